Context: an optimization exercise on an open-source flow, tuned for small area and a short achievable clock period. The choices shown serve that exercise and are no tape-out recipe. At most, simulation tests tie the RTL to the original design; equivalence was not proved. Order is by start time. A run may have started before the one above it ended, and the first run may already hold edits. Some runs may be left out. An edit can pass the tests and still lose a function that they never use. Only the layout flow was run in runs 1 to 6, 10, 11, 14, 15, 18, 19, 22 and 23; the RTL was not checked for function there. The clock port is modelled as an ideal driver; clocking choices that lean on that would not hold on a real chip.

[flow/config.mk]
export PLATFORM = sky130hd
export DESIGN_NAME = mul_A
export DESIGN_NICKNAME = mul_A
export VERILOG_FILES = /design/flow/design.v
export SDC_FILE = /design/flow/constraint.sdc
export NUM_CORES = 4
export LEC_CHECK = 0
export CAP_MARGIN = 20
export CORE_MARGIN = 2
export CORE_UTILIZATION = 40
export SLEW_MARGIN = 20
[flow/constraint.sdc]
create_clock -name core_clock -period 5.0 [get_ports {CLK}]
set_input_delay 1.0000 -clock core_clock [delete_from_list [all_inputs] [get_ports {CLK}]]
set_output_delay 1.0000 -clock core_clock [all_outputs]
set_load 0.01 [all_outputs]
[flow/run.sh]
#!/bin/bash
# synth_recipe.tcl (not shown) runs the flow's synth.tcl, then flattens the netlist and writes it again
# the make line also repeats each setting of config.mk as NAME=value (left out here)
make -C /OpenROAD-flow-scripts/flow DESIGN_CONFIG=/design/flow/config.mk WORK_HOME=/design/flow/orfs CLKGATE_MAP_FILE= SYNTH_SCRIPT=/design/flow/synth_recipe.tcl finish
[flow/design.v]
module mul_A (CLK, RESETn, a, b, y);
	parameter bw = 32;
	input [bw-1:0] a, b;
	input CLK;
	input RESETn;
	output [2*bw-1:0] y;
	reg [bw-1:0] a_pipe [bw-1:0];
	reg [bw-1:0] b_pipe [bw-1:0];
	reg [2*bw-1:0] partials [bw-1:0];
	genvar i, j;
	for(i=0; i<bw; i=i+1) begin : gen1
		always@(posedge CLK) begin
			if(!RESETn) begin
				a_pipe[i] <= 0;
				b_pipe[i] <= 0;
				partials[i] <= 0;
			end
			else begin
				if(i==0) begin
					a_pipe[i] <= a;
					b_pipe[i] <= b;
					partials[i] <=(a_pipe[i][i] ? b_pipe[i] << i : 0);
				end
				else begin
					a_pipe[i] <= a_pipe[i-1];
					b_pipe[i] <= b_pipe[i-1];
					partials[i] <=(a_pipe[i][i] ? b_pipe[i] << i : 0) + partials[i-1];
				end				
			end
		end
	end
	assign y = partials[bw-1];
endmodule
==> results of run 1 <==
==> logic make-up (layout without fill, tap and decap cells) <==
| logic type | Yosys count | in the layout | synth area share (%) |
|---|---|---|---|
| other | 0 | 51 | 0 |
| AOI/OAI and AO/OA | 2719 | 2719 | 13.1 |
| and+or+nand+nor | 5889 | 5889 | 24.1 |
| DFF | 3103 | 3103 | 46.0 |
| buffers and inverters | 775 | 1001 | 2.16 |
| adders and majority gates | 1022 | 1022 | 9.64 |
| muxes | 46 | 46 | 0.342 |
| xor gates and xnor gates | 718 | 718 | 4.66 |
==> flip-flops by register name, indices dropped and copies added (netlist names) <==
signal,flops
partials,1551
a_pipe,528
b_pipe,1024
==> synthesized netlist by cell type, types with 26 or more instances <==
cell type	count	share of area, %
and2_1	3231	15
dfxtp_1	3103	46
nor2_1	1093	3.0
ha_1	991	9.2
a21oi_1	814	3.0
a21o_1	546	3.0
clkbuf_1	540	1.5
nand2_1	506	1.4
o21ai_0	419	1.6
xnor2_1	381	2.5
xor2_1	337	2.2
inv_1	224	0.62
nand3_1	220	0.82
nor3_1	188	0.70
and3_1	146	0.68
o21bai_1	144	0.80
nand2b_1	123	0.57
a211oi_1	115	0.64
o21a_1	112	0.62
a31oi_1	101	0.47
nand4_1	101	0.47
nor2b_1	95	0.44
o211ai_1	68	0.38
mux2i_1	45	0.33
nor3b_1	37	0.21
a41oi_1	36	0.23
o31ai_1	36	0.20
or3_1	35	0.16
fa_1	31	0.46
nor4_1	27	0.13
or2_2	27	0.13
a211o_1	26	0.17
==> per-stage QoR <==
stage	util, %	hold WS (ns)	cell area (um2)	setup slack (ns)
6_report	45.1	0.391	152000	0.886
5_1_grt	45.1	0.407	152000	0.626
4_1_cts	45.1	0.393	152000	0.994
3_5_place_dp	41.8	0.417	141000	1.01
3_3_place_gp	41.8	0.412	141000	1.06
2_1_floorplan	-	0.412	135000	1.82
==> final cells by class <==
class                   count  area share, %
diodes                     51         0.0841
well taps                4515           3.72
multi-input cells       10400           46.1
inverters                 225          0.561
repair buffers            196           1.30
clock inverters           125           1.05
flip-flops and latches   3103           40.9
clock buffers             455           6.24
==> path summary, 6_finish.rpt <==
check,cells past startpoint,to,slack [ns],start
hold reg to reg,1,partials[12][6],0.39,partials[11][6]
setup reg to reg,12,partials[26][56],0.89,a_pipe[26][26]
setup / recovery,12,partials[26][56],0.89,a_pipe[26][26]
hold / removal,1,partials[12][6],0.39,partials[11][6]
==> metal layers <==
metal	global-route usage (%)	up-vias	share of wire [%]
li1	-	48400	-
met5	0	-	0
met4	5.86	0	3.5
met1	22.5	42200	48
met3	1.96	468	2.9
met2	28.1	1244	45
==> worst max-delay path, stage by stage (launching register included) <==
cell      delay (ns)
dfxtp_1         0.58
and2_1          0.28
ha_1            0.21
fa_1            0.44
a21o_1          0.22
a22oi_1         0.29
a211oi_1        0.21
o311ai_2        0.48
o21ai_0         0.41
a31o_2          0.38
a31oi_1         0.22
xor2_1          0.17
nor2_1          0.05
==> results by group, run 1 <==
Run status
  – Status: timing/DRC/antenna clean

Routing
  – Initial drt markers: approximately 5000
  – Routed WL per cell: 15.4 um
  – DR vias: slightly above 90000
  – Vias per cell: around 4.8
  – # DRC: 0
  – Final ANT Viol Nets: 0
  – Drt total wl: a little under 300000 um
  – First-pass iteration count of the detailed router: 6

Cells and area
  – FF+latch area: ~62000 um2
  – Area growth syn-to-layout: 12.4%
  – Post-route insts no fill: 19100
  – Nets: roughly 15000
  – Fraction of layout cells with a size suffix above 1: ~4.8%
  – Filler cell count: between 30000 and 40000
  – Commonest cells after routing, fill and taps aside: 3231 x and2_1, 3103 x dfxtp_1, 1093 x nor2_1
  – Most common cell after layout, fill and taps aside: and2_1
  – Multi-input gate area: 70000 um2

Synthesis
  – Ys async rst share: 0%
  – Synthesized Nets: between 15000 and 20000
  – Count of cell types in the netlist: slightly below 100
  – Top FF cell, synth: dfxtp_1
  – Synth Cell Area: around 140000 um2
  – Seq cells post-synth: 3103
  – Warnings from Yosys: 4
  – Register area share after synthesis: 46.0%
  – EDFF count, synth: 0
  – Avg Inst Size Synth: between 9 and 10 um2
  – Post-Synthesis Cells: between 10000 and 15000

Die
  – Die height: between 500 and 600 um
  – Die ar.: 342000 um2
  – Core area: around 340000 um2
  – Die Wd: between 500 and 600 um
  – Rows: roughly 210
  – Starting Density: 40.2%
  – Ports: 130

STA
  – Final Skew: approximately 0.058 ns
  – Min Tclk post-route: just over 4 ns
  – Achievable clock frequency: about 0.24 GHz
  – Measured slew at the worst slew-check pin: 1.03 ns
  – Finish-stage setup viols: 0
  – Final hold viol count: 0
  – Worst slew margin: 31.4%
  – RSZ-0062 raised after global routing: false
  – Fin. max-slew vios: 0
  – Fin crit share: between 80% and 90%
  – Setup_tns: 0 ns

Placement
  – Cells after DPL: between 15000 and 20000
  – Final GP Congestion: 0.866
  – DP HPWL: about 210000 um
  – Port Buf Inserts: about 130

Global routing
  – GRT overflow: 0
  – First-pass GRT wire length: ~480000 um
  – Initial antenna violation count: 10
  – Total track usage: between 15 and 20%
  – Vias in the first global route: 90600
  – Largest net degree at the start of global routing: 272

Critical path
  – Worst setup path class: reg -> reg
  – Critical path endpoint category: flop
  – Arr. time, crit path: slightly below 5 ns
  – CP startpoint kind: flop
  – Worst Path Max Fanout: 32
  – Worst Path Required: between 5 and 6 ns

Flow run
  – Maxcap violations: 0

Clock network
  – CTS tree: yes
  – Post-CTS Setup Repair Bufs: 0
  – CTS Buffer Depth: 4
  – # hold bufs at CTS: 0
  – H-tree levels: 5
  – Worst-path clk slew: around 0.060 ns
  – Sink Count: 3103
  – Worst-Skew Late Latency: 0.87 ns
  – CTS buffer count: 324
  – CTS Root Cell: clkbuf_16
  – Post-CTS Resized: 0

Worst hold path
  – Worst hold path class: reg -> reg
Power of run 1 is not shown: the default activity estimate is doubtful for this run.
--- run 2: outline of the changes from run 1 ---
flow/design.v: 33 -> 4283 lines; modules unchanged: 0
  mul_A: edited, 33 -> 4283 lines, shown in part
==> module mul_A, changes in run 2, first 106 of 4312 lines <==
@@ -1,33 +1,4283 @@
 module mul_A (CLK, RESETn, a, b, y);
-	parameter bw = 32;
-	input [bw-1:0] a, b;
 	input CLK;
 	input RESETn;
-	output [2*bw-1:0] y;
-	reg [bw-1:0] a_pipe [bw-1:0];
-	reg [bw-1:0] b_pipe [bw-1:0];
-	reg [2*bw-1:0] partials [bw-1:0];
-	genvar i, j;
-	for(i=0; i<bw; i=i+1) begin : gen1
-		always@(posedge CLK) begin
-			if(!RESETn) begin
-				a_pipe[i] <= 0;
-				b_pipe[i] <= 0;
-				partials[i] <= 0;
-			end
-			else begin
-				if(i==0) begin
-					a_pipe[i] <= a;
-					b_pipe[i] <= b;
-					partials[i] <=(a_pipe[i][i] ? b_pipe[i] << i : 0);
-				end
-				else begin
-					a_pipe[i] <= a_pipe[i-1];
-					b_pipe[i] <= b_pipe[i-1];
-					partials[i] <=(a_pipe[i][i] ? b_pipe[i] << i : 0) + partials[i-1];
-				end				
-			end
-		end
+	input [31:0] a, b;
+	output [63:0] y;
+	reg [31:0] b0;
+	reg d0_n0;
+	reg d0_o0;
+	reg d0_t0;
+	reg d0_n1;
+	reg d0_o1;
+	reg d0_t1;
+	reg d0_n2;
+	reg d0_o2;
+	reg d0_t2;
+	reg d0_n3;
+	reg d0_o3;
+	reg d0_t3;
+	reg d0_n4;
+	reg d0_o4;
+	reg d0_t4;
+	reg a0_9;
+	reg a0_10;
+	reg a0_11;
+	reg a0_12;
+	reg a0_13;
+	reg a0_14;
+	reg a0_15;
+	reg a0_16;
+	reg a0_17;
+	reg a0_18;
+	reg a0_19;
+	reg a0_20;
+	reg a0_21;
+	reg a0_22;
+	reg a0_23;
+	reg a0_24;
+	reg a0_25;
+	reg a0_26;
+	reg a0_27;
+	reg a0_28;
+	reg a0_29;
+	reg a0_30;
+	reg a0_31;
+	reg m1_0_0;
+	reg m1_0_1;
+	reg m1_1_0;
+	reg m1_2_0;
+	reg m1_2_1;
+	reg m1_3_0;
+	reg m1_3_1;
+	reg m1_4_0;
+	reg m1_4_1;
+	reg m1_5_0;
+	reg m1_5_1;
+	reg m1_6_0;
+	reg m1_6_1;
+	reg m1_7_0;
+	reg m1_7_1;
+	reg m1_8_0;
+	reg m1_8_1;
+	reg m1_9_0;
+	reg m1_9_1;
+	reg m1_10_0;
+	reg m1_10_1;
+	reg m1_11_0;
+	reg m1_11_1;
+	reg m1_12_0;
+	reg m1_12_1;
+	reg m1_13_0;
+	reg m1_13_1;
+	reg m1_14_0;
+	reg m1_14_1;
+	reg m1_15_0;
+	reg m1_15_1;
+	reg m1_16_0;
+	reg m1_16_1;
+	reg m1_17_0;
==> results by group, run 2 <==
Run status
  – Status: timing/DRC/antenna clean

Synthesis
  – Seq cells post-synth: 2392 (-23%)
  – Top FF cell, synth: dfxtp_1
  – Synthesized Nets: 6053 (-61%)
  – Top post-synthesis cells by area: dfxtp_1 65%, fa_1 13%, xnor2_1 5.5%
  – Avg Inst Size Synth: 13.6 um2 (+44%)
  – Warnings from Yosys: 1 (-3)
  – Most frequent cells after synthesis: 2392 x dfxtp_1, 570 x inv_1, 493 x a22oi_1
  – Post-Synthesis Cells: 5414 (-62%)
  – EDFF count, synth: 0 (unchanged)
  – Count of cell types in the netlist: 63 (-36%)
  – Ys async rst share: 0% (unchanged)
  – Synth Cell Area: 73700 um2 (-45%)
  – Area leader, netlist: dfxtp_1
  – Yosys top cell area share: 65.0% (+19 points)
  – Count leader, synth: dfxtp_1
  – Register area share after synthesis: 65.0% (+19 points)

Cells and area
  – FF+latch area: 48000 um2 (-23%)
  – Design Area, Final: 85400 um2 (-44%)
  – Post-route insts no fill: 8167 (-57%)
  – Area growth syn-to-layout: 15.8%
  – Fraction of layout cells with a size suffix above 1: 8.03% (+3.3 points)
  – Multi-input gate area: 22500 um2 (-68%)
  – Filler cell count: 16200 (-50%)
  – Commonest cells after routing, fill and taps aside: 2351 x dfxtp_1, 570 x inv_1, 493 x a22oi_1
  – Most common cell after layout, fill and taps aside: dfxtp_1
  – Nets: 6145 (-60%)

Critical path
  – Critical path endpoint category: flop
  – Largest stage delay, worst path: 1.01 ns (+0.43 ns)
  – CP startpoint kind: flop
  – Worst Path Required: 5.68 ns (-0.05 ns)
  – Cell mode on critical path: fa_1
  – Slowest-stage cell, CP: dfxtp_1
  – Worst Path Max Fanout: 19 (-41%)
  – Buf/Inv on CP: 3 (+3)
  – Crit path max-delay family: adder cells
  – Worst setup path class: reg -> reg
  – Arr. time, crit path: 3.97 ns (-0.88 ns)
  – CP cell instances: buf_4, a22oi_1, xnor2_1, fa_1, inv_1, fa_1, inv_1, fa_1

Clock network
  – Post-CTS Setup Repair Bufs: 0 (unchanged)
  – H-tree levels: 4 (-1)
  – Sink Count: 2392 (-23%)
  – Post-CTS Resized: 0 (unchanged)
  – CTS buffer count: 225 (-31%)
  – Worst-Skew Late Latency: 0.85 ns (-0.02 ns)
  – CTS Root Cell: clkbuf_16
  – CTS Buffer Depth: 3 (-1)
  – CTS tree: yes
  – Worst-path clk slew: 0.06 ns (about the same)
  – # hold bufs at CTS: 0 (unchanged)

STA
  – Fin. max-slew vios: 0 (unchanged)
  – Setup_tns: 0 ns (unchanged)
  – Hold_ws: 0.263 ns (-0.128 ns)
  – RSZ-0062 raised after global routing: false
  – Final Skew: 0.0789 ns (+0.0213 ns)
  – Finish-stage setup viols: 0 (unchanged)
  – Fin crit share: 65.8% (-16 points)
  – Final hold viol count: 0 (unchanged)
  – Min Tclk post-route: 3.29 ns (-0.825 ns)
  – Measured slew at the worst slew-check pin: 1.13 ns (+0.101 ns)
  – Worst slew margin: 24.5% (-6.9 points)
  – Achievable clock frequency: 0.304 GHz (+25%)

Routing
  – # DRC: 0 (unchanged)
  – Final ANT Viol Nets: 0 (unchanged)
  – Routed WL per cell: 14.4 um (-6.8%)
  – DR vias: 35500 (-62%)
  – First-pass iteration count of the detailed router: 7 (+1)
  – Drt total wl: 117000 um (-60%)
  – Initial drt markers: 2052 (-59%)
  – Vias per cell: 4.35 (-10%)

Global routing
  – Total track usage: 12.6% (-4.3 points)
  – Vias in the first global route: 36400 (-60%)
  – Largest net degree at the start of global routing: 71 (-74%)
  – Initial antenna violation count: 0 (-10)
  – First-pass GRT wire length: 191000 um (-60%)
  – GRT overflow: 0 (unchanged)

Placement
  – Cells after DPL: 7743 (-58%)
  – Placed Area: 77200 um2 (-45%)
  – Port Buf Inserts: 129 (unchanged)
  – Final GP Congestion: 0.814 (-6.1%)
  – DP HPWL: 75600 um (-64%)

Die
  – Die height: 433 um (-26%)
  – Ports: 130 (unchanged)
  – Die ar.: 188000 um2 (-45%)
  – Core area: 183000 um2 (-46%)
  – Die Wd: 433 um (-26%)
  – Rows: 157 (-26%)
  – Starting Density: 40.3% (+0.094 points)

Worst hold path
  – Worst hold path class: reg -> reg

Flow run
  – Maxcap violations: 0 (unchanged)
-- run 2: per-layer routing --
metal  global-route usage, %  vias up  part of all wire, %  routed length, um
met5                       0        -                    0                  0
met4                    5.79        0                  3.6               4190
met3                    2.88      287                  5.4               6330
met2                    20.1      906                   45              53200
met1                    16.2    17000                   46              53700
li1                        -    17300                    -                  -
-- run 2: worst paths after layout --
kind         startpoint       to  slack, ns  depth (start not counted)
max              d2_t12  m3_46_1       1.71                          8
min             p19[29]  p20[29]       0.26                          0
max reg2reg      d2_t12  m3_46_1       1.71                          8
min reg2reg     p19[29]  p20[29]       0.26                          0
-- run 2: area by class of cell --
cell class / instances / share of cell area [%]
Antenna cell: 1 / 0.00293
Clock buffer: 306 / 7.40
Multi-Input combinational cell: 2161 / 26.4
Tap cell: 2464 / 3.61
Timing Repair Buffer: 153 / 1.80
Inverter: 573 / 2.52
Clock inverter: 117 / 2.09
Sequential cell: 2392 / 56.2
-- run 2: per-stage QoR --
stage | utilization [%] | worst slack [ns]
CTS | 46.6 | 1.68
floorplan | - | 2.10
global placement | 42.1 | 1.54
detailed placement | 42.2 | 1.64
global route | 46.6 | 1.64
finish | 46.6 | 1.71
-- run 2: cells by family after synthesis --
kind of cell    after synthesis  share of synthesized area [%]
compound gates              672                           6.57
xor+xnor                    601                           7.14
fa+ha+maj                   573                           14.6
buf+inv                     861                           4.46
flops                      2392                           65.0
mux                           4                         0.0543
simple gates                311                           2.15
Power of run 2 is not shown: the default activity estimate is doubtful for this run.
==> run 3: changes to the inputs <==
--- a/flow/config.mk
+++ b/flow/config.mk
@@ -7,5 +7,6 @@
 export LEC_CHECK = 0
 export CAP_MARGIN = 20
 export CORE_MARGIN = 2
-export CORE_UTILIZATION = 40
+export CORE_UTILIZATION = 55
+export SETUP_SLACK_MARGIN = 2.6
 export SLEW_MARGIN = 20
==> results by group, run 3 <==
Run status
  – Status: timing/DRC/antenna clean

Routing
  – DR vias: 37300 (+4.9%)
  – Initial drt markers: 2150 (+4.8%)
  – Final ANT Viol Nets: 0 (unchanged)
  – # DRC: 0 (unchanged)
  – Routed WL per cell: 16.9 um (+17%)
  – Vias per cell: 4.87 (+12%)
  – First-pass iteration count of the detailed router: 5 (-2)
  – Drt total wl: 129000 um (+10%)

Cells and area
  – N_diodes: 0 (-1)
  – Most common cell after layout, fill and taps aside: dfxtp_1
  – FF+latch area: 48200 um2 (+0.50%)
  – Fraction of layout cells with a size suffix above 1: 23.7% (+16 points)
  – Multi-input gate area: 24900 um2 (+10%)
  – Area growth syn-to-layout: 21.3%
  – Commonest cells after routing, fill and taps aside: 2255 x dfxtp_1, 452 x inv_1, 365 x xnor2_1
  – Filler cell count: 9612 (-41%)
  – Nets: 6343 (+3.2%)

Die
  – Rows: 134 (-15%)
  – Die Wd: 370 um (-15%)
  – Starting Density: 55.3% (+15 points)
  – Die ar.: 137000 um2 (-27%)
  – Core area: 133000 um2 (-27%)
  – Ports: 130 (unchanged)
  – Die height: 370 um (-15%)

Global routing
  – GRT overflow: 0 (unchanged)
  – Vias in the first global route: 38300 (+5.1%)
  – First-pass GRT wire length: 204000 um (+6.9%)
  – Initial antenna violation count: 1 (+1)
  – Total track usage: 19.0% (+6.4 points)
  – Largest net degree at the start of global routing: 71 (unchanged)

Synthesis
  – Post-Synthesis Cells: 5414 (unchanged)
  – Yosys top cell area share: 65.0% (unchanged)
  – Register area share after synthesis: 65.0% (unchanged)
  – Seq cells post-synth: 2392 (unchanged)
  – Top FF cell, synth: dfxtp_1
  – Synthesized Nets: 6053 (unchanged)
  – Count leader, synth: dfxtp_1
  – EDFF count, synth: 0 (unchanged)
  – Avg Inst Size Synth: 13.6 um2 (unchanged)
  – Top post-synthesis cells by area: dfxtp_1 65%, fa_1 13%, xnor2_1 5.5%
  – Count of cell types in the netlist: 63 (unchanged)
  – Ys async rst share: 0% (unchanged)
  – Synth Cell Area: 73700 um2 (unchanged)
  – Most frequent cells after synthesis: 2392 x dfxtp_1, 570 x inv_1, 493 x a22oi_1
  – Warnings from Yosys: 1 (unchanged)
  – Area leader, netlist: dfxtp_1

Clock network
  – CTS Root Cell: clkbuf_16
  – CTS buffer count: 214 (-4.9%)
  – Worst-Skew Late Latency: 0.82 ns (-0.03 ns)
  – CTS tree: yes
  – H-tree levels: 4 (unchanged)
  – CTS Buffer Depth: 3 (unchanged)
  – Worst-path clk slew: 0.06 ns (about the same)
  – Sink Count: 2392 (unchanged)
  – # hold bufs at CTS: 0 (unchanged)

STA
  – Final hold viol count: 0 (unchanged)
  – Fin crit share: 53.7% (-12 points)
  – Finish-stage setup viols: 0 (unchanged)
  – Measured slew at the worst slew-check pin: 0.888 ns (-0.243 ns)
  – Min Tclk post-route: 2.68 ns (-0.606 ns)
  – Final Skew: 0.0676 ns (-0.0113 ns)
  – Achievable clock frequency: 0.373 GHz (+23%)
  – Setup_tns: 0 ns (unchanged)
  – RSZ-0062 raised after global routing: true
  – Worst slew margin: 40.8% (+16 points)
  – Fin. max-slew vios: 0 (unchanged)

Placement
  – Port Buf Inserts: 129 (unchanged)
  – DP HPWL: 77700 um (+2.7%)
  – Final GP Congestion: 0.815 (+0.12%)

Critical path
  – Worst setup path class: reg -> reg
  – Worst Path Max Fanout: 7 (-12)
  – CP startpoint kind: flop
  – Cell mode on critical path: fa_1
  – CP cell instances: buf_12, a22oi_2, xor2_1, fa_1, fa_1, inv_2, fa_2
  – Slowest-stage cell, CP: fa_1
  – Worst Path Required: 5.71 ns (+0.03 ns)
  – Critical path endpoint category: flop
  – Largest stage delay, worst path: 0.57 ns (-0.44 ns)
  – Arr. time, crit path: 3.40 ns (-0.57 ns)

Worst hold path
  – Worst hold path class: reg -> reg

Flow run
  – Maxcap violations: 0 (unchanged)
run 3: cell counts after synthesis:
Identical to the previous run, type by type.
run 3: timing repair:
action | in CTS | in global routing
endpoints found under the setup margin | 350 | 235
buffers inserted | 125 | 52
pin swaps | 208 | 334
gates resized for setup | 660 | 463
cloned | 10 | 6
run 3: cells by family (layout without fill, tap and decap cells):
family                     Yosys count  after routing  share of synthesized area (%)
muxes                                4              4                         0.0543
adders and majority gates          573            573                           14.6
AOI/OAI and AO/OA                  672            672                           6.57
buffers and inverters              861           1332                           4.46
DFF                               2392           2392                           65.0
and+or+nand+nor                    311            311                           2.15
xor gates and xnor gates           601            601                           7.14
run 3: final cells by class:
class	count	area share [%]
well taps	1768	2.47
clock buffers	296	6.89
flip-flops and latches	2392	53.9
multi-input cells	2161	27.8
clock inverters	101	1.65
inverters	573	2.41
repair buffers	362	4.85
run 3: per-stage QoR:
| stage | utilization [%] | worst slack (ns) | instance area (um2) | hold slack, ns | std cells |
|---|---|---|---|---|---|
| global placement | 57.4 | 1.76 | 76500 | 0.309 | 7063 |
| detailed placement | 57.4 | 1.72 | 76500 | 0.312 | 7063 |
| finish | 67.1 | 2.32 | 89400 | 0.259 | 7653 |
| global route | 67.1 | 2.23 | 89400 | 0.255 | 7653 |
| CTS | 65.3 | 2.32 | 87100 | 0.254 | 7595 |
| floorplan | - | 2.52 | 74200 | 0.310 | 5414 |
run 3: path summary, 6_finish.rpt:
path,slack (ns),endpoint,depth (start not counted),startpoint
worst max-delay path,2.32,m2_29_1,7,d1_t5
worst min-delay path,0.26,p9[36],0,p8[36]
worst max register to register,2.32,m2_29_1,7,d1_t5
worst min register to register,0.26,p9[36],0,p8[36]
run 3: routing by layer:
metal | GRT usage, % | share of wire [%] | vias up
li1 | - | - | 17700
met1 | 23.7 | 42 | 18200
met2 | 31.2 | 47 | 1065
met3 | 4.43 | 6.0 | 320
met4 | 8.86 | 4.2 | 2
met5 | 0 | 0.011 | -
run 3: critical path, delay by kind of cell, from the launching register on:
family,cells,cell delay [ns]
compound gates,1,0.16
buf+inv,2,0.20
flops,1,0.39
xor+xnor,1,0.19
fa+ha+maj,3,1.63
Power of run 3 is not shown: the default activity estimate is doubtful for this run.
==> run 4: changes to the inputs <==
--- a/flow/config.mk
+++ b/flow/config.mk
@@ -8,5 +8,6 @@
 export CAP_MARGIN = 20
 export CORE_MARGIN = 2
 export CORE_UTILIZATION = 55
+export CTS_BUF_LIST = sky130_fd_sc_hd__clkbuf_8 sky130_fd_sc_hd__clkbuf_4
 export SETUP_SLACK_MARGIN = 2.6
 export SLEW_MARGIN = 20
==> results by group, run 4 <==
Run status
  – Status: timing/DRC/antenna clean

Synthesis
  – Mux cell area share after synthesis: 0.0543% (unchanged)
  – EDFF count, synth: 0 (unchanged)
  – Seq cells post-synth: 2392 (unchanged)
  – Ys async rst share: 0% (unchanged)
  – Compound-Gate Fraction of Synth Area: 6.57% (unchanged)
  – Yosys top cell area share: 65.0% (unchanged)
  – Count leader, synth: dfxtp_1
  – Adder-cell share of the synthesized area: 14.6% (unchanged)
  – Top FF cell, synth: dfxtp_1
  – Warnings from Yosys: 1 (unchanged)
  – Register area share after synthesis: 65.0% (unchanged)
  – Post-Synthesis Cells: 5414 (unchanged)
  – Synthesized Nets: 6053 (unchanged)
  – Count of cell types in the netlist: 63 (unchanged)
  – Area leader, netlist: dfxtp_1
  – Top post-synthesis cells by area: dfxtp_1 65%, fa_1 13%, xnor2_1 5.5%
  – XOR/XNOR Fraction of Synth Area: 7.14% (unchanged)
  – Main combinational cell family by area after synthesis: adder cells
  – Avg Inst Size Synth: 13.6 um2 (unchanged)
  – Most frequent cells after synthesis: 2392 x dfxtp_1, 570 x inv_1, 493 x a22oi_1
  – Synth Cell Area: 73700 um2 (unchanged)
  – Simple-gate portion of the synthesized area: 2.15% (unchanged)

Critical path
  – Reg2Reg Depth: 7 (unchanged)
  – Flop2flop setup slack: 2.29 ns (-0.03 ns)
  – Critical path endpoint category: flop
  – Worst setup path class: reg -> reg
  – Critical path launch point: d1_t5
  – Slowest-stage cell, CP: fa_1
  – Largest stage delay, worst path: 0.59 ns (+0.02 ns)
  – CP cell instances: clkbuf_16, a22oi_2, xor2_1, fa_2, fa_1, inv_2, fa_2
  – Worst Path Required: 5.88 ns (+0.17 ns)
  – CP Capture Point: m2_30_1
  – Worst Path Max Fanout: 8 (+1)
  – Cell mode on critical path: fa_2
  – Worst r2r src: d1_t5
  – Reg2reg end: m2_30_1
  – CP startpoint kind: flop
  – Arr. time, crit path: 3.59 ns (+0.19 ns)

Die
  – Starting Density: 55.3% (unchanged)
  – Die height: 370 um (unchanged)
  – Core area: 133000 um2 (unchanged)
  – Die ar.: 137000 um2 (unchanged)
  – Rows: 134 (unchanged)
  – Ports: 130 (unchanged)
  – Die Wd: 370 um (unchanged)

Routing
  – Vias per cell: 4.83 (-0.77%)
  – Drt total wl: 131000 um (+1.6%)
  – First-pass iteration count of the detailed router: 5 (unchanged)
  – Routed WL per cell: 16.6 um (-1.4%)
  – DR vias: 38100 (+2.3%)
  – Final ANT Viol Nets: 0 (unchanged)
  – # DRC: 0 (unchanged)
  – Initial drt markers: 2103 (-2.2%)

Global routing
  – Total track usage: 19.0% (+0.073 points)
  – GRT overflow: 0 (unchanged)
  – First-pass GRT wire length: 207000 um (+1.3%)
  – Vias in the first global route: 39900 (+4.3%)
  – Initial antenna violation count: 2 (+1)
  – Largest net degree at the start of global routing: 71 (unchanged)

Cells and area
  – Area growth syn-to-layout: 21.6%
  – Fraction of layout cells with a size suffix above 1: 27.4% (+3.7 points)
  – Nets: 6508 (+2.6%)
  – Commonest cells after routing, fill and taps aside: 2243 x dfxtp_1, 458 x clkbuf_8, 442 x inv_1
  – Most common cell after layout, fill and taps aside: dfxtp_1

STA
  – RSZ-0062 raised after global routing: true
  – Finish-stage setup viols: 0 (unchanged)
  – Final Skew: 0.0754 ns (+0.00781 ns)
  – Fin. max-slew vios: 0 (unchanged)
  – Fin crit share: 54.3% (+0.60 points)
  – Final hold viol count: 0 (unchanged)
  – Measured slew at the worst slew-check pin: 0.891 ns (+0.00320 ns)
  – Min Tclk post-route: 2.71 ns (+0.0298 ns)
  – Setup_tns: 0 ns (unchanged)
  – Achievable clock frequency: 0.369 GHz (-1.1%)
  – Worst slew margin: 40.6% (-0.21 points)

Clock network
  – H-tree levels: 5 (+1)
  – CTS Root Cell: clkbuf_8
  – Worst-Skew Late Latency: 0.97 ns (+0.15 ns)
  – CTS tree: yes
  – CTS buffer count: 364 (+70%)
  – # hold bufs at CTS: 0 (unchanged)
  – Sink Count: 2392 (unchanged)
  – CTS Buffer Depth: 4 (+1)
  – Worst-path clk slew: 0.06 ns (about the same)

Worst hold path
  – Worst hold path class: reg -> reg

Placement
  – Final GP Congestion: 0.815 (unchanged)
  – DP HPWL: 77700 um (unchanged)
  – Port Buf Inserts: 129 (unchanged)

Flow run
  – Maxcap violations: 0 (unchanged)
==> run 4: cell types whose count changed in the layout (fill, tap and decap cells not counted), moves of 19 or more <==
cell       delta
clkbuf_8    +407
clkbuf_16   -206
clkbuf_4    +111
fa_2         +19
clkbuf_1     -32
fa_1         -19
clkinv_2     -24
==> run 4: how the worst min path moves through the flow <==
| stage | from | end | slack [ns] | cells after the start |
|---|---|---|---|---|
| floorplan | a0_18 | a1_18 | 0.31 | 0 |
| global placement | l2_3 | l3_3 | 0.31 | 0 |
| finish | p6[18] | p7[18] | 0.27 | 0 |
| CTS | p6[18] | p7[18] | 0.26 | 0 |
| global route | p6[18] | p7[18] | 0.28 | 0 |
| detailed placement | l3_2 | l4_2 | 0.31 | 0 |
==> run 4: what timing repair did <==
item | 4_1_cts | 5_1_grt
gates resized for setup | 603 | 541
gates cloned | 9 | 15
setup endpoints to repair | 348 | 279
buffers inserted | 127 | 57
pin swaps | 156 | 429
==> run 4: per-layer routing <==
layer	vias to the layer above	wire, um	track usage (%)
met4	0	4950	8.86
li1	18100	-	-
met2	1179	62300	31.4
met3	333	8430	4.87
met5	-	0	0
met1	18500	55500	23.4
==> run 4: area by class of cell <==
type	count	area [um2]
clock inverters	46	579
fillers	9722	43700
clock buffers	569	7140
multi-input cells	2161	24800
inverters	573	2150
flip-flops and latches	2392	48200
diodes	3	7.51
well taps	1768	2210
repair buffers	377	4510
==> run 4: cells by family (layout without fill, tap and decap cells) <==
group | Yosys count | in the layout
mux | 4 | 4
xor+xnor | 601 | 601
flops | 2392 | 2392
simple gates | 311 | 311
buf+inv | 861 | 1565
other cells | 0 | 3
fa+ha+maj | 573 | 573
compound gates | 672 | 672
==> run 4: metrics by stage <==
stage                     std cells  setup slack (ns)  cell area [um2]  hold WS (ns)  utilization [%]
after detailed placement       7063              1.72            76500         0.312             57.4
after global placement         7063              1.76            76500         0.309             57.4
after CTS                      7814              2.36            86800         0.260             65.1
final                          7889              2.29            89600         0.268             67.2
after global routing           7889              2.25            89600         0.277             67.2
after floorplan                5414              2.52            74200         0.310                -
==> run 4: critical path, delay by kind of cell, from the launching register on <==
| kind | cells | cell delay [ns] |
|---|---|---|
| AOI/OAI and AO/OA | 1 | 0.16 |
| xor gates and xnor gates | 1 | 0.20 |
| adders and majority gates | 3 | 1.63 |
| buffers and inverters | 2 | 0.24 |
| DFF | 1 | 0.40 |
Power of run 4 is not shown: the default activity estimate is doubtful for this run.
--- run 5: outline of the changes from run 4 ---
flow/design.v: 4283 -> 5203 lines; modules unchanged: 0
  mul_A: edited, 4283 -> 5203 lines, shown in part
==> module mul_A, changes in run 5, first 130 of 7257 lines <==
@@ -16,9 +16,8 @@
 	reg d0_n3;
 	reg d0_o3;
 	reg d0_t3;
-	reg d0_n4;
-	reg d0_o4;
-	reg d0_t4;
+	reg a0_7;
+	reg a0_8;
 	reg a0_9;
 	reg a0_10;
 	reg a0_11;
@@ -121,24 +120,20 @@
 	reg m1_38_1;
 	reg m1_39_0;
 	reg m1_39_1;
-	reg m1_40_0;
-	reg m1_40_1;
-	reg m1_41_0;
-	reg m1_41_1;
 	reg nd1;
 	reg [31:0] b1;
+	reg d1_n4;
+	reg d1_o4;
+	reg d1_t4;
 	reg d1_n5;
 	reg d1_o5;
 	reg d1_t5;
-	reg d1_n6;
-	reg d1_o6;
-	reg d1_t6;
-	reg d1_n7;
-	reg d1_o7;
-	reg d1_t7;
-	reg d1_n8;
-	reg d1_o8;
-	reg d1_t8;
+	reg a1_11;
+	reg a1_12;
+	reg a1_13;
+	reg a1_14;
+	reg a1_15;
+	reg a1_16;
 	reg a1_17;
 	reg a1_18;
 	reg a1_19;
@@ -162,8 +157,10 @@
 	reg l2_5;
 	reg l2_6;
 	reg l2_7;
-	reg l2_8;
-	reg l2_9;
+	reg m2_8_0;
+	reg m2_8_1;
+	reg m2_9_0;
+	reg m2_9_1;
 	reg m2_10_0;
 	reg m2_10_1;
 	reg m2_11_0;
@@ -232,32 +229,24 @@
 	reg m2_42_1;
 	reg m2_43_0;
 	reg m2_43_1;
-	reg m2_44_0;
-	reg m2_44_1;
-	reg m2_45_0;
-	reg m2_45_1;
-	reg m2_46_0;
-	reg m2_46_1;
-	reg m2_47_0;
-	reg m2_47_1;
-	reg m2_48_0;
-	reg m2_48_1;
-	reg m2_49_0;
-	reg m2_49_1;
 	reg nd2;
 	reg [31:0] b2;
-	reg d2_n9;
-	reg d2_o9;
-	reg d2_t9;
-	reg d2_n10;
-	reg d2_o10;
-	reg d2_t10;
-	reg d2_n11;
-	reg d2_o11;
-	reg d2_t11;
-	reg d2_n12;
-	reg d2_o12;
-	reg d2_t12;
+	reg d2_n6;
+	reg d2_o6;
+	reg d2_t6;
+	reg d2_n7;
+	reg d2_o7;
+	reg d2_t7;
+	reg a2_15;
+	reg a2_16;
+	reg a2_17;
+	reg a2_18;
+	reg a2_19;
+	reg a2_20;
+	reg a2_21;
+	reg a2_22;
+	reg a2_23;
+	reg a2_24;
 	reg a2_25;
 	reg a2_26;
 	reg a2_27;
@@ -265,14 +254,10 @@
 	reg a2_29;
 	reg a2_30;
 	reg a2_31;
+	reg l3_8;
+	reg l3_9;
 	reg l3_10;
 	reg l3_11;
-	reg l3_12;
-	reg l3_13;
-	reg l3_14;
-	reg l3_15;
-	reg l3_16;
-	reg l3_17;
 	reg l3_0;
 	reg l3_1;
 	reg l3_2;
@@ -281,8 +266,18 @@
 	reg l3_5;
 	reg l3_6;
 	reg l3_7;
-	reg l3_8;
--- a/flow/config.mk
+++ b/flow/config.mk
@@ -8,6 +8,5 @@
 export CAP_MARGIN = 20
 export CORE_MARGIN = 2
 export CORE_UTILIZATION = 55
-export CTS_BUF_LIST = sky130_fd_sc_hd__clkbuf_8 sky130_fd_sc_hd__clkbuf_4
-export SETUP_SLACK_MARGIN = 2.6
+export SETUP_SLACK_MARGIN = 2.75
 export SLEW_MARGIN = 20
==> results by group, run 5 <==
Run status
  – Status: timing/DRC/antenna clean

Clock network
  – CTS Buffer Depth: 3 (-1)
  – Worst-path clk slew: 0.06 ns (about the same)
  – H-tree levels: 4 (-1)
  – CTS tree: yes
  – Sink Count: 2652 (+11%)
  – CTS Root Cell: clkbuf_16
  – Worst-Skew Late Latency: 0.85 ns (-0.12 ns)
  – CTS buffer count: 237 (-35%)

Global routing
  – Largest net degree at the start of global routing: 71 (unchanged)
  – GR met3 Demand/Resource: 3.62% (-1.3 points)
  – GR Util met1: 20.7% (-2.7 points)
  – Total track usage: 16.2% (-2.8 points)
  – First-pass GRT wire length: 199000 um (-3.8%)
  – Met2 GRT Util: 27.0% (-4.5 points)
  – Vias in the first global route: 40300 (+0.92%)
  – Gr busiest metal: met2
  – GRT overflow: 0 (unchanged)
  – Initial antenna violation count: 5 (+3)

Synthesis
  – Count of cell types in the netlist: 59 (-6.3%)
  – Count leader, synth: dfxtp_1
  – Synthesized Nets: 6587 (+8.8%)
  – Most frequent cells after synthesis: 2652 x dfxtp_1, 840 x inv_1, 490 x a22oi_1
  – Synth Cell Area: 80200 um2 (+8.8%)
  – Top post-synthesis cells by area: dfxtp_1 66%, fa_1 12%, a22oi_1 4.6%
  – Seq cells post-synth: 2652 (+11%)
  – Area leader, netlist: dfxtp_1
  – Ys async rst share: 0% (unchanged)
  – EDFF count, synth: 0 (unchanged)
  – Yosys top cell area share: 66.2% (+1.2 points)
  – Register area share after synthesis: 66.2% (+1.2 points)
  – Top FF cell, synth: dfxtp_1
  – Warnings from Yosys: 1 (unchanged)
  – Post-Synthesis Cells: 5917 (+9.3%)
  – Avg Inst Size Synth: 13.6 um2 (-0.42%)

Routing
  – # DRC: 0 (unchanged)
  – Final ANT Viol Nets: 0 (unchanged)
  – First-pass iteration count of the detailed router: 5 (unchanged)
  – Vias per cell: 4.65 (-3.7%)
  – Routed WL per cell: 14.4 um (-14%)
  – DR vias: 38300 (+0.49%)
  – Drt total wl: 118000 um (-10%)
  – Initial drt markers: 1310 (-38%)

Cells and area
  – N_diodes: 0 (-3)
  – Fraction of layout cells with a size suffix above 1: 10.0% (-17 points)
  – Post-route insts no fill: 8228 (+4.3%)
  – FF+latch area: 53200 um2 (+10%)
  – Multi-input gate area: 23200 um2 (-6.3%)
  – Most common cell after layout, fill and taps aside: dfxtp_1
  – Filler cell count: 11100 (+14%)
  – Area growth syn-to-layout: 15.0%
  – Commonest cells after routing, fill and taps aside: 2589 x dfxtp_1, 840 x inv_1, 489 x a22oi_1
  – Nets: 6781 (+4.2%)

Worst hold path
  – WHS Endpoint: p12[38]
  – Hold Crit Depth: 0 (unchanged)
  – Worst hold path class: reg -> reg
  – Hold wc startpoint: p11[38]

Die
  – Core area: 145000 um2 (+8.9%)
  – Rows: 140 (+4.5%)
  – Die height: 386 um (+4.3%)
  – Starting Density: 55.2% (-0.060 points)
  – Die Wd: 386 um (+4.3%)
  – Die ar.: 149000 um2 (+8.7%)
  – Ports: 130 (unchanged)

Critical path
  – Worst Path Required: 4.00 ns (-1.88 ns)
  – Worst r2r src: m8_32_1
  – Buf/Inv on CP: 1 (-1)
  – CP startpoint kind: flop
  – Reg2reg end: p9[60]
  – Arr. time, crit path: 1.28 ns (-2.31 ns)
  – Slowest-stage cell, CP: dfxtp_1
  – Worst setup path class: reg -> out
  – CP cell instances: buf_2
  – Critical path endpoint category: output port
  – Worst Path Max Fanout: 1 (-7)
  – Crit path max-delay family: flip-flops
  – Largest stage delay, worst path: 0.31 ns (-0.28 ns)
  – Flop2flop setup slack: 2.76 ns (+0.47 ns)
  – Reg2Reg Depth: 9 (+2)

STA
  – Setup_tns: 0 ns (unchanged)
  – Min Tclk post-route: 2.28 ns (-0.430 ns)
  – Finish-stage setup viols: 0 (unchanged)
  – Final hold viol count: 0 (unchanged)
  – Fin. max-slew vios: 0 (unchanged)
  – Measured slew at the worst slew-check pin: 0.955 ns (+0.0638 ns)
  – Worst slew margin: 36.3% (-4.3 points)
  – Achievable clock frequency: 0.438 GHz (+19%)
  – Fin crit share: 45.7% (-8.6 points)
  – RSZ-0062 raised after global routing: true
  – Final Skew: 0.0928 ns (+0.0174 ns)

Placement
  – Port Buf Inserts: 129 (unchanged)
  – Cells after DPL: 7763 (+9.9%)
  – DP HPWL: 78400 um (+1.0%)
  – Final GP Congestion: 0.791 (-2.9%)

Flow run
  – Maxcap violations: 0 (unchanged)
[run 5: changes by cell type after synthesis, moves of 17 or more]
cell	change
dfxtp_1	+260
nor2_1	-17
xnor2_1	-152
clkbuf_1	-42
inv_1	+270
ha_1	+28
and2_1	+23
clkbuf_2	-21
xor2_1	+154
[run 5: final cells by class]
cell class | instances | area share [%]
Timing Repair Buffer | 196 | 2.06
Tap cell | 1917 | 2.60
Clock inverter | 99 | 1.53
Clock buffer | 340 | 7.53
Inverter | 840 | 3.42
Sequential cell | 2652 | 57.7
Multi-Input combinational cell | 2184 | 25.2
[run 5: how the worst max path moves through the flow]
stage / startpoint / slack (ns) / cells after the start / end
floorplan: d0_n0 / 2.71 / 6 / m1_6_1
global placement: d6_t14 / 2.26 / 6 / m7_33_1
detailed placement: d6_t14 / 2.23 / 6 / m7_38_1
CTS: y[12] / 2.61 / 1 / y[12]
global route: y[13] / 2.62 / 1 / y[13]
finish: y[4] / 2.72 / 1 / y[4]
[run 5: kinds of logic (layout without fill, tap and decap cells)]
family | Yosys count | count (layout) | synth area share (%)
DFF | 2652 | 2652 | 66.2
buffers and inverters | 1081 | 1475 | 5.14
AOI/OAI and AO/OA | 670 | 670 | 6.04
adders and majority gates | 604 | 604 | 14.0
xor gates and xnor gates | 603 | 603 | 6.59
and+or+nand+nor | 305 | 305 | 2.05
muxes | 2 | 2 | 0.0265
[run 5: stage by stage]
| step | setup slack, ns | hold WS (ns) | cell area (um2) | utilization [%] |
|---|---|---|---|---|
| finish | 2.72 | 0.282 | 92200 | 63.5 |
| global route | 2.62 | 0.282 | 92200 | 63.5 |
| CTS | 2.61 | 0.280 | 91600 | 63.1 |
| detailed placement | 2.23 | 0.312 | 83300 | 57.3 |
| global placement | 2.26 | 0.310 | 83200 | 57.3 |
| floorplan | 2.71 | 0.310 | 80200 | - |
[run 5: per-layer routing]
| metal | vias up | routed length (um) |
|---|---|---|
| met2 | 545 | 55600 |
| met4 | 0 | 2980 |
| li1 | 18800 | - |
| met3 | 200 | 5000 |
| met5 | - | 0 |
| met1 | 18700 | 54600 |
[run 5: what timing repair did]
| item | in CTS | in global routing |
|---|---|---|
| pin swaps | 11 | 14 |
| gates cloned | 0 | 1 |
| hold buffers | 0 | 0 |
| endpoints found under the setup margin | 466 | 300 |
| resized for setup | 313 | 102 |
| setup buffers | 14 | 11 |
| endpoints found under the hold margin | 0 | 0 |
Power of run 5 is not shown: the default activity estimate is doubtful for this run.
==> run 6: changes to the inputs <==
--- a/flow/design.v
+++ b/flow/design.v
@@ -673,7 +673,7 @@
 	reg d6_n15;
 	reg d6_o15;
 	reg d6_t15;
-	reg a6_31;
+	reg d6_p16;
 	reg l7_24;
 	reg l7_25;
 	reg l7_26;
@@ -774,105 +774,7 @@
 	reg m7_62_1;
 	reg m7_63_0;
 	reg m7_63_1;
-	reg nd7;
-	reg [31:0] b7;
-	reg d7_p16;
-	reg l8_28;
-	reg l8_29;
-	reg l8_30;
-	reg l8_31;
-	reg l8_0;
-	reg l8_1;
-	reg l8_2;
-	reg l8_3;
-	reg l8_4;
-	reg l8_5;
-	reg l8_6;
-	reg l8_7;
-	reg l8_8;
-	reg l8_9;
-	reg l8_10;
-	reg l8_11;
-	reg l8_12;
-	reg l8_13;
-	reg l8_14;
-	reg l8_15;
-	reg l8_16;
-	reg l8_17;
-	reg l8_18;
-	reg l8_19;
-	reg l8_20;
-	reg l8_21;
-	reg l8_22;
-	reg l8_23;
-	reg l8_24;
-	reg l8_25;
-	reg l8_26;
-	reg l8_27;
-	reg m8_32_0;
-	reg m8_32_1;
-	reg m8_33_0;
-	reg m8_33_1;
-	reg m8_34_0;
-	reg m8_34_1;
-	reg m8_35_0;
-	reg m8_35_1;
-	reg m8_36_0;
-	reg m8_36_1;
-	reg m8_37_0;
-	reg m8_37_1;
-	reg m8_38_0;
-	reg m8_38_1;
-	reg m8_39_0;
-	reg m8_39_1;
-	reg m8_40_0;
-	reg m8_40_1;
-	reg m8_41_0;
-	reg m8_41_1;
-	reg m8_42_0;
-	reg m8_42_1;
-	reg m8_43_0;
-	reg m8_43_1;
-	reg m8_44_0;
-	reg m8_44_1;
-	reg m8_45_0;
-	reg m8_45_1;
-	reg m8_46_0;
-	reg m8_46_1;
-	reg m8_47_0;
-	reg m8_47_1;
-	reg m8_48_0;
-	reg m8_48_1;
-	reg m8_49_0;
-	reg m8_49_1;
-	reg m8_50_0;
-	reg m8_50_1;
-	reg m8_51_0;
-	reg m8_51_1;
-	reg m8_52_0;
-	reg m8_52_1;
-	reg m8_53_0;
-	reg m8_53_1;
-	reg m8_54_0;
-	reg m8_54_1;
-	reg m8_55_0;
-	reg m8_55_1;
-	reg m8_56_0;
-	reg m8_56_1;
-	reg m8_57_0;
-	reg m8_57_1;
-	reg m8_58_0;
-	reg m8_58_1;
-	reg m8_59_0;
-	reg m8_59_1;
-	reg m8_60_0;
-	reg m8_60_1;
-	reg m8_61_0;
-	reg m8_61_1;
-	reg m8_62_0;
-	reg m8_62_1;
-	reg m8_63_0;
-	reg m8_63_1;
+	reg [63:0] p8;
 	reg [63:0] p9;
 	reg [63:0] p10;
 	reg [63:0] p11;
@@ -2291,43 +2193,43 @@
 	wire pp1391;
 	wire pp1392;
 	wire nn1393;
-	wire s1394;
-	wire c1395;
-	wire s1396;
-	wire c1397;
-	wire [4:0] sum1398;
-	wire s1399;
-	wire c1400;
-	wire s1401;
-	wire c1402;
-	wire s1403;
-	wire c1404;
-	wire s1405;
-	wire c1406;
-	wire s1407;
-	wire c1408;
-	wire s1409;
-	wire c1410;
-	wire s1411;
-	wire c1412;
-	wire s1413;
-	wire c1414;
-	wire s1415;
-	wire c1416;
-	wire s1417;
-	wire c1418;
-	wire s1419;
-	wire c1420;
-	wire s1421;
-	wire c1422;
-	wire s1423;
-	wire c1424;
-	wire s1425;
-	wire c1426;
-	wire s1427;
-	wire c1428;
-	wire s1429;
-	wire c1430;
+	wire pp1394;
+	wire pp1395;
+	wire pp1396;
+	wire pp1397;
+	wire pp1398;
+	wire pp1399;
+	wire pp1400;
+	wire pp1401;
+	wire pp1402;
+	wire pp1403;
+	wire pp1404;
+	wire pp1405;
+	wire pp1406;
+	wire pp1407;
+	wire pp1408;
+	wire pp1409;
+	wire pp1410;
+	wire pp1411;
+	wire pp1412;
+	wire pp1413;
+	wire pp1414;
+	wire pp1415;
+	wire pp1416;
+	wire pp1417;
+	wire pp1418;
+	wire pp1419;
+	wire pp1420;
+	wire pp1421;
+	wire pp1422;
+	wire pp1423;
+	wire pp1424;
+	wire pp1425;
+	wire s1426;
+	wire c1427;
+	wire s1428;
+	wire c1429;
+	wire [4:0] sum1430;
 	wire s1431;
 	wire c1432;
 	wire s1433;
@@ -2432,172 +2334,107 @@
 	wire c1532;
 	wire s1533;
 	wire c1534;
-	wire pp1535;
-	wire pp1536;
-	wire pp1537;
-	wire pp1538;
-	wire pp1539;
-	wire pp1540;
-	wire pp1541;
-	wire pp1542;
-	wire pp1543;
-	wire pp1544;
-	wire pp1545;
-	wire pp1546;
-	wire pp1547;
-	wire pp1548;
-	wire pp1549;
-	wire pp1550;
-	wire pp1551;
-	wire pp1552;
-	wire pp1553;
-	wire pp1554;
-	wire pp1555;
-	wire pp1556;
-	wire pp1557;
-	wire pp1558;
-	wire pp1559;
-	wire pp1560;
-	wire pp1561;
-	wire pp1562;
-	wire pp1563;
-	wire pp1564;
-	wire pp1565;
-	wire pp1566;
+	wire s1535;
+	wire c1536;
+	wire s1537;
+	wire c1538;
+	wire s1539;
+	wire c1540;
+	wire s1541;
+	wire c1542;
+	wire s1543;
+	wire c1544;
+	wire s1545;
+	wire c1546;
+	wire s1547;
+	wire c1548;
+	wire s1549;
+	wire c1550;
+	wire s1551;
+	wire c1552;
+	wire s1553;
+	wire c1554;
+	wire s1555;
+	wire c1556;
+	wire s1557;
+	wire c1558;
+	wire s1559;
+	wire c1560;
+	wire s1561;
+	wire c1562;
+	wire s1563;
+	wire c1564;
+	wire s1565;
+	wire c1566;
 	wire s1567;
 	wire c1568;
 	wire s1569;
 	wire c1570;
-	wire [4:0] sum1571;
-	wire s1572;
-	wire c1573;
-	wire s1574;
-	wire c1575;
-	wire s1576;
-	wire c1577;
-	wire s1578;
-	wire c1579;
-	wire s1580;
-	wire c1581;
-	wire s1582;
-	wire c1583;
-	wire s1584;
-	wire c1585;
-	wire s1586;
-	wire c1587;
-	wire s1588;
-	wire c1589;
-	wire s1590;
-	wire c1591;
-	wire s1592;
-	wire c1593;
-	wire s1594;
-	wire c1595;
-	wire s1596;
-	wire c1597;
-	wire s1598;
-	wire c1599;
-	wire s1600;
-	wire c1601;
-	wire s1602;
-	wire c1603;
-	wire s1604;
-	wire c1605;
-	wire s1606;
-	wire c1607;
-	wire s1608;
-	wire c1609;
-	wire s1610;
-	wire c1611;
-	wire s1612;
-	wire c1613;
-	wire s1614;
-	wire c1615;
-	wire s1616;
-	wire c1617;
-	wire s1618;
-	wire c1619;
-	wire s1620;
-	wire c1621;
-	wire s1622;
-	wire c1623;
-	wire s1624;
-	wire c1625;
-	wire s1626;
-	wire c1627;
-	wire s1628;
-	wire c1629;
-	wire s1630;
-	wire c1631;
-	wire s1632;
-	wire c1633;
-	wire s1634;
-	wire c1635;
-	wire s1636;
-	wire c1637;
-	wire s1638;
-	wire c1639;
-	wire s1640;
-	wire c1641;
-	wire s1642;
-	wire c1643;
-	wire s1644;
-	wire c1645;
-	wire s1646;
-	wire c1647;
-	wire s1648;
-	wire c1649;
-	wire s1650;
-	wire c1651;
-	wire s1652;
-	wire c1653;
-	wire s1654;
-	wire c1655;
-	wire s1656;
-	wire c1657;
-	wire s1658;
-	wire c1659;
-	wire s1660;
-	wire c1661;
-	wire s1662;
-	wire c1663;
-	wire s1664;
-	wire c1665;
-	wire s1666;
-	wire c1667;
-	wire s1668;
-	wire c1669;
-	wire s1670;
-	wire c1671;
-	wire s1672;
-	wire c1673;
-	wire s1674;
-	wire c1675;
-	wire s1676;
-	wire c1677;
-	wire s1678;
-	wire c1679;
-	wire s1680;
-	wire c1681;
-	wire s1682;
-	wire c1683;
-	wire s1684;
-	wire c1685;
-	wire s1686;
-	wire c1687;
-	wire s1688;
-	wire c1689;
-	wire s1690;
-	wire c1691;
-	wire s1692;
-	wire c1693;
-	wire s1694;
-	wire c1695;
-	wire s1696;
-	wire c1697;
-	wire s1698;
-	wire c1699;
-	wire [32:0] sum1700;
+	wire s1571;
+	wire c1572;
+	wire s1573;
+	wire c1574;
+	wire s1575;
+	wire c1576;
+	wire s1577;
+	wire c1578;
+	wire s1579;
+	wire c1580;
+	wire s1581;
+	wire c1582;
+	wire s1583;
+	wire c1584;
+	wire s1585;
+	wire c1586;
+	wire s1587;
+	wire c1588;
+	wire s1589;
+	wire c1590;
+	wire s1591;
+	wire c1592;
+	wire s1593;
+	wire c1594;
+	wire s1595;
+	wire c1596;
+	wire s1597;
+	wire c1598;
+	wire s1599;
+	wire c1600;
+	wire s1601;
+	wire c1602;
+	wire s1603;
+	wire c1604;
+	wire s1605;
+	wire c1606;
+	wire s1607;
+	wire c1608;
+	wire s1609;
+	wire c1610;
+	wire s1611;
+	wire c1612;
+	wire s1613;
+	wire c1614;
+	wire s1615;
+	wire c1616;
+	wire s1617;
+	wire c1618;
+	wire s1619;
+	wire c1620;
+	wire s1621;
+	wire c1622;
+	wire s1623;
+	wire c1624;
+	wire s1625;
+	wire c1626;
+	wire s1627;
+	wire c1628;
+	wire s1629;
+	wire c1630;
+	wire s1631;
+	wire c1632;
+	wire s1633;
+	wire c1634;
+	wire [36:0] sum1635;
 	wire [63:0] prod;
 	assign pp1 = (d0_o0 & b0[0]) ^ d0_n0;
 	assign pp2 = ((d0_o0 & b0[1]) | (d0_t0 & b0[0])) ^ d0_n0;
@@ -3992,314 +3829,249 @@
 	assign pp1391 = ((d6_o15 & b6[31]) | (d6_t15 & b6[30])) ^ d6_n15;
 	assign pp1392 = (d6_t15 & b6[31]) ^ d6_n15;
 	assign nn1393 = ~d6_n15;
-	assign s1394 = m6_26_0 ^ m6_26_1;
-	assign c1395 = m6_26_0 & m6_26_1;
-	assign s1396 = m6_27_0 ^ m6_27_1;
-	assign c1397 = m6_27_0 & m6_27_1;
-	assign sum1398 = {1'b0, {c1395, nd6, m6_25_0, m6_24_0}} + {1'b0, {s1396, s1394, m6_25_1, m6_24_1}};
-	assign s1399 = m6_28_0 ^ m6_28_1 ^ d6_n14;
-	assign c1400 = (m6_28_0 & m6_28_1) | (m6_28_0 & d6_n14) | (m6_28_1 & d6_n14);
-	assign s1401 = c1397 ^ s1399 ^ pp1326;
-	assign c1402 = (c1397 & s1399) | (c1397 & pp1326) | (s1399 & pp1326);
-	assign s1403 = m6_29_0 ^ m6_29_1;
-	assign c1404 = m6_29_0 & m6_29_1;
-	assign s1405 = s1403 ^ c1400 ^ pp1327;
-	assign c1406 = (s1403 & c1400) | (s1403 & pp1327) | (c1400 & pp1327);
-	assign s1407 = m6_30_0 ^ m6_30_1 ^ c1404;
-	assign c1408 = (m6_30_0 & m6_30_1) | (m6_30_0 & c1404) | (m6_30_1 & c1404);
-	assign s1409 = pp1328 ^ pp1360 ^ s1407;
-	assign c1410 = (pp1328 & pp1360) | (pp1328 & s1407) | (pp1360 & s1407);
-	assign s1411 = m6_31_0 ^ m6_31_1 ^ pp1329;
-	assign c1412 = (m6_31_0 & m6_31_1) | (m6_31_0 & pp1329) | (m6_31_1 & pp1329);
-	assign s1413 = pp1361 ^ c1408 ^ s1411;
-	assign c1414 = (pp1361 & c1408) | (pp1361 & s1411) | (c1408 & s1411);
-	assign s1415 = m6_32_0 ^ m6_32_1 ^ pp1330;
-	assign c1416 = (m6_32_0 & m6_32_1) | (m6_32_0 & pp1330) | (m6_32_1 & pp1330);
-	assign s1417 = pp1362 ^ c1412 ^ s1415;
-	assign c1418 = (pp1362 & c1412) | (pp1362 & s1415) | (c1412 & s1415);
-	assign s1419 = m6_33_0 ^ m6_33_1 ^ pp1331;
-	assign c1420 = (m6_33_0 & m6_33_1) | (m6_33_0 & pp1331) | (m6_33_1 & pp1331);
-	assign s1421 = pp1363 ^ c1416 ^ s1419;
-	assign c1422 = (pp1363 & c1416) | (pp1363 & s1419) | (c1416 & s1419);
-	assign s1423 = m6_34_0 ^ m6_34_1 ^ pp1332;
-	assign c1424 = (m6_34_0 & m6_34_1) | (m6_34_0 & pp1332) | (m6_34_1 & pp1332);
-	assign s1425 = pp1364 ^ c1420 ^ s1423;
-	assign c1426 = (pp1364 & c1420) | (pp1364 & s1423) | (c1420 & s1423);
-	assign s1427 = m6_35_0 ^ m6_35_1 ^ pp1333;
-	assign c1428 = (m6_35_0 & m6_35_1) | (m6_35_0 & pp1333) | (m6_35_1 & pp1333);
-	assign s1429 = pp1365 ^ c1424 ^ s1427;
-	assign c1430 = (pp1365 & c1424) | (pp1365 & s1427) | (c1424 & s1427);
-	assign s1431 = m6_36_0 ^ m6_36_1 ^ pp1334;
-	assign c1432 = (m6_36_0 & m6_36_1) | (m6_36_0 & pp1334) | (m6_36_1 & pp1334);
-	assign s1433 = pp1366 ^ c1428 ^ s1431;
-	assign c1434 = (pp1366 & c1428) | (pp1366 & s1431) | (c1428 & s1431);
-	assign s1435 = m6_37_0 ^ m6_37_1 ^ pp1335;
-	assign c1436 = (m6_37_0 & m6_37_1) | (m6_37_0 & pp1335) | (m6_37_1 & pp1335);
-	assign s1437 = pp1367 ^ c1432 ^ s1435;
-	assign c1438 = (pp1367 & c1432) | (pp1367 & s1435) | (c1432 & s1435);
-	assign s1439 = m6_38_0 ^ m6_38_1 ^ pp1336;
-	assign c1440 = (m6_38_0 & m6_38_1) | (m6_38_0 & pp1336) | (m6_38_1 & pp1336);
-	assign s1441 = pp1368 ^ c1436 ^ s1439;
-	assign c1442 = (pp1368 & c1436) | (pp1368 & s1439) | (c1436 & s1439);
-	assign s1443 = m6_39_0 ^ m6_39_1 ^ pp1337;
-	assign c1444 = (m6_39_0 & m6_39_1) | (m6_39_0 & pp1337) | (m6_39_1 & pp1337);
-	assign s1445 = pp1369 ^ c1440 ^ s1443;
-	assign c1446 = (pp1369 & c1440) | (pp1369 & s1443) | (c1440 & s1443);
-	assign s1447 = m6_40_0 ^ m6_40_1 ^ pp1338;
-	assign c1448 = (m6_40_0 & m6_40_1) | (m6_40_0 & pp1338) | (m6_40_1 & pp1338);
-	assign s1449 = pp1370 ^ c1444 ^ s1447;
-	assign c1450 = (pp1370 & c1444) | (pp1370 & s1447) | (c1444 & s1447);
-	assign s1451 = m6_41_0 ^ m6_41_1 ^ pp1339;
-	assign c1452 = (m6_41_0 & m6_41_1) | (m6_41_0 & pp1339) | (m6_41_1 & pp1339);
-	assign s1453 = pp1371 ^ c1448 ^ s1451;
-	assign c1454 = (pp1371 & c1448) | (pp1371 & s1451) | (c1448 & s1451);
-	assign s1455 = m6_42_0 ^ m6_42_1 ^ pp1340;
-	assign c1456 = (m6_42_0 & m6_42_1) | (m6_42_0 & pp1340) | (m6_42_1 & pp1340);
-	assign s1457 = pp1372 ^ c1452 ^ s1455;
-	assign c1458 = (pp1372 & c1452) | (pp1372 & s1455) | (c1452 & s1455);
-	assign s1459 = m6_43_0 ^ m6_43_1 ^ pp1341;
-	assign c1460 = (m6_43_0 & m6_43_1) | (m6_43_0 & pp1341) | (m6_43_1 & pp1341);
-	assign s1461 = pp1373 ^ c1456 ^ s1459;
-	assign c1462 = (pp1373 & c1456) | (pp1373 & s1459) | (c1456 & s1459);
-	assign s1463 = m6_44_0 ^ m6_44_1 ^ pp1342;
-	assign c1464 = (m6_44_0 & m6_44_1) | (m6_44_0 & pp1342) | (m6_44_1 & pp1342);
-	assign s1465 = pp1374 ^ c1460 ^ s1463;
-	assign c1466 = (pp1374 & c1460) | (pp1374 & s1463) | (c1460 & s1463);
-	assign s1467 = m6_45_0 ^ m6_45_1 ^ pp1343;
-	assign c1468 = (m6_45_0 & m6_45_1) | (m6_45_0 & pp1343) | (m6_45_1 & pp1343);
-	assign s1469 = pp1375 ^ c1464 ^ s1467;
-	assign c1470 = (pp1375 & c1464) | (pp1375 & s1467) | (c1464 & s1467);
-	assign s1471 = m6_46_0 ^ m6_46_1 ^ pp1344;
-	assign c1472 = (m6_46_0 & m6_46_1) | (m6_46_0 & pp1344) | (m6_46_1 & pp1344);
-	assign s1473 = pp1376 ^ c1468 ^ s1471;
-	assign c1474 = (pp1376 & c1468) | (pp1376 & s1471) | (c1468 & s1471);
-	assign s1475 = m6_47_0 ^ m6_47_1 ^ pp1345;
-	assign c1476 = (m6_47_0 & m6_47_1) | (m6_47_0 & pp1345) | (m6_47_1 & pp1345);
-	assign s1477 = pp1377 ^ c1472 ^ s1475;
-	assign c1478 = (pp1377 & c1472) | (pp1377 & s1475) | (c1472 & s1475);
-	assign s1479 = m6_48_0 ^ m6_48_1 ^ pp1346;
-	assign c1480 = (m6_48_0 & m6_48_1) | (m6_48_0 & pp1346) | (m6_48_1 & pp1346);
-	assign s1481 = pp1378 ^ c1476 ^ s1479;
-	assign c1482 = (pp1378 & c1476) | (pp1378 & s1479) | (c1476 & s1479);
-	assign s1483 = m6_49_0 ^ m6_49_1 ^ pp1347;
-	assign c1484 = (m6_49_0 & m6_49_1) | (m6_49_0 & pp1347) | (m6_49_1 & pp1347);
-	assign s1485 = pp1379 ^ c1480 ^ s1483;
-	assign c1486 = (pp1379 & c1480) | (pp1379 & s1483) | (c1480 & s1483);
-	assign s1487 = m6_50_0 ^ m6_50_1 ^ pp1348;
-	assign c1488 = (m6_50_0 & m6_50_1) | (m6_50_0 & pp1348) | (m6_50_1 & pp1348);
-	assign s1489 = pp1380 ^ c1484 ^ s1487;
-	assign c1490 = (pp1380 & c1484) | (pp1380 & s1487) | (c1484 & s1487);
-	assign s1491 = m6_51_0 ^ m6_51_1 ^ pp1349;
-	assign c1492 = (m6_51_0 & m6_51_1) | (m6_51_0 & pp1349) | (m6_51_1 & pp1349);
-	assign s1493 = pp1381 ^ c1488 ^ s1491;
-	assign c1494 = (pp1381 & c1488) | (pp1381 & s1491) | (c1488 & s1491);
-	assign s1495 = m6_52_0 ^ m6_52_1 ^ pp1350;
-	assign c1496 = (m6_52_0 & m6_52_1) | (m6_52_0 & pp1350) | (m6_52_1 & pp1350);
-	assign s1497 = pp1382 ^ c1492 ^ s1495;
-	assign c1498 = (pp1382 & c1492) | (pp1382 & s1495) | (c1492 & s1495);
-	assign s1499 = m6_53_0 ^ m6_53_1 ^ pp1351;
-	assign c1500 = (m6_53_0 & m6_53_1) | (m6_53_0 & pp1351) | (m6_53_1 & pp1351);
-	assign s1501 = pp1383 ^ c1496 ^ s1499;
-	assign c1502 = (pp1383 & c1496) | (pp1383 & s1499) | (c1496 & s1499);
-	assign s1503 = m6_54_0 ^ m6_54_1 ^ pp1352;
-	assign c1504 = (m6_54_0 & m6_54_1) | (m6_54_0 & pp1352) | (m6_54_1 & pp1352);
-	assign s1505 = pp1384 ^ c1500 ^ s1503;
-	assign c1506 = (pp1384 & c1500) | (pp1384 & s1503) | (c1500 & s1503);
-	assign s1507 = m6_55_0 ^ m6_55_1 ^ pp1353;
-	assign c1508 = (m6_55_0 & m6_55_1) | (m6_55_0 & pp1353) | (m6_55_1 & pp1353);
-	assign s1509 = pp1385 ^ c1504 ^ s1507;
-	assign c1510 = (pp1385 & c1504) | (pp1385 & s1507) | (c1504 & s1507);
-	assign s1511 = m6_56_0 ^ m6_56_1 ^ pp1354;
-	assign c1512 = (m6_56_0 & m6_56_1) | (m6_56_0 & pp1354) | (m6_56_1 & pp1354);
-	assign s1513 = pp1386 ^ c1508 ^ s1511;
-	assign c1514 = (pp1386 & c1508) | (pp1386 & s1511) | (c1508 & s1511);
-	assign s1515 = m6_57_0 ^ m6_57_1 ^ pp1355;
-	assign c1516 = (m6_57_0 & m6_57_1) | (m6_57_0 & pp1355) | (m6_57_1 & pp1355);
-	assign s1517 = pp1387 ^ c1512 ^ s1515;
-	assign c1518 = (pp1387 & c1512) | (pp1387 & s1515) | (c1512 & s1515);
-	assign s1519 = m6_58_0 ^ m6_58_1 ^ pp1356;
-	assign c1520 = (m6_58_0 & m6_58_1) | (m6_58_0 & pp1356) | (m6_58_1 & pp1356);
-	assign s1521 = pp1388 ^ c1516 ^ s1519;
-	assign c1522 = (pp1388 & c1516) | (pp1388 & s1519) | (c1516 & s1519);
-	assign s1523 = m6_59_0 ^ m6_59_1 ^ pp1357;
-	assign c1524 = (m6_59_0 & m6_59_1) | (m6_59_0 & pp1357) | (m6_59_1 & pp1357);
-	assign s1525 = pp1389 ^ c1520 ^ s1523;
-	assign c1526 = (pp1389 & c1520) | (pp1389 & s1523) | (c1520 & s1523);
-	assign s1527 = 1'b1 ^ pp1358;
-	assign c1528 = 1'b1 & pp1358;
-	assign s1529 = pp1390 ^ s1527 ^ c1524;
-	assign c1530 = (pp1390 & s1527) | (pp1390 & c1524) | (s1527 & c1524);
-	assign s1531 = nn1359 ^ pp1391 ^ c1528;
-	assign c1532 = (nn1359 & pp1391) | (nn1359 & c1528) | (pp1391 & c1528);
-	assign s1533 = 1'b1 ^ pp1392;
-	assign c1534 = 1'b1 & pp1392;
-	assign pp1535 = d7_p16 & b7[0];
-	assign pp1536 = d7_p16 & b7[1];
-	assign pp1537 = d7_p16 & b7[2];
-	assign pp1538 = d7_p16 & b7[3];
-	assign pp1539 = d7_p16 & b7[4];
-	assign pp1540 = d7_p16 & b7[5];
-	assign pp1541 = d7_p16 & b7[6];
-	assign pp1542 = d7_p16 & b7[7];
-	assign pp1543 = d7_p16 & b7[8];
-	assign pp1544 = d7_p16 & b7[9];
-	assign pp1545 = d7_p16 & b7[10];
-	assign pp1546 = d7_p16 & b7[11];
-	assign pp1547 = d7_p16 & b7[12];
-	assign pp1548 = d7_p16 & b7[13];
-	assign pp1549 = d7_p16 & b7[14];
-	assign pp1550 = d7_p16 & b7[15];
-	assign pp1551 = d7_p16 & b7[16];
-	assign pp1552 = d7_p16 & b7[17];
-	assign pp1553 = d7_p16 & b7[18];
-	assign pp1554 = d7_p16 & b7[19];
-	assign pp1555 = d7_p16 & b7[20];
-	assign pp1556 = d7_p16 & b7[21];
-	assign pp1557 = d7_p16 & b7[22];
-	assign pp1558 = d7_p16 & b7[23];
-	assign pp1559 = d7_p16 & b7[24];
-	assign pp1560 = d7_p16 & b7[25];
-	assign pp1561 = d7_p16 & b7[26];
-	assign pp1562 = d7_p16 & b7[27];
-	assign pp1563 = d7_p16 & b7[28];
-	assign pp1564 = d7_p16 & b7[29];
-	assign pp1565 = d7_p16 & b7[30];
-	assign pp1566 = d7_p16 & b7[31];
-	assign s1567 = m7_30_0 ^ m7_30_1;
-	assign c1568 = m7_30_0 & m7_30_1;
-	assign s1569 = m7_31_0 ^ m7_31_1;
-	assign c1570 = m7_31_0 & m7_31_1;
-	assign sum1571 = {1'b0, {c1568, nd7, m7_29_0, m7_28_0}} + {1'b0, {s1569, s1567, m7_29_1, m7_28_1}};
-	assign s1572 = m7_32_0 ^ m7_32_1;
-	assign c1573 = m7_32_0 & m7_32_1;
-	assign s1574 = c1570 ^ s1572 ^ pp1535;
-	assign c1575 = (c1570 & s1572) | (c1570 & pp1535) | (s1572 & pp1535);
-	assign s1576 = m7_33_0 ^ m7_33_1;
-	assign c1577 = m7_33_0 & m7_33_1;
-	assign s1578 = c1573 ^ s1576 ^ pp1536;
-	assign c1579 = (c1573 & s1576) | (c1573 & pp1536) | (s1576 & pp1536);
-	assign s1580 = m7_34_0 ^ m7_34_1;
-	assign c1581 = m7_34_0 & m7_34_1;
-	assign s1582 = c1577 ^ s1580 ^ pp1537;
-	assign c1583 = (c1577 & s1580) | (c1577 & pp1537) | (s1580 & pp1537);
-	assign s1584 = m7_35_0 ^ m7_35_1;
-	assign c1585 = m7_35_0 & m7_35_1;
-	assign s1586 = c1581 ^ s1584 ^ pp1538;
-	assign c1587 = (c1581 & s1584) | (c1581 & pp1538) | (s1584 & pp1538);
-	assign s1588 = m7_36_0 ^ m7_36_1;
-	assign c1589 = m7_36_0 & m7_36_1;
-	assign s1590 = c1585 ^ s1588 ^ pp1539;
-	assign c1591 = (c1585 & s1588) | (c1585 & pp1539) | (s1588 & pp1539);
-	assign s1592 = m7_37_0 ^ m7_37_1;
-	assign c1593 = m7_37_0 & m7_37_1;
-	assign s1594 = c1589 ^ s1592 ^ pp1540;
-	assign c1595 = (c1589 & s1592) | (c1589 & pp1540) | (s1592 & pp1540);
-	assign s1596 = m7_38_0 ^ m7_38_1;
-	assign c1597 = m7_38_0 & m7_38_1;
-	assign s1598 = c1593 ^ s1596 ^ pp1541;
-	assign c1599 = (c1593 & s1596) | (c1593 & pp1541) | (s1596 & pp1541);
-	assign s1600 = m7_39_0 ^ m7_39_1;
-	assign c1601 = m7_39_0 & m7_39_1;
-	assign s1602 = c1597 ^ s1600 ^ pp1542;
-	assign c1603 = (c1597 & s1600) | (c1597 & pp1542) | (s1600 & pp1542);
-	assign s1604 = m7_40_0 ^ m7_40_1;
-	assign c1605 = m7_40_0 & m7_40_1;
-	assign s1606 = c1601 ^ s1604 ^ pp1543;
-	assign c1607 = (c1601 & s1604) | (c1601 & pp1543) | (s1604 & pp1543);
-	assign s1608 = m7_41_0 ^ m7_41_1;
-	assign c1609 = m7_41_0 & m7_41_1;
-	assign s1610 = c1605 ^ s1608 ^ pp1544;
-	assign c1611 = (c1605 & s1608) | (c1605 & pp1544) | (s1608 & pp1544);
-	assign s1612 = m7_42_0 ^ m7_42_1;
-	assign c1613 = m7_42_0 & m7_42_1;
-	assign s1614 = c1609 ^ s1612 ^ pp1545;
-	assign c1615 = (c1609 & s1612) | (c1609 & pp1545) | (s1612 & pp1545);
-	assign s1616 = m7_43_0 ^ m7_43_1;
-	assign c1617 = m7_43_0 & m7_43_1;
-	assign s1618 = c1613 ^ s1616 ^ pp1546;
-	assign c1619 = (c1613 & s1616) | (c1613 & pp1546) | (s1616 & pp1546);
-	assign s1620 = m7_44_0 ^ m7_44_1;
-	assign c1621 = m7_44_0 & m7_44_1;
-	assign s1622 = c1617 ^ s1620 ^ pp1547;
-	assign c1623 = (c1617 & s1620) | (c1617 & pp1547) | (s1620 & pp1547);
-	assign s1624 = m7_45_0 ^ m7_45_1;
-	assign c1625 = m7_45_0 & m7_45_1;
-	assign s1626 = c1621 ^ s1624 ^ pp1548;
-	assign c1627 = (c1621 & s1624) | (c1621 & pp1548) | (s1624 & pp1548);
-	assign s1628 = m7_46_0 ^ m7_46_1;
-	assign c1629 = m7_46_0 & m7_46_1;
-	assign s1630 = c1625 ^ s1628 ^ pp1549;
-	assign c1631 = (c1625 & s1628) | (c1625 & pp1549) | (s1628 & pp1549);
-	assign s1632 = m7_47_0 ^ m7_47_1;
-	assign c1633 = m7_47_0 & m7_47_1;
-	assign s1634 = c1629 ^ s1632 ^ pp1550;
-	assign c1635 = (c1629 & s1632) | (c1629 & pp1550) | (s1632 & pp1550);
-	assign s1636 = m7_48_0 ^ m7_48_1;
-	assign c1637 = m7_48_0 & m7_48_1;
-	assign s1638 = c1633 ^ s1636 ^ pp1551;
-	assign c1639 = (c1633 & s1636) | (c1633 & pp1551) | (s1636 & pp1551);
-	assign s1640 = m7_49_0 ^ m7_49_1;
-	assign c1641 = m7_49_0 & m7_49_1;
-	assign s1642 = c1637 ^ s1640 ^ pp1552;
-	assign c1643 = (c1637 & s1640) | (c1637 & pp1552) | (s1640 & pp1552);
-	assign s1644 = m7_50_0 ^ m7_50_1;
-	assign c1645 = m7_50_0 & m7_50_1;
-	assign s1646 = c1641 ^ s1644 ^ pp1553;
-	assign c1647 = (c1641 & s1644) | (c1641 & pp1553) | (s1644 & pp1553);
-	assign s1648 = m7_51_0 ^ m7_51_1;
-	assign c1649 = m7_51_0 & m7_51_1;
-	assign s1650 = c1645 ^ s1648 ^ pp1554;
-	assign c1651 = (c1645 & s1648) | (c1645 & pp1554) | (s1648 & pp1554);
-	assign s1652 = m7_52_0 ^ m7_52_1;
-	assign c1653 = m7_52_0 & m7_52_1;
-	assign s1654 = c1649 ^ s1652 ^ pp1555;
-	assign c1655 = (c1649 & s1652) | (c1649 & pp1555) | (s1652 & pp1555);
-	assign s1656 = m7_53_0 ^ m7_53_1;
-	assign c1657 = m7_53_0 & m7_53_1;
-	assign s1658 = c1653 ^ s1656 ^ pp1556;
-	assign c1659 = (c1653 & s1656) | (c1653 & pp1556) | (s1656 & pp1556);
-	assign s1660 = m7_54_0 ^ m7_54_1;
-	assign c1661 = m7_54_0 & m7_54_1;
-	assign s1662 = c1657 ^ s1660 ^ pp1557;
-	assign c1663 = (c1657 & s1660) | (c1657 & pp1557) | (s1660 & pp1557);
-	assign s1664 = m7_55_0 ^ m7_55_1;
-	assign c1665 = m7_55_0 & m7_55_1;
-	assign s1666 = c1661 ^ s1664 ^ pp1558;
-	assign c1667 = (c1661 & s1664) | (c1661 & pp1558) | (s1664 & pp1558);
-	assign s1668 = m7_56_0 ^ m7_56_1;
-	assign c1669 = m7_56_0 & m7_56_1;
-	assign s1670 = c1665 ^ s1668 ^ pp1559;
-	assign c1671 = (c1665 & s1668) | (c1665 & pp1559) | (s1668 & pp1559);
-	assign s1672 = m7_57_0 ^ m7_57_1;
-	assign c1673 = m7_57_0 & m7_57_1;
-	assign s1674 = c1669 ^ s1672 ^ pp1560;
-	assign c1675 = (c1669 & s1672) | (c1669 & pp1560) | (s1672 & pp1560);
-	assign s1676 = m7_58_0 ^ m7_58_1;
-	assign c1677 = m7_58_0 & m7_58_1;
-	assign s1678 = c1673 ^ s1676 ^ pp1561;
-	assign c1679 = (c1673 & s1676) | (c1673 & pp1561) | (s1676 & pp1561);
-	assign s1680 = m7_59_0 ^ m7_59_1;
-	assign c1681 = m7_59_0 & m7_59_1;
-	assign s1682 = c1677 ^ s1680 ^ pp1562;
-	assign c1683 = (c1677 & s1680) | (c1677 & pp1562) | (s1680 & pp1562);
-	assign s1684 = m7_60_0 ^ m7_60_1;
-	assign c1685 = m7_60_0 & m7_60_1;
-	assign s1686 = c1681 ^ s1684 ^ pp1563;
-	assign c1687 = (c1681 & s1684) | (c1681 & pp1563) | (s1684 & pp1563);
-	assign s1688 = m7_61_0 ^ m7_61_1;
-	assign c1689 = m7_61_0 & m7_61_1;
-	assign s1690 = c1685 ^ s1688 ^ pp1564;
-	assign c1691 = (c1685 & s1688) | (c1685 & pp1564) | (s1688 & pp1564);
-	assign s1692 = m7_62_0 ^ m7_62_1;
-	assign c1693 = m7_62_0 & m7_62_1;
-	assign s1694 = c1689 ^ s1692 ^ pp1565;
-	assign c1695 = (c1689 & s1692) | (c1689 & pp1565) | (s1692 & pp1565);
-	assign s1696 = m7_63_0 ^ m7_63_1;
-	assign c1697 = m7_63_0 & m7_63_1;
-	assign s1698 = c1693 ^ s1696 ^ pp1566;
-	assign c1699 = (c1693 & s1696) | (c1693 & pp1566) | (s1696 & pp1566);
-	assign sum1700 = {1'b0, {m8_63_0, m8_62_0, m8_61_0, m8_60_0, m8_59_0, m8_58_0, m8_57_0, m8_56_0, m8_55_0, m8_54_0, m8_53_0, m8_52_0, m8_51_0, m8_50_0, m8_49_0, m8_48_0, m8_47_0, m8_46_0, m8_45_0, m8_44_0, m8_43_0, m8_42_0, m8_41_0, m8_40_0, m8_39_0, m8_38_0, m8_37_0, m8_36_0, m8_35_0, m8_34_0, m8_33_0, m8_32_0}} + {1'b0, {m8_63_1, m8_62_1, m8_61_1, m8_60_1, m8_59_1, m8_58_1, m8_57_1, m8_56_1, m8_55_1, m8_54_1, m8_53_1, m8_52_1, m8_51_1, m8_50_1, m8_49_1, m8_48_1, m8_47_1, m8_46_1, m8_45_1, m8_44_1, m8_43_1, m8_42_1, m8_41_1, m8_40_1, m8_39_1, m8_38_1, m8_37_1, m8_36_1, m8_35_1, m8_34_1, m8_33_1, m8_32_1}};
-	assign prod = {sum1700[31], sum1700[30], sum1700[29], sum1700[28], sum1700[27], sum1700[26], sum1700[25], sum1700[24], sum1700[23], sum1700[22], sum1700[21], sum1700[20], sum1700[19], sum1700[18], sum1700[17], sum1700[16], sum1700[15], sum1700[14], sum1700[13], sum1700[12], sum1700[11], sum1700[10], sum1700[9], sum1700[8], sum1700[7], sum1700[6], sum1700[5], sum1700[4], sum1700[3], sum1700[2], sum1700[1], sum1700[0], l8_31, l8_30, l8_29, l8_28, l8_27, l8_26, l8_25, l8_24, l8_23, l8_22, l8_21, l8_20, l8_19, l8_18, l8_17, l8_16, l8_15, l8_14, l8_13, l8_12, l8_11, l8_10, l8_9, l8_8, l8_7, l8_6, l8_5, l8_4, l8_3, l8_2, l8_1, l8_0};
+	assign pp1394 = d6_p16 & b6[0];
+	assign pp1395 = d6_p16 & b6[1];
+	assign pp1396 = d6_p16 & b6[2];
+	assign pp1397 = d6_p16 & b6[3];
+	assign pp1398 = d6_p16 & b6[4];
+	assign pp1399 = d6_p16 & b6[5];
+	assign pp1400 = d6_p16 & b6[6];
+	assign pp1401 = d6_p16 & b6[7];
+	assign pp1402 = d6_p16 & b6[8];
+	assign pp1403 = d6_p16 & b6[9];
+	assign pp1404 = d6_p16 & b6[10];
+	assign pp1405 = d6_p16 & b6[11];
+	assign pp1406 = d6_p16 & b6[12];
+	assign pp1407 = d6_p16 & b6[13];
+	assign pp1408 = d6_p16 & b6[14];
+	assign pp1409 = d6_p16 & b6[15];
+	assign pp1410 = d6_p16 & b6[16];
+	assign pp1411 = d6_p16 & b6[17];
+	assign pp1412 = d6_p16 & b6[18];
+	assign pp1413 = d6_p16 & b6[19];
+	assign pp1414 = d6_p16 & b6[20];
+	assign pp1415 = d6_p16 & b6[21];
+	assign pp1416 = d6_p16 & b6[22];
+	assign pp1417 = d6_p16 & b6[23];
+	assign pp1418 = d6_p16 & b6[24];
+	assign pp1419 = d6_p16 & b6[25];
+	assign pp1420 = d6_p16 & b6[26];
+	assign pp1421 = d6_p16 & b6[27];
+	assign pp1422 = d6_p16 & b6[28];
+	assign pp1423 = d6_p16 & b6[29];
+	assign pp1424 = d6_p16 & b6[30];
+	assign pp1425 = d6_p16 & b6[31];
+	assign s1426 = m6_26_0 ^ m6_26_1;
+	assign c1427 = m6_26_0 & m6_26_1;
+	assign s1428 = m6_27_0 ^ m6_27_1;
+	assign c1429 = m6_27_0 & m6_27_1;
+	assign sum1430 = {1'b0, {c1427, nd6, m6_25_0, m6_24_0}} + {1'b0, {s1428, s1426, m6_25_1, m6_24_1}};
+	assign s1431 = m6_28_0 ^ m6_28_1 ^ d6_n14;
+	assign c1432 = (m6_28_0 & m6_28_1) | (m6_28_0 & d6_n14) | (m6_28_1 & d6_n14);
+	assign s1433 = c1429 ^ s1431 ^ pp1326;
+	assign c1434 = (c1429 & s1431) | (c1429 & pp1326) | (s1431 & pp1326);
+	assign s1435 = m6_29_0 ^ m6_29_1;
+	assign c1436 = m6_29_0 & m6_29_1;
+	assign s1437 = s1435 ^ c1432 ^ pp1327;
+	assign c1438 = (s1435 & c1432) | (s1435 & pp1327) | (c1432 & pp1327);
+	assign s1439 = m6_30_0 ^ m6_30_1;
+	assign c1440 = m6_30_0 & m6_30_1;
+	assign s1441 = d6_n15 ^ c1436 ^ s1439;
+	assign c1442 = (d6_n15 & c1436) | (d6_n15 & s1439) | (c1436 & s1439);
+	assign s1443 = pp1328 ^ pp1360 ^ s1441;
+	assign c1444 = (pp1328 & pp1360) | (pp1328 & s1441) | (pp1360 & s1441);
+	assign s1445 = m6_31_0 ^ m6_31_1;
+	assign c1446 = m6_31_0 & m6_31_1;
+	assign s1447 = c1440 ^ s1445 ^ pp1329;
+	assign c1448 = (c1440 & s1445) | (c1440 & pp1329) | (s1445 & pp1329);
+	assign s1449 = pp1361 ^ c1442 ^ s1447;
+	assign c1450 = (pp1361 & c1442) | (pp1361 & s1447) | (c1442 & s1447);
+	assign s1451 = m6_32_0 ^ m6_32_1 ^ c1446;
+	assign c1452 = (m6_32_0 & m6_32_1) | (m6_32_0 & c1446) | (m6_32_1 & c1446);
+	assign s1453 = pp1394 ^ pp1330 ^ pp1362;
+	assign c1454 = (pp1394 & pp1330) | (pp1394 & pp1362) | (pp1330 & pp1362);
+	assign s1455 = s1451 ^ c1448 ^ s1453;
+	assign c1456 = (s1451 & c1448) | (s1451 & s1453) | (c1448 & s1453);
+	assign s1457 = m6_33_0 ^ m6_33_1 ^ pp1395;
+	assign c1458 = (m6_33_0 & m6_33_1) | (m6_33_0 & pp1395) | (m6_33_1 & pp1395);
+	assign s1459 = pp1331 ^ pp1363 ^ c1452;
+	assign c1460 = (pp1331 & pp1363) | (pp1331 & c1452) | (pp1363 & c1452);
+	assign s1461 = s1457 ^ c1454 ^ s1459;
+	assign c1462 = (s1457 & c1454) | (s1457 & s1459) | (c1454 & s1459);
+	assign s1463 = m6_34_0 ^ m6_34_1 ^ pp1396;
+	assign c1464 = (m6_34_0 & m6_34_1) | (m6_34_0 & pp1396) | (m6_34_1 & pp1396);
+	assign s1465 = pp1332 ^ pp1364 ^ c1458;
+	assign c1466 = (pp1332 & pp1364) | (pp1332 & c1458) | (pp1364 & c1458);
+	assign s1467 = s1463 ^ c1460 ^ s1465;
+	assign c1468 = (s1463 & c1460) | (s1463 & s1465) | (c1460 & s1465);
+	assign s1469 = m6_35_0 ^ m6_35_1 ^ pp1397;
+	assign c1470 = (m6_35_0 & m6_35_1) | (m6_35_0 & pp1397) | (m6_35_1 & pp1397);
+	assign s1471 = pp1333 ^ pp1365 ^ c1464;
+	assign c1472 = (pp1333 & pp1365) | (pp1333 & c1464) | (pp1365 & c1464);
+	assign s1473 = s1469 ^ c1466 ^ s1471;
+	assign c1474 = (s1469 & c1466) | (s1469 & s1471) | (c1466 & s1471);
+	assign s1475 = m6_36_0 ^ m6_36_1 ^ pp1398;
+	assign c1476 = (m6_36_0 & m6_36_1) | (m6_36_0 & pp1398) | (m6_36_1 & pp1398);
+	assign s1477 = pp1334 ^ pp1366 ^ c1470;
+	assign c1478 = (pp1334 & pp1366) | (pp1334 & c1470) | (pp1366 & c1470);
+	assign s1479 = s1475 ^ c1472 ^ s1477;
+	assign c1480 = (s1475 & c1472) | (s1475 & s1477) | (c1472 & s1477);
+	assign s1481 = m6_37_0 ^ m6_37_1 ^ pp1399;
+	assign c1482 = (m6_37_0 & m6_37_1) | (m6_37_0 & pp1399) | (m6_37_1 & pp1399);
+	assign s1483 = pp1335 ^ pp1367 ^ c1476;
+	assign c1484 = (pp1335 & pp1367) | (pp1335 & c1476) | (pp1367 & c1476);
+	assign s1485 = s1481 ^ c1478 ^ s1483;
+	assign c1486 = (s1481 & c1478) | (s1481 & s1483) | (c1478 & s1483);
+	assign s1487 = m6_38_0 ^ m6_38_1 ^ pp1400;
+	assign c1488 = (m6_38_0 & m6_38_1) | (m6_38_0 & pp1400) | (m6_38_1 & pp1400);
+	assign s1489 = pp1336 ^ pp1368 ^ c1482;
+	assign c1490 = (pp1336 & pp1368) | (pp1336 & c1482) | (pp1368 & c1482);
+	assign s1491 = s1487 ^ c1484 ^ s1489;
+	assign c1492 = (s1487 & c1484) | (s1487 & s1489) | (c1484 & s1489);
+	assign s1493 = m6_39_0 ^ m6_39_1 ^ pp1401;
+	assign c1494 = (m6_39_0 & m6_39_1) | (m6_39_0 & pp1401) | (m6_39_1 & pp1401);
+	assign s1495 = pp1337 ^ pp1369 ^ c1488;
+	assign c1496 = (pp1337 & pp1369) | (pp1337 & c1488) | (pp1369 & c1488);
+	assign s1497 = s1493 ^ c1490 ^ s1495;
+	assign c1498 = (s1493 & c1490) | (s1493 & s1495) | (c1490 & s1495);
+	assign s1499 = m6_40_0 ^ m6_40_1 ^ pp1402;
+	assign c1500 = (m6_40_0 & m6_40_1) | (m6_40_0 & pp1402) | (m6_40_1 & pp1402);
+	assign s1501 = pp1338 ^ pp1370 ^ c1494;
+	assign c1502 = (pp1338 & pp1370) | (pp1338 & c1494) | (pp1370 & c1494);
+	assign s1503 = s1499 ^ c1496 ^ s1501;
+	assign c1504 = (s1499 & c1496) | (s1499 & s1501) | (c1496 & s1501);
+	assign s1505 = m6_41_0 ^ m6_41_1 ^ pp1403;
+	assign c1506 = (m6_41_0 & m6_41_1) | (m6_41_0 & pp1403) | (m6_41_1 & pp1403);
+	assign s1507 = pp1339 ^ pp1371 ^ c1500;
+	assign c1508 = (pp1339 & pp1371) | (pp1339 & c1500) | (pp1371 & c1500);
+	assign s1509 = s1505 ^ c1502 ^ s1507;
+	assign c1510 = (s1505 & c1502) | (s1505 & s1507) | (c1502 & s1507);
+	assign s1511 = m6_42_0 ^ m6_42_1 ^ pp1404;
+	assign c1512 = (m6_42_0 & m6_42_1) | (m6_42_0 & pp1404) | (m6_42_1 & pp1404);
+	assign s1513 = pp1340 ^ pp1372 ^ c1506;
+	assign c1514 = (pp1340 & pp1372) | (pp1340 & c1506) | (pp1372 & c1506);
+	assign s1515 = s1511 ^ c1508 ^ s1513;
+	assign c1516 = (s1511 & c1508) | (s1511 & s1513) | (c1508 & s1513);
+	assign s1517 = m6_43_0 ^ m6_43_1 ^ pp1405;
+	assign c1518 = (m6_43_0 & m6_43_1) | (m6_43_0 & pp1405) | (m6_43_1 & pp1405);
+	assign s1519 = pp1341 ^ pp1373 ^ c1512;
+	assign c1520 = (pp1341 & pp1373) | (pp1341 & c1512) | (pp1373 & c1512);
+	assign s1521 = s1517 ^ c1514 ^ s1519;
+	assign c1522 = (s1517 & c1514) | (s1517 & s1519) | (c1514 & s1519);
+	assign s1523 = m6_44_0 ^ m6_44_1 ^ pp1406;
+	assign c1524 = (m6_44_0 & m6_44_1) | (m6_44_0 & pp1406) | (m6_44_1 & pp1406);
+	assign s1525 = pp1342 ^ pp1374 ^ c1518;
+	assign c1526 = (pp1342 & pp1374) | (pp1342 & c1518) | (pp1374 & c1518);
+	assign s1527 = s1523 ^ c1520 ^ s1525;
+	assign c1528 = (s1523 & c1520) | (s1523 & s1525) | (c1520 & s1525);
+	assign s1529 = m6_45_0 ^ m6_45_1 ^ pp1407;
+	assign c1530 = (m6_45_0 & m6_45_1) | (m6_45_0 & pp1407) | (m6_45_1 & pp1407);
+	assign s1531 = pp1343 ^ pp1375 ^ c1524;
+	assign c1532 = (pp1343 & pp1375) | (pp1343 & c1524) | (pp1375 & c1524);
+	assign s1533 = s1529 ^ c1526 ^ s1531;
+	assign c1534 = (s1529 & c1526) | (s1529 & s1531) | (c1526 & s1531);
+	assign s1535 = m6_46_0 ^ m6_46_1 ^ pp1408;
+	assign c1536 = (m6_46_0 & m6_46_1) | (m6_46_0 & pp1408) | (m6_46_1 & pp1408);
+	assign s1537 = pp1344 ^ pp1376 ^ c1530;
+	assign c1538 = (pp1344 & pp1376) | (pp1344 & c1530) | (pp1376 & c1530);
+	assign s1539 = s1535 ^ c1532 ^ s1537;
+	assign c1540 = (s1535 & c1532) | (s1535 & s1537) | (c1532 & s1537);
+	assign s1541 = m6_47_0 ^ m6_47_1 ^ pp1409;
+	assign c1542 = (m6_47_0 & m6_47_1) | (m6_47_0 & pp1409) | (m6_47_1 & pp1409);
+	assign s1543 = pp1345 ^ pp1377 ^ c1536;
+	assign c1544 = (pp1345 & pp1377) | (pp1345 & c1536) | (pp1377 & c1536);
+	assign s1545 = s1541 ^ c1538 ^ s1543;
+	assign c1546 = (s1541 & c1538) | (s1541 & s1543) | (c1538 & s1543);
+	assign s1547 = m6_48_0 ^ m6_48_1 ^ pp1410;
+	assign c1548 = (m6_48_0 & m6_48_1) | (m6_48_0 & pp1410) | (m6_48_1 & pp1410);
+	assign s1549 = pp1346 ^ pp1378 ^ c1542;
+	assign c1550 = (pp1346 & pp1378) | (pp1346 & c1542) | (pp1378 & c1542);
+	assign s1551 = s1547 ^ c1544 ^ s1549;
+	assign c1552 = (s1547 & c1544) | (s1547 & s1549) | (c1544 & s1549);
+	assign s1553 = m6_49_0 ^ m6_49_1 ^ pp1411;
+	assign c1554 = (m6_49_0 & m6_49_1) | (m6_49_0 & pp1411) | (m6_49_1 & pp1411);
+	assign s1555 = pp1347 ^ pp1379 ^ c1548;
+	assign c1556 = (pp1347 & pp1379) | (pp1347 & c1548) | (pp1379 & c1548);
+	assign s1557 = s1553 ^ c1550 ^ s1555;
+	assign c1558 = (s1553 & c1550) | (s1553 & s1555) | (c1550 & s1555);
+	assign s1559 = m6_50_0 ^ m6_50_1 ^ pp1412;
+	assign c1560 = (m6_50_0 & m6_50_1) | (m6_50_0 & pp1412) | (m6_50_1 & pp1412);
+	assign s1561 = pp1348 ^ pp1380 ^ c1554;
+	assign c1562 = (pp1348 & pp1380) | (pp1348 & c1554) | (pp1380 & c1554);
+	assign s1563 = s1559 ^ c1556 ^ s1561;
+	assign c1564 = (s1559 & c1556) | (s1559 & s1561) | (c1556 & s1561);
+	assign s1565 = m6_51_0 ^ m6_51_1 ^ pp1413;
+	assign c1566 = (m6_51_0 & m6_51_1) | (m6_51_0 & pp1413) | (m6_51_1 & pp1413);
+	assign s1567 = pp1349 ^ pp1381 ^ c1560;
+	assign c1568 = (pp1349 & pp1381) | (pp1349 & c1560) | (pp1381 & c1560);
+	assign s1569 = s1565 ^ c1562 ^ s1567;
+	assign c1570 = (s1565 & c1562) | (s1565 & s1567) | (c1562 & s1567);
+	assign s1571 = m6_52_0 ^ m6_52_1 ^ pp1414;
+	assign c1572 = (m6_52_0 & m6_52_1) | (m6_52_0 & pp1414) | (m6_52_1 & pp1414);
+	assign s1573 = pp1350 ^ pp1382 ^ c1566;
+	assign c1574 = (pp1350 & pp1382) | (pp1350 & c1566) | (pp1382 & c1566);
+	assign s1575 = s1571 ^ c1568 ^ s1573;
+	assign c1576 = (s1571 & c1568) | (s1571 & s1573) | (c1568 & s1573);
+	assign s1577 = m6_53_0 ^ m6_53_1 ^ pp1415;
+	assign c1578 = (m6_53_0 & m6_53_1) | (m6_53_0 & pp1415) | (m6_53_1 & pp1415);
+	assign s1579 = pp1351 ^ pp1383 ^ c1572;
+	assign c1580 = (pp1351 & pp1383) | (pp1351 & c1572) | (pp1383 & c1572);
+	assign s1581 = s1577 ^ c1574 ^ s1579;
+	assign c1582 = (s1577 & c1574) | (s1577 & s1579) | (c1574 & s1579);
+	assign s1583 = m6_54_0 ^ m6_54_1 ^ pp1416;
+	assign c1584 = (m6_54_0 & m6_54_1) | (m6_54_0 & pp1416) | (m6_54_1 & pp1416);
+	assign s1585 = pp1352 ^ pp1384 ^ c1578;
+	assign c1586 = (pp1352 & pp1384) | (pp1352 & c1578) | (pp1384 & c1578);
+	assign s1587 = s1583 ^ c1580 ^ s1585;
+	assign c1588 = (s1583 & c1580) | (s1583 & s1585) | (c1580 & s1585);
+	assign s1589 = m6_55_0 ^ m6_55_1 ^ pp1417;
+	assign c1590 = (m6_55_0 & m6_55_1) | (m6_55_0 & pp1417) | (m6_55_1 & pp1417);
+	assign s1591 = pp1353 ^ pp1385 ^ c1584;
+	assign c1592 = (pp1353 & pp1385) | (pp1353 & c1584) | (pp1385 & c1584);
+	assign s1593 = s1589 ^ c1586 ^ s1591;
+	assign c1594 = (s1589 & c1586) | (s1589 & s1591) | (c1586 & s1591);
+	assign s1595 = m6_56_0 ^ m6_56_1 ^ pp1418;
+	assign c1596 = (m6_56_0 & m6_56_1) | (m6_56_0 & pp1418) | (m6_56_1 & pp1418);
+	assign s1597 = pp1354 ^ pp1386 ^ c1590;
+	assign c1598 = (pp1354 & pp1386) | (pp1354 & c1590) | (pp1386 & c1590);
+	assign s1599 = s1595 ^ c1592 ^ s1597;
+	assign c1600 = (s1595 & c1592) | (s1595 & s1597) | (c1592 & s1597);
+	assign s1601 = m6_57_0 ^ m6_57_1 ^ pp1419;
+	assign c1602 = (m6_57_0 & m6_57_1) | (m6_57_0 & pp1419) | (m6_57_1 & pp1419);
+	assign s1603 = pp1355 ^ pp1387 ^ c1596;
+	assign c1604 = (pp1355 & pp1387) | (pp1355 & c1596) | (pp1387 & c1596);
+	assign s1605 = s1601 ^ c1598 ^ s1603;
+	assign c1606 = (s1601 & c1598) | (s1601 & s1603) | (c1598 & s1603);
+	assign s1607 = m6_58_0 ^ m6_58_1 ^ pp1420;
+	assign c1608 = (m6_58_0 & m6_58_1) | (m6_58_0 & pp1420) | (m6_58_1 & pp1420);
+	assign s1609 = pp1356 ^ pp1388 ^ c1602;
+	assign c1610 = (pp1356 & pp1388) | (pp1356 & c1602) | (pp1388 & c1602);
+	assign s1611 = s1607 ^ c1604 ^ s1609;
+	assign c1612 = (s1607 & c1604) | (s1607 & s1609) | (c1604 & s1609);
+	assign s1613 = m6_59_0 ^ m6_59_1 ^ pp1421;
+	assign c1614 = (m6_59_0 & m6_59_1) | (m6_59_0 & pp1421) | (m6_59_1 & pp1421);
+	assign s1615 = pp1357 ^ pp1389 ^ c1608;
+	assign c1616 = (pp1357 & pp1389) | (pp1357 & c1608) | (pp1389 & c1608);
+	assign s1617 = s1613 ^ c1610 ^ s1615;
+	assign c1618 = (s1613 & c1610) | (s1613 & s1615) | (c1610 & s1615);
+	assign s1619 = 1'b1 ^ pp1422;
+	assign c1620 = 1'b1 & pp1422;
+	assign s1621 = pp1358 ^ pp1390 ^ s1619;
+	assign c1622 = (pp1358 & pp1390) | (pp1358 & s1619) | (pp1390 & s1619);
+	assign s1623 = c1614 ^ s1621 ^ c1616;
+	assign c1624 = (c1614 & s1621) | (c1614 & c1616) | (s1621 & c1616);
+	assign s1625 = nn1359 ^ pp1423 ^ pp1391;
+	assign c1626 = (nn1359 & pp1423) | (nn1359 & pp1391) | (pp1423 & pp1391);
+	assign s1627 = c1620 ^ s1625 ^ c1622;
+	assign c1628 = (c1620 & s1625) | (c1620 & c1622) | (s1625 & c1622);
+	assign s1629 = 1'b1 ^ pp1424;
+	assign c1630 = 1'b1 & pp1424;
+	assign s1631 = pp1392 ^ s1629 ^ c1626;
+	assign c1632 = (pp1392 & s1629) | (pp1392 & c1626) | (s1629 & c1626);
+	assign s1633 = nn1393 ^ pp1425 ^ c1630;
+	assign c1634 = (nn1393 & pp1425) | (nn1393 & c1630) | (pp1425 & c1630);
+	assign sum1635 = {1'b0, {m7_63_0, m7_62_0, m7_61_0, m7_60_0, m7_59_0, m7_58_0, m7_57_0, m7_56_0, m7_55_0, m7_54_0, m7_53_0, m7_52_0, m7_51_0, m7_50_0, m7_49_0, m7_48_0, m7_47_0, m7_46_0, m7_45_0, m7_44_0, m7_43_0, m7_42_0, m7_41_0, m7_40_0, m7_39_0, m7_38_0, m7_37_0, m7_36_0, m7_35_0, m7_34_0, m7_33_0, m7_32_0, m7_31_0, m7_30_0, m7_29_0, m7_28_0}} + {1'b0, {m7_63_1, m7_62_1, m7_61_1, m7_60_1, m7_59_1, m7_58_1, m7_57_1, m7_56_1, m7_55_1, m7_54_1, m7_53_1, m7_52_1, m7_51_1, m7_50_1, m7_49_1, m7_48_1, m7_47_1, m7_46_1, m7_45_1, m7_44_1, m7_43_1, m7_42_1, m7_41_1, m7_40_1, m7_39_1, m7_38_1, m7_37_1, m7_36_1, m7_35_1, m7_34_1, m7_33_1, m7_32_1, m7_31_1, m7_30_1, m7_29_1, m7_28_1}};
+	assign prod = {sum1635[35], sum1635[34], sum1635[33], sum1635[32], sum1635[31], sum1635[30], sum1635[29], sum1635[28], sum1635[27], sum1635[26], sum1635[25], sum1635[24], sum1635[23], sum1635[22], sum1635[21], sum1635[20], sum1635[19], sum1635[18], sum1635[17], sum1635[16], sum1635[15], sum1635[14], sum1635[13], sum1635[12], sum1635[11], sum1635[10], sum1635[9], sum1635[8], sum1635[7], sum1635[6], sum1635[5], sum1635[4], sum1635[3], sum1635[2], sum1635[1], sum1635[0], l7_27, l7_26, l7_25, l7_24, l7_23, l7_22, l7_21, l7_20, l7_19, l7_18, l7_17, l7_16, l7_15, l7_14, l7_13, l7_12, l7_11, l7_10, l7_9, l7_8, l7_7, l7_6, l7_5, l7_4, l7_3, l7_2, l7_1, l7_0};
 	always @(posedge CLK) begin
 		b0 <= b;
 		d0_n0 <= a[1];
@@ -4971,11 +4743,11 @@
 		d6_n15 <= a5_31;
 		d6_o15 <= a5_30 ^ a5_29;
 		d6_t15 <= (a5_31 & ~a5_30 & ~a5_29) | (~a5_31 & a5_30 & a5_29);
-		a6_31 <= a5_31;
-		l7_24 <= sum1398[0];
-		l7_25 <= sum1398[1];
-		l7_26 <= sum1398[2];
-		l7_27 <= sum1398[3];
+		d6_p16 <= a5_31;
+		l7_24 <= sum1430[0];
+		l7_25 <= sum1430[1];
+		l7_26 <= sum1430[2];
+		l7_27 <= sum1430[3];
 		l7_0 <= l6_0;
 		l7_1 <= l6_1;
 		l7_2 <= l6_2;
@@ -5000,178 +4772,80 @@
 		l7_21 <= l6_21;
 		l7_22 <= l6_22;
 		l7_23 <= l6_23;
-		m7_28_0 <= sum1398[4];
-		m7_28_1 <= s1401;
-		m7_29_0 <= c1402;
-		m7_29_1 <= s1405;
-		m7_30_0 <= c1406;
-		m7_30_1 <= s1409;
-		m7_31_0 <= c1410;
-		m7_31_1 <= s1413;
-		m7_32_0 <= c1414;
-		m7_32_1 <= s1417;
-		m7_33_0 <= c1418;
-		m7_33_1 <= s1421;
-		m7_34_0 <= c1422;
-		m7_34_1 <= s1425;
-		m7_35_0 <= c1426;
-		m7_35_1 <= s1429;
-		m7_36_0 <= c1430;
-		m7_36_1 <= s1433;
-		m7_37_0 <= c1434;
-		m7_37_1 <= s1437;
-		m7_38_0 <= c1438;
-		m7_38_1 <= s1441;
-		m7_39_0 <= c1442;
-		m7_39_1 <= s1445;
-		m7_40_0 <= c1446;
-		m7_40_1 <= s1449;
-		m7_41_0 <= c1450;
-		m7_41_1 <= s1453;
-		m7_42_0 <= c1454;
-		m7_42_1 <= s1457;
-		m7_43_0 <= c1458;
-		m7_43_1 <= s1461;
-		m7_44_0 <= c1462;
-		m7_44_1 <= s1465;
-		m7_45_0 <= c1466;
-		m7_45_1 <= s1469;
-		m7_46_0 <= c1470;
-		m7_46_1 <= s1473;
-		m7_47_0 <= c1474;
-		m7_47_1 <= s1477;
-		m7_48_0 <= c1478;
-		m7_48_1 <= s1481;
-		m7_49_0 <= c1482;
-		m7_49_1 <= s1485;
-		m7_50_0 <= c1486;
-		m7_50_1 <= s1489;
-		m7_51_0 <= c1490;
-		m7_51_1 <= s1493;
-		m7_52_0 <= c1494;
-		m7_52_1 <= s1497;
-		m7_53_0 <= c1498;
-		m7_53_1 <= s1501;
-		m7_54_0 <= c1502;
-		m7_54_1 <= s1505;
-		m7_55_0 <= c1506;
-		m7_55_1 <= s1509;
-		m7_56_0 <= c1510;
-		m7_56_1 <= s1513;
-		m7_57_0 <= c1514;
-		m7_57_1 <= s1517;
-		m7_58_0 <= c1518;
-		m7_58_1 <= s1521;
-		m7_59_0 <= c1522;
-		m7_59_1 <= s1525;
-		m7_60_0 <= c1526;
-		m7_60_1 <= s1529;
-		m7_61_0 <= c1530;
-		m7_61_1 <= s1531;
-		m7_62_0 <= c1532;
-		m7_62_1 <= s1533;
-		m7_63_0 <= nn1393;
-		m7_63_1 <= c1534;
-		nd7 <= d6_n15;
-		b7 <= b6;
-		d7_p16 <= a6_31;
-		l8_28 <= sum1571[0];
-		l8_29 <= sum1571[1];
-		l8_30 <= sum1571[2];
-		l8_31 <= sum1571[3];
-		l8_0 <= l7_0;
-		l8_1 <= l7_1;
-		l8_2 <= l7_2;
-		l8_3 <= l7_3;
-		l8_4 <= l7_4;
-		l8_5 <= l7_5;
-		l8_6 <= l7_6;
-		l8_7 <= l7_7;
-		l8_8 <= l7_8;
-		l8_9 <= l7_9;
-		l8_10 <= l7_10;
-		l8_11 <= l7_11;
-		l8_12 <= l7_12;
-		l8_13 <= l7_13;
-		l8_14 <= l7_14;
-		l8_15 <= l7_15;
-		l8_16 <= l7_16;
-		l8_17 <= l7_17;
-		l8_18 <= l7_18;
-		l8_19 <= l7_19;
-		l8_20 <= l7_20;
-		l8_21 <= l7_21;
-		l8_22 <= l7_22;
-		l8_23 <= l7_23;
-		l8_24 <= l7_24;
-		l8_25 <= l7_25;
-		l8_26 <= l7_26;
-		l8_27 <= l7_27;
-		m8_32_0 <= sum1571[4];
-		m8_32_1 <= s1574;
-		m8_33_0 <= c1575;
-		m8_33_1 <= s1578;
-		m8_34_0 <= c1579;
-		m8_34_1 <= s1582;
-		m8_35_0 <= c1583;
-		m8_35_1 <= s1586;
-		m8_36_0 <= c1587;
-		m8_36_1 <= s1590;
-		m8_37_0 <= c1591;
-		m8_37_1 <= s1594;
-		m8_38_0 <= c1595;
-		m8_38_1 <= s1598;
-		m8_39_0 <= c1599;
-		m8_39_1 <= s1602;
-		m8_40_0 <= c1603;
-		m8_40_1 <= s1606;
-		m8_41_0 <= c1607;
-		m8_41_1 <= s1610;
-		m8_42_0 <= c1611;
-		m8_42_1 <= s1614;
-		m8_43_0 <= c1615;
-		m8_43_1 <= s1618;
-		m8_44_0 <= c1619;
-		m8_44_1 <= s1622;
-		m8_45_0 <= c1623;
-		m8_45_1 <= s1626;
-		m8_46_0 <= c1627;
-		m8_46_1 <= s1630;
-		m8_47_0 <= c1631;
-		m8_47_1 <= s1634;
-		m8_48_0 <= c1635;
-		m8_48_1 <= s1638;
-		m8_49_0 <= c1639;
-		m8_49_1 <= s1642;
-		m8_50_0 <= c1643;
-		m8_50_1 <= s1646;
-		m8_51_0 <= c1647;
-		m8_51_1 <= s1650;
-		m8_52_0 <= c1651;
-		m8_52_1 <= s1654;
-		m8_53_0 <= c1655;
-		m8_53_1 <= s1658;
-		m8_54_0 <= c1659;
-		m8_54_1 <= s1662;
-		m8_55_0 <= c1663;
-		m8_55_1 <= s1666;
-		m8_56_0 <= c1667;
-		m8_56_1 <= s1670;
-		m8_57_0 <= c1671;
-		m8_57_1 <= s1674;
-		m8_58_0 <= c1675;
-		m8_58_1 <= s1678;
-		m8_59_0 <= c1679;
-		m8_59_1 <= s1682;
-		m8_60_0 <= c1683;
-		m8_60_1 <= s1686;
-		m8_61_0 <= c1687;
-		m8_61_1 <= s1690;
-		m8_62_0 <= c1691;
-		m8_62_1 <= s1694;
-		m8_63_0 <= c1695;
-		m8_63_1 <= s1698;
-		p9 <= prod;
+		m7_28_0 <= sum1430[4];
+		m7_28_1 <= s1433;
+		m7_29_0 <= c1434;
+		m7_29_1 <= s1437;
+		m7_30_0 <= c1438;
+		m7_30_1 <= s1443;
+		m7_31_0 <= c1444;
+		m7_31_1 <= s1449;
+		m7_32_0 <= c1450;
+		m7_32_1 <= s1455;
+		m7_33_0 <= c1456;
+		m7_33_1 <= s1461;
+		m7_34_0 <= c1462;
+		m7_34_1 <= s1467;
+		m7_35_0 <= c1468;
+		m7_35_1 <= s1473;
+		m7_36_0 <= c1474;
+		m7_36_1 <= s1479;
+		m7_37_0 <= c1480;
+		m7_37_1 <= s1485;
+		m7_38_0 <= c1486;
+		m7_38_1 <= s1491;
+		m7_39_0 <= c1492;
+		m7_39_1 <= s1497;
+		m7_40_0 <= c1498;
+		m7_40_1 <= s1503;
+		m7_41_0 <= c1504;
+		m7_41_1 <= s1509;
+		m7_42_0 <= c1510;
+		m7_42_1 <= s1515;
+		m7_43_0 <= c1516;
+		m7_43_1 <= s1521;
+		m7_44_0 <= c1522;
+		m7_44_1 <= s1527;
+		m7_45_0 <= c1528;
+		m7_45_1 <= s1533;
+		m7_46_0 <= c1534;
+		m7_46_1 <= s1539;
+		m7_47_0 <= c1540;
+		m7_47_1 <= s1545;
+		m7_48_0 <= c1546;
+		m7_48_1 <= s1551;
+		m7_49_0 <= c1552;
+		m7_49_1 <= s1557;
+		m7_50_0 <= c1558;
+		m7_50_1 <= s1563;
+		m7_51_0 <= c1564;
+		m7_51_1 <= s1569;
+		m7_52_0 <= c1570;
+		m7_52_1 <= s1575;
+		m7_53_0 <= c1576;
+		m7_53_1 <= s1581;
+		m7_54_0 <= c1582;
+		m7_54_1 <= s1587;
+		m7_55_0 <= c1588;
+		m7_55_1 <= s1593;
+		m7_56_0 <= c1594;
+		m7_56_1 <= s1599;
+		m7_57_0 <= c1600;
+		m7_57_1 <= s1605;
+		m7_58_0 <= c1606;
+		m7_58_1 <= s1611;
+		m7_59_0 <= c1612;
+		m7_59_1 <= s1617;
+		m7_60_0 <= c1618;
+		m7_60_1 <= s1623;
+		m7_61_0 <= c1624;
+		m7_61_1 <= s1627;
+		m7_62_0 <= c1628;
+		m7_62_1 <= s1631;
+		m7_63_0 <= c1632;
+		m7_63_1 <= s1633;
+		p8 <= prod;
+		p9 <= p8;
 		p10 <= p9;
 		p11 <= p10;
 		p12 <= p11;
==> results by group, run 6 <==
STA
  – Achievable clock frequency: 0.402 GHz (-8.1%)
  – RSZ-0062 raised after global routing: true
  – Fin crit share: 49.7% (+4.1 points)
  – Final Skew: 0.0729 ns (-0.0200 ns)
  – Measured slew at the worst slew-check pin: 0.932 ns (-0.0234 ns)
  – Setup_tns: 0 ns (unchanged)
  – Min Tclk post-route: 2.49 ns (+0.203 ns)
  – Final hold viol count: 0 (unchanged)
  – Finish-stage setup viols: 0 (unchanged)
  – Fin. max-slew vios: 0 (unchanged)
  – Worst slew margin: 37.9% (+1.6 points)

Clock network
  – Worst-Skew Late Latency: 0.85 ns (about the same)
  – H-tree levels: 4 (unchanged)
  – Sink Count: 2587 (-2.5%)
  – Worst-path clk slew: 0.06 ns (about the same)
  – CTS buffer count: 232 (-2.1%)
  – CTS Buffer Depth: 3 (unchanged)
  – CTS Root Cell: clkbuf_16
  – CTS tree: yes
  – # hold bufs at CTS: 0 (unchanged)

Routing
  – DR vias: 37800 (-1.2%)
  – Final ANT Viol Nets: 0 (unchanged)
  – Routed WL per cell: 15.0 um (+4.5%)
  – # DRC: 0 (unchanged)
  – Drt total wl: 121000 um (+2.3%)
  – First-pass iteration count of the detailed router: 5 (unchanged)
  – Vias per cell: 4.69 (+0.84%)
  – Initial drt markers: 1697 (+30%)

Synthesis
  – EDFF count, synth: 0 (unchanged)
  – Synth Cell Area: 78200 um2 (-2.5%)
  – Ys async rst share: 0% (unchanged)
  – Top FF cell, synth: dfxtp_1
  – Yosys top cell area share: 66.3% (about the same)
  – Count leader, synth: dfxtp_1
  – Post-Synthesis Cells: 5742 (-3.0%)
  – Most frequent cells after synthesis: 2587 x dfxtp_1, 769 x inv_1, 490 x a22oi_1
  – Register area share after synthesis: 66.3% (about the same)
  – Top post-synthesis cells by area: dfxtp_1 66%, fa_1 12%, a22oi_1 4.7%
  – Avg Inst Size Synth: 13.6 um2 (+0.43%)
  – Area leader, netlist: dfxtp_1
  – Synthesized Nets: 6381 (-3.1%)
  – Seq cells post-synth: 2587 (-2.5%)
  – Warnings from Yosys: 1 (unchanged)
  – Count of cell types in the netlist: 50 (-15%)

Cells and area
  – Fraction of layout cells with a size suffix above 1: 12.0% (+2.0 points)
  – Nets: 6609 (-2.5%)
  – Filler cell count: 10800 (-3.3%)
  – Most common cell after layout, fill and taps aside: dfxtp_1
  – FF+latch area: 51900 um2 (-2.4%)
  – Area growth syn-to-layout: 16.1%
  – Multi-input gate area: 23000 um2 (-1.1%)
  – Commonest cells after routing, fill and taps aside: 2516 x dfxtp_1, 746 x inv_1, 490 x a22oi_1

Die
  – Core area: 141000 um2 (-2.7%)
  – Die height: 381 um (-1.3%)
  – Die Wd: 381 um (-1.3%)
  – Rows: 138 (-1.4%)
  – Die ar.: 145000 um2 (-2.5%)
  – Starting Density: 55.3% (+0.11 points)
  – Ports: 130 (unchanged)

Placement
  – Final GP Congestion: 0.805 (+1.8%)
  – DP HPWL: 76700 um (-2.2%)
  – Port Buf Inserts: 129 (unchanged)

Run status
  – Status: timing/DRC/antenna clean

Critical path
  – Worst Path Required: 5.67 ns (+1.67 ns)
  – Arr. time, crit path: 3.15 ns (+1.87 ns)
  – Critical path endpoint category: flop
  – Worst setup path class: reg -> reg
  – CP startpoint kind: flop
  – Flop2flop setup slack: 2.51 ns (-0.25 ns)
  – Worst Path Max Fanout: 3 (+2)

Flow run
  – Maxcap violations: 0 (unchanged)

Global routing
  – GRT overflow: 0 (unchanged)
  – Initial antenna violation count: 2 (-3)
  – Vias in the first global route: 40000 (-0.87%)
  – First-pass GRT wire length: 198000 um (-0.41%)
  – Largest net degree at the start of global routing: 71 (unchanged)
  – Total track usage: 16.5% (+0.26 points)

Worst hold path
  – Worst hold path class: reg -> reg
-- run 6: worst paths after layout --
kind,start,end,cells after the start
setup reg to reg,m7_28_1,p8[40],13
setup / recovery,m7_28_1,p8[40],13
hold / removal,p9[38],p10[38],0
hold reg to reg,p9[38],p10[38],0
-- run 6: per-layer routing --
metal  wire, um  up-vias  track usage [%]
met5         13        -                0
li1           -    18400                -
met1      54700    18500             20.8
met4       3050        2             5.91
met2      58000      673             28.1
met3       5100      213             3.25
-- run 6: critical path, stage by stage (launching register included) --
cell and delay (ns):
dfxtp_2 0.33, ha_4 0.16, fa_2 0.34, a21o_1 0.21
a221oi_4 0.30, nand3_2 0.12, buf_4 0.15, buf_6 0.10
buf_4 0.12, buf_4 0.12, buf_4 0.12, buf_4 0.13
nand2_4 0.06, xnor2_2 0.07
-- run 6: cells by family (layout without fill, tap and decap cells) --
group,count (synthesis),count (layout),share of synthesized area (%)
flip-flops,2587,2587,66.3
buffers and inverters,1011,1437,4.90
AO/OA/AOI/OAI,664,664,6.14
XOR/XNOR,605,605,6.78
adder cells (fa/ha/maj),573,573,13.8
AND/OR/NAND/NOR,301,301,2.08
multiplexers,1,1,0.0128
other,0,1,0
-- run 6: repair_timing --
item	in CTS	in global routing
resized for setup	332	175
cloned	0	8
buffers inserted	16	52
pin swaps	21	41
setup endpoints to repair	470	318
-- run 6: final cells by class --
class | count | share of cell area, %
inverters | 769 | 3.20
diodes | 1 | 0.00276
multi-input cells | 2144 | 25.3
repair buffers | 236 | 2.78
clock inverters | 99 | 1.38
flip-flops and latches | 2587 | 57.2
clock buffers | 333 | 7.53
well taps | 1890 | 2.61
-- run 6: metrics by stage --
stage | hold WS [ns] | setup slack [ns] | cell area (um2) | instances | util, %
after floorplan | 0.310 | 2.58 | 78200 | 5742 | -
after global placement | 0.310 | 2.01 | 81100 | 7550 | 57.4
after detailed placement | 0.312 | 2.19 | 81100 | 7550 | 57.5
after CTS | 0.273 | 2.47 | 89400 | 7998 | 63.3
after global routing | 0.279 | 2.46 | 90800 | 8058 | 64.3
final | 0.274 | 2.51 | 90800 | 8059 | 64.3
Power of run 6 is not shown: the default activity estimate is doubtful for this run.
--- run 7: outline of the changes from run 6 ---
flow/design.v: 4877 -> 4673 lines; modules unchanged: 0
  mul_A: edited, 4877 -> 4661 lines, shown in part
  fa: new, 6 lines
  ha: new, 6 lines
==> module mul_A, changes in run 7, first 123 of 2488 lines <==
@@ -673,7 +673,7 @@
 	reg d6_n15;
 	reg d6_o15;
 	reg d6_t15;
-	reg d6_p16;
+	reg a6_31;
 	reg l7_24;
 	reg l7_25;
 	reg l7_26;
@@ -774,7 +774,105 @@
 	reg m7_62_1;
 	reg m7_63_0;
 	reg m7_63_1;
-	reg [63:0] p8;
+	reg nd7;
+	reg [31:0] b7;
+	reg d7_p16;
+	reg l8_28;
+	reg l8_29;
+	reg l8_30;
+	reg l8_31;
+	reg l8_0;
+	reg l8_1;
+	reg l8_2;
+	reg l8_3;
+	reg l8_4;
+	reg l8_5;
+	reg l8_6;
+	reg l8_7;
+	reg l8_8;
+	reg l8_9;
+	reg l8_10;
+	reg l8_11;
+	reg l8_12;
+	reg l8_13;
+	reg l8_14;
+	reg l8_15;
+	reg l8_16;
+	reg l8_17;
+	reg l8_18;
+	reg l8_19;
+	reg l8_20;
+	reg l8_21;
+	reg l8_22;
+	reg l8_23;
+	reg l8_24;
+	reg l8_25;
+	reg l8_26;
+	reg l8_27;
+	reg m8_32_0;
+	reg m8_32_1;
+	reg m8_33_0;
+	reg m8_33_1;
+	reg m8_34_0;
+	reg m8_34_1;
+	reg m8_35_0;
+	reg m8_35_1;
+	reg m8_36_0;
+	reg m8_36_1;
+	reg m8_37_0;
+	reg m8_37_1;
+	reg m8_38_0;
+	reg m8_38_1;
+	reg m8_39_0;
+	reg m8_39_1;
+	reg m8_40_0;
+	reg m8_40_1;
+	reg m8_41_0;
+	reg m8_41_1;
+	reg m8_42_0;
+	reg m8_42_1;
+	reg m8_43_0;
+	reg m8_43_1;
+	reg m8_44_0;
+	reg m8_44_1;
+	reg m8_45_0;
+	reg m8_45_1;
+	reg m8_46_0;
+	reg m8_46_1;
+	reg m8_47_0;
+	reg m8_47_1;
+	reg m8_48_0;
+	reg m8_48_1;
+	reg m8_49_0;
+	reg m8_49_1;
+	reg m8_50_0;
+	reg m8_50_1;
+	reg m8_51_0;
+	reg m8_51_1;
+	reg m8_52_0;
+	reg m8_52_1;
+	reg m8_53_0;
+	reg m8_53_1;
+	reg m8_54_0;
+	reg m8_54_1;
+	reg m8_55_0;
+	reg m8_55_1;
+	reg m8_56_0;
+	reg m8_56_1;
+	reg m8_57_0;
+	reg m8_57_1;
+	reg m8_58_0;
+	reg m8_58_1;
+	reg m8_59_0;
+	reg m8_59_1;
+	reg m8_60_0;
+	reg m8_60_1;
+	reg m8_61_0;
+	reg m8_61_1;
+	reg m8_62_0;
+	reg m8_62_1;
+	reg m8_63_0;
+	reg m8_63_1;
 	reg [63:0] p9;
 	reg [63:0] p10;
 	reg [63:0] p11;
@@ -2193,43 +2291,43 @@
 	wire pp1391;
 	wire pp1392;
 	wire nn1393;
-	wire pp1394;
-	wire pp1395;
-	wire pp1396;
==> module fa as of run 7 <==
module fa (a, b, ci, s, co);
	input a, b, ci;
	output s, co;
	assign s = a ^ b ^ ci;
	assign co = (a & b) | (a & ci) | (b & ci);
endmodule
==> module ha as of run 7 <==
module ha (a, b, s, co);
	input a, b;
	output s, co;
	assign s = a ^ b;
	assign co = a & b;
endmodule
--- a/flow/config.mk
+++ b/flow/config.mk
@@ -10,3 +10,5 @@
 export CORE_UTILIZATION = 55
 export SETUP_SLACK_MARGIN = 2.75
 export SLEW_MARGIN = 20
+export SYNTH_HIERARCHICAL = 1
+export SYNTH_MINIMUM_KEEP_SIZE = 0
==> results by group, run 7 <==
Run status
  – Status: timing/DRC/antenna clean

Global routing
  – First-pass GRT wire length: 197000 um (-0.53%)
  – Largest net degree at the start of global routing: 71 (unchanged)
  – Initial antenna violation count: 1 (-1)
  – Vias in the first global route: 37000 (-7.4%)
  – GRT overflow: 0 (unchanged)
  – Total track usage: 17.3% (+0.88 points)

STA
  – Fin crit share: 45.9% (-3.8 points)
  – Finish-stage setup viols: 0 (unchanged)
  – Setup_tns: 0 ns (unchanged)
  – Fin. max-slew vios: 0 (unchanged)
  – Worst slew margin: 39.5% (+1.6 points)
  – Measured slew at the worst slew-check pin: 0.907 ns (-0.0246 ns)
  – Achievable clock frequency: 0.436 GHz (+8.4%)
  – Min Tclk post-route: 2.29 ns (-0.192 ns)
  – Final hold viol count: 0 (unchanged)
  – RSZ-0062 raised after global routing: true
  – Final Skew: 0.0640 ns (-0.00882 ns)

Die
  – Die Wd: 378 um (-0.74%)
  – Core area: 139000 um2 (-1.5%)
  – Rows: 137 (-0.72%)
  – Ports: 130 (unchanged)
  – Die ar.: 143000 um2 (-1.5%)
  – Die height: 378 um (-0.74%)
  – Starting Density: 55.3% (about the same)

Cells and area
  – Nets: 5935 (-10%)
  – Area growth syn-to-layout: 15.0%
  – Fraction of layout cells with a size suffix above 1: 10.8% (-1.2 points)
  – Most common cell after layout, fill and taps aside: dfxtp_1
  – Commonest cells after routing, fill and taps aside: 2608 x dfxtp_1, 566 x xnor2_1, 496 x a22oi_1

Synthesis
  – EDFF count, synth: 0 (unchanged)
  – Avg Inst Size Synth: 15.2 um2 (+12%)
  – Top post-synthesis cells by area: dfxtp_1 69%, fa_1 13%, xnor2_1 6.4%
  – Count of cell types in the netlist: 59 (+18%)
  – Register area share after synthesis: 69.0% (+2.7 points)
  – Top FF cell, synth: dfxtp_1
  – Warnings from Yosys: 7 (+6)
  – Synthesized Nets: 5729 (-10%)
  – Post-Synthesis Cells: 5050 (-12%)
  – Most frequent cells after synthesis: 2652 x dfxtp_1, 566 x xnor2_1, 496 x a22oi_1
  – Seq cells post-synth: 2652 (+2.5%)
  – Synth Cell Area: 77000 um2 (-1.5%)
  – Yosys top cell area share: 69.0% (+2.7 points)
  – Count leader, synth: dfxtp_1
  – Ys async rst share: 0% (unchanged)
  – Area leader, netlist: dfxtp_1

Critical path
  – Arr. time, crit path: 1.29 ns (-1.86 ns)
  – Slowest-stage cell, CP: dfxtp_2
  – Worst Path Max Fanout: 1 (-2)
  – Worst setup path class: reg -> out
  – Largest stage delay, worst path: 0.32 ns (-0.02 ns)
  – CP startpoint kind: flop
  – Buf/Inv on CP: 1 (-5)
  – Worst Path Required: 4.00 ns (-1.67 ns)
  – Critical path endpoint category: output port
  – CP cell instances: buf_6
  – Crit path max-delay family: flip-flops
  – Flop2flop setup slack: 2.78 ns (+0.27 ns)

Placement
  – Port Buf Inserts: 129 (unchanged)
  – DP HPWL: 81200 um (+5.9%)
  – Final GP Congestion: 0.803 (-0.24%)

Routing
  – Drt total wl: 122000 um (+0.92%)
  – Vias per cell: 4.78 (+2.0%)
  – Initial drt markers: 1412 (-17%)
  – First-pass iteration count of the detailed router: 5 (unchanged)
  – Routed WL per cell: 16.6 um (+11%)
  – DR vias: 35100 (-7.3%)
  – # DRC: 0 (unchanged)
  – Final ANT Viol Nets: 0 (unchanged)

Clock network
  – Worst-Skew Late Latency: 0.85 ns (about the same)
  – Sink Count: 2652 (+2.5%)
  – CTS tree: yes
  – # hold bufs at CTS: 0 (unchanged)
  – CTS Root Cell: clkbuf_16
  – CTS buffer count: 239 (+3.0%)
  – Worst-path clk slew: 0.06 ns (about the same)
  – H-tree levels: 4 (unchanged)
  – CTS Buffer Depth: 3 (unchanged)

Worst hold path
  – Worst hold path class: reg -> reg

Flow run
  – Maxcap violations: 0 (unchanged)
==> run 7: changes by cell type after synthesis, moves of 18 or more <==
cell / previous run / this run
inv_1: 769 / 59
nand2_1: 79 / 61
dfxtp_1: 2587 / 2652
xnor2_1: 339 / 566
ha_1: 88 / 120
xor2_1: 266 / 28
clkbuf_1: 171 / 149
==> run 7: worst reg2reg max path, delay by kind of cell (launching register included) <==
kind            cells  cell delay [ns]
compound gates      6             1.15
xor+xnor            1             0.12
flops               1             0.34
buf+inv             1             0.18
fa+ha+maj           2             0.34
==> run 7: layout make-up <==
class                           instances  area (um2)
Clock inverter                        100        1470
Multi-Input combinational cell       2118       22900
Timing Repair Buffer                  186        1630
Inverter                               59         221
Antenna cell                            1        2.50
Fill cell                           10400       50600
Sequential cell                      2652       53200
Tap cell                             1876        2350
Clock buffer                          338        6840
==> run 7: path summary, 6_finish.rpt <==
kind,endpoint,startpoint,cells after the start
max,y[28],y[28],1
min,p11[63],p10[63],0
max reg2reg,p9[62],m8_32_1,10
min reg2reg,p11[63],p10[63],0
==> run 7: repair_timing <==
item | CTS | global route
endpoints found under the hold margin | 0 | 0
setup buffers | 6 | 4
setup endpoints to repair | 265 | 129
resized for setup | 292 | 73
pin swaps | 8 | 4
==> run 7: cell families after synthesis <==
| kind of cell | after synthesis | synth area share [%] |
|---|---|---|
| flops | 2652 | 69.0 |
| compound gates | 640 | 6.05 |
| fa+ha+maj | 613 | 14.8 |
| xor+xnor | 594 | 6.76 |
| buf+inv | 280 | 1.48 |
| simple gates | 269 | 1.97 |
| mux | 2 | 0.0260 |
==> run 7: per-module statistics from Yosys, one instance, submodules excluded <==
module	cells inside	copies in the design
ha	1	56
fa	1	486
mul_A	4508	1
==> run 7: routing by layer <==
metal,vias up,wire length (um),global-route usage [%]
li1,17000,-,-
met1,17300,54100,21.6
met2,599,59700,29.7
met3,236,4430,3.11
met4,0,3870,7.30
met5,-,0,0
==> run 7: per-stage QoR <==
stage	setup slack [ns]	instances	hold WS, ns	area [um2]	utilization [%]
2_1_floorplan	2.75	5050	0.310	77000	-
3_3_place_gp	2.41	6881	0.310	80100	57.5
3_5_place_dp	2.41	6881	0.312	80100	57.5
4_1_cts	2.61	7325	0.271	88300	63.4
5_1_grt	2.62	7329	0.276	88600	63.6
6_report	2.71	7330	0.277	88600	63.6
Power of run 7 is not shown: the default activity estimate is doubtful for this run.
==> run 8: changes to the inputs <==
--- a/flow/config.mk
+++ b/flow/config.mk
@@ -8,6 +8,8 @@
 export CAP_MARGIN = 20
 export CORE_MARGIN = 2
 export CORE_UTILIZATION = 55
+export CTS_CLUSTER_DIAMETER = 120
+export CTS_CLUSTER_SIZE = 32
 export SETUP_SLACK_MARGIN = 2.75
 export SLEW_MARGIN = 20
 export SYNTH_HIERARCHICAL = 1
==> results by group, run 8 <==
Run status
  – Status: timing/DRC/antenna clean

Die
  – Die ar.: 143000 um2 (unchanged)
  – Ports: 130 (unchanged)
  – Rows: 137 (unchanged)
  – Starting Density: 55.3% (unchanged)
  – Die height: 378 um (unchanged)
  – Die Wd: 378 um (unchanged)
  – Core area: 139000 um2 (unchanged)

Routing
  – # DRC: 0 (unchanged)
  – DR vias: 33900 (-3.3%)
  – First-pass iteration count of the detailed router: 5 (unchanged)
  – Initial drt markers: 1543 (+9.3%)
  – Drt total wl: 118000 um (-3.5%)
  – Vias per cell: 4.85 (+1.3%)
  – Routed WL per cell: 16.8 um (+1.1%)
  – Final ANT Viol Nets: 0 (unchanged)

Global routing
  – GR Util met1: 21.4% (-0.18 points)
  – GR met3 Demand/Resource: 2.20% (-0.91 points)
  – Gr busiest metal: met2
  – Initial antenna violation count: 1 (unchanged)
  – Vias in the first global route: 35300 (-4.7%)
  – Total track usage: 16.6% (-0.72 points)
  – Largest net degree at the start of global routing: 71 (unchanged)
  – GRT overflow: 0 (unchanged)
  – Met2 GRT Util: 28.8% (-0.90 points)
  – First-pass GRT wire length: 190000 um (-3.5%)

Synthesis
  – Simple-gate portion of the synthesized area: 1.97% (unchanged)
  – Compound-Gate Fraction of Synth Area: 6.05% (unchanged)
  – Top FF cell, synth: dfxtp_1
  – Synthesized Nets: 5729 (unchanged)
  – Count leader, synth: dfxtp_1
  – Area leader, netlist: dfxtp_1
  – Main combinational cell family by area after synthesis: adder cells
  – Most frequent cells after synthesis: 2652 x dfxtp_1, 566 x xnor2_1, 496 x a22oi_1
  – Register area share after synthesis: 69.0% (unchanged)
  – Warnings from Yosys: 7 (unchanged)
  – EDFF count, synth: 0 (unchanged)
  – Seq cells post-synth: 2652 (unchanged)
  – Post-Synthesis Cells: 5050 (unchanged)
  – Top post-synthesis cells by area: dfxtp_1 69%, fa_1 13%, xnor2_1 6.4%
  – Synth Cell Area: 77000 um2 (unchanged)
  – Mux cell area share after synthesis: 0.0260% (unchanged)
  – Count of cell types in the netlist: 59 (unchanged)
  – Adder-cell share of the synthesized area: 14.8% (unchanged)
  – Avg Inst Size Synth: 15.2 um2 (unchanged)
  – XOR/XNOR Fraction of Synth Area: 6.76% (unchanged)
  – Ys async rst share: 0% (unchanged)
  – Yosys top cell area share: 69.0% (unchanged)

Placement
  – Final GP Congestion: 0.803 (unchanged)
  – Port Buf Inserts: 129 (unchanged)
  – DP HPWL: 81200 um (unchanged)

Clock network
  – Worst-Skew Late Latency: 0.75 ns (-0.10 ns)
  – CTS tree: yes
  – CTS Root Cell: clkbuf_16
  – H-tree levels: 3 (-1)
  – CTS buffer count: 93 (-61%)
  – CTS Buffer Depth: 3 (unchanged)
  – Worst-path clk slew: 0.11 ns (+0.05 ns)
  – Sink Count: 2652 (unchanged)

Worst hold path
  – Worst hold path class: reg -> reg

Critical path
  – Worst setup path class: reg -> reg
  – Largest stage delay, worst path: 0.36 ns (+0.04 ns)
  – Worst Path Required: 5.62 ns (+1.62 ns)
  – Critical path endpoint category: flop
  – Buf/Inv on CP: 1 (unchanged)
  – Worst Path Max Fanout: 3 (+2)
  – CP cell instances: ha_4, fa_2, a21o_1, a31oi_2, o21a_2, o21a_4, a2111oi_4, buf_4, nor3_2, xnor2_1
  – Crit path max-delay family: compound AO/OA/AOI/OAI gates
  – Arr. time, crit path: 2.85 ns (+1.56 ns)
  – CP startpoint kind: flop
  – Slowest-stage cell, CP: dfxtp_2

Cells and area
  – Fraction of layout cells with a size suffix above 1: 6.04% (-4.8 points)
  – Filler cell count: 10900 (+5.2%)
  – Most common cell after layout, fill and taps aside: dfxtp_1
  – Area growth syn-to-layout: 7.55%
  – Nets: 5789 (-2.5%)
  – Commonest cells after routing, fill and taps aside: 2609 x dfxtp_1, 566 x xnor2_1, 496 x a22oi_1

STA
  – Min Tclk post-route: 2.23 ns (-0.0611 ns)
  – Setup_tns: 0 ns (unchanged)
  – Measured slew at the worst slew-check pin: 0.895 ns (-0.0125 ns)
  – Fin. max-slew vios: 0 (unchanged)
  – Fin crit share: 44.6% (-1.2 points)
  – Achievable clock frequency: 0.448 GHz (+2.7%)
  – Worst slew margin: 40.3% (+0.83 points)
  – Finish-stage setup viols: 0 (unchanged)
  – Final hold viol count: 0 (unchanged)
  – Final Skew: 0.0296 ns (-0.0344 ns)
  – RSZ-0062 raised after global routing: true

Flow run
  – Maxcap violations: 0 (unchanged)
run 8: changes by cell type in the layout (fill, tap and decap cells not counted), sizes merged:
| cell | change |
|---|---|
| inv | +1 |
| clkbuf | -244 |
| clkinv | -59 |
| clkinvlp | -10 |
| bufinv | -22 |
run 8: repair_timing:
item | CTS | global route
buffers inserted | 6 | 4
pin swaps | 1 | 9
setup endpoints to repair | 257 | 114
hold buffers | 0 | 0
resized for setup | 300 | 60
run 8: final cells by class:
class / instances / area [um2] / share of cell area [%]
clock inverters: 10 / 199 / 0.240
well taps: 1876 / 2350 / 2.83
inverters: 59 / 221 / 0.267
multi-input cells: 2118 / 22900 / 27.7
repair buffers: 186 / 1600 / 1.94
clock buffers: 94 / 2350 / 2.84
diodes: 1 / 2.50 / 0.00302
flip-flops and latches: 2652 / 53200 / 64.2
run 8: worst paths after layout:
| path | startpoint | end | slack (ns) | depth (start not counted) |
|---|---|---|---|---|
| min | a0_30 | a1_30 | 0.31 | 0 |
| min reg2reg | a0_30 | a1_30 | 0.31 | 0 |
| max reg2reg | m8_32_0 | p9[50] | 2.77 | 10 |
| max | m8_32_0 | p9[50] | 2.77 | 10 |
run 8: metal layers:
layer  routed length [um]  vias to the layer above
met5                    0                        -
met4                 3240                        0
met3                 3440                      163
met2                57800                      421
met1                53200                    16800
li1                     -                    16500
run 8: kinds of logic (layout without fill, tap and decap cells):
logic type,Yosys count,in the layout
buffers and inverters,280,349
muxes,2,2
xor gates and xnor gates,594,594
DFF,2652,2652
other,0,1
AOI/OAI and AO/OA,640,640
and+or+nand+nor,269,269
adders and majority gates,613,613
run 8: Yosys stat by module (local to each module, per instance):
module	times used	flip-flops and latches	cells
fa	486	0	1
mul_A	1	2652	4508
ha	56	0	1
run 8: stage by stage:
stage | hold slack, ns | instance area [um2] | std cells | worst slack, ns | util, %
5_1_grt | 0.325 | 82800 | 6995 | 2.66 | 59.5
6_report | 0.314 | 82800 | 6996 | 2.77 | 59.5
4_1_cts | 0.321 | 82500 | 6991 | 2.58 | 59.3
3_3_place_gp | 0.310 | 80100 | 6881 | 2.41 | 57.5
3_5_place_dp | 0.312 | 80100 | 6881 | 2.41 | 57.5
2_1_floorplan | 0.310 | 77000 | 5050 | 2.75 | -
Power of run 8 is not shown: the default activity estimate is doubtful for this run.
==> run 9: changes to the inputs <==
--- a/flow/design.v
+++ b/flow/design.v
@@ -673,7 +673,7 @@
 	reg d6_n15;
 	reg d6_o15;
 	reg d6_t15;
-	reg a6_31;
+	reg d6_p16;
 	reg l7_24;
 	reg l7_25;
 	reg l7_26;
@@ -774,105 +774,87 @@
 	reg m7_62_1;
 	reg m7_63_0;
 	reg m7_63_1;
-	reg nd7;
-	reg [31:0] b7;
-	reg d7_p16;
-	reg l8_28;
-	reg l8_29;
-	reg l8_30;
-	reg l8_31;
-	reg l8_0;
-	reg l8_1;
-	reg l8_2;
-	reg l8_3;
-	reg l8_4;
-	reg l8_5;
-	reg l8_6;
-	reg l8_7;
-	reg l8_8;
-	reg l8_9;
-	reg l8_10;
-	reg l8_11;
-	reg l8_12;
-	reg l8_13;
-	reg l8_14;
-	reg l8_15;
-	reg l8_16;
-	reg l8_17;
-	reg l8_18;
-	reg l8_19;
-	reg l8_20;
-	reg l8_21;
-	reg l8_22;
-	reg l8_23;
-	reg l8_24;
-	reg l8_25;
-	reg l8_26;
-	reg l8_27;
-	reg m8_32_0;
-	reg m8_32_1;
-	reg m8_33_0;
-	reg m8_33_1;
-	reg m8_34_0;
-	reg m8_34_1;
-	reg m8_35_0;
-	reg m8_35_1;
-	reg m8_36_0;
-	reg m8_36_1;
-	reg m8_37_0;
-	reg m8_37_1;
-	reg m8_38_0;
-	reg m8_38_1;
-	reg m8_39_0;
-	reg m8_39_1;
-	reg m8_40_0;
-	reg m8_40_1;
-	reg m8_41_0;
-	reg m8_41_1;
-	reg m8_42_0;
-	reg m8_42_1;
-	reg m8_43_0;
-	reg m8_43_1;
-	reg m8_44_0;
-	reg m8_44_1;
-	reg m8_45_0;
-	reg m8_45_1;
-	reg m8_46_0;
-	reg m8_46_1;
-	reg m8_47_0;
-	reg m8_47_1;
-	reg m8_48_0;
-	reg m8_48_1;
-	reg m8_49_0;
-	reg m8_49_1;
-	reg m8_50_0;
-	reg m8_50_1;
-	reg m8_51_0;
-	reg m8_51_1;
-	reg m8_52_0;
-	reg m8_52_1;
-	reg m8_53_0;
-	reg m8_53_1;
-	reg m8_54_0;
-	reg m8_54_1;
-	reg m8_55_0;
-	reg m8_55_1;
-	reg m8_56_0;
-	reg m8_56_1;
-	reg m8_57_0;
-	reg m8_57_1;
-	reg m8_58_0;
-	reg m8_58_1;
-	reg m8_59_0;
-	reg m8_59_1;
-	reg m8_60_0;
-	reg m8_60_1;
-	reg m8_61_0;
-	reg m8_61_1;
-	reg m8_62_0;
-	reg m8_62_1;
-	reg m8_63_0;
-	reg m8_63_1;
+	reg q8_28;
+	reg q8_29;
+	reg q8_30;
+	reg q8_31;
+	reg q8_32;
+	reg q8_33;
+	reg q8_34;
+	reg q8_35;
+	reg q8_36;
+	reg q8_37;
+	reg q8_38;
+	reg q8_39;
+	reg q8_40;
+	reg q8_41;
+	reg q8_42;
+	reg q8_43;
+	reg q8_44;
+	reg q8_45;
+	reg q8_46;
+	reg q8_47;
+	reg q8_0;
+	reg q8_1;
+	reg q8_2;
+	reg q8_3;
+	reg q8_4;
+	reg q8_5;
+	reg q8_6;
+	reg q8_7;
+	reg q8_8;
+	reg q8_9;
+	reg q8_10;
+	reg q8_11;
+	reg q8_12;
+	reg q8_13;
+	reg q8_14;
+	reg q8_15;
+	reg q8_16;
+	reg q8_17;
+	reg q8_18;
+	reg q8_19;
+	reg q8_20;
+	reg q8_21;
+	reg q8_22;
+	reg q8_23;
+	reg q8_24;
+	reg q8_25;
+	reg q8_26;
+	reg q8_27;
+	reg q8_48_0;
+	reg q8_48_1;
+	reg q8_49_0;
+	reg q8_49_1;
+	reg q8_50_0;
+	reg q8_50_1;
+	reg q8_51_0;
+	reg q8_51_1;
+	reg q8_52_0;
+	reg q8_52_1;
+	reg q8_53_0;
+	reg q8_53_1;
+	reg q8_54_0;
+	reg q8_54_1;
+	reg q8_55_0;
+	reg q8_55_1;
+	reg q8_56_0;
+	reg q8_56_1;
+	reg q8_57_0;
+	reg q8_57_1;
+	reg q8_58_0;
+	reg q8_58_1;
+	reg q8_59_0;
+	reg q8_59_1;
+	reg q8_60_0;
+	reg q8_60_1;
+	reg q8_61_0;
+	reg q8_61_1;
+	reg q8_62_0;
+	reg q8_62_1;
+	reg q8_63_0;
+	reg q8_63_1;
+	reg q8_ci;
 	reg [63:0] p9;
 	reg [63:0] p10;
 	reg [63:0] p11;
@@ -2291,43 +2273,43 @@
 	wire pp1391;
 	wire pp1392;
 	wire nn1393;
-	wire s1394;
-	wire c1395;
-	wire s1396;
-	wire c1397;
-	wire [4:0] sum1398;
-	wire s1399;
-	wire c1400;
-	wire s1401;
-	wire c1402;
-	wire s1403;
-	wire c1404;
-	wire s1405;
-	wire c1406;
-	wire s1407;
-	wire c1408;
-	wire s1409;
-	wire c1410;
-	wire s1411;
-	wire c1412;
-	wire s1413;
-	wire c1414;
-	wire s1415;
-	wire c1416;
-	wire s1417;
-	wire c1418;
-	wire s1419;
-	wire c1420;
-	wire s1421;
-	wire c1422;
-	wire s1423;
-	wire c1424;
-	wire s1425;
-	wire c1426;
-	wire s1427;
-	wire c1428;
-	wire s1429;
-	wire c1430;
+	wire pp1394;
+	wire pp1395;
+	wire pp1396;
+	wire pp1397;
+	wire pp1398;
+	wire pp1399;
+	wire pp1400;
+	wire pp1401;
+	wire pp1402;
+	wire pp1403;
+	wire pp1404;
+	wire pp1405;
+	wire pp1406;
+	wire pp1407;
+	wire pp1408;
+	wire pp1409;
+	wire pp1410;
+	wire pp1411;
+	wire pp1412;
+	wire pp1413;
+	wire pp1414;
+	wire pp1415;
+	wire pp1416;
+	wire pp1417;
+	wire pp1418;
+	wire pp1419;
+	wire pp1420;
+	wire pp1421;
+	wire pp1422;
+	wire pp1423;
+	wire pp1424;
+	wire pp1425;
+	wire s1426;
+	wire c1427;
+	wire s1428;
+	wire c1429;
+	wire [4:0] sum1430;
 	wire s1431;
 	wire c1432;
 	wire s1433;
@@ -2432,172 +2414,108 @@
 	wire c1532;
 	wire s1533;
 	wire c1534;
-	wire pp1535;
-	wire pp1536;
-	wire pp1537;
-	wire pp1538;
-	wire pp1539;
-	wire pp1540;
-	wire pp1541;
-	wire pp1542;
-	wire pp1543;
-	wire pp1544;
-	wire pp1545;
-	wire pp1546;
-	wire pp1547;
-	wire pp1548;
-	wire pp1549;
-	wire pp1550;
-	wire pp1551;
-	wire pp1552;
-	wire pp1553;
-	wire pp1554;
-	wire pp1555;
-	wire pp1556;
-	wire pp1557;
-	wire pp1558;
-	wire pp1559;
-	wire pp1560;
-	wire pp1561;
-	wire pp1562;
-	wire pp1563;
-	wire pp1564;
-	wire pp1565;
-	wire pp1566;
+	wire s1535;
+	wire c1536;
+	wire s1537;
+	wire c1538;
+	wire s1539;
+	wire c1540;
+	wire s1541;
+	wire c1542;
+	wire s1543;
+	wire c1544;
+	wire s1545;
+	wire c1546;
+	wire s1547;
+	wire c1548;
+	wire s1549;
+	wire c1550;
+	wire s1551;
+	wire c1552;
+	wire s1553;
+	wire c1554;
+	wire s1555;
+	wire c1556;
+	wire s1557;
+	wire c1558;
+	wire s1559;
+	wire c1560;
+	wire s1561;
+	wire c1562;
+	wire s1563;
+	wire c1564;
+	wire s1565;
+	wire c1566;
 	wire s1567;
 	wire c1568;
 	wire s1569;
 	wire c1570;
-	wire [4:0] sum1571;
-	wire s1572;
-	wire c1573;
-	wire s1574;
-	wire c1575;
-	wire s1576;
-	wire c1577;
-	wire s1578;
-	wire c1579;
-	wire s1580;
-	wire c1581;
-	wire s1582;
-	wire c1583;
-	wire s1584;
-	wire c1585;
-	wire s1586;
-	wire c1587;
-	wire s1588;
-	wire c1589;
-	wire s1590;
-	wire c1591;
-	wire s1592;
-	wire c1593;
-	wire s1594;
-	wire c1595;
-	wire s1596;
-	wire c1597;
-	wire s1598;
-	wire c1599;
-	wire s1600;
-	wire c1601;
-	wire s1602;
-	wire c1603;
-	wire s1604;
-	wire c1605;
-	wire s1606;
-	wire c1607;
-	wire s1608;
-	wire c1609;
-	wire s1610;
-	wire c1611;
-	wire s1612;
-	wire c1613;
-	wire s1614;
-	wire c1615;
-	wire s1616;
-	wire c1617;
-	wire s1618;
-	wire c1619;
-	wire s1620;
-	wire c1621;
-	wire s1622;
-	wire c1623;
-	wire s1624;
-	wire c1625;
-	wire s1626;
-	wire c1627;
-	wire s1628;
-	wire c1629;
-	wire s1630;
-	wire c1631;
-	wire s1632;
-	wire c1633;
-	wire s1634;
-	wire c1635;
-	wire s1636;
-	wire c1637;
-	wire s1638;
-	wire c1639;
-	wire s1640;
-	wire c1641;
-	wire s1642;
-	wire c1643;
-	wire s1644;
-	wire c1645;
-	wire s1646;
-	wire c1647;
-	wire s1648;
-	wire c1649;
-	wire s1650;
-	wire c1651;
-	wire s1652;
-	wire c1653;
-	wire s1654;
-	wire c1655;
-	wire s1656;
-	wire c1657;
-	wire s1658;
-	wire c1659;
-	wire s1660;
-	wire c1661;
-	wire s1662;
-	wire c1663;
-	wire s1664;
-	wire c1665;
-	wire s1666;
-	wire c1667;
-	wire s1668;
-	wire c1669;
-	wire s1670;
-	wire c1671;
-	wire s1672;
-	wire c1673;
-	wire s1674;
-	wire c1675;
-	wire s1676;
-	wire c1677;
-	wire s1678;
-	wire c1679;
-	wire s1680;
-	wire c1681;
-	wire s1682;
-	wire c1683;
-	wire s1684;
-	wire c1685;
-	wire s1686;
-	wire c1687;
-	wire s1688;
-	wire c1689;
-	wire s1690;
-	wire c1691;
-	wire s1692;
-	wire c1693;
-	wire s1694;
-	wire c1695;
-	wire s1696;
-	wire c1697;
-	wire s1698;
-	wire c1699;
-	wire [32:0] sum1700;
+	wire s1571;
+	wire c1572;
+	wire s1573;
+	wire c1574;
+	wire s1575;
+	wire c1576;
+	wire s1577;
+	wire c1578;
+	wire s1579;
+	wire c1580;
+	wire s1581;
+	wire c1582;
+	wire s1583;
+	wire c1584;
+	wire s1585;
+	wire c1586;
+	wire s1587;
+	wire c1588;
+	wire s1589;
+	wire c1590;
+	wire s1591;
+	wire c1592;
+	wire s1593;
+	wire c1594;
+	wire s1595;
+	wire c1596;
+	wire s1597;
+	wire c1598;
+	wire s1599;
+	wire c1600;
+	wire s1601;
+	wire c1602;
+	wire s1603;
+	wire c1604;
+	wire s1605;
+	wire c1606;
+	wire s1607;
+	wire c1608;
+	wire s1609;
+	wire c1610;
+	wire s1611;
+	wire c1612;
+	wire s1613;
+	wire c1614;
+	wire s1615;
+	wire c1616;
+	wire s1617;
+	wire c1618;
+	wire s1619;
+	wire c1620;
+	wire s1621;
+	wire c1622;
+	wire s1623;
+	wire c1624;
+	wire s1625;
+	wire c1626;
+	wire s1627;
+	wire c1628;
+	wire s1629;
+	wire c1630;
+	wire s1631;
+	wire c1632;
+	wire s1633;
+	wire c1634;
+	wire [20:0] sum1635;
+	wire [16:0] sum1636;
 	wire [63:0] prod;
 	assign pp1 = (d0_o0 & b0[0]) ^ d0_n0;
 	assign pp2 = ((d0_o0 & b0[1]) | (d0_t0 & b0[0])) ^ d0_n0;
@@ -3584,180 +3502,148 @@
 	assign pp1391 = ((d6_o15 & b6[31]) | (d6_t15 & b6[30])) ^ d6_n15;
 	assign pp1392 = (d6_t15 & b6[31]) ^ d6_n15;
 	assign nn1393 = ~d6_n15;
-	ha us1394 (.a(m6_26_0), .b(m6_26_1), .s(s1394), .co(c1395));
-	ha us1396 (.a(m6_27_0), .b(m6_27_1), .s(s1396), .co(c1397));
-	assign sum1398 = {1'b0, {c1395, nd6, m6_25_0, m6_24_0}} + {1'b0, {s1396, s1394, m6_25_1, m6_24_1}};
-	fa us1399 (.a(m6_28_0), .b(m6_28_1), .ci(d6_n14), .s(s1399), .co(c1400));
-	fa us1401 (.a(c1397), .b(s1399), .ci(pp1326), .s(s1401), .co(c1402));
-	ha us1403 (.a(m6_29_0), .b(m6_29_1), .s(s1403), .co(c1404));
-	fa us1405 (.a(s1403), .b(c1400), .ci(pp1327), .s(s1405), .co(c1406));
-	fa us1407 (.a(m6_30_0), .b(m6_30_1), .ci(c1404), .s(s1407), .co(c1408));
-	fa us1409 (.a(pp1328), .b(pp1360), .ci(s1407), .s(s1409), .co(c1410));
-	fa us1411 (.a(m6_31_0), .b(m6_31_1), .ci(pp1329), .s(s1411), .co(c1412));
-	fa us1413 (.a(pp1361), .b(c1408), .ci(s1411), .s(s1413), .co(c1414));
-	fa us1415 (.a(m6_32_0), .b(m6_32_1), .ci(pp1330), .s(s1415), .co(c1416));
-	fa us1417 (.a(pp1362), .b(c1412), .ci(s1415), .s(s1417), .co(c1418));
-	fa us1419 (.a(m6_33_0), .b(m6_33_1), .ci(pp1331), .s(s1419), .co(c1420));
-	fa us1421 (.a(pp1363), .b(c1416), .ci(s1419), .s(s1421), .co(c1422));
-	fa us1423 (.a(m6_34_0), .b(m6_34_1), .ci(pp1332), .s(s1423), .co(c1424));
-	fa us1425 (.a(pp1364), .b(c1420), .ci(s1423), .s(s1425), .co(c1426));
-	fa us1427 (.a(m6_35_0), .b(m6_35_1), .ci(pp1333), .s(s1427), .co(c1428));
-	fa us1429 (.a(pp1365), .b(c1424), .ci(s1427), .s(s1429), .co(c1430));
-	fa us1431 (.a(m6_36_0), .b(m6_36_1), .ci(pp1334), .s(s1431), .co(c1432));
-	fa us1433 (.a(pp1366), .b(c1428), .ci(s1431), .s(s1433), .co(c1434));
-	fa us1435 (.a(m6_37_0), .b(m6_37_1), .ci(pp1335), .s(s1435), .co(c1436));
-	fa us1437 (.a(pp1367), .b(c1432), .ci(s1435), .s(s1437), .co(c1438));
-	fa us1439 (.a(m6_38_0), .b(m6_38_1), .ci(pp1336), .s(s1439), .co(c1440));
-	fa us1441 (.a(pp1368), .b(c1436), .ci(s1439), .s(s1441), .co(c1442));
-	fa us1443 (.a(m6_39_0), .b(m6_39_1), .ci(pp1337), .s(s1443), .co(c1444));
-	fa us1445 (.a(pp1369), .b(c1440), .ci(s1443), .s(s1445), .co(c1446));
-	fa us1447 (.a(m6_40_0), .b(m6_40_1), .ci(pp1338), .s(s1447), .co(c1448));
-	fa us1449 (.a(pp1370), .b(c1444), .ci(s1447), .s(s1449), .co(c1450));
-	fa us1451 (.a(m6_41_0), .b(m6_41_1), .ci(pp1339), .s(s1451), .co(c1452));
-	fa us1453 (.a(pp1371), .b(c1448), .ci(s1451), .s(s1453), .co(c1454));
-	fa us1455 (.a(m6_42_0), .b(m6_42_1), .ci(pp1340), .s(s1455), .co(c1456));
-	fa us1457 (.a(pp1372), .b(c1452), .ci(s1455), .s(s1457), .co(c1458));
-	fa us1459 (.a(m6_43_0), .b(m6_43_1), .ci(pp1341), .s(s1459), .co(c1460));
-	fa us1461 (.a(pp1373), .b(c1456), .ci(s1459), .s(s1461), .co(c1462));
-	fa us1463 (.a(m6_44_0), .b(m6_44_1), .ci(pp1342), .s(s1463), .co(c1464));
-	fa us1465 (.a(pp1374), .b(c1460), .ci(s1463), .s(s1465), .co(c1466));
-	fa us1467 (.a(m6_45_0), .b(m6_45_1), .ci(pp1343), .s(s1467), .co(c1468));
-	fa us1469 (.a(pp1375), .b(c1464), .ci(s1467), .s(s1469), .co(c1470));
-	fa us1471 (.a(m6_46_0), .b(m6_46_1), .ci(pp1344), .s(s1471), .co(c1472));
-	fa us1473 (.a(pp1376), .b(c1468), .ci(s1471), .s(s1473), .co(c1474));
-	fa us1475 (.a(m6_47_0), .b(m6_47_1), .ci(pp1345), .s(s1475), .co(c1476));
-	fa us1477 (.a(pp1377), .b(c1472), .ci(s1475), .s(s1477), .co(c1478));
-	fa us1479 (.a(m6_48_0), .b(m6_48_1), .ci(pp1346), .s(s1479), .co(c1480));
-	fa us1481 (.a(pp1378), .b(c1476), .ci(s1479), .s(s1481), .co(c1482));
-	fa us1483 (.a(m6_49_0), .b(m6_49_1), .ci(pp1347), .s(s1483), .co(c1484));
-	fa us1485 (.a(pp1379), .b(c1480), .ci(s1483), .s(s1485), .co(c1486));
-	fa us1487 (.a(m6_50_0), .b(m6_50_1), .ci(pp1348), .s(s1487), .co(c1488));
-	fa us1489 (.a(pp1380), .b(c1484), .ci(s1487), .s(s1489), .co(c1490));
-	fa us1491 (.a(m6_51_0), .b(m6_51_1), .ci(pp1349), .s(s1491), .co(c1492));
-	fa us1493 (.a(pp1381), .b(c1488), .ci(s1491), .s(s1493), .co(c1494));
-	fa us1495 (.a(m6_52_0), .b(m6_52_1), .ci(pp1350), .s(s1495), .co(c1496));
-	fa us1497 (.a(pp1382), .b(c1492), .ci(s1495), .s(s1497), .co(c1498));
-	fa us1499 (.a(m6_53_0), .b(m6_53_1), .ci(pp1351), .s(s1499), .co(c1500));
-	fa us1501 (.a(pp1383), .b(c1496), .ci(s1499), .s(s1501), .co(c1502));
-	fa us1503 (.a(m6_54_0), .b(m6_54_1), .ci(pp1352), .s(s1503), .co(c1504));
-	fa us1505 (.a(pp1384), .b(c1500), .ci(s1503), .s(s1505), .co(c1506));
-	fa us1507 (.a(m6_55_0), .b(m6_55_1), .ci(pp1353), .s(s1507), .co(c1508));
-	fa us1509 (.a(pp1385), .b(c1504), .ci(s1507), .s(s1509), .co(c1510));
-	fa us1511 (.a(m6_56_0), .b(m6_56_1), .ci(pp1354), .s(s1511), .co(c1512));
-	fa us1513 (.a(pp1386), .b(c1508), .ci(s1511), .s(s1513), .co(c1514));
-	fa us1515 (.a(m6_57_0), .b(m6_57_1), .ci(pp1355), .s(s1515), .co(c1516));
-	fa us1517 (.a(pp1387), .b(c1512), .ci(s1515), .s(s1517), .co(c1518));
-	fa us1519 (.a(m6_58_0), .b(m6_58_1), .ci(pp1356), .s(s1519), .co(c1520));
-	fa us1521 (.a(pp1388), .b(c1516), .ci(s1519), .s(s1521), .co(c1522));
-	fa us1523 (.a(m6_59_0), .b(m6_59_1), .ci(pp1357), .s(s1523), .co(c1524));
-	fa us1525 (.a(pp1389), .b(c1520), .ci(s1523), .s(s1525), .co(c1526));
-	assign s1527 = ~pp1358;
-	assign c1528 = pp1358;
-	fa us1529 (.a(pp1390), .b(s1527), .ci(c1524), .s(s1529), .co(c1530));
-	fa us1531 (.a(nn1359), .b(pp1391), .ci(c1528), .s(s1531), .co(c1532));
-	assign s1533 = ~pp1392;
-	assign c1534 = pp1392;
-	assign pp1535 = d7_p16 & b7[0];
-	assign pp1536 = d7_p16 & b7[1];
-	assign pp1537 = d7_p16 & b7[2];
-	assign pp1538 = d7_p16 & b7[3];
-	assign pp1539 = d7_p16 & b7[4];
-	assign pp1540 = d7_p16 & b7[5];
-	assign pp1541 = d7_p16 & b7[6];
-	assign pp1542 = d7_p16 & b7[7];
-	assign pp1543 = d7_p16 & b7[8];
-	assign pp1544 = d7_p16 & b7[9];
-	assign pp1545 = d7_p16 & b7[10];
-	assign pp1546 = d7_p16 & b7[11];
-	assign pp1547 = d7_p16 & b7[12];
-	assign pp1548 = d7_p16 & b7[13];
-	assign pp1549 = d7_p16 & b7[14];
-	assign pp1550 = d7_p16 & b7[15];
-	assign pp1551 = d7_p16 & b7[16];
-	assign pp1552 = d7_p16 & b7[17];
-	assign pp1553 = d7_p16 & b7[18];
-	assign pp1554 = d7_p16 & b7[19];
-	assign pp1555 = d7_p16 & b7[20];
-	assign pp1556 = d7_p16 & b7[21];
-	assign pp1557 = d7_p16 & b7[22];
-	assign pp1558 = d7_p16 & b7[23];
-	assign pp1559 = d7_p16 & b7[24];
-	assign pp1560 = d7_p16 & b7[25];
-	assign pp1561 = d7_p16 & b7[26];
-	assign pp1562 = d7_p16 & b7[27];
-	assign pp1563 = d7_p16 & b7[28];
-	assign pp1564 = d7_p16 & b7[29];
-	assign pp1565 = d7_p16 & b7[30];
-	assign pp1566 = d7_p16 & b7[31];
-	ha us1567 (.a(m7_30_0), .b(m7_30_1), .s(s1567), .co(c1568));
-	ha us1569 (.a(m7_31_0), .b(m7_31_1), .s(s1569), .co(c1570));
-	assign sum1571 = {1'b0, {c1568, nd7, m7_29_0, m7_28_0}} + {1'b0, {s1569, s1567, m7_29_1, m7_28_1}};
-	ha us1572 (.a(m7_32_0), .b(m7_32_1), .s(s1572), .co(c1573));
-	fa us1574 (.a(c1570), .b(s1572), .ci(pp1535), .s(s1574), .co(c1575));
-	ha us1576 (.a(m7_33_0), .b(m7_33_1), .s(s1576), .co(c1577));
-	fa us1578 (.a(c1573), .b(s1576), .ci(pp1536), .s(s1578), .co(c1579));
-	ha us1580 (.a(m7_34_0), .b(m7_34_1), .s(s1580), .co(c1581));
-	fa us1582 (.a(c1577), .b(s1580), .ci(pp1537), .s(s1582), .co(c1583));
-	ha us1584 (.a(m7_35_0), .b(m7_35_1), .s(s1584), .co(c1585));
-	fa us1586 (.a(c1581), .b(s1584), .ci(pp1538), .s(s1586), .co(c1587));
-	ha us1588 (.a(m7_36_0), .b(m7_36_1), .s(s1588), .co(c1589));
-	fa us1590 (.a(c1585), .b(s1588), .ci(pp1539), .s(s1590), .co(c1591));
-	ha us1592 (.a(m7_37_0), .b(m7_37_1), .s(s1592), .co(c1593));
-	fa us1594 (.a(c1589), .b(s1592), .ci(pp1540), .s(s1594), .co(c1595));
-	ha us1596 (.a(m7_38_0), .b(m7_38_1), .s(s1596), .co(c1597));
-	fa us1598 (.a(c1593), .b(s1596), .ci(pp1541), .s(s1598), .co(c1599));
-	ha us1600 (.a(m7_39_0), .b(m7_39_1), .s(s1600), .co(c1601));
-	fa us1602 (.a(c1597), .b(s1600), .ci(pp1542), .s(s1602), .co(c1603));
-	ha us1604 (.a(m7_40_0), .b(m7_40_1), .s(s1604), .co(c1605));
-	fa us1606 (.a(c1601), .b(s1604), .ci(pp1543), .s(s1606), .co(c1607));
-	ha us1608 (.a(m7_41_0), .b(m7_41_1), .s(s1608), .co(c1609));
-	fa us1610 (.a(c1605), .b(s1608), .ci(pp1544), .s(s1610), .co(c1611));
-	ha us1612 (.a(m7_42_0), .b(m7_42_1), .s(s1612), .co(c1613));
-	fa us1614 (.a(c1609), .b(s1612), .ci(pp1545), .s(s1614), .co(c1615));
-	ha us1616 (.a(m7_43_0), .b(m7_43_1), .s(s1616), .co(c1617));
-	fa us1618 (.a(c1613), .b(s1616), .ci(pp1546), .s(s1618), .co(c1619));
-	ha us1620 (.a(m7_44_0), .b(m7_44_1), .s(s1620), .co(c1621));
-	fa us1622 (.a(c1617), .b(s1620), .ci(pp1547), .s(s1622), .co(c1623));
-	ha us1624 (.a(m7_45_0), .b(m7_45_1), .s(s1624), .co(c1625));
-	fa us1626 (.a(c1621), .b(s1624), .ci(pp1548), .s(s1626), .co(c1627));
-	ha us1628 (.a(m7_46_0), .b(m7_46_1), .s(s1628), .co(c1629));
-	fa us1630 (.a(c1625), .b(s1628), .ci(pp1549), .s(s1630), .co(c1631));
-	ha us1632 (.a(m7_47_0), .b(m7_47_1), .s(s1632), .co(c1633));
-	fa us1634 (.a(c1629), .b(s1632), .ci(pp1550), .s(s1634), .co(c1635));
-	ha us1636 (.a(m7_48_0), .b(m7_48_1), .s(s1636), .co(c1637));
-	fa us1638 (.a(c1633), .b(s1636), .ci(pp1551), .s(s1638), .co(c1639));
-	ha us1640 (.a(m7_49_0), .b(m7_49_1), .s(s1640), .co(c1641));
-	fa us1642 (.a(c1637), .b(s1640), .ci(pp1552), .s(s1642), .co(c1643));
-	ha us1644 (.a(m7_50_0), .b(m7_50_1), .s(s1644), .co(c1645));
-	fa us1646 (.a(c1641), .b(s1644), .ci(pp1553), .s(s1646), .co(c1647));
-	ha us1648 (.a(m7_51_0), .b(m7_51_1), .s(s1648), .co(c1649));
-	fa us1650 (.a(c1645), .b(s1648), .ci(pp1554), .s(s1650), .co(c1651));
-	ha us1652 (.a(m7_52_0), .b(m7_52_1), .s(s1652), .co(c1653));
-	fa us1654 (.a(c1649), .b(s1652), .ci(pp1555), .s(s1654), .co(c1655));
-	ha us1656 (.a(m7_53_0), .b(m7_53_1), .s(s1656), .co(c1657));
-	fa us1658 (.a(c1653), .b(s1656), .ci(pp1556), .s(s1658), .co(c1659));
-	ha us1660 (.a(m7_54_0), .b(m7_54_1), .s(s1660), .co(c1661));
-	fa us1662 (.a(c1657), .b(s1660), .ci(pp1557), .s(s1662), .co(c1663));
-	ha us1664 (.a(m7_55_0), .b(m7_55_1), .s(s1664), .co(c1665));
-	fa us1666 (.a(c1661), .b(s1664), .ci(pp1558), .s(s1666), .co(c1667));
-	ha us1668 (.a(m7_56_0), .b(m7_56_1), .s(s1668), .co(c1669));
-	fa us1670 (.a(c1665), .b(s1668), .ci(pp1559), .s(s1670), .co(c1671));
-	ha us1672 (.a(m7_57_0), .b(m7_57_1), .s(s1672), .co(c1673));
-	fa us1674 (.a(c1669), .b(s1672), .ci(pp1560), .s(s1674), .co(c1675));
-	ha us1676 (.a(m7_58_0), .b(m7_58_1), .s(s1676), .co(c1677));
-	fa us1678 (.a(c1673), .b(s1676), .ci(pp1561), .s(s1678), .co(c1679));
-	ha us1680 (.a(m7_59_0), .b(m7_59_1), .s(s1680), .co(c1681));
-	fa us1682 (.a(c1677), .b(s1680), .ci(pp1562), .s(s1682), .co(c1683));
-	ha us1684 (.a(m7_60_0), .b(m7_60_1), .s(s1684), .co(c1685));
-	fa us1686 (.a(c1681), .b(s1684), .ci(pp1563), .s(s1686), .co(c1687));
-	ha us1688 (.a(m7_61_0), .b(m7_61_1), .s(s1688), .co(c1689));
-	fa us1690 (.a(c1685), .b(s1688), .ci(pp1564), .s(s1690), .co(c1691));
-	ha us1692 (.a(m7_62_0), .b(m7_62_1), .s(s1692), .co(c1693));
-	fa us1694 (.a(c1689), .b(s1692), .ci(pp1565), .s(s1694), .co(c1695));
-	ha us1696 (.a(m7_63_0), .b(m7_63_1), .s(s1696), .co(c1697));
-	fa us1698 (.a(c1693), .b(s1696), .ci(pp1566), .s(s1698), .co(c1699));
-	assign sum1700 = {1'b0, {m8_63_0, m8_62_0, m8_61_0, m8_60_0, m8_59_0, m8_58_0, m8_57_0, m8_56_0, m8_55_0, m8_54_0, m8_53_0, m8_52_0, m8_51_0, m8_50_0, m8_49_0, m8_48_0, m8_47_0, m8_46_0, m8_45_0, m8_44_0, m8_43_0, m8_42_0, m8_41_0, m8_40_0, m8_39_0, m8_38_0, m8_37_0, m8_36_0, m8_35_0, m8_34_0, m8_33_0, m8_32_0}} + {1'b0, {m8_63_1, m8_62_1, m8_61_1, m8_60_1, m8_59_1, m8_58_1, m8_57_1, m8_56_1, m8_55_1, m8_54_1, m8_53_1, m8_52_1, m8_51_1, m8_50_1, m8_49_1, m8_48_1, m8_47_1, m8_46_1, m8_45_1, m8_44_1, m8_43_1, m8_42_1, m8_41_1, m8_40_1, m8_39_1, m8_38_1, m8_37_1, m8_36_1, m8_35_1, m8_34_1, m8_33_1, m8_32_1}};
-	assign prod = {sum1700[31], sum1700[30], sum1700[29], sum1700[28], sum1700[27], sum1700[26], sum1700[25], sum1700[24], sum1700[23], sum1700[22], sum1700[21], sum1700[20], sum1700[19], sum1700[18], sum1700[17], sum1700[16], sum1700[15], sum1700[14], sum1700[13], sum1700[12], sum1700[11], sum1700[10], sum1700[9], sum1700[8], sum1700[7], sum1700[6], sum1700[5], sum1700[4], sum1700[3], sum1700[2], sum1700[1], sum1700[0], l8_31, l8_30, l8_29, l8_28, l8_27, l8_26, l8_25, l8_24, l8_23, l8_22, l8_21, l8_20, l8_19, l8_18, l8_17, l8_16, l8_15, l8_14, l8_13, l8_12, l8_11, l8_10, l8_9, l8_8, l8_7, l8_6, l8_5, l8_4, l8_3, l8_2, l8_1, l8_0};
+	assign pp1394 = d6_p16 & b6[0];
+	assign pp1395 = d6_p16 & b6[1];
+	assign pp1396 = d6_p16 & b6[2];
+	assign pp1397 = d6_p16 & b6[3];
+	assign pp1398 = d6_p16 & b6[4];
+	assign pp1399 = d6_p16 & b6[5];
+	assign pp1400 = d6_p16 & b6[6];
+	assign pp1401 = d6_p16 & b6[7];
+	assign pp1402 = d6_p16 & b6[8];
+	assign pp1403 = d6_p16 & b6[9];
+	assign pp1404 = d6_p16 & b6[10];
+	assign pp1405 = d6_p16 & b6[11];
+	assign pp1406 = d6_p16 & b6[12];
+	assign pp1407 = d6_p16 & b6[13];
+	assign pp1408 = d6_p16 & b6[14];
+	assign pp1409 = d6_p16 & b6[15];
+	assign pp1410 = d6_p16 & b6[16];
+	assign pp1411 = d6_p16 & b6[17];
+	assign pp1412 = d6_p16 & b6[18];
+	assign pp1413 = d6_p16 & b6[19];
+	assign pp1414 = d6_p16 & b6[20];
+	assign pp1415 = d6_p16 & b6[21];
+	assign pp1416 = d6_p16 & b6[22];
+	assign pp1417 = d6_p16 & b6[23];
+	assign pp1418 = d6_p16 & b6[24];
+	assign pp1419 = d6_p16 & b6[25];
+	assign pp1420 = d6_p16 & b6[26];
+	assign pp1421 = d6_p16 & b6[27];
+	assign pp1422 = d6_p16 & b6[28];
+	assign pp1423 = d6_p16 & b6[29];
+	assign pp1424 = d6_p16 & b6[30];
+	assign pp1425 = d6_p16 & b6[31];
+	ha us1426 (.a(m6_26_0), .b(m6_26_1), .s(s1426), .co(c1427));
+	ha us1428 (.a(m6_27_0), .b(m6_27_1), .s(s1428), .co(c1429));
+	assign sum1430 = {1'b0, {c1427, nd6, m6_25_0, m6_24_0}} + {1'b0, {s1428, s1426, m6_25_1, m6_24_1}};
+	fa us1431 (.a(m6_28_0), .b(m6_28_1), .ci(d6_n14), .s(s1431), .co(c1432));
+	fa us1433 (.a(c1429), .b(s1431), .ci(pp1326), .s(s1433), .co(c1434));
+	ha us1435 (.a(m6_29_0), .b(m6_29_1), .s(s1435), .co(c1436));
+	fa us1437 (.a(s1435), .b(c1432), .ci(pp1327), .s(s1437), .co(c1438));
+	ha us1439 (.a(m6_30_0), .b(m6_30_1), .s(s1439), .co(c1440));
+	fa us1441 (.a(d6_n15), .b(c1436), .ci(s1439), .s(s1441), .co(c1442));
+	fa us1443 (.a(pp1328), .b(pp1360), .ci(s1441), .s(s1443), .co(c1444));
+	ha us1445 (.a(m6_31_0), .b(m6_31_1), .s(s1445), .co(c1446));
+	fa us1447 (.a(c1440), .b(s1445), .ci(pp1329), .s(s1447), .co(c1448));
+	fa us1449 (.a(pp1361), .b(c1442), .ci(s1447), .s(s1449), .co(c1450));
+	fa us1451 (.a(m6_32_0), .b(m6_32_1), .ci(c1446), .s(s1451), .co(c1452));
+	fa us1453 (.a(pp1394), .b(pp1330), .ci(pp1362), .s(s1453), .co(c1454));
+	fa us1455 (.a(s1451), .b(c1448), .ci(s1453), .s(s1455), .co(c1456));
+	fa us1457 (.a(m6_33_0), .b(m6_33_1), .ci(pp1395), .s(s1457), .co(c1458));
+	fa us1459 (.a(pp1331), .b(pp1363), .ci(c1452), .s(s1459), .co(c1460));
+	fa us1461 (.a(s1457), .b(c1454), .ci(s1459), .s(s1461), .co(c1462));
+	fa us1463 (.a(m6_34_0), .b(m6_34_1), .ci(pp1396), .s(s1463), .co(c1464));
+	fa us1465 (.a(pp1332), .b(pp1364), .ci(c1458), .s(s1465), .co(c1466));
+	fa us1467 (.a(s1463), .b(c1460), .ci(s1465), .s(s1467), .co(c1468));
+	fa us1469 (.a(m6_35_0), .b(m6_35_1), .ci(pp1397), .s(s1469), .co(c1470));
+	fa us1471 (.a(pp1333), .b(pp1365), .ci(c1464), .s(s1471), .co(c1472));
+	fa us1473 (.a(s1469), .b(c1466), .ci(s1471), .s(s1473), .co(c1474));
+	fa us1475 (.a(m6_36_0), .b(m6_36_1), .ci(pp1398), .s(s1475), .co(c1476));
+	fa us1477 (.a(pp1334), .b(pp1366), .ci(c1470), .s(s1477), .co(c1478));
+	fa us1479 (.a(s1475), .b(c1472), .ci(s1477), .s(s1479), .co(c1480));
+	fa us1481 (.a(m6_37_0), .b(m6_37_1), .ci(pp1399), .s(s1481), .co(c1482));
+	fa us1483 (.a(pp1335), .b(pp1367), .ci(c1476), .s(s1483), .co(c1484));
+	fa us1485 (.a(s1481), .b(c1478), .ci(s1483), .s(s1485), .co(c1486));
+	fa us1487 (.a(m6_38_0), .b(m6_38_1), .ci(pp1400), .s(s1487), .co(c1488));
+	fa us1489 (.a(pp1336), .b(pp1368), .ci(c1482), .s(s1489), .co(c1490));
+	fa us1491 (.a(s1487), .b(c1484), .ci(s1489), .s(s1491), .co(c1492));
+	fa us1493 (.a(m6_39_0), .b(m6_39_1), .ci(pp1401), .s(s1493), .co(c1494));
+	fa us1495 (.a(pp1337), .b(pp1369), .ci(c1488), .s(s1495), .co(c1496));
+	fa us1497 (.a(s1493), .b(c1490), .ci(s1495), .s(s1497), .co(c1498));
+	fa us1499 (.a(m6_40_0), .b(m6_40_1), .ci(pp1402), .s(s1499), .co(c1500));
+	fa us1501 (.a(pp1338), .b(pp1370), .ci(c1494), .s(s1501), .co(c1502));
+	fa us1503 (.a(s1499), .b(c1496), .ci(s1501), .s(s1503), .co(c1504));
+	fa us1505 (.a(m6_41_0), .b(m6_41_1), .ci(pp1403), .s(s1505), .co(c1506));
+	fa us1507 (.a(pp1339), .b(pp1371), .ci(c1500), .s(s1507), .co(c1508));
+	fa us1509 (.a(s1505), .b(c1502), .ci(s1507), .s(s1509), .co(c1510));
+	fa us1511 (.a(m6_42_0), .b(m6_42_1), .ci(pp1404), .s(s1511), .co(c1512));
+	fa us1513 (.a(pp1340), .b(pp1372), .ci(c1506), .s(s1513), .co(c1514));
+	fa us1515 (.a(s1511), .b(c1508), .ci(s1513), .s(s1515), .co(c1516));
+	fa us1517 (.a(m6_43_0), .b(m6_43_1), .ci(pp1405), .s(s1517), .co(c1518));
+	fa us1519 (.a(pp1341), .b(pp1373), .ci(c1512), .s(s1519), .co(c1520));
+	fa us1521 (.a(s1517), .b(c1514), .ci(s1519), .s(s1521), .co(c1522));
+	fa us1523 (.a(m6_44_0), .b(m6_44_1), .ci(pp1406), .s(s1523), .co(c1524));
+	fa us1525 (.a(pp1342), .b(pp1374), .ci(c1518), .s(s1525), .co(c1526));
+	fa us1527 (.a(s1523), .b(c1520), .ci(s1525), .s(s1527), .co(c1528));
+	fa us1529 (.a(m6_45_0), .b(m6_45_1), .ci(pp1407), .s(s1529), .co(c1530));
+	fa us1531 (.a(pp1343), .b(pp1375), .ci(c1524), .s(s1531), .co(c1532));
+	fa us1533 (.a(s1529), .b(c1526), .ci(s1531), .s(s1533), .co(c1534));
+	fa us1535 (.a(m6_46_0), .b(m6_46_1), .ci(pp1408), .s(s1535), .co(c1536));
+	fa us1537 (.a(pp1344), .b(pp1376), .ci(c1530), .s(s1537), .co(c1538));
+	fa us1539 (.a(s1535), .b(c1532), .ci(s1537), .s(s1539), .co(c1540));
+	fa us1541 (.a(m6_47_0), .b(m6_47_1), .ci(pp1409), .s(s1541), .co(c1542));
+	fa us1543 (.a(pp1345), .b(pp1377), .ci(c1536), .s(s1543), .co(c1544));
+	fa us1545 (.a(s1541), .b(c1538), .ci(s1543), .s(s1545), .co(c1546));
+	fa us1547 (.a(m6_48_0), .b(m6_48_1), .ci(pp1410), .s(s1547), .co(c1548));
+	fa us1549 (.a(pp1346), .b(pp1378), .ci(c1542), .s(s1549), .co(c1550));
+	fa us1551 (.a(s1547), .b(c1544), .ci(s1549), .s(s1551), .co(c1552));
+	fa us1553 (.a(m6_49_0), .b(m6_49_1), .ci(pp1411), .s(s1553), .co(c1554));
+	fa us1555 (.a(pp1347), .b(pp1379), .ci(c1548), .s(s1555), .co(c1556));
+	fa us1557 (.a(s1553), .b(c1550), .ci(s1555), .s(s1557), .co(c1558));
+	fa us1559 (.a(m6_50_0), .b(m6_50_1), .ci(pp1412), .s(s1559), .co(c1560));
+	fa us1561 (.a(pp1348), .b(pp1380), .ci(c1554), .s(s1561), .co(c1562));
+	fa us1563 (.a(s1559), .b(c1556), .ci(s1561), .s(s1563), .co(c1564));
+	fa us1565 (.a(m6_51_0), .b(m6_51_1), .ci(pp1413), .s(s1565), .co(c1566));
+	fa us1567 (.a(pp1349), .b(pp1381), .ci(c1560), .s(s1567), .co(c1568));
+	fa us1569 (.a(s1565), .b(c1562), .ci(s1567), .s(s1569), .co(c1570));
+	fa us1571 (.a(m6_52_0), .b(m6_52_1), .ci(pp1414), .s(s1571), .co(c1572));
+	fa us1573 (.a(pp1350), .b(pp1382), .ci(c1566), .s(s1573), .co(c1574));
+	fa us1575 (.a(s1571), .b(c1568), .ci(s1573), .s(s1575), .co(c1576));
+	fa us1577 (.a(m6_53_0), .b(m6_53_1), .ci(pp1415), .s(s1577), .co(c1578));
+	fa us1579 (.a(pp1351), .b(pp1383), .ci(c1572), .s(s1579), .co(c1580));
+	fa us1581 (.a(s1577), .b(c1574), .ci(s1579), .s(s1581), .co(c1582));
+	fa us1583 (.a(m6_54_0), .b(m6_54_1), .ci(pp1416), .s(s1583), .co(c1584));
+	fa us1585 (.a(pp1352), .b(pp1384), .ci(c1578), .s(s1585), .co(c1586));
+	fa us1587 (.a(s1583), .b(c1580), .ci(s1585), .s(s1587), .co(c1588));
+	fa us1589 (.a(m6_55_0), .b(m6_55_1), .ci(pp1417), .s(s1589), .co(c1590));
+	fa us1591 (.a(pp1353), .b(pp1385), .ci(c1584), .s(s1591), .co(c1592));
+	fa us1593 (.a(s1589), .b(c1586), .ci(s1591), .s(s1593), .co(c1594));
+	fa us1595 (.a(m6_56_0), .b(m6_56_1), .ci(pp1418), .s(s1595), .co(c1596));
+	fa us1597 (.a(pp1354), .b(pp1386), .ci(c1590), .s(s1597), .co(c1598));
+	fa us1599 (.a(s1595), .b(c1592), .ci(s1597), .s(s1599), .co(c1600));
+	fa us1601 (.a(m6_57_0), .b(m6_57_1), .ci(pp1419), .s(s1601), .co(c1602));
+	fa us1603 (.a(pp1355), .b(pp1387), .ci(c1596), .s(s1603), .co(c1604));
+	fa us1605 (.a(s1601), .b(c1598), .ci(s1603), .s(s1605), .co(c1606));
+	fa us1607 (.a(m6_58_0), .b(m6_58_1), .ci(pp1420), .s(s1607), .co(c1608));
+	fa us1609 (.a(pp1356), .b(pp1388), .ci(c1602), .s(s1609), .co(c1610));
+	fa us1611 (.a(s1607), .b(c1604), .ci(s1609), .s(s1611), .co(c1612));
+	fa us1613 (.a(m6_59_0), .b(m6_59_1), .ci(pp1421), .s(s1613), .co(c1614));
+	fa us1615 (.a(pp1357), .b(pp1389), .ci(c1608), .s(s1615), .co(c1616));
+	fa us1617 (.a(s1613), .b(c1610), .ci(s1615), .s(s1617), .co(c1618));
+	assign s1619 = ~pp1422;
+	assign c1620 = pp1422;
+	fa us1621 (.a(s1619), .b(pp1358), .ci(pp1390), .s(s1621), .co(c1622));
+	fa us1623 (.a(c1614), .b(s1621), .ci(c1616), .s(s1623), .co(c1624));
+	fa us1625 (.a(nn1359), .b(pp1423), .ci(c1620), .s(s1625), .co(c1626));
+	fa us1627 (.a(pp1391), .b(s1625), .ci(c1622), .s(s1627), .co(c1628));
+	assign s1629 = ~pp1424;
+	assign c1630 = pp1424;
+	fa us1631 (.a(s1629), .b(pp1392), .ci(c1626), .s(s1631), .co(c1632));
+	fa us1633 (.a(nn1393), .b(pp1425), .ci(c1630), .s(s1633), .co(c1634));
+	assign sum1635 = {1'b0, {m7_47_0, m7_46_0, m7_45_0, m7_44_0, m7_43_0, m7_42_0, m7_41_0, m7_40_0, m7_39_0, m7_38_0, m7_37_0, m7_36_0, m7_35_0, m7_34_0, m7_33_0, m7_32_0, m7_31_0, m7_30_0, m7_29_0, m7_28_0}} + {1'b0, {m7_47_1, m7_46_1, m7_45_1, m7_44_1, m7_43_1, m7_42_1, m7_41_1, m7_40_1, m7_39_1, m7_38_1, m7_37_1, m7_36_1, m7_35_1, m7_34_1, m7_33_1, m7_32_1, m7_31_1, m7_30_1, m7_29_1, m7_28_1}};
+	assign sum1636 = {{q8_63_0, q8_62_0, q8_61_0, q8_60_0, q8_59_0, q8_58_0, q8_57_0, q8_56_0, q8_55_0, q8_54_0, q8_53_0, q8_52_0, q8_51_0, q8_50_0, q8_49_0, q8_48_0}, 1'b1} + {{q8_63_1, q8_62_1, q8_61_1, q8_60_1, q8_59_1, q8_58_1, q8_57_1, q8_56_1, q8_55_1, q8_54_1, q8_53_1, q8_52_1, q8_51_1, q8_50_1, q8_49_1, q8_48_1}, q8_ci};
+	assign prod = {sum1636[16], sum1636[15], sum1636[14], sum1636[13], sum1636[12], sum1636[11], sum1636[10], sum1636[9], sum1636[8], sum1636[7], sum1636[6], sum1636[5], sum1636[4], sum1636[3], sum1636[2], sum1636[1], q8_47, q8_46, q8_45, q8_44, q8_43, q8_42, q8_41, q8_40, q8_39, q8_38, q8_37, q8_36, q8_35, q8_34, q8_33, q8_32, q8_31, q8_30, q8_29, q8_28, q8_27, q8_26, q8_25, q8_24, q8_23, q8_22, q8_21, q8_20, q8_19, q8_18, q8_17, q8_16, q8_15, q8_14, q8_13, q8_12, q8_11, q8_10, q8_9, q8_8, q8_7, q8_6, q8_5, q8_4, q8_3, q8_2, q8_1, q8_0};
 	always @(posedge CLK) begin
 		b0 <= b;
 		d0_n0 <= a[1];
@@ -4429,11 +4315,11 @@
 		d6_n15 <= a5_31;
 		d6_o15 <= a5_30 ^ a5_29;
 		d6_t15 <= (a5_31 & ~a5_30 & ~a5_29) | (~a5_31 & a5_30 & a5_29);
-		a6_31 <= a5_31;
-		l7_24 <= sum1398[0];
-		l7_25 <= sum1398[1];
-		l7_26 <= sum1398[2];
-		l7_27 <= sum1398[3];
+		d6_p16 <= a5_31;
+		l7_24 <= sum1430[0];
+		l7_25 <= sum1430[1];
+		l7_26 <= sum1430[2];
+		l7_27 <= sum1430[3];
 		l7_0 <= l6_0;
 		l7_1 <= l6_1;
 		l7_2 <= l6_2;
@@ -4458,177 +4344,159 @@
 		l7_21 <= l6_21;
 		l7_22 <= l6_22;
 		l7_23 <= l6_23;
-		m7_28_0 <= sum1398[4];
-		m7_28_1 <= s1401;
-		m7_29_0 <= c1402;
-		m7_29_1 <= s1405;
-		m7_30_0 <= c1406;
-		m7_30_1 <= s1409;
-		m7_31_0 <= c1410;
-		m7_31_1 <= s1413;
-		m7_32_0 <= c1414;
-		m7_32_1 <= s1417;
-		m7_33_0 <= c1418;
-		m7_33_1 <= s1421;
-		m7_34_0 <= c1422;
-		m7_34_1 <= s1425;
-		m7_35_0 <= c1426;
-		m7_35_1 <= s1429;
-		m7_36_0 <= c1430;
-		m7_36_1 <= s1433;
-		m7_37_0 <= c1434;
-		m7_37_1 <= s1437;
-		m7_38_0 <= c1438;
-		m7_38_1 <= s1441;
-		m7_39_0 <= c1442;
-		m7_39_1 <= s1445;
-		m7_40_0 <= c1446;
-		m7_40_1 <= s1449;
-		m7_41_0 <= c1450;
-		m7_41_1 <= s1453;
-		m7_42_0 <= c1454;
-		m7_42_1 <= s1457;
-		m7_43_0 <= c1458;
-		m7_43_1 <= s1461;
-		m7_44_0 <= c1462;
-		m7_44_1 <= s1465;
-		m7_45_0 <= c1466;
-		m7_45_1 <= s1469;
-		m7_46_0 <= c1470;
-		m7_46_1 <= s1473;
-		m7_47_0 <= c1474;
-		m7_47_1 <= s1477;
-		m7_48_0 <= c1478;
-		m7_48_1 <= s1481;
-		m7_49_0 <= c1482;
-		m7_49_1 <= s1485;
-		m7_50_0 <= c1486;
-		m7_50_1 <= s1489;
-		m7_51_0 <= c1490;
-		m7_51_1 <= s1493;
-		m7_52_0 <= c1494;
-		m7_52_1 <= s1497;
-		m7_53_0 <= c1498;
-		m7_53_1 <= s1501;
-		m7_54_0 <= c1502;
-		m7_54_1 <= s1505;
-		m7_55_0 <= c1506;
-		m7_55_1 <= s1509;
-		m7_56_0 <= c1510;
-		m7_56_1 <= s1513;
-		m7_57_0 <= c1514;
-		m7_57_1 <= s1517;
-		m7_58_0 <= c1518;
-		m7_58_1 <= s1521;
-		m7_59_0 <= c1522;
-		m7_59_1 <= s1525;
-		m7_60_0 <= c1526;
-		m7_60_1 <= s1529;
-		m7_61_0 <= c1530;
-		m7_61_1 <= s1531;
-		m7_62_0 <= c1532;
-		m7_62_1 <= s1533;
-		m7_63_0 <= nn1393;
-		m7_63_1 <= c1534;
-		nd7 <= d6_n15;
-		b7 <= b6;
-		d7_p16 <= a6_31;
-		l8_28 <= sum1571[0];
-		l8_29 <= sum1571[1];
-		l8_30 <= sum1571[2];
-		l8_31 <= sum1571[3];
-		l8_0 <= l7_0;
-		l8_1 <= l7_1;
-		l8_2 <= l7_2;
-		l8_3 <= l7_3;
-		l8_4 <= l7_4;
-		l8_5 <= l7_5;
-		l8_6 <= l7_6;
-		l8_7 <= l7_7;
-		l8_8 <= l7_8;
-		l8_9 <= l7_9;
-		l8_10 <= l7_10;
-		l8_11 <= l7_11;
-		l8_12 <= l7_12;
-		l8_13 <= l7_13;
-		l8_14 <= l7_14;
-		l8_15 <= l7_15;
-		l8_16 <= l7_16;
-		l8_17 <= l7_17;
-		l8_18 <= l7_18;
-		l8_19 <= l7_19;
-		l8_20 <= l7_20;
-		l8_21 <= l7_21;
-		l8_22 <= l7_22;
-		l8_23 <= l7_23;
-		l8_24 <= l7_24;
-		l8_25 <= l7_25;
-		l8_26 <= l7_26;
-		l8_27 <= l7_27;
-		m8_32_0 <= sum1571[4];
-		m8_32_1 <= s1574;
-		m8_33_0 <= c1575;
-		m8_33_1 <= s1578;
-		m8_34_0 <= c1579;
-		m8_34_1 <= s1582;
-		m8_35_0 <= c1583;
-		m8_35_1 <= s1586;
-		m8_36_0 <= c1587;
-		m8_36_1 <= s1590;
-		m8_37_0 <= c1591;
-		m8_37_1 <= s1594;
-		m8_38_0 <= c1595;
-		m8_38_1 <= s1598;
-		m8_39_0 <= c1599;
-		m8_39_1 <= s1602;
-		m8_40_0 <= c1603;
-		m8_40_1 <= s1606;
-		m8_41_0 <= c1607;
-		m8_41_1 <= s1610;
-		m8_42_0 <= c1611;
-		m8_42_1 <= s1614;
-		m8_43_0 <= c1615;
-		m8_43_1 <= s1618;
-		m8_44_0 <= c1619;
-		m8_44_1 <= s1622;
-		m8_45_0 <= c1623;
-		m8_45_1 <= s1626;
-		m8_46_0 <= c1627;
-		m8_46_1 <= s1630;
-		m8_47_0 <= c1631;
-		m8_47_1 <= s1634;
-		m8_48_0 <= c1635;
-		m8_48_1 <= s1638;
-		m8_49_0 <= c1639;
-		m8_49_1 <= s1642;
-		m8_50_0 <= c1643;
-		m8_50_1 <= s1646;
-		m8_51_0 <= c1647;
-		m8_51_1 <= s1650;
-		m8_52_0 <= c1651;
-		m8_52_1 <= s1654;
-		m8_53_0 <= c1655;
-		m8_53_1 <= s1658;
-		m8_54_0 <= c1659;
-		m8_54_1 <= s1662;
-		m8_55_0 <= c1663;
-		m8_55_1 <= s1666;
-		m8_56_0 <= c1667;
-		m8_56_1 <= s1670;
-		m8_57_0 <= c1671;
-		m8_57_1 <= s1674;
-		m8_58_0 <= c1675;
-		m8_58_1 <= s1678;
-		m8_59_0 <= c1679;
-		m8_59_1 <= s1682;
-		m8_60_0 <= c1683;
-		m8_60_1 <= s1686;
-		m8_61_0 <= c1687;
-		m8_61_1 <= s1690;
-		m8_62_0 <= c1691;
-		m8_62_1 <= s1694;
-		m8_63_0 <= c1695;
-		m8_63_1 <= s1698;
+		m7_28_0 <= sum1430[4];
+		m7_28_1 <= s1433;
+		m7_29_0 <= c1434;
+		m7_29_1 <= s1437;
+		m7_30_0 <= c1438;
+		m7_30_1 <= s1443;
+		m7_31_0 <= c1444;
+		m7_31_1 <= s1449;
+		m7_32_0 <= c1450;
+		m7_32_1 <= s1455;
+		m7_33_0 <= c1456;
+		m7_33_1 <= s1461;
+		m7_34_0 <= c1462;
+		m7_34_1 <= s1467;
+		m7_35_0 <= c1468;
+		m7_35_1 <= s1473;
+		m7_36_0 <= c1474;
+		m7_36_1 <= s1479;
+		m7_37_0 <= c1480;
+		m7_37_1 <= s1485;
+		m7_38_0 <= c1486;
+		m7_38_1 <= s1491;
+		m7_39_0 <= c1492;
+		m7_39_1 <= s1497;
+		m7_40_0 <= c1498;
+		m7_40_1 <= s1503;
+		m7_41_0 <= c1504;
+		m7_41_1 <= s1509;
+		m7_42_0 <= c1510;
+		m7_42_1 <= s1515;
+		m7_43_0 <= c1516;
+		m7_43_1 <= s1521;
+		m7_44_0 <= c1522;
+		m7_44_1 <= s1527;
+		m7_45_0 <= c1528;
+		m7_45_1 <= s1533;
+		m7_46_0 <= c1534;
+		m7_46_1 <= s1539;
+		m7_47_0 <= c1540;
+		m7_47_1 <= s1545;
+		m7_48_0 <= c1546;
+		m7_48_1 <= s1551;
+		m7_49_0 <= c1552;
+		m7_49_1 <= s1557;
+		m7_50_0 <= c1558;
+		m7_50_1 <= s1563;
+		m7_51_0 <= c1564;
+		m7_51_1 <= s1569;
+		m7_52_0 <= c1570;
+		m7_52_1 <= s1575;
+		m7_53_0 <= c1576;
+		m7_53_1 <= s1581;
+		m7_54_0 <= c1582;
+		m7_54_1 <= s1587;
+		m7_55_0 <= c1588;
+		m7_55_1 <= s1593;
+		m7_56_0 <= c1594;
+		m7_56_1 <= s1599;
+		m7_57_0 <= c1600;
+		m7_57_1 <= s1605;
+		m7_58_0 <= c1606;
+		m7_58_1 <= s1611;
+		m7_59_0 <= c1612;
+		m7_59_1 <= s1617;
+		m7_60_0 <= c1618;
+		m7_60_1 <= s1623;
+		m7_61_0 <= c1624;
+		m7_61_1 <= s1627;
+		m7_62_0 <= c1628;
+		m7_62_1 <= s1631;
+		m7_63_0 <= c1632;
+		m7_63_1 <= s1633;
+		q8_28 <= sum1635[0];
+		q8_29 <= sum1635[1];
+		q8_30 <= sum1635[2];
+		q8_31 <= sum1635[3];
+		q8_32 <= sum1635[4];
+		q8_33 <= sum1635[5];
+		q8_34 <= sum1635[6];
+		q8_35 <= sum1635[7];
+		q8_36 <= sum1635[8];
+		q8_37 <= sum1635[9];
+		q8_38 <= sum1635[10];
+		q8_39 <= sum1635[11];
+		q8_40 <= sum1635[12];
+		q8_41 <= sum1635[13];
+		q8_42 <= sum1635[14];
+		q8_43 <= sum1635[15];
+		q8_44 <= sum1635[16];
+		q8_45 <= sum1635[17];
+		q8_46 <= sum1635[18];
+		q8_47 <= sum1635[19];
+		q8_0 <= l7_0;
+		q8_1 <= l7_1;
+		q8_2 <= l7_2;
+		q8_3 <= l7_3;
+		q8_4 <= l7_4;
+		q8_5 <= l7_5;
+		q8_6 <= l7_6;
+		q8_7 <= l7_7;
+		q8_8 <= l7_8;
+		q8_9 <= l7_9;
+		q8_10 <= l7_10;
+		q8_11 <= l7_11;
+		q8_12 <= l7_12;
+		q8_13 <= l7_13;
+		q8_14 <= l7_14;
+		q8_15 <= l7_15;
+		q8_16 <= l7_16;
+		q8_17 <= l7_17;
+		q8_18 <= l7_18;
+		q8_19 <= l7_19;
+		q8_20 <= l7_20;
+		q8_21 <= l7_21;
+		q8_22 <= l7_22;
+		q8_23 <= l7_23;
+		q8_24 <= l7_24;
+		q8_25 <= l7_25;
+		q8_26 <= l7_26;
+		q8_27 <= l7_27;
+		q8_48_0 <= m7_48_0;
+		q8_48_1 <= m7_48_1;
+		q8_49_0 <= m7_49_0;
+		q8_49_1 <= m7_49_1;
+		q8_50_0 <= m7_50_0;
+		q8_50_1 <= m7_50_1;
+		q8_51_0 <= m7_51_0;
+		q8_51_1 <= m7_51_1;
+		q8_52_0 <= m7_52_0;
+		q8_52_1 <= m7_52_1;
+		q8_53_0 <= m7_53_0;
+		q8_53_1 <= m7_53_1;
+		q8_54_0 <= m7_54_0;
+		q8_54_1 <= m7_54_1;
+		q8_55_0 <= m7_55_0;
+		q8_55_1 <= m7_55_1;
+		q8_56_0 <= m7_56_0;
+		q8_56_1 <= m7_56_1;
+		q8_57_0 <= m7_57_0;
+		q8_57_1 <= m7_57_1;
+		q8_58_0 <= m7_58_0;
+		q8_58_1 <= m7_58_1;
+		q8_59_0 <= m7_59_0;
+		q8_59_1 <= m7_59_1;
+		q8_60_0 <= m7_60_0;
+		q8_60_1 <= m7_60_1;
+		q8_61_0 <= m7_61_0;
+		q8_61_1 <= m7_61_1;
+		q8_62_0 <= m7_62_0;
+		q8_62_1 <= m7_62_1;
+		q8_63_0 <= m7_63_0;
+		q8_63_1 <= m7_63_1;
+		q8_ci <= sum1635[20];
 		p9 <= prod;
 		p10 <= p9;
 		p11 <= p10;
--- a/flow/config.mk
+++ b/flow/config.mk
@@ -7,10 +7,10 @@
 export LEC_CHECK = 0
 export CAP_MARGIN = 20
 export CORE_MARGIN = 2
-export CORE_UTILIZATION = 55
+export CORE_UTILIZATION = 70
 export CTS_CLUSTER_DIAMETER = 120
 export CTS_CLUSTER_SIZE = 32
-export SETUP_SLACK_MARGIN = 2.75
+export SETUP_SLACK_MARGIN = 2.85
 export SLEW_MARGIN = 20
 export SYNTH_HIERARCHICAL = 1
 export SYNTH_MINIMUM_KEEP_SIZE = 0
==> results by group, run 9 <==
Critical path
  – Reg2reg end: q8_ci
  – Flop2flop setup slack: 2.80 ns (+0.03 ns)
  – Reg2Reg Depth: 8 (-2)
  – CP startpoint kind: flop
  – Worst r2r src: m7_28_1
  – Worst Path Max Fanout: 6 (+3)
  – Arr. time, crit path: 2.76 ns (-0.09 ns)
  – Critical path endpoint category: flop
  – Worst Path Required: 5.56 ns (-0.06 ns)
  – Worst setup path class: reg -> reg

Die
  – Die Wd: 332 um (-12%)
  – Die ar.: 110000 um2 (-23%)
  – Core area: 107000 um2 (-23%)
  – Rows: 120 (-12%)
  – Starting Density: 70.5% (+15 points)
  – Ports: 130 (unchanged)
  – Die height: 332 um (-12%)

Global routing
  – Largest net degree at the start of global routing: 47 (-34%)
  – Initial antenna violation count: 0 (-1)
  – Total track usage: 21.1% (+4.5 points)
  – First-pass GRT wire length: 188000 um (-0.97%)
  – Vias in the first global route: 36500 (+3.4%)
  – GRT overflow: 0 (unchanged)

Clock network
  – # hold bufs at CTS: 0 (unchanged)
  – Worst-path clk slew: 0.11 ns (about the same)
  – Sink Count: 2604 (-1.8%)
  – CTS Buffer Depth: 3 (unchanged)
  – CTS tree: yes
  – CTS Root Cell: clkbuf_16
  – H-tree levels: 3 (unchanged)
  – CTS buffer count: 91 (-2.2%)
  – Worst-Skew Late Latency: 0.72 ns (-0.03 ns)

Cells and area
  – N_diodes: 0 (-1)
  – Post-route insts no fill: 6415 (-8.3%)
  – Area growth syn-to-layout: 7.44% (about the same)
  – Design Area, Final: 81000 um2 (-2.2%)
  – Fraction of layout cells with a size suffix above 1: 7.24% (+1.2 points)
  – Most common cell after layout, fill and taps aside: dfxtp_1
  – Fin util: 75.8% (+16 points)
  – Commonest cells after routing, fill and taps aside: 2548 x dfxtp_1, 566 x xnor2_1, 495 x a22oi_1
  – Filler cell count: 6500 (-40%)
  – Nets: 5653 (-2.3%)

Worst hold path
  – Hold Crit Depth: 0 (unchanged)
  – WHS Endpoint: p17[19]
  – Worst hold path class: reg -> reg
  – Hold wc startpoint: p16[19]

Synthesis
  – Avg Inst Size Synth: 15.3 um2 (+0.59%)
  – Ys async rst share: 0% (unchanged)
  – Synth Cell Area: 75400 um2 (-2.1%)
  – Most frequent cells after synthesis: 2604 x dfxtp_1, 567 x xnor2_1, 496 x a22oi_1
  – Warnings from Yosys: 7 (unchanged)
  – Count of cell types in the netlist: 52 (-12%)
  – Post-Synthesis Cells: 4915 (-2.7%)
  – Yosys top cell area share: 69.2% (+0.20 points)
  – Synthesized Nets: 5562 (-2.9%)
  – EDFF count, synth: 0 (unchanged)
  – Top post-synthesis cells by area: dfxtp_1 69%, fa_1 13%, xnor2_1 6.6%
  – Top FF cell, synth: dfxtp_1
  – Seq cells post-synth: 2604 (-1.8%)
  – Area leader, netlist: dfxtp_1
  – Count leader, synth: dfxtp_1
  – Register area share after synthesis: 69.2% (+0.20 points)

Placement
  – Port Buf Inserts: 129 (unchanged)
  – Cells after DPL: 6282 (-8.7%)
  – DP HPWL: 77000 um (-5.2%)
  – Placed Area: 77900 um2 (-2.7%)
  – Final GP Congestion: 0.839 (+4.4%)

STA
  – RSZ-0062 raised after global routing: true
  – Achievable clock frequency: 0.454 GHz (+1.3%)
  – Worst slew margin: 50.2% (+9.9 points)
  – Fin. max-slew vios: 0 (unchanged)
  – Min Tclk post-route: 2.20 ns (-0.0287 ns)
  – Measured slew at the worst slew-check pin: 0.747 ns (-0.148 ns)
  – Setup_tns: 0 ns (unchanged)
  – Fin crit share: 44.1% (-0.57 points)
  – Final hold viol count: 0 (unchanged)
  – Finish-stage setup viols: 0 (unchanged)
  – Final Skew: 0.0324 ns (+0.00278 ns)

Routing
  – Drt total wl: 117000 um (-0.88%)
  – # DRC: 0 (unchanged)
  – Initial drt markers: 1792 (+16%)
  – First-pass iteration count of the detailed router: 5 (unchanged)
  – Routed WL per cell: 18.2 um (+8.1%)
  – Final ANT Viol Nets: 0 (unchanged)
  – DR vias: 33800 (-0.24%)
  – Vias per cell: 5.27 (+8.8%)

Flow run
  – Maxcap violations: 0 (unchanged)

Run status
  – Status: timing/DRC/antenna clean
run 9: cell count changes after synthesis, sizes merged, moves of 7 or more:
cell / delta
a211oi: +7
buf: +12
clkbuf: -21
dfxtp: -48
ha: -32
nand2: -9
run 9: logic make-up after synthesis:
group	Yosys count	synth area share, %
flops	2604	69.2
compound gates	636	6.21
xor+xnor	594	6.90
fa+ha+maj	581	14.6
buf+inv	268	1.46
simple gates	231	1.70
mux	1	0.0133
run 9: Yosys stat by module, one instance, submodules excluded:
module	times used	cells inside
mul_A	1	4405
fa	486	1
ha	24	1
run 9: worst max-delay path by stage:
stage,slack [ns],endpoint,startpoint,cells past startpoint
global placement,2.16,m7_42_1,d6_p16,5
global route,2.72,q8_44,m7_28_0,8
finish,2.80,q8_ci,m7_28_1,8
CTS,2.73,q8_44,m7_28_1,8
floorplan,2.82,m1_10_1,d0_n0,5
detailed placement,2.16,m7_41_1,d6_p16,5
run 9: routing by layer:
layer	wire length, um	part of all wire (%)	GRT usage, %	up-vias
met4	3350	2.9	7.53	0
li1	-	-	-	16100
met3	3710	3.2	2.40	216
met1	47800	41	25.2	16900
met5	0	0	0	-
met2	61800	53	39.3	629
run 9: metrics by stage:
stage	setup WS, ns	hold WS [ns]
after floorplan	2.82	0.310
after global placement	2.16	0.309
after detailed placement	2.16	0.312
after CTS	2.73	0.315
after global routing	2.72	0.322
final	2.80	0.315
run 9: final cells by class:
class,count,area (um2),area share (%)
Timing Repair Buffer,210,2020,2.49
Multi-Input combinational cell,2043,22300,27.6
Clock buffer,92,2300,2.84
Inverter,56,210,0.260
Tap cell,1403,1760,2.17
Sequential cell,2604,52200,64.5
Clock inverter,7,134,0.165
run 9: repair_timing:
| action | 4_1_cts | 5_1_grt |
|---|---|---|
| endpoints found under the setup margin | 420 | 237 |
| gates resized for setup | 351 | 79 |
| hold endpoints to repair | 0 | 0 |
| cloned | 0 | 2 |
| setup buffers | 12 | 20 |
| pin swaps | 10 | 17 |
run 9: critical path: stages, from the launching register on:
cell and delay (ns):
dfxtp_2 0.35, ha_4 0.17, fa_2 0.37, a211oi_4 0.28
o21ai_4 0.10, o2111ai_4 0.25, a21boi_4 0.14, a21oi_1 0.25
o22ai_1 0.13
Power of run 9 is not shown: the default activity estimate is doubtful for this run.
==> run 10: changes to the inputs <==
--- a/flow/design.v
+++ b/flow/design.v
@@ -673,7 +673,7 @@
 	reg d6_n15;
 	reg d6_o15;
 	reg d6_t15;
-	reg d6_p16;
+	reg a6_31;
 	reg l7_24;
 	reg l7_25;
 	reg l7_26;
@@ -774,6 +774,9 @@
 	reg m7_62_1;
 	reg m7_63_0;
 	reg m7_63_1;
+	reg nd7;
+	reg [31:0] b7;
+	reg d7_p16;
 	reg q8_28;
 	reg q8_29;
 	reg q8_30;
@@ -786,14 +789,6 @@
 	reg q8_37;
 	reg q8_38;
 	reg q8_39;
-	reg q8_40;
-	reg q8_41;
-	reg q8_42;
-	reg q8_43;
-	reg q8_44;
-	reg q8_45;
-	reg q8_46;
-	reg q8_47;
 	reg q8_0;
 	reg q8_1;
 	reg q8_2;
@@ -822,6 +817,22 @@
 	reg q8_25;
 	reg q8_26;
 	reg q8_27;
+	reg q8_40_0;
+	reg q8_40_1;
+	reg q8_41_0;
+	reg q8_41_1;
+	reg q8_42_0;
+	reg q8_42_1;
+	reg q8_43_0;
+	reg q8_43_1;
+	reg q8_44_0;
+	reg q8_44_1;
+	reg q8_45_0;
+	reg q8_45_1;
+	reg q8_46_0;
+	reg q8_46_1;
+	reg q8_47_0;
+	reg q8_47_1;
 	reg q8_48_0;
 	reg q8_48_1;
 	reg q8_49_0;
@@ -2273,43 +2284,43 @@
 	wire pp1391;
 	wire pp1392;
 	wire nn1393;
-	wire pp1394;
-	wire pp1395;
-	wire pp1396;
-	wire pp1397;
-	wire pp1398;
-	wire pp1399;
-	wire pp1400;
-	wire pp1401;
-	wire pp1402;
-	wire pp1403;
-	wire pp1404;
-	wire pp1405;
-	wire pp1406;
-	wire pp1407;
-	wire pp1408;
-	wire pp1409;
-	wire pp1410;
-	wire pp1411;
-	wire pp1412;
-	wire pp1413;
-	wire pp1414;
-	wire pp1415;
-	wire pp1416;
-	wire pp1417;
-	wire pp1418;
-	wire pp1419;
-	wire pp1420;
-	wire pp1421;
-	wire pp1422;
-	wire pp1423;
-	wire pp1424;
-	wire pp1425;
-	wire s1426;
-	wire c1427;
-	wire s1428;
-	wire c1429;
-	wire [4:0] sum1430;
+	wire s1394;
+	wire c1395;
+	wire s1396;
+	wire c1397;
+	wire [4:0] sum1398;
+	wire s1399;
+	wire c1400;
+	wire s1401;
+	wire c1402;
+	wire s1403;
+	wire c1404;
+	wire s1405;
+	wire c1406;
+	wire s1407;
+	wire c1408;
+	wire s1409;
+	wire c1410;
+	wire s1411;
+	wire c1412;
+	wire s1413;
+	wire c1414;
+	wire s1415;
+	wire c1416;
+	wire s1417;
+	wire c1418;
+	wire s1419;
+	wire c1420;
+	wire s1421;
+	wire c1422;
+	wire s1423;
+	wire c1424;
+	wire s1425;
+	wire c1426;
+	wire s1427;
+	wire c1428;
+	wire s1429;
+	wire c1430;
 	wire s1431;
 	wire c1432;
 	wire s1433;
@@ -2414,38 +2425,38 @@
 	wire c1532;
 	wire s1533;
 	wire c1534;
-	wire s1535;
-	wire c1536;
-	wire s1537;
-	wire c1538;
-	wire s1539;
-	wire c1540;
-	wire s1541;
-	wire c1542;
-	wire s1543;
-	wire c1544;
-	wire s1545;
-	wire c1546;
-	wire s1547;
-	wire c1548;
-	wire s1549;
-	wire c1550;
-	wire s1551;
-	wire c1552;
-	wire s1553;
-	wire c1554;
-	wire s1555;
-	wire c1556;
-	wire s1557;
-	wire c1558;
-	wire s1559;
-	wire c1560;
-	wire s1561;
-	wire c1562;
-	wire s1563;
-	wire c1564;
-	wire s1565;
-	wire c1566;
+	wire pp1535;
+	wire pp1536;
+	wire pp1537;
+	wire pp1538;
+	wire pp1539;
+	wire pp1540;
+	wire pp1541;
+	wire pp1542;
+	wire pp1543;
+	wire pp1544;
+	wire pp1545;
+	wire pp1546;
+	wire pp1547;
+	wire pp1548;
+	wire pp1549;
+	wire pp1550;
+	wire pp1551;
+	wire pp1552;
+	wire pp1553;
+	wire pp1554;
+	wire pp1555;
+	wire pp1556;
+	wire pp1557;
+	wire pp1558;
+	wire pp1559;
+	wire pp1560;
+	wire pp1561;
+	wire pp1562;
+	wire pp1563;
+	wire pp1564;
+	wire pp1565;
+	wire pp1566;
 	wire s1567;
 	wire c1568;
 	wire s1569;
@@ -2514,8 +2525,8 @@
 	wire c1632;
 	wire s1633;
 	wire c1634;
-	wire [20:0] sum1635;
-	wire [16:0] sum1636;
+	wire [12:0] sum1635;
+	wire [24:0] sum1636;
 	wire [63:0] prod;
 	assign pp1 = (d0_o0 & b0[0]) ^ d0_n0;
 	assign pp2 = ((d0_o0 & b0[1]) | (d0_t0 & b0[0])) ^ d0_n0;
@@ -3502,148 +3513,148 @@
 	assign pp1391 = ((d6_o15 & b6[31]) | (d6_t15 & b6[30])) ^ d6_n15;
 	assign pp1392 = (d6_t15 & b6[31]) ^ d6_n15;
 	assign nn1393 = ~d6_n15;
-	assign pp1394 = d6_p16 & b6[0];
-	assign pp1395 = d6_p16 & b6[1];
-	assign pp1396 = d6_p16 & b6[2];
-	assign pp1397 = d6_p16 & b6[3];
-	assign pp1398 = d6_p16 & b6[4];
-	assign pp1399 = d6_p16 & b6[5];
-	assign pp1400 = d6_p16 & b6[6];
-	assign pp1401 = d6_p16 & b6[7];
-	assign pp1402 = d6_p16 & b6[8];
-	assign pp1403 = d6_p16 & b6[9];
-	assign pp1404 = d6_p16 & b6[10];
-	assign pp1405 = d6_p16 & b6[11];
-	assign pp1406 = d6_p16 & b6[12];
-	assign pp1407 = d6_p16 & b6[13];
-	assign pp1408 = d6_p16 & b6[14];
-	assign pp1409 = d6_p16 & b6[15];
-	assign pp1410 = d6_p16 & b6[16];
-	assign pp1411 = d6_p16 & b6[17];
-	assign pp1412 = d6_p16 & b6[18];
-	assign pp1413 = d6_p16 & b6[19];
-	assign pp1414 = d6_p16 & b6[20];
-	assign pp1415 = d6_p16 & b6[21];
-	assign pp1416 = d6_p16 & b6[22];
-	assign pp1417 = d6_p16 & b6[23];
-	assign pp1418 = d6_p16 & b6[24];
-	assign pp1419 = d6_p16 & b6[25];
-	assign pp1420 = d6_p16 & b6[26];
-	assign pp1421 = d6_p16 & b6[27];
-	assign pp1422 = d6_p16 & b6[28];
-	assign pp1423 = d6_p16 & b6[29];
-	assign pp1424 = d6_p16 & b6[30];
-	assign pp1425 = d6_p16 & b6[31];
-	ha us1426 (.a(m6_26_0), .b(m6_26_1), .s(s1426), .co(c1427));
-	ha us1428 (.a(m6_27_0), .b(m6_27_1), .s(s1428), .co(c1429));
-	assign sum1430 = {1'b0, {c1427, nd6, m6_25_0, m6_24_0}} + {1'b0, {s1428, s1426, m6_25_1, m6_24_1}};
-	fa us1431 (.a(m6_28_0), .b(m6_28_1), .ci(d6_n14), .s(s1431), .co(c1432));
-	fa us1433 (.a(c1429), .b(s1431), .ci(pp1326), .s(s1433), .co(c1434));
-	ha us1435 (.a(m6_29_0), .b(m6_29_1), .s(s1435), .co(c1436));
-	fa us1437 (.a(s1435), .b(c1432), .ci(pp1327), .s(s1437), .co(c1438));
-	ha us1439 (.a(m6_30_0), .b(m6_30_1), .s(s1439), .co(c1440));
-	fa us1441 (.a(d6_n15), .b(c1436), .ci(s1439), .s(s1441), .co(c1442));
-	fa us1443 (.a(pp1328), .b(pp1360), .ci(s1441), .s(s1443), .co(c1444));
-	ha us1445 (.a(m6_31_0), .b(m6_31_1), .s(s1445), .co(c1446));
-	fa us1447 (.a(c1440), .b(s1445), .ci(pp1329), .s(s1447), .co(c1448));
-	fa us1449 (.a(pp1361), .b(c1442), .ci(s1447), .s(s1449), .co(c1450));
-	fa us1451 (.a(m6_32_0), .b(m6_32_1), .ci(c1446), .s(s1451), .co(c1452));
-	fa us1453 (.a(pp1394), .b(pp1330), .ci(pp1362), .s(s1453), .co(c1454));
-	fa us1455 (.a(s1451), .b(c1448), .ci(s1453), .s(s1455), .co(c1456));
-	fa us1457 (.a(m6_33_0), .b(m6_33_1), .ci(pp1395), .s(s1457), .co(c1458));
-	fa us1459 (.a(pp1331), .b(pp1363), .ci(c1452), .s(s1459), .co(c1460));
-	fa us1461 (.a(s1457), .b(c1454), .ci(s1459), .s(s1461), .co(c1462));
-	fa us1463 (.a(m6_34_0), .b(m6_34_1), .ci(pp1396), .s(s1463), .co(c1464));
-	fa us1465 (.a(pp1332), .b(pp1364), .ci(c1458), .s(s1465), .co(c1466));
-	fa us1467 (.a(s1463), .b(c1460), .ci(s1465), .s(s1467), .co(c1468));
-	fa us1469 (.a(m6_35_0), .b(m6_35_1), .ci(pp1397), .s(s1469), .co(c1470));
-	fa us1471 (.a(pp1333), .b(pp1365), .ci(c1464), .s(s1471), .co(c1472));
-	fa us1473 (.a(s1469), .b(c1466), .ci(s1471), .s(s1473), .co(c1474));
-	fa us1475 (.a(m6_36_0), .b(m6_36_1), .ci(pp1398), .s(s1475), .co(c1476));
-	fa us1477 (.a(pp1334), .b(pp1366), .ci(c1470), .s(s1477), .co(c1478));
-	fa us1479 (.a(s1475), .b(c1472), .ci(s1477), .s(s1479), .co(c1480));
-	fa us1481 (.a(m6_37_0), .b(m6_37_1), .ci(pp1399), .s(s1481), .co(c1482));
-	fa us1483 (.a(pp1335), .b(pp1367), .ci(c1476), .s(s1483), .co(c1484));
-	fa us1485 (.a(s1481), .b(c1478), .ci(s1483), .s(s1485), .co(c1486));
-	fa us1487 (.a(m6_38_0), .b(m6_38_1), .ci(pp1400), .s(s1487), .co(c1488));
-	fa us1489 (.a(pp1336), .b(pp1368), .ci(c1482), .s(s1489), .co(c1490));
-	fa us1491 (.a(s1487), .b(c1484), .ci(s1489), .s(s1491), .co(c1492));
-	fa us1493 (.a(m6_39_0), .b(m6_39_1), .ci(pp1401), .s(s1493), .co(c1494));
-	fa us1495 (.a(pp1337), .b(pp1369), .ci(c1488), .s(s1495), .co(c1496));
-	fa us1497 (.a(s1493), .b(c1490), .ci(s1495), .s(s1497), .co(c1498));
-	fa us1499 (.a(m6_40_0), .b(m6_40_1), .ci(pp1402), .s(s1499), .co(c1500));
-	fa us1501 (.a(pp1338), .b(pp1370), .ci(c1494), .s(s1501), .co(c1502));
-	fa us1503 (.a(s1499), .b(c1496), .ci(s1501), .s(s1503), .co(c1504));
-	fa us1505 (.a(m6_41_0), .b(m6_41_1), .ci(pp1403), .s(s1505), .co(c1506));
-	fa us1507 (.a(pp1339), .b(pp1371), .ci(c1500), .s(s1507), .co(c1508));
-	fa us1509 (.a(s1505), .b(c1502), .ci(s1507), .s(s1509), .co(c1510));
-	fa us1511 (.a(m6_42_0), .b(m6_42_1), .ci(pp1404), .s(s1511), .co(c1512));
-	fa us1513 (.a(pp1340), .b(pp1372), .ci(c1506), .s(s1513), .co(c1514));
-	fa us1515 (.a(s1511), .b(c1508), .ci(s1513), .s(s1515), .co(c1516));
-	fa us1517 (.a(m6_43_0), .b(m6_43_1), .ci(pp1405), .s(s1517), .co(c1518));
-	fa us1519 (.a(pp1341), .b(pp1373), .ci(c1512), .s(s1519), .co(c1520));
-	fa us1521 (.a(s1517), .b(c1514), .ci(s1519), .s(s1521), .co(c1522));
-	fa us1523 (.a(m6_44_0), .b(m6_44_1), .ci(pp1406), .s(s1523), .co(c1524));
-	fa us1525 (.a(pp1342), .b(pp1374), .ci(c1518), .s(s1525), .co(c1526));
-	fa us1527 (.a(s1523), .b(c1520), .ci(s1525), .s(s1527), .co(c1528));
-	fa us1529 (.a(m6_45_0), .b(m6_45_1), .ci(pp1407), .s(s1529), .co(c1530));
-	fa us1531 (.a(pp1343), .b(pp1375), .ci(c1524), .s(s1531), .co(c1532));
-	fa us1533 (.a(s1529), .b(c1526), .ci(s1531), .s(s1533), .co(c1534));
-	fa us1535 (.a(m6_46_0), .b(m6_46_1), .ci(pp1408), .s(s1535), .co(c1536));
-	fa us1537 (.a(pp1344), .b(pp1376), .ci(c1530), .s(s1537), .co(c1538));
-	fa us1539 (.a(s1535), .b(c1532), .ci(s1537), .s(s1539), .co(c1540));
-	fa us1541 (.a(m6_47_0), .b(m6_47_1), .ci(pp1409), .s(s1541), .co(c1542));
-	fa us1543 (.a(pp1345), .b(pp1377), .ci(c1536), .s(s1543), .co(c1544));
-	fa us1545 (.a(s1541), .b(c1538), .ci(s1543), .s(s1545), .co(c1546));
-	fa us1547 (.a(m6_48_0), .b(m6_48_1), .ci(pp1410), .s(s1547), .co(c1548));
-	fa us1549 (.a(pp1346), .b(pp1378), .ci(c1542), .s(s1549), .co(c1550));
-	fa us1551 (.a(s1547), .b(c1544), .ci(s1549), .s(s1551), .co(c1552));
-	fa us1553 (.a(m6_49_0), .b(m6_49_1), .ci(pp1411), .s(s1553), .co(c1554));
-	fa us1555 (.a(pp1347), .b(pp1379), .ci(c1548), .s(s1555), .co(c1556));
-	fa us1557 (.a(s1553), .b(c1550), .ci(s1555), .s(s1557), .co(c1558));
-	fa us1559 (.a(m6_50_0), .b(m6_50_1), .ci(pp1412), .s(s1559), .co(c1560));
-	fa us1561 (.a(pp1348), .b(pp1380), .ci(c1554), .s(s1561), .co(c1562));
-	fa us1563 (.a(s1559), .b(c1556), .ci(s1561), .s(s1563), .co(c1564));
-	fa us1565 (.a(m6_51_0), .b(m6_51_1), .ci(pp1413), .s(s1565), .co(c1566));
-	fa us1567 (.a(pp1349), .b(pp1381), .ci(c1560), .s(s1567), .co(c1568));
-	fa us1569 (.a(s1565), .b(c1562), .ci(s1567), .s(s1569), .co(c1570));
-	fa us1571 (.a(m6_52_0), .b(m6_52_1), .ci(pp1414), .s(s1571), .co(c1572));
-	fa us1573 (.a(pp1350), .b(pp1382), .ci(c1566), .s(s1573), .co(c1574));
-	fa us1575 (.a(s1571), .b(c1568), .ci(s1573), .s(s1575), .co(c1576));
-	fa us1577 (.a(m6_53_0), .b(m6_53_1), .ci(pp1415), .s(s1577), .co(c1578));
-	fa us1579 (.a(pp1351), .b(pp1383), .ci(c1572), .s(s1579), .co(c1580));
-	fa us1581 (.a(s1577), .b(c1574), .ci(s1579), .s(s1581), .co(c1582));
-	fa us1583 (.a(m6_54_0), .b(m6_54_1), .ci(pp1416), .s(s1583), .co(c1584));
-	fa us1585 (.a(pp1352), .b(pp1384), .ci(c1578), .s(s1585), .co(c1586));
-	fa us1587 (.a(s1583), .b(c1580), .ci(s1585), .s(s1587), .co(c1588));
-	fa us1589 (.a(m6_55_0), .b(m6_55_1), .ci(pp1417), .s(s1589), .co(c1590));
-	fa us1591 (.a(pp1353), .b(pp1385), .ci(c1584), .s(s1591), .co(c1592));
-	fa us1593 (.a(s1589), .b(c1586), .ci(s1591), .s(s1593), .co(c1594));
-	fa us1595 (.a(m6_56_0), .b(m6_56_1), .ci(pp1418), .s(s1595), .co(c1596));
-	fa us1597 (.a(pp1354), .b(pp1386), .ci(c1590), .s(s1597), .co(c1598));
-	fa us1599 (.a(s1595), .b(c1592), .ci(s1597), .s(s1599), .co(c1600));
-	fa us1601 (.a(m6_57_0), .b(m6_57_1), .ci(pp1419), .s(s1601), .co(c1602));
-	fa us1603 (.a(pp1355), .b(pp1387), .ci(c1596), .s(s1603), .co(c1604));
-	fa us1605 (.a(s1601), .b(c1598), .ci(s1603), .s(s1605), .co(c1606));
-	fa us1607 (.a(m6_58_0), .b(m6_58_1), .ci(pp1420), .s(s1607), .co(c1608));
-	fa us1609 (.a(pp1356), .b(pp1388), .ci(c1602), .s(s1609), .co(c1610));
-	fa us1611 (.a(s1607), .b(c1604), .ci(s1609), .s(s1611), .co(c1612));
-	fa us1613 (.a(m6_59_0), .b(m6_59_1), .ci(pp1421), .s(s1613), .co(c1614));
-	fa us1615 (.a(pp1357), .b(pp1389), .ci(c1608), .s(s1615), .co(c1616));
-	fa us1617 (.a(s1613), .b(c1610), .ci(s1615), .s(s1617), .co(c1618));
-	assign s1619 = ~pp1422;
-	assign c1620 = pp1422;
-	fa us1621 (.a(s1619), .b(pp1358), .ci(pp1390), .s(s1621), .co(c1622));
-	fa us1623 (.a(c1614), .b(s1621), .ci(c1616), .s(s1623), .co(c1624));
-	fa us1625 (.a(nn1359), .b(pp1423), .ci(c1620), .s(s1625), .co(c1626));
-	fa us1627 (.a(pp1391), .b(s1625), .ci(c1622), .s(s1627), .co(c1628));
-	assign s1629 = ~pp1424;
-	assign c1630 = pp1424;
-	fa us1631 (.a(s1629), .b(pp1392), .ci(c1626), .s(s1631), .co(c1632));
-	fa us1633 (.a(nn1393), .b(pp1425), .ci(c1630), .s(s1633), .co(c1634));
-	assign sum1635 = {1'b0, {m7_47_0, m7_46_0, m7_45_0, m7_44_0, m7_43_0, m7_42_0, m7_41_0, m7_40_0, m7_39_0, m7_38_0, m7_37_0, m7_36_0, m7_35_0, m7_34_0, m7_33_0, m7_32_0, m7_31_0, m7_30_0, m7_29_0, m7_28_0}} + {1'b0, {m7_47_1, m7_46_1, m7_45_1, m7_44_1, m7_43_1, m7_42_1, m7_41_1, m7_40_1, m7_39_1, m7_38_1, m7_37_1, m7_36_1, m7_35_1, m7_34_1, m7_33_1, m7_32_1, m7_31_1, m7_30_1, m7_29_1, m7_28_1}};
-	assign sum1636 = {{q8_63_0, q8_62_0, q8_61_0, q8_60_0, q8_59_0, q8_58_0, q8_57_0, q8_56_0, q8_55_0, q8_54_0, q8_53_0, q8_52_0, q8_51_0, q8_50_0, q8_49_0, q8_48_0}, 1'b1} + {{q8_63_1, q8_62_1, q8_61_1, q8_60_1, q8_59_1, q8_58_1, q8_57_1, q8_56_1, q8_55_1, q8_54_1, q8_53_1, q8_52_1, q8_51_1, q8_50_1, q8_49_1, q8_48_1}, q8_ci};
-	assign prod = {sum1636[16], sum1636[15], sum1636[14], sum1636[13], sum1636[12], sum1636[11], sum1636[10], sum1636[9], sum1636[8], sum1636[7], sum1636[6], sum1636[5], sum1636[4], sum1636[3], sum1636[2], sum1636[1], q8_47, q8_46, q8_45, q8_44, q8_43, q8_42, q8_41, q8_40, q8_39, q8_38, q8_37, q8_36, q8_35, q8_34, q8_33, q8_32, q8_31, q8_30, q8_29, q8_28, q8_27, q8_26, q8_25, q8_24, q8_23, q8_22, q8_21, q8_20, q8_19, q8_18, q8_17, q8_16, q8_15, q8_14, q8_13, q8_12, q8_11, q8_10, q8_9, q8_8, q8_7, q8_6, q8_5, q8_4, q8_3, q8_2, q8_1, q8_0};
+	ha us1394 (.a(m6_26_0), .b(m6_26_1), .s(s1394), .co(c1395));
+	ha us1396 (.a(m6_27_0), .b(m6_27_1), .s(s1396), .co(c1397));
+	assign sum1398 = {1'b0, {c1395, nd6, m6_25_0, m6_24_0}} + {1'b0, {s1396, s1394, m6_25_1, m6_24_1}};
+	fa us1399 (.a(m6_28_0), .b(m6_28_1), .ci(d6_n14), .s(s1399), .co(c1400));
+	fa us1401 (.a(c1397), .b(s1399), .ci(pp1326), .s(s1401), .co(c1402));
+	ha us1403 (.a(m6_29_0), .b(m6_29_1), .s(s1403), .co(c1404));
+	fa us1405 (.a(s1403), .b(c1400), .ci(pp1327), .s(s1405), .co(c1406));
+	fa us1407 (.a(m6_30_0), .b(m6_30_1), .ci(c1404), .s(s1407), .co(c1408));
+	fa us1409 (.a(pp1328), .b(pp1360), .ci(s1407), .s(s1409), .co(c1410));
+	fa us1411 (.a(m6_31_0), .b(m6_31_1), .ci(pp1329), .s(s1411), .co(c1412));
+	fa us1413 (.a(pp1361), .b(c1408), .ci(s1411), .s(s1413), .co(c1414));
+	fa us1415 (.a(m6_32_0), .b(m6_32_1), .ci(pp1330), .s(s1415), .co(c1416));
+	fa us1417 (.a(pp1362), .b(c1412), .ci(s1415), .s(s1417), .co(c1418));
+	fa us1419 (.a(m6_33_0), .b(m6_33_1), .ci(pp1331), .s(s1419), .co(c1420));
+	fa us1421 (.a(pp1363), .b(c1416), .ci(s1419), .s(s1421), .co(c1422));
+	fa us1423 (.a(m6_34_0), .b(m6_34_1), .ci(pp1332), .s(s1423), .co(c1424));
+	fa us1425 (.a(pp1364), .b(c1420), .ci(s1423), .s(s1425), .co(c1426));
+	fa us1427 (.a(m6_35_0), .b(m6_35_1), .ci(pp1333), .s(s1427), .co(c1428));
+	fa us1429 (.a(pp1365), .b(c1424), .ci(s1427), .s(s1429), .co(c1430));
+	fa us1431 (.a(m6_36_0), .b(m6_36_1), .ci(pp1334), .s(s1431), .co(c1432));
+	fa us1433 (.a(pp1366), .b(c1428), .ci(s1431), .s(s1433), .co(c1434));
+	fa us1435 (.a(m6_37_0), .b(m6_37_1), .ci(pp1335), .s(s1435), .co(c1436));
+	fa us1437 (.a(pp1367), .b(c1432), .ci(s1435), .s(s1437), .co(c1438));
+	fa us1439 (.a(m6_38_0), .b(m6_38_1), .ci(pp1336), .s(s1439), .co(c1440));
+	fa us1441 (.a(pp1368), .b(c1436), .ci(s1439), .s(s1441), .co(c1442));
+	fa us1443 (.a(m6_39_0), .b(m6_39_1), .ci(pp1337), .s(s1443), .co(c1444));
+	fa us1445 (.a(pp1369), .b(c1440), .ci(s1443), .s(s1445), .co(c1446));
+	fa us1447 (.a(m6_40_0), .b(m6_40_1), .ci(pp1338), .s(s1447), .co(c1448));
+	fa us1449 (.a(pp1370), .b(c1444), .ci(s1447), .s(s1449), .co(c1450));
+	fa us1451 (.a(m6_41_0), .b(m6_41_1), .ci(pp1339), .s(s1451), .co(c1452));
+	fa us1453 (.a(pp1371), .b(c1448), .ci(s1451), .s(s1453), .co(c1454));
+	fa us1455 (.a(m6_42_0), .b(m6_42_1), .ci(pp1340), .s(s1455), .co(c1456));
+	fa us1457 (.a(pp1372), .b(c1452), .ci(s1455), .s(s1457), .co(c1458));
+	fa us1459 (.a(m6_43_0), .b(m6_43_1), .ci(pp1341), .s(s1459), .co(c1460));
+	fa us1461 (.a(pp1373), .b(c1456), .ci(s1459), .s(s1461), .co(c1462));
+	fa us1463 (.a(m6_44_0), .b(m6_44_1), .ci(pp1342), .s(s1463), .co(c1464));
+	fa us1465 (.a(pp1374), .b(c1460), .ci(s1463), .s(s1465), .co(c1466));
+	fa us1467 (.a(m6_45_0), .b(m6_45_1), .ci(pp1343), .s(s1467), .co(c1468));
+	fa us1469 (.a(pp1375), .b(c1464), .ci(s1467), .s(s1469), .co(c1470));
+	fa us1471 (.a(m6_46_0), .b(m6_46_1), .ci(pp1344), .s(s1471), .co(c1472));
+	fa us1473 (.a(pp1376), .b(c1468), .ci(s1471), .s(s1473), .co(c1474));
+	fa us1475 (.a(m6_47_0), .b(m6_47_1), .ci(pp1345), .s(s1475), .co(c1476));
+	fa us1477 (.a(pp1377), .b(c1472), .ci(s1475), .s(s1477), .co(c1478));
+	fa us1479 (.a(m6_48_0), .b(m6_48_1), .ci(pp1346), .s(s1479), .co(c1480));
+	fa us1481 (.a(pp1378), .b(c1476), .ci(s1479), .s(s1481), .co(c1482));
+	fa us1483 (.a(m6_49_0), .b(m6_49_1), .ci(pp1347), .s(s1483), .co(c1484));
+	fa us1485 (.a(pp1379), .b(c1480), .ci(s1483), .s(s1485), .co(c1486));
+	fa us1487 (.a(m6_50_0), .b(m6_50_1), .ci(pp1348), .s(s1487), .co(c1488));
+	fa us1489 (.a(pp1380), .b(c1484), .ci(s1487), .s(s1489), .co(c1490));
+	fa us1491 (.a(m6_51_0), .b(m6_51_1), .ci(pp1349), .s(s1491), .co(c1492));
+	fa us1493 (.a(pp1381), .b(c1488), .ci(s1491), .s(s1493), .co(c1494));
+	fa us1495 (.a(m6_52_0), .b(m6_52_1), .ci(pp1350), .s(s1495), .co(c1496));
+	fa us1497 (.a(pp1382), .b(c1492), .ci(s1495), .s(s1497), .co(c1498));
+	fa us1499 (.a(m6_53_0), .b(m6_53_1), .ci(pp1351), .s(s1499), .co(c1500));
+	fa us1501 (.a(pp1383), .b(c1496), .ci(s1499), .s(s1501), .co(c1502));
+	fa us1503 (.a(m6_54_0), .b(m6_54_1), .ci(pp1352), .s(s1503), .co(c1504));
+	fa us1505 (.a(pp1384), .b(c1500), .ci(s1503), .s(s1505), .co(c1506));
+	fa us1507 (.a(m6_55_0), .b(m6_55_1), .ci(pp1353), .s(s1507), .co(c1508));
+	fa us1509 (.a(pp1385), .b(c1504), .ci(s1507), .s(s1509), .co(c1510));
+	fa us1511 (.a(m6_56_0), .b(m6_56_1), .ci(pp1354), .s(s1511), .co(c1512));
+	fa us1513 (.a(pp1386), .b(c1508), .ci(s1511), .s(s1513), .co(c1514));
+	fa us1515 (.a(m6_57_0), .b(m6_57_1), .ci(pp1355), .s(s1515), .co(c1516));
+	fa us1517 (.a(pp1387), .b(c1512), .ci(s1515), .s(s1517), .co(c1518));
+	fa us1519 (.a(m6_58_0), .b(m6_58_1), .ci(pp1356), .s(s1519), .co(c1520));
+	fa us1521 (.a(pp1388), .b(c1516), .ci(s1519), .s(s1521), .co(c1522));
+	fa us1523 (.a(m6_59_0), .b(m6_59_1), .ci(pp1357), .s(s1523), .co(c1524));
+	fa us1525 (.a(pp1389), .b(c1520), .ci(s1523), .s(s1525), .co(c1526));
+	assign s1527 = ~pp1358;
+	assign c1528 = pp1358;
+	fa us1529 (.a(pp1390), .b(s1527), .ci(c1524), .s(s1529), .co(c1530));
+	fa us1531 (.a(nn1359), .b(pp1391), .ci(c1528), .s(s1531), .co(c1532));
+	assign s1533 = ~pp1392;
+	assign c1534 = pp1392;
+	assign pp1535 = d7_p16 & b7[0];
+	assign pp1536 = d7_p16 & b7[1];
+	assign pp1537 = d7_p16 & b7[2];
+	assign pp1538 = d7_p16 & b7[3];
+	assign pp1539 = d7_p16 & b7[4];
+	assign pp1540 = d7_p16 & b7[5];
+	assign pp1541 = d7_p16 & b7[6];
+	assign pp1542 = d7_p16 & b7[7];
+	assign pp1543 = d7_p16 & b7[8];
+	assign pp1544 = d7_p16 & b7[9];
+	assign pp1545 = d7_p16 & b7[10];
+	assign pp1546 = d7_p16 & b7[11];
+	assign pp1547 = d7_p16 & b7[12];
+	assign pp1548 = d7_p16 & b7[13];
+	assign pp1549 = d7_p16 & b7[14];
+	assign pp1550 = d7_p16 & b7[15];
+	assign pp1551 = d7_p16 & b7[16];
+	assign pp1552 = d7_p16 & b7[17];
+	assign pp1553 = d7_p16 & b7[18];
+	assign pp1554 = d7_p16 & b7[19];
+	assign pp1555 = d7_p16 & b7[20];
+	assign pp1556 = d7_p16 & b7[21];
+	assign pp1557 = d7_p16 & b7[22];
+	assign pp1558 = d7_p16 & b7[23];
+	assign pp1559 = d7_p16 & b7[24];
+	assign pp1560 = d7_p16 & b7[25];
+	assign pp1561 = d7_p16 & b7[26];
+	assign pp1562 = d7_p16 & b7[27];
+	assign pp1563 = d7_p16 & b7[28];
+	assign pp1564 = d7_p16 & b7[29];
+	assign pp1565 = d7_p16 & b7[30];
+	assign pp1566 = d7_p16 & b7[31];
+	ha us1567 (.a(m7_30_0), .b(m7_30_1), .s(s1567), .co(c1568));
+	ha us1569 (.a(m7_31_0), .b(m7_31_1), .s(s1569), .co(c1570));
+	fa us1571 (.a(m7_32_0), .b(m7_32_1), .ci(c1570), .s(s1571), .co(c1572));
+	fa us1573 (.a(m7_33_0), .b(m7_33_1), .ci(pp1536), .s(s1573), .co(c1574));
+	fa us1575 (.a(m7_34_0), .b(m7_34_1), .ci(pp1537), .s(s1575), .co(c1576));
+	fa us1577 (.a(m7_35_0), .b(m7_35_1), .ci(pp1538), .s(s1577), .co(c1578));
+	fa us1579 (.a(m7_36_0), .b(m7_36_1), .ci(pp1539), .s(s1579), .co(c1580));
+	fa us1581 (.a(m7_37_0), .b(m7_37_1), .ci(pp1540), .s(s1581), .co(c1582));
+	fa us1583 (.a(m7_38_0), .b(m7_38_1), .ci(pp1541), .s(s1583), .co(c1584));
+	fa us1585 (.a(m7_39_0), .b(m7_39_1), .ci(pp1542), .s(s1585), .co(c1586));
+	fa us1587 (.a(m7_40_0), .b(m7_40_1), .ci(pp1543), .s(s1587), .co(c1588));
+	fa us1589 (.a(m7_41_0), .b(m7_41_1), .ci(pp1544), .s(s1589), .co(c1590));
+	fa us1591 (.a(m7_42_0), .b(m7_42_1), .ci(pp1545), .s(s1591), .co(c1592));
+	fa us1593 (.a(m7_43_0), .b(m7_43_1), .ci(pp1546), .s(s1593), .co(c1594));
+	fa us1595 (.a(m7_44_0), .b(m7_44_1), .ci(pp1547), .s(s1595), .co(c1596));
+	fa us1597 (.a(m7_45_0), .b(m7_45_1), .ci(pp1548), .s(s1597), .co(c1598));
+	fa us1599 (.a(m7_46_0), .b(m7_46_1), .ci(pp1549), .s(s1599), .co(c1600));
+	fa us1601 (.a(m7_47_0), .b(m7_47_1), .ci(pp1550), .s(s1601), .co(c1602));
+	fa us1603 (.a(m7_48_0), .b(m7_48_1), .ci(pp1551), .s(s1603), .co(c1604));
+	fa us1605 (.a(m7_49_0), .b(m7_49_1), .ci(pp1552), .s(s1605), .co(c1606));
+	fa us1607 (.a(m7_50_0), .b(m7_50_1), .ci(pp1553), .s(s1607), .co(c1608));
+	fa us1609 (.a(m7_51_0), .b(m7_51_1), .ci(pp1554), .s(s1609), .co(c1610));
+	fa us1611 (.a(m7_52_0), .b(m7_52_1), .ci(pp1555), .s(s1611), .co(c1612));
+	fa us1613 (.a(m7_53_0), .b(m7_53_1), .ci(pp1556), .s(s1613), .co(c1614));
+	fa us1615 (.a(m7_54_0), .b(m7_54_1), .ci(pp1557), .s(s1615), .co(c1616));
+	fa us1617 (.a(m7_55_0), .b(m7_55_1), .ci(pp1558), .s(s1617), .co(c1618));
+	fa us1619 (.a(m7_56_0), .b(m7_56_1), .ci(pp1559), .s(s1619), .co(c1620));
+	fa us1621 (.a(m7_57_0), .b(m7_57_1), .ci(pp1560), .s(s1621), .co(c1622));
+	fa us1623 (.a(m7_58_0), .b(m7_58_1), .ci(pp1561), .s(s1623), .co(c1624));
+	fa us1625 (.a(m7_59_0), .b(m7_59_1), .ci(pp1562), .s(s1625), .co(c1626));
+	fa us1627 (.a(m7_60_0), .b(m7_60_1), .ci(pp1563), .s(s1627), .co(c1628));
+	fa us1629 (.a(m7_61_0), .b(m7_61_1), .ci(pp1564), .s(s1629), .co(c1630));
+	fa us1631 (.a(m7_62_0), .b(m7_62_1), .ci(pp1565), .s(s1631), .co(c1632));
+	fa us1633 (.a(m7_63_0), .b(m7_63_1), .ci(pp1566), .s(s1633), .co(c1634));
+	assign sum1635 = {1'b0, {c1584, c1582, c1580, c1578, c1576, c1574, c1572, pp1535, c1568, nd7, m7_29_0, m7_28_0}} + {1'b0, {s1585, s1583, s1581, s1579, s1577, s1575, s1573, s1571, s1569, s1567, m7_29_1, m7_28_1}};
+	assign sum1636 = {{q8_63_0, q8_62_0, q8_61_0, q8_60_0, q8_59_0, q8_58_0, q8_57_0, q8_56_0, q8_55_0, q8_54_0, q8_53_0, q8_52_0, q8_51_0, q8_50_0, q8_49_0, q8_48_0, q8_47_0, q8_46_0, q8_45_0, q8_44_0, q8_43_0, q8_42_0, q8_41_0, q8_40_0}, 1'b1} + {{q8_63_1, q8_62_1, q8_61_1, q8_60_1, q8_59_1, q8_58_1, q8_57_1, q8_56_1, q8_55_1, q8_54_1, q8_53_1, q8_52_1, q8_51_1, q8_50_1, q8_49_1, q8_48_1, q8_47_1, q8_46_1, q8_45_1, q8_44_1, q8_43_1, q8_42_1, q8_41_1, q8_40_1}, q8_ci};
+	assign prod = {sum1636[24], sum1636[23], sum1636[22], sum1636[21], sum1636[20], sum1636[19], sum1636[18], sum1636[17], sum1636[16], sum1636[15], sum1636[14], sum1636[13], sum1636[12], sum1636[11], sum1636[10], sum1636[9], sum1636[8], sum1636[7], sum1636[6], sum1636[5], sum1636[4], sum1636[3], sum1636[2], sum1636[1], q8_39, q8_38, q8_37, q8_36, q8_35, q8_34, q8_33, q8_32, q8_31, q8_30, q8_29, q8_28, q8_27, q8_26, q8_25, q8_24, q8_23, q8_22, q8_21, q8_20, q8_19, q8_18, q8_17, q8_16, q8_15, q8_14, q8_13, q8_12, q8_11, q8_10, q8_9, q8_8, q8_7, q8_6, q8_5, q8_4, q8_3, q8_2, q8_1, q8_0};
 	always @(posedge CLK) begin
 		b0 <= b;
 		d0_n0 <= a[1];
@@ -4315,11 +4326,11 @@
 		d6_n15 <= a5_31;
 		d6_o15 <= a5_30 ^ a5_29;
 		d6_t15 <= (a5_31 & ~a5_30 & ~a5_29) | (~a5_31 & a5_30 & a5_29);
-		d6_p16 <= a5_31;
-		l7_24 <= sum1430[0];
-		l7_25 <= sum1430[1];
-		l7_26 <= sum1430[2];
-		l7_27 <= sum1430[3];
+		a6_31 <= a5_31;
+		l7_24 <= sum1398[0];
+		l7_25 <= sum1398[1];
+		l7_26 <= sum1398[2];
+		l7_27 <= sum1398[3];
 		l7_0 <= l6_0;
 		l7_1 <= l6_1;
 		l7_2 <= l6_2;
@@ -4344,78 +4355,81 @@
 		l7_21 <= l6_21;
 		l7_22 <= l6_22;
 		l7_23 <= l6_23;
-		m7_28_0 <= sum1430[4];
-		m7_28_1 <= s1433;
-		m7_29_0 <= c1434;
-		m7_29_1 <= s1437;
-		m7_30_0 <= c1438;
-		m7_30_1 <= s1443;
-		m7_31_0 <= c1444;
-		m7_31_1 <= s1449;
-		m7_32_0 <= c1450;
-		m7_32_1 <= s1455;
-		m7_33_0 <= c1456;
-		m7_33_1 <= s1461;
-		m7_34_0 <= c1462;
-		m7_34_1 <= s1467;
-		m7_35_0 <= c1468;
-		m7_35_1 <= s1473;
-		m7_36_0 <= c1474;
-		m7_36_1 <= s1479;
-		m7_37_0 <= c1480;
-		m7_37_1 <= s1485;
-		m7_38_0 <= c1486;
-		m7_38_1 <= s1491;
-		m7_39_0 <= c1492;
-		m7_39_1 <= s1497;
-		m7_40_0 <= c1498;
-		m7_40_1 <= s1503;
-		m7_41_0 <= c1504;
-		m7_41_1 <= s1509;
-		m7_42_0 <= c1510;
-		m7_42_1 <= s1515;
-		m7_43_0 <= c1516;
-		m7_43_1 <= s1521;
-		m7_44_0 <= c1522;
-		m7_44_1 <= s1527;
-		m7_45_0 <= c1528;
-		m7_45_1 <= s1533;
-		m7_46_0 <= c1534;
-		m7_46_1 <= s1539;
-		m7_47_0 <= c1540;
-		m7_47_1 <= s1545;
-		m7_48_0 <= c1546;
-		m7_48_1 <= s1551;
-		m7_49_0 <= c1552;
-		m7_49_1 <= s1557;
-		m7_50_0 <= c1558;
-		m7_50_1 <= s1563;
-		m7_51_0 <= c1564;
-		m7_51_1 <= s1569;
-		m7_52_0 <= c1570;
-		m7_52_1 <= s1575;
-		m7_53_0 <= c1576;
-		m7_53_1 <= s1581;
-		m7_54_0 <= c1582;
-		m7_54_1 <= s1587;
-		m7_55_0 <= c1588;
-		m7_55_1 <= s1593;
-		m7_56_0 <= c1594;
-		m7_56_1 <= s1599;
-		m7_57_0 <= c1600;
-		m7_57_1 <= s1605;
-		m7_58_0 <= c1606;
-		m7_58_1 <= s1611;
-		m7_59_0 <= c1612;
-		m7_59_1 <= s1617;
-		m7_60_0 <= c1618;
-		m7_60_1 <= s1623;
-		m7_61_0 <= c1624;
-		m7_61_1 <= s1627;
-		m7_62_0 <= c1628;
-		m7_62_1 <= s1631;
-		m7_63_0 <= c1632;
-		m7_63_1 <= s1633;
+		m7_28_0 <= sum1398[4];
+		m7_28_1 <= s1401;
+		m7_29_0 <= c1402;
+		m7_29_1 <= s1405;
+		m7_30_0 <= c1406;
+		m7_30_1 <= s1409;
+		m7_31_0 <= c1410;
+		m7_31_1 <= s1413;
+		m7_32_0 <= c1414;
+		m7_32_1 <= s1417;
+		m7_33_0 <= c1418;
+		m7_33_1 <= s1421;
+		m7_34_0 <= c1422;
+		m7_34_1 <= s1425;
+		m7_35_0 <= c1426;
+		m7_35_1 <= s1429;
+		m7_36_0 <= c1430;
+		m7_36_1 <= s1433;
+		m7_37_0 <= c1434;
+		m7_37_1 <= s1437;
+		m7_38_0 <= c1438;
+		m7_38_1 <= s1441;
+		m7_39_0 <= c1442;
+		m7_39_1 <= s1445;
+		m7_40_0 <= c1446;
+		m7_40_1 <= s1449;
+		m7_41_0 <= c1450;
+		m7_41_1 <= s1453;
+		m7_42_0 <= c1454;
+		m7_42_1 <= s1457;
+		m7_43_0 <= c1458;
+		m7_43_1 <= s1461;
+		m7_44_0 <= c1462;
+		m7_44_1 <= s1465;
+		m7_45_0 <= c1466;
+		m7_45_1 <= s1469;
+		m7_46_0 <= c1470;
+		m7_46_1 <= s1473;
+		m7_47_0 <= c1474;
+		m7_47_1 <= s1477;
+		m7_48_0 <= c1478;
+		m7_48_1 <= s1481;
+		m7_49_0 <= c1482;
+		m7_49_1 <= s1485;
+		m7_50_0 <= c1486;
+		m7_50_1 <= s1489;
+		m7_51_0 <= c1490;
+		m7_51_1 <= s1493;
+		m7_52_0 <= c1494;
+		m7_52_1 <= s1497;
+		m7_53_0 <= c1498;
+		m7_53_1 <= s1501;
+		m7_54_0 <= c1502;
+		m7_54_1 <= s1505;
+		m7_55_0 <= c1506;
+		m7_55_1 <= s1509;
+		m7_56_0 <= c1510;
+		m7_56_1 <= s1513;
+		m7_57_0 <= c1514;
+		m7_57_1 <= s1517;
+		m7_58_0 <= c1518;
+		m7_58_1 <= s1521;
+		m7_59_0 <= c1522;
+		m7_59_1 <= s1525;
+		m7_60_0 <= c1526;
+		m7_60_1 <= s1529;
+		m7_61_0 <= c1530;
+		m7_61_1 <= s1531;
+		m7_62_0 <= c1532;
+		m7_62_1 <= s1533;
+		m7_63_0 <= nn1393;
+		m7_63_1 <= c1534;
+		nd7 <= d6_n15;
+		b7 <= b6;
+		d7_p16 <= a6_31;
 		q8_28 <= sum1635[0];
 		q8_29 <= sum1635[1];
 		q8_30 <= sum1635[2];
@@ -4428,14 +4442,6 @@
 		q8_37 <= sum1635[9];
 		q8_38 <= sum1635[10];
 		q8_39 <= sum1635[11];
-		q8_40 <= sum1635[12];
-		q8_41 <= sum1635[13];
-		q8_42 <= sum1635[14];
-		q8_43 <= sum1635[15];
-		q8_44 <= sum1635[16];
-		q8_45 <= sum1635[17];
-		q8_46 <= sum1635[18];
-		q8_47 <= sum1635[19];
 		q8_0 <= l7_0;
 		q8_1 <= l7_1;
 		q8_2 <= l7_2;
@@ -4464,39 +4470,55 @@
 		q8_25 <= l7_25;
 		q8_26 <= l7_26;
 		q8_27 <= l7_27;
-		q8_48_0 <= m7_48_0;
-		q8_48_1 <= m7_48_1;
-		q8_49_0 <= m7_49_0;
-		q8_49_1 <= m7_49_1;
-		q8_50_0 <= m7_50_0;
-		q8_50_1 <= m7_50_1;
-		q8_51_0 <= m7_51_0;
-		q8_51_1 <= m7_51_1;
-		q8_52_0 <= m7_52_0;
-		q8_52_1 <= m7_52_1;
-		q8_53_0 <= m7_53_0;
-		q8_53_1 <= m7_53_1;
-		q8_54_0 <= m7_54_0;
-		q8_54_1 <= m7_54_1;
-		q8_55_0 <= m7_55_0;
-		q8_55_1 <= m7_55_1;
-		q8_56_0 <= m7_56_0;
-		q8_56_1 <= m7_56_1;
-		q8_57_0 <= m7_57_0;
-		q8_57_1 <= m7_57_1;
-		q8_58_0 <= m7_58_0;
-		q8_58_1 <= m7_58_1;
-		q8_59_0 <= m7_59_0;
-		q8_59_1 <= m7_59_1;
-		q8_60_0 <= m7_60_0;
-		q8_60_1 <= m7_60_1;
-		q8_61_0 <= m7_61_0;
-		q8_61_1 <= m7_61_1;
-		q8_62_0 <= m7_62_0;
-		q8_62_1 <= m7_62_1;
-		q8_63_0 <= m7_63_0;
-		q8_63_1 <= m7_63_1;
-		q8_ci <= sum1635[20];
+		q8_40_0 <= c1586;
+		q8_40_1 <= s1587;
+		q8_41_0 <= c1588;
+		q8_41_1 <= s1589;
+		q8_42_0 <= c1590;
+		q8_42_1 <= s1591;
+		q8_43_0 <= c1592;
+		q8_43_1 <= s1593;
+		q8_44_0 <= c1594;
+		q8_44_1 <= s1595;
+		q8_45_0 <= c1596;
+		q8_45_1 <= s1597;
+		q8_46_0 <= c1598;
+		q8_46_1 <= s1599;
+		q8_47_0 <= c1600;
+		q8_47_1 <= s1601;
+		q8_48_0 <= c1602;
+		q8_48_1 <= s1603;
+		q8_49_0 <= c1604;
+		q8_49_1 <= s1605;
+		q8_50_0 <= c1606;
+		q8_50_1 <= s1607;
+		q8_51_0 <= c1608;
+		q8_51_1 <= s1609;
+		q8_52_0 <= c1610;
+		q8_52_1 <= s1611;
+		q8_53_0 <= c1612;
+		q8_53_1 <= s1613;
+		q8_54_0 <= c1614;
+		q8_54_1 <= s1615;
+		q8_55_0 <= c1616;
+		q8_55_1 <= s1617;
+		q8_56_0 <= c1618;
+		q8_56_1 <= s1619;
+		q8_57_0 <= c1620;
+		q8_57_1 <= s1621;
+		q8_58_0 <= c1622;
+		q8_58_1 <= s1623;
+		q8_59_0 <= c1624;
+		q8_59_1 <= s1625;
+		q8_60_0 <= c1626;
+		q8_60_1 <= s1627;
+		q8_61_0 <= c1628;
+		q8_61_1 <= s1629;
+		q8_62_0 <= c1630;
+		q8_62_1 <= s1631;
+		q8_63_0 <= c1632;
+		q8_63_1 <= s1633;
+		q8_ci <= sum1635[12];
 		p9 <= prod;
 		p10 <= p9;
 		p11 <= p10;
--- a/flow/config.mk
+++ b/flow/config.mk
@@ -7,7 +7,7 @@
 export LEC_CHECK = 0
 export CAP_MARGIN = 20
 export CORE_MARGIN = 2
-export CORE_UTILIZATION = 70
+export CORE_UTILIZATION = 55
 export CTS_CLUSTER_DIAMETER = 120
 export CTS_CLUSTER_SIZE = 32
 export SETUP_SLACK_MARGIN = 2.85
==> results by group, run 10 <==
Synthesis
  – Avg Inst Size Synth: 15.4 um2 (+0.24%)
  – Warnings from Yosys: 7 (unchanged)
  – Count leader, synth: dfxtp_1
  – Most frequent cells after synthesis: 2645 x dfxtp_1, 564 x xnor2_1, 496 x a22oi_1
  – Compound-Gate Fraction of Synth Area: 5.90% (-0.32 points)
  – Top post-synthesis cells by area: dfxtp_1 70%, fa_1 13%, xnor2_1 6.5%
  – Synthesized Nets: 5593 (+0.56%)
  – Register area share after synthesis: 69.6% (+0.48 points)
  – Adder-cell share of the synthesized area: 14.4% (-0.13 points)
  – Synth Cell Area: 76000 um2 (+0.87%)
  – Area leader, netlist: dfxtp_1
  – EDFF count, synth: 0 (unchanged)
  – Ys async rst share: 0% (unchanged)
  – Seq cells post-synth: 2645 (+1.6%)
  – Count of cell types in the netlist: 51 (-1.9%)
  – Mux cell area share after synthesis: 0.0263% (+0.013 points)
  – Post-Synthesis Cells: 4946 (+0.63%)
  – Yosys top cell area share: 69.6% (+0.48 points)
  – XOR/XNOR Fraction of Synth Area: 6.84% (-0.060 points)
  – Simple-gate portion of the synthesized area: 1.80% (+0.10 points)
  – Top FF cell, synth: dfxtp_1
  – Main combinational cell family by area after synthesis: adder cells

Routing
  – Drt total wl: 106000 um (-8.8%)
  – DR vias: 33000 (-2.3%)
  – Final ANT Viol Nets: 0 (unchanged)
  – First-pass iteration count of the detailed router: 5 (unchanged)
  – Initial drt markers: 1538 (-14%)
  – Routed WL per cell: 15.5 um (-15%)
  – Vias per cell: 4.83 (-8.5%)
  – # DRC: 0 (unchanged)

Cells and area
  – Area growth syn-to-layout: 8.23%
  – Commonest cells after routing, fill and taps aside: 2575 x dfxtp_1, 563 x xnor2_1, 496 x a22oi_1
  – Post-route insts no fill: 6846 (+6.7%)
  – Fraction of layout cells with a size suffix above 1: 7.38% (+0.14 points)
  – Multi-input gate area: 22300 um2 (about the same)
  – Filler cell count: 10600 (+63%)
  – Fin util: 59.9% (-16 points)
  – Most common cell after layout, fill and taps aside: dfxtp_1
  – FF+latch area: 53100 um2 (+1.6%)
  – Nets: 5690 (+0.65%)

STA
  – Fin. max-slew vios: 0 (unchanged)
  – Fin crit share: 44.2% (+0.12 points)
  – Setup_tns: 0 ns (unchanged)
  – Final Skew: 0.0470 ns (+0.0146 ns)
  – Worst slew margin: 53.0% (+2.8 points)
  – Measured slew at the worst slew-check pin: 0.704 ns (-0.0421 ns)
  – Min Tclk post-route: 2.21 ns (+0.00593 ns)
  – Finish-stage setup viols: 0 (unchanged)
  – RSZ-0062 raised after global routing: true
  – Final hold viol count: 0 (unchanged)
  – Achievable clock frequency: 0.453 GHz (-0.27%)

Global routing
  – First-pass GRT wire length: 175000 um (-6.9%)
  – Total track usage: 15.1% (-6.0 points)
  – Vias in the first global route: 33700 (-7.6%)
  – GRT overflow: 0 (unchanged)
  – Initial antenna violation count: 2 (+2)
  – Largest net degree at the start of global routing: 71 (+51%)

Critical path
  – Buf/Inv on CP: 1 (+1)
  – Worst Path Required: 5.60 ns (+0.04 ns)
  – CP startpoint kind: flop
  – Slowest-stage cell, CP: fa_1
  – Largest stage delay, worst path: 0.52 ns (+0.15 ns)
  – CP cell instances: ha_2, fa_1, ha_4, inv_2, o21bai_1, a21oi_2, o21bai_2, a211oi_2, o21bai_1, xor2_1
  – Arr. time, crit path: 2.81 ns (+0.05 ns)
  – Critical path endpoint category: flop
  – Worst setup path class: reg -> reg
  – Crit path max-delay family: adder cells
  – Cell mode on critical path: o21bai_1
  – Worst Path Max Fanout: 3 (-3)

Clock network
  – CTS Buffer Depth: 3 (unchanged)
  – Worst-Skew Late Latency: 0.73 ns (about the same)
  – CTS buffer count: 92 (+1.1%)
  – Worst-path clk slew: 0.11 ns (about the same)
  – H-tree levels: 3 (unchanged)
  – CTS tree: yes
  – CTS Root Cell: clkbuf_16
  – Sink Count: 2645 (+1.6%)

Die
  – Ports: 130 (unchanged)
  – Starting Density: 55.4% (-15 points)
  – Die height: 376 um (+13%)
  – Die Wd: 376 um (+13%)
  – Core area: 137000 um2 (+28%)
  – Rows: 136 (+13%)
  – Die ar.: 141000 um2 (+28%)

Run status
  – Status: timing/DRC/antenna clean

Placement
  – Port Buf Inserts: 129 (unchanged)
  – Final GP Congestion: 0.761 (-9.2%)
  – Cells after DPL: 6700 (+6.7%)
  – DP HPWL: 71700 um (-6.9%)

Flow run
  – Maxcap violations: 0 (unchanged)

Worst hold path
  – Worst hold path class: reg -> reg
run 10: kinds of logic (layout without fill, tap and decap cells):
group	after synthesis	count (layout)
xor gates and xnor gates	594	594
buffers and inverters	268	373
other	0	1
and+or+nand+nor	243	243
DFF	2645	2645
adders and majority gates	581	581
muxes	2	2
AOI/OAI and AO/OA	613	613
run 10: repair_timing:
action | CTS | global route
endpoints found under the hold margin | 0 | 0
cloned | 0 | 0
hold buffers | 0 | 0
pin swaps | 28 | 13
endpoints found under the setup margin | 449 | 211
buffers inserted | 27 | 16
gates resized for setup | 335 | 65
run 10: final timing paths:
| check | start | endpoint | slack [ns] | cells past startpoint |
|---|---|---|---|---|
| setup / recovery | m7_31_0 | q8_38 | 2.79 | 10 |
| setup reg to reg | m7_31_0 | q8_38 | 2.79 | 10 |
| hold reg to reg | q8_23 | p9[23] | 0.32 | 0 |
| hold / removal | q8_23 | p9[23] | 0.32 | 0 |
run 10: per-stage QoR:
step / setup WS [ns] / cell area (um2) / hold WS (ns)
finish: 2.79 / 82300 / 0.323
CTS: 2.74 / 81900 / 0.328
detailed placement: 2.48 / 79100 / 0.312
global placement: 2.16 / 79100 / 0.310
floorplan: 2.85 / 76100 / 0.310
global route: 2.63 / 82300 / 0.333
run 10: cell type report:
| type | count | share of cell area, % |
|---|---|---|
| Multi-Input combinational cell | 2033 | 27.1 |
| Antenna cell | 1 | 0.00304 |
| Inverter | 59 | 0.269 |
| Sequential cell | 2645 | 64.5 |
| Tap cell | 1794 | 2.73 |
| Clock buffer | 98 | 2.94 |
| Clock inverter | 4 | 0.0730 |
| Timing Repair Buffer | 212 | 2.37 |
run 10: metal layers:
metal / up-vias / GRT usage (%) / share of wire [%]
met4: 0 / 4.59 / 2.4
li1: 16200 / - / -
met1: 16300 / 20.0 / 46
met3: 166 / 2.33 / 3.6
met5: - / 0 / 0
met2: 418 / 25.6 / 48
run 10: Yosys stat by module, one instance, submodules excluded:
module  times used  flip-flops and latches  cells inside
fa             486                       0             1
ha              24                       0             1
mul_A            1                    2645          4436
Power of run 10 is not shown: the default activity estimate is doubtful for this run.
==> run 11: changes to the inputs <==
--- a/flow/design.v
+++ b/flow/design.v
@@ -789,6 +789,10 @@
 	reg q8_37;
 	reg q8_38;
 	reg q8_39;
+	reg q8_40;
+	reg q8_41;
+	reg q8_42;
+	reg q8_43;
 	reg q8_0;
 	reg q8_1;
 	reg q8_2;
@@ -817,14 +821,6 @@
 	reg q8_25;
 	reg q8_26;
 	reg q8_27;
-	reg q8_40_0;
-	reg q8_40_1;
-	reg q8_41_0;
-	reg q8_41_1;
-	reg q8_42_0;
-	reg q8_42_1;
-	reg q8_43_0;
-	reg q8_43_1;
 	reg q8_44_0;
 	reg q8_44_1;
 	reg q8_45_0;
@@ -2525,8 +2521,8 @@
 	wire c1632;
 	wire s1633;
 	wire c1634;
-	wire [12:0] sum1635;
-	wire [24:0] sum1636;
+	wire [16:0] sum1635;
+	wire [20:0] sum1636;
 	wire [63:0] prod;
 	assign pp1 = (d0_o0 & b0[0]) ^ d0_n0;
 	assign pp2 = ((d0_o0 & b0[1]) | (d0_t0 & b0[0])) ^ d0_n0;
@@ -3652,9 +3648,9 @@
 	fa us1629 (.a(m7_61_0), .b(m7_61_1), .ci(pp1564), .s(s1629), .co(c1630));
 	fa us1631 (.a(m7_62_0), .b(m7_62_1), .ci(pp1565), .s(s1631), .co(c1632));
 	fa us1633 (.a(m7_63_0), .b(m7_63_1), .ci(pp1566), .s(s1633), .co(c1634));
-	assign sum1635 = {1'b0, {c1584, c1582, c1580, c1578, c1576, c1574, c1572, pp1535, c1568, nd7, m7_29_0, m7_28_0}} + {1'b0, {s1585, s1583, s1581, s1579, s1577, s1575, s1573, s1571, s1569, s1567, m7_29_1, m7_28_1}};
-	assign sum1636 = {{q8_63_0, q8_62_0, q8_61_0, q8_60_0, q8_59_0, q8_58_0, q8_57_0, q8_56_0, q8_55_0, q8_54_0, q8_53_0, q8_52_0, q8_51_0, q8_50_0, q8_49_0, q8_48_0, q8_47_0, q8_46_0, q8_45_0, q8_44_0, q8_43_0, q8_42_0, q8_41_0, q8_40_0}, 1'b1} + {{q8_63_1, q8_62_1, q8_61_1, q8_60_1, q8_59_1, q8_58_1, q8_57_1, q8_56_1, q8_55_1, q8_54_1, q8_53_1, q8_52_1, q8_51_1, q8_50_1, q8_49_1, q8_48_1, q8_47_1, q8_46_1, q8_45_1, q8_44_1, q8_43_1, q8_42_1, q8_41_1, q8_40_1}, q8_ci};
-	assign prod = {sum1636[24], sum1636[23], sum1636[22], sum1636[21], sum1636[20], sum1636[19], sum1636[18], sum1636[17], sum1636[16], sum1636[15], sum1636[14], sum1636[13], sum1636[12], sum1636[11], sum1636[10], sum1636[9], sum1636[8], sum1636[7], sum1636[6], sum1636[5], sum1636[4], sum1636[3], sum1636[2], sum1636[1], q8_39, q8_38, q8_37, q8_36, q8_35, q8_34, q8_33, q8_32, q8_31, q8_30, q8_29, q8_28, q8_27, q8_26, q8_25, q8_24, q8_23, q8_22, q8_21, q8_20, q8_19, q8_18, q8_17, q8_16, q8_15, q8_14, q8_13, q8_12, q8_11, q8_10, q8_9, q8_8, q8_7, q8_6, q8_5, q8_4, q8_3, q8_2, q8_1, q8_0};
+	assign sum1635 = {1'b0, {c1592, c1590, c1588, c1586, c1584, c1582, c1580, c1578, c1576, c1574, c1572, pp1535, c1568, nd7, m7_29_0, m7_28_0}} + {1'b0, {s1593, s1591, s1589, s1587, s1585, s1583, s1581, s1579, s1577, s1575, s1573, s1571, s1569, s1567, m7_29_1, m7_28_1}};
+	assign sum1636 = {{q8_63_0, q8_62_0, q8_61_0, q8_60_0, q8_59_0, q8_58_0, q8_57_0, q8_56_0, q8_55_0, q8_54_0, q8_53_0, q8_52_0, q8_51_0, q8_50_0, q8_49_0, q8_48_0, q8_47_0, q8_46_0, q8_45_0, q8_44_0}, 1'b1} + {{q8_63_1, q8_62_1, q8_61_1, q8_60_1, q8_59_1, q8_58_1, q8_57_1, q8_56_1, q8_55_1, q8_54_1, q8_53_1, q8_52_1, q8_51_1, q8_50_1, q8_49_1, q8_48_1, q8_47_1, q8_46_1, q8_45_1, q8_44_1}, q8_ci};
+	assign prod = {sum1636[20], sum1636[19], sum1636[18], sum1636[17], sum1636[16], sum1636[15], sum1636[14], sum1636[13], sum1636[12], sum1636[11], sum1636[10], sum1636[9], sum1636[8], sum1636[7], sum1636[6], sum1636[5], sum1636[4], sum1636[3], sum1636[2], sum1636[1], q8_43, q8_42, q8_41, q8_40, q8_39, q8_38, q8_37, q8_36, q8_35, q8_34, q8_33, q8_32, q8_31, q8_30, q8_29, q8_28, q8_27, q8_26, q8_25, q8_24, q8_23, q8_22, q8_21, q8_20, q8_19, q8_18, q8_17, q8_16, q8_15, q8_14, q8_13, q8_12, q8_11, q8_10, q8_9, q8_8, q8_7, q8_6, q8_5, q8_4, q8_3, q8_2, q8_1, q8_0};
 	always @(posedge CLK) begin
 		b0 <= b;
 		d0_n0 <= a[1];
@@ -4442,6 +4438,10 @@
 		q8_37 <= sum1635[9];
 		q8_38 <= sum1635[10];
 		q8_39 <= sum1635[11];
+		q8_40 <= sum1635[12];
+		q8_41 <= sum1635[13];
+		q8_42 <= sum1635[14];
+		q8_43 <= sum1635[15];
 		q8_0 <= l7_0;
 		q8_1 <= l7_1;
 		q8_2 <= l7_2;
@@ -4470,14 +4470,6 @@
 		q8_25 <= l7_25;
 		q8_26 <= l7_26;
 		q8_27 <= l7_27;
-		q8_40_0 <= c1586;
-		q8_40_1 <= s1587;
-		q8_41_0 <= c1588;
-		q8_41_1 <= s1589;
-		q8_42_0 <= c1590;
-		q8_42_1 <= s1591;
-		q8_43_0 <= c1592;
-		q8_43_1 <= s1593;
 		q8_44_0 <= c1594;
 		q8_44_1 <= s1595;
 		q8_45_0 <= c1596;
@@ -4518,7 +4510,7 @@
 		q8_62_1 <= s1631;
 		q8_63_0 <= c1632;
 		q8_63_1 <= s1633;
-		q8_ci <= sum1635[12];
+		q8_ci <= sum1635[16];
 		p9 <= prod;
 		p10 <= p9;
 		p11 <= p10;
==> results by group, run 11 <==
Synthesis
  – Post-Synthesis Cells: 4974 (+0.57%)
  – Adder-cell share of the synthesized area: 14.4% (-0.020 points)
  – Seq cells post-synth: 2641 (-0.15%)
  – Simple-gate portion of the synthesized area: 1.84% (+0.040 points)
  – Top FF cell, synth: dfxtp_1
  – Yosys top cell area share: 69.4% (-0.20 points)
  – XOR/XNOR Fraction of Synth Area: 6.83% (-0.0094 points)
  – Mux cell area share after synthesis: 0.0263% (-0.000036 points)
  – Area leader, netlist: dfxtp_1
  – Register area share after synthesis: 69.4% (-0.20 points)
  – Count of cell types in the netlist: 52 (+2.0%)
  – Main combinational cell family by area after synthesis: adder cells
  – Synth Cell Area: 76100 um2 (+0.14%)
  – Most frequent cells after synthesis: 2641 x dfxtp_1, 563 x xnor2_1, 496 x a22oi_1
  – Synthesized Nets: 5621 (+0.50%)
  – EDFF count, synth: 0 (unchanged)
  – Top post-synthesis cells by area: dfxtp_1 69%, fa_1 13%, xnor2_1 6.5%
  – Avg Inst Size Synth: 15.3 um2 (-0.43%)
  – Warnings from Yosys: 7 (unchanged)
  – Count leader, synth: dfxtp_1
  – Compound-Gate Fraction of Synth Area: 6.02% (+0.12 points)
  – Ys async rst share: 0% (unchanged)

Critical path
  – Worst setup path class: reg -> reg
  – Worst r2r src: m7_31_1
  – Critical path endpoint category: flop
  – Worst Path Max Fanout: 5 (+2)
  – Reg2Reg Depth: 11 (+1)
  – Slowest-stage cell, CP: fa_1
  – Arr. time, crit path: 3.14 ns (+0.33 ns)
  – Critical path launch point: m7_31_1
  – Reg2reg end: q8_43
  – Cell mode on critical path: buf_4
  – CP startpoint kind: flop
  – CP cell instances: ha_2, fa_1, ha_4, a21oi_4, o211ai_1, buf_4, a221oi_4, buf_4, nor3_2, nor2_1, xnor2_1
  – Worst Path Required: 5.68 ns (+0.08 ns)
  – Largest stage delay, worst path: 0.53 ns (about the same)
  – Flop2flop setup slack: 2.55 ns (-0.24 ns)

STA
  – Worst slew margin: 51.7% (-1.4 points)
  – Final Skew: 0.0420 ns (-0.00500 ns)
  – Setup slack after layout: 2.55 ns (-0.243 ns)
  – Measured slew at the worst slew-check pin: 0.725 ns (+0.0205 ns)
  – Fin. max-slew vios: 0 (unchanged)
  – Hold_ws: 0.302 ns (-0.0215 ns)
  – Min Tclk post-route: 2.45 ns (+0.243 ns)
  – RSZ-0062 raised after global routing: true
  – Fin crit share: 49.0% (+4.9 points)
  – Finish-stage setup viols: 0 (unchanged)
  – Final hold viol count: 0 (unchanged)
  – Achievable clock frequency: 0.408 GHz (-9.9%)
  – Setup_tns: 0 ns (unchanged)

Routing
  – Final ANT Viol Nets: 0 (unchanged)
  – First-pass iteration count of the detailed router: 5 (unchanged)
  – Routed WL per cell: 16.0 um (+2.7%)
  – Initial drt markers: 1444 (-6.1%)
  – Drt total wl: 109000 um (+2.8%)
  – DR vias: 33300 (+0.83%)
  – # DRC: 0 (unchanged)
  – Vias per cell: 4.86 (+0.71%)

Die
  – Die ar.: 141000 um2 (+0.14%)
  – Rows: 136 (unchanged)
  – Ports: 130 (unchanged)
  – Starting Density: 55.4% (about the same)
  – Core area: 137000 um2 (+0.12%)
  – Die height: 376 um (about the same)
  – Die Wd: 376 um (about the same)

Cells and area
  – Area growth syn-to-layout: 7.94%
  – Most common cell after layout, fill and taps aside: dfxtp_1
  – Commonest cells after routing, fill and taps aside: 2593 x dfxtp_1, 563 x xnor2_1, 496 x a22oi_1
  – Design Area, Final: 82200 um2 (-0.14%)
  – Filler cell count: 10700 (+0.98%)
  – Multi-input gate area: 22400 um2 (+0.52%)
  – Nets: 5698 (+0.14%)
  – N_diodes: 0 (-1)
  – FF+latch area: 53000 um2 (-0.22%)
  – Fraction of layout cells with a size suffix above 1: 6.56% (-0.82 points)

Global routing
  – Largest net degree at the start of global routing: 71 (unchanged)
  – First-pass GRT wire length: 177000 um (+1.2%)
  – GRT overflow: 0 (unchanged)
  – Vias in the first global route: 33900 (+0.51%)
  – Total track usage: 15.3% (+0.18 points)
  – Initial antenna violation count: 0 (-2)

Worst hold path
  – WHS Endpoint: p20[19]
  – Hold wc startpoint: p19[19]
  – Worst hold path class: reg -> reg
  – Hold Crit Depth: 0 (unchanged)

Clock network
  – Worst-path clk slew: 0.12 ns (about the same)
  – CTS Root Cell: clkbuf_16
  – Worst-Skew Late Latency: 0.76 ns (+0.03 ns)
  – Sink Count: 2641 (-0.15%)
  – CTS tree: yes
  – CTS Buffer Depth: 3 (unchanged)
  – CTS buffer count: 92 (unchanged)
  – # hold bufs at CTS: 0 (unchanged)
  – H-tree levels: 3 (unchanged)

Placement
  – Port Buf Inserts: 129 (unchanged)
  – DP HPWL: 72900 um (+1.7%)
  – Placed Area: 79200 um2 (+0.13%)
  – Final GP Congestion: 0.783 (+2.9%)
  – Pre-CTS WS: 2.26 ns (-0.224 ns)

Run status
  – Status: timing/DRC/antenna clean

Flow run
  – Maxcap violations: 0 (unchanged)
-- run 11: cell count changes after synthesis, sizes merged, moves of 4 or more --
cell,change
or3,-4
nor2,+7
clkbuf,-21
nand2,+10
nor2b,-5
dfxtp,-4
buf,+28
a21o,-4
a211oi,+5
-- run 11: worst max-delay path: cells and delay by family, from the launching register on --
| kind | cells | cell delay, ns |
|---|---|---|
| adder cells (fa/ha/maj) | 3 | 0.95 |
| AND/OR/NAND/NOR | 2 | 0.16 |
| XOR/XNOR | 1 | 0.12 |
| AO/OA/AOI/OAI | 3 | 0.52 |
| buffers and inverters | 2 | 0.32 |
| flip-flops | 1 | 0.32 |
-- run 11: timing repair --
item / in CTS / in global routing
pin swaps: 23 / 11
endpoints found under the setup margin: 420 / 240
setup buffers: 15 / 13
resized for setup: 321 / 60
-- run 11: worst max path at each step --
stage	to	slack [ns]	cells after the start
floorplan	q8_41	2.65	10
global placement	m1_7_1	2.15	4
detailed placement	q8_41	2.26	9
CTS	q8_41	2.60	10
global route	q8_43	2.46	11
finish	q8_43	2.55	11
-- run 11: cells by family after synthesis --
kind of cell | Yosys count
DFF | 2641
AOI/OAI and AO/OA | 626
xor gates and xnor gates | 594
adders and majority gates | 581
buffers and inverters | 274
and+or+nand+nor | 256
muxes | 2
-- run 11: layer usage --
metal | global-route usage, % | up-vias | wire length, um
met4 | 4.49 | 0 | 3050
met5 | 0 | - | 0
met2 | 26.5 | 419 | 53500
li1 | - | 16200 | -
met1 | 19.9 | 16500 | 49700
met3 | 2.28 | 176 | 3120
-- run 11: per-module statistics from Yosys (local to each module, per instance) --
module  flops+latches  cells inside  cell area [um2]  times used
fa                  0             1             20.0         486
mul_A            2641          4464            66100           1
ha                  0             1             12.5          24
-- run 11: cell type report --
class | count | share of cell area [%]
flip-flops and latches | 2641 | 64.4
clock inverters | 8 | 0.250
repair buffers | 199 | 2.19
multi-input cells | 2059 | 27.3
well taps | 1794 | 2.73
inverters | 58 | 0.265
clock buffers | 95 | 2.82
-- run 11: through the flow --
step                      utilization [%]  std cells
final                                59.8       6854
after global routing                 59.8       6854
after CTS                            59.5       6841
after detailed placement             57.6       6723
after global placement               57.6       6723
after floorplan                         -       4974
Power of run 11 is not shown: the default activity estimate is doubtful for this run.
==> run 12: changes to the inputs <==
==> flow/design.v: back to that of run 9 <==
==> results by group, run 12 <==
STA
  – Setup_tns: 0 ns (unchanged)
  – Worst slew margin: 46.4% (-5.3 points)
  – RSZ-0062 raised after global routing: true
  – Finish-stage setup viols: 0 (unchanged)
  – Final Skew: 0.0294 ns (-0.0126 ns)
  – Measured slew at the worst slew-check pin: 0.804 ns (+0.0793 ns)
  – Fin crit share: 43.6% (-5.4 points)
  – Final hold viol count: 0 (unchanged)
  – Achievable clock frequency: 0.459 GHz (+12%)
  – Min Tclk post-route: 2.18 ns (-0.271 ns)
  – Fin. max-slew vios: 0 (unchanged)

Clock network
  – Sink Count: 2604 (-1.4%)
  – # hold bufs at CTS: 0 (unchanged)
  – Worst-path clk slew: 0.12 ns (about the same)
  – CTS tree: yes
  – CTS buffer count: 91 (-1.1%)
  – H-tree levels: 3 (unchanged)
  – Worst-Skew Late Latency: 0.73 ns (-0.03 ns)
  – CTS Root Cell: clkbuf_16
  – CTS Buffer Depth: 3 (unchanged)

Flow run
  – Maxcap violations: 0 (unchanged)

Critical path
  – Worst setup path class: reg -> out
  – CP cell instances: buf_6
  – Arr. time, crit path: 1.18 ns (-1.96 ns)
  – Worst Path Required: 4.00 ns (-1.68 ns)
  – CP startpoint kind: flop
  – Slowest-stage cell, CP: dfxtp_2
  – Worst Path Max Fanout: 1 (-4)
  – Largest stage delay, worst path: 0.34 ns (-0.19 ns)
  – Critical path endpoint category: output port
  – Buf/Inv on CP: 1 (-1)
  – Levels on crit path: 1 (-10)
  – Crit path max-delay family: flip-flops
  – Reg2Reg Depth: 5 (-6)

Cells and area
  – Nets: 5638 (-1.1%)
  – N_diodes: 0 (unchanged)
  – Most common cell after layout, fill and taps aside: dfxtp_1
  – Commonest cells after routing, fill and taps aside: 2549 x dfxtp_1, 563 x xnor2_1, 495 x a22oi_1
  – Area growth syn-to-layout: 7.82%
  – Fraction of layout cells with a size suffix above 1: 6.86% (+0.30 points)
  – Post-route insts no fill: 6782 (-1.1%)

Synthesis
  – Register area share after synthesis: 69.2% (-0.28 points)
  – Synth Cell Area: 75400 um2 (-1.0%)
  – Count leader, synth: dfxtp_1
  – Most frequent cells after synthesis: 2604 x dfxtp_1, 567 x xnor2_1, 496 x a22oi_1
  – Top post-synthesis cells by area: dfxtp_1 69%, fa_1 13%, xnor2_1 6.6%
  – Area leader, netlist: dfxtp_1
  – Warnings from Yosys: 7 (unchanged)
  – Avg Inst Size Synth: 15.3 um2 (+0.19%)
  – Top FF cell, synth: dfxtp_1
  – EDFF count, synth: 0 (unchanged)
  – Seq cells post-synth: 2604 (-1.4%)
  – Yosys top cell area share: 69.2% (-0.28 points)
  – Synthesized Nets: 5562 (-1.0%)
  – Post-Synthesis Cells: 4915 (-1.2%)
  – Count of cell types in the netlist: 52 (unchanged)
  – Ys async rst share: 0% (unchanged)

Placement
  – Final GP Congestion: 0.792 (+1.1%)
  – Cells after DPL: 6657 (-0.98%)
  – Port Buf Inserts: 129 (unchanged)
  – DP HPWL: 78800 um (+8.1%)

Die
  – Starting Density: 55.5% (+0.13 points)
  – Core area: 136000 um2 (-1.2%)
  – Die height: 374 um (-0.50%)
  – Ports: 130 (unchanged)
  – Die ar.: 140000 um2 (-0.99%)
  – Rows: 135 (-0.74%)
  – Die Wd: 374 um (-0.50%)

Routing
  – Vias per cell: 4.89 (+0.58%)
  – Final ANT Viol Nets: 0 (unchanged)
  – # DRC: 0 (unchanged)
  – Drt total wl: 116000 um (+5.9%)
  – First-pass iteration count of the detailed router: 5 (unchanged)
  – DR vias: 33200 (-0.47%)
  – Routed WL per cell: 17.1 um (+7.0%)
  – Initial drt markers: 1620 (+12%)

Global routing
  – Vias in the first global route: 35300 (+4.2%)
  – Largest net degree at the start of global routing: 71 (unchanged)
  – Total track usage: 16.6% (+1.3 points)
  – First-pass GRT wire length: 188000 um (+6.3%)
  – GRT overflow: 0 (unchanged)
  – Initial antenna violation count: 1 (+1)

Worst hold path
  – Hold Crit Depth: 0 (unchanged)
  – Worst hold path class: reg -> reg

Run status
  – Status: timing/DRC/antenna clean
==> run 12: cell count changes in the layout (fill, tap and decap cells not counted), sizes merged, moves of 4 or more <==
cell,delta
nor3,-5
a2111oi,+4
and3,-4
and2,-5
xor2,-4
o21ai,+5
dfxtp,-37
buf,-8
xnor2,+4
nand2,-7
==> run 12: timing repair <==
action                                  4_1_cts  5_1_grt
cloned                                        1        0
setup buffers                                12        9
resized for setup                           319       79
pin swaps                                    10       15
endpoints found under the setup margin      357      277
==> run 12: modules after synthesis, one instance, submodules excluded <==
module	flops+latches	times used	cells inside
mul_A	2604	1	4405
fa	0	486	1
ha	0	24	1
==> run 12: layout make-up <==
type	count	area, um2
clock buffer	94	2320
clock inverter	9	139
fill	10700	54500
inverter	56	210
multi-input combinational	2043	22300
sequential	2604	52200
tap	1781	2230
timing repair buffer	195	1860
==> run 12: layer usage <==
| metal | track usage (%) | vias to the layer above | wire length [um] |
|---|---|---|---|
| met1 | 20.6 | 16500 | 50600 |
| met5 | 0 | - | 0 |
| met3 | 2.03 | 165 | 3160 |
| met2 | 30.0 | 425 | 58900 |
| met4 | 5.72 | 0 | 3110 |
| li1 | - | 16100 | - |
==> run 12: path summary, 6_finish.rpt <==
check,slack (ns),startpoint,to
hold reg to reg,0.32,p15[13],p16[13]
setup reg to reg,2.84,d6_p16,m7_44_1
hold / removal,0.32,p15[13],p16[13]
setup / recovery,2.82,y[16],y[16]
==> run 12: kinds of logic (layout without fill, tap and decap cells) <==
kind of cell,after synthesis,after routing,synth area share (%)
buffers and inverters,268,354,1.46
adders and majority gates,581,581,14.6
xor gates and xnor gates,594,594,6.90
AOI/OAI and AO/OA,636,636,6.21
muxes,1,1,0.0133
and+or+nand+nor,231,231,1.70
DFF,2604,2604,69.2
==> run 12: per-stage QoR <==
stage | hold WS (ns) | utilization, % | instance area [um2] | worst slack [ns]
floorplan | 0.310 | - | 75400 | 2.82
global placement | 0.310 | 57.7 | 78400 | 2.09
detailed placement | 0.312 | 57.7 | 78400 | 2.33
CTS | 0.325 | 59.6 | 80900 | 2.73
global route | 0.333 | 59.8 | 81300 | 2.74
finish | 0.324 | 59.8 | 81300 | 2.82
Power of run 12 is not shown: the default activity estimate is doubtful for this run.
==> run 13: changes to the inputs <==
--- a/flow/config.mk
+++ b/flow/config.mk
@@ -8,7 +8,7 @@
 export CAP_MARGIN = 20
 export CORE_MARGIN = 2
 export CORE_UTILIZATION = 55
-export CTS_CLUSTER_DIAMETER = 120
+export CTS_CLUSTER_DIAMETER = 70
 export CTS_CLUSTER_SIZE = 32
 export SETUP_SLACK_MARGIN = 2.85
 export SLEW_MARGIN = 20
==> results by group, run 13 <==
Run status
  – Status: timing/DRC/antenna clean

Die
  – Ports: 130 (unchanged)
  – Die height: 374 um (unchanged)
  – Core area: 136000 um2 (unchanged)
  – Die ar.: 140000 um2 (unchanged)
  – Starting Density: 55.5% (unchanged)
  – Rows: 135 (unchanged)
  – Die Wd: 374 um (unchanged)

Cells and area
  – Area growth syn-to-layout: 10.6%
  – Fin util: 61.4% (+1.6 points)
  – Nets: 5681 (+0.76%)
  – N_diodes: 0 (unchanged)
  – Design Area, Final: 83400 um2 (+2.6%)
  – Commonest cells after routing, fill and taps aside: 2552 x dfxtp_1, 565 x xnor2_1, 496 x a22oi_1
  – Most common cell after layout, fill and taps aside: dfxtp_1
  – Filler cell count: 10500 (-1.7%)
  – Fraction of layout cells with a size suffix above 1: 8.98% (+2.1 points)

STA
  – Fin. max-slew vios: 0 (unchanged)
  – Min Tclk post-route: 2.23 ns (+0.0447 ns)
  – Fin crit share: 44.5% (+0.89 points)
  – Final Skew: 0.0410 ns (+0.0116 ns)
  – Setup_tns: 0 ns (unchanged)
  – Measured slew at the worst slew-check pin: 0.811 ns (+0.00651 ns)
  – Hold_ws: 0.319 ns (-0.00548 ns)
  – Achievable clock frequency: 0.449 GHz (-2.0%)
  – Finish-stage setup viols: 0 (unchanged)
  – Final hold viol count: 0 (unchanged)
  – RSZ-0062 raised after global routing: true
  – Worst slew margin: 46.0% (-0.43 points)

Flow run
  – Maxcap violations: 0 (unchanged)

Routing
  – Vias per cell: 4.87 (-0.44%)
  – Met3 WL: 3490 um (+10%)
  – Routed WL per cell: 17.1 um (-0.15%)
  – DR vias: 33600 (+1.2%)
  – Drt total wl: 118000 um (+1.5%)
  – Top layer in use: met4
  – First-pass iteration count of the detailed router: 5 (unchanged)
  – Final ANT Viol Nets: 0 (unchanged)
  – # DRC: 0 (unchanged)
  – Initial drt markers: 1541 (-4.9%)
  – Met1 WL: 51300 um (+1.3%)
  – Routed wl met2: 59000 um (+0.12%)

Synthesis
  – Top FF cell, synth: dfxtp_1
  – Top post-synthesis cells by area: dfxtp_1 69%, fa_1 13%, xnor2_1 6.6%
  – Post-Synthesis Cells: 4915 (unchanged)
  – Avg Inst Size Synth: 15.3 um2 (unchanged)
  – Count of cell types in the netlist: 52 (unchanged)
  – Register area share after synthesis: 69.2% (unchanged)
  – Area leader, netlist: dfxtp_1
  – Synthesized Nets: 5562 (unchanged)
  – Most frequent cells after synthesis: 2604 x dfxtp_1, 567 x xnor2_1, 496 x a22oi_1
  – Yosys top cell area share: 69.2% (unchanged)
  – EDFF count, synth: 0 (unchanged)
  – Count leader, synth: dfxtp_1
  – Synth Cell Area: 75400 um2 (unchanged)
  – Ys async rst share: 0% (unchanged)
  – Seq cells post-synth: 2604 (unchanged)
  – Warnings from Yosys: 7 (unchanged)

Critical path
  – CP Capture Point: m7_47_1
  – Reg2reg end: m7_47_1
  – Worst r2r src: d6_p16
  – Critical path endpoint category: flop
  – Flop2flop setup slack: 2.77 ns (-0.07 ns)
  – Critical path launch point: d6_p16
  – Worst Path Max Fanout: 8 (+7)
  – Worst Path Required: 5.62 ns (+1.62 ns)
  – CP startpoint kind: flop
  – Reg2Reg Depth: 5 (unchanged)
  – Worst setup path class: reg -> reg
  – Arr. time, crit path: 2.84 ns (+1.66 ns)

Placement
  – Port Buf Inserts: 129 (unchanged)
  – Placed Area: 78400 um2 (unchanged)
  – Final GP Congestion: 0.792 (unchanged)
  – DP HPWL: 78800 um (unchanged)

Clock network
  – H-tree levels: 4 (+1)
  – CTS tree: yes
  – Sink Count: 2604 (unchanged)
  – CTS buffer count: 131 (+44%)
  – Worst-path clk slew: 0.10 ns (-0.02 ns)
  – Worst-Skew Late Latency: 0.78 ns (+0.05 ns)
  – CTS Root Cell: clkbuf_16
  – CTS Buffer Depth: 3 (unchanged)
  – # hold bufs at CTS: 0 (unchanged)

Global routing
  – Vias in the first global route: 35700 (+1.2%)
  – Largest net degree at the start of global routing: 71 (unchanged)
  – GRT overflow: 0 (unchanged)
  – Total track usage: 16.9% (+0.32 points)
  – First-pass GRT wire length: 191000 um (+1.3%)
  – Initial antenna violation count: 1 (unchanged)

Worst hold path
  – Worst hold path class: reg -> reg
## run 13: cell types whose count changed in the layout (fill, tap and decap cells not counted), sizes merged
cell	change
bufbuf	-1
clkinv	+25
buf	+5
clkbuf	+49
bufinv	+8
inv	+21
clkinvlp	+5
## run 13: metal layers
metal	up-vias	GRT usage, %
met5	-	0
met4	0	6.25
met3	240	2.68
met2	496	30.1
met1	16600	20.8
li1	16300	-
## run 13: logic make-up (layout without fill, tap and decap cells)
kind of cell,Yosys count,after routing,share of synthesized area (%)
AO/OA/AOI/OAI,636,636,6.21
AND/OR/NAND/NOR,231,231,1.70
multiplexers,1,1,0.0133
XOR/XNOR,594,594,6.90
buffers and inverters,268,466,1.46
flip-flops,2604,2604,69.2
adder cells (fa/ha/maj),581,581,14.6
## run 13: layout make-up
type | count | area (um2) | share of cell area [%]
sequential | 2604 | 52200 | 62.6
clock inverter | 68 | 1020 | 1.22
inverter | 56 | 210 | 0.252
multi-input combinational | 2043 | 22300 | 26.7
clock buffer | 144 | 3450 | 4.14
timing repair buffer | 198 | 1960 | 2.35
tap | 1781 | 2230 | 2.67
## run 13: how the worst min path moves through the flow
stage	startpoint	end	slack, ns	depth (start not counted)
4_1_cts	p9[63]	p10[63]	0.32	0
3_5_place_dp	a0_14	a1_14	0.31	0
2_1_floorplan	a0_12	a1_12	0.31	0
6_report	p11[40]	p12[40]	0.32	0
3_3_place_gp	p18[20]	p19[20]	0.31	0
5_1_grt	p9[63]	p10[63]	0.32	0
## run 13: worst max-delay path, cell delays in order (launching register included)
cell     delay [ns]
dfxtp_4        0.44
buf_12         0.17
and2_1         0.14
fa_2           0.35
fa_2           0.55
fa_1           0.41
## run 13: stage by stage
stage / setup slack (ns) / cells
3_5_place_dp: 2.33 / 6657
3_3_place_gp: 2.09 / 6656
5_1_grt: 2.70 / 6894
6_report: 2.77 / 6894
4_1_cts: 2.70 / 6885
2_1_floorplan: 2.82 / 4915
## run 13: Yosys stat by module, one instance, submodules excluded
module	times used	cells inside
ha	24	1
fa	486	1
mul_A	1	4405
## run 13: repair_timing
| action | in CTS | in global routing |
|---|---|---|
| resized for setup | 353 | 62 |
| setup endpoints to repair | 374 | 242 |
| pin swaps | 18 | 14 |
| gates cloned | 2 | 1 |
| buffers inserted | 14 | 8 |
Power of run 13 is not shown: the default activity estimate is doubtful for this run.
--- run 14: outline of the changes from run 13 ---
flow/design.v: 4541 -> 4533 lines; modules unchanged: 2
  mul_A: edited, 4529 -> 4521 lines, shown in part
==> module mul_A, changes in run 14, first 125 of 3306 lines <==
@@ -1156,10 +1156,10 @@
 	wire c274;
 	wire s275;
 	wire c276;
-	wire s277;
-	wire c278;
-	wire s279;
-	wire c280;
+	wire pp277;
+	wire pp278;
+	wire pp279;
+	wire pp280;
 	wire pp281;
 	wire pp282;
 	wire pp283;
@@ -1189,11 +1189,11 @@
 	wire pp307;
 	wire pp308;
 	wire pp309;
-	wire pp310;
+	wire nn310;
 	wire pp311;
 	wire pp312;
 	wire pp313;
-	wire nn314;
+	wire pp314;
 	wire pp315;
 	wire pp316;
 	wire pp317;
@@ -1223,16 +1223,16 @@
 	wire pp341;
 	wire pp342;
 	wire pp343;
-	wire pp344;
-	wire pp345;
-	wire pp346;
-	wire pp347;
-	wire nn348;
-	wire s349;
-	wire c350;
-	wire s351;
-	wire c352;
-	wire [8:0] sum353;
+	wire nn344;
+	wire s345;
+	wire c346;
+	wire s347;
+	wire c348;
+	wire [8:0] sum349;
+	wire s350;
+	wire c351;
+	wire s352;
+	wire c353;
 	wire s354;
 	wire c355;
 	wire s356;
@@ -1365,10 +1365,10 @@
 	wire c483;
 	wire s484;
 	wire c485;
-	wire s486;
-	wire c487;
-	wire s488;
-	wire c489;
+	wire pp486;
+	wire pp487;
+	wire pp488;
+	wire pp489;
 	wire pp490;
 	wire pp491;
 	wire pp492;
@@ -1398,11 +1398,11 @@
 	wire pp516;
 	wire pp517;
 	wire pp518;
-	wire pp519;
+	wire nn519;
 	wire pp520;
 	wire pp521;
 	wire pp522;
-	wire nn523;
+	wire pp523;
 	wire pp524;
 	wire pp525;
 	wire pp526;
@@ -1432,16 +1432,16 @@
 	wire pp550;
 	wire pp551;
 	wire pp552;
-	wire pp553;
-	wire pp554;
-	wire pp555;
-	wire pp556;
-	wire nn557;
-	wire s558;
-	wire c559;
-	wire s560;
-	wire c561;
-	wire [4:0] sum562;
+	wire nn553;
+	wire s554;
+	wire c555;
+	wire s556;
+	wire c557;
+	wire [4:0] sum558;
+	wire s559;
+	wire c560;
+	wire s561;
+	wire c562;
 	wire s563;
 	wire c564;
 	wire s565;
@@ -1574,10 +1574,10 @@
 	wire c692;
 	wire s693;
 	wire c694;
-	wire s695;
-	wire c696;
-	wire s697;
-	wire c698;
+	wire pp695;
+	wire pp696;
+	wire pp697;
+	wire pp698;
 	wire pp699;
--- a/flow/config.mk
+++ b/flow/config.mk
@@ -8,8 +8,8 @@
 export CAP_MARGIN = 20
 export CORE_MARGIN = 2
 export CORE_UTILIZATION = 55
-export CTS_CLUSTER_DIAMETER = 70
-export CTS_CLUSTER_SIZE = 32
+export CTS_CLUSTER_DIAMETER = 120
+export CTS_CLUSTER_SIZE = 30
 export SETUP_SLACK_MARGIN = 2.85
 export SLEW_MARGIN = 20
 export SYNTH_HIERARCHICAL = 1
==> results by group, run 14 <==
Run status
  – Status: timing/DRC/antenna clean

STA
  – Setup slack after layout: 2.80 ns (+0.0302 ns)
  – Final hold viol count: 0 (unchanged)
  – RSZ-0062 raised after global routing: true
  – Worst slew margin: 43.5% (-2.4 points)
  – Hold_ws: 0.313 ns (-0.00570 ns)
  – Fin. max-slew vios: 0 (unchanged)
  – Min Tclk post-route: 2.20 ns (-0.0302 ns)
  – Achievable clock frequency: 0.456 GHz (+1.4%)
  – Fin crit share: 43.9% (-0.60 points)
  – Measured slew at the worst slew-check pin: 0.847 ns (+0.0362 ns)
  – Finish-stage setup viols: 0 (unchanged)
  – Final Skew: 0.0306 ns (-0.0104 ns)
  – Setup_tns: 0 ns (unchanged)

Placement
  – Pre-CTS WS: 2.27 ns (-0.0566 ns)
  – Port Buf Inserts: 129 (unchanged)
  – DP HPWL: 78700 um (about the same)
  – Final GP Congestion: 0.786 (-0.77%)

Clock network
  – H-tree levels: 3 (-1)
  – # hold bufs at CTS: 0 (unchanged)
  – Worst-Skew Late Latency: 0.75 ns (-0.03 ns)
  – CTS Root Cell: clkbuf_16
  – CTS tree: yes
  – Sink Count: 2604 (unchanged)
  – Worst-path clk slew: 0.11 ns (about the same)
  – CTS Buffer Depth: 3 (unchanged)
  – CTS buffer count: 96 (-27%)

Synthesis
  – Seq cells post-synth: 2604 (unchanged)
  – Count leader, synth: dfxtp_1
  – Post-Synthesis Cells: 4915 (unchanged)
  – Most frequent cells after synthesis: 2604 x dfxtp_1, 567 x xnor2_1, 496 x a22oi_1
  – Ys async rst share: 0% (unchanged)
  – Warnings from Yosys: 7 (unchanged)
  – Top post-synthesis cells by area: dfxtp_1 69%, fa_1 13%, xnor2_1 6.6%
  – Area leader, netlist: dfxtp_1
  – EDFF count, synth: 0 (unchanged)
  – Yosys top cell area share: 69.2% (unchanged)
  – Register area share after synthesis: 69.2% (unchanged)
  – Synth Cell Area: 75400 um2 (unchanged)
  – Avg Inst Size Synth: 15.3 um2 (unchanged)
  – Synthesized Nets: 5562 (unchanged)
  – Top FF cell, synth: dfxtp_1
  – Count of cell types in the netlist: 52 (unchanged)

Global routing
  – Total track usage: 16.8% (-0.19 points)
  – First-pass GRT wire length: 189000 um (-0.84%)
  – Largest net degree at the start of global routing: 71 (unchanged)
  – Vias in the first global route: 35100 (-1.7%)
  – Initial antenna violation count: 0 (-1)
  – GRT overflow: 0 (unchanged)

Cells and area
  – Filler cell count: 10500 (-0.17%)
  – Commonest cells after routing, fill and taps aside: 2550 x dfxtp_1, 567 x xnor2_1, 496 x a22oi_1
  – Most common cell after layout, fill and taps aside: dfxtp_1
  – Fraction of layout cells with a size suffix above 1: 7.06% (-1.9 points)
  – Fin util: 60.1% (-1.3 points)
  – Nets: 5651 (-0.53%)
  – Area growth syn-to-layout: 8.28%
  – FF+latch area: 52200 um2 (about the same)
  – Multi-input gate area: 22300 um2 (-0.17%)

Routing
  – # DRC: 0 (unchanged)
  – Routed WL per cell: 17.3 um (+1.5%)
  – Drt total wl: 118000 um (about the same)
  – DR vias: 33400 (-0.38%)
  – Vias per cell: 4.92 (+1.1%)
  – Initial drt markers: 1679 (+9.0%)
  – First-pass iteration count of the detailed router: 5 (unchanged)
  – Final ANT Viol Nets: 0 (unchanged)

Critical path
  – Buf/Inv on CP: 1 (unchanged)
  – Worst Path Max Fanout: 1 (-7)
  – Crit path max-delay family: flip-flops
  – Worst setup path class: reg -> out
  – Arr. time, crit path: 1.20 ns (-1.64 ns)
  – Worst Path Required: 4.00 ns (-1.62 ns)
  – Critical path endpoint category: output port
  – Largest stage delay, worst path: 0.34 ns (-0.21 ns)
  – CP cell instances: buf_6
  – Slowest-stage cell, CP: dfxtp_2
  – CP startpoint kind: flop

Die
  – Ports: 130 (unchanged)
  – Rows: 135 (unchanged)
  – Core area: 136000 um2 (unchanged)
  – Starting Density: 55.5% (unchanged)
  – Die ar.: 140000 um2 (unchanged)
  – Die Wd: 374 um (unchanged)
  – Die height: 374 um (unchanged)

Worst hold path
  – Worst hold path class: reg -> reg

Flow run
  – Maxcap violations: 0 (unchanged)
## run 14: changes by cell type in the layout (fill, tap and decap cells not counted), moves of 7 or more
| cell | delta |
|---|---|
| fa_2 | -12 |
| fa_1 | +12 |
| clkbuf_16 | -41 |
| clkinv_8 | -12 |
| clkinv_4 | -11 |
| bufinv_16 | -7 |
| inv_6 | -10 |
## run 14: final cells by class
type                       instances  area share (%)
clock buffer                      99            2.97
sequential                      2604            64.0
inverter                          56           0.258
antenna                            2         0.00613
tap                             1781            2.73
timing repair buffer             203            2.50
multi-input combinational       2043            27.3
clock inverter                     8           0.256
## run 14: cell families after synthesis
family | share of synthesized area, %
compound gates | 6.21
xor+xnor | 6.90
fa+ha+maj | 14.6
buf+inv | 1.46
flops | 69.2
mux | 0.0133
simple gates | 1.70
## run 14: path summary, 6_finish.rpt
path / from / end / slack (ns) / cells after the start
hold reg to reg: p16[12] / p17[12] / 0.31 / 0
setup reg to reg: m7_28_1 / q8_44 / 2.86 / 8
hold / removal: p16[12] / p17[12] / 0.31 / 0
setup / recovery: y[15] / y[15] / 2.80 / 1
## run 14: repair_timing
| item | 4_1_cts | 5_1_grt |
|---|---|---|
| pin swaps | 10 | 11 |
| resized for setup | 322 | 78 |
| setup endpoints to repair | 429 | 226 |
| gates cloned | 0 | 1 |
| setup buffers | 11 | 23 |
## run 14: worst register-to-register path, stage by stage, from the launching register on
cell and delay, ns:
dfxtp_2 0.35, ha_4 0.16, fa_2 0.37, a211oi_2 0.23, o21ai_2 0.11, o2111ai_2 0.27
a21boi_4 0.15, a2111oi_2 0.31, nor3_1 0.07
## run 14: stage by stage
stage | instances | instance area, um2
floorplan | 4915 | 75400
global placement | 6652 | 78300
detailed placement | 6652 | 78300
CTS | 6770 | 81000
global route | 6794 | 81600
finish | 6796 | 81600
## run 14: metal layers
metal	GRT usage (%)	vias to the layer above	wire length [um]
met1	20.7	16600	50500
met5	0	-	0
met2	30.1	561	59800
li1	-	16100	-
met4	5.65	0	3770
met3	2.33	218	3630
## run 14: modules after synthesis (local to each module, per instance)
| module | flip-flops and latches | copies in the design | area, um2 |
|---|---|---|---|
| mul_A | 2604 | 1 | 65300 |
| fa | 0 | 486 | 20.0 |
| ha | 0 | 24 | 12.5 |
Power of run 14 is not shown: the default activity estimate is doubtful for this run.
--- run 15: outline of the changes from run 14 ---
flow/design.v: 4533 -> 4644 lines; modules unchanged: 2
  mul_A: edited, 4521 -> 4632 lines, shown in part
==> module mul_A, changes in run 15, first 126 of 5741 lines <==
@@ -120,6 +120,9 @@
 	reg m1_38_1;
 	reg m1_39_0;
 	reg m1_39_1;
+	reg m1_40_0;
+	reg m1_40_1;
+	reg m1_41_0;
 	reg nd1;
 	reg [31:0] b1;
 	reg d1_n4;
@@ -229,6 +232,9 @@
 	reg m2_42_1;
 	reg m2_43_0;
 	reg m2_43_1;
+	reg m2_44_0;
+	reg m2_44_1;
+	reg m2_45_0;
 	reg nd2;
 	reg [31:0] b2;
 	reg d2_n6;
@@ -338,6 +344,9 @@
 	reg m3_46_1;
 	reg m3_47_0;
 	reg m3_47_1;
+	reg m3_48_0;
+	reg m3_48_1;
+	reg m3_49_0;
 	reg nd3;
 	reg [31:0] b3;
 	reg d3_n8;
@@ -447,6 +456,9 @@
 	reg m4_50_1;
 	reg m4_51_0;
 	reg m4_51_1;
+	reg m4_52_0;
+	reg m4_52_1;
+	reg m4_53_0;
 	reg nd4;
 	reg [31:0] b4;
 	reg d4_n10;
@@ -556,6 +568,9 @@
 	reg m5_54_1;
 	reg m5_55_0;
 	reg m5_55_1;
+	reg m5_56_0;
+	reg m5_56_1;
+	reg m5_57_0;
 	reg nd5;
 	reg [31:0] b5;
 	reg d5_n12;
@@ -665,6 +680,9 @@
 	reg m6_58_1;
 	reg m6_59_0;
 	reg m6_59_1;
+	reg m6_60_0;
+	reg m6_60_1;
+	reg m6_61_0;
 	reg nd6;
 	reg [31:0] b6;
 	reg d6_n14;
@@ -673,7 +691,7 @@
 	reg d6_n15;
 	reg d6_o15;
 	reg d6_t15;
-	reg d6_p16;
+	reg a6_31;
 	reg l7_24;
 	reg l7_25;
 	reg l7_26;
@@ -1016,159 +1034,159 @@
 	wire pp134;
 	wire pp135;
 	wire nn136;
-	wire s137;
-	wire c138;
-	wire s139;
-	wire c140;
-	wire s141;
-	wire c142;
-	wire s143;
-	wire c144;
-	wire s145;
-	wire c146;
-	wire s147;
-	wire c148;
-	wire s149;
-	wire c150;
-	wire s151;
-	wire c152;
-	wire s153;
-	wire c154;
-	wire s155;
-	wire c156;
-	wire s157;
-	wire c158;
-	wire s159;
-	wire c160;
-	wire s161;
-	wire c162;
-	wire s163;
-	wire c164;
-	wire s165;
-	wire c166;
-	wire s167;
-	wire c168;
-	wire s169;
-	wire c170;
-	wire s171;
-	wire c172;
-	wire s173;
-	wire c174;
-	wire s175;
-	wire c176;
-	wire s177;
-	wire c178;
-	wire s179;
-	wire c180;
-	wire s181;
-	wire c182;
-	wire s183;
-	wire c184;
-	wire s185;
-	wire c186;
-	wire s187;
-	wire c188;
-	wire s189;
==> results by group, run 15 <==
Run status
  – Status: timing/DRC/antenna clean

Synthesis
  – Warnings from Yosys: 7 (unchanged)
  – Top post-synthesis cells by area: dfxtp_1 69%, fa_1 13%, xnor2_1 6.5%
  – Count of cell types in the netlist: 52 (unchanged)
  – Post-Synthesis Cells: 4964 (+1.0%)
  – Adder-cell share of the synthesized area: 14.9% (+0.31 points)
  – Synth Cell Area: 76000 um2 (+0.82%)
  – Most frequent cells after synthesis: 2622 x dfxtp_1, 566 x xnor2_1, 496 x a22oi_1
  – Seq cells post-synth: 2622 (+0.69%)
  – Ys async rst share: 0% (unchanged)
  – XOR/XNOR Fraction of Synth Area: 6.85% (-0.056 points)
  – Top FF cell, synth: dfxtp_1
  – Register area share after synthesis: 69.1% (-0.086 points)
  – Compound-Gate Fraction of Synth Area: 6.05% (-0.17 points)
  – EDFF count, synth: 0 (unchanged)
  – Count leader, synth: dfxtp_1
  – Simple-gate portion of the synthesized area: 1.74% (+0.039 points)
  – Avg Inst Size Synth: 15.3 um2 (-0.18%)
  – Yosys top cell area share: 69.1% (-0.086 points)
  – Main combinational cell family by area after synthesis: adder cells
  – Synthesized Nets: 5638 (+1.4%)
  – Mux cell area share after synthesis: 0.0132% (-0.00011 points)
  – Area leader, netlist: dfxtp_1

STA
  – Min Tclk post-route: 2.20 ns (+0.00334 ns)
  – Worst slew margin: 39.0% (-4.5 points)
  – Setup_tns: 0 ns (unchanged)
  – Fin. max-slew vios: 0 (unchanged)
  – Final hold viol count: 0 (unchanged)
  – Fin crit share: 44.0% (+0.067 points)
  – Measured slew at the worst slew-check pin: 0.915 ns (+0.0682 ns)
  – Achievable clock frequency: 0.455 GHz (-0.15%)
  – Final Skew: 0.0511 ns (+0.0205 ns)
  – RSZ-0062 raised after global routing: true
  – Finish-stage setup viols: 0 (unchanged)

Cells and area
  – Fraction of layout cells with a size suffix above 1: 6.73% (-0.33 points)
  – Commonest cells after routing, fill and taps aside: 2552 x dfxtp_1, 566 x xnor2_1, 496 x a22oi_1
  – Area growth syn-to-layout: 8.29% (about the same)
  – N_diodes: 0 (-2)
  – Nets: 5735 (+1.5%)
  – Most common cell after layout, fill and taps aside: dfxtp_1

Critical path
  – Slowest-stage cell, CP: dfxtp_2
  – Crit path max-delay family: flip-flops
  – Worst Path Max Fanout: 1 (unchanged)
  – Arr. time, crit path: 1.20 ns (about the same)
  – Critical path launch point: y[23]
  – Buf/Inv on CP: 1 (unchanged)
  – Largest stage delay, worst path: 0.33 ns (about the same)
  – CP cell instances: buf_6
  – Worst Path Required: 4.00 ns (about the same)
  – CP startpoint kind: flop
  – Worst setup path class: reg -> out
  – Worst r2r src: q8_48_0
  – Critical path endpoint category: output port

Routing
  – Vias per cell: 4.94 (+0.36%)
  – Final ANT Viol Nets: 0 (unchanged)
  – Routed WL per cell: 18.0 um (+4.0%)
  – First-pass iteration count of the detailed router: 5 (unchanged)
  – Drt total wl: 124000 um (+5.0%)
  – # DRC: 0 (unchanged)
  – Initial drt markers: 1779 (+6.0%)
  – DR vias: 33900 (+1.3%)

Worst hold path
  – Hold wc startpoint: l6_19
  – Worst hold path class: reg -> reg

Clock network
  – H-tree levels: 3 (unchanged)
  – # hold bufs at CTS: 0 (unchanged)
  – CTS Buffer Depth: 3 (unchanged)
  – Sink Count: 2622 (+0.69%)
  – Worst-Skew Late Latency: 0.76 ns (about the same)
  – CTS tree: yes
  – CTS Root Cell: clkbuf_16
  – Worst-path clk slew: 0.11 ns (about the same)
  – CTS buffer count: 97 (+1.0%)

Placement
  – DP HPWL: 82600 um (+4.8%)
  – Port Buf Inserts: 129 (unchanged)
  – Final GP Congestion: 0.794 (+1.1%)

Die
  – Die Wd: 376 um (+0.40%)
  – Core area: 137000 um2 (+1.1%)
  – Ports: 130 (unchanged)
  – Die height: 376 um (+0.40%)
  – Starting Density: 55.3% (-0.16 points)
  – Die ar.: 141000 um2 (+0.81%)
  – Rows: 136 (+0.74%)

Global routing
  – GRT overflow: 0 (unchanged)
  – Initial antenna violation count: 1 (+1)
  – Total track usage: 17.5% (+0.71 points)
  – First-pass GRT wire length: 194000 um (+2.7%)
  – Vias in the first global route: 34600 (-1.4%)
  – Largest net degree at the start of global routing: 71 (unchanged)

Flow run
  – Maxcap violations: 0 (unchanged)
run 15: worst register-to-register path, stage by stage (launching register included):
cell      delay, ns
dfxtp_1        0.35
ha_1           0.32
a211oi_1       0.44
o21ai_2        0.15
a21oi_2        0.24
a21oi_2        0.12
or4_1          0.41
nand4_1        0.09
run 15: final timing paths:
check | endpoint | slack [ns] | cells after the start
worst max-delay path | y[23] | 2.80 | 1
worst min-delay path | l7_19 | 0.31 | 0
worst max register to register | p9[62] | 2.84 | 7
worst min register to register | l7_19 | 0.31 | 0
run 15: metal layers:
metal	global-route usage, %	part of all wire [%]
met3	2.47	3.0
met1	22.9	45
met4	5.23	2.9
met5	0	0
met2	30.2	49
run 15: kinds of logic after synthesis:
group	Yosys count
flip-flops	2622
AO/OA/AOI/OAI	627
adder cells (fa/ha/maj)	608
XOR/XNOR	594
buffers and inverters	273
AND/OR/NAND/NOR	239
multiplexers	1
run 15: Yosys stat by module (local to each module, per instance):
module / copies in the design / flops+latches / cell area (um2)
fa: 484 / 0 / 20.0
ha: 51 / 0 / 12.5
mul_A: 1 / 2622 / 65700
run 15: per-stage QoR:
stage / hold WS [ns] / instance area [um2] / std cells / setup WS, ns / util, %
after CTS: 0.304 / 81600 / 6827 / 2.72 / 59.5
final: 0.311 / 82300 / 6861 / 2.80 / 59.9
after detailed placement: 0.312 / 79000 / 6711 / 2.30 / 57.5
after global routing: 0.320 / 82300 / 6861 / 2.72 / 59.9
after global placement: 0.309 / 79000 / 6711 / 2.33 / 57.5
after floorplan: 0.310 / 76000 / 4964 / 2.85 / -
run 15: final cells by class:
class | instances | area (um2)
Multi-Input combinational cell | 2069 | 22500
Fill cell | 10700 | 55000
Clock inverter | 7 | 169
Sequential cell | 2622 | 52600
Inverter | 64 | 240
Clock buffer | 98 | 2450
Tap cell | 1794 | 2240
Timing Repair Buffer | 207 | 2020
run 15: what timing repair did:
item	CTS	global route
buffers inserted	11	34
gates resized for setup	320	74
endpoints found under the setup margin	462	241
pin swaps	8	17
Power of run 15 is not shown: the default activity estimate is doubtful for this run.
==> run 16: changes to the inputs <==
==> flow/design.v: back to that of run 9 <==
--- a/flow/config.mk
+++ b/flow/config.mk
@@ -10,7 +10,7 @@
 export CORE_UTILIZATION = 55
 export CTS_CLUSTER_DIAMETER = 120
 export CTS_CLUSTER_SIZE = 30
-export SETUP_SLACK_MARGIN = 2.85
+export SETUP_SLACK_MARGIN = 2.95
 export SLEW_MARGIN = 20
 export SYNTH_HIERARCHICAL = 1
 export SYNTH_MINIMUM_KEEP_SIZE = 0
==> results by group, run 16 <==
Placement
  – Port Buf Inserts: 129 (unchanged)
  – Final GP Congestion: 0.788 (-0.77%)
  – DP HPWL: 77600 um (-6.0%)

Clock network
  – CTS tree: yes
  – # hold bufs at CTS: 0 (unchanged)
  – H-tree levels: 3 (unchanged)
  – Sink Count: 2604 (-0.69%)
  – CTS Buffer Depth: 3 (unchanged)
  – CTS Root Cell: clkbuf_16
  – Worst-Skew Late Latency: 0.75 ns (about the same)
  – CTS buffer count: 96 (-1.0%)
  – Worst-path clk slew: 0.11 ns (about the same)

STA
  – Worst slew margin: 44.2% (+5.2 points)
  – Achievable clock frequency: 0.443 GHz (-2.6%)
  – Fin crit share: 45.2% (+1.2 points)
  – Min Tclk post-route: 2.26 ns (+0.0588 ns)
  – Measured slew at the worst slew-check pin: 0.837 ns (-0.0786 ns)
  – RSZ-0062 raised after global routing: true
  – Fin. max-slew vios: 0 (unchanged)
  – Final Skew: 0.0297 ns (-0.0214 ns)
  – Final hold viol count: 0 (unchanged)
  – Setup_tns: 0 ns (unchanged)
  – Finish-stage setup viols: 0 (unchanged)

Critical path
  – Critical path endpoint category: flop
  – Worst Path Required: 5.63 ns (+1.63 ns)
  – Worst setup path class: reg -> reg
  – CP startpoint kind: flop
  – Worst Path Max Fanout: 8 (+7)
  – Arr. time, crit path: 2.89 ns (+1.69 ns)

Die
  – Die Wd: 374 um (-0.40%)
  – Rows: 135 (-0.74%)
  – Starting Density: 55.5% (+0.16 points)
  – Die height: 374 um (-0.40%)
  – Core area: 136000 um2 (-1.1%)
  – Ports: 130 (unchanged)
  – Die ar.: 140000 um2 (-0.80%)

Global routing
  – First-pass GRT wire length: 190000 um (-2.1%)
  – Largest net degree at the start of global routing: 71 (unchanged)
  – Total track usage: 16.9% (-0.57 points)
  – GRT overflow: 0 (unchanged)
  – Vias in the first global route: 35200 (+1.6%)
  – Initial antenna violation count: 0 (-1)

Synthesis
  – Register area share after synthesis: 69.2% (+0.086 points)
  – Area leader, netlist: dfxtp_1
  – EDFF count, synth: 0 (unchanged)
  – Yosys top cell area share: 69.2% (+0.086 points)
  – Warnings from Yosys: 7 (unchanged)
  – Most frequent cells after synthesis: 2604 x dfxtp_1, 567 x xnor2_1, 496 x a22oi_1
  – Top post-synthesis cells by area: dfxtp_1 69%, fa_1 13%, xnor2_1 6.6%
  – Seq cells post-synth: 2604 (-0.69%)
  – Ys async rst share: 0% (unchanged)
  – Synthesized Nets: 5562 (-1.3%)
  – Count leader, synth: dfxtp_1
  – Avg Inst Size Synth: 15.3 um2 (+0.18%)
  – Top FF cell, synth: dfxtp_1
  – Synth Cell Area: 75400 um2 (-0.81%)
  – Post-Synthesis Cells: 4915 (-0.99%)
  – Count of cell types in the netlist: 52 (unchanged)

Routing
  – First-pass iteration count of the detailed router: 5 (unchanged)
  – Initial drt markers: 1568 (-12%)
  – # DRC: 0 (unchanged)
  – Vias per cell: 4.92 (-0.29%)
  – Drt total wl: 121000 um (-2.2%)
  – Final ANT Viol Nets: 0 (unchanged)
  – Routed WL per cell: 17.7 um (-1.7%)
  – DR vias: 33600 (-0.73%)

Cells and area
  – Fraction of layout cells with a size suffix above 1: 10.2% (+3.5 points)
  – Commonest cells after routing, fill and taps aside: 2517 x dfxtp_1, 554 x xnor2_1, 468 x a22oi_1
  – Nets: 5689 (-0.80%)
  – Filler cell count: 10400 (-2.2%)
  – Area growth syn-to-layout: 9.87%
  – N_diodes: 0 (unchanged)
  – FF+latch area: 52300 um2 (-0.63%)
  – Multi-input gate area: 22800 um2 (+1.1%)
  – Most common cell after layout, fill and taps aside: dfxtp_1

Run status
  – Status: timing/DRC/antenna clean

Flow run
  – Maxcap violations: 0 (unchanged)

Worst hold path
  – Worst hold path class: reg -> reg
-- run 16: cell types whose count changed in the layout (fill, tap and decap cells not counted), sizes merged, moves of 4 or more --
cell and change:
a221oi -4, nand2 -8, ha -29, and2 +9
nand3 -6, dfxtp -18, o21ai +6, a211oi +4
buf +24, and3 -5, nand2b +4, clkbuf +12
inv -9, nor2 +7
-- run 16: cell families (layout without fill, tap and decap cells) --
logic type | count (synthesis) | count (layout) | share of synthesized area (%)
buf+inv | 268 | 403 | 1.46
xor+xnor | 594 | 594 | 6.90
fa+ha+maj | 581 | 581 | 14.6
mux | 1 | 1 | 0.0133
flops | 2604 | 2604 | 69.2
simple gates | 231 | 231 | 1.70
compound gates | 636 | 636 | 6.21
-- run 16: repair_timing --
item | CTS | global route
cloned | 4 | 10
buffers inserted | 46 | 14
resized for setup | 418 | 160
endpoints found under the setup margin | 476 | 280
pin swaps | 25 | 36
hold endpoints to repair | 0 | 0
-- run 16: path summary, 6_finish.rpt --
check	end	depth (start not counted)	start	slack, ns
hold reg to reg	q8_25	0	l7_25	0.31
setup / recovery	m7_42_1	6	d6_p16	2.74
hold / removal	q8_25	0	l7_25	0.31
setup reg to reg	m7_42_1	6	d6_p16	2.74
-- run 16: layout make-up --
| class | instances | share of cell area [%] |
|---|---|---|
| inverter | 56 | 0.254 |
| clock buffer | 100 | 3.00 |
| tap | 1781 | 2.69 |
| clock inverter | 6 | 0.106 |
| sequential | 2604 | 63.1 |
| multi-input combinational | 2043 | 27.5 |
| timing repair buffer | 241 | 3.29 |
-- run 16: modules after synthesis (local to each module, per instance) --
module / cell area [um2] / times used / cells inside / flops+latches
mul_A: 65300 / 1 / 4405 / 2604
fa: 20.0 / 486 / 1 / 0
ha: 12.5 / 24 / 1 / 0
-- run 16: layer usage --
metal	track usage, %	vias up	share of wire [%]
li1	-	16200	-
met5	0	-	0
met4	6.19	0	2.8
met3	2.23	192	3.0
met2	30.5	523	51
met1	20.6	16700	43
-- run 16: worst max-delay path, cell delays in order, from the launching register on --
cell and delay (ns):
dfxtp_4 0.44, buf_12 0.16, buf_16 0.13, and2_4 0.13, fa_2 0.33, fa_2 0.53, fa_2 0.42
-- run 16: through the flow --
| stage | instances | area (um2) | hold slack (ns) | setup slack (ns) | utilization, % |
|---|---|---|---|---|---|
| finish | 6831 | 82800 | 0.312 | 2.74 | 61.0 |
| global route | 6831 | 82800 | 0.314 | 2.70 | 61.0 |
| CTS | 6807 | 81800 | 0.306 | 2.73 | 60.2 |
| detailed placement | 6651 | 78400 | 0.312 | 2.24 | 57.7 |
| global placement | 6650 | 78300 | 0.310 | 2.10 | 57.7 |
| floorplan | 4915 | 75400 | 0.310 | 2.87 | - |
Power of run 16 is not shown: the default activity estimate is doubtful for this run.
==> run 17: changes to the inputs <==
--- a/flow/config.mk
+++ b/flow/config.mk
@@ -7,10 +7,11 @@
 export LEC_CHECK = 0
 export CAP_MARGIN = 20
 export CORE_MARGIN = 2
-export CORE_UTILIZATION = 55
+export CORE_UTILIZATION = 60
 export CTS_CLUSTER_DIAMETER = 120
 export CTS_CLUSTER_SIZE = 30
-export SETUP_SLACK_MARGIN = 2.95
+export PLACE_DENSITY = 0.7
+export SETUP_SLACK_MARGIN = 2.85
 export SLEW_MARGIN = 20
 export SYNTH_HIERARCHICAL = 1
 export SYNTH_MINIMUM_KEEP_SIZE = 0
==> results by group, run 17 <==
Die
  – Core area: 125000 um2 (-7.9%)
  – Ports: 130 (unchanged)
  – Die Wd: 358 um (-4.2%)
  – Rows: 130 (-3.7%)
  – Die ar.: 128000 um2 (-8.2%)
  – Starting Density: 60.3% (+4.8 points)
  – Die height: 358 um (-4.2%)

Clock network
  – # hold bufs at CTS: 0 (unchanged)
  – Worst-Skew Late Latency: 0.74 ns (about the same)
  – CTS tree: yes
  – H-tree levels: 3 (unchanged)
  – Sink Count: 2604 (unchanged)
  – CTS Root Cell: clkbuf_16
  – CTS Buffer Depth: 3 (unchanged)
  – Worst-path clk slew: 0.11 ns (about the same)
  – CTS buffer count: 96 (unchanged)

Flow run
  – Maxcap violations: 0 (unchanged)

Run status
  – Status: timing/DRC/antenna clean

Synthesis
  – Count leader, synth: dfxtp_1
  – Avg Inst Size Synth: 15.3 um2 (unchanged)
  – Synthesized Nets: 5562 (unchanged)
  – Most frequent cells after synthesis: 2604 x dfxtp_1, 567 x xnor2_1, 496 x a22oi_1
  – Area leader, netlist: dfxtp_1
  – Top FF cell, synth: dfxtp_1
  – Synth Cell Area: 75400 um2 (unchanged)
  – Warnings from Yosys: 7 (unchanged)
  – Yosys top cell area share: 69.2% (unchanged)
  – Register area share after synthesis: 69.2% (unchanged)
  – Count of cell types in the netlist: 52 (unchanged)
  – Top post-synthesis cells by area: dfxtp_1 69%, fa_1 13%, xnor2_1 6.6%
  – Seq cells post-synth: 2604 (unchanged)
  – EDFF count, synth: 0 (unchanged)
  – Post-Synthesis Cells: 4915 (unchanged)
  – Ys async rst share: 0% (unchanged)

Critical path
  – Worst setup path class: reg -> reg
  – Critical path endpoint category: flop
  – Worst Path Max Fanout: 5 (-3)
  – Arr. time, crit path: 2.90 ns (about the same)
  – CP startpoint kind: flop
  – Worst Path Required: 5.64 ns (about the same)

Global routing
  – Gr busiest metal: met2
  – GR met3 Demand/Resource: 2.24% (+0.0044 points)
  – GR Util met1: 21.4% (+0.75 points)
  – Vias in the first global route: 35100 (-0.33%)
  – First-pass GRT wire length: 183000 um (-4.0%)
  – Met2 GRT Util: 32.5% (+1.9 points)
  – Largest net degree at the start of global routing: 71 (unchanged)
  – Initial antenna violation count: 0 (unchanged)
  – Total track usage: 17.7% (+0.81 points)
  – GRT overflow: 0 (unchanged)

STA
  – Worst slew margin: 52.1% (+7.9 points)
  – Achievable clock frequency: 0.444 GHz (+0.24%)
  – Finish-stage setup viols: 0 (unchanged)
  – Measured slew at the worst slew-check pin: 0.718 ns (-0.119 ns)
  – Final Skew: 0.0383 ns (+0.00860 ns)
  – Final hold viol count: 0 (unchanged)
  – RSZ-0062 raised after global routing: true
  – Fin crit share: 45.0% (-0.11 points)
  – Fin. max-slew vios: 0 (unchanged)
  – Min Tclk post-route: 2.25 ns (-0.00529 ns)
  – Setup slack after layout: 2.75 ns (+0.00529 ns)
  – Setup_tns: 0 ns (unchanged)

Cells and area
  – Most common cell after layout, fill and taps aside: dfxtp_1
  – Filler cell count: 8905 (-15%)
  – Commonest cells after routing, fill and taps aside: 2542 x dfxtp_1, 563 x xnor2_1, 495 x a22oi_1
  – Nets: 5645 (-0.77%)
  – Area growth syn-to-layout: 7.89%
  – Fraction of layout cells with a size suffix above 1: 7.24% (-3.0 points)

Routing
  – Final ANT Viol Nets: 0 (unchanged)
  – Initial drt markers: 1653 (+5.4%)
  – DR vias: 33300 (-0.91%)
  – First-pass iteration count of the detailed router: 5 (unchanged)
  – Routed WL per cell: 16.9 um (-4.5%)
  – Vias per cell: 5.01 (+1.7%)
  – # DRC: 0 (unchanged)
  – Drt total wl: 113000 um (-6.9%)

Placement
  – Port Buf Inserts: 129 (unchanged)
  – Pre-CTS WS: 2.16 ns (-0.0833 ns)
  – DP HPWL: 76200 um (-1.9%)
  – Final GP Congestion: 0.834 (+5.8%)

Worst hold path
  – Worst hold path class: reg -> reg
## run 17: cell counts after synthesis
No cell type changed its count.
## run 17: kinds of logic (layout without fill, tap and decap cells)
kind of cell,Yosys count,count (layout),share of synthesized area (%)
and+or+nand+nor,231,231,1.70
adders and majority gates,581,581,14.6
muxes,1,1,0.0133
buffers and inverters,268,356,1.46
AOI/OAI and AO/OA,636,636,6.21
DFF,2604,2604,69.2
xor gates and xnor gates,594,594,6.90
other,0,2,0
## run 17: modules after synthesis, one instance, submodules excluded
module | cells | flip-flops and latches
mul_A | 4405 | 2604
ha | 1 | 0
fa | 1 | 0
## run 17: final cells by class
class / instances / area, um2 / area share [%]
Multi-Input combinational cell: 2043 / 22300 / 27.4
Inverter: 56 / 210 / 0.258
Clock inverter: 6 / 86.3 / 0.106
Timing Repair Buffer: 197 / 1990 / 2.44
Sequential cell: 2604 / 52200 / 64.2
Tap cell: 1650 / 2060 / 2.54
Antenna cell: 2 / 5.00 / 0.00615
Clock buffer: 97 / 2430 / 2.98
## run 17: what timing repair did
item / in CTS / in global routing
setup endpoints to repair: 319 / 251
endpoints found under the hold margin: 0 / 0
gates resized for setup: 327 / 110
pin swaps: 9 / 23
cloned: 3 / 1
setup buffers: 10 / 8
## run 17: worst paths after layout
check / start / to / slack [ns] / cells after the start
worst min register to register: q8_0 / p9[0] / 0.31 / 0
worst max register to register: m7_28_1 / q8_46 / 2.75 / 8
worst max-delay path: m7_28_1 / q8_46 / 2.75 / 8
worst min-delay path: q8_0 / p9[0] / 0.31 / 0
## run 17: metal layers
metal  up-vias  wire (um)
li1      16100          -
met1     16500      47900
met2       497      58300
met3       188       3510
met4         0       2870
met5         -          0
## run 17: metrics by stage
step | utilization, % | hold WS [ns] | cell area [um2] | std cells
3_3_place_gp | 62.5 | 0.310 | 78200 | 6528
6_report | 65.0 | 0.313 | 81300 | 6655
3_5_place_dp | 62.5 | 0.312 | 78200 | 6528
4_1_cts | 64.6 | 0.321 | 80800 | 6644
2_1_floorplan | - | 0.310 | 75400 | 4915
5_1_grt | 65.0 | 0.328 | 81300 | 6653
## run 17: worst max-delay path, stage by stage (launching register included)
cell and delay (ns):
dfxtp_2 0.35, ha_4 0.17, fa_2 0.37, a211oi_4 0.26
o21ai_2 0.11, o2111ai_2 0.28, a21boi_4 0.14, a311oi_2 0.35
xnor2_1 0.15
Power of run 17 is not shown: the default activity estimate is doubtful for this run.
==> run 18: changes to the inputs <==
--- a/flow/design.v
+++ b/flow/design.v
@@ -5,15 +5,19 @@
 	output [63:0] y;
 	reg [31:0] b0;
 	reg d0_n0;
+	reg d0_m0;
 	reg d0_o0;
 	reg d0_t0;
 	reg d0_n1;
+	reg d0_m1;
 	reg d0_o1;
 	reg d0_t1;
 	reg d0_n2;
+	reg d0_m2;
 	reg d0_o2;
 	reg d0_t2;
 	reg d0_n3;
+	reg d0_m3;
 	reg d0_o3;
 	reg d0_t3;
 	reg a0_7;
@@ -123,9 +127,11 @@
 	reg nd1;
 	reg [31:0] b1;
 	reg d1_n4;
+	reg d1_m4;
 	reg d1_o4;
 	reg d1_t4;
 	reg d1_n5;
+	reg d1_m5;
 	reg d1_o5;
 	reg d1_t5;
 	reg a1_11;
@@ -232,9 +238,11 @@
 	reg nd2;
 	reg [31:0] b2;
 	reg d2_n6;
+	reg d2_m6;
 	reg d2_o6;
 	reg d2_t6;
 	reg d2_n7;
+	reg d2_m7;
 	reg d2_o7;
 	reg d2_t7;
 	reg a2_15;
@@ -341,9 +349,11 @@
 	reg nd3;
 	reg [31:0] b3;
 	reg d3_n8;
+	reg d3_m8;
 	reg d3_o8;
 	reg d3_t8;
 	reg d3_n9;
+	reg d3_m9;
 	reg d3_o9;
 	reg d3_t9;
 	reg a3_19;
@@ -450,9 +460,11 @@
 	reg nd4;
 	reg [31:0] b4;
 	reg d4_n10;
+	reg d4_m10;
 	reg d4_o10;
 	reg d4_t10;
 	reg d4_n11;
+	reg d4_m11;
 	reg d4_o11;
 	reg d4_t11;
 	reg a4_23;
@@ -559,9 +571,11 @@
 	reg nd5;
 	reg [31:0] b5;
 	reg d5_n12;
+	reg d5_m12;
 	reg d5_o12;
 	reg d5_t12;
 	reg d5_n13;
+	reg d5_m13;
 	reg d5_o13;
 	reg d5_t13;
 	reg a5_27;
@@ -668,9 +682,11 @@
 	reg nd6;
 	reg [31:0] b6;
 	reg d6_n14;
+	reg d6_m14;
 	reg d6_o14;
 	reg d6_t14;
 	reg d6_n15;
+	reg d6_m15;
 	reg d6_o15;
 	reg d6_t15;
 	reg d6_p16;
@@ -2533,23 +2549,23 @@
 	assign pp14 = ((d0_o0 & b0[13]) | (d0_t0 & b0[12])) ^ d0_n0;
 	assign pp15 = ((d0_o0 & b0[14]) | (d0_t0 & b0[13])) ^ d0_n0;
 	assign pp16 = ((d0_o0 & b0[15]) | (d0_t0 & b0[14])) ^ d0_n0;
-	assign pp17 = ((d0_o0 & b0[16]) | (d0_t0 & b0[15])) ^ d0_n0;
-	assign pp18 = ((d0_o0 & b0[17]) | (d0_t0 & b0[16])) ^ d0_n0;
-	assign pp19 = ((d0_o0 & b0[18]) | (d0_t0 & b0[17])) ^ d0_n0;
-	assign pp20 = ((d0_o0 & b0[19]) | (d0_t0 & b0[18])) ^ d0_n0;
-	assign pp21 = ((d0_o0 & b0[20]) | (d0_t0 & b0[19])) ^ d0_n0;
-	assign pp22 = ((d0_o0 & b0[21]) | (d0_t0 & b0[20])) ^ d0_n0;
-	assign pp23 = ((d0_o0 & b0[22]) | (d0_t0 & b0[21])) ^ d0_n0;
-	assign pp24 = ((d0_o0 & b0[23]) | (d0_t0 & b0[22])) ^ d0_n0;
-	assign pp25 = ((d0_o0 & b0[24]) | (d0_t0 & b0[23])) ^ d0_n0;
-	assign pp26 = ((d0_o0 & b0[25]) | (d0_t0 & b0[24])) ^ d0_n0;
-	assign pp27 = ((d0_o0 & b0[26]) | (d0_t0 & b0[25])) ^ d0_n0;
-	assign pp28 = ((d0_o0 & b0[27]) | (d0_t0 & b0[26])) ^ d0_n0;
-	assign pp29 = ((d0_o0 & b0[28]) | (d0_t0 & b0[27])) ^ d0_n0;
-	assign pp30 = ((d0_o0 & b0[29]) | (d0_t0 & b0[28])) ^ d0_n0;
-	assign pp31 = ((d0_o0 & b0[30]) | (d0_t0 & b0[29])) ^ d0_n0;
-	assign pp32 = ((d0_o0 & b0[31]) | (d0_t0 & b0[30])) ^ d0_n0;
-	assign pp33 = (d0_t0 & b0[31]) ^ d0_n0;
+	assign pp17 = ~(((d0_o0 & b0[16]) | (d0_t0 & b0[15])) ^ d0_m0);
+	assign pp18 = ~(((d0_o0 & b0[17]) | (d0_t0 & b0[16])) ^ d0_m0);
+	assign pp19 = ~(((d0_o0 & b0[18]) | (d0_t0 & b0[17])) ^ d0_m0);
+	assign pp20 = ~(((d0_o0 & b0[19]) | (d0_t0 & b0[18])) ^ d0_m0);
+	assign pp21 = ~(((d0_o0 & b0[20]) | (d0_t0 & b0[19])) ^ d0_m0);
+	assign pp22 = ~(((d0_o0 & b0[21]) | (d0_t0 & b0[20])) ^ d0_m0);
+	assign pp23 = ~(((d0_o0 & b0[22]) | (d0_t0 & b0[21])) ^ d0_m0);
+	assign pp24 = ~(((d0_o0 & b0[23]) | (d0_t0 & b0[22])) ^ d0_m0);
+	assign pp25 = ~(((d0_o0 & b0[24]) | (d0_t0 & b0[23])) ^ d0_m0);
+	assign pp26 = ~(((d0_o0 & b0[25]) | (d0_t0 & b0[24])) ^ d0_m0);
+	assign pp27 = ~(((d0_o0 & b0[26]) | (d0_t0 & b0[25])) ^ d0_m0);
+	assign pp28 = ~(((d0_o0 & b0[27]) | (d0_t0 & b0[26])) ^ d0_m0);
+	assign pp29 = ~(((d0_o0 & b0[28]) | (d0_t0 & b0[27])) ^ d0_m0);
+	assign pp30 = ~(((d0_o0 & b0[29]) | (d0_t0 & b0[28])) ^ d0_m0);
+	assign pp31 = ~(((d0_o0 & b0[30]) | (d0_t0 & b0[29])) ^ d0_m0);
+	assign pp32 = ~(((d0_o0 & b0[31]) | (d0_t0 & b0[30])) ^ d0_m0);
+	assign pp33 = ~((d0_t0 & b0[31]) ^ d0_m0);
 	assign nn34 = ~d0_n0;
 	assign pp35 = (d0_o1 & b0[0]) ^ d0_n1;
 	assign pp36 = ((d0_o1 & b0[1]) | (d0_t1 & b0[0])) ^ d0_n1;
@@ -2567,23 +2583,23 @@
 	assign pp48 = ((d0_o1 & b0[13]) | (d0_t1 & b0[12])) ^ d0_n1;
 	assign pp49 = ((d0_o1 & b0[14]) | (d0_t1 & b0[13])) ^ d0_n1;
 	assign pp50 = ((d0_o1 & b0[15]) | (d0_t1 & b0[14])) ^ d0_n1;
-	assign pp51 = ((d0_o1 & b0[16]) | (d0_t1 & b0[15])) ^ d0_n1;
-	assign pp52 = ((d0_o1 & b0[17]) | (d0_t1 & b0[16])) ^ d0_n1;
-	assign pp53 = ((d0_o1 & b0[18]) | (d0_t1 & b0[17])) ^ d0_n1;
-	assign pp54 = ((d0_o1 & b0[19]) | (d0_t1 & b0[18])) ^ d0_n1;
-	assign pp55 = ((d0_o1 & b0[20]) | (d0_t1 & b0[19])) ^ d0_n1;
-	assign pp56 = ((d0_o1 & b0[21]) | (d0_t1 & b0[20])) ^ d0_n1;
-	assign pp57 = ((d0_o1 & b0[22]) | (d0_t1 & b0[21])) ^ d0_n1;
-	assign pp58 = ((d0_o1 & b0[23]) | (d0_t1 & b0[22])) ^ d0_n1;
-	assign pp59 = ((d0_o1 & b0[24]) | (d0_t1 & b0[23])) ^ d0_n1;
-	assign pp60 = ((d0_o1 & b0[25]) | (d0_t1 & b0[24])) ^ d0_n1;
-	assign pp61 = ((d0_o1 & b0[26]) | (d0_t1 & b0[25])) ^ d0_n1;
-	assign pp62 = ((d0_o1 & b0[27]) | (d0_t1 & b0[26])) ^ d0_n1;
-	assign pp63 = ((d0_o1 & b0[28]) | (d0_t1 & b0[27])) ^ d0_n1;
-	assign pp64 = ((d0_o1 & b0[29]) | (d0_t1 & b0[28])) ^ d0_n1;
-	assign pp65 = ((d0_o1 & b0[30]) | (d0_t1 & b0[29])) ^ d0_n1;
-	assign pp66 = ((d0_o1 & b0[31]) | (d0_t1 & b0[30])) ^ d0_n1;
-	assign pp67 = (d0_t1 & b0[31]) ^ d0_n1;
+	assign pp51 = ~(((d0_o1 & b0[16]) | (d0_t1 & b0[15])) ^ d0_m1);
+	assign pp52 = ~(((d0_o1 & b0[17]) | (d0_t1 & b0[16])) ^ d0_m1);
+	assign pp53 = ~(((d0_o1 & b0[18]) | (d0_t1 & b0[17])) ^ d0_m1);
+	assign pp54 = ~(((d0_o1 & b0[19]) | (d0_t1 & b0[18])) ^ d0_m1);
+	assign pp55 = ~(((d0_o1 & b0[20]) | (d0_t1 & b0[19])) ^ d0_m1);
+	assign pp56 = ~(((d0_o1 & b0[21]) | (d0_t1 & b0[20])) ^ d0_m1);
+	assign pp57 = ~(((d0_o1 & b0[22]) | (d0_t1 & b0[21])) ^ d0_m1);
+	assign pp58 = ~(((d0_o1 & b0[23]) | (d0_t1 & b0[22])) ^ d0_m1);
+	assign pp59 = ~(((d0_o1 & b0[24]) | (d0_t1 & b0[23])) ^ d0_m1);
+	assign pp60 = ~(((d0_o1 & b0[25]) | (d0_t1 & b0[24])) ^ d0_m1);
+	assign pp61 = ~(((d0_o1 & b0[26]) | (d0_t1 & b0[25])) ^ d0_m1);
+	assign pp62 = ~(((d0_o1 & b0[27]) | (d0_t1 & b0[26])) ^ d0_m1);
+	assign pp63 = ~(((d0_o1 & b0[28]) | (d0_t1 & b0[27])) ^ d0_m1);
+	assign pp64 = ~(((d0_o1 & b0[29]) | (d0_t1 & b0[28])) ^ d0_m1);
+	assign pp65 = ~(((d0_o1 & b0[30]) | (d0_t1 & b0[29])) ^ d0_m1);
+	assign pp66 = ~(((d0_o1 & b0[31]) | (d0_t1 & b0[30])) ^ d0_m1);
+	assign pp67 = ~((d0_t1 & b0[31]) ^ d0_m1);
 	assign nn68 = ~d0_n1;
 	assign pp69 = (d0_o2 & b0[0]) ^ d0_n2;
 	assign pp70 = ((d0_o2 & b0[1]) | (d0_t2 & b0[0])) ^ d0_n2;
@@ -2601,23 +2617,23 @@
 	assign pp82 = ((d0_o2 & b0[13]) | (d0_t2 & b0[12])) ^ d0_n2;
 	assign pp83 = ((d0_o2 & b0[14]) | (d0_t2 & b0[13])) ^ d0_n2;
 	assign pp84 = ((d0_o2 & b0[15]) | (d0_t2 & b0[14])) ^ d0_n2;
-	assign pp85 = ((d0_o2 & b0[16]) | (d0_t2 & b0[15])) ^ d0_n2;
-	assign pp86 = ((d0_o2 & b0[17]) | (d0_t2 & b0[16])) ^ d0_n2;
-	assign pp87 = ((d0_o2 & b0[18]) | (d0_t2 & b0[17])) ^ d0_n2;
-	assign pp88 = ((d0_o2 & b0[19]) | (d0_t2 & b0[18])) ^ d0_n2;
-	assign pp89 = ((d0_o2 & b0[20]) | (d0_t2 & b0[19])) ^ d0_n2;
-	assign pp90 = ((d0_o2 & b0[21]) | (d0_t2 & b0[20])) ^ d0_n2;
-	assign pp91 = ((d0_o2 & b0[22]) | (d0_t2 & b0[21])) ^ d0_n2;
-	assign pp92 = ((d0_o2 & b0[23]) | (d0_t2 & b0[22])) ^ d0_n2;
-	assign pp93 = ((d0_o2 & b0[24]) | (d0_t2 & b0[23])) ^ d0_n2;
-	assign pp94 = ((d0_o2 & b0[25]) | (d0_t2 & b0[24])) ^ d0_n2;
-	assign pp95 = ((d0_o2 & b0[26]) | (d0_t2 & b0[25])) ^ d0_n2;
-	assign pp96 = ((d0_o2 & b0[27]) | (d0_t2 & b0[26])) ^ d0_n2;
-	assign pp97 = ((d0_o2 & b0[28]) | (d0_t2 & b0[27])) ^ d0_n2;
-	assign pp98 = ((d0_o2 & b0[29]) | (d0_t2 & b0[28])) ^ d0_n2;
-	assign pp99 = ((d0_o2 & b0[30]) | (d0_t2 & b0[29])) ^ d0_n2;
-	assign pp100 = ((d0_o2 & b0[31]) | (d0_t2 & b0[30])) ^ d0_n2;
-	assign pp101 = (d0_t2 & b0[31]) ^ d0_n2;
+	assign pp85 = ~(((d0_o2 & b0[16]) | (d0_t2 & b0[15])) ^ d0_m2);
+	assign pp86 = ~(((d0_o2 & b0[17]) | (d0_t2 & b0[16])) ^ d0_m2);
+	assign pp87 = ~(((d0_o2 & b0[18]) | (d0_t2 & b0[17])) ^ d0_m2);
+	assign pp88 = ~(((d0_o2 & b0[19]) | (d0_t2 & b0[18])) ^ d0_m2);
+	assign pp89 = ~(((d0_o2 & b0[20]) | (d0_t2 & b0[19])) ^ d0_m2);
+	assign pp90 = ~(((d0_o2 & b0[21]) | (d0_t2 & b0[20])) ^ d0_m2);
+	assign pp91 = ~(((d0_o2 & b0[22]) | (d0_t2 & b0[21])) ^ d0_m2);
+	assign pp92 = ~(((d0_o2 & b0[23]) | (d0_t2 & b0[22])) ^ d0_m2);
+	assign pp93 = ~(((d0_o2 & b0[24]) | (d0_t2 & b0[23])) ^ d0_m2);
+	assign pp94 = ~(((d0_o2 & b0[25]) | (d0_t2 & b0[24])) ^ d0_m2);
+	assign pp95 = ~(((d0_o2 & b0[26]) | (d0_t2 & b0[25])) ^ d0_m2);
+	assign pp96 = ~(((d0_o2 & b0[27]) | (d0_t2 & b0[26])) ^ d0_m2);
+	assign pp97 = ~(((d0_o2 & b0[28]) | (d0_t2 & b0[27])) ^ d0_m2);
+	assign pp98 = ~(((d0_o2 & b0[29]) | (d0_t2 & b0[28])) ^ d0_m2);
+	assign pp99 = ~(((d0_o2 & b0[30]) | (d0_t2 & b0[29])) ^ d0_m2);
+	assign pp100 = ~(((d0_o2 & b0[31]) | (d0_t2 & b0[30])) ^ d0_m2);
+	assign pp101 = ~((d0_t2 & b0[31]) ^ d0_m2);
 	assign nn102 = ~d0_n2;
 	assign pp103 = (d0_o3 & b0[0]) ^ d0_n3;
 	assign pp104 = ((d0_o3 & b0[1]) | (d0_t3 & b0[0])) ^ d0_n3;
@@ -2635,23 +2651,23 @@
 	assign pp116 = ((d0_o3 & b0[13]) | (d0_t3 & b0[12])) ^ d0_n3;
 	assign pp117 = ((d0_o3 & b0[14]) | (d0_t3 & b0[13])) ^ d0_n3;
 	assign pp118 = ((d0_o3 & b0[15]) | (d0_t3 & b0[14])) ^ d0_n3;
-	assign pp119 = ((d0_o3 & b0[16]) | (d0_t3 & b0[15])) ^ d0_n3;
-	assign pp120 = ((d0_o3 & b0[17]) | (d0_t3 & b0[16])) ^ d0_n3;
-	assign pp121 = ((d0_o3 & b0[18]) | (d0_t3 & b0[17])) ^ d0_n3;
-	assign pp122 = ((d0_o3 & b0[19]) | (d0_t3 & b0[18])) ^ d0_n3;
-	assign pp123 = ((d0_o3 & b0[20]) | (d0_t3 & b0[19])) ^ d0_n3;
-	assign pp124 = ((d0_o3 & b0[21]) | (d0_t3 & b0[20])) ^ d0_n3;
-	assign pp125 = ((d0_o3 & b0[22]) | (d0_t3 & b0[21])) ^ d0_n3;
-	assign pp126 = ((d0_o3 & b0[23]) | (d0_t3 & b0[22])) ^ d0_n3;
-	assign pp127 = ((d0_o3 & b0[24]) | (d0_t3 & b0[23])) ^ d0_n3;
-	assign pp128 = ((d0_o3 & b0[25]) | (d0_t3 & b0[24])) ^ d0_n3;
-	assign pp129 = ((d0_o3 & b0[26]) | (d0_t3 & b0[25])) ^ d0_n3;
-	assign pp130 = ((d0_o3 & b0[27]) | (d0_t3 & b0[26])) ^ d0_n3;
-	assign pp131 = ((d0_o3 & b0[28]) | (d0_t3 & b0[27])) ^ d0_n3;
-	assign pp132 = ((d0_o3 & b0[29]) | (d0_t3 & b0[28])) ^ d0_n3;
-	assign pp133 = ((d0_o3 & b0[30]) | (d0_t3 & b0[29])) ^ d0_n3;
-	assign pp134 = ((d0_o3 & b0[31]) | (d0_t3 & b0[30])) ^ d0_n3;
-	assign pp135 = (d0_t3 & b0[31]) ^ d0_n3;
+	assign pp119 = ~(((d0_o3 & b0[16]) | (d0_t3 & b0[15])) ^ d0_m3);
+	assign pp120 = ~(((d0_o3 & b0[17]) | (d0_t3 & b0[16])) ^ d0_m3);
+	assign pp121 = ~(((d0_o3 & b0[18]) | (d0_t3 & b0[17])) ^ d0_m3);
+	assign pp122 = ~(((d0_o3 & b0[19]) | (d0_t3 & b0[18])) ^ d0_m3);
+	assign pp123 = ~(((d0_o3 & b0[20]) | (d0_t3 & b0[19])) ^ d0_m3);
+	assign pp124 = ~(((d0_o3 & b0[21]) | (d0_t3 & b0[20])) ^ d0_m3);
+	assign pp125 = ~(((d0_o3 & b0[22]) | (d0_t3 & b0[21])) ^ d0_m3);
+	assign pp126 = ~(((d0_o3 & b0[23]) | (d0_t3 & b0[22])) ^ d0_m3);
+	assign pp127 = ~(((d0_o3 & b0[24]) | (d0_t3 & b0[23])) ^ d0_m3);
+	assign pp128 = ~(((d0_o3 & b0[25]) | (d0_t3 & b0[24])) ^ d0_m3);
+	assign pp129 = ~(((d0_o3 & b0[26]) | (d0_t3 & b0[25])) ^ d0_m3);
+	assign pp130 = ~(((d0_o3 & b0[27]) | (d0_t3 & b0[26])) ^ d0_m3);
+	assign pp131 = ~(((d0_o3 & b0[28]) | (d0_t3 & b0[27])) ^ d0_m3);
+	assign pp132 = ~(((d0_o3 & b0[29]) | (d0_t3 & b0[28])) ^ d0_m3);
+	assign pp133 = ~(((d0_o3 & b0[30]) | (d0_t3 & b0[29])) ^ d0_m3);
+	assign pp134 = ~(((d0_o3 & b0[31]) | (d0_t3 & b0[30])) ^ d0_m3);
+	assign pp135 = ~((d0_t3 & b0[31]) ^ d0_m3);
 	assign nn136 = ~d0_n3;
 	ha us137 (.a(d0_n1), .b(pp3), .s(s137), .co(c138));
 	ha us139 (.a(pp4), .b(pp36), .s(s139), .co(c140));
@@ -2745,23 +2761,23 @@
 	assign pp294 = ((d1_o4 & b1[13]) | (d1_t4 & b1[12])) ^ d1_n4;
 	assign pp295 = ((d1_o4 & b1[14]) | (d1_t4 & b1[13])) ^ d1_n4;
 	assign pp296 = ((d1_o4 & b1[15]) | (d1_t4 & b1[14])) ^ d1_n4;
-	assign pp297 = ((d1_o4 & b1[16]) | (d1_t4 & b1[15])) ^ d1_n4;
-	assign pp298 = ((d1_o4 & b1[17]) | (d1_t4 & b1[16])) ^ d1_n4;
-	assign pp299 = ((d1_o4 & b1[18]) | (d1_t4 & b1[17])) ^ d1_n4;
-	assign pp300 = ((d1_o4 & b1[19]) | (d1_t4 & b1[18])) ^ d1_n4;
-	assign pp301 = ((d1_o4 & b1[20]) | (d1_t4 & b1[19])) ^ d1_n4;
-	assign pp302 = ((d1_o4 & b1[21]) | (d1_t4 & b1[20])) ^ d1_n4;
-	assign pp303 = ((d1_o4 & b1[22]) | (d1_t4 & b1[21])) ^ d1_n4;
-	assign pp304 = ((d1_o4 & b1[23]) | (d1_t4 & b1[22])) ^ d1_n4;
-	assign pp305 = ((d1_o4 & b1[24]) | (d1_t4 & b1[23])) ^ d1_n4;
-	assign pp306 = ((d1_o4 & b1[25]) | (d1_t4 & b1[24])) ^ d1_n4;
-	assign pp307 = ((d1_o4 & b1[26]) | (d1_t4 & b1[25])) ^ d1_n4;
-	assign pp308 = ((d1_o4 & b1[27]) | (d1_t4 & b1[26])) ^ d1_n4;
-	assign pp309 = ((d1_o4 & b1[28]) | (d1_t4 & b1[27])) ^ d1_n4;
-	assign pp310 = ((d1_o4 & b1[29]) | (d1_t4 & b1[28])) ^ d1_n4;
-	assign pp311 = ((d1_o4 & b1[30]) | (d1_t4 & b1[29])) ^ d1_n4;
-	assign pp312 = ((d1_o4 & b1[31]) | (d1_t4 & b1[30])) ^ d1_n4;
-	assign pp313 = (d1_t4 & b1[31]) ^ d1_n4;
+	assign pp297 = ~(((d1_o4 & b1[16]) | (d1_t4 & b1[15])) ^ d1_m4);
+	assign pp298 = ~(((d1_o4 & b1[17]) | (d1_t4 & b1[16])) ^ d1_m4);
+	assign pp299 = ~(((d1_o4 & b1[18]) | (d1_t4 & b1[17])) ^ d1_m4);
+	assign pp300 = ~(((d1_o4 & b1[19]) | (d1_t4 & b1[18])) ^ d1_m4);
+	assign pp301 = ~(((d1_o4 & b1[20]) | (d1_t4 & b1[19])) ^ d1_m4);
+	assign pp302 = ~(((d1_o4 & b1[21]) | (d1_t4 & b1[20])) ^ d1_m4);
+	assign pp303 = ~(((d1_o4 & b1[22]) | (d1_t4 & b1[21])) ^ d1_m4);
+	assign pp304 = ~(((d1_o4 & b1[23]) | (d1_t4 & b1[22])) ^ d1_m4);
+	assign pp305 = ~(((d1_o4 & b1[24]) | (d1_t4 & b1[23])) ^ d1_m4);
+	assign pp306 = ~(((d1_o4 & b1[25]) | (d1_t4 & b1[24])) ^ d1_m4);
+	assign pp307 = ~(((d1_o4 & b1[26]) | (d1_t4 & b1[25])) ^ d1_m4);
+	assign pp308 = ~(((d1_o4 & b1[27]) | (d1_t4 & b1[26])) ^ d1_m4);
+	assign pp309 = ~(((d1_o4 & b1[28]) | (d1_t4 & b1[27])) ^ d1_m4);
+	assign pp310 = ~(((d1_o4 & b1[29]) | (d1_t4 & b1[28])) ^ d1_m4);
+	assign pp311 = ~(((d1_o4 & b1[30]) | (d1_t4 & b1[29])) ^ d1_m4);
+	assign pp312 = ~(((d1_o4 & b1[31]) | (d1_t4 & b1[30])) ^ d1_m4);
+	assign pp313 = ~((d1_t4 & b1[31]) ^ d1_m4);
 	assign nn314 = ~d1_n4;
 	assign pp315 = (d1_o5 & b1[0]) ^ d1_n5;
 	assign pp316 = ((d1_o5 & b1[1]) | (d1_t5 & b1[0])) ^ d1_n5;
@@ -2779,23 +2795,23 @@
 	assign pp328 = ((d1_o5 & b1[13]) | (d1_t5 & b1[12])) ^ d1_n5;
 	assign pp329 = ((d1_o5 & b1[14]) | (d1_t5 & b1[13])) ^ d1_n5;
 	assign pp330 = ((d1_o5 & b1[15]) | (d1_t5 & b1[14])) ^ d1_n5;
-	assign pp331 = ((d1_o5 & b1[16]) | (d1_t5 & b1[15])) ^ d1_n5;
-	assign pp332 = ((d1_o5 & b1[17]) | (d1_t5 & b1[16])) ^ d1_n5;
-	assign pp333 = ((d1_o5 & b1[18]) | (d1_t5 & b1[17])) ^ d1_n5;
-	assign pp334 = ((d1_o5 & b1[19]) | (d1_t5 & b1[18])) ^ d1_n5;
-	assign pp335 = ((d1_o5 & b1[20]) | (d1_t5 & b1[19])) ^ d1_n5;
-	assign pp336 = ((d1_o5 & b1[21]) | (d1_t5 & b1[20])) ^ d1_n5;
-	assign pp337 = ((d1_o5 & b1[22]) | (d1_t5 & b1[21])) ^ d1_n5;
-	assign pp338 = ((d1_o5 & b1[23]) | (d1_t5 & b1[22])) ^ d1_n5;
-	assign pp339 = ((d1_o5 & b1[24]) | (d1_t5 & b1[23])) ^ d1_n5;
-	assign pp340 = ((d1_o5 & b1[25]) | (d1_t5 & b1[24])) ^ d1_n5;
-	assign pp341 = ((d1_o5 & b1[26]) | (d1_t5 & b1[25])) ^ d1_n5;
-	assign pp342 = ((d1_o5 & b1[27]) | (d1_t5 & b1[26])) ^ d1_n5;
-	assign pp343 = ((d1_o5 & b1[28]) | (d1_t5 & b1[27])) ^ d1_n5;
-	assign pp344 = ((d1_o5 & b1[29]) | (d1_t5 & b1[28])) ^ d1_n5;
-	assign pp345 = ((d1_o5 & b1[30]) | (d1_t5 & b1[29])) ^ d1_n5;
-	assign pp346 = ((d1_o5 & b1[31]) | (d1_t5 & b1[30])) ^ d1_n5;
-	assign pp347 = (d1_t5 & b1[31]) ^ d1_n5;
+	assign pp331 = ~(((d1_o5 & b1[16]) | (d1_t5 & b1[15])) ^ d1_m5);
+	assign pp332 = ~(((d1_o5 & b1[17]) | (d1_t5 & b1[16])) ^ d1_m5);
+	assign pp333 = ~(((d1_o5 & b1[18]) | (d1_t5 & b1[17])) ^ d1_m5);
+	assign pp334 = ~(((d1_o5 & b1[19]) | (d1_t5 & b1[18])) ^ d1_m5);
+	assign pp335 = ~(((d1_o5 & b1[20]) | (d1_t5 & b1[19])) ^ d1_m5);
+	assign pp336 = ~(((d1_o5 & b1[21]) | (d1_t5 & b1[20])) ^ d1_m5);
+	assign pp337 = ~(((d1_o5 & b1[22]) | (d1_t5 & b1[21])) ^ d1_m5);
+	assign pp338 = ~(((d1_o5 & b1[23]) | (d1_t5 & b1[22])) ^ d1_m5);
+	assign pp339 = ~(((d1_o5 & b1[24]) | (d1_t5 & b1[23])) ^ d1_m5);
+	assign pp340 = ~(((d1_o5 & b1[25]) | (d1_t5 & b1[24])) ^ d1_m5);
+	assign pp341 = ~(((d1_o5 & b1[26]) | (d1_t5 & b1[25])) ^ d1_m5);
+	assign pp342 = ~(((d1_o5 & b1[27]) | (d1_t5 & b1[26])) ^ d1_m5);
+	assign pp343 = ~(((d1_o5 & b1[28]) | (d1_t5 & b1[27])) ^ d1_m5);
+	assign pp344 = ~(((d1_o5 & b1[29]) | (d1_t5 & b1[28])) ^ d1_m5);
+	assign pp345 = ~(((d1_o5 & b1[30]) | (d1_t5 & b1[29])) ^ d1_m5);
+	assign pp346 = ~(((d1_o5 & b1[31]) | (d1_t5 & b1[30])) ^ d1_m5);
+	assign pp347 = ~((d1_t5 & b1[31]) ^ d1_m5);
 	assign nn348 = ~d1_n5;
 	ha us349 (.a(m1_6_0), .b(m1_6_1), .s(s349), .co(c350));
 	ha us351 (.a(m1_7_0), .b(m1_7_1), .s(s351), .co(c352));
@@ -2886,23 +2902,23 @@
 	assign pp503 = ((d2_o6 & b2[13]) | (d2_t6 & b2[12])) ^ d2_n6;
 	assign pp504 = ((d2_o6 & b2[14]) | (d2_t6 & b2[13])) ^ d2_n6;
 	assign pp505 = ((d2_o6 & b2[15]) | (d2_t6 & b2[14])) ^ d2_n6;
-	assign pp506 = ((d2_o6 & b2[16]) | (d2_t6 & b2[15])) ^ d2_n6;
-	assign pp507 = ((d2_o6 & b2[17]) | (d2_t6 & b2[16])) ^ d2_n6;
-	assign pp508 = ((d2_o6 & b2[18]) | (d2_t6 & b2[17])) ^ d2_n6;
-	assign pp509 = ((d2_o6 & b2[19]) | (d2_t6 & b2[18])) ^ d2_n6;
-	assign pp510 = ((d2_o6 & b2[20]) | (d2_t6 & b2[19])) ^ d2_n6;
-	assign pp511 = ((d2_o6 & b2[21]) | (d2_t6 & b2[20])) ^ d2_n6;
-	assign pp512 = ((d2_o6 & b2[22]) | (d2_t6 & b2[21])) ^ d2_n6;
-	assign pp513 = ((d2_o6 & b2[23]) | (d2_t6 & b2[22])) ^ d2_n6;
-	assign pp514 = ((d2_o6 & b2[24]) | (d2_t6 & b2[23])) ^ d2_n6;
-	assign pp515 = ((d2_o6 & b2[25]) | (d2_t6 & b2[24])) ^ d2_n6;
-	assign pp516 = ((d2_o6 & b2[26]) | (d2_t6 & b2[25])) ^ d2_n6;
-	assign pp517 = ((d2_o6 & b2[27]) | (d2_t6 & b2[26])) ^ d2_n6;
-	assign pp518 = ((d2_o6 & b2[28]) | (d2_t6 & b2[27])) ^ d2_n6;
-	assign pp519 = ((d2_o6 & b2[29]) | (d2_t6 & b2[28])) ^ d2_n6;
-	assign pp520 = ((d2_o6 & b2[30]) | (d2_t6 & b2[29])) ^ d2_n6;
-	assign pp521 = ((d2_o6 & b2[31]) | (d2_t6 & b2[30])) ^ d2_n6;
-	assign pp522 = (d2_t6 & b2[31]) ^ d2_n6;
+	assign pp506 = ~(((d2_o6 & b2[16]) | (d2_t6 & b2[15])) ^ d2_m6);
+	assign pp507 = ~(((d2_o6 & b2[17]) | (d2_t6 & b2[16])) ^ d2_m6);
+	assign pp508 = ~(((d2_o6 & b2[18]) | (d2_t6 & b2[17])) ^ d2_m6);
+	assign pp509 = ~(((d2_o6 & b2[19]) | (d2_t6 & b2[18])) ^ d2_m6);
+	assign pp510 = ~(((d2_o6 & b2[20]) | (d2_t6 & b2[19])) ^ d2_m6);
+	assign pp511 = ~(((d2_o6 & b2[21]) | (d2_t6 & b2[20])) ^ d2_m6);
+	assign pp512 = ~(((d2_o6 & b2[22]) | (d2_t6 & b2[21])) ^ d2_m6);
+	assign pp513 = ~(((d2_o6 & b2[23]) | (d2_t6 & b2[22])) ^ d2_m6);
+	assign pp514 = ~(((d2_o6 & b2[24]) | (d2_t6 & b2[23])) ^ d2_m6);
+	assign pp515 = ~(((d2_o6 & b2[25]) | (d2_t6 & b2[24])) ^ d2_m6);
+	assign pp516 = ~(((d2_o6 & b2[26]) | (d2_t6 & b2[25])) ^ d2_m6);
+	assign pp517 = ~(((d2_o6 & b2[27]) | (d2_t6 & b2[26])) ^ d2_m6);
+	assign pp518 = ~(((d2_o6 & b2[28]) | (d2_t6 & b2[27])) ^ d2_m6);
+	assign pp519 = ~(((d2_o6 & b2[29]) | (d2_t6 & b2[28])) ^ d2_m6);
+	assign pp520 = ~(((d2_o6 & b2[30]) | (d2_t6 & b2[29])) ^ d2_m6);
+	assign pp521 = ~(((d2_o6 & b2[31]) | (d2_t6 & b2[30])) ^ d2_m6);
+	assign pp522 = ~((d2_t6 & b2[31]) ^ d2_m6);
 	assign nn523 = ~d2_n6;
 	assign pp524 = (d2_o7 & b2[0]) ^ d2_n7;
 	assign pp525 = ((d2_o7 & b2[1]) | (d2_t7 & b2[0])) ^ d2_n7;
@@ -2920,23 +2936,23 @@
 	assign pp537 = ((d2_o7 & b2[13]) | (d2_t7 & b2[12])) ^ d2_n7;
 	assign pp538 = ((d2_o7 & b2[14]) | (d2_t7 & b2[13])) ^ d2_n7;
 	assign pp539 = ((d2_o7 & b2[15]) | (d2_t7 & b2[14])) ^ d2_n7;
-	assign pp540 = ((d2_o7 & b2[16]) | (d2_t7 & b2[15])) ^ d2_n7;
-	assign pp541 = ((d2_o7 & b2[17]) | (d2_t7 & b2[16])) ^ d2_n7;
-	assign pp542 = ((d2_o7 & b2[18]) | (d2_t7 & b2[17])) ^ d2_n7;
-	assign pp543 = ((d2_o7 & b2[19]) | (d2_t7 & b2[18])) ^ d2_n7;
-	assign pp544 = ((d2_o7 & b2[20]) | (d2_t7 & b2[19])) ^ d2_n7;
-	assign pp545 = ((d2_o7 & b2[21]) | (d2_t7 & b2[20])) ^ d2_n7;
-	assign pp546 = ((d2_o7 & b2[22]) | (d2_t7 & b2[21])) ^ d2_n7;
-	assign pp547 = ((d2_o7 & b2[23]) | (d2_t7 & b2[22])) ^ d2_n7;
-	assign pp548 = ((d2_o7 & b2[24]) | (d2_t7 & b2[23])) ^ d2_n7;
-	assign pp549 = ((d2_o7 & b2[25]) | (d2_t7 & b2[24])) ^ d2_n7;
-	assign pp550 = ((d2_o7 & b2[26]) | (d2_t7 & b2[25])) ^ d2_n7;
-	assign pp551 = ((d2_o7 & b2[27]) | (d2_t7 & b2[26])) ^ d2_n7;
-	assign pp552 = ((d2_o7 & b2[28]) | (d2_t7 & b2[27])) ^ d2_n7;
-	assign pp553 = ((d2_o7 & b2[29]) | (d2_t7 & b2[28])) ^ d2_n7;
-	assign pp554 = ((d2_o7 & b2[30]) | (d2_t7 & b2[29])) ^ d2_n7;
-	assign pp555 = ((d2_o7 & b2[31]) | (d2_t7 & b2[30])) ^ d2_n7;
-	assign pp556 = (d2_t7 & b2[31]) ^ d2_n7;
+	assign pp540 = ~(((d2_o7 & b2[16]) | (d2_t7 & b2[15])) ^ d2_m7);
+	assign pp541 = ~(((d2_o7 & b2[17]) | (d2_t7 & b2[16])) ^ d2_m7);
+	assign pp542 = ~(((d2_o7 & b2[18]) | (d2_t7 & b2[17])) ^ d2_m7);
+	assign pp543 = ~(((d2_o7 & b2[19]) | (d2_t7 & b2[18])) ^ d2_m7);
+	assign pp544 = ~(((d2_o7 & b2[20]) | (d2_t7 & b2[19])) ^ d2_m7);
+	assign pp545 = ~(((d2_o7 & b2[21]) | (d2_t7 & b2[20])) ^ d2_m7);
+	assign pp546 = ~(((d2_o7 & b2[22]) | (d2_t7 & b2[21])) ^ d2_m7);
+	assign pp547 = ~(((d2_o7 & b2[23]) | (d2_t7 & b2[22])) ^ d2_m7);
+	assign pp548 = ~(((d2_o7 & b2[24]) | (d2_t7 & b2[23])) ^ d2_m7);
+	assign pp549 = ~(((d2_o7 & b2[25]) | (d2_t7 & b2[24])) ^ d2_m7);
+	assign pp550 = ~(((d2_o7 & b2[26]) | (d2_t7 & b2[25])) ^ d2_m7);
+	assign pp551 = ~(((d2_o7 & b2[27]) | (d2_t7 & b2[26])) ^ d2_m7);
+	assign pp552 = ~(((d2_o7 & b2[28]) | (d2_t7 & b2[27])) ^ d2_m7);
+	assign pp553 = ~(((d2_o7 & b2[29]) | (d2_t7 & b2[28])) ^ d2_m7);
+	assign pp554 = ~(((d2_o7 & b2[30]) | (d2_t7 & b2[29])) ^ d2_m7);
+	assign pp555 = ~(((d2_o7 & b2[31]) | (d2_t7 & b2[30])) ^ d2_m7);
+	assign pp556 = ~((d2_t7 & b2[31]) ^ d2_m7);
 	assign nn557 = ~d2_n7;
 	ha us558 (.a(m2_10_0), .b(m2_10_1), .s(s558), .co(c559));
 	ha us560 (.a(m2_11_0), .b(m2_11_1), .s(s560), .co(c561));
@@ -3027,23 +3043,23 @@
 	assign pp712 = ((d3_o8 & b3[13]) | (d3_t8 & b3[12])) ^ d3_n8;
 	assign pp713 = ((d3_o8 & b3[14]) | (d3_t8 & b3[13])) ^ d3_n8;
 	assign pp714 = ((d3_o8 & b3[15]) | (d3_t8 & b3[14])) ^ d3_n8;
-	assign pp715 = ((d3_o8 & b3[16]) | (d3_t8 & b3[15])) ^ d3_n8;
-	assign pp716 = ((d3_o8 & b3[17]) | (d3_t8 & b3[16])) ^ d3_n8;
-	assign pp717 = ((d3_o8 & b3[18]) | (d3_t8 & b3[17])) ^ d3_n8;
-	assign pp718 = ((d3_o8 & b3[19]) | (d3_t8 & b3[18])) ^ d3_n8;
-	assign pp719 = ((d3_o8 & b3[20]) | (d3_t8 & b3[19])) ^ d3_n8;
-	assign pp720 = ((d3_o8 & b3[21]) | (d3_t8 & b3[20])) ^ d3_n8;
-	assign pp721 = ((d3_o8 & b3[22]) | (d3_t8 & b3[21])) ^ d3_n8;
-	assign pp722 = ((d3_o8 & b3[23]) | (d3_t8 & b3[22])) ^ d3_n8;
-	assign pp723 = ((d3_o8 & b3[24]) | (d3_t8 & b3[23])) ^ d3_n8;
-	assign pp724 = ((d3_o8 & b3[25]) | (d3_t8 & b3[24])) ^ d3_n8;
-	assign pp725 = ((d3_o8 & b3[26]) | (d3_t8 & b3[25])) ^ d3_n8;
-	assign pp726 = ((d3_o8 & b3[27]) | (d3_t8 & b3[26])) ^ d3_n8;
-	assign pp727 = ((d3_o8 & b3[28]) | (d3_t8 & b3[27])) ^ d3_n8;
-	assign pp728 = ((d3_o8 & b3[29]) | (d3_t8 & b3[28])) ^ d3_n8;
-	assign pp729 = ((d3_o8 & b3[30]) | (d3_t8 & b3[29])) ^ d3_n8;
-	assign pp730 = ((d3_o8 & b3[31]) | (d3_t8 & b3[30])) ^ d3_n8;
-	assign pp731 = (d3_t8 & b3[31]) ^ d3_n8;
+	assign pp715 = ~(((d3_o8 & b3[16]) | (d3_t8 & b3[15])) ^ d3_m8);
+	assign pp716 = ~(((d3_o8 & b3[17]) | (d3_t8 & b3[16])) ^ d3_m8);
+	assign pp717 = ~(((d3_o8 & b3[18]) | (d3_t8 & b3[17])) ^ d3_m8);
+	assign pp718 = ~(((d3_o8 & b3[19]) | (d3_t8 & b3[18])) ^ d3_m8);
+	assign pp719 = ~(((d3_o8 & b3[20]) | (d3_t8 & b3[19])) ^ d3_m8);
+	assign pp720 = ~(((d3_o8 & b3[21]) | (d3_t8 & b3[20])) ^ d3_m8);
+	assign pp721 = ~(((d3_o8 & b3[22]) | (d3_t8 & b3[21])) ^ d3_m8);
+	assign pp722 = ~(((d3_o8 & b3[23]) | (d3_t8 & b3[22])) ^ d3_m8);
+	assign pp723 = ~(((d3_o8 & b3[24]) | (d3_t8 & b3[23])) ^ d3_m8);
+	assign pp724 = ~(((d3_o8 & b3[25]) | (d3_t8 & b3[24])) ^ d3_m8);
+	assign pp725 = ~(((d3_o8 & b3[26]) | (d3_t8 & b3[25])) ^ d3_m8);
+	assign pp726 = ~(((d3_o8 & b3[27]) | (d3_t8 & b3[26])) ^ d3_m8);
+	assign pp727 = ~(((d3_o8 & b3[28]) | (d3_t8 & b3[27])) ^ d3_m8);
+	assign pp728 = ~(((d3_o8 & b3[29]) | (d3_t8 & b3[28])) ^ d3_m8);
+	assign pp729 = ~(((d3_o8 & b3[30]) | (d3_t8 & b3[29])) ^ d3_m8);
+	assign pp730 = ~(((d3_o8 & b3[31]) | (d3_t8 & b3[30])) ^ d3_m8);
+	assign pp731 = ~((d3_t8 & b3[31]) ^ d3_m8);
 	assign nn732 = ~d3_n8;
 	assign pp733 = (d3_o9 & b3[0]) ^ d3_n9;
 	assign pp734 = ((d3_o9 & b3[1]) | (d3_t9 & b3[0])) ^ d3_n9;
@@ -3061,23 +3077,23 @@
 	assign pp746 = ((d3_o9 & b3[13]) | (d3_t9 & b3[12])) ^ d3_n9;
 	assign pp747 = ((d3_o9 & b3[14]) | (d3_t9 & b3[13])) ^ d3_n9;
 	assign pp748 = ((d3_o9 & b3[15]) | (d3_t9 & b3[14])) ^ d3_n9;
-	assign pp749 = ((d3_o9 & b3[16]) | (d3_t9 & b3[15])) ^ d3_n9;
-	assign pp750 = ((d3_o9 & b3[17]) | (d3_t9 & b3[16])) ^ d3_n9;
-	assign pp751 = ((d3_o9 & b3[18]) | (d3_t9 & b3[17])) ^ d3_n9;
-	assign pp752 = ((d3_o9 & b3[19]) | (d3_t9 & b3[18])) ^ d3_n9;
-	assign pp753 = ((d3_o9 & b3[20]) | (d3_t9 & b3[19])) ^ d3_n9;
-	assign pp754 = ((d3_o9 & b3[21]) | (d3_t9 & b3[20])) ^ d3_n9;
-	assign pp755 = ((d3_o9 & b3[22]) | (d3_t9 & b3[21])) ^ d3_n9;
-	assign pp756 = ((d3_o9 & b3[23]) | (d3_t9 & b3[22])) ^ d3_n9;
-	assign pp757 = ((d3_o9 & b3[24]) | (d3_t9 & b3[23])) ^ d3_n9;
-	assign pp758 = ((d3_o9 & b3[25]) | (d3_t9 & b3[24])) ^ d3_n9;
-	assign pp759 = ((d3_o9 & b3[26]) | (d3_t9 & b3[25])) ^ d3_n9;
-	assign pp760 = ((d3_o9 & b3[27]) | (d3_t9 & b3[26])) ^ d3_n9;
-	assign pp761 = ((d3_o9 & b3[28]) | (d3_t9 & b3[27])) ^ d3_n9;
-	assign pp762 = ((d3_o9 & b3[29]) | (d3_t9 & b3[28])) ^ d3_n9;
-	assign pp763 = ((d3_o9 & b3[30]) | (d3_t9 & b3[29])) ^ d3_n9;
-	assign pp764 = ((d3_o9 & b3[31]) | (d3_t9 & b3[30])) ^ d3_n9;
-	assign pp765 = (d3_t9 & b3[31]) ^ d3_n9;
+	assign pp749 = ~(((d3_o9 & b3[16]) | (d3_t9 & b3[15])) ^ d3_m9);
+	assign pp750 = ~(((d3_o9 & b3[17]) | (d3_t9 & b3[16])) ^ d3_m9);
+	assign pp751 = ~(((d3_o9 & b3[18]) | (d3_t9 & b3[17])) ^ d3_m9);
+	assign pp752 = ~(((d3_o9 & b3[19]) | (d3_t9 & b3[18])) ^ d3_m9);
+	assign pp753 = ~(((d3_o9 & b3[20]) | (d3_t9 & b3[19])) ^ d3_m9);
+	assign pp754 = ~(((d3_o9 & b3[21]) | (d3_t9 & b3[20])) ^ d3_m9);
+	assign pp755 = ~(((d3_o9 & b3[22]) | (d3_t9 & b3[21])) ^ d3_m9);
+	assign pp756 = ~(((d3_o9 & b3[23]) | (d3_t9 & b3[22])) ^ d3_m9);
+	assign pp757 = ~(((d3_o9 & b3[24]) | (d3_t9 & b3[23])) ^ d3_m9);
+	assign pp758 = ~(((d3_o9 & b3[25]) | (d3_t9 & b3[24])) ^ d3_m9);
+	assign pp759 = ~(((d3_o9 & b3[26]) | (d3_t9 & b3[25])) ^ d3_m9);
+	assign pp760 = ~(((d3_o9 & b3[27]) | (d3_t9 & b3[26])) ^ d3_m9);
+	assign pp761 = ~(((d3_o9 & b3[28]) | (d3_t9 & b3[27])) ^ d3_m9);
+	assign pp762 = ~(((d3_o9 & b3[29]) | (d3_t9 & b3[28])) ^ d3_m9);
+	assign pp763 = ~(((d3_o9 & b3[30]) | (d3_t9 & b3[29])) ^ d3_m9);
+	assign pp764 = ~(((d3_o9 & b3[31]) | (d3_t9 & b3[30])) ^ d3_m9);
+	assign pp765 = ~((d3_t9 & b3[31]) ^ d3_m9);
 	assign nn766 = ~d3_n9;
 	ha us767 (.a(m3_14_0), .b(m3_14_1), .s(s767), .co(c768));
 	ha us769 (.a(m3_15_0), .b(m3_15_1), .s(s769), .co(c770));
@@ -3168,23 +3184,23 @@
 	assign pp921 = ((d4_o10 & b4[13]) | (d4_t10 & b4[12])) ^ d4_n10;
 	assign pp922 = ((d4_o10 & b4[14]) | (d4_t10 & b4[13])) ^ d4_n10;
 	assign pp923 = ((d4_o10 & b4[15]) | (d4_t10 & b4[14])) ^ d4_n10;
-	assign pp924 = ((d4_o10 & b4[16]) | (d4_t10 & b4[15])) ^ d4_n10;
-	assign pp925 = ((d4_o10 & b4[17]) | (d4_t10 & b4[16])) ^ d4_n10;
-	assign pp926 = ((d4_o10 & b4[18]) | (d4_t10 & b4[17])) ^ d4_n10;
-	assign pp927 = ((d4_o10 & b4[19]) | (d4_t10 & b4[18])) ^ d4_n10;
-	assign pp928 = ((d4_o10 & b4[20]) | (d4_t10 & b4[19])) ^ d4_n10;
-	assign pp929 = ((d4_o10 & b4[21]) | (d4_t10 & b4[20])) ^ d4_n10;
-	assign pp930 = ((d4_o10 & b4[22]) | (d4_t10 & b4[21])) ^ d4_n10;
-	assign pp931 = ((d4_o10 & b4[23]) | (d4_t10 & b4[22])) ^ d4_n10;
-	assign pp932 = ((d4_o10 & b4[24]) | (d4_t10 & b4[23])) ^ d4_n10;
-	assign pp933 = ((d4_o10 & b4[25]) | (d4_t10 & b4[24])) ^ d4_n10;
-	assign pp934 = ((d4_o10 & b4[26]) | (d4_t10 & b4[25])) ^ d4_n10;
-	assign pp935 = ((d4_o10 & b4[27]) | (d4_t10 & b4[26])) ^ d4_n10;
-	assign pp936 = ((d4_o10 & b4[28]) | (d4_t10 & b4[27])) ^ d4_n10;
-	assign pp937 = ((d4_o10 & b4[29]) | (d4_t10 & b4[28])) ^ d4_n10;
-	assign pp938 = ((d4_o10 & b4[30]) | (d4_t10 & b4[29])) ^ d4_n10;
-	assign pp939 = ((d4_o10 & b4[31]) | (d4_t10 & b4[30])) ^ d4_n10;
-	assign pp940 = (d4_t10 & b4[31]) ^ d4_n10;
+	assign pp924 = ~(((d4_o10 & b4[16]) | (d4_t10 & b4[15])) ^ d4_m10);
+	assign pp925 = ~(((d4_o10 & b4[17]) | (d4_t10 & b4[16])) ^ d4_m10);
+	assign pp926 = ~(((d4_o10 & b4[18]) | (d4_t10 & b4[17])) ^ d4_m10);
+	assign pp927 = ~(((d4_o10 & b4[19]) | (d4_t10 & b4[18])) ^ d4_m10);
+	assign pp928 = ~(((d4_o10 & b4[20]) | (d4_t10 & b4[19])) ^ d4_m10);
+	assign pp929 = ~(((d4_o10 & b4[21]) | (d4_t10 & b4[20])) ^ d4_m10);
+	assign pp930 = ~(((d4_o10 & b4[22]) | (d4_t10 & b4[21])) ^ d4_m10);
+	assign pp931 = ~(((d4_o10 & b4[23]) | (d4_t10 & b4[22])) ^ d4_m10);
+	assign pp932 = ~(((d4_o10 & b4[24]) | (d4_t10 & b4[23])) ^ d4_m10);
+	assign pp933 = ~(((d4_o10 & b4[25]) | (d4_t10 & b4[24])) ^ d4_m10);
+	assign pp934 = ~(((d4_o10 & b4[26]) | (d4_t10 & b4[25])) ^ d4_m10);
+	assign pp935 = ~(((d4_o10 & b4[27]) | (d4_t10 & b4[26])) ^ d4_m10);
+	assign pp936 = ~(((d4_o10 & b4[28]) | (d4_t10 & b4[27])) ^ d4_m10);
+	assign pp937 = ~(((d4_o10 & b4[29]) | (d4_t10 & b4[28])) ^ d4_m10);
+	assign pp938 = ~(((d4_o10 & b4[30]) | (d4_t10 & b4[29])) ^ d4_m10);
+	assign pp939 = ~(((d4_o10 & b4[31]) | (d4_t10 & b4[30])) ^ d4_m10);
+	assign pp940 = ~((d4_t10 & b4[31]) ^ d4_m10);
 	assign nn941 = ~d4_n10;
 	assign pp942 = (d4_o11 & b4[0]) ^ d4_n11;
 	assign pp943 = ((d4_o11 & b4[1]) | (d4_t11 & b4[0])) ^ d4_n11;
@@ -3202,23 +3218,23 @@
 	assign pp955 = ((d4_o11 & b4[13]) | (d4_t11 & b4[12])) ^ d4_n11;
 	assign pp956 = ((d4_o11 & b4[14]) | (d4_t11 & b4[13])) ^ d4_n11;
 	assign pp957 = ((d4_o11 & b4[15]) | (d4_t11 & b4[14])) ^ d4_n11;
-	assign pp958 = ((d4_o11 & b4[16]) | (d4_t11 & b4[15])) ^ d4_n11;
-	assign pp959 = ((d4_o11 & b4[17]) | (d4_t11 & b4[16])) ^ d4_n11;
-	assign pp960 = ((d4_o11 & b4[18]) | (d4_t11 & b4[17])) ^ d4_n11;
-	assign pp961 = ((d4_o11 & b4[19]) | (d4_t11 & b4[18])) ^ d4_n11;
-	assign pp962 = ((d4_o11 & b4[20]) | (d4_t11 & b4[19])) ^ d4_n11;
-	assign pp963 = ((d4_o11 & b4[21]) | (d4_t11 & b4[20])) ^ d4_n11;
-	assign pp964 = ((d4_o11 & b4[22]) | (d4_t11 & b4[21])) ^ d4_n11;
-	assign pp965 = ((d4_o11 & b4[23]) | (d4_t11 & b4[22])) ^ d4_n11;
-	assign pp966 = ((d4_o11 & b4[24]) | (d4_t11 & b4[23])) ^ d4_n11;
-	assign pp967 = ((d4_o11 & b4[25]) | (d4_t11 & b4[24])) ^ d4_n11;
-	assign pp968 = ((d4_o11 & b4[26]) | (d4_t11 & b4[25])) ^ d4_n11;
-	assign pp969 = ((d4_o11 & b4[27]) | (d4_t11 & b4[26])) ^ d4_n11;
-	assign pp970 = ((d4_o11 & b4[28]) | (d4_t11 & b4[27])) ^ d4_n11;
-	assign pp971 = ((d4_o11 & b4[29]) | (d4_t11 & b4[28])) ^ d4_n11;
-	assign pp972 = ((d4_o11 & b4[30]) | (d4_t11 & b4[29])) ^ d4_n11;
-	assign pp973 = ((d4_o11 & b4[31]) | (d4_t11 & b4[30])) ^ d4_n11;
-	assign pp974 = (d4_t11 & b4[31]) ^ d4_n11;
+	assign pp958 = ~(((d4_o11 & b4[16]) | (d4_t11 & b4[15])) ^ d4_m11);
+	assign pp959 = ~(((d4_o11 & b4[17]) | (d4_t11 & b4[16])) ^ d4_m11);
+	assign pp960 = ~(((d4_o11 & b4[18]) | (d4_t11 & b4[17])) ^ d4_m11);
+	assign pp961 = ~(((d4_o11 & b4[19]) | (d4_t11 & b4[18])) ^ d4_m11);
+	assign pp962 = ~(((d4_o11 & b4[20]) | (d4_t11 & b4[19])) ^ d4_m11);
+	assign pp963 = ~(((d4_o11 & b4[21]) | (d4_t11 & b4[20])) ^ d4_m11);
+	assign pp964 = ~(((d4_o11 & b4[22]) | (d4_t11 & b4[21])) ^ d4_m11);
+	assign pp965 = ~(((d4_o11 & b4[23]) | (d4_t11 & b4[22])) ^ d4_m11);
+	assign pp966 = ~(((d4_o11 & b4[24]) | (d4_t11 & b4[23])) ^ d4_m11);
+	assign pp967 = ~(((d4_o11 & b4[25]) | (d4_t11 & b4[24])) ^ d4_m11);
+	assign pp968 = ~(((d4_o11 & b4[26]) | (d4_t11 & b4[25])) ^ d4_m11);
+	assign pp969 = ~(((d4_o11 & b4[27]) | (d4_t11 & b4[26])) ^ d4_m11);
+	assign pp970 = ~(((d4_o11 & b4[28]) | (d4_t11 & b4[27])) ^ d4_m11);
+	assign pp971 = ~(((d4_o11 & b4[29]) | (d4_t11 & b4[28])) ^ d4_m11);
+	assign pp972 = ~(((d4_o11 & b4[30]) | (d4_t11 & b4[29])) ^ d4_m11);
+	assign pp973 = ~(((d4_o11 & b4[31]) | (d4_t11 & b4[30])) ^ d4_m11);
+	assign pp974 = ~((d4_t11 & b4[31]) ^ d4_m11);
 	assign nn975 = ~d4_n11;
 	ha us976 (.a(m4_18_0), .b(m4_18_1), .s(s976), .co(c977));
 	ha us978 (.a(m4_19_0), .b(m4_19_1), .s(s978), .co(c979));
@@ -3309,23 +3325,23 @@
 	assign pp1130 = ((d5_o12 & b5[13]) | (d5_t12 & b5[12])) ^ d5_n12;
 	assign pp1131 = ((d5_o12 & b5[14]) | (d5_t12 & b5[13])) ^ d5_n12;
 	assign pp1132 = ((d5_o12 & b5[15]) | (d5_t12 & b5[14])) ^ d5_n12;
-	assign pp1133 = ((d5_o12 & b5[16]) | (d5_t12 & b5[15])) ^ d5_n12;
-	assign pp1134 = ((d5_o12 & b5[17]) | (d5_t12 & b5[16])) ^ d5_n12;
-	assign pp1135 = ((d5_o12 & b5[18]) | (d5_t12 & b5[17])) ^ d5_n12;
-	assign pp1136 = ((d5_o12 & b5[19]) | (d5_t12 & b5[18])) ^ d5_n12;
-	assign pp1137 = ((d5_o12 & b5[20]) | (d5_t12 & b5[19])) ^ d5_n12;
-	assign pp1138 = ((d5_o12 & b5[21]) | (d5_t12 & b5[20])) ^ d5_n12;
-	assign pp1139 = ((d5_o12 & b5[22]) | (d5_t12 & b5[21])) ^ d5_n12;
-	assign pp1140 = ((d5_o12 & b5[23]) | (d5_t12 & b5[22])) ^ d5_n12;
-	assign pp1141 = ((d5_o12 & b5[24]) | (d5_t12 & b5[23])) ^ d5_n12;
-	assign pp1142 = ((d5_o12 & b5[25]) | (d5_t12 & b5[24])) ^ d5_n12;
-	assign pp1143 = ((d5_o12 & b5[26]) | (d5_t12 & b5[25])) ^ d5_n12;
-	assign pp1144 = ((d5_o12 & b5[27]) | (d5_t12 & b5[26])) ^ d5_n12;
-	assign pp1145 = ((d5_o12 & b5[28]) | (d5_t12 & b5[27])) ^ d5_n12;
-	assign pp1146 = ((d5_o12 & b5[29]) | (d5_t12 & b5[28])) ^ d5_n12;
-	assign pp1147 = ((d5_o12 & b5[30]) | (d5_t12 & b5[29])) ^ d5_n12;
-	assign pp1148 = ((d5_o12 & b5[31]) | (d5_t12 & b5[30])) ^ d5_n12;
-	assign pp1149 = (d5_t12 & b5[31]) ^ d5_n12;
+	assign pp1133 = ~(((d5_o12 & b5[16]) | (d5_t12 & b5[15])) ^ d5_m12);
+	assign pp1134 = ~(((d5_o12 & b5[17]) | (d5_t12 & b5[16])) ^ d5_m12);
+	assign pp1135 = ~(((d5_o12 & b5[18]) | (d5_t12 & b5[17])) ^ d5_m12);
+	assign pp1136 = ~(((d5_o12 & b5[19]) | (d5_t12 & b5[18])) ^ d5_m12);
+	assign pp1137 = ~(((d5_o12 & b5[20]) | (d5_t12 & b5[19])) ^ d5_m12);
+	assign pp1138 = ~(((d5_o12 & b5[21]) | (d5_t12 & b5[20])) ^ d5_m12);
+	assign pp1139 = ~(((d5_o12 & b5[22]) | (d5_t12 & b5[21])) ^ d5_m12);
+	assign pp1140 = ~(((d5_o12 & b5[23]) | (d5_t12 & b5[22])) ^ d5_m12);
+	assign pp1141 = ~(((d5_o12 & b5[24]) | (d5_t12 & b5[23])) ^ d5_m12);
+	assign pp1142 = ~(((d5_o12 & b5[25]) | (d5_t12 & b5[24])) ^ d5_m12);
+	assign pp1143 = ~(((d5_o12 & b5[26]) | (d5_t12 & b5[25])) ^ d5_m12);
+	assign pp1144 = ~(((d5_o12 & b5[27]) | (d5_t12 & b5[26])) ^ d5_m12);
+	assign pp1145 = ~(((d5_o12 & b5[28]) | (d5_t12 & b5[27])) ^ d5_m12);
+	assign pp1146 = ~(((d5_o12 & b5[29]) | (d5_t12 & b5[28])) ^ d5_m12);
+	assign pp1147 = ~(((d5_o12 & b5[30]) | (d5_t12 & b5[29])) ^ d5_m12);
+	assign pp1148 = ~(((d5_o12 & b5[31]) | (d5_t12 & b5[30])) ^ d5_m12);
+	assign pp1149 = ~((d5_t12 & b5[31]) ^ d5_m12);
 	assign nn1150 = ~d5_n12;
 	assign pp1151 = (d5_o13 & b5[0]) ^ d5_n13;
 	assign pp1152 = ((d5_o13 & b5[1]) | (d5_t13 & b5[0])) ^ d5_n13;
@@ -3343,23 +3359,23 @@
 	assign pp1164 = ((d5_o13 & b5[13]) | (d5_t13 & b5[12])) ^ d5_n13;
 	assign pp1165 = ((d5_o13 & b5[14]) | (d5_t13 & b5[13])) ^ d5_n13;
 	assign pp1166 = ((d5_o13 & b5[15]) | (d5_t13 & b5[14])) ^ d5_n13;
-	assign pp1167 = ((d5_o13 & b5[16]) | (d5_t13 & b5[15])) ^ d5_n13;
-	assign pp1168 = ((d5_o13 & b5[17]) | (d5_t13 & b5[16])) ^ d5_n13;
-	assign pp1169 = ((d5_o13 & b5[18]) | (d5_t13 & b5[17])) ^ d5_n13;
-	assign pp1170 = ((d5_o13 & b5[19]) | (d5_t13 & b5[18])) ^ d5_n13;
-	assign pp1171 = ((d5_o13 & b5[20]) | (d5_t13 & b5[19])) ^ d5_n13;
-	assign pp1172 = ((d5_o13 & b5[21]) | (d5_t13 & b5[20])) ^ d5_n13;
-	assign pp1173 = ((d5_o13 & b5[22]) | (d5_t13 & b5[21])) ^ d5_n13;
-	assign pp1174 = ((d5_o13 & b5[23]) | (d5_t13 & b5[22])) ^ d5_n13;
-	assign pp1175 = ((d5_o13 & b5[24]) | (d5_t13 & b5[23])) ^ d5_n13;
-	assign pp1176 = ((d5_o13 & b5[25]) | (d5_t13 & b5[24])) ^ d5_n13;
-	assign pp1177 = ((d5_o13 & b5[26]) | (d5_t13 & b5[25])) ^ d5_n13;
-	assign pp1178 = ((d5_o13 & b5[27]) | (d5_t13 & b5[26])) ^ d5_n13;
-	assign pp1179 = ((d5_o13 & b5[28]) | (d5_t13 & b5[27])) ^ d5_n13;
-	assign pp1180 = ((d5_o13 & b5[29]) | (d5_t13 & b5[28])) ^ d5_n13;
-	assign pp1181 = ((d5_o13 & b5[30]) | (d5_t13 & b5[29])) ^ d5_n13;
-	assign pp1182 = ((d5_o13 & b5[31]) | (d5_t13 & b5[30])) ^ d5_n13;
-	assign pp1183 = (d5_t13 & b5[31]) ^ d5_n13;
+	assign pp1167 = ~(((d5_o13 & b5[16]) | (d5_t13 & b5[15])) ^ d5_m13);
+	assign pp1168 = ~(((d5_o13 & b5[17]) | (d5_t13 & b5[16])) ^ d5_m13);
+	assign pp1169 = ~(((d5_o13 & b5[18]) | (d5_t13 & b5[17])) ^ d5_m13);
+	assign pp1170 = ~(((d5_o13 & b5[19]) | (d5_t13 & b5[18])) ^ d5_m13);
+	assign pp1171 = ~(((d5_o13 & b5[20]) | (d5_t13 & b5[19])) ^ d5_m13);
+	assign pp1172 = ~(((d5_o13 & b5[21]) | (d5_t13 & b5[20])) ^ d5_m13);
+	assign pp1173 = ~(((d5_o13 & b5[22]) | (d5_t13 & b5[21])) ^ d5_m13);
+	assign pp1174 = ~(((d5_o13 & b5[23]) | (d5_t13 & b5[22])) ^ d5_m13);
+	assign pp1175 = ~(((d5_o13 & b5[24]) | (d5_t13 & b5[23])) ^ d5_m13);
+	assign pp1176 = ~(((d5_o13 & b5[25]) | (d5_t13 & b5[24])) ^ d5_m13);
+	assign pp1177 = ~(((d5_o13 & b5[26]) | (d5_t13 & b5[25])) ^ d5_m13);
+	assign pp1178 = ~(((d5_o13 & b5[27]) | (d5_t13 & b5[26])) ^ d5_m13);
+	assign pp1179 = ~(((d5_o13 & b5[28]) | (d5_t13 & b5[27])) ^ d5_m13);
+	assign pp1180 = ~(((d5_o13 & b5[29]) | (d5_t13 & b5[28])) ^ d5_m13);
+	assign pp1181 = ~(((d5_o13 & b5[30]) | (d5_t13 & b5[29])) ^ d5_m13);
+	assign pp1182 = ~(((d5_o13 & b5[31]) | (d5_t13 & b5[30])) ^ d5_m13);
+	assign pp1183 = ~((d5_t13 & b5[31]) ^ d5_m13);
 	assign nn1184 = ~d5_n13;
 	ha us1185 (.a(m5_22_0), .b(m5_22_1), .s(s1185), .co(c1186));
 	ha us1187 (.a(m5_23_0), .b(m5_23_1), .s(s1187), .co(c1188));
@@ -3450,23 +3466,23 @@
 	assign pp1339 = ((d6_o14 & b6[13]) | (d6_t14 & b6[12])) ^ d6_n14;
 	assign pp1340 = ((d6_o14 & b6[14]) | (d6_t14 & b6[13])) ^ d6_n14;
 	assign pp1341 = ((d6_o14 & b6[15]) | (d6_t14 & b6[14])) ^ d6_n14;
-	assign pp1342 = ((d6_o14 & b6[16]) | (d6_t14 & b6[15])) ^ d6_n14;
-	assign pp1343 = ((d6_o14 & b6[17]) | (d6_t14 & b6[16])) ^ d6_n14;
-	assign pp1344 = ((d6_o14 & b6[18]) | (d6_t14 & b6[17])) ^ d6_n14;
-	assign pp1345 = ((d6_o14 & b6[19]) | (d6_t14 & b6[18])) ^ d6_n14;
-	assign pp1346 = ((d6_o14 & b6[20]) | (d6_t14 & b6[19])) ^ d6_n14;
-	assign pp1347 = ((d6_o14 & b6[21]) | (d6_t14 & b6[20])) ^ d6_n14;
-	assign pp1348 = ((d6_o14 & b6[22]) | (d6_t14 & b6[21])) ^ d6_n14;
-	assign pp1349 = ((d6_o14 & b6[23]) | (d6_t14 & b6[22])) ^ d6_n14;
-	assign pp1350 = ((d6_o14 & b6[24]) | (d6_t14 & b6[23])) ^ d6_n14;
-	assign pp1351 = ((d6_o14 & b6[25]) | (d6_t14 & b6[24])) ^ d6_n14;
-	assign pp1352 = ((d6_o14 & b6[26]) | (d6_t14 & b6[25])) ^ d6_n14;
-	assign pp1353 = ((d6_o14 & b6[27]) | (d6_t14 & b6[26])) ^ d6_n14;
-	assign pp1354 = ((d6_o14 & b6[28]) | (d6_t14 & b6[27])) ^ d6_n14;
-	assign pp1355 = ((d6_o14 & b6[29]) | (d6_t14 & b6[28])) ^ d6_n14;
-	assign pp1356 = ((d6_o14 & b6[30]) | (d6_t14 & b6[29])) ^ d6_n14;
-	assign pp1357 = ((d6_o14 & b6[31]) | (d6_t14 & b6[30])) ^ d6_n14;
-	assign pp1358 = (d6_t14 & b6[31]) ^ d6_n14;
+	assign pp1342 = ~(((d6_o14 & b6[16]) | (d6_t14 & b6[15])) ^ d6_m14);
+	assign pp1343 = ~(((d6_o14 & b6[17]) | (d6_t14 & b6[16])) ^ d6_m14);
+	assign pp1344 = ~(((d6_o14 & b6[18]) | (d6_t14 & b6[17])) ^ d6_m14);
+	assign pp1345 = ~(((d6_o14 & b6[19]) | (d6_t14 & b6[18])) ^ d6_m14);
+	assign pp1346 = ~(((d6_o14 & b6[20]) | (d6_t14 & b6[19])) ^ d6_m14);
+	assign pp1347 = ~(((d6_o14 & b6[21]) | (d6_t14 & b6[20])) ^ d6_m14);
+	assign pp1348 = ~(((d6_o14 & b6[22]) | (d6_t14 & b6[21])) ^ d6_m14);
+	assign pp1349 = ~(((d6_o14 & b6[23]) | (d6_t14 & b6[22])) ^ d6_m14);
+	assign pp1350 = ~(((d6_o14 & b6[24]) | (d6_t14 & b6[23])) ^ d6_m14);
+	assign pp1351 = ~(((d6_o14 & b6[25]) | (d6_t14 & b6[24])) ^ d6_m14);
+	assign pp1352 = ~(((d6_o14 & b6[26]) | (d6_t14 & b6[25])) ^ d6_m14);
+	assign pp1353 = ~(((d6_o14 & b6[27]) | (d6_t14 & b6[26])) ^ d6_m14);
+	assign pp1354 = ~(((d6_o14 & b6[28]) | (d6_t14 & b6[27])) ^ d6_m14);
+	assign pp1355 = ~(((d6_o14 & b6[29]) | (d6_t14 & b6[28])) ^ d6_m14);
+	assign pp1356 = ~(((d6_o14 & b6[30]) | (d6_t14 & b6[29])) ^ d6_m14);
+	assign pp1357 = ~(((d6_o14 & b6[31]) | (d6_t14 & b6[30])) ^ d6_m14);
+	assign pp1358 = ~((d6_t14 & b6[31]) ^ d6_m14);
 	assign nn1359 = ~d6_n14;
 	assign pp1360 = (d6_o15 & b6[0]) ^ d6_n15;
 	assign pp1361 = ((d6_o15 & b6[1]) | (d6_t15 & b6[0])) ^ d6_n15;
@@ -3484,23 +3500,23 @@
 	assign pp1373 = ((d6_o15 & b6[13]) | (d6_t15 & b6[12])) ^ d6_n15;
 	assign pp1374 = ((d6_o15 & b6[14]) | (d6_t15 & b6[13])) ^ d6_n15;
 	assign pp1375 = ((d6_o15 & b6[15]) | (d6_t15 & b6[14])) ^ d6_n15;
-	assign pp1376 = ((d6_o15 & b6[16]) | (d6_t15 & b6[15])) ^ d6_n15;
-	assign pp1377 = ((d6_o15 & b6[17]) | (d6_t15 & b6[16])) ^ d6_n15;
-	assign pp1378 = ((d6_o15 & b6[18]) | (d6_t15 & b6[17])) ^ d6_n15;
-	assign pp1379 = ((d6_o15 & b6[19]) | (d6_t15 & b6[18])) ^ d6_n15;
-	assign pp1380 = ((d6_o15 & b6[20]) | (d6_t15 & b6[19])) ^ d6_n15;
-	assign pp1381 = ((d6_o15 & b6[21]) | (d6_t15 & b6[20])) ^ d6_n15;
-	assign pp1382 = ((d6_o15 & b6[22]) | (d6_t15 & b6[21])) ^ d6_n15;
-	assign pp1383 = ((d6_o15 & b6[23]) | (d6_t15 & b6[22])) ^ d6_n15;
-	assign pp1384 = ((d6_o15 & b6[24]) | (d6_t15 & b6[23])) ^ d6_n15;
-	assign pp1385 = ((d6_o15 & b6[25]) | (d6_t15 & b6[24])) ^ d6_n15;
-	assign pp1386 = ((d6_o15 & b6[26]) | (d6_t15 & b6[25])) ^ d6_n15;
-	assign pp1387 = ((d6_o15 & b6[27]) | (d6_t15 & b6[26])) ^ d6_n15;
-	assign pp1388 = ((d6_o15 & b6[28]) | (d6_t15 & b6[27])) ^ d6_n15;
-	assign pp1389 = ((d6_o15 & b6[29]) | (d6_t15 & b6[28])) ^ d6_n15;
-	assign pp1390 = ((d6_o15 & b6[30]) | (d6_t15 & b6[29])) ^ d6_n15;
-	assign pp1391 = ((d6_o15 & b6[31]) | (d6_t15 & b6[30])) ^ d6_n15;
-	assign pp1392 = (d6_t15 & b6[31]) ^ d6_n15;
+	assign pp1376 = ~(((d6_o15 & b6[16]) | (d6_t15 & b6[15])) ^ d6_m15);
+	assign pp1377 = ~(((d6_o15 & b6[17]) | (d6_t15 & b6[16])) ^ d6_m15);
+	assign pp1378 = ~(((d6_o15 & b6[18]) | (d6_t15 & b6[17])) ^ d6_m15);
+	assign pp1379 = ~(((d6_o15 & b6[19]) | (d6_t15 & b6[18])) ^ d6_m15);
+	assign pp1380 = ~(((d6_o15 & b6[20]) | (d6_t15 & b6[19])) ^ d6_m15);
+	assign pp1381 = ~(((d6_o15 & b6[21]) | (d6_t15 & b6[20])) ^ d6_m15);
+	assign pp1382 = ~(((d6_o15 & b6[22]) | (d6_t15 & b6[21])) ^ d6_m15);
+	assign pp1383 = ~(((d6_o15 & b6[23]) | (d6_t15 & b6[22])) ^ d6_m15);
+	assign pp1384 = ~(((d6_o15 & b6[24]) | (d6_t15 & b6[23])) ^ d6_m15);
+	assign pp1385 = ~(((d6_o15 & b6[25]) | (d6_t15 & b6[24])) ^ d6_m15);
+	assign pp1386 = ~(((d6_o15 & b6[26]) | (d6_t15 & b6[25])) ^ d6_m15);
+	assign pp1387 = ~(((d6_o15 & b6[27]) | (d6_t15 & b6[26])) ^ d6_m15);
+	assign pp1388 = ~(((d6_o15 & b6[28]) | (d6_t15 & b6[27])) ^ d6_m15);
+	assign pp1389 = ~(((d6_o15 & b6[29]) | (d6_t15 & b6[28])) ^ d6_m15);
+	assign pp1390 = ~(((d6_o15 & b6[30]) | (d6_t15 & b6[29])) ^ d6_m15);
+	assign pp1391 = ~(((d6_o15 & b6[31]) | (d6_t15 & b6[30])) ^ d6_m15);
+	assign pp1392 = ~((d6_t15 & b6[31]) ^ d6_m15);
 	assign nn1393 = ~d6_n15;
 	assign pp1394 = d6_p16 & b6[0];
 	assign pp1395 = d6_p16 & b6[1];
@@ -3647,15 +3663,19 @@
 	always @(posedge CLK) begin
 		b0 <= b;
 		d0_n0 <= a[1];
+		d0_m0 <= ~a[1];
 		d0_o0 <= a[0] ^ 1'b0;
 		d0_t0 <= (a[1] & ~a[0] & ~1'b0) | (~a[1] & a[0] & 1'b0);
 		d0_n1 <= a[3];
+		d0_m1 <= ~a[3];
 		d0_o1 <= a[2] ^ a[1];
 		d0_t1 <= (a[3] & ~a[2] & ~a[1]) | (~a[3] & a[2] & a[1]);
 		d0_n2 <= a[5];
+		d0_m2 <= ~a[5];
 		d0_o2 <= a[4] ^ a[3];
 		d0_t2 <= (a[5] & ~a[4] & ~a[3]) | (~a[5] & a[4] & a[3]);
 		d0_n3 <= a[7];
+		d0_m3 <= ~a[7];
 		d0_o3 <= a[6] ^ a[5];
 		d0_t3 <= (a[7] & ~a[6] & ~a[5]) | (~a[7] & a[6] & a[5]);
 		a0_7 <= a[7];
@@ -3765,9 +3785,11 @@
 		nd1 <= d0_n3;
 		b1 <= b0;
 		d1_n4 <= a0_9;
+		d1_m4 <= ~a0_9;
 		d1_o4 <= a0_8 ^ a0_7;
 		d1_t4 <= (a0_9 & ~a0_8 & ~a0_7) | (~a0_9 & a0_8 & a0_7);
 		d1_n5 <= a0_11;
+		d1_m5 <= ~a0_11;
 		d1_o5 <= a0_10 ^ a0_9;
 		d1_t5 <= (a0_11 & ~a0_10 & ~a0_9) | (~a0_11 & a0_10 & a0_9);
 		a1_11 <= a0_11;
@@ -3874,9 +3896,11 @@
 		nd2 <= d1_n5;
 		b2 <= b1;
 		d2_n6 <= a1_13;
+		d2_m6 <= ~a1_13;
 		d2_o6 <= a1_12 ^ a1_11;
 		d2_t6 <= (a1_13 & ~a1_12 & ~a1_11) | (~a1_13 & a1_12 & a1_11);
 		d2_n7 <= a1_15;
+		d2_m7 <= ~a1_15;
 		d2_o7 <= a1_14 ^ a1_13;
 		d2_t7 <= (a1_15 & ~a1_14 & ~a1_13) | (~a1_15 & a1_14 & a1_13);
 		a2_15 <= a1_15;
@@ -3983,9 +4007,11 @@
 		nd3 <= d2_n7;
 		b3 <= b2;
 		d3_n8 <= a2_17;
+		d3_m8 <= ~a2_17;
 		d3_o8 <= a2_16 ^ a2_15;
 		d3_t8 <= (a2_17 & ~a2_16 & ~a2_15) | (~a2_17 & a2_16 & a2_15);
 		d3_n9 <= a2_19;
+		d3_m9 <= ~a2_19;
 		d3_o9 <= a2_18 ^ a2_17;
 		d3_t9 <= (a2_19 & ~a2_18 & ~a2_17) | (~a2_19 & a2_18 & a2_17);
 		a3_19 <= a2_19;
@@ -4092,9 +4118,11 @@
 		nd4 <= d3_n9;
 		b4 <= b3;
 		d4_n10 <= a3_21;
+		d4_m10 <= ~a3_21;
 		d4_o10 <= a3_20 ^ a3_19;
 		d4_t10 <= (a3_21 & ~a3_20 & ~a3_19) | (~a3_21 & a3_20 & a3_19);
 		d4_n11 <= a3_23;
+		d4_m11 <= ~a3_23;
 		d4_o11 <= a3_22 ^ a3_21;
 		d4_t11 <= (a3_23 & ~a3_22 & ~a3_21) | (~a3_23 & a3_22 & a3_21);
 		a4_23 <= a3_23;
@@ -4201,9 +4229,11 @@
 		nd5 <= d4_n11;
 		b5 <= b4;
 		d5_n12 <= a4_25;
+		d5_m12 <= ~a4_25;
 		d5_o12 <= a4_24 ^ a4_23;
 		d5_t12 <= (a4_25 & ~a4_24 & ~a4_23) | (~a4_25 & a4_24 & a4_23);
 		d5_n13 <= a4_27;
+		d5_m13 <= ~a4_27;
 		d5_o13 <= a4_26 ^ a4_25;
 		d5_t13 <= (a4_27 & ~a4_26 & ~a4_25) | (~a4_27 & a4_26 & a4_25);
 		a5_27 <= a4_27;
@@ -4310,9 +4340,11 @@
 		nd6 <= d5_n13;
 		b6 <= b5;
 		d6_n14 <= a5_29;
+		d6_m14 <= ~a5_29;
 		d6_o14 <= a5_28 ^ a5_27;
 		d6_t14 <= (a5_29 & ~a5_28 & ~a5_27) | (~a5_29 & a5_28 & a5_27);
 		d6_n15 <= a5_31;
+		d6_m15 <= ~a5_31;
 		d6_o15 <= a5_30 ^ a5_29;
 		d6_t15 <= (a5_31 & ~a5_30 & ~a5_29) | (~a5_31 & a5_30 & a5_29);
 		d6_p16 <= a5_31;
--- a/flow/config.mk
+++ b/flow/config.mk
@@ -7,10 +7,9 @@
 export LEC_CHECK = 0
 export CAP_MARGIN = 20
 export CORE_MARGIN = 2
-export CORE_UTILIZATION = 60
+export CORE_UTILIZATION = 55
 export CTS_CLUSTER_DIAMETER = 120
-export CTS_CLUSTER_SIZE = 30
-export PLACE_DENSITY = 0.7
+export CTS_CLUSTER_SIZE = 32
 export SETUP_SLACK_MARGIN = 2.85
 export SLEW_MARGIN = 20
 export SYNTH_HIERARCHICAL = 1
==> results by group, run 18 <==
Die
  – Ports: 130 (unchanged)
  – Rows: 136 (+4.6%)
  – Die Wd: 375 um (+4.6%)
  – Starting Density: 55.3% (-5.0 points)
  – Core area: 137000 um2 (+9.5%)
  – Die height: 375 um (+4.6%)
  – Die ar.: 141000 um2 (+9.4%)

Critical path
  – CP cell instances: buf_2
  – Crit path max-delay family: flip-flops
  – Critical path endpoint category: output port
  – Arr. time, crit path: 1.18 ns (-1.72 ns)
  – Slowest-stage cell, CP: dfxtp_1
  – Largest stage delay, worst path: 0.32 ns (-0.05 ns)
  – Worst Path Required: 4.00 ns (-1.64 ns)
  – Buf/Inv on CP: 1 (+1)
  – CP startpoint kind: flop
  – Worst Path Max Fanout: 1 (-4)
  – Worst setup path class: reg -> out

Placement
  – Port Buf Inserts: 129 (unchanged)
  – DP HPWL: 77500 um (+1.7%)
  – Final GP Congestion: 0.815 (-2.3%)

Synthesis
  – Ys async rst share: 0% (unchanged)
  – Count of cell types in the netlist: 52 (unchanged)
  – Synthesized Nets: 5594 (+0.58%)
  – Post-Synthesis Cells: 4947 (+0.65%)
  – EDFF count, synth: 0 (unchanged)
  – Most frequent cells after synthesis: 2620 x dfxtp_1, 496 x a22oi_1, 493 x fa_1
  – Main combinational cell family by area after synthesis: adder cells
  – Seq cells post-synth: 2620 (+0.61%)
  – Simple-gate portion of the synthesized area: 1.64% (-0.060 points)
  – Synth Cell Area: 75700 um2 (+0.41%)
  – XOR/XNOR Fraction of Synth Area: 6.87% (-0.028 points)
  – Warnings from Yosys: 7 (unchanged)
  – Count leader, synth: dfxtp_1
  – Adder-cell share of the synthesized area: 14.5% (-0.059 points)
  – Top FF cell, synth: dfxtp_1
  – Mux cell area share after synthesis: 0.0132% (-0.000054 points)
  – Compound-Gate Fraction of Synth Area: 6.19% (-0.025 points)
  – Top post-synthesis cells by area: dfxtp_1 69%, fa_1 13%, a22oi_1 4.9%
  – Avg Inst Size Synth: 15.3 um2 (-0.24%)
  – Yosys top cell area share: 69.3% (+0.14 points)
  – Register area share after synthesis: 69.3% (+0.14 points)
  – Area leader, netlist: dfxtp_1

Routing
  – Initial drt markers: 1748 (+5.7%)
  – Routed WL per cell: 16.6 um (-2.1%)
  – Vias per cell: 4.85 (-3.0%)
  – # DRC: 0 (unchanged)
  – DR vias: 33100 (-0.60%)
  – Final ANT Viol Nets: 0 (unchanged)
  – Drt total wl: 113000 um (+0.40%)
  – First-pass iteration count of the detailed router: 5 (unchanged)

Global routing
  – Vias in the first global route: 34400 (-2.0%)
  – Largest net degree at the start of global routing: 71 (unchanged)
  – Initial antenna violation count: 0 (unchanged)
  – GRT overflow: 0 (unchanged)
  – Total track usage: 16.0% (-1.7 points)
  – First-pass GRT wire length: 183000 um (+0.11%)

STA
  – Worst slew margin: 26.3% (-26 points)
  – RSZ-0062 raised after global routing: true
  – Final Skew: 0.0382 ns (-0.000170 ns)
  – Fin. max-slew vios: 0 (unchanged)
  – Fin crit share: 43.6% (-1.4 points)
  – Achievable clock frequency: 0.459 GHz (+3.3%)
  – Final hold viol count: 0 (unchanged)
  – Setup_tns: 0 ns (unchanged)
  – Measured slew at the worst slew-check pin: 1.10 ns (+0.385 ns)
  – Min Tclk post-route: 2.18 ns (-0.0724 ns)
  – Finish-stage setup viols: 0 (unchanged)

Clock network
  – Sink Count: 2620 (+0.61%)
  – CTS buffer count: 91 (-5.2%)
  – CTS tree: yes
  – Worst-Skew Late Latency: 0.74 ns (about the same)
  – CTS Buffer Depth: 3 (unchanged)
  – CTS Root Cell: clkbuf_16
  – Worst-path clk slew: 0.11 ns (about the same)
  – H-tree levels: 3 (unchanged)

Cells and area
  – Area growth syn-to-layout: 7.71%
  – Filler cell count: 10600 (+19%)
  – Commonest cells after routing, fill and taps aside: 2561 x dfxtp_1, 490 x a22oi_1, 473 x fa_1
  – Fraction of layout cells with a size suffix above 1: 6.72% (-0.51 points)
  – Most common cell after layout, fill and taps aside: dfxtp_1
  – Nets: 5667 (+0.39%)

Run status
  – Status: timing/DRC/antenna clean

Worst hold path
  – Worst hold path class: reg -> reg

Flow run
  – Maxcap violations: 0 (unchanged)
==> run 18: what timing repair did <==
action / in CTS / in global routing
resized for setup: 328 / 67
hold buffers: 0 / 0
endpoints found under the setup margin: 462 / 184
setup buffers: 8 / 19
pin swaps: 7 / 1
==> run 18: metrics by stage <==
stage | hold WS (ns) | instance area, um2 | utilization [%] | worst slack (ns) | std cells
final | 0.325 | 81500 | 59.5 | 2.82 | 6822
after global routing | 0.332 | 81500 | 59.5 | 2.73 | 6821
after CTS | 0.320 | 81100 | 59.2 | 2.61 | 6802
after detailed placement | 0.312 | 78600 | 57.4 | 2.36 | 6694
after global placement | 0.310 | 78600 | 57.4 | 2.14 | 6694
after floorplan | 0.310 | 75700 | - | 2.86 | 4947
==> run 18: kinds of logic after synthesis <==
logic type               after synthesis
flip-flops                          2620
AO/OA/AOI/OAI                        636
XOR/XNOR                             594
adder cells (fa/ha/maj)              581
buffers and inverters                284
AND/OR/NAND/NOR                      231
multiplexers                           1
==> run 18: final cells by class <==
| class | instances | area [um2] | share of cell area (%) |
|---|---|---|---|
| antenna | 1 | 2.50 | 0.00307 |
| sequential | 2620 | 52600 | 64.5 |
| tap | 1794 | 2240 | 2.75 |
| clock buffer | 93 | 2310 | 2.83 |
| timing repair buffer | 192 | 1770 | 2.17 |
| inverter | 72 | 270 | 0.332 |
| clock inverter | 7 | 108 | 0.132 |
| multi-input combinational | 2043 | 22300 | 27.3 |
==> run 18: worst paths after layout <==
path | startpoint | endpoint | slack [ns] | cells after the start
max | y[28] | y[28] | 2.82 | 1
min | p22[34] | p23[34] | 0.33 | 0
max reg2reg | m7_28_0 | q8_ci | 2.85 | 9
min reg2reg | p22[34] | p23[34] | 0.33 | 0
==> run 18: per-module statistics from Yosys (local to each module, per instance) <==
module,copies in the design,cells inside,flip-flops and latches,cell area [um2]
mul_A,1,4437,2620,65700
fa,486,1,0,20.0
ha,24,1,0,12.5
==> run 18: metal layers <==
metal	wire length, um	part of all wire [%]	global-route usage (%)
met3	3300	2.9	2.17
met5	0	0	0
met1	51700	46	20.9
met4	2850	2.5	4.81
met2	55100	49	27.8
Power of run 18 is not shown: the default activity estimate is doubtful for this run.
--- run 19: outline of the changes from run 18 ---
flow/design.v: 4573 -> 4569 lines; modules unchanged: 2
  mul_A: edited, 4561 -> 4557 lines, shown in part
==> module mul_A, changes in run 19, first 124 of 3335 lines <==
@@ -808,8 +808,6 @@
 	reg q8_43;
 	reg q8_44;
 	reg q8_45;
-	reg q8_46;
-	reg q8_47;
 	reg q8_0;
 	reg q8_1;
 	reg q8_2;
@@ -838,6 +836,10 @@
 	reg q8_25;
 	reg q8_26;
 	reg q8_27;
+	reg q8_46_0;
+	reg q8_46_1;
+	reg q8_47_0;
+	reg q8_47_1;
 	reg q8_48_0;
 	reg q8_48_1;
 	reg q8_49_0;
@@ -1172,10 +1174,10 @@
 	wire c274;
 	wire s275;
 	wire c276;
-	wire s277;
-	wire c278;
-	wire s279;
-	wire c280;
+	wire pp277;
+	wire pp278;
+	wire pp279;
+	wire pp280;
 	wire pp281;
 	wire pp282;
 	wire pp283;
@@ -1205,11 +1207,11 @@
 	wire pp307;
 	wire pp308;
 	wire pp309;
-	wire pp310;
+	wire nn310;
 	wire pp311;
 	wire pp312;
 	wire pp313;
-	wire nn314;
+	wire pp314;
 	wire pp315;
 	wire pp316;
 	wire pp317;
@@ -1239,16 +1241,16 @@
 	wire pp341;
 	wire pp342;
 	wire pp343;
-	wire pp344;
-	wire pp345;
-	wire pp346;
-	wire pp347;
-	wire nn348;
-	wire s349;
-	wire c350;
-	wire s351;
-	wire c352;
-	wire [8:0] sum353;
+	wire nn344;
+	wire s345;
+	wire c346;
+	wire s347;
+	wire c348;
+	wire [8:0] sum349;
+	wire s350;
+	wire c351;
+	wire s352;
+	wire c353;
 	wire s354;
 	wire c355;
 	wire s356;
@@ -1381,10 +1383,10 @@
 	wire c483;
 	wire s484;
 	wire c485;
-	wire s486;
-	wire c487;
-	wire s488;
-	wire c489;
+	wire pp486;
+	wire pp487;
+	wire pp488;
+	wire pp489;
 	wire pp490;
 	wire pp491;
 	wire pp492;
@@ -1414,11 +1416,11 @@
 	wire pp516;
 	wire pp517;
 	wire pp518;
-	wire pp519;
+	wire nn519;
 	wire pp520;
 	wire pp521;
 	wire pp522;
-	wire nn523;
+	wire pp523;
 	wire pp524;
 	wire pp525;
 	wire pp526;
@@ -1448,16 +1450,16 @@
 	wire pp550;
 	wire pp551;
 	wire pp552;
-	wire pp553;
-	wire pp554;
-	wire pp555;
-	wire pp556;
-	wire nn557;
-	wire s558;
-	wire c559;
-	wire s560;
-	wire c561;
-	wire [4:0] sum562;
+	wire nn553;
+	wire s554;
+	wire c555;
+	wire s556;
+	wire c557;
==> results by group, run 19 <==
Synthesis
  – Synth Cell Area: 75700 um2 (about the same)
  – Yosys top cell area share: 69.3% (about the same)
  – Post-Synthesis Cells: 4967 (+0.40%)
  – Area leader, netlist: dfxtp_1
  – Register area share after synthesis: 69.3% (about the same)
  – Most frequent cells after synthesis: 2622 x dfxtp_1, 496 x a22oi_1, 493 x fa_1
  – Warnings from Yosys: 7 (unchanged)
  – Count of cell types in the netlist: 47 (-9.6%)
  – Seq cells post-synth: 2622 (+0.076%)
  – Avg Inst Size Synth: 15.2 um2 (-0.34%)
  – EDFF count, synth: 0 (unchanged)
  – Top post-synthesis cells by area: dfxtp_1 69%, fa_1 13%, a22oi_1 4.9%
  – Top FF cell, synth: dfxtp_1
  – Ys async rst share: 0% (unchanged)
  – Count leader, synth: dfxtp_1
  – Synthesized Nets: 5614 (+0.36%)

Die
  – Starting Density: 55.2% (about the same)
  – Die Wd: 375 um (about the same)
  – Die height: 375 um (about the same)
  – Ports: 130 (unchanged)
  – Rows: 136 (unchanged)
  – Core area: 137000 um2 (+0.12%)
  – Die ar.: 141000 um2 (about the same)

Routing
  – Routed WL per cell: 16.7 um (+0.79%)
  – # DRC: 0 (unchanged)
  – Drt total wl: 114000 um (+1.1%)
  – First-pass iteration count of the detailed router: 7 (+2)
  – Initial drt markers: 1486 (-15%)
  – Vias per cell: 4.86 (+0.17%)
  – Final ANT Viol Nets: 0 (unchanged)
  – DR vias: 33300 (+0.44%)

STA
  – Final hold viol count: 0 (unchanged)
  – Fin crit share: 44.0% (+0.45 points)
  – Min Tclk post-route: 2.20 ns (+0.0223 ns)
  – Measured slew at the worst slew-check pin: 1.08 ns (-0.0254 ns)
  – Fin. max-slew vios: 0 (unchanged)
  – RSZ-0062 raised after global routing: true
  – Finish-stage setup viols: 0 (unchanged)
  – Worst slew margin: 28.0% (+1.7 points)
  – Final Skew: 0.0380 ns (-0.000158 ns)
  – Achievable clock frequency: 0.454 GHz (-1.0%)
  – Setup_tns: 0 ns (unchanged)

Critical path
  – Largest stage delay, worst path: 0.53 ns (+0.21 ns)
  – Slowest-stage cell, CP: fa_2
  – Crit path max-delay family: adder cells
  – Worst Path Required: 5.61 ns (+1.61 ns)
  – Arr. time, crit path: 2.82 ns (+1.64 ns)
  – Worst setup path class: reg -> reg
  – CP startpoint kind: flop
  – Buf/Inv on CP: 2 (+1)
  – Critical path endpoint category: flop
  – Cell mode on critical path: fa_2
  – CP cell instances: buf_12, buf_16, and2_1, fa_2, fa_2, fa_1
  – Worst Path Max Fanout: 13 (+12)

Cells and area
  – Area growth syn-to-layout: 7.86%
  – Most common cell after layout, fill and taps aside: dfxtp_1
  – Nets: 5685 (+0.32%)
  – Commonest cells after routing, fill and taps aside: 2562 x dfxtp_1, 492 x a22oi_1, 461 x fa_1
  – Fraction of layout cells with a size suffix above 1: 6.84% (+0.12 points)

Global routing
  – Vias in the first global route: 34400 (-0.052%)
  – GR met3 Demand/Resource: 2.05% (-0.12 points)
  – Met2 GRT Util: 27.7% (-0.13 points)
  – First-pass GRT wire length: 184000 um (+0.34%)
  – Total track usage: 16.1% (+0.13 points)
  – Largest net degree at the start of global routing: 71 (unchanged)
  – GR Util met1: 21.0% (+0.12 points)
  – GRT overflow: 0 (unchanged)
  – Gr busiest metal: met2
  – Initial antenna violation count: 1 (+1)

Placement
  – Final GP Congestion: 0.814 (about the same)
  – Port Buf Inserts: 129 (unchanged)
  – DP HPWL: 76700 um (-0.99%)

Clock network
  – # hold bufs at CTS: 0 (unchanged)
  – CTS buffer count: 91 (unchanged)
  – Worst-path clk slew: 0.12 ns (about the same)
  – H-tree levels: 3 (unchanged)
  – CTS tree: yes
  – CTS Root Cell: clkbuf_16
  – Sink Count: 2622 (+0.076%)
  – CTS Buffer Depth: 3 (unchanged)
  – Worst-Skew Late Latency: 0.74 ns (about the same)

Flow run
  – Maxcap violations: 0 (unchanged)

Run status
  – Status: timing/DRC/antenna clean

Worst hold path
  – Worst hold path class: reg -> reg
==> run 19: through the flow <==
step           instances  cell area (um2)  worst slack [ns]  utilization [%]  hold WS (ns)
2_1_floorplan       4967            75700              2.86                -         0.310
3_3_place_gp        6712            78700              2.20             57.4         0.309
3_5_place_dp        6712            78700              2.37             57.4         0.312
4_1_cts             6814            81100              2.74             59.1         0.318
5_1_grt             6839            81700              2.75             59.6         0.320
6_report            6840            81700              2.80             59.6         0.314
==> run 19: timing repair <==
action                     CTS  global route
resized for setup          340            79
gates cloned                 2             0
buffers inserted             1            24
pin swaps                    1            11
setup endpoints to repair  465           214
==> run 19: layout make-up <==
cell class | count | area, um2
Fill cell | 10700 | 55500
Sequential cell | 2622 | 52600
Multi-Input combinational cell | 2050 | 22200
Clock buffer | 94 | 2340
Tap cell | 1794 | 2240
Timing Repair Buffer | 195 | 1860
Inverter | 78 | 293
Clock inverter | 5 | 98.8
Antenna cell | 2 | 5.00
==> run 19: per-module statistics from Yosys (local to each module, per instance) <==
module  area [um2]  copies in the design  cells  flops+latches
ha            12.5                    24      1              0
mul_A        65700                     1   4457           2622
fa            20.0                   486      1              0
==> run 19: kinds of logic (layout without fill, tap and decap cells) <==
| kind of cell | after synthesis | after routing | synth area share (%) |
|---|---|---|---|
| flip-flops | 2622 | 2622 | 69.3 |
| AO/OA/AOI/OAI | 626 | 626 | 6.00 |
| AND/OR/NAND/NOR | 247 | 247 | 1.77 |
| buffers and inverters | 295 | 372 | 1.54 |
| XOR/XNOR | 595 | 595 | 6.88 |
| multiplexers | 1 | 1 | 0.0132 |
| other | 0 | 2 | 0 |
| adder cells (fa/ha/maj) | 581 | 581 | 14.5 |
==> run 19: worst paths after layout <==
| path | slack, ns | from | to | depth (start not counted) |
|---|---|---|---|---|
| max | 2.80 | d6_p16 | m7_34_1 | 6 |
| min | 0.31 | p16[12] | p17[12] | 0 |
| max reg2reg | 2.80 | d6_p16 | m7_34_1 | 6 |
| min reg2reg | 0.31 | p16[12] | p17[12] | 0 |
==> run 19: layer usage <==
layer	vias up	share of wire, %
li1	16200	-
met4	0	3.2
met1	16400	45
met5	-	0
met3	185	3.1
met2	509	48
Power of run 19 is not shown: the default activity estimate is doubtful for this run.
==> run 20: changes to the inputs <==
==> flow/design.v: back to that of run 9 <==
--- a/flow/config.mk
+++ b/flow/config.mk
@@ -10,7 +10,7 @@
 export CORE_UTILIZATION = 55
 export CTS_CLUSTER_DIAMETER = 120
 export CTS_CLUSTER_SIZE = 32
-export SETUP_SLACK_MARGIN = 2.85
+export SETUP_SLACK_MARGIN = 2.8
 export SLEW_MARGIN = 20
 export SYNTH_HIERARCHICAL = 1
 export SYNTH_MINIMUM_KEEP_SIZE = 0
==> results by group, run 20 <==
Routing
  – Initial drt markers: 1592 (+7.1%)
  – First-pass iteration count of the detailed router: 5 (-2)
  – Drt total wl: 115000 um (+0.81%)
  – DR vias: 33100 (-0.38%)
  – Vias per cell: 4.88 (+0.43%)
  – Final ANT Viol Nets: 0 (unchanged)
  – # DRC: 0 (unchanged)
  – Routed WL per cell: 17.0 um (+1.6%)

STA
  – Fin crit share: 44.5% (+0.42 points)
  – Min Tclk post-route: 2.22 ns (+0.0210 ns)
  – Fin. max-slew vios: 0 (unchanged)
  – Final hold viol count: 0 (unchanged)
  – RSZ-0062 raised after global routing: true
  – Achievable clock frequency: 0.450 GHz (-0.94%)
  – Final Skew: 0.0346 ns (-0.00344 ns)
  – Setup_tns: 0 ns (unchanged)
  – Finish-stage setup viols: 0 (unchanged)
  – Worst slew margin: 44.3% (+16 points)
  – Measured slew at the worst slew-check pin: 0.835 ns (-0.243 ns)

Synthesis
  – Post-Synthesis Cells: 4915 (-1.0%)
  – Top post-synthesis cells by area: dfxtp_1 69%, fa_1 13%, xnor2_1 6.6%
  – Ys async rst share: 0% (unchanged)
  – Count of cell types in the netlist: 52 (+11%)
  – Count leader, synth: dfxtp_1
  – Synthesized Nets: 5562 (-0.93%)
  – Warnings from Yosys: 7 (unchanged)
  – Synth Cell Area: 75400 um2 (-0.47%)
  – Top FF cell, synth: dfxtp_1
  – Area leader, netlist: dfxtp_1
  – Yosys top cell area share: 69.2% (-0.15 points)
  – Register area share after synthesis: 69.2% (-0.15 points)
  – EDFF count, synth: 0 (unchanged)
  – Avg Inst Size Synth: 15.3 um2 (+0.59%)
  – Most frequent cells after synthesis: 2604 x dfxtp_1, 567 x xnor2_1, 496 x a22oi_1
  – Seq cells post-synth: 2604 (-0.69%)

Critical path
  – CP cell instances: ha_4, fa_2, a211oi_4, o21ai_2, o2111ai_4, a21boi_4, a311oi_2, xnor2_1
  – Flop2flop setup slack: 2.78 ns (-0.02 ns)
  – CP Capture Point: q8_46
  – Slowest-stage cell, CP: fa_2
  – Critical path endpoint category: flop
  – Largest stage delay, worst path: 0.39 ns (-0.14 ns)
  – Worst Path Max Fanout: 6 (-7)
  – Worst setup path class: reg -> reg
  – CP startpoint kind: flop
  – Critical path launch point: m7_28_0
  – Worst Path Required: 5.64 ns (+0.03 ns)
  – Worst r2r src: m7_28_0
  – Reg2reg end: q8_46
  – Arr. time, crit path: 2.87 ns (+0.05 ns)
  – Reg2Reg Depth: 8 (+2)

Global routing
  – Total track usage: 16.4% (+0.31 points)
  – GRT overflow: 0 (unchanged)
  – Vias in the first global route: 34900 (+1.6%)
  – Met2 GRT Util: 29.7% (+2.0 points)
  – Gr busiest metal: met2
  – GR met3 Demand/Resource: 2.16% (+0.11 points)
  – Largest net degree at the start of global routing: 71 (unchanged)
  – GR Util met1: 20.5% (-0.49 points)
  – First-pass GRT wire length: 186000 um (+1.5%)
  – Initial antenna violation count: 0 (-1)

Clock network
  – CTS tree: yes
  – CTS Buffer Depth: 3 (unchanged)
  – H-tree levels: 3 (unchanged)
  – Sink Count: 2604 (-0.69%)
  – Worst-path clk slew: 0.11 ns (about the same)
  – CTS Root Cell: clkbuf_16
  – Worst-Skew Late Latency: 0.75 ns (about the same)
  – CTS buffer count: 91 (unchanged)

Cells and area
  – Commonest cells after routing, fill and taps aside: 2558 x dfxtp_1, 562 x xnor2_1, 496 x a22oi_1
  – Fraction of layout cells with a size suffix above 1: 6.47% (-0.36 points)
  – Area growth syn-to-layout: 7.64%
  – Most common cell after layout, fill and taps aside: dfxtp_1
  – N_diodes: 0 (-2)
  – FF+latch area: 52200 um2 (-0.74%)
  – Nets: 5643 (-0.74%)
  – Filler cell count: 10600 (-0.37%)
  – Multi-input gate area: 22300 um2 (+0.18%)

Flow run
  – Maxcap violations: 0 (unchanged)

Placement
  – Final GP Congestion: 0.784 (-3.7%)
  – Port Buf Inserts: 129 (unchanged)
  – DP HPWL: 77800 um (+1.5%)

Worst hold path
  – Hold wc startpoint: p9[17]
  – Worst hold path class: reg -> reg

Die
  – Die ar.: 140000 um2 (-0.46%)
  – Die Wd: 374 um (-0.23%)
  – Die height: 374 um (-0.23%)
  – Core area: 136000 um2 (-0.98%)
  – Ports: 130 (unchanged)
  – Starting Density: 55.5% (+0.29 points)
  – Rows: 135 (-0.74%)

Run status
  – Status: timing/DRC/antenna clean
[run 20: cell types whose count changed after synthesis, sizes merged, moves of 15 or more]
cell,before,now
clkbuf,181,155
inv,78,56
nand3b,0,15
buf,36,57
xnor2,304,567
xor2,291,27
dfxtp,2622,2604
[run 20: metrics by stage]
| step | hold WS (ns) | utilization (%) | cells | instance area (um2) | setup slack [ns] |
|---|---|---|---|---|---|
| CTS | 0.317 | 59.5 | 6767 | 80700 | 2.67 |
| finish | 0.316 | 59.7 | 6785 | 81100 | 2.78 |
| floorplan | 0.310 | - | 4915 | 75400 | 2.82 |
| global placement | 0.310 | 57.7 | 6658 | 78400 | 2.13 |
| global route | 0.317 | 59.7 | 6785 | 81100 | 2.70 |
| detailed placement | 0.312 | 57.7 | 6658 | 78400 | 2.12 |
[run 20: worst max-delay path: cells and delay by family, from the launching register on]
family                     cells  cell delay (ns)
AOI/OAI and AO/OA              5             1.07
adders and majority gates      2             0.55
DFF                            1             0.35
xor gates and xnor gates       1             0.16
[run 20: how the worst min path moves through the flow]
stage	end	cells after the start
floorplan	a1_12	0
global placement	p27[25]	0
detailed placement	a3_21	0
CTS	l7_18	0
global route	p13[20]	0
finish	p10[17]	0
[run 20: timing repair]
action                     in CTS  in global routing
buffers inserted                8                 18
setup endpoints to repair     322                208
resized for setup             314                 57
hold buffers                    0                  0
pin swaps                       7                 12
cloned                          0                  0
[run 20: final cells by class]
cell class,count,area share (%)
flip-flops and latches,2604,64.3
repair buffers,200,2.21
multi-input cells,2043,27.5
inverters,56,0.259
clock inverters,6,0.0971
clock buffers,95,2.88
well taps,1781,2.75
[run 20: kinds of logic after synthesis]
| logic type | synth area share [%] |
|---|---|
| muxes | 0.0133 |
| and+or+nand+nor | 1.70 |
| xor gates and xnor gates | 6.90 |
| adders and majority gates | 14.6 |
| DFF | 69.2 |
| AOI/OAI and AO/OA | 6.21 |
| buffers and inverters | 1.46 |
[run 20: Yosys stat by module, one instance, submodules excluded]
module / area (um2) / flip-flops and latches / copies in the design / cells
ha: 12.5 / 0 / 24 / 1
fa: 20.0 / 0 / 486 / 1
mul_A: 65300 / 2604 / 1 / 4405
[run 20: routing by layer]
metal  vias to the layer above  part of all wire [%]
met5                         -                     0
met4                         0                   2.3
met3                       163                   3.1
met2                       438                    51
met1                     16400                    44
li1                      16100                     -
Power of run 20 is not shown: the default activity estimate is doubtful for this run.
==> run 21: changes to the inputs <==
--- a/flow/config.mk
+++ b/flow/config.mk
@@ -10,7 +10,7 @@
 export CORE_UTILIZATION = 55
 export CTS_CLUSTER_DIAMETER = 120
 export CTS_CLUSTER_SIZE = 32
-export SETUP_SLACK_MARGIN = 2.8
+export SETUP_SLACK_MARGIN = 2.75
 export SLEW_MARGIN = 20
 export SYNTH_HIERARCHICAL = 1
 export SYNTH_MINIMUM_KEEP_SIZE = 0
==> results by group, run 21 <==
Cells and area
  – Commonest cells after routing, fill and taps aside: 2564 x dfxtp_1, 567 x xnor2_1, 496 x a22oi_1
  – Nets: 5625 (-0.32%)
  – N_diodes: 0 (unchanged)
  – Most common cell after layout, fill and taps aside: dfxtp_1
  – Area growth syn-to-layout: 7.26%
  – Fraction of layout cells with a size suffix above 1: 5.75% (-0.72 points)

Routing
  – Vias per cell: 4.88 (about the same)
  – # DRC: 0 (unchanged)
  – DR vias: 33000 (-0.29%)
  – First-pass iteration count of the detailed router: 5 (unchanged)
  – Final ANT Viol Nets: 0 (unchanged)
  – Routed WL per cell: 16.8 um (-0.97%)
  – Initial drt markers: 1660 (+4.3%)
  – Drt total wl: 114000 um (-1.2%)

Synthesis
  – Register area share after synthesis: 69.2% (unchanged)
  – Area leader, netlist: dfxtp_1
  – Top FF cell, synth: dfxtp_1
  – Most frequent cells after synthesis: 2604 x dfxtp_1, 567 x xnor2_1, 496 x a22oi_1
  – Ys async rst share: 0% (unchanged)
  – Count of cell types in the netlist: 52 (unchanged)
  – Yosys top cell area share: 69.2% (unchanged)
  – Top post-synthesis cells by area: dfxtp_1 69%, fa_1 13%, xnor2_1 6.6%
  – Warnings from Yosys: 7 (unchanged)
  – Post-Synthesis Cells: 4915 (unchanged)
  – Synthesized Nets: 5562 (unchanged)
  – Synth Cell Area: 75400 um2 (unchanged)
  – EDFF count, synth: 0 (unchanged)
  – Avg Inst Size Synth: 15.3 um2 (unchanged)
  – Count leader, synth: dfxtp_1
  – Seq cells post-synth: 2604 (unchanged)

Die
  – Die height: 374 um (unchanged)
  – Core area: 136000 um2 (unchanged)
  – Rows: 135 (unchanged)
  – Die ar.: 140000 um2 (unchanged)
  – Ports: 130 (unchanged)
  – Die Wd: 374 um (unchanged)
  – Starting Density: 55.5% (unchanged)

Critical path
  – CP startpoint kind: flop
  – Crit path max-delay family: compound AO/OA/AOI/OAI gates
  – Largest stage delay, worst path: 0.39 ns (about the same)
  – Reg2reg end: q8_44
  – Buf/Inv on CP: 0 (unchanged)
  – Flop2flop setup slack: 2.77 ns (about the same)
  – Critical path endpoint category: flop
  – Arr. time, crit path: 2.84 ns (-0.03 ns)
  – Worst setup path class: reg -> reg
  – CP cell instances: ha_4, fa_2, a211oi_4, o21ai_2, o2111ai_2, a21boi_4, a2111oi_4, nor3_1
  – Worst Path Required: 5.61 ns (-0.03 ns)
  – Slowest-stage cell, CP: fa_2
  – Worst r2r src: m7_28_1
  – Worst Path Max Fanout: 6 (unchanged)
  – Reg2Reg Depth: 8 (unchanged)

Global routing
  – Vias in the first global route: 34800 (-0.26%)
  – First-pass GRT wire length: 186000 um (-0.43%)
  – Total track usage: 16.4% (-0.069 points)
  – GRT overflow: 0 (unchanged)
  – Initial antenna violation count: 0 (unchanged)
  – Largest net degree at the start of global routing: 71 (unchanged)

Placement
  – Port Buf Inserts: 129 (unchanged)
  – DP HPWL: 77600 um (-0.31%)
  – Final GP Congestion: 0.781 (-0.40%)

STA
  – Final Skew: 0.0444 ns (+0.00980 ns)
  – Min Tclk post-route: 2.23 ns (+0.00868 ns)
  – Finish-stage setup viols: 0 (unchanged)
  – Achievable clock frequency: 0.448 GHz (-0.39%)
  – Measured slew at the worst slew-check pin: 0.801 ns (-0.0339 ns)
  – Fin. max-slew vios: 0 (unchanged)
  – Fin crit share: 44.6% (+0.17 points)
  – Setup_tns: 0 ns (unchanged)
  – Worst slew margin: 46.6% (+2.3 points)
  – Final hold viol count: 0 (unchanged)
  – RSZ-0062 raised after global routing: true

Clock network
  – # hold bufs at CTS: 0 (unchanged)
  – CTS Root Cell: clkbuf_16
  – Worst-Skew Late Latency: 0.75 ns (about the same)
  – Worst-path clk slew: 0.12 ns (about the same)
  – CTS buffer count: 91 (unchanged)
  – H-tree levels: 3 (unchanged)
  – Sink Count: 2604 (unchanged)
  – CTS tree: yes
  – CTS Buffer Depth: 3 (unchanged)

Worst hold path
  – WHS Endpoint: p26[12]
  – Worst hold path class: reg -> reg
  – Hold wc startpoint: p25[12]
  – Hold Crit Depth: 0 (unchanged)

Flow run
  – Maxcap violations: 0 (unchanged)

Run status
  – Status: timing/DRC/antenna clean
[run 21: stage by stage]
stage                     hold slack, ns  util, %  area, um2  instances  setup slack (ns)
after floorplan                    0.310        -      75400       4915              2.77
after global placement             0.309     57.7      78400       6657              2.13
after detailed placement           0.312     57.7      78400       6657              2.09
after CTS                          0.318     59.4      80700       6765              2.71
after global routing               0.326     59.5      80800       6768              2.68
final                              0.317     59.5      80800       6768              2.77
[run 21: worst max-delay path by stage]
| stage | startpoint | endpoint | slack [ns] | cells past startpoint |
|---|---|---|---|---|
| after global routing | m7_28_1 | q8_46 | 2.68 | 8 |
| after global placement | d6_p16 | m7_41_1 | 2.13 | 5 |
| after CTS | m7_28_1 | q8_44 | 2.71 | 8 |
| final | m7_28_1 | q8_44 | 2.77 | 8 |
| after floorplan | d6_p16 | m7_34_1 | 2.77 | 6 |
| after detailed placement | d6_p16 | m7_43_1 | 2.09 | 5 |
[run 21: cell type report]
class	instances	area (um2)
clock buffers	96	2360
clock inverters	6	108
fillers	10600	55000
inverters	56	210
multi-input cells	2043	22200
flip-flops and latches	2604	52200
well taps	1781	2230
repair buffers	182	1530
[run 21: what timing repair did]
action	CTS	global route
endpoints found under the setup margin	310	90
buffers inserted	6	3
pin swaps	9	5
gates resized for setup	296	32
[run 21: per-layer routing]
layer  track usage (%)  vias to the layer above  routed length (um)
li1                  -                    16000                   -
met1              20.3                    16400               49800
met2              29.4                      439               57400
met3              2.14                      188                3360
met4              5.50                        0                3090
met5                 0                        -                   0
[run 21: kinds of logic after synthesis]
logic type | Yosys count | synth area share, %
compound gates | 636 | 6.21
xor+xnor | 594 | 6.90
fa+ha+maj | 581 | 14.6
buf+inv | 268 | 1.46
flops | 2604 | 69.2
mux | 1 | 0.0133
simple gates | 231 | 1.70
[run 21: modules after synthesis (local to each module, per instance)]
module	area [um2]	cells	copies in the design	flip-flops and latches
fa	20.0	1	486	0
ha	12.5	1	24	0
mul_A	65300	4405	1	2604
Power of run 21 is not shown: the default activity estimate is doubtful for this run.
## Run 22: large edit since run 21, in outline
flow/design.v: 4541 -> 4828 lines; modules unchanged: 2
  mul_A: edited, 4529 -> 4816 lines, shown in part
==> module mul_A, changes in run 22, first 124 of 4954 lines <==
@@ -120,6 +120,9 @@
 	reg m1_38_1;
 	reg m1_39_0;
 	reg m1_39_1;
+	reg m1_40_0;
+	reg m1_40_1;
+	reg m1_41_0;
 	reg nd1;
 	reg [31:0] b1;
 	reg d1_n4;
@@ -229,6 +232,9 @@
 	reg m2_42_1;
 	reg m2_43_0;
 	reg m2_43_1;
+	reg m2_44_0;
+	reg m2_44_1;
+	reg m2_45_0;
 	reg nd2;
 	reg [31:0] b2;
 	reg d2_n6;
@@ -338,6 +344,9 @@
 	reg m3_46_1;
 	reg m3_47_0;
 	reg m3_47_1;
+	reg m3_48_0;
+	reg m3_48_1;
+	reg m3_49_0;
 	reg nd3;
 	reg [31:0] b3;
 	reg d3_n8;
@@ -447,6 +456,9 @@
 	reg m4_50_1;
 	reg m4_51_0;
 	reg m4_51_1;
+	reg m4_52_0;
+	reg m4_52_1;
+	reg m4_53_0;
 	reg nd4;
 	reg [31:0] b4;
 	reg d4_n10;
@@ -556,6 +568,9 @@
 	reg m5_54_1;
 	reg m5_55_0;
 	reg m5_55_1;
+	reg m5_56_0;
+	reg m5_56_1;
+	reg m5_57_0;
 	reg nd5;
 	reg [31:0] b5;
 	reg d5_n12;
@@ -665,6 +680,9 @@
 	reg m6_58_1;
 	reg m6_59_0;
 	reg m6_59_1;
+	reg m6_60_0;
+	reg m6_60_1;
+	reg m6_61_0;
 	reg nd6;
 	reg [31:0] b6;
 	reg d6_n14;
@@ -673,7 +691,7 @@
 	reg d6_n15;
 	reg d6_o15;
 	reg d6_t15;
-	reg d6_p16;
+	reg a6_31;
 	reg l7_24;
 	reg l7_25;
 	reg l7_26;
@@ -774,26 +792,6 @@
 	reg m7_62_1;
 	reg m7_63_0;
 	reg m7_63_1;
-	reg q8_28;
-	reg q8_29;
-	reg q8_30;
-	reg q8_31;
-	reg q8_32;
-	reg q8_33;
-	reg q8_34;
-	reg q8_35;
-	reg q8_36;
-	reg q8_37;
-	reg q8_38;
-	reg q8_39;
-	reg q8_40;
-	reg q8_41;
-	reg q8_42;
-	reg q8_43;
-	reg q8_44;
-	reg q8_45;
-	reg q8_46;
-	reg q8_47;
 	reg q8_0;
 	reg q8_1;
 	reg q8_2;
@@ -822,6 +820,35 @@
 	reg q8_25;
 	reg q8_26;
 	reg q8_27;
+	reg q8_28;
+	reg q8_29;
+	reg q8_30;
+	reg q8_31;
+	reg q8_32;
+	reg q8_33;
+	reg q8_34;
+	reg q8_35;
+	reg q8_36;
+	reg q8_37;
+	reg q8_38;
+	reg q8_39;
+	reg q8_ci;
+	reg q8_40_0;
+	reg q8_40_1;
+	reg q8_41_0;
+	reg q8_41_1;
+	reg q8_42_0;
+	reg q8_42_1;
+	reg q8_43_0;
+	reg q8_43_1;
+	reg q8_44_0;
+	reg q8_44_1;
+	reg q8_45_0;
--- a/flow/config.mk
+++ b/flow/config.mk
@@ -9,8 +9,8 @@
 export CORE_MARGIN = 2
 export CORE_UTILIZATION = 55
 export CTS_CLUSTER_DIAMETER = 120
-export CTS_CLUSTER_SIZE = 32
-export SETUP_SLACK_MARGIN = 2.75
+export CTS_CLUSTER_SIZE = 30
+export SETUP_SLACK_MARGIN = 2.85
 export SLEW_MARGIN = 20
 export SYNTH_HIERARCHICAL = 1
 export SYNTH_MINIMUM_KEEP_SIZE = 0
==> results by group, run 22 <==
Die
  – Core area: 137000 um2 (+1.1%)
  – Ports: 130 (unchanged)
  – Die height: 376 um (+0.47%)
  – Starting Density: 55.4% (-0.093 points)
  – Rows: 136 (+0.74%)
  – Die Wd: 376 um (+0.47%)
  – Die ar.: 141000 um2 (+0.94%)

Synthesis
  – Post-Synthesis Cells: 4937 (+0.45%)
  – EDFF count, synth: 0 (unchanged)
  – Register area share after synthesis: 69.5% (+0.38 points)
  – Area leader, netlist: dfxtp_1
  – Top FF cell, synth: dfxtp_1
  – Count of cell types in the netlist: 40 (-23%)
  – Warnings from Yosys: 7 (unchanged)
  – Top post-synthesis cells by area: dfxtp_1 70%, fa_1 13%, xnor2_1 6.5%
  – Seq cells post-synth: 2643 (+1.5%)
  – Ys async rst share: 0% (unchanged)
  – Synth Cell Area: 76100 um2 (+0.95%)
  – XOR/XNOR Fraction of Synth Area: 6.84% (-0.065 points)
  – Compound-Gate Fraction of Synth Area: 5.88% (-0.33 points)
  – Yosys top cell area share: 69.5% (+0.38 points)
  – Adder-cell share of the synthesized area: 14.9% (+0.34 points)
  – Avg Inst Size Synth: 15.4 um2 (+0.50%)
  – Mux cell area share after synthesis: 0.0132% (-0.00012 points)
  – Count leader, synth: dfxtp_1
  – Simple-gate portion of the synthesized area: 1.52% (-0.18 points)
  – Most frequent cells after synthesis: 2643 x dfxtp_1, 565 x xnor2_1, 497 x a22oi_1
  – Main combinational cell family by area after synthesis: adder cells
  – Synthesized Nets: 5613 (+0.92%)

STA
  – Measured slew at the worst slew-check pin: 0.888 ns (+0.0866 ns)
  – Setup_tns: 0 ns (unchanged)
  – Min Tclk post-route: 2.22 ns (-0.0143 ns)
  – Fin crit share: 44.4% (-0.29 points)
  – Worst slew margin: 40.8% (-5.8 points)
  – Final Skew: 0.0392 ns (-0.00510 ns)
  – Final hold viol count: 0 (unchanged)
  – Achievable clock frequency: 0.451 GHz (+0.64%)
  – Finish-stage setup viols: 0 (unchanged)
  – RSZ-0062 raised after global routing: true
  – Fin. max-slew vios: 0 (unchanged)

Routing
  – Vias per cell: 4.91 (+0.49%)
  – Routed WL per cell: 18.0 um (+7.3%)
  – # DRC: 0 (unchanged)
  – DR vias: 33600 (+1.7%)
  – Drt total wl: 124000 um (+8.6%)
  – Initial drt markers: 1759 (+6.0%)
  – Final ANT Viol Nets: 0 (unchanged)
  – First-pass iteration count of the detailed router: 5 (unchanged)

Run status
  – Status: timing/DRC/antenna clean

Clock network
  – CTS Root Cell: clkbuf_16
  – CTS buffer count: 98 (+7.7%)
  – CTS Buffer Depth: 3 (unchanged)
  – Worst-path clk slew: 0.11 ns (about the same)
  – Sink Count: 2643 (+1.5%)
  – CTS tree: yes
  – H-tree levels: 3 (unchanged)
  – Worst-Skew Late Latency: 0.76 ns (about the same)

Critical path
  – Critical path launch point: y[23]
  – Worst r2r src: q8_42_0
  – Largest stage delay, worst path: 0.36 ns (-0.03 ns)
  – Critical path endpoint category: output port
  – Worst Path Required: 4.00 ns (-1.61 ns)
  – CP cell instances: buf_6
  – Crit path max-delay family: flip-flops
  – Arr. time, crit path: 1.22 ns (-1.62 ns)
  – Buf/Inv on CP: 1 (+1)
  – Worst setup path class: reg -> out
  – CP startpoint kind: flop
  – Slowest-stage cell, CP: dfxtp_2
  – Worst Path Max Fanout: 1 (-5)

Global routing
  – GRT overflow: 0 (unchanged)
  – Total track usage: 17.5% (+1.1 points)
  – Initial antenna violation count: 3 (+3)
  – Largest net degree at the start of global routing: 71 (unchanged)
  – Vias in the first global route: 34800 (-0.16%)
  – First-pass GRT wire length: 194000 um (+4.7%)

Cells and area
  – Nets: 5723 (+1.7%)
  – Commonest cells after routing, fill and taps aside: 2560 x dfxtp_1, 564 x xnor2_1, 496 x a22oi_1
  – Most common cell after layout, fill and taps aside: dfxtp_1
  – Design Area, Final: 82700 um2 (+2.3%)
  – Filler cell count: 10600 (-0.35%)
  – Fraction of layout cells with a size suffix above 1: 7.38% (+1.6 points)
  – Fin util: 60.3% (+0.72 points)
  – Area growth syn-to-layout: 8.74%

Flow run
  – Maxcap violations: 0 (unchanged)

Placement
  – Placed Area: 79100 um2 (+0.96%)
  – Port Buf Inserts: 129 (unchanged)
  – Final GP Congestion: 0.781 (about the same)
  – DP HPWL: 82500 um (+6.3%)

Worst hold path
  – Hold wc startpoint: p22[55]
  – Worst hold path class: reg -> reg
[run 22: cell types whose count changed in the layout (fill, tap and decap cells not counted), sizes merged, moves of 8 or more]
| cell | change |
|---|---|
| dfxtp | +39 |
| buf | +33 |
| ha | +29 |
| and2 | -12 |
| o21ai | -9 |
| a21o | +8 |
[run 22: final timing paths]
check,end,slack (ns),cells after the start
setup reg to reg,q9_ci,2.85,7
setup / recovery,y[23],2.78,1
hold / removal,p23[55],0.31,0
hold reg to reg,p23[55],0.31,0
[run 22: area by class of cell]
| class | count | area [um2] | area share (%) |
|---|---|---|---|
| clock inverters | 10 | 244 | 0.295 |
| diodes | 1 | 2.50 | 0.00302 |
| multi-input cells | 2033 | 22300 | 26.9 |
| flip-flops and latches | 2643 | 53100 | 64.2 |
| clock buffers | 99 | 2470 | 2.98 |
| well taps | 1794 | 2240 | 2.71 |
| repair buffers | 217 | 2190 | 2.65 |
| inverters | 54 | 203 | 0.245 |
[run 22: what timing repair did]
action                                  CTS  global route
gates cloned                              1             1
resized for setup                       357            56
hold buffers                              0             0
pin swaps                                13            15
buffers inserted                         30            25
endpoints found under the setup margin  495           201
endpoints found under the hold margin     0             0
[run 22: logic make-up after synthesis]
kind of cell	after synthesis
AO/OA/AOI/OAI	615
AND/OR/NAND/NOR	213
buffers and inverters	261
adder cells (fa/ha/maj)	610
flip-flops	2643
multiplexers	1
XOR/XNOR	594
[run 22: per-stage QoR]
stage	cells	hold slack, ns	setup WS (ns)
6_report	6851	0.308	2.78
5_1_grt	6850	0.312	2.71
4_1_cts	6824	0.300	2.69
3_5_place_dp	6684	0.312	2.40
3_3_place_gp	6683	0.310	2.16
2_1_floorplan	4937	0.310	2.82
[run 22: layer usage]
metal | share of wire [%] | GRT usage (%) | vias to the layer above | wire length [um]
li1 | - | - | 16200 | -
met1 | 45 | 22.9 | 16700 | 55300
met2 | 49 | 30.2 | 513 | 60700
met3 | 3.4 | 2.23 | 172 | 4180
met4 | 2.7 | 5.61 | 0 | 3310
met5 | 0 | 0 | - | 0
[run 22: per-module statistics from Yosys, one instance, submodules excluded]
module | cells | flip-flops and latches | area [um2]
fa | 1 | 0 | 20.0
ha | 1 | 0 | 12.5
mul_A | 4400 | 2643 | 65700
Power of run 22 is not shown: the default activity estimate is doubtful for this run.
--- run 23: outline of the changes from run 22 ---
flow/design.v: 4828 -> 4711 lines; modules unchanged: 2
  mul_A: edited, 4816 -> 4699 lines, shown in part
==> module mul_A, changes in run 23, first 124 of 4729 lines <==
@@ -120,9 +120,6 @@
 	reg m1_38_1;
 	reg m1_39_0;
 	reg m1_39_1;
-	reg m1_40_0;
-	reg m1_40_1;
-	reg m1_41_0;
 	reg nd1;
 	reg [31:0] b1;
 	reg d1_n4;
@@ -232,9 +229,6 @@
 	reg m2_42_1;
 	reg m2_43_0;
 	reg m2_43_1;
-	reg m2_44_0;
-	reg m2_44_1;
-	reg m2_45_0;
 	reg nd2;
 	reg [31:0] b2;
 	reg d2_n6;
@@ -344,9 +338,6 @@
 	reg m3_46_1;
 	reg m3_47_0;
 	reg m3_47_1;
-	reg m3_48_0;
-	reg m3_48_1;
-	reg m3_49_0;
 	reg nd3;
 	reg [31:0] b3;
 	reg d3_n8;
@@ -456,9 +447,6 @@
 	reg m4_50_1;
 	reg m4_51_0;
 	reg m4_51_1;
-	reg m4_52_0;
-	reg m4_52_1;
-	reg m4_53_0;
 	reg nd4;
 	reg [31:0] b4;
 	reg d4_n10;
@@ -568,9 +556,6 @@
 	reg m5_54_1;
 	reg m5_55_0;
 	reg m5_55_1;
-	reg m5_56_0;
-	reg m5_56_1;
-	reg m5_57_0;
 	reg nd5;
 	reg [31:0] b5;
 	reg d5_n12;
@@ -680,9 +665,6 @@
 	reg m6_58_1;
 	reg m6_59_0;
 	reg m6_59_1;
-	reg m6_60_0;
-	reg m6_60_1;
-	reg m6_61_0;
 	reg nd6;
 	reg [31:0] b6;
 	reg d6_n14;
@@ -691,7 +673,7 @@
 	reg d6_n15;
 	reg d6_o15;
 	reg d6_t15;
-	reg a6_31;
+	reg d6_p16;
 	reg l7_24;
 	reg l7_25;
 	reg l7_26;
@@ -1118,12 +1100,12 @@
 	wire pp134;
 	wire pp135;
 	wire nn136;
-	wire pp137;
-	wire pp138;
-	wire pp139;
-	wire pp140;
-	wire pp141;
-	wire pp142;
+	wire s137;
+	wire c138;
+	wire s139;
+	wire c140;
+	wire s141;
+	wire c142;
 	wire s143;
 	wire c144;
 	wire s145;
@@ -1262,24 +1244,24 @@
 	wire c278;
 	wire s279;
 	wire c280;
-	wire s281;
-	wire c282;
-	wire s283;
-	wire c284;
-	wire s285;
-	wire c286;
-	wire s287;
-	wire c288;
-	wire s289;
-	wire c290;
-	wire s291;
-	wire c292;
-	wire s293;
-	wire c294;
-	wire s295;
-	wire c296;
-	wire s297;
-	wire c298;
+	wire pp281;
+	wire pp282;
+	wire pp283;
+	wire pp284;
+	wire pp285;
+	wire pp286;
+	wire pp287;
+	wire pp288;
+	wire pp289;
+	wire pp290;
+	wire pp291;
+	wire pp292;
+	wire pp293;
+	wire pp294;
--- a/flow/config.mk
+++ b/flow/config.mk
@@ -9,7 +9,7 @@
 export CORE_MARGIN = 2
 export CORE_UTILIZATION = 55
 export CTS_CLUSTER_DIAMETER = 120
-export CTS_CLUSTER_SIZE = 30
+export CTS_CLUSTER_SIZE = 32
 export SETUP_SLACK_MARGIN = 2.85
 export SLEW_MARGIN = 20
 export SYNTH_HIERARCHICAL = 1
==> results by group, run 23 <==
Run status
  – Status: timing/DRC/antenna clean

Cells and area
  – N_diodes: 0 (-1)
  – Multi-input gate area: 22100 um2 (-0.98%)
  – Area growth syn-to-layout: 8.01%
  – Most common cell after layout, fill and taps aside: dfxtp_1
  – FF+latch area: 52600 um2 (-0.85%)
  – Design Area, Final: 81500 um2 (-1.6%)
  – Commonest cells after routing, fill and taps aside: 2575 x dfxtp_1, 555 x xnor2_1, 497 x a22oi_1
  – Filler cell count: 10600 (-0.21%)
  – Nets: 5618 (-1.8%)
  – Fraction of layout cells with a size suffix above 1: 6.89% (-0.49 points)

Synthesis
  – Most frequent cells after synthesis: 2625 x dfxtp_1, 564 x xnor2_1, 497 x a22oi_1
  – Count leader, synth: dfxtp_1
  – Register area share after synthesis: 69.7% (+0.15 points)
  – EDFF count, synth: 0 (unchanged)
  – Yosys top cell area share: 69.7% (+0.15 points)
  – Synthesized Nets: 5533 (-1.4%)
  – Count of cell types in the netlist: 40 (unchanged)
  – Ys async rst share: 0% (unchanged)
  – Post-Synthesis Cells: 4885 (-1.1%)
  – Seq cells post-synth: 2625 (-0.68%)
  – Top post-synthesis cells by area: dfxtp_1 70%, fa_1 13%, xnor2_1 6.6%
  – Avg Inst Size Synth: 15.4 um2 (+0.16%)
  – Area leader, netlist: dfxtp_1
  – Warnings from Yosys: 7 (unchanged)
  – Synth Cell Area: 75400 um2 (-0.89%)
  – Top FF cell, synth: dfxtp_1

Die
  – Ports: 130 (unchanged)
  – Rows: 135 (-0.74%)
  – Die Wd: 374 um (-0.44%)
  – Core area: 136000 um2 (-1.1%)
  – Starting Density: 55.5% (+0.12 points)
  – Die ar.: 140000 um2 (-0.88%)
  – Die height: 374 um (-0.44%)

STA
  – Measured slew at the worst slew-check pin: 0.817 ns (-0.0701 ns)
  – Min Tclk post-route: 2.17 ns (-0.0452 ns)
  – Worst slew margin: 45.5% (+4.7 points)
  – Final Skew: 0.0243 ns (-0.0149 ns)
  – Fin. max-slew vios: 0 (unchanged)
  – Hold_ws: 0.324 ns (+0.0160 ns)
  – Setup_tns: 0 ns (unchanged)
  – Final hold viol count: 0 (unchanged)
  – RSZ-0062 raised after global routing: true
  – Fin crit share: 43.4% (-0.90 points)
  – Achievable clock frequency: 0.460 GHz (+2.1%)
  – Finish-stage setup viols: 0 (unchanged)

Clock network
  – H-tree levels: 3 (unchanged)
  – CTS tree: yes
  – Worst-Skew Late Latency: 0.72 ns (-0.04 ns)
  – CTS buffer count: 92 (-6.1%)
  – Worst-path clk slew: 0.11 ns (about the same)
  – CTS Root Cell: clkbuf_16
  – # hold bufs at CTS: 0 (unchanged)
  – CTS Buffer Depth: 3 (unchanged)
  – Sink Count: 2625 (-0.68%)

Routing
  – Vias per cell: 4.87 (-0.66%)
  – DR vias: 32900 (-2.0%)
  – First-pass iteration count of the detailed router: 5 (unchanged)
  – Initial drt markers: 1646 (-6.4%)
  – Drt total wl: 110000 um (-11%)
  – Routed WL per cell: 16.3 um (-9.4%)
  – Final ANT Viol Nets: 0 (unchanged)
  – # DRC: 0 (unchanged)

Worst hold path
  – Hold wc startpoint: p21[4]
  – WHS Endpoint: p22[4]
  – Hold Crit Depth: 0 (unchanged)
  – Worst hold path class: reg -> reg

Critical path
  – Worst Path Required: 5.61 ns (+1.61 ns)
  – Flop2flop setup slack: 2.83 ns (-0.02 ns)
  – Reg2Reg Depth: 7 (unchanged)
  – Worst r2r src: q8_40_0
  – Critical path endpoint category: flop
  – Largest stage delay, worst path: 0.39 ns (+0.03 ns)
  – Arr. time, crit path: 2.78 ns (+1.56 ns)
  – CP cell instances: ha_4, a21oi_2, nor2b_2, a311o_2, a221o_2, a221o_1, a21o_1
  – Worst Path Max Fanout: 2 (+1)
  – CP startpoint kind: flop
  – Reg2reg end: q9_ci
  – Worst setup path class: reg -> reg
  – Slowest-stage cell, CP: a221o_2

Placement
  – Placed Area: 78500 um2 (-0.77%)
  – Port Buf Inserts: 129 (unchanged)
  – Final GP Congestion: 0.792 (+1.5%)
  – DP HPWL: 73700 um (-11%)

Global routing
  – Largest net degree at the start of global routing: 71 (unchanged)
  – Vias in the first global route: 34100 (-2.0%)
  – GRT overflow: 0 (unchanged)
  – First-pass GRT wire length: 180000 um (-7.5%)
  – Initial antenna violation count: 1 (-2)
  – Total track usage: 15.8% (-1.7 points)

Flow run
  – Maxcap violations: 0 (unchanged)
-- run 23: cell count changes after synthesis, moves of 2 or more --
cell / change
a21o_1: +2
and2_1: +12
buf_1: +2
clkbuf_1: -7
clkbuf_2: +7
dfxtp_1: -18
ha_1: -29
inv_1: -6
nand2_1: -14
-- run 23: routing by layer --
metal,wire length (um),GRT usage [%]
met1,49100,19.8
met2,55100,28.0
met3,3390,2.11
met4,2810,5.22
met5,0,0
-- run 23: worst max-delay path: cells and delay by family, from the launching register on --
family | cells | cell delay [ns]
compound gates | 5 | 1.41
flops | 1 | 0.36
fa+ha+maj | 1 | 0.23
simple gates | 1 | 0.07
-- run 23: logic make-up (layout without fill, tap and decap cells) --
kind of cell	after synthesis	after routing	synth area share [%]
xor+xnor	594	594	6.90
fa+ha+maj	582	582	14.6
flops	2625	2625	69.7
buf+inv	257	351	1.33
compound gates	616	616	5.95
simple gates	210	210	1.56
mux	1	1	0.0133
-- run 23: repair_timing --
item / CTS / global route
cloned: 1 / 0
endpoints found under the setup margin: 439 / 219
buffers inserted: 11 / 13
resized for setup: 325 / 86
pin swaps: 8 / 17
-- run 23: per-stage QoR --
stage / cells / util (%) / setup slack [ns]
floorplan: 4885 / - / 2.85
global placement: 6631 / 57.8 / 2.29
detailed placement: 6632 / 57.8 / 2.24
CTS: 6747 / 59.7 / 2.75
global route: 6760 / 60.0 / 2.76
finish: 6760 / 60.0 / 2.83
-- run 23: final cells by class --
| cell class | instances | share of cell area (%) |
|---|---|---|
| Multi-Input combinational cell | 2003 | 27.1 |
| Clock inverter | 6 | 0.117 |
| Sequential cell | 2625 | 64.6 |
| Timing Repair Buffer | 200 | 2.27 |
| Tap cell | 1781 | 2.74 |
| Inverter | 48 | 0.221 |
| Clock buffer | 97 | 2.91 |
-- run 23: worst max path at each step --
stage | from | end | slack [ns]
final | q8_40_0 | q9_ci | 2.83
after global routing | y[19] | y[19] | 2.76
after CTS | y[22] | y[22] | 2.75
after detailed placement | d6_p16 | m7_38_1 | 2.24
after global placement | d6_t14 | m7_49_1 | 2.29
after floorplan | d6_p16 | m7_37_1 | 2.85
-- run 23: Yosys stat by module (local to each module, per instance) --
module | copies in the design | flops+latches
mul_A | 1 | 2625
fa | 486 | 0
ha | 24 | 0
Power of run 23 is not shown: the default activity estimate is doubtful for this run.

## re-timing with driven ports
The results above use ideal ports. As a check the final layouts listed here were re-extracted and re-timed, cells and wires unchanged.
Step 1 sets driving cells, clkbuf_16 on the clock port and buf_2 on the other inputs (assumed; they add their load-dependent delay and slew).
Step 2 moves the port delays by t, midway between the first and last clock arrival at a register: inputs arrive t later, outputs are due t later. That takes back most of the time a late clock gives input paths.
Slacks: ideal / step 1 / step 2; pairs: ideal / step 1.
run	t (ns)	setup slack, ns	clock arrival spread, ns	worst data-port slew with drivers (ns)
run 1	0.953	0.886 / 0.886 / 0.886	0.071 / 0.071	0.12
run 2	0.894	1.711 / 1.711 / 1.711	0.086 / 0.087	0.08
run 3	0.869	2.317 / 2.317 / 2.317	0.079 / 0.078	0.07
run 4	1.016	2.287 / 2.287 / 2.287	0.091 / 0.091	0.09
run 5	0.879	2.717 / 2.643 / 2.761	0.094 / 0.093	0.10
run 6	0.892	2.515 / 2.515 / 2.515	0.076 / 0.076	0.07
run 7	0.902	2.707 / 2.631 / 2.783	0.078 / 0.078	0.07
run 8	0.805	2.768 / 2.750 / 2.768	0.037 / 0.037	0.07
run 9	0.784	2.797 / 2.756 / 2.797	0.047 / 0.047	0.07
run 10	0.789	2.791 / 2.756 / 2.791	0.047 / 0.048	0.04
run 11	0.808	2.548 / 2.548 / 2.548	0.048 / 0.048	0.04
run 12	0.792	2.819 / 2.748 / 2.839	0.041 / 0.041	0.06
run 13	0.834	2.774 / 2.701 / 2.774	0.044 / 0.044	0.06
run 14	0.818	2.805 / 2.726 / 2.863	0.042 / 0.042	0.07
run 15	0.821	2.801 / 2.720 / 2.836	0.054 / 0.054	0.05
run 16	0.810	2.742 / 2.742 / 2.742	0.043 / 0.044	0.07
run 17	0.795	2.748 / 2.748 / 2.748	0.048 / 0.048	0.08
run 18	0.794	2.820 / 2.743 / 2.847	0.040 / 0.040	0.04
run 19	0.797	2.798 / 2.752 / 2.798	0.043 / 0.043	0.05
run 20	0.806	2.777 / 2.746 / 2.777	0.044 / 0.044	0.07
run 21	0.808	2.768 / 2.749 / 2.768	0.054 / 0.054	0.08
run 22	0.811	2.782 / 2.707 / 2.846	0.051 / 0.051	0.05
run 23	0.782	2.828 / 2.761 / 2.828	0.036 / 0.036	0.09
After both steps setup and hold are still met in every run listed.
